Background: an optimization exercise with open tools, aiming at small area, a short achievable clock period and few clock cycles per item. Do not read the settings as production practice.
Where RTL was checked, it was by simulation tests only, not by an equivalence proof against the original.
Runs are listed by start time; runs that overlapped did not see each other's results, and the first one shown may already differ from the original design.
The series may have gaps, and a smaller design here may also do less where the tests do not look.
The RTL of runs 11 to 16, 18 to 20, 26, 27, 36 and 42 was laid out without a check of its function.
Power is estimated from default activity; no workload was simulated.

[flow/config.mk]
export PLATFORM = sky130hd
export DESIGN_NAME = IOTDF
export DESIGN_NICKNAME = IOTDF
export VERILOG_FILES = /design/flow/design.v
export SDC_FILE = /design/flow/constraint.sdc
export NUM_CORES = 4
export LEC_CHECK = 0
export CAP_MARGIN = 20
export CORE_MARGIN = 2
export CORE_UTILIZATION = 40
export SLEW_MARGIN = 20
[flow/constraint.sdc]
create_clock -name core_clock -period 4.5 [get_ports {clk}]
set_input_delay 0.9000 -clock core_clock [delete_from_list [all_inputs] [get_ports {clk}]]
set_output_delay 0.9000 -clock core_clock [all_outputs]
set_load 0.01 [all_outputs]
[flow/design.v]
module Sbox (input [47:0] S_in, output [31:0] S_out);
    S1 box1(.x(S_in[47:42]), .y(S_out[31:28]));
    S2 box2(.x(S_in[41:36]), .y(S_out[27:24]));
    S3 box3(.x(S_in[35:30]), .y(S_out[23:20]));
    S4 box4(.x(S_in[29:24]), .y(S_out[19:16]));
    S5 box5(.x(S_in[23:18]), .y(S_out[15:12]));
    S6 box6(.x(S_in[17:12]), .y(S_out[11:8]));
    S7 box7(.x(S_in[11:6]), .y(S_out[7:4]));
    S8 box8(.x(S_in[5:0]), .y(S_out[3:0]));
endmodule
module S1 (input [5:0] x, output [3:0] y);
    reg [3:0] o_data;
    assign y = o_data;
    always @(*) begin
        case ({x[5], x[0]})
            2'd0 : begin
                case (x[4:1])
                    4'd0 : o_data = 4'd14;
                    4'd1 : o_data = 4'd4;
                    4'd2 : o_data = 4'd13;
                    4'd3 : o_data = 4'd1;
                    4'd4 : o_data = 4'd2;
                    4'd5 : o_data = 4'd15;
                    4'd6 : o_data = 4'd11;
                    4'd7 : o_data = 4'd8;
                    4'd8 : o_data = 4'd3;
                    4'd9 : o_data = 4'd10;
                    4'd10 : o_data = 4'd6;
                    4'd11 : o_data = 4'd12;
                    4'd12 : o_data = 4'd5;
                    4'd13 : o_data = 4'd9;
                    4'd14 : o_data = 4'd0;
                    4'd15 : o_data = 4'd7;
                    default : o_data = 0;
                endcase
            end
            2'd1 : begin
                case (x[4:1])
                    4'd0 : o_data = 4'd0;
                    4'd1 : o_data = 4'd15;
                    4'd2 : o_data = 4'd7;
                    4'd3 : o_data = 4'd4;
                    4'd4 : o_data = 4'd14;
                    4'd5 : o_data = 4'd2;
                    4'd6 : o_data = 4'd13;
                    4'd7 : o_data = 4'd1;
                    4'd8 : o_data = 4'd10;
                    4'd9 : o_data = 4'd6;
                    4'd10 : o_data = 4'd12;
                    4'd11 : o_data = 4'd11;
                    4'd12 : o_data = 4'd9;
                    4'd13 : o_data = 4'd5;
                    4'd14 : o_data = 4'd3;
                    4'd15 : o_data = 4'd8;
                    default : o_data = 0;
                endcase
            end
            2'd2 : begin
                case (x[4:1])
                    4'd0 : o_data = 4'd4;
                    4'd1 : o_data = 4'd1;
                    4'd2 : o_data = 4'd14;
                    4'd3 : o_data = 4'd8;
                    4'd4 : o_data = 4'd13;
                    4'd5 : o_data = 4'd6;
                    4'd6 : o_data = 4'd2;
                    4'd7 : o_data = 4'd11;
                    4'd8 : o_data = 4'd15;
                    4'd9 : o_data = 4'd12;
                    4'd10 : o_data = 4'd9;
                    4'd11 : o_data = 4'd7;
                    4'd12 : o_data = 4'd3;
                    4'd13 : o_data = 4'd10;
                    4'd14 : o_data = 4'd5;
                    4'd15 : o_data = 4'd0;
                    default : o_data = 0;
                endcase
            end
            2'd3 : begin
                case (x[4:1])
                    4'd0 : o_data = 4'd15;
                    4'd1 : o_data = 4'd12;
                    4'd2 : o_data = 4'd8;
                    4'd3 : o_data = 4'd2;
                    4'd4 : o_data = 4'd4;
                    4'd5 : o_data = 4'd9;
                    4'd6 : o_data = 4'd1;
                    4'd7 : o_data = 4'd7;
                    4'd8 : o_data = 4'd5;
                    4'd9 : o_data = 4'd11;
                    4'd10 : o_data = 4'd3;
                    4'd11 : o_data = 4'd14;
                    4'd12 : o_data = 4'd10;
                    4'd13 : o_data = 4'd0;
                    4'd14 : o_data = 4'd6;
                    4'd15 : o_data = 4'd13;
                    default : o_data = 0;
                endcase
            end
        endcase
    end
endmodule
module S2 (input [5:0] x, output [3:0] y);
    reg [3:0] o_data;
    assign y = o_data;
    always @(*) begin
        case ({x[5], x[0]})
            2'd0 : begin
                case (x[4:1])
                    4'd0 : o_data = 4'd15;
                    4'd1 : o_data = 4'd1;
                    4'd2 : o_data = 4'd8;
                    4'd3 : o_data = 4'd14;
                    4'd4 : o_data = 4'd6;
                    4'd5 : o_data = 4'd11;
                    4'd6 : o_data = 4'd3;
                    4'd7 : o_data = 4'd4;
                    4'd8 : o_data = 4'd9;
                    4'd9 : o_data = 4'd7;
                    4'd10 : o_data = 4'd2;
                    4'd11 : o_data = 4'd13;
                    4'd12 : o_data = 4'd12;
                    4'd13 : o_data = 4'd0;
                    4'd14 : o_data = 4'd5;
                    4'd15 : o_data = 4'd10;
                    default : o_data = 0;
                endcase
            end
            2'd1 : begin
                case (x[4:1])
                    4'd0 : o_data = 4'd3;
                    4'd1 : o_data = 4'd13;
                    4'd2 : o_data = 4'd4;
                    4'd3 : o_data = 4'd7;
                    4'd4 : o_data = 4'd15;
                    4'd5 : o_data = 4'd2;
                    4'd6 : o_data = 4'd8;
                    4'd7 : o_data = 4'd14;
                    4'd8 : o_data = 4'd12;
                    4'd9 : o_data = 4'd0;
                    4'd10 : o_data = 4'd1;
                    4'd11 : o_data = 4'd10;
                    4'd12 : o_data = 4'd6;
                    4'd13 : o_data = 4'd9;
                    4'd14 : o_data = 4'd11;
                    4'd15 : o_data = 4'd5;
                    default : o_data = 0;
                endcase
            end
            2'd2 : begin
                case (x[4:1])
                    4'd0 : o_data = 4'd0;
                    4'd1 : o_data = 4'd14;
                    4'd2 : o_data = 4'd7;
                    4'd3 : o_data = 4'd11;
                    4'd4 : o_data = 4'd10;
                    4'd5 : o_data = 4'd4;
                    4'd6 : o_data = 4'd13;
                    4'd7 : o_data = 4'd1;
                    4'd8 : o_data = 4'd5;
                    4'd9 : o_data = 4'd8;
                    4'd10 : o_data = 4'd12;
                    4'd11 : o_data = 4'd6;
                    4'd12 : o_data = 4'd9;
                    4'd13 : o_data = 4'd3;
                    4'd14 : o_data = 4'd2;
                    4'd15 : o_data = 4'd15;
                    default : o_data = 0;
                endcase
            end
            2'd3 : begin
                case (x[4:1])
                    4'd0 : o_data = 4'd13;
                    4'd1 : o_data = 4'd8;
                    4'd2 : o_data = 4'd10;
                    4'd3 : o_data = 4'd1;
                    4'd4 : o_data = 4'd3;
                    4'd5 : o_data = 4'd15;
                    4'd6 : o_data = 4'd4;
                    4'd7 : o_data = 4'd2;
                    4'd8 : o_data = 4'd11;
                    4'd9 : o_data = 4'd6;
                    4'd10 : o_data = 4'd7;
                    4'd11 : o_data = 4'd12;
                    4'd12 : o_data = 4'd0;
                    4'd13 : o_data = 4'd5;
                    4'd14 : o_data = 4'd14;
                    4'd15 : o_data = 4'd9;
                    default : o_data = 0;
                endcase
            end
        endcase
    end
endmodule
module S3 (input [5:0] x, output [3:0] y);
    reg [3:0] o_data;
    assign y = o_data;
    always @(*) begin
        case ({x[5], x[0]})
            2'd0 : begin
                case (x[4:1])
                    4'd0 : o_data = 4'd10;
                    4'd1 : o_data = 4'd0;
                    4'd2 : o_data = 4'd9;
                    4'd3 : o_data = 4'd14;
                    4'd4 : o_data = 4'd6;
                    4'd5 : o_data = 4'd3;
                    4'd6 : o_data = 4'd15;
                    4'd7 : o_data = 4'd5;
                    4'd8 : o_data = 4'd1;
                    4'd9 : o_data = 4'd13;
                    4'd10 : o_data = 4'd12;
                    4'd11 : o_data = 4'd7;
                    4'd12 : o_data = 4'd11;
                    4'd13 : o_data = 4'd4;
                    4'd14 : o_data = 4'd2;
                    4'd15 : o_data = 4'd8;
                    default : o_data = 0;
                endcase
            end
            2'd1 : begin
                case (x[4:1])
                    4'd0 : o_data = 4'd13;
                    4'd1 : o_data = 4'd7;
                    4'd2 : o_data = 4'd0;
                    4'd3 : o_data = 4'd9;
                    4'd4 : o_data = 4'd3;
                    4'd5 : o_data = 4'd4;
                    4'd6 : o_data = 4'd6;
                    4'd7 : o_data = 4'd10;
                    4'd8 : o_data = 4'd2;
                    4'd9 : o_data = 4'd8;
                    4'd10 : o_data = 4'd5;
                    4'd11 : o_data = 4'd14;
                    4'd12 : o_data = 4'd12;
                    4'd13 : o_data = 4'd11;
                    4'd14 : o_data = 4'd15;
                    4'd15 : o_data = 4'd1;
                    default : o_data = 0;
                endcase
            end
            2'd2 : begin
                case (x[4:1])
                    4'd0 : o_data = 4'd13;
                    4'd1 : o_data = 4'd6;
                    4'd2 : o_data = 4'd4;
                    4'd3 : o_data = 4'd9;
                    4'd4 : o_data = 4'd8;
                    4'd5 : o_data = 4'd15;
                    4'd6 : o_data = 4'd3;
                    4'd7 : o_data = 4'd0;
                    4'd8 : o_data = 4'd11;
                    4'd9 : o_data = 4'd1;
                    4'd10 : o_data = 4'd2;
                    4'd11 : o_data = 4'd12;
                    4'd12 : o_data = 4'd5;
                    4'd13 : o_data = 4'd10;
                    4'd14 : o_data = 4'd14;
                    4'd15 : o_data = 4'd7;
                    default : o_data = 0;
                endcase
            end
            2'd3 : begin
                case (x[4:1])
                    4'd0 : o_data = 4'd1;
                    4'd1 : o_data = 4'd10;
                    4'd2 : o_data = 4'd13;
                    4'd3 : o_data = 4'd0;
                    4'd4 : o_data = 4'd6;
                    4'd5 : o_data = 4'd9;
                    4'd6 : o_data = 4'd8;
                    4'd7 : o_data = 4'd7;
                    4'd8 : o_data = 4'd4;
                    4'd9 : o_data = 4'd15;
                    4'd10 : o_data = 4'd14;
                    4'd11 : o_data = 4'd3;
                    4'd12 : o_data = 4'd11;
                    4'd13 : o_data = 4'd5;
                    4'd14 : o_data = 4'd2;
                    4'd15 : o_data = 4'd12;
                    default : o_data = 0;
                endcase
            end
        endcase
    end
endmodule
module S4 (input [5:0] x, output [3:0] y);
    reg [3:0] o_data;
    assign y = o_data;
    always @(*) begin
        case ({x[5], x[0]})
            2'd0 : begin
                case (x[4:1])
                    4'd0 : o_data = 4'd7;
                    4'd1 : o_data = 4'd13;
                    4'd2 : o_data = 4'd14;
                    4'd3 : o_data = 4'd3;
                    4'd4 : o_data = 4'd0;
                    4'd5 : o_data = 4'd6;
                    4'd6 : o_data = 4'd9;
                    4'd7 : o_data = 4'd10;
                    4'd8 : o_data = 4'd1;
                    4'd9 : o_data = 4'd2;
                    4'd10 : o_data = 4'd8;
                    4'd11 : o_data = 4'd5;
                    4'd12 : o_data = 4'd11;
                    4'd13 : o_data = 4'd12;
                    4'd14 : o_data = 4'd4;
                    4'd15 : o_data = 4'd15;
                    default : o_data = 0;
                endcase
            end
            2'd1 : begin
                case (x[4:1])
                    4'd0 : o_data = 4'd13;
                    4'd1 : o_data = 4'd8;
                    4'd2 : o_data = 4'd11;
                    4'd3 : o_data = 4'd5;
                    4'd4 : o_data = 4'd6;
                    4'd5 : o_data = 4'd15;
                    4'd6 : o_data = 4'd0;
                    4'd7 : o_data = 4'd3;
                    4'd8 : o_data = 4'd4;
                    4'd9 : o_data = 4'd7;
                    4'd10 : o_data = 4'd2;
                    4'd11 : o_data = 4'd12;
                    4'd12 : o_data = 4'd1;
                    4'd13 : o_data = 4'd10;
                    4'd14 : o_data = 4'd14;
                    4'd15 : o_data = 4'd9;
                    default : o_data = 0;
                endcase
            end
            2'd2 : begin
                case (x[4:1])
                    4'd0 : o_data = 4'd10;
                    4'd1 : o_data = 4'd6;
                    4'd2 : o_data = 4'd9;
                    4'd3 : o_data = 4'd0;
                    4'd4 : o_data = 4'd12;
                    4'd5 : o_data = 4'd11;
                    4'd6 : o_data = 4'd7;
                    4'd7 : o_data = 4'd13;
                    4'd8 : o_data = 4'd15;
                    4'd9 : o_data = 4'd1;
                    4'd10 : o_data = 4'd3;
                    4'd11 : o_data = 4'd14;
                    4'd12 : o_data = 4'd5;
                    4'd13 : o_data = 4'd2;
                    4'd14 : o_data = 4'd8;
                    4'd15 : o_data = 4'd4;
                    default : o_data = 0;
                endcase
            end
            2'd3 : begin
                case (x[4:1])
                    4'd0 : o_data = 4'd3;
                    4'd1 : o_data = 4'd15;
                    4'd2 : o_data = 4'd0;
                    4'd3 : o_data = 4'd6;
                    4'd4 : o_data = 4'd10;
                    4'd5 : o_data = 4'd1;
                    4'd6 : o_data = 4'd13;
                    4'd7 : o_data = 4'd8;
                    4'd8 : o_data = 4'd9;
                    4'd9 : o_data = 4'd4;
                    4'd10 : o_data = 4'd5;
                    4'd11 : o_data = 4'd11;
                    4'd12 : o_data = 4'd12;
                    4'd13 : o_data = 4'd7;
                    4'd14 : o_data = 4'd2;
                    4'd15 : o_data = 4'd14;
                    default : o_data = 0;
                endcase
            end
        endcase
    end
endmodule
module S5 (input [5:0] x, output [3:0] y);
    reg [3:0] o_data;
    assign y = o_data;
    always @(*) begin
        case ({x[5], x[0]})
            2'd0 : begin
                case (x[4:1])
                    4'd0 : o_data = 4'd2;
                    4'd1 : o_data = 4'd12;
                    4'd2 : o_data = 4'd4;
                    4'd3 : o_data = 4'd1;
                    4'd4 : o_data = 4'd7;
                    4'd5 : o_data = 4'd10;
                    4'd6 : o_data = 4'd11;
                    4'd7 : o_data = 4'd6;
                    4'd8 : o_data = 4'd8;
                    4'd9 : o_data = 4'd5;
                    4'd10 : o_data = 4'd3;
                    4'd11 : o_data = 4'd15;
                    4'd12 : o_data = 4'd13;
                    4'd13 : o_data = 4'd0;
                    4'd14 : o_data = 4'd14;
                    4'd15 : o_data = 4'd9;
                    default : o_data = 0;
                endcase
            end
            2'd1 : begin
                case (x[4:1])
                    4'd0 : o_data = 4'd14;
                    4'd1 : o_data = 4'd11;
                    4'd2 : o_data = 4'd2;
                    4'd3 : o_data = 4'd12;
                    4'd4 : o_data = 4'd4;
                    4'd5 : o_data = 4'd7;
                    4'd6 : o_data = 4'd13;
                    4'd7 : o_data = 4'd1;
                    4'd8 : o_data = 4'd5;
                    4'd9 : o_data = 4'd0;
                    4'd10 : o_data = 4'd15;
                    4'd11 : o_data = 4'd10;
                    4'd12 : o_data = 4'd3;
                    4'd13 : o_data = 4'd9;
                    4'd14 : o_data = 4'd8;
                    4'd15 : o_data = 4'd6;
                    default : o_data = 0;
                endcase
            end
            2'd2 : begin
                case (x[4:1])
                    4'd0 : o_data = 4'd4;
                    4'd1 : o_data = 4'd2;
                    4'd2 : o_data = 4'd1;
                    4'd3 : o_data = 4'd11;
                    4'd4 : o_data = 4'd10;
                    4'd5 : o_data = 4'd13;
                    4'd6 : o_data = 4'd7;
                    4'd7 : o_data = 4'd8;
                    4'd8 : o_data = 4'd15;
                    4'd9 : o_data = 4'd9;
                    4'd10 : o_data = 4'd12;
                    4'd11 : o_data = 4'd5;
                    4'd12 : o_data = 4'd6;
                    4'd13 : o_data = 4'd3;
                    4'd14 : o_data = 4'd0;
                    4'd15 : o_data = 4'd14;
                    default : o_data = 0;
                endcase
            end
            2'd3 : begin
                case (x[4:1])
                    4'd0 : o_data = 4'd11;
                    4'd1 : o_data = 4'd8;
                    4'd2 : o_data = 4'd12;
                    4'd3 : o_data = 4'd7;
                    4'd4 : o_data = 4'd1;
                    4'd5 : o_data = 4'd14;
                    4'd6 : o_data = 4'd2;
                    4'd7 : o_data = 4'd13;
                    4'd8 : o_data = 4'd6;
                    4'd9 : o_data = 4'd15;
                    4'd10 : o_data = 4'd0;
                    4'd11 : o_data = 4'd9;
                    4'd12 : o_data = 4'd10;
                    4'd13 : o_data = 4'd4;
                    4'd14 : o_data = 4'd5;
                    4'd15 : o_data = 4'd3;
                    default : o_data = 0;
                endcase
            end
        endcase
    end
endmodule
module S6 (input [5:0] x, output [3:0] y);
    reg [3:0] o_data;
    assign y = o_data;
    always @(*) begin
        case ({x[5], x[0]})
            2'd0 : begin
                case (x[4:1])
                    4'd0 : o_data = 4'd12;
                    4'd1 : o_data = 4'd1;
                    4'd2 : o_data = 4'd10;
                    4'd3 : o_data = 4'd15;
                    4'd4 : o_data = 4'd9;
                    4'd5 : o_data = 4'd2;
                    4'd6 : o_data = 4'd6;
                    4'd7 : o_data = 4'd8;
                    4'd8 : o_data = 4'd0;
                    4'd9 : o_data = 4'd13;
                    4'd10 : o_data = 4'd3;
                    4'd11 : o_data = 4'd4;
                    4'd12 : o_data = 4'd14;
                    4'd13 : o_data = 4'd7;
                    4'd14 : o_data = 4'd5;
                    4'd15 : o_data = 4'd11;
                    default : o_data = 0;
                endcase
            end
            2'd1 : begin
                case (x[4:1])
                    4'd0 : o_data = 4'd10;
                    4'd1 : o_data = 4'd15;
                    4'd2 : o_data = 4'd4;
                    4'd3 : o_data = 4'd2;
                    4'd4 : o_data = 4'd7;
                    4'd5 : o_data = 4'd12;
                    4'd6 : o_data = 4'd9;
                    4'd7 : o_data = 4'd5;
                    4'd8 : o_data = 4'd6;
                    4'd9 : o_data = 4'd1;
                    4'd10 : o_data = 4'd13;
                    4'd11 : o_data = 4'd14;
                    4'd12 : o_data = 4'd0;
                    4'd13 : o_data = 4'd11;
                    4'd14 : o_data = 4'd3;
                    4'd15 : o_data = 4'd8;
                    default : o_data = 0;
                endcase
            end
            2'd2 : begin
                case (x[4:1])
                    4'd0 : o_data = 4'd9;
                    4'd1 : o_data = 4'd14;
                    4'd2 : o_data = 4'd15;
                    4'd3 : o_data = 4'd5;
                    4'd4 : o_data = 4'd2;
                    4'd5 : o_data = 4'd8;
                    4'd6 : o_data = 4'd12;
                    4'd7 : o_data = 4'd3;
                    4'd8 : o_data = 4'd7;
                    4'd9 : o_data = 4'd0;
                    4'd10 : o_data = 4'd4;
                    4'd11 : o_data = 4'd10;
                    4'd12 : o_data = 4'd1;
                    4'd13 : o_data = 4'd13;
                    4'd14 : o_data = 4'd11;
                    4'd15 : o_data = 4'd6;
                    default : o_data = 0;
                endcase
            end
            2'd3 : begin
                case (x[4:1])
                    4'd0 : o_data = 4'd4;
                    4'd1 : o_data = 4'd3;
                    4'd2 : o_data = 4'd2;
                    4'd3 : o_data = 4'd12;
                    4'd4 : o_data = 4'd9;
                    4'd5 : o_data = 4'd5;
                    4'd6 : o_data = 4'd15;
                    4'd7 : o_data = 4'd10;
                    4'd8 : o_data = 4'd11;
                    4'd9 : o_data = 4'd14;
                    4'd10 : o_data = 4'd1;
                    4'd11 : o_data = 4'd7;
                    4'd12 : o_data = 4'd6;
                    4'd13 : o_data = 4'd0;
                    4'd14 : o_data = 4'd8;
                    4'd15 : o_data = 4'd13;
                    default : o_data = 0;
                endcase
            end
        endcase
    end
endmodule
module S7 (input [5:0] x, output [3:0] y);
    reg [3:0] o_data;
    assign y = o_data;
    always @(*) begin
        case ({x[5], x[0]})
            2'd0 : begin
                case (x[4:1])
                    4'd0 : o_data = 4'd4;
                    4'd1 : o_data = 4'd11;
                    4'd2 : o_data = 4'd2;
                    4'd3 : o_data = 4'd14;
                    4'd4 : o_data = 4'd15;
                    4'd5 : o_data = 4'd0;
                    4'd6 : o_data = 4'd8;
                    4'd7 : o_data = 4'd13;
                    4'd8 : o_data = 4'd3;
                    4'd9 : o_data = 4'd12;
                    4'd10 : o_data = 4'd9;
                    4'd11 : o_data = 4'd7;
                    4'd12 : o_data = 4'd5;
                    4'd13 : o_data = 4'd10;
                    4'd14 : o_data = 4'd6;
                    4'd15 : o_data = 4'd1;
                    default : o_data = 0;
                endcase
            end
            2'd1 : begin
                case (x[4:1])
                    4'd0 : o_data = 4'd13;
                    4'd1 : o_data = 4'd0;
                    4'd2 : o_data = 4'd11;
                    4'd3 : o_data = 4'd7;
                    4'd4 : o_data = 4'd4;
                    4'd5 : o_data = 4'd9;
                    4'd6 : o_data = 4'd1;
                    4'd7 : o_data = 4'd10;
                    4'd8 : o_data = 4'd14;
                    4'd9 : o_data = 4'd3;
                    4'd10 : o_data = 4'd5;
                    4'd11 : o_data = 4'd12;
                    4'd12 : o_data = 4'd2;
                    4'd13 : o_data = 4'd15;
                    4'd14 : o_data = 4'd8;
                    4'd15 : o_data = 4'd6;
                    default : o_data = 0;
                endcase
            end
            2'd2 : begin
                case (x[4:1])
                    4'd0 : o_data = 4'd1;
                    4'd1 : o_data = 4'd4;
                    4'd2 : o_data = 4'd11;
                    4'd3 : o_data = 4'd13;
                    4'd4 : o_data = 4'd12;
                    4'd5 : o_data = 4'd3;
                    4'd6 : o_data = 4'd7;
                    4'd7 : o_data = 4'd14;
                    4'd8 : o_data = 4'd10;
                    4'd9 : o_data = 4'd15;
                    4'd10 : o_data = 4'd6;
                    4'd11 : o_data = 4'd8;
                    4'd12 : o_data = 4'd0;
                    4'd13 : o_data = 4'd5;
                    4'd14 : o_data = 4'd9;
                    4'd15 : o_data = 4'd2;
                    default : o_data = 0;
                endcase
            end
            2'd3 : begin
                case (x[4:1])
                    4'd0 : o_data = 4'd6;
                    4'd1 : o_data = 4'd11;
                    4'd2 : o_data = 4'd13;
                    4'd3 : o_data = 4'd8;
                    4'd4 : o_data = 4'd1;
                    4'd5 : o_data = 4'd4;
                    4'd6 : o_data = 4'd10;
                    4'd7 : o_data = 4'd7;
                    4'd8 : o_data = 4'd9;
                    4'd9 : o_data = 4'd5;
                    4'd10 : o_data = 4'd0;
                    4'd11 : o_data = 4'd15;
                    4'd12 : o_data = 4'd14;
                    4'd13 : o_data = 4'd2;
                    4'd14 : o_data = 4'd3;
                    4'd15 : o_data = 4'd12;
                    default : o_data = 0;
                endcase
            end
        endcase
    end
endmodule
module S8 (input [5:0] x, output [3:0] y);
    reg [3:0] o_data;
    assign y = o_data;
    always @(*) begin
        case ({x[5], x[0]})
            2'd0 : begin
                case (x[4:1])
                    4'd0 : o_data = 4'd13;
                    4'd1 : o_data = 4'd2;
                    4'd2 : o_data = 4'd8;
                    4'd3 : o_data = 4'd4;
                    4'd4 : o_data = 4'd6;
                    4'd5 : o_data = 4'd15;
                    4'd6 : o_data = 4'd11;
                    4'd7 : o_data = 4'd1;
                    4'd8 : o_data = 4'd10;
                    4'd9 : o_data = 4'd9;
                    4'd10 : o_data = 4'd3;
                    4'd11 : o_data = 4'd14;
                    4'd12 : o_data = 4'd5;
                    4'd13 : o_data = 4'd0;
                    4'd14 : o_data = 4'd12;
                    4'd15 : o_data = 4'd7;
                    default : o_data = 0;
                endcase
            end
            2'd1 : begin
                case (x[4:1])
                    4'd0 : o_data = 4'd1;
                    4'd1 : o_data = 4'd15;
                    4'd2 : o_data = 4'd13;
                    4'd3 : o_data = 4'd8;
                    4'd4 : o_data = 4'd10;
                    4'd5 : o_data = 4'd3;
                    4'd6 : o_data = 4'd7;
                    4'd7 : o_data = 4'd4;
                    4'd8 : o_data = 4'd12;
                    4'd9 : o_data = 4'd5;
                    4'd10 : o_data = 4'd6;
                    4'd11 : o_data = 4'd11;
                    4'd12 : o_data = 4'd0;
                    4'd13 : o_data = 4'd14;
                    4'd14 : o_data = 4'd9;
                    4'd15 : o_data = 4'd2;
                    default : o_data = 0;
                endcase
            end
            2'd2 : begin
                case (x[4:1])
                    4'd0 : o_data = 4'd7;
                    4'd1 : o_data = 4'd11;
                    4'd2 : o_data = 4'd4;
                    4'd3 : o_data = 4'd1;
                    4'd4 : o_data = 4'd9;
                    4'd5 : o_data = 4'd12;
                    4'd6 : o_data = 4'd14;
                    4'd7 : o_data = 4'd2;
                    4'd8 : o_data = 4'd0;
                    4'd9 : o_data = 4'd6;
                    4'd10 : o_data = 4'd10;
                    4'd11 : o_data = 4'd13;
                    4'd12 : o_data = 4'd15;
                    4'd13 : o_data = 4'd3;
                    4'd14 : o_data = 4'd5;
                    4'd15 : o_data = 4'd8;
                    default : o_data = 0;
                endcase
            end
            2'd3 : begin
                case (x[4:1])
                    4'd0 : o_data = 4'd2;
                    4'd1 : o_data = 4'd1;
                    4'd2 : o_data = 4'd14;
                    4'd3 : o_data = 4'd7;
                    4'd4 : o_data = 4'd4;
                    4'd5 : o_data = 4'd10;
                    4'd6 : o_data = 4'd8;
                    4'd7 : o_data = 4'd13;
                    4'd8 : o_data = 4'd15;
                    4'd9 : o_data = 4'd12;
                    4'd10 : o_data = 4'd9;
                    4'd11 : o_data = 4'd0;
                    4'd12 : o_data = 4'd3;
                    4'd13 : o_data = 4'd5;
                    4'd14 : o_data = 4'd6;
                    4'd15 : o_data = 4'd11;
                    default : o_data = 0;
                endcase
            end
        endcase
    end
endmodule
module F_function (input [47:0] key, input [31:0] F_in, output [31:0] F_out);
    wire [47:0] o_exp, i_sbox;
    wire [31:0] o_sbox;
    assign i_sbox = key ^ o_exp;
    Expansion exp(.x(F_in), .y(o_exp));
    Sbox s_box(.S_in(i_sbox), .S_out(o_sbox));
    P p1(.x(o_sbox), .y(F_out));
endmodule
module Expansion (input [31:0] x, output [47:0] y);
    wire[47:0]  data;
    assign y = ~data;
    assign data = ~{x[0], x[31], x[30], x[29], x[28], x[27], x[28], x[27], 
                x[26], x[25], x[24], x[23], x[24], x[23], x[22], x[21], 
                x[20], x[19], x[20], x[19], x[18], x[17], x[16], x[15], 
                x[16], x[15], x[14], x[13], x[12], x[11], x[12], x[11], 
                x[10], x[9], x[8], x[7], x[8], x[7], x[6], x[5], 
                x[4], x[3], x[4], x[3], x[2], x[1], x[0], x[31]};
endmodule
module P (input [31:0] x, output [31:0] y);
    wire[31:0]  data;
    assign y = ~data;
    assign data = ~{x[16], x[25], x[12], x[11], x[3], x[20], x[4], x[15], 
                x[31], x[17], x[9], x[6], x[27], x[14], x[1], x[22], 
                x[30], x[24], x[8], x[18], x[0], x[5], x[29], x[23], 
                x[13], x[19], x[2], x[26], x[10], x[21], x[28], x[7]};
endmodule
module CRC (input clk, input rst, input en, input [127:0] i_data, output [2:0] o_data, output o_valid);
    localparam idle = 2'd0;
    localparam load = 2'd1;
    localparam crc_gen = 2'd2;
    localparam crc_out = 2'd3;
    localparam poly = 4'b1011;
    reg [1:0]   state, next_state;
    reg [2:0]   o_data_r;
    reg [3:0]   poly_reg;
    reg [6:0]   crc_cnt;
    reg [127:0] in_reg;
    assign o_valid = (state == crc_out);
    assign o_data = o_data_r;
    always @(*) begin
        case (state)
            idle : next_state = (en) ? load : idle;
            load : next_state = crc_gen;
            crc_gen : next_state = (&crc_cnt) ? crc_out : crc_gen;
            crc_out : next_state = idle;
            default : next_state = state;
        endcase
    end
    always @(posedge clk or posedge rst) begin
        if (rst) begin
            state <= idle;
            poly_reg <= 0;
            in_reg <= 0;
            crc_cnt <= 0;
            o_data_r <= 0;
        end else begin
            state <= next_state;
            in_reg <= (state == load) ? i_data : in_reg << 1;
            if (state == crc_gen) begin
                crc_cnt <= crc_cnt + 1;
                poly_reg <= (poly_reg[3]) ? {poly[2:0] ^ poly_reg[2:0], in_reg[123]} : {poly_reg[2:0], in_reg[123]};
            end else begin
                crc_cnt <= crc_cnt;
                poly_reg <= (state == load) ? i_data[127:124] : poly_reg;
            end
            o_data_r <= (state == crc_out) ? poly_reg[3:1] : 0;
        end
    end
endmodule
module Gray_Bin (input en, input[2:0] fn, input clk, input rst, input[127:0] i_data, output[127:0] o_data, output o_valid);
    parameter idle = 2'd0;
    parameter bin2gray = 2'd1;
    parameter gray2bin = 2'd2;
    parameter data_out = 2'd3;
    reg [1:0] state, next_state;
    reg [6:0] cnt;
    reg [128:0] data_reg;
    assign o_valid = (state == data_out);
    assign o_data = data_reg[127:0];
    always @(*) begin
        case (state) 
            idle : begin
                if (en) begin
                    case (fn)
                        4 : next_state = bin2gray;
                        5 : next_state = gray2bin;
                        default : next_state = state;
                    endcase
                end else next_state = idle;
            end
            bin2gray : next_state = (&cnt) ? data_out : bin2gray;
            gray2bin : next_state = (&cnt) ? data_out : gray2bin;
            data_out : next_state = idle;
            default : next_state = state;
        endcase
    end
    always @(posedge clk or posedge rst) begin
        if (rst) begin
            state <= idle;
            cnt <= 0;
            data_reg <= 0;
        end else begin
            state <= next_state;
            cnt <= (^state) ? cnt + 1 : 0;
            case (state)
                idle : data_reg <= (fn == 4) ? {1'b0, i_data} : (fn == 5) ? {i_data, 1'b0} : 0;
                bin2gray : data_reg <= {data_reg[127:0], ^data_reg[128:127]};
                gray2bin : data_reg <= {data_reg[127:0], data_reg[128] ^ data_reg[0]};
                default : data_reg <= data_reg;
            endcase
        end
    end
endmodule
module IOTDF (input clk, input rst, input in_en, input [7:0] iot_in, input [2:0] fn_sel, output busy, output valid, output [127:0] iot_out);
    integer i;
    reg         busy_w, busy_r, valid_w, valid_r;
    reg [127:0] iot_out_w, iot_out_r;
    assign busy = busy_r;
    assign valid = valid_r;
    assign iot_out = iot_out_r;
    wire        DES_valid, CRC_valid, GB_valid;
    wire        DES_en, CRC_en, GB_en; 
    wire[2:0]   o_CRC;
    wire[63:0]  o_DES;
    wire[47:0]  sub_key;
    reg [3:0]   state, next_state;
    reg [3:0]   load_cnt, key_cnt;
    reg [7:0]   in_reg[15:0];
    wire[63:0]  Left_data, Right_data;
    wire[127:0] o_GB;
    Key_generator kg(.fn(fn_sel), .clk(clk), .rst(rst), .key_cnt(key_cnt), .i_mk(Left_data), .o_sk(sub_key));
    Plaintext pt(.state(state), .clk(clk), .rst(rst), .key(sub_key), .key_cnt(key_cnt), .i_pt(Right_data), .o_ct(o_DES), .o_valid(DES_valid));
    CRC crc(.clk(clk), .rst(rst), .en(CRC_en), .i_data({Left_data, Right_data}), .o_data(o_CRC), .o_valid(CRC_valid));
    Gray_Bin GB(.en(GB_en), .fn(fn_sel), .clk(clk), .rst(rst), .i_data({Left_data, Right_data}), .o_data(o_GB), .o_valid(GB_valid));
    assign Left_data = {in_reg[15], in_reg[14], in_reg[13], in_reg[12], in_reg[11], in_reg[10], in_reg[9], in_reg[8]};
    assign Right_data = {in_reg[7], in_reg[6], in_reg[5], in_reg[4], in_reg[3], in_reg[2], in_reg[1], in_reg[0]};
    assign CRC_en = (state == 3);
    assign GB_en = (state == 4);
    always @(*) begin
        case (state)
            0 : next_state = 1;
            1 : begin
                if(&load_cnt)begin
                    case (fn_sel)
                        1, 2 : next_state = 2;
                        3 : next_state = 3;
                        4 : next_state = 4;
                        5 : next_state = 4;
                        default : next_state = state;
                    endcase
                end else next_state = 1;
            end
            2 : next_state = (DES_valid) ? 5 : 2;
            3 : next_state = (CRC_valid) ? 5 : 3;
            4 : next_state = (GB_valid) ? 5 : 4;
            5 : next_state = 0;
            default : next_state = state;
        endcase
        busy_w = (state == 1) ? &load_cnt[3:1] : (state != 0);
        valid_w = (state == 5);
        case (fn_sel)
            1, 2 : iot_out_w = (state == 5) ? {Left_data, o_DES} : 0;
            3 : iot_out_w = (state == 5) ? {125'b0, o_CRC} : 0;
            4, 5 : iot_out_w = (state == 5) ? o_GB : 0;
            default : iot_out_w = iot_out_r; 
        endcase
    end
    always @(posedge clk or posedge rst) begin
        if (rst) begin
            busy_r <= 1; valid_r <= 0; iot_out_r <= 0;
            state <= 0;
            load_cnt <= 0;
            key_cnt <= 0;
            for(i = 0;i < 16; i = i + 1) in_reg[i] <= 0;
        end else begin
            busy_r <= busy_w; valid_r <= valid_w; iot_out_r <= iot_out_w;
            state <= next_state;
            load_cnt <= (in_en) ? load_cnt + 1 : load_cnt;
            key_cnt <= (state == 2) ? key_cnt + 1 : 0;
            in_reg[0] <= (in_en) ? iot_in : in_reg[0];
            for(i = 1;i < 16; i = i + 1) in_reg[i] <= (in_en) ? in_reg[i - 1] : in_reg[i];
        end
    end
endmodule
module Key_generator (input[2:0] fn, input clk, input rst, input[3:0] key_cnt, input[63:0] i_mk, output[47:0] o_sk);
    wire[55:0]  cipher_key, x;
    reg [27:0]  inL_w, inL, inR_w, inR;
    assign x = {inL, inR};
    assign cipher_key =  
        {i_mk[7], i_mk[15], i_mk[23], i_mk[31], i_mk[39], i_mk[47], i_mk[55], i_mk[63], 
         i_mk[6], i_mk[14], i_mk[22], i_mk[30], i_mk[38], i_mk[46], i_mk[54], i_mk[62], 
         i_mk[5], i_mk[13], i_mk[21], i_mk[29], i_mk[37], i_mk[45], i_mk[53], i_mk[61], 
         i_mk[4], i_mk[12], i_mk[20], i_mk[28], i_mk[1], i_mk[9], i_mk[17], i_mk[25], 
         i_mk[33], i_mk[41], i_mk[49], i_mk[57], i_mk[2], i_mk[10], i_mk[18], i_mk[26], 
         i_mk[34], i_mk[42], i_mk[50], i_mk[58], i_mk[3], i_mk[11], i_mk[19], i_mk[27], 
         i_mk[35], i_mk[43], i_mk[51], i_mk[59], i_mk[36], i_mk[44], i_mk[52], i_mk[60]};
    assign o_sk =  
        {x[42], x[39], x[45], x[32], x[55], x[51], x[53], x[28], 
         x[41], x[50], x[35], x[46], x[33], x[37], x[44], x[52], 
         x[30], x[48], x[40], x[49], x[29], x[36], x[43], x[54], 
         x[15], x[4], x[25], x[19], x[9], x[1], x[26], x[16], 
         x[5], x[11], x[23], x[8], x[12], x[7], x[17], x[0], 
         x[22], x[3], x[10], x[14], x[6], x[20], x[27], x[24]};
    always @(*) begin
        if (fn == 1) begin
            case (key_cnt)
                4'h0 : {inL_w, inR_w} = {{cipher_key[54:28], cipher_key[55]}, {cipher_key[26:0], cipher_key[27]}};
                4'h1, 4'h8, 4'hF : {inL_w, inR_w} = {{inL[26:0], inL[27]}, {inR[26:0], inR[27]}};
                default : {inL_w, inR_w} = {{inL[25:0], inL[27:26]}, {inR[25:0], inR[27:26]}};
            endcase
        end else if (fn == 2) begin
            case (key_cnt)
                4'h0 : {inL_w, inR_w} = {cipher_key[55:28], cipher_key[27:0]};
                4'h1, 4'h8, 4'hF : {inL_w, inR_w} = {{inL[0], inL[27:1]}, {inR[0], inR[27:1]}};
                default : {inL_w, inR_w} = {{inL[1:0], inL[27:2]}, {inR[1:0], inR[27:2]}};
            endcase            
        end else {inL_w, inR_w} = 0;
    end
    always @(posedge clk or posedge rst) begin
        if (rst) begin
            inL <= 0;   inR <= 0;
        end else begin
            inL <= inL_w;   inR <= inR_w;
        end
    end    
endmodule
module Plaintext (input[3:0] state, input clk, input rst, input[47:0] key, input[3:0] key_cnt, input[63:0] i_pt, output[63:0] o_ct, output o_valid);
    wire[31:0]  dataL, dataR, f_out, LxorF;
    wire[63:0]  x;
    reg [3:0]   DES_cnt;
    reg [31:0]  Ln, Rn;
    assign o_valid = &DES_cnt;
    assign x = {Ln, Rn};
    assign dataL = {i_pt[6], i_pt[14], i_pt[22], i_pt[30], i_pt[38], i_pt[46], i_pt[54], i_pt[62], 
                    i_pt[4], i_pt[12], i_pt[20], i_pt[28], i_pt[36], i_pt[44], i_pt[52], i_pt[60], 
                    i_pt[2], i_pt[10], i_pt[18], i_pt[26], i_pt[34], i_pt[42], i_pt[50], i_pt[58], 
                    i_pt[0], i_pt[8], i_pt[16], i_pt[24], i_pt[32], i_pt[40], i_pt[48], i_pt[56]};
    assign dataR = {i_pt[7], i_pt[15], i_pt[23], i_pt[31], i_pt[39], i_pt[47], i_pt[55], i_pt[63], 
                    i_pt[5], i_pt[13], i_pt[21], i_pt[29], i_pt[37], i_pt[45], i_pt[53], i_pt[61], 
                    i_pt[3], i_pt[11], i_pt[19], i_pt[27], i_pt[35], i_pt[43], i_pt[51], i_pt[59], 
                    i_pt[1], i_pt[9], i_pt[17], i_pt[25], i_pt[33], i_pt[41], i_pt[49], i_pt[57]};
    assign o_ct = {x[24], x[56], x[16], x[48], x[8], x[40], x[0], x[32], 
                   x[25], x[57], x[17], x[49], x[9], x[41], x[1], x[33], 
                   x[26], x[58], x[18], x[50], x[10], x[42], x[2], x[34], 
                   x[27], x[59], x[19], x[51], x[11], x[43], x[3], x[35], 
                   x[28], x[60], x[20], x[52], x[12], x[44], x[4], x[36], 
                   x[29], x[61], x[21], x[53], x[13], x[45], x[5], x[37], 
                   x[30], x[62], x[22], x[54], x[14], x[46], x[6], x[38], 
                   x[31], x[63], x[23], x[55], x[15], x[47], x[7], x[39]};
    assign LxorF = Ln ^ f_out;
    F_function f(.key(key), .F_in(Rn), .F_out(f_out));
    always @(posedge clk or posedge rst) begin
        if (rst) begin
            DES_cnt <= 0;
            Ln <= 0;
            Rn <= 0;
        end else begin
            DES_cnt <= key_cnt;
            if(state == 2) begin
                Ln <= (~|key_cnt & ~|DES_cnt) ? dataL : (~|key_cnt & (&DES_cnt)) ? LxorF : Rn;
                Rn <= (~|key_cnt & ~|DES_cnt) ? dataR : (~|key_cnt & (&DES_cnt)) ? Rn : LxorF;                
            end else begin
                Ln <= Ln;
                Rn <= Rn;
            end
        end
    end
endmodule
[flow/run.sh]
#!/bin/bash
# synth_recipe.tcl (not shown) runs the flow's synth.tcl, then flattens the netlist and writes it again
# the make line also repeats each setting of config.mk as NAME=value (left out here)
make -C /OpenROAD-flow-scripts/flow DESIGN_CONFIG=/design/flow/config.mk WORK_HOME=/design/flow/orfs CLKGATE_MAP_FILE= SYNTH_SCRIPT=/design/flow/synth_recipe.tcl finish
==> impl_results.md, run 1 <==
- Hold_buf cts: 0
- Status: no timing/DRC/antenna violations
- CTS Buffer Depth: 3
- Top-Level Pins: between 100 and 150
- Most frequent CP cell: xnor2_1
- Share of the yosys chip area belonging to registers: 0.457
- Vias in the first global route: 27500
- Largest net degree at the start of global routing: ~130
- Post-synthesis compound-gate area fraction: 0.193
- Vias after detailed routing: between 20000 and 30000
- CTS tree: yes
- Die ar.: 94300 sq um
- First-pass GRT wire length: 169000 um
- Leading area contributor after synthesis: dfrtp_1
- Setup ws final: just under 1 ns
- Postcts setup bufs: 0
- GP Congestion: 0.958
- Period utilisation layout: 0.785
- Post-synth ARST share: 1.00
- CTS H-tree lvls: 3
- Max reg flops: 129
- Die Y: ~310 um
- Worst setup SP type: flop
- Internal reg-to-reg setup slack: about 0.97 ns
- Wirelength per Cell: 22.4 um
- Final HPWL DP: a little over 70000 um
- Post-synth top area share: 0.456
- Synth Area in Adders: 0.0262
- Worst slew pin tran: 1.11 ns
- CP bufs+invs: 1
- Mapped Cells: about 3500
- Clk root buf: clkbuf_16
- Site row count: 111
- Post-synthesis mux area share: 0.159
- RSZ-0062 raised after global routing: false
- Layout cells sized above 1: 0.192
- Cell Chain, Critical Path: xnor2_1 -> inv_1 -> ha_1 -> mux2_2 -> a211o_1 -> mux4_2 -> xnor2_1 -> nand2_1 -> a21oi_1
- Post-Synth XOR/XNOR Area: 0.0366
- Post-synth EDFFs: 0
- Routed Antenna Nets: 0
- Max Freq: ~0.28 GHz
- Resized Gates After CTS: 0
- Core footprint: 91400 sq um
- Tightest Hold Check Type: flop to flop
- Synth warnings: 14
- Count of cell types in the netlist: 82
- PwrDens: 541 nW/um^2
- # diodes: 0
- DR pass1 iterations: 7
- Synth Cell Area: 36800 sq um
- Critical path's top delay family: XOR/XNOR gates
- Final WL: 107000 um
- Number of synthesized register bits: around 670
- Main combinational cell family by area after synthesis: compound AO/OA/AOI/OAI gates
- Clock sink total: 671
- Final slew viol count: 0
- Gr ovfl total: 0
- Layout area overhead: 14.4%
- Clock Pin Slew Worst Setup and Hold Paths: 0.07 ns
- Syn Area/Cell: 10.5 sq um
- Simple-gate area share of the yosys netlist: 0.0768
- Hold WS: 0.460 ns
- Max incr delay on CP: between 0.8 and 0.9 ns
- Ranking of synthesized cells by area: dfrtp_1 (46%), mux2_2 (12%), a221oi_1 (5.9%)
- Vias/cell: around 6.0
- Setup violators final: 0
- Post-route minimum period: 3.53 ns
- Max-cap check violation count: 0
- Final Net Count: 3609
- DP Worst Slack: 1.02 ns
- Crit path DAT: approximately 4.1 ns
- Final number of hold-violating endpoints: 0
- CTS Buf Count: 75
- Slew headroom: 0.257
- Crit Path Class: flop to flop
- DRT iter0 DRCs: 2930
- Worst vdd ir: 272 uV
- DRC violations left: 0
- Buffers added on ports: ~140
- Critical Path RT: roughly 5 ns
- Worst path slowest cell: xnor2_1
- Crit. End Element: flop
- Ys flop type: dfrtp_1
- Mapped Nets: 3599
- GRT Resource Usage Total: 0.225
- Die width: 307 um
- CP Max Fanout: 12
- Clock latency (worst-skew pair): 0.65 ns
- Initial antenna violation count: 1
- Worst clock skew: 0.0309 ns
- Leakage: 17.8 nW
- Starting density of the core: 0.402
==> final timing paths <==
kind,start,to,cells after the start
setup reg to reg,pt.Rn[0],pt.Rn[5],9
hold reg to reg,key_cnt[1],pt.DES_cnt[1],0
max in group asynchronous,rst,GB.data_reg[93],4
setup / recovery,pt.Rn[0],pt.Rn[5],9
min in group asynchronous,rst,GB.data_reg[19],2
hold / removal,key_cnt[1],pt.DES_cnt[1],0
==> cells by family after synthesis <==
family,after synthesis
buf+inv,486
simple gates,610
fa+ha+maj,77
compound gates,1037
mux,491
flops,671
xor+xnor,136
==> power by group <==
| group | internal [mW] | switching (mW) | leakage, nW | total (mW) |
|---|---|---|---|---|
| Clock | 3.61 | 2.59 | 1.22 | 6.20 |
| Combinational | 3.69 | 3.88 | 7.68 | 7.57 |
| Sequential | 6.98 | 1.98 | 8.90 | 8.97 |
==> synthesized netlist by cell type, drive strengths merged (36+ instances only) <==
library cell  number
a21oi            219
a221oi           247
a22oi            130
buf               57
clkbuf           239
dfrtp            670
ha                77
inv              189
mux2             392
mux2i             63
mux4              36
nand2            253
nand3             62
nor2             108
nor2b             59
nor3              38
o21ai            192
o22ai             86
xnor2             82
xor2              54
==> layout by cell type (no fill, tap or decap), types with 20 or more instances in the layout <==
cell type and count:
nand2_1 251, clkdlybuf4s50_1 141, and3_1 25, nor2b_1 58
clkbuf_16 75, a221oi_1 246, a22oi_1 129, xnor2_1 72
nor2_1 105, a31oi_1 20, buf_12 23, dfrtp_1 670
nand3_1 62, nor3_1 38, ha_1 75, o21ai_0 175
inv_1 177, mux4_2 36, a21oi_1 216, o22ai_1 86
xor2_1 44, a211oi_1 27, mux2_2 389, buf_4 63
mux2i_1 63
==> metal layers <==
layer  wire (um)  vias to the layer above  GRT usage  part of all wire
li1            -                    13000          -                 -
met1       49100                    14300      0.328              0.46
met2       48200                      898      0.343              0.45
met3        6180                      151     0.0313             0.058
met4        3250                        0     0.0763             0.030
met5           0                        -          0                 0
==> worst register-to-register path, stage by stage, from the launching register on <==
cell     delay, ns
dfrtp_1       0.51
xnor2_1       0.88
inv_1         0.18
ha_1          0.39
mux2_2        0.28
a211o_1       0.30
mux4_2        0.55
xnor2_1       0.17
nand2_1       0.07
a21oi_1       0.15
==> per-stage QoR <==
step | area (sq um) | std cells | total power [mW] | setup TNS [ns] | utilization
5_1_grt | 42100 | 4756 | 24.1 | 0 | 0.460
4_1_cts | 42000 | 4755 | 22.8 | 0 | 0.460
3_3_place_gp | 39500 | 4626 | 16.5 | 0 | 0.433
2_1_floorplan | 36800 | 3508 | 14.1 | -3738.58 | -
3_5_place_dp | 39500 | 4626 | 16.5 | 0 | 0.433
6_report | 42100 | 4756 | 22.7 | 0 | 0.460
==> cell type report <==
type	count	area, sq um
clock buffers	108	2180
clock inverters	21	293
fillers	8431	49300
inverters	190	719
multi-input cells	2351	18200
flip-flops and latches	671	16800
well taps	1186	1480
repair buffers	229	2380
Testbench counts, summed over its fixed seeds: cycles 49,356, items 480.
==> run 2: changes to the inputs <==
==> flow/design.v (replaced) <==
module IOTDF (input clk, input rst, input in_en, input [7:0] iot_in, input [2:0] fn_sel,
              output busy, output valid, output [127:0] iot_out);
    function [3:0] s1;
        input [5:0] x;
        case (x)
            6'd0: s1 = 4'd14;
            6'd1: s1 = 4'd0;
            6'd2: s1 = 4'd4;
            6'd3: s1 = 4'd15;
            6'd4: s1 = 4'd13;
            6'd5: s1 = 4'd7;
            6'd6: s1 = 4'd1;
            6'd7: s1 = 4'd4;
            6'd8: s1 = 4'd2;
            6'd9: s1 = 4'd14;
            6'd10: s1 = 4'd15;
            6'd11: s1 = 4'd2;
            6'd12: s1 = 4'd11;
            6'd13: s1 = 4'd13;
            6'd14: s1 = 4'd8;
            6'd15: s1 = 4'd1;
            6'd16: s1 = 4'd3;
            6'd17: s1 = 4'd10;
            6'd18: s1 = 4'd10;
            6'd19: s1 = 4'd6;
            6'd20: s1 = 4'd6;
            6'd21: s1 = 4'd12;
            6'd22: s1 = 4'd12;
            6'd23: s1 = 4'd11;
            6'd24: s1 = 4'd5;
            6'd25: s1 = 4'd9;
            6'd26: s1 = 4'd9;
            6'd27: s1 = 4'd5;
            6'd28: s1 = 4'd0;
            6'd29: s1 = 4'd3;
            6'd30: s1 = 4'd7;
            6'd31: s1 = 4'd8;
            6'd32: s1 = 4'd4;
            6'd33: s1 = 4'd15;
            6'd34: s1 = 4'd1;
            6'd35: s1 = 4'd12;
            6'd36: s1 = 4'd14;
            6'd37: s1 = 4'd8;
            6'd38: s1 = 4'd8;
            6'd39: s1 = 4'd2;
            6'd40: s1 = 4'd13;
            6'd41: s1 = 4'd4;
            6'd42: s1 = 4'd6;
            6'd43: s1 = 4'd9;
            6'd44: s1 = 4'd2;
            6'd45: s1 = 4'd1;
            6'd46: s1 = 4'd11;
            6'd47: s1 = 4'd7;
            6'd48: s1 = 4'd15;
            6'd49: s1 = 4'd5;
            6'd50: s1 = 4'd12;
            6'd51: s1 = 4'd11;
            6'd52: s1 = 4'd9;
            6'd53: s1 = 4'd3;
            6'd54: s1 = 4'd7;
            6'd55: s1 = 4'd14;
            6'd56: s1 = 4'd3;
            6'd57: s1 = 4'd10;
            6'd58: s1 = 4'd10;
            6'd59: s1 = 4'd0;
            6'd60: s1 = 4'd5;
            6'd61: s1 = 4'd6;
            6'd62: s1 = 4'd0;
            6'd63: s1 = 4'd13;
        endcase
    endfunction
    function [3:0] s2;
        input [5:0] x;
        case (x)
            6'd0: s2 = 4'd15;
            6'd1: s2 = 4'd3;
            6'd2: s2 = 4'd1;
            6'd3: s2 = 4'd13;
            6'd4: s2 = 4'd8;
            6'd5: s2 = 4'd4;
            6'd6: s2 = 4'd14;
            6'd7: s2 = 4'd7;
            6'd8: s2 = 4'd6;
            6'd9: s2 = 4'd15;
            6'd10: s2 = 4'd11;
            6'd11: s2 = 4'd2;
            6'd12: s2 = 4'd3;
            6'd13: s2 = 4'd8;
            6'd14: s2 = 4'd4;
            6'd15: s2 = 4'd14;
            6'd16: s2 = 4'd9;
            6'd17: s2 = 4'd12;
            6'd18: s2 = 4'd7;
            6'd19: s2 = 4'd0;
            6'd20: s2 = 4'd2;
            6'd21: s2 = 4'd1;
            6'd22: s2 = 4'd13;
            6'd23: s2 = 4'd10;
            6'd24: s2 = 4'd12;
            6'd25: s2 = 4'd6;
            6'd26: s2 = 4'd0;
            6'd27: s2 = 4'd9;
            6'd28: s2 = 4'd5;
            6'd29: s2 = 4'd11;
            6'd30: s2 = 4'd10;
            6'd31: s2 = 4'd5;
            6'd32: s2 = 4'd0;
            6'd33: s2 = 4'd13;
            6'd34: s2 = 4'd14;
            6'd35: s2 = 4'd8;
            6'd36: s2 = 4'd7;
            6'd37: s2 = 4'd10;
            6'd38: s2 = 4'd11;
            6'd39: s2 = 4'd1;
            6'd40: s2 = 4'd10;
            6'd41: s2 = 4'd3;
            6'd42: s2 = 4'd4;
            6'd43: s2 = 4'd15;
            6'd44: s2 = 4'd13;
            6'd45: s2 = 4'd4;
            6'd46: s2 = 4'd1;
            6'd47: s2 = 4'd2;
            6'd48: s2 = 4'd5;
            6'd49: s2 = 4'd11;
            6'd50: s2 = 4'd8;
            6'd51: s2 = 4'd6;
            6'd52: s2 = 4'd12;
            6'd53: s2 = 4'd7;
            6'd54: s2 = 4'd6;
            6'd55: s2 = 4'd12;
            6'd56: s2 = 4'd9;
            6'd57: s2 = 4'd0;
            6'd58: s2 = 4'd3;
            6'd59: s2 = 4'd5;
            6'd60: s2 = 4'd2;
            6'd61: s2 = 4'd14;
            6'd62: s2 = 4'd15;
            6'd63: s2 = 4'd9;
        endcase
    endfunction
    function [3:0] s3;
        input [5:0] x;
        case (x)
            6'd0: s3 = 4'd10;
            6'd1: s3 = 4'd13;
            6'd2: s3 = 4'd0;
            6'd3: s3 = 4'd7;
            6'd4: s3 = 4'd9;
            6'd5: s3 = 4'd0;
            6'd6: s3 = 4'd14;
            6'd7: s3 = 4'd9;
            6'd8: s3 = 4'd6;
            6'd9: s3 = 4'd3;
            6'd10: s3 = 4'd3;
            6'd11: s3 = 4'd4;
            6'd12: s3 = 4'd15;
            6'd13: s3 = 4'd6;
            6'd14: s3 = 4'd5;
            6'd15: s3 = 4'd10;
            6'd16: s3 = 4'd1;
            6'd17: s3 = 4'd2;
            6'd18: s3 = 4'd13;
            6'd19: s3 = 4'd8;
            6'd20: s3 = 4'd12;
            6'd21: s3 = 4'd5;
            6'd22: s3 = 4'd7;
            6'd23: s3 = 4'd14;
            6'd24: s3 = 4'd11;
            6'd25: s3 = 4'd12;
            6'd26: s3 = 4'd4;
            6'd27: s3 = 4'd11;
            6'd28: s3 = 4'd2;
            6'd29: s3 = 4'd15;
            6'd30: s3 = 4'd8;
            6'd31: s3 = 4'd1;
            6'd32: s3 = 4'd13;
            6'd33: s3 = 4'd1;
            6'd34: s3 = 4'd6;
            6'd35: s3 = 4'd10;
            6'd36: s3 = 4'd4;
            6'd37: s3 = 4'd13;
            6'd38: s3 = 4'd9;
            6'd39: s3 = 4'd0;
            6'd40: s3 = 4'd8;
            6'd41: s3 = 4'd6;
            6'd42: s3 = 4'd15;
            6'd43: s3 = 4'd9;
            6'd44: s3 = 4'd3;
            6'd45: s3 = 4'd8;
            6'd46: s3 = 4'd0;
            6'd47: s3 = 4'd7;
            6'd48: s3 = 4'd11;
            6'd49: s3 = 4'd4;
            6'd50: s3 = 4'd1;
            6'd51: s3 = 4'd15;
            6'd52: s3 = 4'd2;
            6'd53: s3 = 4'd14;
            6'd54: s3 = 4'd12;
            6'd55: s3 = 4'd3;
            6'd56: s3 = 4'd5;
            6'd57: s3 = 4'd11;
            6'd58: s3 = 4'd10;
            6'd59: s3 = 4'd5;
            6'd60: s3 = 4'd14;
            6'd61: s3 = 4'd2;
            6'd62: s3 = 4'd7;
            6'd63: s3 = 4'd12;
        endcase
    endfunction
    function [3:0] s4;
        input [5:0] x;
        case (x)
            6'd0: s4 = 4'd7;
            6'd1: s4 = 4'd13;
            6'd2: s4 = 4'd13;
            6'd3: s4 = 4'd8;
            6'd4: s4 = 4'd14;
            6'd5: s4 = 4'd11;
            6'd6: s4 = 4'd3;
            6'd7: s4 = 4'd5;
            6'd8: s4 = 4'd0;
            6'd9: s4 = 4'd6;
            6'd10: s4 = 4'd6;
            6'd11: s4 = 4'd15;
            6'd12: s4 = 4'd9;
            6'd13: s4 = 4'd0;
            6'd14: s4 = 4'd10;
            6'd15: s4 = 4'd3;
            6'd16: s4 = 4'd1;
            6'd17: s4 = 4'd4;
            6'd18: s4 = 4'd2;
            6'd19: s4 = 4'd7;
            6'd20: s4 = 4'd8;
            6'd21: s4 = 4'd2;
            6'd22: s4 = 4'd5;
            6'd23: s4 = 4'd12;
            6'd24: s4 = 4'd11;
            6'd25: s4 = 4'd1;
            6'd26: s4 = 4'd12;
            6'd27: s4 = 4'd10;
            6'd28: s4 = 4'd4;
            6'd29: s4 = 4'd14;
            6'd30: s4 = 4'd15;
            6'd31: s4 = 4'd9;
            6'd32: s4 = 4'd10;
            6'd33: s4 = 4'd3;
            6'd34: s4 = 4'd6;
            6'd35: s4 = 4'd15;
            6'd36: s4 = 4'd9;
            6'd37: s4 = 4'd0;
            6'd38: s4 = 4'd0;
            6'd39: s4 = 4'd6;
            6'd40: s4 = 4'd12;
            6'd41: s4 = 4'd10;
            6'd42: s4 = 4'd11;
            6'd43: s4 = 4'd1;
            6'd44: s4 = 4'd7;
            6'd45: s4 = 4'd13;
            6'd46: s4 = 4'd13;
            6'd47: s4 = 4'd8;
            6'd48: s4 = 4'd15;
            6'd49: s4 = 4'd9;
            6'd50: s4 = 4'd1;
            6'd51: s4 = 4'd4;
            6'd52: s4 = 4'd3;
            6'd53: s4 = 4'd5;
            6'd54: s4 = 4'd14;
            6'd55: s4 = 4'd11;
            6'd56: s4 = 4'd5;
            6'd57: s4 = 4'd12;
            6'd58: s4 = 4'd2;
            6'd59: s4 = 4'd7;
            6'd60: s4 = 4'd8;
            6'd61: s4 = 4'd2;
            6'd62: s4 = 4'd4;
            6'd63: s4 = 4'd14;
        endcase
    endfunction
    function [3:0] s5;
        input [5:0] x;
        case (x)
            6'd0: s5 = 4'd2;
            6'd1: s5 = 4'd14;
            6'd2: s5 = 4'd12;
            6'd3: s5 = 4'd11;
            6'd4: s5 = 4'd4;
            6'd5: s5 = 4'd2;
            6'd6: s5 = 4'd1;
            6'd7: s5 = 4'd12;
            6'd8: s5 = 4'd7;
            6'd9: s5 = 4'd4;
            6'd10: s5 = 4'd10;
            6'd11: s5 = 4'd7;
            6'd12: s5 = 4'd11;
            6'd13: s5 = 4'd13;
            6'd14: s5 = 4'd6;
            6'd15: s5 = 4'd1;
            6'd16: s5 = 4'd8;
            6'd17: s5 = 4'd5;
            6'd18: s5 = 4'd5;
            6'd19: s5 = 4'd0;
            6'd20: s5 = 4'd3;
            6'd21: s5 = 4'd15;
            6'd22: s5 = 4'd15;
            6'd23: s5 = 4'd10;
            6'd24: s5 = 4'd13;
            6'd25: s5 = 4'd3;
            6'd26: s5 = 4'd0;
            6'd27: s5 = 4'd9;
            6'd28: s5 = 4'd14;
            6'd29: s5 = 4'd8;
            6'd30: s5 = 4'd9;
            6'd31: s5 = 4'd6;
            6'd32: s5 = 4'd4;
            6'd33: s5 = 4'd11;
            6'd34: s5 = 4'd2;
            6'd35: s5 = 4'd8;
            6'd36: s5 = 4'd1;
            6'd37: s5 = 4'd12;
            6'd38: s5 = 4'd11;
            6'd39: s5 = 4'd7;
            6'd40: s5 = 4'd10;
            6'd41: s5 = 4'd1;
            6'd42: s5 = 4'd13;
            6'd43: s5 = 4'd14;
            6'd44: s5 = 4'd7;
            6'd45: s5 = 4'd2;
            6'd46: s5 = 4'd8;
            6'd47: s5 = 4'd13;
            6'd48: s5 = 4'd15;
            6'd49: s5 = 4'd6;
            6'd50: s5 = 4'd9;
            6'd51: s5 = 4'd15;
            6'd52: s5 = 4'd12;
            6'd53: s5 = 4'd0;
            6'd54: s5 = 4'd5;
            6'd55: s5 = 4'd9;
            6'd56: s5 = 4'd6;
            6'd57: s5 = 4'd10;
            6'd58: s5 = 4'd3;
            6'd59: s5 = 4'd4;
            6'd60: s5 = 4'd0;
            6'd61: s5 = 4'd5;
            6'd62: s5 = 4'd14;
            6'd63: s5 = 4'd3;
        endcase
    endfunction
    function [3:0] s6;
        input [5:0] x;
        case (x)
            6'd0: s6 = 4'd12;
            6'd1: s6 = 4'd10;
            6'd2: s6 = 4'd1;
            6'd3: s6 = 4'd15;
            6'd4: s6 = 4'd10;
            6'd5: s6 = 4'd4;
            6'd6: s6 = 4'd15;
            6'd7: s6 = 4'd2;
            6'd8: s6 = 4'd9;
            6'd9: s6 = 4'd7;
            6'd10: s6 = 4'd2;
            6'd11: s6 = 4'd12;
            6'd12: s6 = 4'd6;
            6'd13: s6 = 4'd9;
            6'd14: s6 = 4'd8;
            6'd15: s6 = 4'd5;
            6'd16: s6 = 4'd0;
            6'd17: s6 = 4'd6;
            6'd18: s6 = 4'd13;
            6'd19: s6 = 4'd1;
            6'd20: s6 = 4'd3;
            6'd21: s6 = 4'd13;
            6'd22: s6 = 4'd4;
            6'd23: s6 = 4'd14;
            6'd24: s6 = 4'd14;
            6'd25: s6 = 4'd0;
            6'd26: s6 = 4'd7;
            6'd27: s6 = 4'd11;
            6'd28: s6 = 4'd5;
            6'd29: s6 = 4'd3;
            6'd30: s6 = 4'd11;
            6'd31: s6 = 4'd8;
            6'd32: s6 = 4'd9;
            6'd33: s6 = 4'd4;
            6'd34: s6 = 4'd14;
            6'd35: s6 = 4'd3;
            6'd36: s6 = 4'd15;
            6'd37: s6 = 4'd2;
            6'd38: s6 = 4'd5;
            6'd39: s6 = 4'd12;
            6'd40: s6 = 4'd2;
            6'd41: s6 = 4'd9;
            6'd42: s6 = 4'd8;
            6'd43: s6 = 4'd5;
            6'd44: s6 = 4'd12;
            6'd45: s6 = 4'd15;
            6'd46: s6 = 4'd3;
            6'd47: s6 = 4'd10;
            6'd48: s6 = 4'd7;
            6'd49: s6 = 4'd11;
            6'd50: s6 = 4'd0;
            6'd51: s6 = 4'd14;
            6'd52: s6 = 4'd4;
            6'd53: s6 = 4'd1;
            6'd54: s6 = 4'd10;
            6'd55: s6 = 4'd7;
            6'd56: s6 = 4'd1;
            6'd57: s6 = 4'd6;
            6'd58: s6 = 4'd13;
            6'd59: s6 = 4'd0;
            6'd60: s6 = 4'd11;
            6'd61: s6 = 4'd8;
            6'd62: s6 = 4'd6;
            6'd63: s6 = 4'd13;
        endcase
    endfunction
    function [3:0] s7;
        input [5:0] x;
        case (x)
            6'd0: s7 = 4'd4;
            6'd1: s7 = 4'd13;
            6'd2: s7 = 4'd11;
            6'd3: s7 = 4'd0;
            6'd4: s7 = 4'd2;
            6'd5: s7 = 4'd11;
            6'd6: s7 = 4'd14;
            6'd7: s7 = 4'd7;
            6'd8: s7 = 4'd15;
            6'd9: s7 = 4'd4;
            6'd10: s7 = 4'd0;
            6'd11: s7 = 4'd9;
            6'd12: s7 = 4'd8;
            6'd13: s7 = 4'd1;
            6'd14: s7 = 4'd13;
            6'd15: s7 = 4'd10;
            6'd16: s7 = 4'd3;
            6'd17: s7 = 4'd14;
            6'd18: s7 = 4'd12;
            6'd19: s7 = 4'd3;
            6'd20: s7 = 4'd9;
            6'd21: s7 = 4'd5;
            6'd22: s7 = 4'd7;
            6'd23: s7 = 4'd12;
            6'd24: s7 = 4'd5;
            6'd25: s7 = 4'd2;
            6'd26: s7 = 4'd10;
            6'd27: s7 = 4'd15;
            6'd28: s7 = 4'd6;
            6'd29: s7 = 4'd8;
            6'd30: s7 = 4'd1;
            6'd31: s7 = 4'd6;
            6'd32: s7 = 4'd1;
            6'd33: s7 = 4'd6;
            6'd34: s7 = 4'd4;
            6'd35: s7 = 4'd11;
            6'd36: s7 = 4'd11;
            6'd37: s7 = 4'd13;
            6'd38: s7 = 4'd13;
            6'd39: s7 = 4'd8;
            6'd40: s7 = 4'd12;
            6'd41: s7 = 4'd1;
            6'd42: s7 = 4'd3;
            6'd43: s7 = 4'd4;
            6'd44: s7 = 4'd7;
            6'd45: s7 = 4'd10;
            6'd46: s7 = 4'd14;
            6'd47: s7 = 4'd7;
            6'd48: s7 = 4'd10;
            6'd49: s7 = 4'd9;
            6'd50: s7 = 4'd15;
            6'd51: s7 = 4'd5;
            6'd52: s7 = 4'd6;
            6'd53: s7 = 4'd0;
            6'd54: s7 = 4'd8;
            6'd55: s7 = 4'd15;
            6'd56: s7 = 4'd0;
            6'd57: s7 = 4'd14;
            6'd58: s7 = 4'd5;
            6'd59: s7 = 4'd2;
            6'd60: s7 = 4'd9;
            6'd61: s7 = 4'd3;
            6'd62: s7 = 4'd2;
            6'd63: s7 = 4'd12;
        endcase
    endfunction
    function [3:0] s8;
        input [5:0] x;
        case (x)
            6'd0: s8 = 4'd13;
            6'd1: s8 = 4'd1;
            6'd2: s8 = 4'd2;
            6'd3: s8 = 4'd15;
            6'd4: s8 = 4'd8;
            6'd5: s8 = 4'd13;
            6'd6: s8 = 4'd4;
            6'd7: s8 = 4'd8;
            6'd8: s8 = 4'd6;
            6'd9: s8 = 4'd10;
            6'd10: s8 = 4'd15;
            6'd11: s8 = 4'd3;
            6'd12: s8 = 4'd11;
            6'd13: s8 = 4'd7;
            6'd14: s8 = 4'd1;
            6'd15: s8 = 4'd4;
            6'd16: s8 = 4'd10;
            6'd17: s8 = 4'd12;
            6'd18: s8 = 4'd9;
            6'd19: s8 = 4'd5;
            6'd20: s8 = 4'd3;
            6'd21: s8 = 4'd6;
            6'd22: s8 = 4'd14;
            6'd23: s8 = 4'd11;
            6'd24: s8 = 4'd5;
            6'd25: s8 = 4'd0;
            6'd26: s8 = 4'd0;
            6'd27: s8 = 4'd14;
            6'd28: s8 = 4'd12;
            6'd29: s8 = 4'd9;
            6'd30: s8 = 4'd7;
            6'd31: s8 = 4'd2;
            6'd32: s8 = 4'd7;
            6'd33: s8 = 4'd2;
            6'd34: s8 = 4'd11;
            6'd35: s8 = 4'd1;
            6'd36: s8 = 4'd4;
            6'd37: s8 = 4'd14;
            6'd38: s8 = 4'd1;
            6'd39: s8 = 4'd7;
            6'd40: s8 = 4'd9;
            6'd41: s8 = 4'd4;
            6'd42: s8 = 4'd12;
            6'd43: s8 = 4'd10;
            6'd44: s8 = 4'd14;
            6'd45: s8 = 4'd8;
            6'd46: s8 = 4'd2;
            6'd47: s8 = 4'd13;
            6'd48: s8 = 4'd0;
            6'd49: s8 = 4'd15;
            6'd50: s8 = 4'd6;
            6'd51: s8 = 4'd12;
            6'd52: s8 = 4'd10;
            6'd53: s8 = 4'd9;
            6'd54: s8 = 4'd13;
            6'd55: s8 = 4'd0;
            6'd56: s8 = 4'd15;
            6'd57: s8 = 4'd3;
            6'd58: s8 = 4'd3;
            6'd59: s8 = 4'd5;
            6'd60: s8 = 4'd5;
            6'd61: s8 = 4'd6;
            6'd62: s8 = 4'd8;
            6'd63: s8 = 4'd11;
        endcase
    endfunction
    function [55:0] pc1;
        input [63:0] k;
        pc1 = {k[7], k[15], k[23], k[31], k[39], k[47], k[55], k[63], k[6], k[14], k[22], k[30], k[38], k[46], k[54], k[62], k[5], k[13], k[21], k[29], k[37], k[45], k[53], k[61], k[4], k[12], k[20], k[28], k[1], k[9], k[17], k[25], k[33], k[41], k[49], k[57], k[2], k[10], k[18], k[26], k[34], k[42], k[50], k[58], k[3], k[11], k[19], k[27], k[35], k[43], k[51], k[59], k[36], k[44], k[52], k[60]};
    endfunction
    function [63:0] ipc1;
        input [55:0] cd;
        input [7:0] p;
        ipc1 = {cd[48], cd[40], cd[32], cd[0], cd[4], cd[12], cd[20], p[7], cd[49], cd[41], cd[33], cd[1], cd[5], cd[13], cd[21], p[6], cd[50], cd[42], cd[34], cd[2], cd[6], cd[14], cd[22], p[5], cd[51], cd[43], cd[35], cd[3], cd[7], cd[15], cd[23], p[4], cd[52], cd[44], cd[36], cd[28], cd[8], cd[16], cd[24], p[3], cd[53], cd[45], cd[37], cd[29], cd[9], cd[17], cd[25], p[2], cd[54], cd[46], cd[38], cd[30], cd[10], cd[18], cd[26], p[1], cd[55], cd[47], cd[39], cd[31], cd[11], cd[19], cd[27], p[0]};
    endfunction
    function [47:0] pc2;
        input [55:0] x;
        pc2 = {x[42], x[39], x[45], x[32], x[55], x[51], x[53], x[28], x[41], x[50], x[35], x[46], x[33], x[37], x[44], x[52], x[30], x[48], x[40], x[49], x[29], x[36], x[43], x[54], x[15], x[4], x[25], x[19], x[9], x[1], x[26], x[16], x[5], x[11], x[23], x[8], x[12], x[7], x[17], x[0], x[22], x[3], x[10], x[14], x[6], x[20], x[27], x[24]};
    endfunction
    function [63:0] ip;
        input [63:0] p;
        ip = {p[6], p[14], p[22], p[30], p[38], p[46], p[54], p[62], p[4], p[12], p[20], p[28], p[36], p[44], p[52], p[60], p[2], p[10], p[18], p[26], p[34], p[42], p[50], p[58], p[0], p[8], p[16], p[24], p[32], p[40], p[48], p[56], p[7], p[15], p[23], p[31], p[39], p[47], p[55], p[63], p[5], p[13], p[21], p[29], p[37], p[45], p[53], p[61], p[3], p[11], p[19], p[27], p[35], p[43], p[51], p[59], p[1], p[9], p[17], p[25], p[33], p[41], p[49], p[57]};
    endfunction
    function [63:0] fp;
        input [63:0] x;
        fp = {x[24], x[56], x[16], x[48], x[8], x[40], x[0], x[32], x[25], x[57], x[17], x[49], x[9], x[41], x[1], x[33], x[26], x[58], x[18], x[50], x[10], x[42], x[2], x[34], x[27], x[59], x[19], x[51], x[11], x[43], x[3], x[35], x[28], x[60], x[20], x[52], x[12], x[44], x[4], x[36], x[29], x[61], x[21], x[53], x[13], x[45], x[5], x[37], x[30], x[62], x[22], x[54], x[14], x[46], x[6], x[38], x[31], x[63], x[23], x[55], x[15], x[47], x[7], x[39]};
    endfunction
    function [47:0] e;
        input [31:0] x;
        e = {x[0], x[31], x[30], x[29], x[28], x[27], x[28], x[27], x[26], x[25], x[24], x[23], x[24], x[23], x[22], x[21], x[20], x[19], x[20], x[19], x[18], x[17], x[16], x[15], x[16], x[15], x[14], x[13], x[12], x[11], x[12], x[11], x[10], x[9], x[8], x[7], x[8], x[7], x[6], x[5], x[4], x[3], x[4], x[3], x[2], x[1], x[0], x[31]};
    endfunction
    function [31:0] pp;
        input [31:0] x;
        pp = {x[16], x[25], x[12], x[11], x[3], x[20], x[4], x[15], x[31], x[17], x[9], x[6], x[27], x[14], x[1], x[22], x[30], x[24], x[8], x[18], x[0], x[5], x[29], x[23], x[13], x[19], x[2], x[26], x[10], x[21], x[28], x[7]};
    endfunction
    function [2:0] crc8;
        input [2:0] r;
        input [7:0] d;
        integer i;
        reg [2:0] c;
        reg fb;
        begin
            c = r;
            for (i = 7; i >= 0; i = i - 1) begin
                fb = c[2] ^ d[i];
                c = {c[1], c[0] ^ fb, fb};
            end
            crc8 = c;
        end
    endfunction
    function [7:0] g2b;
        input c;
        input [7:0] g;
        integer i;
        reg b;
        begin
            b = c;
            for (i = 7; i >= 0; i = i - 1) begin
                b = b ^ g[i];
                g2b[i] = b;
            end
        end
    endfunction
    reg         busy_r, valid_r;
    reg [3:0]   cnt;         
    reg         sv;          
    reg [7:0]   S;           
    reg         m_des, m_enc, m_crc, m_b2g, m_g2b;    
    reg         plsb;        
    reg [127:0] O;           
    reg         act;         
    reg [3:0]   rc;          
    reg [31:0]  Lr, Rr;
    reg [27:0]  Cr, Dr;
    reg [7:0]   P;           
    assign busy = busy_r;
    assign valid = valid_r;
    assign iot_out = O;
    wire [127:0] blk   = {O[119:0], S};            
    wire         first = sv & (cnt == 4'd1);
    wire         load  = sv & (cnt == 4'd0) & m_des;
    wire         copy  = act & (rc == 4'd0);
    wire [55:0]  cd0 = pc1(blk[127:64]);
    wire [47:0]  K   = pc2({Cr, Dr});
    wire [47:0]  sx  = e(Rr) ^ K;
    wire [31:0]  so  = {s1(sx[47:42]), s2(sx[41:36]), s3(sx[35:30]), s4(sx[29:24]),
                        s5(sx[23:18]), s6(sx[17:12]), s7(sx[11:6]), s8(sx[5:0])};
    wire [31:0]  Rn  = Lr ^ pp(so);
    wire [63:0]  des_out = fp({Rn, Rr});
    wire [55:0]  cd_key  = m_enc ? {Cr, Dr} : {Cr[0], Cr[27:1], Dr[0], Dr[27:1]};
    wire [63:0]  key_out = ipc1(cd_key, P);
    wire         amt1 = (rc == 4'd1) | (rc == 4'd8) | (rc == 4'd15);
    wire         c_in = first ? 1'b0 : (m_g2b ? O[0] : plsb);
    wire [2:0]   crc_in = first ? 3'd0 : O[2:0];
    reg  [7:0]   byte_in;
    always @(*) begin
        if (m_crc)      byte_in = {5'd0, crc8(crc_in, S)};
        else if (m_b2g) byte_in = S ^ {c_in, S[7:1]};
        else if (m_g2b) byte_in = g2b(c_in, S);
        else            byte_in = S;
    end
    wire busy_n = ~(in_en & (cnt == 4'd14)) &
                  ((in_en & (cnt == 4'd15) & m_des) | load |
                   (act & ~((rc == 4'd0) | (rc == 4'd14) | (rc == 4'd15))));
    wire valid_n = (sv & (cnt == 4'd0) & ~m_des) | copy;
    always @(posedge clk or posedge rst) begin
        if (rst) begin
            busy_r <= 1'b0; valid_r <= 1'b0;
            cnt <= 4'd0; sv <= 1'b0;
            act <= 1'b0; rc <= 4'd0;
        end else begin
            busy_r <= busy_n; valid_r <= valid_n;
            if (in_en) cnt <= cnt + 4'd1;
            sv <= in_en;
            if (load) begin
                act <= 1'b1; rc <= 4'd1;
            end else begin
                if (copy) act <= 1'b0;
                rc <= rc + 4'd1;
            end
        end
    end
    always @(posedge clk) begin
        S <= iot_in;
        plsb <= S[0];
        m_des <= (fn_sel == 3'd1) | (fn_sel == 3'd2);
        m_enc <= (fn_sel == 3'd1);
        m_crc <= (fn_sel == 3'd3);
        m_b2g <= (fn_sel == 3'd4);
        m_g2b <= (fn_sel == 3'd5);
        if (copy) O <= {key_out, des_out};
        else O <= {O[119:8], O[7:3], O[2:0] & {3{~m_crc}}, byte_in};
        if (load) begin
            {Lr, Rr} <= ip(blk[63:0]);
            {Cr, Dr} <= m_enc ? {cd0[54:28], cd0[55], cd0[26:0], cd0[27]} : cd0;
            P <= {blk[120], blk[112], blk[104], blk[96], blk[88], blk[80], blk[72], blk[64]};
        end else begin
            Lr <= Rr;
            Rr <= Rn;
            if (m_enc) begin
                if (amt1) {Cr, Dr} <= {Cr[26:0], Cr[27], Dr[26:0], Dr[27]};
                else      {Cr, Dr} <= {Cr[25:0], Cr[27:26], Dr[25:0], Dr[27:26]};
            end else begin
                if (amt1) {Cr, Dr} <= {Cr[0], Cr[27:1], Dr[0], Dr[27:1]};
                else      {Cr, Dr} <= {Cr[1:0], Cr[27:2], Dr[1:0], Dr[27:2]};
            end
        end
    end
endmodule
==> run 2 against run 1 <==
First-iteration DRC count down 50%. Still clean on timing, DRC and antenna. Via count down 47%. Global-route usage down 1.1 points.
==> impl_results.md, run 2 <==
- Post-synth EDFFs: 8
- CTS Buffer Depth: 3
- Number of synthesized register bits: around 280
- Mapped Nets: 2095
- Crit. End Element: flop
- Clk root buf: clkbuf_16
- Resized Gates After CTS: 0
- R2R depth: 9
- CP Max Fanout: 10
- Worst clock skew: ~0.024 ns
- Hold_buf cts: 0
- Worst R2R Start: Dr[27]
- Worst path slowest cell: xor2_1
- Internal reg-to-reg setup slack: between 0.9 and 1 ns
- GRT Resource Usage Total: 0.214
- CTS tree: yes
- Layout area overhead: 17.2%
- Crit Path Class: flop to flop
- Vias in the first global route: 13900
- DRT iter0 DRCs: 1461
- Max incr delay on CP: 0.80 ns
- CP startpoint: Dr[27]
- # diodes: 0
- Worst setup SP type: flop
- Gr ovfl total: 0
- Synth Cell Area: between 15000 and 20000 sq um
- Hold depth: 2
- Largest net degree at the start of global routing: slightly below 90
- Most frequent CP cell: xor2_1
- Worst slew pin tran: 1.09 ns
- Final WL: 50600 um
- Max reg flops: 128
- Mapped Cells: 2017
- Post-synth ARST share: 0.0426
- DRC violations left: 0
- Core footprint: 43900 sq um
- CP bufs+invs: 1
- CTS H-tree lvls: 2
- Critical Path RT: roughly 4.9 ns
- Commonest non-fill, non-tap cell in the layout: nand2_1
- Syn Area/Cell: 8.76 sq um
- Clock latency (worst-skew pair): 0.56 ns
- Min-Delay Endpoint: O[96]
- Final HPWL DP: approximately 36000 um
- First-pass GRT wire length: roughly 80000 um
- Status: no timing/DRC/antenna violations
- Max-cap check violation count: 0
- Vias after detailed routing: 14900
- Routed Antenna Nets: 0
- Design Area, Final: 20700 sq um
- Post-Route Setup TNS: 0 ns
- Clock sink total: 282
- GP Congestion: 0.896
- Wirelength per Cell: approximately 19 um
- Synth warnings: 1
- Top cells by count, synth: nand2_1 (383), dfxtp_1 (262), nor2_1 (148)
- Worst R2R End: Rr[27]
- Min-delay src: P[4]
- Die ar.: about 46000 sq um
- Post-route minimum period: 3.51 ns
- Buffers added on ports: 143
- RSZ-0062 raised after global routing: false
- Starting density of the core: 0.402
- Clock Pin Slew Worst Setup and Hold Paths: 0.06 ns
- Postcts setup bufs: 0
- Count of cell types in the netlist: 73
- CTS Buf Count: 35
- Area after DPL: 19500 sq um
- Max Freq: 0.285 GHz
- Top-Level Pins: around 140
- Site row count: 77
- Crit path DAT: 3.92 ns
- Setup violators final: 0
- Leading area contributor after synthesis: dfxtp_1
- Ys flop type: dfxtp_1
- Die Y: between 200 and 250 um
- DR pass1 iterations: 5
- Critical path's top delay family: XOR/XNOR gates
- Cell Chain, Critical Path: xor2_1 -> inv_1 -> ha_1 -> nor2_1 -> a21oi_1 -> mux4_2 -> mux2i_1 -> xor2_1 -> o21ai_0
- Die width: 214 um
- Ranking of synthesized cells by area: dfxtp_1 (30%), mux4_2 (10%), mux2i_1 (8.2%)
- Period utilisation layout: 0.780
- Vias/cell: 5.56
- Share of the yosys chip area belonging to registers: 0.327
- Initial antenna violation count: 0
- Final Net Count: approximately 2100
- Top-count cell post-synth: nand2_1
- Final number of hold-violating endpoints: 0
- Layout cells sized above 1: 0.101
- Final slew viol count: 0
- Tightest Hold Check Type: flop to flop
- Slew headroom: 0.267
- Post-synth top area share: 0.297
- Most frequent cells in the layout: nand2_1 (382), dfxtp_1 (261), nor2_1 (148)
==> run 2: cell count changes after synthesis, sizes merged, moves of 49 or more <==
cell	before	now
dfrtp	670	12
mux2	392	7
dfxtp	0	262
a221oi	247	4
inv	189	38
clkbuf	239	107
nand2	253	383
a22oi	130	4
a21oi	219	130
o22ai	86	3
mux2i	63	144
nor2b	59	1
mux4	36	85
==> run 2: metal layers <==
| metal | global-route usage | wire length [um] |
|---|---|---|
| met5 | 0 | 0 |
| met4 | 0.0583 | 1170 |
| met3 | 0.0409 | 3220 |
| met2 | 0.322 | 22200 |
| met1 | 0.311 | 24000 |
==> run 2: worst reg2reg max path: stages (launching register included) <==
cell and delay, ns:
dfxtp_1 0.45, xor2_1 0.80, inv_1 0.31, ha_1 0.31, nor2_1 0.24, a21oi_1 0.08, mux4_2 0.51, mux2i_1 0.36
xor2_1 0.23, o21ai_0 0.09
==> run 2: per-stage QoR <==
step / setup WS (ns) / util / cells / hold slack (ns)
2_1_floorplan: 1.76 / - / 2017 / 0.329
3_3_place_gp: 1.08 / 0.443 / 2620 / 0.414
3_5_place_dp: 1.06 / 0.443 / 2620 / 0.423
4_1_cts: 1.04 / 0.471 / 2681 / 0.431
5_1_grt: 0.761 / 0.471 / 2681 / 0.451
6_report: 0.991 / 0.471 / 2681 / 0.427
==> run 2: worst max-delay path by stage <==
| stage | end | slack [ns] | depth (start not counted) |
|---|---|---|---|
| final | Rr[27] | 0.99 | 9 |
| after global routing | Rr[27] | 0.76 | 9 |
| after CTS | Rr[27] | 1.04 | 9 |
| after detailed placement | Rr[27] | 1.06 | 9 |
| after global placement | Rr[27] | 1.08 | 9 |
| after floorplan | Rr[12] | 1.76 | 11 |
==> run 2: final cells by class <==
cell class,count,area (sq um)
fillers,4227,23200
multi-input cells,1530,11100
flip-flops and latches,282,5790
repair buffers,178,1720
clock buffers,47,1010
well taps,592,741
clock inverters,14,195
inverters,38,150
==> run 2: logic make-up after synthesis <==
kind of cell	count (synthesis)	synth area share
compound gates	426	0.146
xor+xnor	158	0.0883
fa+ha+maj	64	0.0453
buf+inv	205	0.0474
flops	282	0.327
mux	236	0.195
simple gates	646	0.151
Testbench counts for the RTL of run 2, summed over its fixed seeds: cycles 8,152, items 480.
Power of run 2 is left out: the tool's default activity adds up to more than one toggle a clock period on the data nets, which glitch-free logic cannot reach.
==> run 3: changes to the inputs <==
--- a/flow/config.mk
+++ b/flow/config.mk
@@ -7,5 +7,7 @@
 export LEC_CHECK = 0
+export ABC_CLOCK_PERIOD_IN_PS = 2200
 export CAP_MARGIN = 20
 export CORE_MARGIN = 2
-export CORE_UTILIZATION = 40
+export CORE_UTILIZATION = 65
+export SETUP_SLACK_MARGIN = 2.3
 export SLEW_MARGIN = 20
==> run 3 against run 2 <==
Critical path depth did not move. Design area rose by 19%. Non-clock buffer count rose by 198. Highest routed layer unchanged.
==> impl_results.md, run 3 <==
- Period utilisation layout: 0.593
- Synth Area in Adders: 0.0453
- Most frequent cells in the layout: nand2_1 (374), buf_4 (169), dfxtp_1 (153)
- FILL cells: 1000
- CTS Buffer Depth: 3
- Starting density of the core: 0.660
- Wirelength per Cell: roughly 27 um
- Clk root buf: clkbuf_16
- Critical path's top delay family: XOR/XNOR gates
- CTS tree: yes
- Post-route minimum period: approximately 2.7 ns
- GP Congestion: 0.949
- Count of cell types in the netlist: 73
- Max Freq: about 0.37 GHz
- CTS Buf Count: 31
- Post-synth EDFFs: 8
- Die width: 169 um
- Gr ovfl total: 0
- First-pass GRT wire length: 91200 um
- Status: no timing/DRC/antenna violations
- Vias/cell: 7.14
- Final slew viol count: 0
- Largest net degree at the start of global routing: ~170
- Mapped Cells: about 2000
- Final Net Count: 2339
- Routed Antenna Nets: 0
- Main combinational cell family by area after synthesis: multiplexers
- CP bufs+invs: 1
- GRT Resource Usage Total: 0.401
- Worst slew pin tran: 0.926 ns
- Number of synthesized register bits: 282
- DR pass1 iterations: 8
- Post-Synth XOR/XNOR Area: 0.0883
- RSZ-0062 raised after global routing: true
- Synth warnings: 1
- Synth Cell Area: approximately 18000 sq um
- Layout area overhead: 39.7%
- Final WL: ~70000 um
- Area of the multi-input gates: 13400 sq um
- Slew headroom: 0.381
- Max reg flops: 128
- Crit. End Element: flop
- Initial antenna violation count: 0
- Post-synthesis compound-gate area fraction: 0.146
- Final number of hold-violating endpoints: 0
- Site row count: 60
- Setup violators final: 0
- Top-count cell post-synth: nand2_1
- CTS H-tree lvls: 1
- Worst setup SP type: flop
- Post-synth ARST share: 0.0426
- Vias in the first global route: 16600
- Die Y: 169 um
- DRT iter0 DRCs: 3031
- Cell Chain, Critical Path: xor2_4 -> buf_6 -> ha_4 -> mux4_2 -> or2_4 -> o211ai_1 -> o21ai_1 -> xnor2_1 -> o21ai_1
- Die ar.: 28500 sq um
- Tightest Hold Check Type: flop to flop
- Commonest non-fill, non-tap cell in the layout: nand2_1
- Leading area contributor after synthesis: dfxtp_1
- Max incr delay on CP: 0.47 ns
- Top cells by count, synth: nand2_1 (383), dfxtp_1 (262), nor2_1 (148)
- Crit Path Class: flop to flop
- Clock Pin Slew Worst Setup and Hold Paths: 0.07 ns
- Ranking of synthesized cells by area: dfxtp_1 (30%), mux4_2 (10%), mux2i_1 (8.2%)
- Post-synth top area share: 0.297
- Worst path slowest cell: mux4_2
- Register Area: 6010 sq um
- Final HPWL DP: between 30000 and 40000 um
- Clock latency (worst-skew pair): around 0.58 ns
- Worst clock skew: around 0.018 ns
- Critical Path RT: just under 5 ns
- Vias after detailed routing: 18800
- Crit path DAT: around 3.1 ns
- Share of the yosys chip area belonging to registers: 0.327
- Clock sink total: 282
- Simple-gate area share of the yosys netlist: 0.151
- Ys flop type: dfxtp_1
- Mapped Nets: 2095
- Post-synthesis mux area share: 0.195
- Hold_buf cts: 0
- Post-Route Setup TNS: 0 ns
- Most frequent CP cell: o21ai_1
- Core footprint: roughly 27000 sq um
- Buffers added on ports: 143
- Top-Level Pins: approximately 140
- CP Max Fanout: 7
- Max-cap check violation count: 0
- DRC violations left: 0
- Syn Area/Cell: between 8 and 9 sq um
- Layout cells sized above 1: 0.341
-- run 3: worst paths after layout --
path                        start       to  slack [ns]  cells past startpoint
max reg2reg                Rr[12]    O[62]        1.83                      9
min in group asynchronous     rst       sv        0.63                      2
max                        Rr[12]    O[62]        1.83                      9
min reg2reg                  P[0]    O[64]        0.44                      2
min                          P[0]    O[64]        0.44                      2
max in group asynchronous     rst  valid_r        3.55                      2
-- run 3: area by class of cell --
cell class	instances	share of cell area
flip-flops and latches	282	0.244
clock inverters	14	0.00856
clock buffers	44	0.0380
diodes	1	0.000101
well taps	341	0.0173
inverters	38	0.00785
multi-input cells	1532	0.543
repair buffers	376	0.142
-- run 3: tightest hold or removal path: stages, from the launching register on --
cell      delay (ns)
edfxtp_1        0.32
nand2_1         0.05
nand2_1         0.04
-- run 3: what timing repair did --
item	CTS	global route
setup buffers	144	53
cloned	4	6
pin swaps	116	114
resized for setup	531	194
endpoints found under the setup margin	269	153
-- run 3: per-layer routing --
layer | vias to the layer above | part of all wire | global-route usage
met1 | 8845 | 0.34 | 0.525
met5 | - | 0 | 0
met3 | 512 | 0.13 | 0.0837
met2 | 1827 | 0.46 | 0.650
met4 | 0 | 0.074 | 0.165
li1 | 7586 | - | -
-- run 3: metrics by stage --
stage | setup slack (ns) | utilization | instance area (sq um) | instances | hold slack (ns)
global placement | 1.57 | 0.728 | 19500 | 2361 | 0.412
finish | 1.83 | 0.921 | 24700 | 2628 | 0.442
CTS | 2.13 | 0.869 | 23300 | 2567 | 0.437
floorplan | 2.18 | - | 18200 | 2017 | 0.329
detailed placement | 1.52 | 0.728 | 19500 | 2361 | 0.421
global route | 1.78 | 0.921 | 24700 | 2627 | 0.471
-- run 3: cells by family (layout without fill, tap and decap cells) --
family / after synthesis / count (layout)
xor gates and xnor gates: 158 / 160
and+or+nand+nor: 646 / 646
DFF: 282 / 282
other: 0 / 1
adders and majority gates: 64 / 64
buffers and inverters: 205 / 472
AOI/OAI and AO/OA: 426 / 426
muxes: 236 / 236
Power of run 3 is left out for the same reason.
==> run 4: changes to the inputs <==
--- a/flow/config.mk
+++ b/flow/config.mk
@@ -10,3 +10,3 @@
 export CORE_MARGIN = 2
-export CORE_UTILIZATION = 65
+export CORE_UTILIZATION = 40
 export SETUP_SLACK_MARGIN = 2.3
==> run 4 against run 3 <==
Still clean on timing, DRC and antenna. Count of clock-buffer cells in the layout is 2 lower. Sequential cell count stayed put. Worst setup slack better by 0.19 ns. Design area is 0.31% lower. Global-route usage is 16 points lower. Worst hold slack worse by 0.020 ns. Via count is 14% lower. Die area is 61% higher. First-iteration DRC count is 58% lower. Critical path depth is 2 higher. Critical endpoint is now Rr[7]. Highest routed layer unchanged.
==> impl_results.md, run 4 <==
- Status: no timing/DRC/antenna violations
- Initial antenna violation count: 4
- DRT iter0 DRCs: 1277
- Clock latency (worst-skew pair): between 0.5 and 0.6 ns
- Synth Cell Area: 17700 sq um
- DRC violations left: 0
- CTS Buffer Depth: 3
- Crit Path Class: flop to flop
- Max Freq: 0.403 GHz
- Post-route minimum period: approximately 2.5 ns
- Mapped Cells: 2017
- Worst setup SP type: flop
- Share of the yosys chip area belonging to registers: 0.327
- Tightest Hold Check Type: flop to flop
- Final slew viol count: 0
- Setup ws final: 2.02 ns
- Max-cap check violation count: 0
- Period utilisation layout: 0.552
- Busiest layer in global routing: met2
- R2R depth: 11
- RSZ-0062 raised after global routing: true
- CTS Buf Count: 34
- Largest net degree at the start of global routing: 98
- CP startpoint: Dr[9]
- Clock Pin Slew Worst Setup and Hold Paths: around 0.060 ns
- Slew headroom: 0.276
- Post-Route Setup TNS: 0 ns
- Top-count cell post-synth: nand2_1
- Leading area contributor after synthesis: dfxtp_1
- Crit. End Element: flop
- Vias after detailed routing: 16100
- DR pass1 iterations: 5
- Synth warnings: 1
- CTS tree: yes
- DP Worst Slack: 1.64 ns
- Die Y: roughly 210 um
- Vias/cell: 5.64
- Setup violators final: 0
- Gr ovfl total: 0
- Finished Layout Cells: about 2900
- First-pass GRT wire length: 88000 um
- Site row count: 77
- Syn Area/Cell: 8.76 sq um
- Final WL: 57700 um
- Buffers added on ports: 143
- Setup crit end: Rr[7]
- Global Route met3 Usage: 0.0484
- GR Util met1: 0.335
- Ranking of synthesized cells by area: dfxtp_1 (30%), mux4_2 (10%), mux2i_1 (8.2%)
- Wirelength per Cell: 20.2 um
- Layout area overhead: 39.2%
- Internal reg-to-reg setup slack: just over 2 ns
- CTS H-tree lvls: 2
- Clock sink total: 282
- Worst R2R Start: Dr[9]
- Crit path DAT: 2.92 ns
- CP Max Fanout: 6
- GRT Resource Usage Total: 0.240
- Grt met2 use: 0.371
- Top-Level Pins: ~140
- Vias in the first global route: 15200
- Final HPWL DP: 34700 um
- Post-synth EDFFs: 8
- Most frequent cells in the layout: nand2_1 (375), dfxtp_1 (157), buf_4 (142)
- Commonest non-fill, non-tap cell in the layout: nand2_1
- # diodes: 0
- Die ar.: about 46000 sq um
- Clk root buf: clkbuf_16
- Worst slew pin tran: 1.08 ns
- Count of cell types in the netlist: 73
- Number of synthesized register bits: roughly 280
- Mapped Nets: ~2100
- Core footprint: 43900 sq um
- Die width: 214 um
- Worst R2R End: Rr[7]
- Layout cells sized above 1: 0.318
- Ys flop type: dfxtp_1
- Starting density of the core: 0.402
- Post-synth top area share: 0.297
- Post-synth ARST share: 0.0426
- Routed Antenna Nets: 0
- Max reg flops: between 100 and 150
- Final Net Count: between 2000 and 2500
- Final number of hold-violating endpoints: 0
- Critical Path RT: 4.94 ns
- Placed cell count: 2615
- Top cells by count, synth: nand2_1 (383), dfxtp_1 (262), nor2_1 (148)
- Worst clock skew: about 0.024 ns
- Final Util: 0.560
- GP Congestion: between 0.8 and 0.9
run 4: cell counts after synthesis:
Identical to the previous run, type by type.
run 4: per-layer routing:
metal  share of wire  vias up
met2            0.45      612
li1                -     7537
met5               0        -
met3           0.069      120
met4           0.034        0
met1            0.45     7828
run 4: timing repair:
action | CTS | global route
pin swaps | 128 | 83
resized for setup | 503 | 163
gates cloned | 8 | 3
setup endpoints to repair | 327 | 165
setup buffers | 129 | 38
hold buffers | 0 | 0
run 4: cells by family after synthesis:
kind of cell,after synthesis,share of synthesized area
AO/OA/AOI/OAI,426,0.146
flip-flops,282,0.327
buffers and inverters,205,0.0474
adder cells (fa/ha/maj),64,0.0453
AND/OR/NAND/NOR,646,0.151
XOR/XNOR,158,0.0883
multiplexers,236,0.195
run 4: how the worst min path moves through the flow:
| stage | end | cells after the start | slack (ns) | from |
|---|---|---|---|---|
| 2_1_floorplan | plsb | 0 | 0.33 | S[0] |
| 3_3_place_gp | O[72] | 2 | 0.41 | P[1] |
| 3_5_place_dp | O[64] | 2 | 0.42 | P[0] |
| 4_1_cts | O[72] | 2 | 0.43 | P[1] |
| 5_1_grt | O[64] | 2 | 0.45 | P[0] |
| 6_report | O[72] | 2 | 0.42 | P[1] |
run 4: cell type report:
type / instances / area (sq um)
Inverter: 38 / 220
Timing Repair inverter: 1 / 8.76
Tap cell: 592 / 741
Sequential cell: 282 / 6020
Multi-Input combinational cell: 1534 / 13100
Clock buffer: 42 / 932
Fill cell: 3845 / 19300
Timing Repair Buffer: 346 / 3270
Clock inverter: 20 / 275
run 4: through the flow:
step	hold slack (ns)	instance area (sq um)
after floorplan	0.329	18200
after global placement	0.413	19900
after detailed placement	0.417	19900
after CTS	0.425	23600
after global routing	0.445	24600
final	0.422	24600
run 4: critical path, stage by stage (launching register included):
cell	delay, ns
dfxtp_4	0.41
xor2_4	0.29
buf_4	0.17
buf_6	0.09
ha_4	0.14
nor2_2	0.06
mux4_2	0.46
nor2_1	0.10
a31oi_1	0.06
o21ai_2	0.19
xor2_1	0.12
mux2_2	0.27
Power of run 4 is left out for the same reason.
==> run 5: changes to the inputs <==
--- a/flow/design.v
+++ b/flow/design.v
@@ -613,5 +613,3 @@
     reg [3:0]   cnt;         
-    reg         sv;          
-    reg [7:0]   S;           
-    reg         m_des, m_enc, m_crc, m_b2g, m_g2b;    
+    reg         m_des, m_enc;    
     reg         plsb;        
@@ -626,5 +624,6 @@
     assign iot_out = O;
-    wire [127:0] blk   = {O[119:0], S};            
-    wire         first = sv & (cnt == 4'd1);
-    wire         load  = sv & (cnt == 4'd0) & m_des;
+    wire [127:0] blk   = {O[119:0], iot_in};       
+    wire         first = (cnt == 4'd0);
+    wire         last  = in_en & (cnt == 4'd15);
+    wire         load  = last & m_des;
     wire         copy  = act & (rc == 4'd0);
@@ -640,3 +639,6 @@
     wire         amt1 = (rc == 4'd1) | (rc == 4'd8) | (rc == 4'd15);
-    wire         c_in = first ? 1'b0 : (m_g2b ? O[0] : plsb);
+    wire         f_crc = (fn_sel == 3'd3);
+    wire         f_b2g = (fn_sel == 3'd4);
+    wire         f_g2b = (fn_sel == 3'd5);
+    wire         c_in = ~first & (f_g2b ? O[0] : plsb);
     wire [2:0]   crc_in = first ? 3'd0 : O[2:0];
@@ -644,11 +646,10 @@
     always @(*) begin
-        if (m_crc)      byte_in = {5'd0, crc8(crc_in, S)};
-        else if (m_b2g) byte_in = S ^ {c_in, S[7:1]};
-        else if (m_g2b) byte_in = g2b(c_in, S);
-        else            byte_in = S;
+        if (f_crc)      byte_in = {5'd0, crc8(crc_in, iot_in)};
+        else if (f_b2g) byte_in = iot_in ^ {c_in, iot_in[7:1]};
+        else if (f_g2b) byte_in = g2b(c_in, iot_in);
+        else            byte_in = iot_in;
     end
     wire busy_n = ~(in_en & (cnt == 4'd14)) &
-                  ((in_en & (cnt == 4'd15) & m_des) | load |
-                   (act & ~((rc == 4'd0) | (rc == 4'd14) | (rc == 4'd15))));
-    wire valid_n = (sv & (cnt == 4'd0) & ~m_des) | copy;
+                  (load | (act & ~((rc == 4'd0) | (rc == 4'd15))));
+    wire valid_n = (last & ~m_des) | copy;
     always @(posedge clk or posedge rst) begin
@@ -656,4 +657,4 @@
             busy_r <= 1'b0; valid_r <= 1'b0;
-            cnt <= 4'd0; sv <= 1'b0;
-            act <= 1'b0; rc <= 4'd0;
+            cnt <= 4'd0;
+            act <= 1'b0;
         end else begin
@@ -661,9 +662,4 @@
             if (in_en) cnt <= cnt + 4'd1;
-            sv <= in_en;
-            if (load) begin
-                act <= 1'b1; rc <= 4'd1;
-            end else begin
-                if (copy) act <= 1'b0;
-                rc <= rc + 4'd1;
-            end
+            if (load) act <= 1'b1;
+            else if (copy) act <= 1'b0;
         end
@@ -671,11 +667,8 @@
     always @(posedge clk) begin
-        S <= iot_in;
-        plsb <= S[0];
+        plsb <= iot_in[0];
         m_des <= (fn_sel == 3'd1) | (fn_sel == 3'd2);
         m_enc <= (fn_sel == 3'd1);
-        m_crc <= (fn_sel == 3'd3);
-        m_b2g <= (fn_sel == 3'd4);
-        m_g2b <= (fn_sel == 3'd5);
+        rc <= load ? 4'd1 : rc + 4'd1;
         if (copy) O <= {key_out, des_out};
-        else O <= {O[119:8], O[7:3], O[2:0] & {3{~m_crc}}, byte_in};
+        else O <= {O[119:8], O[7:3], O[2:0] & {3{~f_crc}}, byte_in};
         if (load) begin
--- a/flow/config.mk
+++ b/flow/config.mk
@@ -7,3 +7,3 @@
 export LEC_CHECK = 0
-export ABC_CLOCK_PERIOD_IN_PS = 2200
+export ABC_CLOCK_PERIOD_IN_PS = 2800
 export CAP_MARGIN = 20
@@ -11,3 +11,3 @@
 export CORE_UTILIZATION = 40
-export SETUP_SLACK_MARGIN = 2.3
+export SETUP_SLACK_MARGIN = 1.7
 export SLEW_MARGIN = 20
==> run 5 against run 4 <==
Still clean. Non-clock buffer count decreased by 163. Design area fell by 15%. First-iteration DRC count is 3.4% lower. Worst setup slack worse by 0.21 ns. Final cell count fell by 7.4%. Critical path type unchanged.
==> impl_results.md, run 5 <==
- Buffers added on ports: 143
- GP Congestion: 0.896
- FILL cells: 4055
- Cell Chain, Critical Path: xor2_1 -> buf_4 -> inv_2 -> ha_1 -> nor2_2 -> mux4_2 -> nand2_1 -> o211ai_1 -> o21ai_2 -> xnor2_1 -> o21ai_0
- Max incr delay on CP: between 0.4 and 0.5 ns
- First-pass GRT wire length: roughly 79000 um
- Worst path slowest cell: mux4_2
- Synth Cell Area: about 17000 sq um
- Gr ovfl total: 0
- Share of the yosys chip area belonging to registers: 0.320
- CTS Buf Count: 34
- Worst clock skew: 0.0162 ns
- Synth warnings: 1
- Clock latency (worst-skew pair): 0.54 ns
- Die ar.: between 40000 and 50000 sq um
- Die Y: 212 um
- Mapped Cells: 1980
- Post-synth EDFFs: 8
- Post-Route Setup TNS: 0 ns
- Top cells by count, synth: nand2_1 (395), dfxtp_1 (255), mux2i_1 (149)
- Routed Antenna Nets: 0
- Hold WS: 0.433 ns
- Starting density of the core: 0.403
- Mapped Nets: around 2000
- Vias/cell: 5.58
- RSZ-0062 raised after global routing: false
- Critical Path RT: 4.88 ns
- Commonest non-fill, non-tap cell in the layout: nand2_1
- Max-cap check violation count: 0
- Vias in the first global route: 13600
- Hold_buf cts: 0
- Final Net Count: about 2100
- Layout area overhead: 20.6%
- CTS Buffer Depth: 3
- Syn Area/Cell: 8.72 sq um
- Ranking of synthesized cells by area: dfxtp_1 (30%), mux4_2 (10%), mux2i_1 (8.6%)
- Core footprint: 42900 sq um
- Clock sink total: 270
- Worst setup SP type: flop
- CTS H-tree lvls: 2
- Max Freq: around 0.37 GHz
- Clk root buf: clkbuf_16
- Layout cells sized above 1: 0.144
- CTS tree: yes
- Top-Level Pins: 144
- Number of synthesized register bits: between 200 and 300
- Post-route minimum period: 2.69 ns
- Vias after detailed routing: 14700
- Area of the multi-input gates: 11400 sq um
- Site row count: 76
- DR pass1 iterations: 6
- CP Max Fanout: 10
- Wirelength per Cell: ~19 um
- Setup violators final: 0
- Period utilisation layout: 0.597
- Crit path DAT: ~3 ns
- Slew headroom: 0.324
- Final WL: 50700 um
- Most frequent cells in the layout: nand2_1 (395), dfxtp_1 (227), mux2i_1 (149)
- Final HPWL DP: 35300 um
- R2R depth: 11
- Final slew viol count: 0
- Tightest Hold Check Type: flop to flop
- Post-synth top area share: 0.296
- DRT iter0 DRCs: around 1200
- Crit. End Element: flop
- Post-synth ARST share: 0.0259
- Ys flop type: dfxtp_1
- Die width: 212 um
- Leading area contributor after synthesis: dfxtp_1
- Status: no timing/DRC/antenna violations
- Initial antenna violation count: 0
- Crit Path Class: flop to flop
- Hold depth: 2
- GRT Resource Usage Total: 0.224
- DRC violations left: 0
- Worst slew pin tran: 1.01 ns
- Final number of hold-violating endpoints: 0
- # diodes: 0
- Clock Pin Slew Worst Setup and Hold Paths: 0.06 ns
- Register Area: 5560 sq um
- Largest net degree at the start of global routing: 131
- Count of cell types in the netlist: 74
- Top-count cell post-synth: nand2_1
- Max reg flops: 128
-- run 5: per-layer routing --
layer  part of all wire  routed length, um  global-route usage  up-vias
li1                   -                  -                   -     7108
met1               0.45              22500               0.307     7130
met2               0.47              23900               0.370      418
met3              0.052               2620              0.0264       89
met4              0.032               1620              0.0707        0
met5                  0                  0                   0        -
-- run 5: worst max-delay path, delay by kind of cell (launching register included) --
family | cells | cell delay, ns
mux | 1 | 0.48
compound gates | 3 | 0.43
flops | 1 | 0.38
xor+xnor | 2 | 0.36
fa+ha+maj | 1 | 0.34
buf+inv | 2 | 0.34
simple gates | 2 | 0.19
-- run 5: cell families after synthesis --
| logic type | count (synthesis) | share of synthesized area |
|---|---|---|
| DFF | 270 | 0.320 |
| AOI/OAI and AO/OA | 438 | 0.156 |
| muxes | 238 | 0.197 |
| adders and majority gates | 62 | 0.0449 |
| and+or+nand+nor | 612 | 0.143 |
| xor gates and xnor gates | 149 | 0.0887 |
| buffers and inverters | 211 | 0.0508 |
-- run 5: layout make-up --
| cell class | instances | share of cell area |
|---|---|---|
| multi-input combinational | 1499 | 0.547 |
| sequential | 270 | 0.267 |
| timing repair buffer | 183 | 0.0859 |
| clock buffer | 45 | 0.0462 |
| tap | 585 | 0.0351 |
| clock inverter | 16 | 0.00967 |
| inverter | 46 | 0.00895 |
-- run 5: worst paths after layout --
path | startpoint | end | slack (ns)
worst min register to register | P[6] | O[112] | 0.43
min in group asynchronous | rst | cnt[1] | 0.61
worst min-delay path | P[6] | O[112] | 0.43
worst max-delay path | Dr[24] | Rr[17] | 1.81
worst max register to register | Dr[24] | Rr[17] | 1.81
max in group asynchronous | rst | cnt[3] | 3.67
-- run 5: repair_timing --
item                                   4_1_cts  5_1_grt
cloned                                       0        0
gates resized for setup                     45       58
pin swaps                                    3        3
endpoints found under the hold margin        0        0
setup endpoints to repair                   52       61
buffers inserted                             3        8
-- run 5: through the flow --
step                instance area (sq um)  cells  utilization  worst slack, ns
floorplan                           17300   1980            -             1.70
global placement                    19000   2572        0.444             1.07
detailed placement                  19000   2572        0.444             1.03
CTS                                 20500   2636        0.477             1.70
global route                        20800   2644        0.486             1.66
finish                              20800   2644        0.486             1.81
Testbench counts for the RTL of run 5, summed over its fixed seeds: cycles 8,100, items 480.
Power of run 5 is not shown: the default activity estimate is doubtful for this run.
==> run 6: changes to the inputs <==
--- a/flow/config.mk
+++ b/flow/config.mk
@@ -7,3 +7,3 @@
 export LEC_CHECK = 0
-export ABC_CLOCK_PERIOD_IN_PS = 2800
+export ABC_CLOCK_PERIOD_IN_PS = 1900
 export CAP_MARGIN = 20
@@ -11,3 +11,3 @@
 export CORE_UTILIZATION = 40
-export SETUP_SLACK_MARGIN = 1.7
+export SETUP_SLACK_MARGIN = 2.6
 export SLEW_MARGIN = 20
==> run 6 against run 5 <==
Worst setup slack better by 0.22 ns. Final cell count is 12% higher. Maximum frequency is 8.9% higher. Die area stayed put. Worst hold slack worse by 0.0071 ns. Area after synthesis stayed put. Sequential cell count stayed put. Design area is 25% higher.
==> impl_results.md, run 6 <==
- Status: no timing/DRC/antenna violations
- Met2 routed wirelength: 30200 um
- Post-synth top area share: 0.296
- Routed Antenna Nets: 0
- CTS H-tree lvls: 1
- Ys flop type: dfxtp_1
- Met1 WL: 25800 um
- Worst R2R End: O[50]
- Top-Level Pins: around 140
- GP Congestion: 0.907
- Syn Area/Cell: roughly 8.7 sq um
- Slew headroom: 0.578
- Count of cell types in the netlist: 74
- Largest net degree at the start of global routing: 139
- Final number of hold-violating endpoints: 0
- DRC violations left: 0
- Synth warnings: 1
- Number of synthesized register bits: 270
- Die ar.: 44900 sq um
- Die Y: 212 um
- Post-synth ARST share: 0.0259
- RSZ-0062 raised after global routing: true
- Worst slew pin tran: 0.633 ns
- GRT Resource Usage Total: 0.260
- Crit. End Element: flop
- Starting density of the core: 0.403
- Final slew viol count: 0
- DR pass1 iterations: 5
- Register Area: 5950 sq um
- Layout area overhead: 50.9%
- Buffers added on ports: 143
- CTS Buf Count: 31
- First-pass GRT wire length: 91300 um
- Clock sink total: 270
- Post-synth EDFFs: 8
- Design Area, Final: between 20000 and 30000 sq um
- Clk root buf: clkbuf_16
- Highest metal used: met4
- Top-count cell post-synth: nand2_1
- Crit Path Class: flop to flop
- Clock latency (worst-skew pair): about 0.59 ns
- Leading area contributor after synthesis: dfxtp_1
- Met3 wire length: 4110 um
- DRT iter0 DRCs: 1242
- Final HPWL DP: 36300 um
- Area after DPL: around 20000 sq um
- Die width: about 210 um
- Vias/cell: 5.61
- Ranking of synthesized cells by area: dfxtp_1 (30%), mux4_2 (10%), mux2i_1 (8.6%)
- Commonest non-fill, non-tap cell in the layout: nand2_1
- CTS Buffer Depth: 3
- Share of the yosys chip area belonging to registers: 0.320
- Internal reg-to-reg setup slack: 2.03 ns
- Setup crit end: O[50]
- FILL cells: 3510
- Wirelength per Cell: 20.9 um
- Area of the multi-input gates: 13300 sq um
- Final Net Count: 2439
- Initial antenna violation count: 0
- Synth Cell Area: around 17000 sq um
- Max-cap check violation count: 0
- Crit path DAT: 2.92 ns
- Mapped Nets: 2056
- Vias after detailed routing: between 15000 and 20000
- Post-Route Setup TNS: 0 ns
- Critical Path RT: approximately 5 ns
- Core footprint: roughly 43000 sq um
- Setup violators final: 0
- Most frequent cells in the layout: nand2_1 (383), buf_4 (304), buf_6 (162)
- Vias in the first global route: between 15000 and 20000
- Top cells by count, synth: nand2_1 (395), dfxtp_1 (255), mux2i_1 (149)
- Worst clock skew: 0.0218 ns
- CP Max Fanout: 5
- Worst R2R Start: Cr[23]
- Tightest Hold Check Type: flop to flop
- Gr ovfl total: 0
- Period utilisation layout: 0.549
- Layout cells sized above 1: 0.474
- Site row count: between 70 and 80
- CTS tree: yes
- Final WL: 62100 um
- Worst setup SP type: flop
- Max reg flops: around 130
- CP startpoint: Cr[23]
- Post-route minimum period: between 2 and 2.5 ns
- R2R depth: 11
- Mapped Cells: 1980
- Max Freq: roughly 0.40 GHz
- Clock Pin Slew Worst Setup and Hold Paths: 0.07 ns
==> run 6: cell types whose count changed in the layout (fill, tap and decap cells not counted), sizes merged, moves of 2 or more <==
cell           delta
clkdlybuf4s50   -132
bufinv            -2
clkinv            +6
dlygate4sd2       -2
inv               +7
dlymetal6s2s      -5
clkdlybuf4s15     +6
clkbuf            -5
buf             +455
clkinvlp          -2
==> run 6: logic make-up (layout without fill, tap and decap cells) <==
group                    count (synthesis)  in the layout  synth area share
flip-flops                             270            270             0.320
buffers and inverters                  211            616            0.0508
AO/OA/AOI/OAI                          438            438             0.156
multiplexers                           238            238             0.197
XOR/XNOR                               149            150            0.0887
AND/OR/NAND/NOR                        612            614             0.143
other                                    0              1                 0
adder cells (fa/ha/maj)                 62             62            0.0449
==> run 6: per-stage QoR <==
stage          cells  setup slack [ns]  hold WS, ns   util
2_1_floorplan   1980              1.73        0.403      -
3_3_place_gp    2565             0.770        0.413  0.460
3_5_place_dp    2565             0.675        0.419  0.460
4_1_cts         2898              2.05        0.427  0.574
5_1_grt         2973              1.97        0.436  0.608
6_report        2974              2.03        0.426  0.608
==> run 6: worst min path at each step <==
stage,from,endpoint,cells past startpoint
after floorplan,rc[0],rc[0],1
after global placement,P[4],O[96],2
after detailed placement,P[3],O[88],2
after CTS,rc[0],rc[0],1
after global routing,rc[0],rc[0],1
final,rc[0],rc[0],1
==> run 6: worst max-delay path, stage by stage, from the launching register on <==
cell and delay (ns):
dfxtp_4 0.38, xnor2_4 0.25, inv_2 0.09, ha_4 0.30, buf_12 0.12, inv_6 0.04, mux4_2 0.46, nand2_2 0.10
o311ai_4 0.12, o31ai_4 0.12, xor2_1 0.24, o21ai_1 0.09
==> run 6: layout make-up <==
cell class	instances	share of cell area
inverters	46	0.00951
repair inverters	4	0.00144
repair buffers	508	0.184
clock buffers	37	0.0310
well taps	585	0.0281
diodes	1	0.0000960
flip-flops and latches	270	0.228
multi-input cells	1502	0.510
clock inverters	21	0.00758
==> run 6: repair_timing <==
item | in CTS | in global routing
setup buffers | 265 | 71
pin swaps | 113 | 108
endpoints found under the setup margin | 362 | 259
hold buffers | 0 | 0
cloned | 10 | 4
resized for setup | 1124 | 174
==> run 6: layer usage <==
layer,global-route usage,up-vias
met4,0.0782,0
met2,0.447,665
met1,0.341,8128
met3,0.0341,114
met5,0,-
li1,-,7785
Power of run 6 is not shown: the default activity estimate is doubtful for this run.
==> run 7: changes to the inputs <==
--- a/flow/config.mk
+++ b/flow/config.mk
@@ -7,3 +7,3 @@
 export LEC_CHECK = 0
-export ABC_CLOCK_PERIOD_IN_PS = 1900
+export ABC_CLOCK_PERIOD_IN_PS = 2600
 export CAP_MARGIN = 20
@@ -11,3 +11,3 @@
 export CORE_UTILIZATION = 40
-export SETUP_SLACK_MARGIN = 2.6
+export SETUP_SLACK_MARGIN = 1.9
 export SLEW_MARGIN = 20
==> run 7 against run 6 <==
Still clean on timing, DRC and antenna. Design area fell by 17%. Critical path depth fell by 2. Via count shrank 9.8%. Clock skew shrank 0.00089 ns. Register-to-register slack got worse by 0.09 ns. Routed wire length decreased by 16%. Final cell count down 9.6%. Maximum frequency is 3.7% lower. Core utilization fell by 10 points. Area after synthesis unchanged. Global-route usage decreased by 2.8 points. Worst hold slack better by 0.0032 ns. Highest routed layer unchanged.
==> impl_results.md, run 7 <==
- Status: no timing/DRC/antenna violations
- Placed cell count: around 2600
- Setup violators final: 0
- Top-Level Pins: 144
- Mapped Nets: 2056
- Ranking of synthesized cells by area: dfxtp_1 (30%), mux4_2 (10%), mux2i_1 (8.6%)
- Slew headroom: 0.360
- Final Net Count: 2156
- Synth warnings: 1
- Gr ovfl total: 0
- Final WL: 52300 um
- Routed Antenna Nets: 0
- Crit. End Element: flop
- CP startpoint: Cr[27]
- Largest net degree at the start of global routing: between 150 and 200
- Critical Path RT: 4.89 ns
- Die width: 212 um
- Max reg flops: 128
- Worst setup SP type: flop
- Post-synth top area share: 0.296
- First-pass GRT wire length: 82000 um
- Synth Cell Area: 17300 sq um
- RSZ-0062 raised after global routing: true
- Internal reg-to-reg setup slack: 1.94 ns
- CTS H-tree lvls: 2
- Clock sink total: 270
- Count of cell types in the netlist: 74
- Die ar.: 44900 sq um
- Commonest non-fill, non-tap cell in the layout: nand2_1
- Setup ws final: ~1.9 ns
- Post-synth ARST share: 0.0259
- Ys flop type: dfxtp_1
- CTS Buffer Depth: 3
- GP Congestion: 0.911
- Tightest Hold Check Type: flop to flop
- Leading area contributor after synthesis: dfxtp_1
- Vias after detailed routing: about 15000
- Worst R2R End: O[4]
- Period utilisation layout: 0.570
- R2R depth: 9
- Post-route minimum period: 2.56 ns
- Worst slew pin tran: 0.960 ns
- Max incr delay on CP: 0.54 ns
- CP bufs+invs: 2
- Crit Path Class: flop to flop
- Layout area overhead: 25.0%
- Final HPWL DP: 36000 um
- Syn Area/Cell: 8.72 sq um
- Finished Layout Cells: 2688
- DP Worst Slack: 0.680 ns
- Clock Pin Slew Worst Setup and Hold Paths: approximately 0.060 ns
- GRT Resource Usage Total: 0.232
- Area after DPL: between 15000 and 20000 sq um
- Global Route met3 Usage: 0.0309
- Layout cells sized above 1: 0.189
- Top cells by count, synth: nand2_1 (395), dfxtp_1 (255), mux2i_1 (149)
- Starting density of the core: 0.403
- Worst path slowest cell: mux4_2
- Final slew viol count: 0
- Cell Chain, Critical Path: xor2_4 -> buf_4 -> ha_1 -> inv_1 -> o21ai_0 -> a21oi_1 -> mux4_2 -> xor2_2 -> o21ai_1
- Setup crit end: O[4]
- Crit path DAT: 2.95 ns
- CP Max Fanout: 6
- Vias/cell: 5.60
- CP Depth: 9
- Vias in the first global route: 14100
- Core footprint: between 40000 and 50000 sq um
- Number of synthesized register bits: 270
- CTS tree: yes
- Post-Route Setup TNS: 0 ns
- Die Y: 212 um
- Final number of hold-violating endpoints: 0
- Wirelength per Cell: approximately 19 um
- Initial antenna violation count: 0
- Grt met2 use: 0.397
- Critical path's top delay family: multiplexers
- Top-count cell post-synth: nand2_1
- GR Util met1: 0.299
- Mapped Cells: 1980
- Max-cap check violation count: 0
- Most frequent cells in the layout: nand2_1 (394), dfxtp_1 (211), mux2i_1 (148)
- Worst R2R Start: Cr[27]
- Post-synth EDFFs: 8
- # diodes: 0
- DRT iter0 DRCs: 1300
- Worst clock skew: 0.0209 ns
- Design Area, Final: about 22000 sq um
- DR pass1 iterations: 6
- DRC violations left: 0
- Site row count: 76
- Clk root buf: clkbuf_16
- Buffers added on ports: 143
- Share of the yosys chip area belonging to registers: 0.320
- Max Freq: 0.390 GHz
- Busiest layer in global routing: met2
- CTS Buf Count: 35
- Clock latency (worst-skew pair): around 0.55 ns
run 7: cell count changes in the layout (fill, tap and decap cells not counted), moves of 17 or more:
cell / previous run / this run
xnor2_1: 35 / 56
buf_4: 304 / 77
dfxtp_1: 71 / 211
nor2_1: 110 / 127
buf_6: 162 / 4
clkdlybuf4s50_1: 3 / 136
o21ai_1: 54 / 13
dfxtp_2: 104 / 22
o21ai_0: 78 / 130
ha_1: 16 / 49
dfxtp_4: 80 / 22
ha_4: 33 / 8
run 7: worst min-delay path by stage:
stage               startpoint     end  slack, ns  cells after the start
finish                    P[4]   O[96]       0.43                      2
global placement          P[5]  O[104]       0.42                      2
floorplan                rc[0]   rc[0]       0.40                      1
detailed placement        P[3]   O[88]       0.42                      2
global route              P[7]  O[120]       0.46                      2
CTS                       P[3]   O[88]       0.44                      2
run 7: logic make-up after synthesis:
logic type | after synthesis | share of synthesized area
and+or+nand+nor | 612 | 0.143
AOI/OAI and AO/OA | 438 | 0.156
DFF | 270 | 0.320
muxes | 238 | 0.197
buffers and inverters | 211 | 0.0508
xor gates and xnor gates | 149 | 0.0887
adders and majority gates | 62 | 0.0449
run 7: metal layers:
| metal | vias to the layer above | wire length, um |
|---|---|---|
| met3 | 81 | 2670 |
| met2 | 463 | 25600 |
| met1 | 7328 | 22100 |
| met5 | - | 0 |
| li1 | 7180 | - |
| met4 | 0 | 1870 |
run 7: metrics by stage:
step            util  hold WS [ns]
3_3_place_gp   0.444         0.417
5_1_grt        0.503         0.458
3_5_place_dp   0.444         0.423
2_1_floorplan      -         0.403
6_report       0.503         0.429
4_1_cts        0.489         0.437
run 7: repair_timing:
action	CTS	global route
pin swaps	16	25
setup buffers	29	32
hold buffers	0	0
hold endpoints to repair	0	0
gates resized for setup	119	91
setup endpoints to repair	67	99
run 7: worst reg2reg max path, delay by kind of cell, from the launching register on:
kind	cells	cell delay, ns
adder cells (fa/ha/maj)	1	0.23
AO/OA/AOI/OAI	3	0.48
XOR/XNOR	2	0.48
flip-flops	1	0.42
multiplexers	1	0.54
buffers and inverters	2	0.26
run 7: layout make-up:
class / instances / area [sq um]
Fill cell: 4018 / 21300
Multi-Input combinational cell: 1499 / 11800
Sequential cell: 270 / 5630
Timing Repair Buffer: 228 / 2120
Clock buffer: 46 / 968
Tap cell: 585 / 732
Inverter: 46 / 184
Clock inverter: 14 / 173
Power of run 7 is not shown: the default activity estimate is doubtful for this run.
==> run 8: changes to the inputs <==
--- a/flow/config.mk
+++ b/flow/config.mk
@@ -7,3 +7,3 @@
 export LEC_CHECK = 0
-export ABC_CLOCK_PERIOD_IN_PS = 2600
+export ABC_CLOCK_PERIOD_IN_PS = 3000
 export CAP_MARGIN = 20
@@ -11,3 +11,3 @@
 export CORE_UTILIZATION = 40
-export SETUP_SLACK_MARGIN = 1.9
+export SETUP_SLACK_MARGIN = 1.5
 export SLEW_MARGIN = 20
==> run 8 against run 7 <==
Still clean. Die area stayed put. Worst hold slack better by 0.0032 ns. Count of clock-buffer cells in the layout is 4 higher. Worst setup slack worse by 0.36 ns. Register-to-register slack worse by 0.36 ns. Routed wire length is 3.9% lower.
==> impl_results.md, run 8 <==
- Wirelength per Cell: around 19 um
- Worst R2R Start: Cr[13]
- Final slew viol count: 0
- Final WL: 50200 um
- Max reg flops: 128
- Share of the yosys chip area belonging to registers: 0.320
- Clock sink total: 270
- Period utilisation layout: 0.649
- Worst clock skew: around 0.028 ns
- Post-synth ARST share: 0.0259
- Crit Path Class: flop to flop
- Clk root buf: clkbuf_16
- Buffers added on ports: roughly 140
- Top-count cell post-synth: nand2_1
- CP Max Fanout: 18
- DRC violations left: 0
- Top-Level Pins: around 140
- Syn Area/Cell: 8.72 sq um
- Vias in the first global route: between 10000 and 15000
- Setup violators final: 0
- Core footprint: 42900 sq um
- First-pass GRT wire length: 79600 um
- Post-Route Setup TNS: 0 ns
- Critical Path RT: 4.92 ns
- Vias after detailed routing: 14700
- Mapped Cells: 1980
- Die width: ~210 um
- CTS Buf Count: 34
- Initial antenna violation count: 0
- DRT iter0 DRCs: 1058
- Min-delay src: P[7]
- CTS Buffer Depth: 3
- Clock Pin Slew Worst Setup and Hold Paths: 0.06 ns
- Die Y: approximately 210 um
- Count of cell types in the netlist: 74
- Die ar.: 44900 sq um
- Routed Antenna Nets: 0
- Leading area contributor after synthesis: dfxtp_1
- Vias/cell: 5.59
- CP startpoint: Cr[13]
- Top cells by count, synth: nand2_1 (395), dfxtp_1 (255), mux2i_1 (149)
- Final Net Count: 2094
- Final number of hold-violating endpoints: 0
- Final HPWL DP: 35200 um
- Max Freq: 0.343 GHz
- Starting density of the core: 0.403
- Slew headroom: 0.338
- Post-synth EDFFs: 8
- Ranking of synthesized cells by area: dfxtp_1 (30%), mux4_2 (10%), mux2i_1 (8.6%)
- Clock latency (worst-skew pair): roughly 0.54 ns
- Crit. End Element: flop
- CTS tree: yes
- Largest net degree at the start of global routing: 131
- Layout cells sized above 1: 0.124
- RSZ-0062 raised after global routing: true
- Crit path DAT: about 3.3 ns
- GRT Resource Usage Total: 0.225
- Site row count: 76
- Worst setup SP type: flop
- CTS H-tree lvls: 2
- Ys flop type: dfxtp_1
- Postcts setup bufs: 0
- Gr ovfl total: 0
- Max-cap check violation count: 0
- Synth Cell Area: 17300 sq um
- Number of synthesized register bits: 270
- Status: no timing/DRC/antenna violations
- Tightest Hold Check Type: flop to flop
- Post-synth top area share: 0.296
- GP Congestion: just under 0.9
- DR pass1 iterations: 5
- Worst slew pin tran: 0.986 ns
- Commonest non-fill, non-tap cell in the layout: nand2_1
- Hold_buf cts: 0
- Most frequent cells in the layout: nand2_1 (395), dfxtp_1 (242), mux2i_1 (149)
- # diodes: 0
- Post-route minimum period: 2.92 ns
- Mapped Nets: 2056
- Synth warnings: 1
- Layout area overhead: 18.3%
==> run 8: routing by layer <==
metal / vias up / part of all wire / track usage
met5: - / 0 / 0
li1: 7067 / - / -
met2: 425 / 0.47 / 0.361
met1: 7121 / 0.44 / 0.296
met4: 0 / 0.038 / 0.0949
met3: 90 / 0.057 / 0.0467
==> run 8: final cells by class <==
| cell class | instances | area [sq um] |
|---|---|---|
| Clock inverter | 11 | 77.6 |
| Sequential cell | 270 | 5540 |
| Fill cell | 4104 | 22400 |
| Inverter | 46 | 179 |
| Tap cell | 585 | 732 |
| Clock buffer | 50 | 1070 |
| Multi-Input combinational cell | 1499 | 11200 |
| Timing Repair Buffer | 167 | 1660 |
==> run 8: repair_timing <==
| action | in CTS | in global routing |
|---|---|---|
| pin swaps | 0 | 1 |
| endpoints found under the setup margin | 33 | 43 |
| resized for setup | 15 | 34 |
==> run 8: worst max-delay path, cell delays in order, from the launching register on <==
cell,delay (ns)
dfxtp_1,0.60
xor2_2,0.76
nand2_1,0.22
a21oi_1,0.20
a311oi_1,0.07
o31ai_1,0.62
xnor2_1,0.23
o21ai_1,0.10
==> run 8: final timing paths <==
check	endpoint	slack, ns	depth (start not counted)
worst min register to register	O[120]	0.43	2
min in group asynchronous	busy_r	0.64	2
worst min-delay path	O[120]	0.43	2
worst max-delay path	Rr[14]	1.58	7
max in group asynchronous	act	3.58	2
worst max register to register	Rr[14]	1.58	7
==> run 8: cells by family after synthesis <==
logic type                 share of synthesized area
AOI/OAI and AO/OA                              0.156
adders and majority gates                     0.0449
and+or+nand+nor                                0.143
muxes                                          0.197
xor gates and xnor gates                      0.0887
DFF                                            0.320
buffers and inverters                         0.0508
==> run 8: through the flow <==
stage	instances	hold slack, ns	utilization	area (sq um)	setup slack, ns
4_1_cts	2628	0.439	0.472	20200	1.50
5_1_grt	2628	0.454	0.477	20400	1.41
6_report	2628	0.432	0.477	20400	1.58
3_3_place_gp	2567	0.416	0.443	19000	1.05
2_1_floorplan	1980	0.403	-	17300	1.59
3_5_place_dp	2567	0.427	0.443	19000	0.993
Power of run 8 is not shown: the default activity estimate is doubtful for this run.
==> run 9: changes to the inputs <==
==> flow/flow/run.sh (new file) <==
#!/bin/bash
# Standard ORFS layout (standard.sh, standard synthesis), with the
# port buffers made of sky130_fd_sc_hd__buf_1 instead of the resizer's default pick.
set -uo pipefail
export BUFFER_PORTS_ARGS="-buffer_cell sky130_fd_sc_hd__buf_1"
bash standard.sh > standard_flow.log 2>&1
==> flow/standard.sh (new file) <==
#!/bin/bash
# synth_recipe.tcl (not shown) runs the flow's synth.tcl, then flattens the netlist and writes it again
# the make line also repeats each setting of config.mk as NAME=value (left out here)
make -C /OpenROAD-flow-scripts/flow DESIGN_CONFIG=/design/flow/config.mk WORK_HOME=/design/flow/orfs CLKGATE_MAP_FILE= SYNTH_SCRIPT=/design/flow/synth_recipe.tcl "${@:-finish}"
--- a/flow/config.mk
+++ b/flow/config.mk
@@ -7,3 +7,3 @@
 export LEC_CHECK = 0
-export ABC_CLOCK_PERIOD_IN_PS = 3000
+export ABC_CLOCK_PERIOD_IN_PS = 2600
 export CAP_MARGIN = 20
@@ -11,3 +11,3 @@
 export CORE_UTILIZATION = 40
-export SETUP_SLACK_MARGIN = 1.5
+export SETUP_SLACK_MARGIN = 1.9
 export SLEW_MARGIN = 20
removed: flow/run.sh
==> run 9 against run 8 <==
Maximum frequency up 15%. Largest cell class unchanged. Design area increased by 1.2%. First-iteration DRC count rose by 9.9%. Core utilization is 0.57 points higher. Worst setup slack improved by 0.37 ns. Sequential share of layout area up 0.096 points. Still clean on timing, DRC and antenna. Sequential cell count is the same. Critical endpoint is now Rr[7]. Critical path type unchanged.
==> impl_results.md, run 9 <==
- Final slew viol count: 0
- Setup crit end: Rr[7]
- FILL cells: 4050
- Post-synth ARST share: 0.0259
- Clock Pin Slew Worst Setup and Hold Paths: ~0.06 ns
- RSZ-0062 raised after global routing: true
- Register Area: 5630 sq um
- Placed cell count: 2567
- Clk root buf: clkbuf_16
- Die width: 212 um
- Commonest non-fill, non-tap cell in the layout: nand2_1
- Hold WS: roughly 0.26 ns
- Area of the multi-input gates: 11700 sq um
- Gr ovfl total: 0
- Ys flop type: dfxtp_1
- Worst slew pin tran: 0.932 ns
- Finished Layout Cells: ~2700
- Worst R2R Start: Rr[12]
- Mapped Nets: ~2100
- Vias/cell: 5.62
- CTS Buffer Depth: 3
- CTS H-tree lvls: 2
- Clock sink total: 270
- Post-synth top area share: 0.296
- CP startpoint: Rr[12]
- DRT iter0 DRCs: 1163
- Clock latency (worst-skew pair): between 0.5 and 0.6 ns
- Max-cap check violation count: 0
- GRT Resource Usage Total: 0.225
- Layout area overhead: 19.7%
- Critical Path RT: 4.92 ns
- Core footprint: between 40000 and 50000 sq um
- Final WL: approximately 52000 um
- Wirelength per Cell: 19.3 um
- Crit path DAT: 2.97 ns
- Design Area, Final: 20700 sq um
- First-pass GRT wire length: between 70000 and 80000 um
- Synth warnings: 1
- Count of cell types in the netlist: 74
- Number of synthesized register bits: 270
- Tightest Hold Check Type: input port to async pin
- CP Max Fanout: 5
- Status: no timing/DRC/antenna violations
- Most frequent cells in the layout: nand2_1 (395), dfxtp_1 (215), mux2i_1 (149)
- Routed Antenna Nets: 0
- Area after DPL: 18200 sq um
- DRC violations left: 0
- Crit Path Class: flop to flop
- Worst clock skew: 0.0205 ns
- Post-route minimum period: around 2.5 ns
- Top cells by count, synth: nand2_1 (395), dfxtp_1 (255), mux2i_1 (149)
- Period utilisation layout: 0.565
- Post-synth EDFFs: 8
- Syn Area/Cell: around 8.7 sq um
- GP Congestion: 0.893
- Mapped Cells: 1980
- Site row count: 76
- Ranking of synthesized cells by area: dfxtp_1 (30%), mux4_2 (10%), mux2i_1 (8.6%)
- Internal reg-to-reg setup slack: between 1.5 and 2 ns
- Final Net Count: approximately 2200
- CTS Buf Count: 34
- Largest net degree at the start of global routing: between 100 and 150
- Max Freq: 0.393 GHz
- Final HPWL DP: ~36000 um
- Worst R2R End: Rr[7]
- Leading area contributor after synthesis: dfxtp_1
- CTS tree: yes
- Initial antenna violation count: 0
- Worst setup SP type: flop
- Starting density of the core: 0.403
- Max reg flops: approximately 130
- DR pass1 iterations: 4
- Vias after detailed routing: around 15000
- Die Y: around 210 um
- Top-Level Pins: ~140
- Crit. End Element: flop
- # diodes: 0
- Top-count cell post-synth: nand2_1
- Die ar.: between 40000 and 50000 sq um
- Post-Route Setup TNS: 0 ns
- Layout cells sized above 1: 0.189
- Slew headroom: 0.376
- Share of the yosys chip area belonging to registers: 0.320
- Setup violators final: 0
- Buffers added on ports: ~140
- R2R depth: 9
- Vias in the first global route: 13900
- Synth Cell Area: 17300 sq um
- Final number of hold-violating endpoints: 0
## run 9: per-stage QoR
step | setup slack, ns | utilization
2_1_floorplan | 1.73 | -
3_3_place_gp | 1.06 | 0.423
3_5_place_dp | 0.993 | 0.423
4_1_cts | 1.86 | 0.463
5_1_grt | 1.85 | 0.482
6_report | 1.96 | 0.482
## run 9: how the worst min path moves through the flow
stage | startpoint | endpoint | slack (ns) | depth (start not counted)
3_3_place_gp | P[6] | O[112] | 0.41 | 2
5_1_grt | rst | cnt[1] | 0.27 | 2
6_report | rst | cnt[1] | 0.26 | 2
4_1_cts | rst | cnt[1] | 0.24 | 2
2_1_floorplan | rc[0] | rc[0] | 0.40 | 1
3_5_place_dp | P[7] | O[120] | 0.42 | 2
## run 9: metal layers
metal	vias up	routed length, um	GRT usage
met2	494	25600	0.379
met4	0	1780	0.0823
met3	76	2750	0.0297
li1	7190	-	-
met5	-	0	0
met1	7369	21900	0.295
## run 9: critical path: stages, from the launching register on
cell,delay [ns]
dfxtp_4,0.39
xnor2_4,0.15
inv_1,0.17
ha_1,0.29
nor2_1,0.11
mux4_2,0.48
o211ai_1,0.18
o21ai_1,0.18
xnor2_1,0.20
mux2_2,0.27
## run 9: area by class of cell
cell class              count  share of cell area
multi-input cells        1499               0.567
flip-flops and latches    270               0.272
repair buffers            236              0.0634
clock buffers              46              0.0472
well taps                 585              0.0354
inverters                  46             0.00907
clock inverters            11             0.00563
## run 9: cell families (layout without fill, tap and decap cells)
group	after synthesis	after routing	synth area share
buffers and inverters	211	339	0.0508
AO/OA/AOI/OAI	438	438	0.156
adder cells (fa/ha/maj)	62	62	0.0449
XOR/XNOR	149	149	0.0887
flip-flops	270	270	0.320
AND/OR/NAND/NOR	612	612	0.143
multiplexers	238	238	0.197
## run 9: repair_timing
item,in CTS,in global routing
pin swaps,12,22
resized for setup,99,88
setup endpoints to repair,80,62
hold buffers,0,0
setup buffers,17,52
hold endpoints to repair,0,0
Power of run 9 is not shown: the default activity estimate is doubtful for this run.
==> run 10: changes to the inputs <==
--- a/flow/config.mk
+++ b/flow/config.mk
@@ -11,2 +11,5 @@
 export CORE_UTILIZATION = 40
+export CTS_BUF_LIST = sky130_fd_sc_hd__clkbuf_8
+export CTS_CLUSTER_DIAMETER = 60
+export CTS_CLUSTER_SIZE = 14
 export SETUP_SLACK_MARGIN = 1.9
==> run 10 against run 9 <==
Area after synthesis is the same. Highest routed layer unchanged. Sequential cell count unchanged. Maximum frequency about the same. Clock skew grew 0.012 ns. Register-to-register slack is essentially flat. Final cell count is 0.26% lower. Non-clock buffer count down 3. Routed wire length is 1.1% lower. Sequential share of layout area increased by 0.62 points. Synthesized cell count unchanged.
==> impl_results.md, run 10 <==
- Synth warnings: 1
- Hold_buf cts: 0
- Die Y: about 210 um
- Internal reg-to-reg setup slack: 1.95 ns
- Clk root buf: clkbuf_8
- Mapped Nets: 2056
- Clock sink total: 270
- Final Net Count: 2156
- Top-count cell post-synth: nand2_1
- Critical Path RT: between 5 and 6 ns
- Most frequent cells in the layout: nand2_1 (394), dfxtp_1 (214), mux2i_1 (149)
- Setup violators final: 0
- Gr ovfl total: 0
- First-pass GRT wire length: 79300 um
- Site row count: 76
- Tightest Hold Check Type: input port to async pin
- Post-synth EDFFs: 8
- Final WL: 51600 um
- Initial antenna violation count: 0
- DP Worst Slack: 0.993 ns
- Synth Cell Area: 17300 sq um
- Crit path DAT: 3.06 ns
- DRC violations left: 0
- Clock Pin Slew Worst Setup and Hold Paths: 0.09 ns
- Syn Area/Cell: 8.72 sq um
- Final slew viol count: 0
- Mapped Cells: 1980
- CP Max Fanout: 6
- CTS tree: yes
- Finished Layout Cells: approximately 2700
- Post-route minimum period: 2.55 ns
- Worst setup SP type: input port
- Top cells by count, synth: nand2_1 (395), dfxtp_1 (255), mux2i_1 (149)
- Starting density of the core: 0.403
- Max-cap check violation count: 0
- Period utilisation layout: 0.566
- Ranking of synthesized cells by area: dfxtp_1 (30%), mux4_2 (10%), mux2i_1 (8.6%)
- Final Util: 0.472
- R2R depth: 9
- Leading area contributor after synthesis: dfxtp_1
- Ys flop type: dfxtp_1
- Vias/cell: 5.58
- Setup ws final: 1.95 ns
- Layout area overhead: 17.3%
- Crit Path Class: input port to flop
- Layout cells sized above 1: 0.185
- Status: no timing/DRC/antenna violations
- Worst clock skew: 0.0329 ns
- RSZ-0062 raised after global routing: true
- Final number of hold-violating endpoints: 0
- Vias in the first global route: 13800
- FILL cells: 4118
- Worst slew pin tran: just over 0.9 ns
- Top-Level Pins: 144
- CTS Buf Count: 30
- Commonest non-fill, non-tap cell in the layout: nand2_1
- GP Congestion: ~0.89
- Buffers added on ports: 143
- Number of synthesized register bits: 270
- Count of cell types in the netlist: 74
- Post-Route Setup TNS: 0 ns
- Core footprint: 42900 sq um
- Post-synth ARST share: 0.0259
- Clock latency (worst-skew pair): 0.64 ns
- Worst R2R End: Rr[7]
- Post-synth top area share: 0.296
- Worst R2R Start: Rr[11]
- Final HPWL DP: 35500 um
- CTS H-tree lvls: 1
- Vias after detailed routing: 15000
- DRT iter0 DRCs: 1146
- Share of the yosys chip area belonging to registers: 0.320
- GRT Resource Usage Total: 0.222
- CTS Buffer Depth: 3
- # diodes: 0
- Max reg flops: 128
- Max Freq: 0.393 GHz
- Die ar.: 44900 sq um
- DR pass1 iterations: 5
- Crit. End Element: flop
- Slew headroom: 0.380
- Routed Antenna Nets: 0
- Wirelength per Cell: 19.2 um
- Placed cell count: 2567
- Die width: 212 um
- Largest net degree at the start of global routing: 140
## run 10: cell type report
type | instances | area, sq um | area share
clock inverter | 22 | 210 | 0.0104
sequential | 270 | 5640 | 0.278
multi-input combinational | 1499 | 11800 | 0.581
tap | 585 | 732 | 0.0361
clock buffer | 31 | 427 | 0.0211
timing repair buffer | 233 | 1290 | 0.0637
inverter | 46 | 185 | 0.00914
## run 10: repair_timing
action                                  CTS  global route
pin swaps                                14            28
resized for setup                        99            91
buffers inserted                         17            49
endpoints found under the hold margin     0             0
endpoints found under the setup margin   81            64
## run 10: cells by family (layout without fill, tap and decap cells)
kind of cell	count (synthesis)	in the layout	synth area share
multiplexers	238	238	0.197
AO/OA/AOI/OAI	438	438	0.156
XOR/XNOR	149	149	0.0887
buffers and inverters	211	332	0.0508
flip-flops	270	270	0.320
adder cells (fa/ha/maj)	62	62	0.0449
AND/OR/NAND/NOR	612	612	0.143
## run 10: worst max-delay path by stage
stage	start	slack, ns	to	cells past startpoint
after floorplan	iot_in[7]	1.73	O[0]	8
after global placement	fn_sel[2]	1.06	O[0]	8
after detailed placement	fn_sel[2]	0.99	O[1]	8
after CTS	Rr[12]	1.89	Rr[24]	10
after global routing	Rr[7]	1.82	O[30]	10
final	iot_in[7]	1.95	O[1]	8
## run 10: worst max-delay path, cell delays in order
cell,delay (ns)
buf_1,0.32
xor3_2,0.54
xnor3_1,0.25
a21oi_1,0.24
nor2_1,0.11
mux2_2,0.28
a311oi_1,0.31
o21ai_1,0.11
## run 10: per-layer routing
metal | up-vias | GRT usage | share of wire
met5 | - | 0 | 0
met4 | 0 | 0.0665 | 0.029
met2 | 482 | 0.381 | 0.49
met1 | 7251 | 0.294 | 0.42
met3 | 74 | 0.0257 | 0.056
li1 | 7170 | - | -
## run 10: stage by stage
step | area (sq um) | hold WS, ns
6_report | 20300 | 0.132
5_1_grt | 20300 | 0.120
4_1_cts | 19400 | 0.0964
3_5_place_dp | 18200 | 0.424
3_3_place_gp | 18100 | 0.415
2_1_floorplan | 17300 | 0.403
Power of run 10 is not shown: the default activity estimate is doubtful for this run.
==> run 11: changes to the inputs <==
==> flow/design.v (replaced) <==
module IOTDF (input clk, input rst, input in_en, input [7:0] iot_in, input [2:0] fn_sel,
              output busy, output valid, output [127:0] iot_out);
    function [3:0] s1;
        input [5:0] x;
        reg [63:0] t0, t1, t2, t3;
        begin
            t0 = 64'h917be9066f81b478;
            t1 = 64'h27e9d492609f1f29;
            t2 = 64'hb0c7871b497826bd;
            t3 = 64'h869d497a86e67619;
            s1 = {t3[x], t2[x], t1[x], t0[x]};
        end
    endfunction
    function [3:0] s2;
        input [5:0] x;
        reg [63:0] t0, t1, t2, t3;
        begin
            t0 = 64'hcd235ad2b865168f;
            t1 = 64'h746a8b7462949fc3;
            t2 = 64'h68f93c169346c3e9;
            t3 = 64'he196196e69c3a659;
            s2 = {t3[x], t2[x], t1[x], t0[x]};
        end
    endfunction
    function [3:0] s3;
        input [5:0] x;
        reg [63:0] t0, t1, t2, t3;
        begin
            t0 = 64'h4b8d9c63a965569a;
            t1 = 64'h76b9960c39c2b749;
            t2 = 64'hd96a863526f4794a;
            t3 = 64'h96692d696b9c90d3;
            s3 = {t3[x], t2[x], t1[x], t0[x]};
        end
    endfunction
    function [3:0] s4;
        input [5:0] x;
        reg [63:0] t0, t1, t2, t3;
        begin
            t0 = 64'h09b77c1ac34998e7;
            t1 = 64'hacd1168f692cce71;
            t2 = 64'hcb69718c74ca0e97;
            t3 = 64'h92c3e719ed90583e;
            s4 = {t3[x], t2[x], t1[x], t0[x]};
        end
    endfunction
    function [3:0] s5;
        input [5:0] x;
        reg [63:0] t0, t1, t2, t3;
        begin
            t0 = 64'ha4cd96d24b76b948;
            t1 = 64'hc70b39c692f05d2b;
            t2 = 64'h695b9ca191666b96;
            t3 = 64'h429dcd6a79e1348e;
            s5 = {t3[x], t2[x], t1[x], t0[x]};
        end
    endfunction
    function [3:0] s6;
        input [5:0] x;
        reg [63:0] t0, t1, t2, t3;
        begin
            t0 = 64'h95a36a597c3ca34c;
            t1 = 64'h52cbe13c6d9216da;
            t2 = 64'hc69938d615e69a69;
            t3 = 64'hb44ab695c9a4695b;
            s6 = {t3[x], t2[x], t1[x], t0[x]};
        end
    endfunction
    function [3:0] s7;
        input [5:0] x;
        reg [63:0] t0, t1, t2, t3;
        begin
            t0 = 64'h348e9679497969a6;
            t1 = 64'h6a95f41a9e4b81f4;
            t2 = 64'h869cd96699e643c3;
            t3 = 64'h92c761f82c96d966;
            s7 = {t3[x], t2[x], t1[x], t0[x]};
        end
    endfunction
    function [3:0] s8;
        input [5:0] x;
        reg [63:0] t0, t1, t2, t3;
        begin
            t0 = 64'h9f6281cd619c7c2b;
            t1 = 64'ha71658a7c8f13f0c;
            t2 = 64'h394e96b1596aa569;
            t3 = 64'hc17abd2438c716b9;
            s8 = {t3[x], t2[x], t1[x], t0[x]};
        end
    endfunction
    function [55:0] pc1;
        input [63:0] k;
        pc1 = {k[7], k[15], k[23], k[31], k[39], k[47], k[55], k[63], k[6], k[14], k[22], k[30], k[38], k[46], k[54], k[62], k[5], k[13], k[21], k[29], k[37], k[45], k[53], k[61], k[4], k[12], k[20], k[28], k[1], k[9], k[17], k[25], k[33], k[41], k[49], k[57], k[2], k[10], k[18], k[26], k[34], k[42], k[50], k[58], k[3], k[11], k[19], k[27], k[35], k[43], k[51], k[59], k[36], k[44], k[52], k[60]};
    endfunction
    function [63:0] ipc1;
        input [55:0] cd;
        input [7:0] p;
        ipc1 = {cd[48], cd[40], cd[32], cd[0], cd[4], cd[12], cd[20], p[7], cd[49], cd[41], cd[33], cd[1], cd[5], cd[13], cd[21], p[6], cd[50], cd[42], cd[34], cd[2], cd[6], cd[14], cd[22], p[5], cd[51], cd[43], cd[35], cd[3], cd[7], cd[15], cd[23], p[4], cd[52], cd[44], cd[36], cd[28], cd[8], cd[16], cd[24], p[3], cd[53], cd[45], cd[37], cd[29], cd[9], cd[17], cd[25], p[2], cd[54], cd[46], cd[38], cd[30], cd[10], cd[18], cd[26], p[1], cd[55], cd[47], cd[39], cd[31], cd[11], cd[19], cd[27], p[0]};
    endfunction
    function [47:0] pc2;
        input [55:0] x;
        pc2 = {x[42], x[39], x[45], x[32], x[55], x[51], x[53], x[28], x[41], x[50], x[35], x[46], x[33], x[37], x[44], x[52], x[30], x[48], x[40], x[49], x[29], x[36], x[43], x[54], x[15], x[4], x[25], x[19], x[9], x[1], x[26], x[16], x[5], x[11], x[23], x[8], x[12], x[7], x[17], x[0], x[22], x[3], x[10], x[14], x[6], x[20], x[27], x[24]};
    endfunction
    function [63:0] ip;
        input [63:0] p;
        ip = {p[6], p[14], p[22], p[30], p[38], p[46], p[54], p[62], p[4], p[12], p[20], p[28], p[36], p[44], p[52], p[60], p[2], p[10], p[18], p[26], p[34], p[42], p[50], p[58], p[0], p[8], p[16], p[24], p[32], p[40], p[48], p[56], p[7], p[15], p[23], p[31], p[39], p[47], p[55], p[63], p[5], p[13], p[21], p[29], p[37], p[45], p[53], p[61], p[3], p[11], p[19], p[27], p[35], p[43], p[51], p[59], p[1], p[9], p[17], p[25], p[33], p[41], p[49], p[57]};
    endfunction
    function [63:0] fp;
        input [63:0] x;
        fp = {x[24], x[56], x[16], x[48], x[8], x[40], x[0], x[32], x[25], x[57], x[17], x[49], x[9], x[41], x[1], x[33], x[26], x[58], x[18], x[50], x[10], x[42], x[2], x[34], x[27], x[59], x[19], x[51], x[11], x[43], x[3], x[35], x[28], x[60], x[20], x[52], x[12], x[44], x[4], x[36], x[29], x[61], x[21], x[53], x[13], x[45], x[5], x[37], x[30], x[62], x[22], x[54], x[14], x[46], x[6], x[38], x[31], x[63], x[23], x[55], x[15], x[47], x[7], x[39]};
    endfunction
    function [47:0] e;
        input [31:0] x;
        e = {x[0], x[31], x[30], x[29], x[28], x[27], x[28], x[27], x[26], x[25], x[24], x[23], x[24], x[23], x[22], x[21], x[20], x[19], x[20], x[19], x[18], x[17], x[16], x[15], x[16], x[15], x[14], x[13], x[12], x[11], x[12], x[11], x[10], x[9], x[8], x[7], x[8], x[7], x[6], x[5], x[4], x[3], x[4], x[3], x[2], x[1], x[0], x[31]};
    endfunction
    function [31:0] pp;
        input [31:0] x;
        pp = {x[16], x[25], x[12], x[11], x[3], x[20], x[4], x[15], x[31], x[17], x[9], x[6], x[27], x[14], x[1], x[22], x[30], x[24], x[8], x[18], x[0], x[5], x[29], x[23], x[13], x[19], x[2], x[26], x[10], x[21], x[28], x[7]};
    endfunction
    function [2:0] crc8;
        input [2:0] r;
        input [7:0] d;
        integer i;
        reg [2:0] c;
        reg fb;
        begin
            c = r;
            for (i = 7; i >= 0; i = i - 1) begin
                fb = c[2] ^ d[i];
                c = {c[1], c[0] ^ fb, fb};
            end
            crc8 = c;
        end
    endfunction
    function [7:0] g2b;
        input c;
        input [7:0] g;
        integer i;
        reg b;
        begin
            b = c;
            for (i = 7; i >= 0; i = i - 1) begin
                b = b ^ g[i];
                g2b[i] = b;
            end
        end
    endfunction
    reg         busy_r, valid_r;
    reg [3:0]   cnt;         
    reg         m_des, m_enc;    
    reg         plsb;        
    reg [127:0] O;           
    reg         act;         
    reg [3:0]   rc;          
    reg [31:0]  Lr;
    reg [47:0]  Xr;          
    reg [27:0]  Cr, Dr;
    reg [7:0]   P;           
    assign busy = busy_r;
    assign valid = valid_r;
    assign iot_out = O;
    wire [127:0] blk   = {O[119:0], iot_in};       
    wire         first = (cnt == 4'd0);
    wire         last  = in_en & (cnt == 4'd15);
    wire         load  = last & m_des;
    wire         copy  = act & (rc == 4'd0);
    wire [55:0]  cd0 = pc1(blk[127:64]);
    wire [47:0]  K   = pc2({Cr, Dr});
    wire [31:0]  so  = {s1(Xr[47:42]), s2(Xr[41:36]), s3(Xr[35:30]), s4(Xr[29:24]),
                        s5(Xr[23:18]), s6(Xr[17:12]), s7(Xr[11:6]), s8(Xr[5:0])};
    wire [31:0]  fo  = pp(so);
    wire [47:0]  XK  = Xr ^ K;
    wire [31:0]  Rc  = {XK[46:43], XK[40:37], XK[34:31], XK[28:25], XK[22:19], XK[16:13], XK[10:7], XK[4:1]};
    wire [31:0]  Rn  = Lr ^ fo;
    wire [63:0]  des_out = fp({Rn, Rc});
    wire [55:0]  cd_key  = m_enc ? {Cr, Dr} : {Cr[0], Cr[27:1], Dr[0], Dr[27:1]};
    wire [63:0]  key_out = ipc1(cd_key, P);
    reg  [55:0]  cd_n;
    wire [63:0]  ip_blk = ip(blk[63:0]);
    wire [31:0]  Lsrc = load ? ip_blk[31:0] : Lr;
    wire [47:0]  Z    = e(Lsrc) ^ pc2(cd_n);
    wire [47:0]  Xn   = Z ^ (e(fo) & {48{~load}});
    wire         amt1 = (rc == 4'd1) | (rc == 4'd8) | (rc == 4'd15);
    wire         f_crc = (fn_sel == 3'd3);
    wire         f_b2g = (fn_sel == 3'd4);
    wire         f_g2b = (fn_sel == 3'd5);
    wire         c_in = ~first & (f_g2b ? O[0] : plsb);
    wire [2:0]   crc_in = first ? 3'd0 : O[2:0];
    reg  [7:0]   byte_in;
    always @(*) begin
        if (f_crc)      byte_in = {5'd0, crc8(crc_in, iot_in)};
        else if (f_b2g) byte_in = iot_in ^ {c_in, iot_in[7:1]};
        else if (f_g2b) byte_in = g2b(c_in, iot_in);
        else            byte_in = iot_in;
    end
    always @(*) begin
        if (load)
            cd_n = m_enc ? {cd0[54:28], cd0[55], cd0[26:0], cd0[27]} : cd0;
        else if (m_enc)
            cd_n = amt1 ? {Cr[26:0], Cr[27], Dr[26:0], Dr[27]} : {Cr[25:0], Cr[27:26], Dr[25:0], Dr[27:26]};
        else
            cd_n = amt1 ? {Cr[0], Cr[27:1], Dr[0], Dr[27:1]} : {Cr[1:0], Cr[27:2], Dr[1:0], Dr[27:2]};
    end
    wire busy_n = ~(in_en & (cnt == 4'd14)) &
                  (load | (act & ~((rc == 4'd0) | (rc == 4'd15))));
    wire valid_n = (last & ~m_des) | copy;
    always @(posedge clk or posedge rst) begin
        if (rst) begin
            busy_r <= 1'b0; valid_r <= 1'b0;
            cnt <= 4'd0;
            act <= 1'b0;
        end else begin
            busy_r <= busy_n; valid_r <= valid_n;
            if (in_en) cnt <= cnt + 4'd1;
            if (load) act <= 1'b1;
            else if (copy) act <= 1'b0;
        end
    end
    always @(posedge clk) begin
        plsb <= iot_in[0];
        m_des <= (fn_sel == 3'd1) | (fn_sel == 3'd2);
        m_enc <= (fn_sel == 3'd1);
        rc <= load ? 4'd1 : rc + 4'd1;
        if (copy) O <= {key_out, des_out};
        else O <= {O[119:8], O[7:3], O[2:0] & {3{~f_crc}}, byte_in};
        Xr <= Xn;
        {Cr, Dr} <= cd_n;
        if (load) begin
            Lr <= ip_blk[63:32];
            P <= {blk[120], blk[112], blk[104], blk[96], blk[88], blk[80], blk[72], blk[64]};
        end else begin
            Lr <= Rc;
        end
    end
endmodule
--- a/flow/config.mk
+++ b/flow/config.mk
@@ -11,5 +11,2 @@
 export CORE_UTILIZATION = 40
-export CTS_BUF_LIST = sky130_fd_sc_hd__clkbuf_8
-export CTS_CLUSTER_DIAMETER = 60
-export CTS_CLUSTER_SIZE = 14
 export SETUP_SLACK_MARGIN = 1.9
==> run 11 against run 10 <==
Maximum frequency decreased by 2.2%. Count of clock-buffer cells in the layout increased by 16. First-iteration DRC count increased by 48%. Die area increased by 3.5%. Highest routed layer is now met5. Via count increased by 2.3%. Worst setup slack got worse by 0.057 ns. Area after synthesis increased by 3.5%. Routed wire length increased by 11%.
==> impl_results.md, run 11 <==
- CTS H-tree lvls: 2
- Setup violators final: 0
- Worst clock skew: 0.0180 ns
- Die width: 215 um
- Post-Synth XOR/XNOR Area: 0.0901
- GRT Resource Usage Total: 0.236
- Number of synthesized register bits: 286
- Gr ovfl total: 0
- Synth warnings: 1
- Ranking of synthesized cells by area: dfxtp_1 (30%), mux4_2 (11%), mux2i_1 (8.6%)
- First-pass GRT wire length: 85600 um
- Top cells by count, synth: dfxtp_1 (271), nand2_1 (227), o21ai_0 (173)
- Worst R2R End: Xr[12]
- Crit. End Element: flop
- CTS Buffer Depth: 3
- Starting density of the core: 0.405
- Internal reg-to-reg setup slack: 1.90 ns
- Buffers added on ports: 143
- GP Congestion: 0.952
- Critical Path RT: slightly below 5 ns
- Status: no timing/DRC/antenna violations
- Worst R2R Start: Xr[18]
- Post-synthesis compound-gate area fraction: 0.156
- Final number of hold-violating endpoints: 0
- Initial antenna violation count: 3
- Finished Layout Cells: about 2700
- # diodes: 0
- Share of the yosys chip area belonging to registers: 0.327
- Ys flop type: dfxtp_1
- DRT iter0 DRCs: 1699
- Crit Path Class: flop to flop
- Max reg flops: 128
- Mapped Nets: just over 2000
- Vias in the first global route: roughly 14000
- Routed Antenna Nets: 0
- Leading area contributor after synthesis: dfxtp_1
- Post-synth top area share: 0.303
- Clock Pin Slew Worst Setup and Hold Paths: 0.06 ns
- Vias after detailed routing: 15300
- Tightest Hold Check Type: input port to async pin
- Crit path DAT: between 3 and 4 ns
- Count of cell types in the netlist: 80
- Top-count cell post-synth: dfxtp_1
- RSZ-0062 raised after global routing: true
- Layout cells sized above 1: 0.163
- Core footprint: 44100 sq um
- DRC violations left: 0
- Post-synthesis mux area share: 0.205
- Top-Level Pins: 144
- Synth Cell Area: between 15000 and 20000 sq um
- Vias/cell: 5.68
- CTS tree: yes
- Main combinational cell family by area after synthesis: multiplexers
- Period utilisation layout: 0.578
- Placed cell count: 2597
- Clk root buf: clkbuf_16
- Clock sink total: 286
- Slew headroom: 0.422
- Final Net Count: between 2000 and 2500
- Syn Area/Cell: a little under 9 sq um
- Die ar.: 46400 sq um
- Design Area, Final: about 21000 sq um
- Final Util: 0.470
- Synth Area in Adders: 0.0399
- R2R depth: 8
- Max-cap check violation count: 0
- Clock latency (worst-skew pair): 0.53 ns
- Worst setup SP type: flop
- Largest net degree at the start of global routing: about 110
- Final HPWL DP: 41300 um
- Post-Route Setup TNS: 0 ns
- Final WL: about 57000 um
- Layout area overhead: 16.1%
- Site row count: slightly below 80
- Area after DPL: 18700 sq um
- Simple-gate area share of the yosys netlist: 0.128
- Mapped Cells: around 2000
- DR pass1 iterations: 5
- Post-route minimum period: 2.60 ns
- CP Max Fanout: 7
- CTS Buf Count: 34
- FILL cells: 4225
- Commonest non-fill, non-tap cell in the layout: dfxtp_1
- Most frequent cells in the layout: dfxtp_1 (242), nand2_1 (225), o21ai_0 (170)
- Final slew viol count: 0
- Die Y: 215 um
- Worst slew pin tran: 0.868 ns
- Post-synth ARST share: 0.0245
- Post-synth EDFFs: 8
- Wirelength per Cell: 21.1 um
- Max Freq: 0.384 GHz
[run 11: area by class of cell]
| type | instances | area (sq um) | share of cell area |
|---|---|---|---|
| multi-input cells | 1494 | 11500 | 0.556 |
| flip-flops and latches | 286 | 5910 | 0.285 |
| repair buffers | 209 | 1130 | 0.0544 |
| clock buffers | 47 | 981 | 0.0473 |
| well taps | 592 | 741 | 0.0357 |
| inverters | 57 | 241 | 0.0116 |
| clock inverters | 14 | 214 | 0.0103 |
[run 11: kinds of logic (layout without fill, tap and decap cells)]
logic type,count (synthesis),in the layout
AND/OR/NAND/NOR,525,525
XOR/XNOR,178,178
buffers and inverters,219,327
flip-flops,286,286
AO/OA/AOI/OAI,479,479
multiplexers,255,255
adder cells (fa/ha/maj),57,57
[run 11: layer usage]
metal,up-vias,global-route usage,share of wire
met5,-,0,0.00023
met4,2,0.0726,0.030
met1,7449,0.345,0.46
met2,600,0.348,0.43
met3,86,0.0462,0.076
li1,7185,-,-
[run 11: timing repair]
| action | in CTS | in global routing |
|---|---|---|
| setup endpoints to repair | 102 | 56 |
| hold buffers | 0 | 0 |
| buffers inserted | 10 | 30 |
| pin swaps | 9 | 16 |
| cloned | 0 | 1 |
| resized for setup | 78 | 66 |
[run 11: worst max path at each step]
| stage | startpoint | endpoint | slack [ns] | cells after the start |
|---|---|---|---|---|
| finish | Xr[18] | Xr[12] | 1.90 | 8 |
| global route | Xr[18] | Xr[12] | 1.81 | 9 |
| CTS | Xr[18] | Xr[12] | 1.86 | 9 |
| detailed placement | in_en | Xr[22] | 1.13 | 8 |
| global placement | in_en | Xr[22] | 1.19 | 8 |
| floorplan | Xr[12] | Xr[4] | 1.93 | 10 |
[run 11: through the flow]
step,setup WS [ns],hold WS (ns)
floorplan,1.93,0.404
global placement,1.19,0.411
detailed placement,1.13,0.414
CTS,1.86,0.287
global route,1.81,0.298
finish,1.90,0.277
[run 11: worst max-delay path, cell delays in order, from the launching register on]
cell and delay, ns:
dfxtp_4 0.41, clkinvlp_4 0.18, ha_4 0.22, mux4_2 0.44
mux4_2 0.53, xor2_4 0.20, nand2_1 0.12, o21ai_4 0.10
xnor2_2 0.27
Power of run 11 is not shown: the default activity estimate is doubtful for this run.
==> run 12: changes to the inputs <==
--- a/flow/config.mk
+++ b/flow/config.mk
@@ -7,3 +7,3 @@
 export LEC_CHECK = 0
-export ABC_CLOCK_PERIOD_IN_PS = 2600
+export ABC_CLOCK_PERIOD_IN_PS = 2300
 export CAP_MARGIN = 20
@@ -11,3 +11,6 @@
 export CORE_UTILIZATION = 40
-export SETUP_SLACK_MARGIN = 1.9
+export CTS_BUF_LIST = sky130_fd_sc_hd__clkbuf_8
+export CTS_CLUSTER_DIAMETER = 60
+export CTS_CLUSTER_SIZE = 14
+export SETUP_SLACK_MARGIN = 2.2
 export SLEW_MARGIN = 20
==> run 12 against run 11 <==
Critical path depth increased by 2. Global-route usage is 0.83 points higher. Synthesized cell count did not move. Area after synthesis unchanged. Die area did not move. Still clean on timing, DRC and antenna. Maximum frequency up 5.9%. Count of clock-buffer cells in the layout fell by 16. Worst setup slack better by 0.15 ns. Clock skew rose by 0.017 ns. Non-clock buffer count is 62 higher. First-iteration DRC count is 13% lower.
==> impl_results.md, run 12 <==
- Top cells by count, synth: dfxtp_1 (271), nand2_1 (227), o21ai_0 (173)
- Final slew viol count: 0
- Crit. End Element: flop
- Post-synth top area share: 0.303
- Most frequent cells in the layout: dfxtp_1 (226), nand2_1 (218), o21ai_0 (159)
- Setup violators final: 0
- Crit Path Class: flop to flop
- Mapped Cells: 1999
- Die Y: 215 um
- Busiest layer in global routing: met2
- Initial antenna violation count: 0
- Routed Antenna Nets: 0
- Top-count cell post-synth: dfxtp_1
- # diodes: 0
- Internal reg-to-reg setup slack: 2.04 ns
- Count of cell types in the netlist: 80
- CTS tree: yes
- Vias/cell: 5.69
- Max-cap check violation count: 0
- Clock sink total: 286
- Clock latency (worst-skew pair): 0.63 ns
- Clk root buf: clkbuf_8
- Worst clock skew: between 0.03 and 0.04 ns
- R2R depth: 10
- Crit path DAT: 3.02 ns
- Layout cells sized above 1: 0.243
- GP Congestion: approximately 0.9
- Largest net degree at the start of global routing: 79
- Area of the multi-input gates: 12300 sq um
- CTS Buf Count: 28
- Placed cell count: between 2000 and 3000
- Post-route minimum period: 2.46 ns
- GRT Resource Usage Total: 0.244
- Gr ovfl total: 0
- Final WL: approximately 59000 um
- Site row count: between 70 and 80
- Global Route met3 Usage: 0.0390
- Synth Cell Area: 17900 sq um
- Die ar.: 46400 sq um
- Grt met2 use: 0.373
- Syn Area/Cell: around 9 sq um
- Max Freq: about 0.41 GHz
- Leading area contributor after synthesis: dfxtp_1
- Ranking of synthesized cells by area: dfxtp_1 (30%), mux4_2 (11%), mux2i_1 (8.6%)
- GR Util met1: 0.354
- Wirelength per Cell: 21.6 um
- Share of the yosys chip area belonging to registers: 0.327
- Vias in the first global route: 14500
- Layout area overhead: 20.7%
- Period utilisation layout: 0.546
- DP Worst Slack: 1.29 ns
- Post-synth EDFFs: 8
- Max reg flops: ~130
- DRC violations left: 0
- Final Net Count: 2209
- Register Area: between 5000 and 6000 sq um
- Core footprint: 44100 sq um
- Commonest non-fill, non-tap cell in the layout: dfxtp_1
- Post-synth ARST share: 0.0245
- Tightest Hold Check Type: input port to async pin
- CP startpoint: Xr[31]
- CTS H-tree lvls: 1
- Worst R2R Start: Xr[31]
- Worst setup SP type: flop
- Worst R2R End: Xr[23]
- Final number of hold-violating endpoints: 0
- Critical Path RT: 5.06 ns
- Slew headroom: 0.478
- Post-Route Setup TNS: 0 ns
- FILL cells: 4224
- Mapped Nets: 2070
- Worst slew pin tran: around 0.8 ns
- Status: no timing/DRC/antenna violations
- Finished Layout Cells: around 2700
- Number of synthesized register bits: roughly 290
- Synth warnings: 1
- Vias after detailed routing: 15600
- RSZ-0062 raised after global routing: true
- Starting density of the core: 0.405
- CTS Buffer Depth: 3
- DRT iter0 DRCs: 1484
- Area after DPL: 18800 sq um
- Top-Level Pins: about 140
- Design Area, Final: 21600 sq um
- Die width: 215 um
- Setup ws final: 2.04 ns
- CP Max Fanout: 6
- Hold_buf cts: 0
- Final HPWL DP: 41700 um
- DR pass1 iterations: 5
- Buffers added on ports: 143
- Ys flop type: dfxtp_1
- Clock Pin Slew Worst Setup and Hold Paths: 0.09 ns
- First-pass GRT wire length: 88900 um
-- run 12: cell counts after synthesis --
No cell type changed its count.
-- run 12: timing repair --
| item | CTS | global route |
|---|---|---|
| gates resized for setup | 234 | 135 |
| endpoints found under the setup margin | 182 | 138 |
| pin swaps | 71 | 93 |
| buffers inserted | 72 | 30 |
-- run 12: through the flow --
stage | hold WS, ns | util
floorplan | 0.404 | -
CTS | 0.136 | 0.471
finish | 0.158 | 0.489
global route | 0.192 | 0.489
detailed placement | 0.418 | 0.426
global placement | 0.412 | 0.426
-- run 12: worst max-delay path by stage --
stage	endpoint	slack, ns	cells after the start
floorplan	O[0]	2.16	7
global placement	Xr[39]	1.32	8
detailed placement	Xr[39]	1.29	8
CTS	Xr[42]	2.07	9
global route	Xr[23]	1.96	10
finish	Xr[23]	2.04	10
-- run 12: area by class of cell --
class                           count  share of cell area
Multi-Input combinational cell   1494               0.569
Sequential cell                   286               0.277
Timing Repair Buffer              271              0.0808
Tap cell                          592              0.0343
Clock buffer                       31              0.0198
Inverter                           57              0.0125
Clock inverter                     16             0.00672
-- run 12: logic make-up after synthesis --
logic type / count (synthesis) / synth area share
AO/OA/AOI/OAI: 479 / 0.156
XOR/XNOR: 178 / 0.0901
adder cells (fa/ha/maj): 57 / 0.0399
buffers and inverters: 219 / 0.0546
flip-flops: 286 / 0.327
multiplexers: 255 / 0.205
AND/OR/NAND/NOR: 525 / 0.128
-- run 12: per-layer routing --
layer / up-vias / routed length (um)
li1: 7292 / -
met1: 7622 / 26900
met2: 634 / 26700
met3: 82 / 4300
met4: 0 / 1560
met5: - / 0
-- run 12: worst max-delay path, cell delays in order (launching register included) --
cell,delay (ns)
dfxtp_4,0.43
inv_4,0.05
ha_4,0.30
buf_6,0.12
inv_2,0.03
mux4_2,0.46
mux2i_2,0.24
o221ai_4,0.20
xnor2_2,0.20
a21oi_2,0.20
xor2_1,0.17
Power of run 12 is not shown: the default activity estimate is doubtful for this run.
==> run 13: changes to the inputs <==
--- a/flow/config.mk
+++ b/flow/config.mk
@@ -7,3 +7,3 @@
 export LEC_CHECK = 0
-export ABC_CLOCK_PERIOD_IN_PS = 2300
+export ABC_CLOCK_PERIOD_IN_PS = 2450
 export CAP_MARGIN = 20
@@ -14,3 +14,3 @@
 export CTS_CLUSTER_SIZE = 14
-export SETUP_SLACK_MARGIN = 2.2
+export SETUP_SLACK_MARGIN = 2.05
 export SLEW_MARGIN = 20
==> run 13 against run 12 <==
First-iteration DRC count is 4.2% higher. Count of clock-buffer cells in the layout is 2 lower. Synthesized cell count stayed put. Clock skew is 0.0031 ns lower. Sequential cell count stayed put. Register-to-register slack hardly changed. Design area is 3.4% lower. Routed wire length is 3.8% lower. Area after synthesis stayed put. Worst hold slack better by 0.019 ns. Non-clock buffer count is 32 lower. Sequential share of layout area is 0.87 points higher. Highest routed layer unchanged.
==> impl_results.md, run 13 <==
- GP Congestion: 0.905
- Mapped Nets: between 2000 and 2500
- Worst R2R Start: Xr[43]
- Clock sink total: 286
- Layout area overhead: 16.6%
- Final WL: about 57000 um
- Setup violators final: 0
- Synth warnings: 1
- Clock latency (worst-skew pair): about 0.64 ns
- Die Y: 215 um
- DRC violations left: 0
- Max reg flops: 128
- Design Area, Final: about 21000 sq um
- First-pass GRT wire length: ~85000 um
- Finished Layout Cells: roughly 2700
- Area after DPL: 18700 sq um
- Die ar.: 46400 sq um
- Ranking of synthesized cells by area: dfxtp_1 (30%), mux4_2 (11%), mux2i_1 (8.6%)
- DRT iter0 DRCs: 1547
- Internal reg-to-reg setup slack: just over 2 ns
- Tightest Hold Check Type: input port to async pin
- Starting density of the core: 0.405
- Syn Area/Cell: 8.95 sq um
- Top cells by count, synth: dfxtp_1 (271), nand2_1 (227), o21ai_0 (173)
- DR pass1 iterations: 5
- Mapped Cells: 1999
- FILL cells: 4257
- Worst slew pin tran: 0.853 ns
- Slew headroom: 0.431
- Leading area contributor after synthesis: dfxtp_1
- Vias in the first global route: 14100
- Commonest non-fill, non-tap cell in the layout: dfxtp_1
- Worst R2R End: Xr[14]
- R2R depth: 10
- Ys flop type: dfxtp_1
- CP Max Fanout: 5
- Post-route minimum period: between 2 and 2.5 ns
- Initial antenna violation count: 1
- Max-cap check violation count: 0
- Worst setup SP type: flop
- CTS Buf Count: 29
- Final number of hold-violating endpoints: 0
- RSZ-0062 raised after global routing: true
- Vias after detailed routing: 15500
- Max Freq: between 0.4 and 0.5 GHz
- Most frequent cells in the layout: dfxtp_1 (232), nand2_1 (222), o21ai_0 (169)
- Number of synthesized register bits: roughly 290
- CTS H-tree lvls: 1
- Worst clock skew: around 0.032 ns
- Status: no timing/DRC/antenna violations
- Routed Antenna Nets: 0
- Layout cells sized above 1: 0.201
- Final HPWL DP: 40500 um
- Critical Path RT: 5.02 ns
- Largest net degree at the start of global routing: 89
- Buffers added on ports: ~140
- Wirelength per Cell: 21.1 um
- Crit. End Element: flop
- GRT Resource Usage Total: 0.234
- Post-synth top area share: 0.303
- Post-Route Setup TNS: 0 ns
- Gr ovfl total: 0
- Site row count: 77
- Clk root buf: clkbuf_8
- CTS tree: yes
- Die width: ~220 um
- Hold_buf cts: 0
- Synth Cell Area: ~18000 sq um
- Core footprint: 44100 sq um
- Clock Pin Slew Worst Setup and Hold Paths: ~0.10 ns
- Post-synth ARST share: 0.0245
- Final Net Count: 2179
- Period utilisation layout: 0.544
- Crit path DAT: 2.97 ns
- Vias/cell: 5.70
- Crit Path Class: flop to flop
- Share of the yosys chip area belonging to registers: 0.327
- Top-Level Pins: 144
- Post-synth EDFFs: 8
- Final slew viol count: 0
- Placed cell count: between 2000 and 3000
- CTS Buffer Depth: 3
- Top-count cell post-synth: dfxtp_1
- Count of cell types in the netlist: 80
-- run 13: worst max-delay path, stage by stage, from the launching register on --
cell and delay, ns:
dfxtp_4 0.39, inv_4 0.05, ha_4 0.30, buf_4 0.11, or3b_2 0.43, a21oi_1 0.16
a2111oi_1 0.09, a31oi_2 0.31, xor2_1 0.21, o21ai_0 0.12, xor2_1 0.16
-- run 13: metrics by stage --
step	hold WS, ns	util	setup WS (ns)
6_report	0.177	0.473	2.05
5_1_grt	0.208	0.473	1.93
4_1_cts	0.165	0.456	2.05
3_5_place_dp	0.422	0.424	1.28
3_3_place_gp	0.414	0.424	1.21
2_1_floorplan	0.404	-	2.06
-- run 13: worst max path at each step --
stage / from / endpoint / slack, ns / cells after the start
4_1_cts: Xr[25] / Xr[33] / 2.05 / 10
6_report: Xr[43] / Xr[14] / 2.05 / 10
3_5_place_dp: in_en / Xr[5] / 1.28 / 8
3_3_place_gp: in_en / Xr[5] / 1.21 / 8
2_1_floorplan: Xr[31] / Xr[23] / 2.06 / 11
5_1_grt: Xr[43] / Xr[14] / 1.93 / 10
-- run 13: area by class of cell --
class / instances / area (sq um) / share of cell area
clock inverters: 16 / 164 / 0.00786
clock buffers: 29 / 399 / 0.0191
flip-flops and latches: 286 / 5950 / 0.285
inverters: 57 / 270 / 0.0130
repair buffers: 239 / 1440 / 0.0691
diodes: 1 / 2.50 / 0.000120
multi-input cells: 1495 / 11900 / 0.570
well taps: 592 / 741 / 0.0355
-- run 13: cell families after synthesis --
family / Yosys count / synth area share
AND/OR/NAND/NOR: 525 / 0.128
AO/OA/AOI/OAI: 479 / 0.156
flip-flops: 286 / 0.327
multiplexers: 255 / 0.205
buffers and inverters: 219 / 0.0546
XOR/XNOR: 178 / 0.0901
adder cells (fa/ha/maj): 57 / 0.0399
-- run 13: timing repair --
item,in CTS,in global routing
setup endpoints to repair,132,60
gates resized for setup,137,121
pin swaps,20,49
buffers inserted,40,29
gates cloned,1,2
-- run 13: layer usage --
layer	global-route usage	wire, um	vias to the layer above
met2	0.347	24900	596
li1	-	-	7243
met4	0.0782	1850	0
met5	0	0	-
met3	0.0482	4610	97
met1	0.339	25800	7534
Power of run 13 is not shown: the default activity estimate is doubtful for this run.
==> run 14: changes to the inputs <==
--- a/flow/flow/run.sh
+++ b/flow/flow/run.sh
@@ -5,2 +5,3 @@
 export BUFFER_PORTS_ARGS="-buffer_cell sky130_fd_sc_hd__buf_1"
+export RECOVER_POWER=100
 bash standard.sh > standard_flow.log 2>&1
==> run 14 against run 13 <==
Design area down 1.4%. Sequential share of layout area increased by 0.31 points. Via count barely moved. Routed wire length fell by 0.13%. Area after synthesis unchanged. Global-route usage is the same. Core utilization shrank 0.66 points. Largest cell class unchanged. Maximum frequency down 29%. Critical path type unchanged. Still clean on timing, DRC and antenna. Non-clock buffer count unchanged.
==> impl_results.md, run 14 <==
- Setup violators final: 0
- CTS Buf Count: 29
- Starting density of the core: 0.405
- Largest net degree at the start of global routing: 89
- Clock latency (worst-skew pair): approximately 0.64 ns
- GP Congestion: 0.905
- Worst path slowest cell: clkbuf_1
- CTS H-tree lvls: 1
- Count of cell types in the netlist: 80
- Crit. End Element: flop
- Initial antenna violation count: 1
- CP startpoint: rc[1]
- Number of synthesized register bits: 286
- Die ar.: 46400 sq um
- Crit path DAT: 3.95 ns
- Vias after detailed routing: between 15000 and 20000
- Die width: 215 um
- First-pass GRT wire length: between 80000 and 90000 um
- Clk root buf: clkbuf_8
- Max-cap check violation count: 0
- Top-Level Pins: 144
- Final slew viol count: 0
- Final Net Count: 2179
- R2R depth: 11
- Share of the yosys chip area belonging to registers: 0.327
- Buffers added on ports: 143
- Wirelength per Cell: 21.0 um
- Routed Antenna Nets: 0
- Vias in the first global route: approximately 14000
- Max Freq: 0.291 GHz
- Crit Path Class: flop to flop
- Post-synth ARST share: 0.0245
- Critical Path RT: roughly 5 ns
- Status: no timing/DRC/antenna violations
- DRC violations left: 0
- Most frequent cells in the layout: dfxtp_1 (238), nand2_1 (223), o21ai_0 (181)
- Worst R2R End: Xr[7]
- Clock sink total: 286
- Slew headroom: 0.408
- Max incr delay on CP: 0.73 ns
- Max reg flops: 128
- Final HPWL DP: 40500 um
- Ys flop type: dfxtp_1
- Post-synth EDFFs: 8
- Hold_buf cts: 0
- Top cells by count, synth: dfxtp_1 (271), nand2_1 (227), o21ai_0 (173)
- Period utilisation layout: 0.763
- Vias/cell: approximately 5.7
- Worst clock skew: 0.0267 ns
- GRT Resource Usage Total: 0.234
- Worst setup SP type: flop
- Post-synth top area share: 0.303
- Core footprint: roughly 44000 sq um
- Clock Pin Slew Worst Setup and Hold Paths: 0.09 ns
- Worst slew pin tran: ~0.89 ns
- CTS tree: yes
- Ranking of synthesized cells by area: dfxtp_1 (30%), mux4_2 (11%), mux2i_1 (8.6%)
- Internal reg-to-reg setup slack: 1.06 ns
- RSZ-0062 raised after global routing: true
- CTS Buffer Depth: 3
- DRT iter0 DRCs: 1529
- Final WL: 57100 um
- Mapped Nets: approximately 2100
- Mapped Cells: 1999
- Synth warnings: 1
- CP Max Fanout: 8
- Syn Area/Cell: 8.95 sq um
- Commonest non-fill, non-tap cell in the layout: dfxtp_1
- Worst R2R Start: rc[1]
- Tightest Hold Check Type: input port to async pin
- Most frequent CP cell: clkbuf_1
- Cell Chain, Critical Path: clkinvlp_2 -> ha_1 -> mux2i_4 -> o21ai_0 -> clkbuf_1 -> clkbuf_1 -> clkbuf_16 -> mux4_2 -> nor2_1 -> a21oi_2 -> xor2_1
- Gr ovfl total: 0
- Post-Route Setup TNS: 0 ns
- Critical path's top delay family: buffers and inverters
- Layout cells sized above 1: 0.178
- Synth Cell Area: 17900 sq um
- Die Y: 215 um
- CP bufs+invs: 4
- Leading area contributor after synthesis: dfxtp_1
- Post-route minimum period: 3.44 ns
- Top-count cell post-synth: dfxtp_1
- Final number of hold-violating endpoints: 0
- Site row count: 77
- DR pass1 iterations: 5
- Layout area overhead: 15.0%
-- run 14: cell counts after synthesis --
No cell type changed its count.
-- run 14: cell families after synthesis --
kind of cell | synth area share
AND/OR/NAND/NOR | 0.128
multiplexers | 0.205
XOR/XNOR | 0.0901
AO/OA/AOI/OAI | 0.156
buffers and inverters | 0.0546
adder cells (fa/ha/maj) | 0.0399
flip-flops | 0.327
-- run 14: through the flow --
stage / instance area, sq um / utilization / instances / hold slack (ns) / setup slack, ns
2_1_floorplan: 17900 / - / 1999 / 0.404 / 2.06
3_3_place_gp: 18700 / 0.424 / 2597 / 0.414 / 1.21
3_5_place_dp: 18700 / 0.424 / 2597 / 0.422 / 1.28
4_1_cts: 20100 / 0.456 / 2683 / 0.165 / 2.05
5_1_grt: 20600 / 0.466 / 2715 / 0.208 / 0.987
6_report: 20600 / 0.466 / 2715 / 0.175 / 1.06
-- run 14: worst max-delay path by stage --
stage | endpoint | slack [ns] | cells after the start
2_1_floorplan | Xr[23] | 2.06 | 11
3_3_place_gp | Xr[5] | 1.21 | 8
3_5_place_dp | Xr[5] | 1.28 | 8
4_1_cts | Xr[33] | 2.05 | 10
5_1_grt | Xr[7] | 0.99 | 11
6_report | Xr[7] | 1.06 | 11
-- run 14: per-layer routing --
layer  wire, um  GRT usage  up-vias
met5          0          0        -
met1      25700      0.339     7534
li1           -          -     7242
met4       1980     0.0782        0
met3       4680     0.0482       95
met2      24700      0.347      604
-- run 14: repair_timing --
item | 4_1_cts | 5_1_grt
gates cloned | 1 | 2
setup buffers | 40 | 29
pin swaps | 20 | 49
resized for setup | 137 | 121
setup endpoints to repair | 132 | 60
-- run 14: layout make-up --
type                    instances  area [sq um]
diodes                          1          2.50
clock buffers                  29           399
clock inverters                16           164
fillers                      4315         23600
inverters                      57           269
multi-input cells            1495         11700
flip-flops and latches        286          5930
well taps                     592           741
repair buffers                239          1340
Power of run 14 is not shown: the default activity estimate is doubtful for this run.
==> run 15: changes to the inputs <==
--- a/flow/flow/run.sh
+++ b/flow/flow/run.sh
@@ -5,3 +5,2 @@
 export BUFFER_PORTS_ARGS="-buffer_cell sky130_fd_sc_hd__buf_1"
-export RECOVER_POWER=100
 bash standard.sh > standard_flow.log 2>&1
--- a/flow/config.mk
+++ b/flow/config.mk
@@ -7,2 +7,3 @@
 export LEC_CHECK = 0
+export ABC_AREA = 1
 export ABC_CLOCK_PERIOD_IN_PS = 2450
==> run 15 against run 14 <==
Worst setup slack better by 1.1 ns. Core utilization fell by 1.5 points. Still clean. Maximum frequency up 46%. Routed wire length increased by 7.9%.
==> impl_results.md, run 15 <==
- Status: no timing/DRC/antenna violations
- Worst R2R Start: Xr[43]
- Most frequent cells in the layout: nand2_1 (697), o21ai_0 (267), dfxtp_1 (241), inv_1 (241), nand3_1 (240)
- Hold WS: 0.179 ns
- Worst R2R End: Xr[36]
- Die width: 213 um
- Clk root buf: clkbuf_8
- First-pass GRT wire length: 91800 um
- CP Max Fanout: 9
- GP Congestion: 0.962
- Buffers added on ports: 143
- Die ar.: 45400 sq um
- DRC violations left: 0
- Synth warnings: 1
- Layout area overhead: 11.1%
- RSZ-0062 raised after global routing: true
- Final Util: 0.451
- Leading area contributor after synthesis: dfxtp_1
- Final WL: roughly 60000 um
- R2R depth: 13
- CTS tree: yes
- Clock sink total: 286
- Number of synthesized register bits: 286
- Final number of hold-violating endpoints: 0
- CTS Buf Count: 27
- Crit path DAT: 2.89 ns
- Wirelength per Cell: 19.0 um
- Final Net Count: approximately 2700
- Crit Path Class: flop to flop
- Layout cells sized above 1: 0.0761
- Final slew viol count: 0
- Worst slew pin tran: 0.912 ns
- DRT iter0 DRCs: 1815
- Ranking of synthesized cells by area: dfxtp_1 (31%), nand2_1 (15%), o21ai_0 (7.9%)
- GRT Resource Usage Total: 0.259
- Post-synth ARST share: 0.0245
- Share of the yosys chip area belonging to registers: 0.334
- Vias in the first global route: 15900
- Initial antenna violation count: 0
- Max-cap check violation count: 0
- Vias after detailed routing: 18000
- Tightest Hold Check Type: input port to async pin
- Max reg flops: 128
- FILL cells: about 4400
- Worst setup SP type: flop
- Vias/cell: 5.55
- CTS Buffer Depth: 3
- Post-route minimum period: 2.35 ns
- Setup violators final: 0
- Post-synth top area share: 0.310
- Critical Path RT: 5.04 ns
- Mapped Nets: 2659
- Gr ovfl total: 0
- Worst clock skew: 0.0287 ns
- Core footprint: roughly 43000 sq um
- DR pass1 iterations: 7
- Max Freq: 0.425 GHz
- Crit. End Element: flop
- Period utilisation layout: 0.523
- Internal reg-to-reg setup slack: between 2 and 2.5 ns
- Starting density of the core: 0.406
- Slew headroom: 0.392
- Top cells by count, synth: nand2_1 (703), o21ai_0 (277), dfxtp_1 (271)
- Top-Level Pins: about 140
- Syn Area/Cell: 6.76 sq um
- Clock Pin Slew Worst Setup and Hold Paths: 0.09 ns
- Commonest non-fill, non-tap cell in the layout: nand2_1
- CTS H-tree lvls: 1
- Synth Cell Area: 17500 sq um
- Site row count: 76
- Final HPWL DP: 45600 um
- Mapped Cells: 2588
- Hold_buf cts: 0
- Ys flop type: dfxtp_1
- Top-count cell post-synth: nand2_1
- Clock latency (worst-skew pair): 0.61 ns
- Die Y: 213 um
- # diodes: 0
- Routed Antenna Nets: 0
- Count of cell types in the netlist: 57
- Area after DPL: 18200 sq um
- Largest net degree at the start of global routing: 100
- Post-synth EDFFs: 8
- Design Area, Final: 19400 sq um
- Post-Route Setup TNS: 0 ns
-- run 15: changes by cell type in the layout (fill, tap and decap cells not counted), moves of 86 or more --
cell	delta
mux4_2	-87
inv_1	+200
mux2i_1	-145
nand2_1	+474
nand3_1	+220
o21ai_0	+86
-- run 15: worst max path at each step --
stage | startpoint | end | slack [ns] | cells past startpoint
6_report | Xr[43] | Xr[36] | 2.15 | 13
5_1_grt | cnt[0] | Xr[18] | 2.01 | 11
4_1_cts | Xr[42] | Xr[36] | 1.99 | 12
3_5_place_dp | in_en | Xr[44] | 1.42 | 12
3_3_place_gp | in_en | Xr[44] | 1.42 | 12
2_1_floorplan | in_en | P[0] | 2.20 | 10
-- run 15: kinds of logic (layout without fill, tap and decap cells) --
| group | count (synthesis) | count (layout) | share of synthesized area |
|---|---|---|---|
| buffers and inverters | 403 | 468 | 0.0955 |
| xor gates and xnor gates | 133 | 133 | 0.0666 |
| and+or+nand+nor | 1129 | 1131 | 0.266 |
| AOI/OAI and AO/OA | 578 | 578 | 0.196 |
| muxes | 2 | 2 | 0.00114 |
| adders and majority gates | 57 | 57 | 0.0408 |
| DFF | 286 | 286 | 0.334 |
-- run 15: layer usage --
metal	vias to the layer above	part of all wire	GRT usage
met3	114	0.089	0.0481
met2	829	0.42	0.387
met1	8382	0.45	0.371
met4	0	0.039	0.0926
met5	-	0	0
li1	8647	-	-
-- run 15: timing repair --
action | in CTS | in global routing
pin swaps | 1 | 11
setup endpoints to repair | 96 | 92
gates cloned | 0 | 5
buffers inserted | 0 | 11
resized for setup | 43 | 97
-- run 15: cell type report --
class                           instances  area, sq um  share of cell area
Multi-Input combinational cell       1901        10300               0.532
Sequential cell                       286         5910               0.304
Inverter                              254         1000              0.0517
Timing Repair Buffer                  174          875              0.0450
Tap cell                              585          732              0.0377
Clock buffer                           30          413              0.0212
Clock inverter                         10          164             0.00843
-- run 15: critical path, cell delays in order (launching register included) --
cell and delay, ns:
dfxtp_1 0.34, buf_6 0.17, inv_1 0.12, ha_4 0.31
nor2_4 0.04, o21ai_1 0.15, nand2_1 0.09, o211ai_1 0.28
nand2_1 0.10, nor2_1 0.12, nor2_2 0.04, buf_4 0.15
mux2i_4 0.20, xnor2_1 0.15
-- run 15: metrics by stage --
| stage | worst slack [ns] | instances |
|---|---|---|
| floorplan | 2.20 | 2588 |
| global placement | 1.42 | 3184 |
| detailed placement | 1.42 | 3184 |
| CTS | 1.99 | 3224 |
| global route | 2.01 | 3240 |
| finish | 2.15 | 3240 |
Power of run 15 is not shown: the default activity estimate is doubtful for this run.
==> run 16: changes to the inputs <==
--- a/flow/config.mk
+++ b/flow/config.mk
@@ -8,3 +8,3 @@
 export ABC_AREA = 1
-export ABC_CLOCK_PERIOD_IN_PS = 2450
+export ABC_CLOCK_PERIOD_IN_PS = 2300
 export CAP_MARGIN = 20
@@ -15,3 +15,3 @@
 export CTS_CLUSTER_SIZE = 14
-export SETUP_SLACK_MARGIN = 2.05
+export SETUP_SLACK_MARGIN = 2.2
 export SLEW_MARGIN = 20
==> run 16 against run 15 <==
Still clean. Synthesized cell count did not move. Design area rose by 4.5%. Global-route usage grew 0.47 points. Core utilization up 2.0 points. Maximum frequency rose by 3.1%. Critical endpoint is now Xr[5].
==> impl_results.md, run 16 <==
- Status: no timing/DRC/antenna violations
- Layout area overhead: 16.1%
- CTS tree: yes
- Tightest Hold Check Type: input port to async pin
- Buffers added on ports: 143
- Main combinational cell family by area after synthesis: simple AND/OR/NAND/NOR gates
- Post-synthesis compound-gate area fraction: 0.196
- Period utilisation layout: 0.507
- Synth Area in Adders: 0.0408
- Post-synth EDFFs: 8
- Worst path slowest cell: dfxtp_4
- Count of cell types in the netlist: 57
- # diodes: 0
- CTS Buf Count: 27
- Layout cells sized above 1: 0.122
- Most frequent cells in the layout: nand2_1 (673), o21ai_0 (253), dfxtp_1 (238)
- Post-Route Setup TNS: 0 ns
- Critical path's top delay family: simple AND/OR/NAND/NOR gates
- Max-cap check violation count: 0
- Final slew viol count: 0
- CTS H-tree lvls: 1
- DRT iter0 DRCs: 1917
- Max incr delay on CP: 0.41 ns
- Top-Level Pins: 144
- Synth Cell Area: between 15000 and 20000 sq um
- Post-synth top area share: 0.310
- Wirelength per Cell: between 15 and 20 um
- Top cells by count, synth: nand2_1 (703), o21ai_0 (277), dfxtp_1 (271)
- Post-route minimum period: 2.28 ns
- Max Freq: 0.438 GHz
- FILL cells: 4385
- Crit Path Class: flop to flop
- DR pass1 iterations: 8
- Clk root buf: clkbuf_8
- Post-synthesis mux area share: 0.00114
- Routed Antenna Nets: 0
- Setup violators final: 0
- Crit path DAT: 2.75 ns
- Simple-gate area share of the yosys netlist: 0.266
- CTS Buffer Depth: 3
- Max reg flops: 128
- Final HPWL DP: 45600 um
- Mapped Cells: ~2600
- Synth warnings: 1
- Area of the multi-input gates: 10600 sq um
- CP bufs+invs: 3
- Top-count cell post-synth: nand2_1
- Vias/cell: 5.55
- Post-synth ARST share: 0.0245
- Syn Area/Cell: a little under 7 sq um
- Initial antenna violation count: 0
- Die ar.: 45400 sq um
- Crit. End Element: flop
- Final WL: around 64000 um
- Number of synthesized register bits: 286
- GP Congestion: 0.962
- Post-Synth XOR/XNOR Area: 0.0666
- CP startpoint: Xr[37]
- Core footprint: 43100 sq um
- Die Y: 213 um
- Commonest non-fill, non-tap cell in the layout: nand2_1
- Critical Path RT: 4.96 ns
- Site row count: 76
- Clock latency (worst-skew pair): 0.61 ns
- CP Max Fanout: 4
- Ranking of synthesized cells by area: dfxtp_1 (31%), nand2_1 (15%), o21ai_0 (7.9%)
- Worst setup SP type: flop
- Largest net degree at the start of global routing: 100
- RSZ-0062 raised after global routing: true
- Mapped Nets: 2659
- Cell Chain, Critical Path: clkinvlp_4 -> ha_4 -> inv_2 -> nand2_4 -> inv_1 -> nor3_2 -> o21ai_1 -> o31ai_1 -> nand2_1 -> nand2_2 -> xor2_2 -> nor2_1 -> nor2_2 -> xnor2_1
- Final number of hold-violating endpoints: 0
- Final Net Count: about 2800
- Starting density of the core: 0.406
- Hold_buf cts: 0
- First-pass GRT wire length: 93200 um
- Worst R2R Start: Xr[37]
- DRC violations left: 0
- Clock Pin Slew Worst Setup and Hold Paths: 0.10 ns
- Slew headroom: 0.564
- Leading area contributor after synthesis: dfxtp_1
- Clock sink total: 286
- Gr ovfl total: 0
- Vias after detailed routing: 18200
- Vias in the first global route: 16100
- Ys flop type: dfxtp_1
- Worst slew pin tran: 0.654 ns
- GRT Resource Usage Total: 0.264
- Worst clock skew: 0.0283 ns
- Register Area: 5930 sq um
- Share of the yosys chip area belonging to registers: 0.334
- Die width: 213 um
==> run 16: cell types whose count changed in the layout (fill, tap and decap cells not counted), sizes merged <==
cell      change
clkinv        +1
buf          +45
inv           -5
clkbuf        +3
clkinvlp      +5
==> run 16: through the flow <==
stage	util	hold slack (ns)	area, sq um	worst slack [ns]	instances
3_5_place_dp	0.423	0.431	18200	1.42	3184
3_3_place_gp	0.423	0.427	18200	1.42	3184
4_1_cts	0.445	0.160	19200	2.18	3232
6_report	0.471	0.179	20300	2.22	3289
5_1_grt	0.471	0.211	20300	2.12	3289
2_1_floorplan	-	0.412	17500	2.20	2588
==> run 16: path summary, 6_finish.rpt <==
| kind | slack (ns) | to | depth (start not counted) |
|---|---|---|---|
| hold reg to reg | 0.43 | O[120] | 2 |
| hold / removal | 0.18 | cnt[1] | 2 |
| setup reg to reg | 2.22 | Xr[5] | 14 |
| min in group core_clock | 0.43 | O[120] | 2 |
| setup / recovery | 2.22 | Xr[5] | 14 |
| max in group asynchronous | 4.10 | cnt[0] | 2 |
==> run 16: area by class of cell <==
| class | instances | area share |
|---|---|---|
| multi-input combinational | 1901 | 0.523 |
| clock inverter | 10 | 0.00807 |
| timing repair inverter | 1 | 0.000431 |
| clock buffer | 30 | 0.0203 |
| timing repair buffer | 222 | 0.0685 |
| sequential | 286 | 0.292 |
| inverter | 254 | 0.0515 |
| tap | 585 | 0.0360 |
==> run 16: logic make-up after synthesis <==
family,Yosys count
xor+xnor,133
buf+inv,403
simple gates,1129
flops,286
fa+ha+maj,57
compound gates,578
mux,2
==> run 16: metal layers <==
layer | part of all wire | vias to the layer above | global-route usage | routed length, um
li1 | - | 8739 | - | -
met1 | 0.44 | 8536 | 0.375 | 28100
met2 | 0.43 | 866 | 0.396 | 27300
met3 | 0.092 | 107 | 0.0482 | 5880
met4 | 0.036 | 0 | 0.0984 | 2310
met5 | 0 | - | 0 | 0
==> run 16: worst register-to-register path, cell delays in order, from the launching register on <==
cell,delay [ns]
dfxtp_4,0.41
clkinvlp_4,0.16
ha_4,0.29
inv_2,0.07
nand2_4,0.06
inv_1,0.10
nor3_2,0.04
o21ai_1,0.15
o31ai_1,0.09
nand2_1,0.10
nand2_2,0.11
xor2_2,0.20
nor2_1,0.07
nor2_2,0.17
xnor2_1,0.10
==> run 16: what timing repair did <==
action | 4_1_cts | 5_1_grt
setup buffers | 6 | 49
pin swaps | 8 | 52
resized for setup | 100 | 171
endpoints found under the setup margin | 145 | 74
cloned | 2 | 8
Power of run 16 is not shown: the default activity estimate is doubtful for this run.
==> run 17: changes to the inputs <==
==> flow/design.v: back to that of run 5 <==
--- a/flow/config.mk
+++ b/flow/config.mk
@@ -8,3 +8,3 @@
 export ABC_AREA = 1
-export ABC_CLOCK_PERIOD_IN_PS = 2300
+export ABC_CLOCK_PERIOD_IN_PS = 2450
 export CAP_MARGIN = 20
@@ -15,3 +15,3 @@
 export CTS_CLUSTER_SIZE = 14
-export SETUP_SLACK_MARGIN = 2.2
+export SETUP_SLACK_MARGIN = 2.05
 export SLEW_MARGIN = 20
==> run 17 against run 16 <==
Final cell count decreased by 3.9%. Still clean. Routed wire length decreased by 10%. Sequential cell count decreased by 16. Sequential share of layout area increased by 0.32 points. Synthesized cell count decreased by 3.4%. Count of clock-buffer cells in the layout increased by 12.
==> impl_results.md, run 17 <==
- Layout cells sized above 1: 0.0981
- Ranking of synthesized cells by area: dfxtp_1 (31%), nand2_1 (17%), nand3_1 (10%)
- Vias in the first global route: 15600
- Core footprint: 40900 sq um
- Mapped Nets: 2575
- CTS tree: yes
- DRC violations left: 0
- Most frequent cells in the layout: nand2_1 (733), nand3_1 (334), o21ai_0 (225)
- Clk root buf: clkbuf_8
- Post-route minimum period: around 2.3 ns
- Mapped Cells: 2499
- Final number of hold-violating endpoints: 0
- Top-Level Pins: 144
- # diodes: 0
- Starting density of the core: 0.406
- Die Y: 208 um
- Top-count cell post-synth: nand2_1
- Setup violators final: 0
- Ys flop type: dfxtp_1
- Period utilisation layout: 0.520
- Cell Chain, Critical Path: xnor2_2 -> buf_4 -> inv_1 -> ha_4 -> inv_1 -> nand2_2 -> nand2_1 -> o211ai_1 -> o21ai_1 -> nand2_1 -> nand2_2 -> xnor2_2 -> nand2_1 -> o21ai_0
- CTS Buffer Depth: 3
- Count of cell types in the netlist: 48
- Layout area overhead: 14.4%
- Worst clock skew: roughly 0.024 ns
- CTS H-tree lvls: 1
- Crit path DAT: around 2.8 ns
- RSZ-0062 raised after global routing: false
- Crit. End Element: flop
- Post-Route Setup TNS: 0 ns
- First-pass GRT wire length: 88200 um
- Synth Cell Area: between 15000 and 20000 sq um
- Gr ovfl total: 0
- Tightest Hold Check Type: input port to async pin
- CTS Buf Count: 30
- Slew headroom: 0.342
- Clock latency (worst-skew pair): 0.63 ns
- Share of the yosys chip area belonging to registers: 0.332
- Largest net degree at the start of global routing: 163
- Max incr delay on CP: a little under 0.4 ns
- Final HPWL DP: 41700 um
- Top cells by count, synth: nand2_1 (742), nand3_1 (335), dfxtp_1 (255)
- Worst setup SP type: flop
- DRT iter0 DRCs: 1889
- Site row count: 74
- Syn Area/Cell: 6.65 sq um
- Routed Antenna Nets: 0
- Initial antenna violation count: 0
- GP Congestion: 0.934
- GRT Resource Usage Total: 0.253
- Worst slew pin tran: between 0.9 and 1 ns
- Internal reg-to-reg setup slack: 2.16 ns
- Buffers added on ports: around 140
- Die ar.: 43200 sq um
- Final slew viol count: 0
- Clock Pin Slew Worst Setup and Hold Paths: 0.09 ns
- Max Freq: 0.427 GHz
- Vias/cell: between 5 and 6
- Post-synth top area share: 0.307
- Status: no timing/DRC/antenna violations
- Critical Path RT: 4.99 ns
- Vias after detailed routing: 17400
- Leading area contributor after synthesis: dfxtp_1
- Max-cap check violation count: 0
- Final Net Count: 2682
- Clock sink total: 270
- Final WL: 57300 um
- Crit Path Class: flop to flop
- Synth warnings: 1
- Worst path slowest cell: dfxtp_4
- DR pass1 iterations: 6
- Wirelength per Cell: 18.1 um
- Post-synth EDFFs: 8
- Die width: ~210 um
- CP Max Fanout: 5
- Max reg flops: 128
- Number of synthesized register bits: 270
- Post-synth ARST share: 0.0259
- Commonest non-fill, non-tap cell in the layout: nand2_1
- Most frequent CP cell: nand2_1
## run 17: cell count changes after synthesis, sizes merged, moves of 27 or more
cell	before	now
buf	87	58
a21oi	96	40
xor2	95	25
o31ai	19	55
inv	252	202
nand3	244	337
o21ai	303	263
nand2	707	752
nor2	147	174
## run 17: repair_timing
item / in CTS / in global routing
resized for setup: 56 / 85
endpoints found under the setup margin: 124 / 115
pin swaps: 6 / 16
setup buffers: 10 / 37
cloned: 0 / 1
hold buffers: 0 / 0
## run 17: path summary, 6_finish.rpt
| check | cells past startpoint | endpoint | from |
|---|---|---|---|
| min in group core_clock | 2 | O[104] | P[5] |
| hold reg to reg | 2 | O[104] | P[5] |
| max in group asynchronous | 2 | cnt[1] | rst |
| setup reg to reg | 14 | Rr[21] | Dr[8] |
| setup / recovery | 14 | Rr[21] | Dr[8] |
| hold / removal | 2 | act | rst |
## run 17: area by class of cell
type / instances / area (sq um)
clock buffers: 42 / 578
clock inverters: 13 / 109
fillers: 4252 / 21900
inverters: 202 / 806
multi-input cells: 1896 / 10200
flip-flops and latches: 270 / 5620
well taps: 532 / 666
repair buffers: 205 / 1040
repair inverters: 1 / 5.00
## run 17: metal layers
layer	global-route usage	routed length, um	up-vias
met4	0.0768	1930	0
met3	0.0382	4110	102
met1	0.364	26300	8132
li1	-	-	8535
met5	0	0	-
met2	0.390	25000	675
## run 17: worst max-delay path, delay by kind of cell, from the launching register on
kind | cells | cell delay, ns
buffers and inverters | 3 | 0.34
and+or+nand+nor | 5 | 0.47
AOI/OAI and AO/OA | 3 | 0.37
adders and majority gates | 1 | 0.31
DFF | 1 | 0.39
xor gates and xnor gates | 2 | 0.32
## run 17: metrics by stage
step                setup WS, ns  cell area [sq um]   util  hold slack (ns)  instances
finish                      2.16              19000  0.465            0.161       3161
global route                2.02              19000  0.465            0.182       3161
CTS                         2.06              18400  0.449            0.140       3123
detailed placement          1.55              17400  0.424            0.436       3058
global placement            1.59              17400  0.424            0.425       3058
floorplan                   2.22              16600      -            0.413       2499
## run 17: logic make-up after synthesis
kind of cell    synth area share
xor+xnor                  0.0467
flops                      0.332
buf+inv                   0.0822
simple gates               0.321
fa+ha+maj                 0.0467
compound gates             0.172
Testbench counts for the RTL of run 17, summed over its fixed seeds: cycles 8,100, items 480.
Power of run 17 is not shown: default switching activity piles up to over one toggle a cycle in this logic, so the estimate is an artifact.
==> run 18: changes to the inputs <==
==> flow/design.v (replaced) <==
module IOTDF (input clk, input rst, input in_en, input [7:0] iot_in, input [2:0] fn_sel,
              output busy, output valid, output [127:0] iot_out);
    function [3:0] s1;
        input [5:0] x;
        reg [63:0] t0, t1, t2, t3;
        begin
            t0 = 64'h917be9066f81b478;
            t1 = 64'h27e9d492609f1f29;
            t2 = 64'hb0c7871b497826bd;
            t3 = 64'h869d497a86e67619;
            s1 = {t3[x], t2[x], t1[x], t0[x]};
        end
    endfunction
    function [3:0] s2;
        input [5:0] x;
        reg [63:0] t0, t1, t2, t3;
        begin
            t0 = 64'hcd235ad2b865168f;
            t1 = 64'h746a8b7462949fc3;
            t2 = 64'h68f93c169346c3e9;
            t3 = 64'he196196e69c3a659;
            s2 = {t3[x], t2[x], t1[x], t0[x]};
        end
    endfunction
    function [3:0] s3;
        input [5:0] x;
        reg [63:0] t0, t1, t2, t3;
        begin
            t0 = 64'h4b8d9c63a965569a;
            t1 = 64'h76b9960c39c2b749;
            t2 = 64'hd96a863526f4794a;
            t3 = 64'h96692d696b9c90d3;
            s3 = {t3[x], t2[x], t1[x], t0[x]};
        end
    endfunction
    function [3:0] s4;
        input [5:0] x;
        reg [63:0] t0, t1, t2, t3;
        begin
            t0 = 64'h09b77c1ac34998e7;
            t1 = 64'hacd1168f692cce71;
            t2 = 64'hcb69718c74ca0e97;
            t3 = 64'h92c3e719ed90583e;
            s4 = {t3[x], t2[x], t1[x], t0[x]};
        end
    endfunction
    function [3:0] s5;
        input [5:0] x;
        reg [63:0] t0, t1, t2, t3;
        begin
            t0 = 64'ha4cd96d24b76b948;
            t1 = 64'hc70b39c692f05d2b;
            t2 = 64'h695b9ca191666b96;
            t3 = 64'h429dcd6a79e1348e;
            s5 = {t3[x], t2[x], t1[x], t0[x]};
        end
    endfunction
    function [3:0] s6;
        input [5:0] x;
        reg [63:0] t0, t1, t2, t3;
        begin
            t0 = 64'h95a36a597c3ca34c;
            t1 = 64'h52cbe13c6d9216da;
            t2 = 64'hc69938d615e69a69;
            t3 = 64'hb44ab695c9a4695b;
            s6 = {t3[x], t2[x], t1[x], t0[x]};
        end
    endfunction
    function [3:0] s7;
        input [5:0] x;
        reg [63:0] t0, t1, t2, t3;
        begin
            t0 = 64'h348e9679497969a6;
            t1 = 64'h6a95f41a9e4b81f4;
            t2 = 64'h869cd96699e643c3;
            t3 = 64'h92c761f82c96d966;
            s7 = {t3[x], t2[x], t1[x], t0[x]};
        end
    endfunction
    function [3:0] s8;
        input [5:0] x;
        reg [63:0] t0, t1, t2, t3;
        begin
            t0 = 64'h9f6281cd619c7c2b;
            t1 = 64'ha71658a7c8f13f0c;
            t2 = 64'h394e96b1596aa569;
            t3 = 64'hc17abd2438c716b9;
            s8 = {t3[x], t2[x], t1[x], t0[x]};
        end
    endfunction
    function [55:0] pc1;
        input [63:0] k;
        pc1 = {k[7], k[15], k[23], k[31], k[39], k[47], k[55], k[63], k[6], k[14], k[22], k[30], k[38], k[46], k[54], k[62], k[5], k[13], k[21], k[29], k[37], k[45], k[53], k[61], k[4], k[12], k[20], k[28], k[1], k[9], k[17], k[25], k[33], k[41], k[49], k[57], k[2], k[10], k[18], k[26], k[34], k[42], k[50], k[58], k[3], k[11], k[19], k[27], k[35], k[43], k[51], k[59], k[36], k[44], k[52], k[60]};
    endfunction
    function [63:0] ipc1;
        input [55:0] cd;
        input [7:0] p;
        ipc1 = {cd[48], cd[40], cd[32], cd[0], cd[4], cd[12], cd[20], p[7], cd[49], cd[41], cd[33], cd[1], cd[5], cd[13], cd[21], p[6], cd[50], cd[42], cd[34], cd[2], cd[6], cd[14], cd[22], p[5], cd[51], cd[43], cd[35], cd[3], cd[7], cd[15], cd[23], p[4], cd[52], cd[44], cd[36], cd[28], cd[8], cd[16], cd[24], p[3], cd[53], cd[45], cd[37], cd[29], cd[9], cd[17], cd[25], p[2], cd[54], cd[46], cd[38], cd[30], cd[10], cd[18], cd[26], p[1], cd[55], cd[47], cd[39], cd[31], cd[11], cd[19], cd[27], p[0]};
    endfunction
    function [47:0] pc2;
        input [55:0] x;
        pc2 = {x[42], x[39], x[45], x[32], x[55], x[51], x[53], x[28], x[41], x[50], x[35], x[46], x[33], x[37], x[44], x[52], x[30], x[48], x[40], x[49], x[29], x[36], x[43], x[54], x[15], x[4], x[25], x[19], x[9], x[1], x[26], x[16], x[5], x[11], x[23], x[8], x[12], x[7], x[17], x[0], x[22], x[3], x[10], x[14], x[6], x[20], x[27], x[24]};
    endfunction
    function [63:0] ip;
        input [63:0] p;
        ip = {p[6], p[14], p[22], p[30], p[38], p[46], p[54], p[62], p[4], p[12], p[20], p[28], p[36], p[44], p[52], p[60], p[2], p[10], p[18], p[26], p[34], p[42], p[50], p[58], p[0], p[8], p[16], p[24], p[32], p[40], p[48], p[56], p[7], p[15], p[23], p[31], p[39], p[47], p[55], p[63], p[5], p[13], p[21], p[29], p[37], p[45], p[53], p[61], p[3], p[11], p[19], p[27], p[35], p[43], p[51], p[59], p[1], p[9], p[17], p[25], p[33], p[41], p[49], p[57]};
    endfunction
    function [63:0] fp;
        input [63:0] x;
        fp = {x[24], x[56], x[16], x[48], x[8], x[40], x[0], x[32], x[25], x[57], x[17], x[49], x[9], x[41], x[1], x[33], x[26], x[58], x[18], x[50], x[10], x[42], x[2], x[34], x[27], x[59], x[19], x[51], x[11], x[43], x[3], x[35], x[28], x[60], x[20], x[52], x[12], x[44], x[4], x[36], x[29], x[61], x[21], x[53], x[13], x[45], x[5], x[37], x[30], x[62], x[22], x[54], x[14], x[46], x[6], x[38], x[31], x[63], x[23], x[55], x[15], x[47], x[7], x[39]};
    endfunction
    function [47:0] e;
        input [31:0] x;
        e = {x[0], x[31], x[30], x[29], x[28], x[27], x[28], x[27], x[26], x[25], x[24], x[23], x[24], x[23], x[22], x[21], x[20], x[19], x[20], x[19], x[18], x[17], x[16], x[15], x[16], x[15], x[14], x[13], x[12], x[11], x[12], x[11], x[10], x[9], x[8], x[7], x[8], x[7], x[6], x[5], x[4], x[3], x[4], x[3], x[2], x[1], x[0], x[31]};
    endfunction
    function [31:0] pp;
        input [31:0] x;
        pp = {x[16], x[25], x[12], x[11], x[3], x[20], x[4], x[15], x[31], x[17], x[9], x[6], x[27], x[14], x[1], x[22], x[30], x[24], x[8], x[18], x[0], x[5], x[29], x[23], x[13], x[19], x[2], x[26], x[10], x[21], x[28], x[7]};
    endfunction
    function [2:0] crc8;
        input [2:0] r;
        input [7:0] d;
        integer i;
        reg [2:0] c;
        reg fb;
        begin
            c = r;
            for (i = 7; i >= 0; i = i - 1) begin
                fb = c[2] ^ d[i];
                c = {c[1], c[0] ^ fb, fb};
            end
            crc8 = c;
        end
    endfunction
    function [7:0] g2b;
        input c;
        input [7:0] g;
        integer i;
        reg b;
        begin
            b = c;
            for (i = 7; i >= 0; i = i - 1) begin
                b = b ^ g[i];
                g2b[i] = b;
            end
        end
    endfunction
    reg         busy_r, valid_r;
    reg [3:0]   cnt;         
    reg         m_des, m_enc;    
    reg         m_e0, m_d1;      
    reg         ldA, ldB, ldC;   
    reg         amt1;            
    reg         plsb;        
    reg [127:0] O;           
    reg         act;         
    reg [3:0]   rc;          
    reg [31:0]  Lr;
    reg [47:0]  Xr;          
    reg [27:0]  Cr, Dr;
    reg [7:0]   P;           
    assign busy = busy_r;
    assign valid = valid_r;
    assign iot_out = O;
    wire [127:0] blk   = {O[119:0], iot_in};       
    wire         first = (cnt == 4'd0);
    wire         last  = in_en & (cnt == 4'd15);
    wire         load  = ldC;    
    wire         copy  = act & (rc == 4'd0);
    wire [55:0]  cd0 = pc1(blk[127:64]);
    wire [47:0]  K   = pc2({Cr, Dr});
    wire [31:0]  so  = {s1(Xr[47:42]), s2(Xr[41:36]), s3(Xr[35:30]), s4(Xr[29:24]),
                        s5(Xr[23:18]), s6(Xr[17:12]), s7(Xr[11:6]), s8(Xr[5:0])};
    wire [31:0]  fo  = pp(so);
    wire [47:0]  XK  = Xr ^ K;
    wire [31:0]  Rc  = {XK[46:43], XK[40:37], XK[34:31], XK[28:25], XK[22:19], XK[16:13], XK[10:7], XK[4:1]};
    wire [31:0]  Rn  = Lr ^ fo;
    wire [63:0]  des_out = fp({Rn, Rc});
    wire [55:0]  cd_key  = m_enc ? {Cr, Dr} : {Cr[0], Cr[27:1], Dr[0], Dr[27:1]};
    wire [63:0]  key_out = ipc1(cd_key, P);
    reg  [55:0]  cd_n;
    wire [63:0]  ip_blk = ip(blk[63:0]);
    wire [31:0]  Lsrc = ldB ? ip_blk[31:0] : Lr;
    wire [47:0]  Z    = e(Lsrc) ^ pc2(cd_n);
    wire [47:0]  Xn   = Z ^ (e(fo) & {48{~ldB}});
    wire         f_crc = (fn_sel == 3'd3);
    wire         f_b2g = (fn_sel == 3'd4);
    wire         f_g2b = (fn_sel == 3'd5);
    wire         c_in = ~first & (f_g2b ? O[0] : plsb);
    wire [2:0]   crc_in = first ? 3'd0 : O[2:0];
    reg  [7:0]   byte_in;
    always @(*) begin
        if (f_crc)      byte_in = {5'd0, crc8(crc_in, iot_in)};
        else if (f_b2g) byte_in = iot_in ^ {c_in, iot_in[7:1]};
        else if (f_g2b) byte_in = g2b(c_in, iot_in);
        else            byte_in = iot_in;
    end
    always @(*) begin
        if (ldA)
            cd_n = m_d1 ? cd0 : {cd0[54:28], cd0[55], cd0[26:0], cd0[27]};
        else if (m_e0)
            cd_n = amt1 ? {Cr[26:0], Cr[27], Dr[26:0], Dr[27]} : {Cr[25:0], Cr[27:26], Dr[25:0], Dr[27:26]};
        else
            cd_n = amt1 ? {Cr[0], Cr[27:1], Dr[0], Dr[27:1]} : {Cr[1:0], Cr[27:2], Dr[1:0], Dr[27:2]};
    end
    wire busy_n = ~(in_en & (cnt == 4'd14)) &
                  (load | (act & ~((rc == 4'd0) | (rc == 4'd15))));
    wire valid_n = (last & ~m_des) | copy;
    always @(posedge clk or posedge rst) begin
        if (rst) begin
            busy_r <= 1'b0; valid_r <= 1'b0; ldC <= 1'b0;
            cnt <= 4'd0;
            act <= 1'b0;
        end else begin
            busy_r <= busy_n; valid_r <= valid_n;
            ldC <= in_en & (cnt == 4'd14) & ((fn_sel == 3'd1) | (fn_sel == 3'd2));
            if (in_en) cnt <= cnt + 4'd1;
            if (load) act <= 1'b1;
            else if (copy) act <= 1'b0;
        end
    end
    always @(posedge clk) begin
        plsb <= iot_in[0];
        m_des <= (fn_sel == 3'd1) | (fn_sel == 3'd2);
        m_enc <= (fn_sel == 3'd1);
        m_e0 <= fn_sel[0];
        m_d1 <= fn_sel[1];
        ldA <= in_en & (cnt == 4'd14) & ~fn_sel[2];
        ldB <= in_en & (cnt == 4'd14);
        amt1 <= load | (rc == 4'd7) | (rc == 4'd14);
        rc <= load ? 4'd1 : rc + 4'd1;
        if (copy) O <= {key_out, des_out};
        else O <= {O[119:8], O[7:3], O[2:0] & {3{~f_crc}}, byte_in};
        Xr <= Xn;
        {Cr, Dr} <= cd_n;
        Lr <= ldB ? ip_blk[63:32] : Rc;
        if (ldA) P <= {blk[120], blk[112], blk[104], blk[96], blk[88], blk[80], blk[72], blk[64]};
    end
endmodule
==> run 18 against run 17 <==
Still clean. Worst hold slack better by 0.0035 ns. Via count grew 1.0%. Worst setup slack worse by 0.012 ns. Maximum frequency decreased by 0.51%. Design area is 1.5% higher. Count of clock-buffer cells in the layout is 9 lower. Global-route usage down 0.49 points. Critical endpoint is now Xr[29].
==> impl_results.md, run 18 <==
- Post-route minimum period: 2.35 ns
- RSZ-0062 raised after global routing: true
- R2R depth: 7
- First-pass GRT wire length: 91000 um
- Max-cap check violation count: 0
- CP Max Fanout: 38
- Buffers added on ports: 143
- Clock latency (worst-skew pair): between 0.6 and 0.7 ns
- Vias in the first global route: 15800
- Commonest non-fill, non-tap cell in the layout: nand2_1
- Max Freq: about 0.43 GHz
- Share of the yosys chip area belonging to registers: 0.338
- Register Area: 6020 sq um
- Routed Antenna Nets: 0
- Max reg flops: 128
- GRT Resource Usage Total: 0.248
- Count of cell types in the netlist: 48
- Post-Route Setup TNS: 0 ns
- Crit. End Element: flop
- Ys flop type: dfxtp_1
- Tightest Hold Check Type: input port to async pin
- Site row count: 76
- Area of the multi-input gates: about 10000 sq um
- Worst setup SP type: flop
- Slew headroom: 0.399
- Wirelength per Cell: between 15 and 20 um
- # diodes: 0
- Starting density of the core: 0.407
- CTS H-tree lvls: 1
- Die ar.: between 40000 and 50000 sq um
- Post-synth EDFFs: 8
- Vias/cell: 5.40
- Leading area contributor after synthesis: dfxtp_1
- Final slew viol count: 0
- Die Y: roughly 210 um
- Vias after detailed routing: 17600
- Clk root buf: clkbuf_8
- Layout cells sized above 1: 0.0556
- Synth Cell Area: 17700 sq um
- Placed cell count: 3204
- DRC violations left: 0
- Mapped Nets: 2676
- Most frequent cells in the layout: nand2_1 (588), o21ai_0 (323), inv_1 (270)
- Finished Layout Cells: around 3300
- Worst slew pin tran: roughly 0.9 ns
- Setup violators final: 0
- Crit path DAT: 2.88 ns
- Hold_buf cts: 0
- Number of synthesized register bits: 292
- Top-count cell post-synth: nand2_1
- Synth warnings: 1
- CTS tree: yes
- Post-synth top area share: 0.313
- Largest net degree at the start of global routing: ~120
- Status: no timing/DRC/antenna violations
- Top-Level Pins: 144
- DR pass1 iterations: 8
- Layout area overhead: 9.33%
- Clock sink total: 292
- Crit Path Class: flop to flop
- Clock Pin Slew Worst Setup and Hold Paths: 0.09 ns
- Top cells by count, synth: nand2_1 (588), o21ai_0 (333), dfxtp_1 (276)
- Post-synth ARST share: 0.0274
- GP Congestion: 0.908
- Final number of hold-violating endpoints: 0
- Initial antenna violation count: 0
- DRT iter0 DRCs: 1990
- CTS Buffer Depth: 3
- FILL cells: 4566
- Final WL: 59900 um
- Syn Area/Cell: approximately 6.8 sq um
- CTS Buf Count: 30
- Period utilisation layout: 0.523
- Die width: 214 um
- Mapped Cells: 2604
- Core footprint: 43400 sq um
- Final Net Count: 2730
- Worst clock skew: 0.0216 ns
- Gr ovfl total: 0
- Critical Path RT: 5.03 ns
- Ranking of synthesized cells by area: dfxtp_1 (31%), nand2_1 (13%), o21ai_0 (9.4%)
- Final HPWL DP: 44900 um
==> run 18: cell count changes in the layout (fill, tap and decap cells not counted), sizes merged, moves of 49 or more <==
cell | previous run | this run
a21oi | 40 | 179
xor2 | 25 | 135
nand3 | 337 | 220
o21ai | 263 | 337
nand2 | 752 | 604
inv | 204 | 280
o31ai | 55 | 6
==> run 18: logic make-up after synthesis <==
logic type,Yosys count,share of synthesized area
DFF,292,0.338
and+or+nand+nor,1011,0.238
AOI/OAI and AO/OA,664,0.211
buffers and inverters,419,0.0930
adders and majority gates,58,0.0411
xor gates and xnor gates,160,0.0794
==> run 18: final timing paths <==
check	slack, ns	to	start
setup / recovery	2.15	Xr[29]	amt1
hold / removal	0.16	valid_r	rst
setup reg to reg	2.15	Xr[29]	amt1
hold reg to reg	0.43	rc[0]	rc[0]
max in group asynchronous	4.11	cnt[2]	rst
min in group core_clock	0.43	rc[0]	rc[0]
==> run 18: repair_timing <==
action | CTS | global route
cloned | 0 | 0
buffers inserted | 2 | 5
endpoints found under the hold margin | 0 | 0
gates resized for setup | 12 | 39
pin swaps | 2 | 2
endpoints found under the setup margin | 23 | 63
==> run 18: worst max-delay path, cell delays in order, from the launching register on <==
cell	delay, ns
dfxtp_2	0.60
buf_4	0.46
nand2_1	0.12
nand3_1	0.11
a21oi_1	0.07
nor2_1	0.51
xor2_1	0.16
xor2_1	0.19
==> run 18: per-layer routing <==
metal	track usage	wire length, um
met5	0	0
met4	0.0775	2130
met1	0.323	26100
met3	0.0313	3440
met2	0.427	28300
==> run 18: layout make-up <==
| type | instances | share of cell area |
|---|---|---|
| clock buffer | 33 | 0.0235 |
| clock inverter | 19 | 0.0102 |
| inverter | 273 | 0.0533 |
| multi-input combinational | 1893 | 0.525 |
| sequential | 292 | 0.312 |
| tap | 585 | 0.0379 |
| timing repair buffer | 168 | 0.0386 |
==> run 18: metrics by stage <==
stage	hold WS, ns	cell area, sq um	worst slack (ns)	util
2_1_floorplan	0.395	17700	2.29	-
3_3_place_gp	0.410	18500	1.90	0.426
3_5_place_dp	0.415	18500	1.78	0.426
4_1_cts	0.136	19200	2.07	0.442
5_1_grt	0.184	19300	1.98	0.445
6_report	0.164	19300	2.15	0.445
Power of run 18 is not shown: the default activity estimate is doubtful for this run.
==> run 19: changes to the inputs <==
--- a/flow/design.v
+++ b/flow/design.v
@@ -4,10 +4,68 @@
         input [5:0] x;
-        reg [63:0] t0, t1, t2, t3;
-        begin
-            t0 = 64'h917be9066f81b478;
-            t1 = 64'h27e9d492609f1f29;
-            t2 = 64'hb0c7871b497826bd;
-            t3 = 64'h869d497a86e67619;
-            s1 = {t3[x], t2[x], t1[x], t0[x]};
-        end
+        case (x)
+            6'd0: s1 = 4'd14;
+            6'd1: s1 = 4'd0;
+            6'd2: s1 = 4'd4;
+            6'd3: s1 = 4'd15;
+            6'd4: s1 = 4'd13;
+            6'd5: s1 = 4'd7;
+            6'd6: s1 = 4'd1;
+            6'd7: s1 = 4'd4;
+            6'd8: s1 = 4'd2;
+            6'd9: s1 = 4'd14;
+            6'd10: s1 = 4'd15;
+            6'd11: s1 = 4'd2;
+            6'd12: s1 = 4'd11;
+            6'd13: s1 = 4'd13;
+            6'd14: s1 = 4'd8;
+            6'd15: s1 = 4'd1;
+            6'd16: s1 = 4'd3;
+            6'd17: s1 = 4'd10;
+            6'd18: s1 = 4'd10;
+            6'd19: s1 = 4'd6;
+            6'd20: s1 = 4'd6;
+            6'd21: s1 = 4'd12;
+            6'd22: s1 = 4'd12;
+            6'd23: s1 = 4'd11;
+            6'd24: s1 = 4'd5;
+            6'd25: s1 = 4'd9;
+            6'd26: s1 = 4'd9;
+            6'd27: s1 = 4'd5;
+            6'd28: s1 = 4'd0;
+            6'd29: s1 = 4'd3;
+            6'd30: s1 = 4'd7;
+            6'd31: s1 = 4'd8;
+            6'd32: s1 = 4'd4;
+            6'd33: s1 = 4'd15;
+            6'd34: s1 = 4'd1;
+            6'd35: s1 = 4'd12;
+            6'd36: s1 = 4'd14;
+            6'd37: s1 = 4'd8;
+            6'd38: s1 = 4'd8;
+            6'd39: s1 = 4'd2;
+            6'd40: s1 = 4'd13;
+            6'd41: s1 = 4'd4;
+            6'd42: s1 = 4'd6;
+            6'd43: s1 = 4'd9;
+            6'd44: s1 = 4'd2;
+            6'd45: s1 = 4'd1;
+            6'd46: s1 = 4'd11;
+            6'd47: s1 = 4'd7;
+            6'd48: s1 = 4'd15;
+            6'd49: s1 = 4'd5;
+            6'd50: s1 = 4'd12;
+            6'd51: s1 = 4'd11;
+            6'd52: s1 = 4'd9;
+            6'd53: s1 = 4'd3;
+            6'd54: s1 = 4'd7;
+            6'd55: s1 = 4'd14;
+            6'd56: s1 = 4'd3;
+            6'd57: s1 = 4'd10;
+            6'd58: s1 = 4'd10;
+            6'd59: s1 = 4'd0;
+            6'd60: s1 = 4'd5;
+            6'd61: s1 = 4'd6;
+            6'd62: s1 = 4'd0;
+            6'd63: s1 = 4'd13;
+        endcase
     endfunction
@@ -15,10 +73,68 @@
         input [5:0] x;
-        reg [63:0] t0, t1, t2, t3;
-        begin
-            t0 = 64'hcd235ad2b865168f;
-            t1 = 64'h746a8b7462949fc3;
-            t2 = 64'h68f93c169346c3e9;
-            t3 = 64'he196196e69c3a659;
-            s2 = {t3[x], t2[x], t1[x], t0[x]};
-        end
+        case (x)
+            6'd0: s2 = 4'd15;
+            6'd1: s2 = 4'd3;
+            6'd2: s2 = 4'd1;
+            6'd3: s2 = 4'd13;
+            6'd4: s2 = 4'd8;
+            6'd5: s2 = 4'd4;
+            6'd6: s2 = 4'd14;
+            6'd7: s2 = 4'd7;
+            6'd8: s2 = 4'd6;
+            6'd9: s2 = 4'd15;
+            6'd10: s2 = 4'd11;
+            6'd11: s2 = 4'd2;
+            6'd12: s2 = 4'd3;
+            6'd13: s2 = 4'd8;
+            6'd14: s2 = 4'd4;
+            6'd15: s2 = 4'd14;
+            6'd16: s2 = 4'd9;
+            6'd17: s2 = 4'd12;
+            6'd18: s2 = 4'd7;
+            6'd19: s2 = 4'd0;
+            6'd20: s2 = 4'd2;
+            6'd21: s2 = 4'd1;
+            6'd22: s2 = 4'd13;
+            6'd23: s2 = 4'd10;
+            6'd24: s2 = 4'd12;
+            6'd25: s2 = 4'd6;
+            6'd26: s2 = 4'd0;
+            6'd27: s2 = 4'd9;
+            6'd28: s2 = 4'd5;
+            6'd29: s2 = 4'd11;
+            6'd30: s2 = 4'd10;
+            6'd31: s2 = 4'd5;
+            6'd32: s2 = 4'd0;
+            6'd33: s2 = 4'd13;
+            6'd34: s2 = 4'd14;
+            6'd35: s2 = 4'd8;
+            6'd36: s2 = 4'd7;
+            6'd37: s2 = 4'd10;
+            6'd38: s2 = 4'd11;
+            6'd39: s2 = 4'd1;
+            6'd40: s2 = 4'd10;
+            6'd41: s2 = 4'd3;
+            6'd42: s2 = 4'd4;
+            6'd43: s2 = 4'd15;
+            6'd44: s2 = 4'd13;
+            6'd45: s2 = 4'd4;
+            6'd46: s2 = 4'd1;
+            6'd47: s2 = 4'd2;
+            6'd48: s2 = 4'd5;
+            6'd49: s2 = 4'd11;
+            6'd50: s2 = 4'd8;
+            6'd51: s2 = 4'd6;
+            6'd52: s2 = 4'd12;
+            6'd53: s2 = 4'd7;
+            6'd54: s2 = 4'd6;
+            6'd55: s2 = 4'd12;
+            6'd56: s2 = 4'd9;
+            6'd57: s2 = 4'd0;
+            6'd58: s2 = 4'd3;
+            6'd59: s2 = 4'd5;
+            6'd60: s2 = 4'd2;
+            6'd61: s2 = 4'd14;
+            6'd62: s2 = 4'd15;
+            6'd63: s2 = 4'd9;
+        endcase
     endfunction
@@ -26,10 +142,68 @@
         input [5:0] x;
-        reg [63:0] t0, t1, t2, t3;
-        begin
-            t0 = 64'h4b8d9c63a965569a;
-            t1 = 64'h76b9960c39c2b749;
-            t2 = 64'hd96a863526f4794a;
-            t3 = 64'h96692d696b9c90d3;
-            s3 = {t3[x], t2[x], t1[x], t0[x]};
-        end
+        case (x)
+            6'd0: s3 = 4'd10;
+            6'd1: s3 = 4'd13;
+            6'd2: s3 = 4'd0;
+            6'd3: s3 = 4'd7;
+            6'd4: s3 = 4'd9;
+            6'd5: s3 = 4'd0;
+            6'd6: s3 = 4'd14;
+            6'd7: s3 = 4'd9;
+            6'd8: s3 = 4'd6;
+            6'd9: s3 = 4'd3;
+            6'd10: s3 = 4'd3;
+            6'd11: s3 = 4'd4;
+            6'd12: s3 = 4'd15;
+            6'd13: s3 = 4'd6;
+            6'd14: s3 = 4'd5;
+            6'd15: s3 = 4'd10;
+            6'd16: s3 = 4'd1;
+            6'd17: s3 = 4'd2;
+            6'd18: s3 = 4'd13;
+            6'd19: s3 = 4'd8;
+            6'd20: s3 = 4'd12;
+            6'd21: s3 = 4'd5;
+            6'd22: s3 = 4'd7;
+            6'd23: s3 = 4'd14;
+            6'd24: s3 = 4'd11;
+            6'd25: s3 = 4'd12;
+            6'd26: s3 = 4'd4;
+            6'd27: s3 = 4'd11;
+            6'd28: s3 = 4'd2;
+            6'd29: s3 = 4'd15;
+            6'd30: s3 = 4'd8;
+            6'd31: s3 = 4'd1;
+            6'd32: s3 = 4'd13;
+            6'd33: s3 = 4'd1;
+            6'd34: s3 = 4'd6;
+            6'd35: s3 = 4'd10;
+            6'd36: s3 = 4'd4;
+            6'd37: s3 = 4'd13;
+            6'd38: s3 = 4'd9;
+            6'd39: s3 = 4'd0;
+            6'd40: s3 = 4'd8;
+            6'd41: s3 = 4'd6;
+            6'd42: s3 = 4'd15;
+            6'd43: s3 = 4'd9;
+            6'd44: s3 = 4'd3;
+            6'd45: s3 = 4'd8;
+            6'd46: s3 = 4'd0;
+            6'd47: s3 = 4'd7;
+            6'd48: s3 = 4'd11;
+            6'd49: s3 = 4'd4;
+            6'd50: s3 = 4'd1;
+            6'd51: s3 = 4'd15;
+            6'd52: s3 = 4'd2;
+            6'd53: s3 = 4'd14;
+            6'd54: s3 = 4'd12;
+            6'd55: s3 = 4'd3;
+            6'd56: s3 = 4'd5;
+            6'd57: s3 = 4'd11;
+            6'd58: s3 = 4'd10;
+            6'd59: s3 = 4'd5;
+            6'd60: s3 = 4'd14;
+            6'd61: s3 = 4'd2;
+            6'd62: s3 = 4'd7;
+            6'd63: s3 = 4'd12;
+        endcase
     endfunction
@@ -37,10 +211,68 @@
         input [5:0] x;
-        reg [63:0] t0, t1, t2, t3;
-        begin
-            t0 = 64'h09b77c1ac34998e7;
-            t1 = 64'hacd1168f692cce71;
-            t2 = 64'hcb69718c74ca0e97;
-            t3 = 64'h92c3e719ed90583e;
-            s4 = {t3[x], t2[x], t1[x], t0[x]};
-        end
+        case (x)
+            6'd0: s4 = 4'd7;
+            6'd1: s4 = 4'd13;
+            6'd2: s4 = 4'd13;
+            6'd3: s4 = 4'd8;
+            6'd4: s4 = 4'd14;
+            6'd5: s4 = 4'd11;
+            6'd6: s4 = 4'd3;
+            6'd7: s4 = 4'd5;
+            6'd8: s4 = 4'd0;
+            6'd9: s4 = 4'd6;
+            6'd10: s4 = 4'd6;
+            6'd11: s4 = 4'd15;
+            6'd12: s4 = 4'd9;
+            6'd13: s4 = 4'd0;
+            6'd14: s4 = 4'd10;
+            6'd15: s4 = 4'd3;
+            6'd16: s4 = 4'd1;
+            6'd17: s4 = 4'd4;
+            6'd18: s4 = 4'd2;
+            6'd19: s4 = 4'd7;
+            6'd20: s4 = 4'd8;
+            6'd21: s4 = 4'd2;
+            6'd22: s4 = 4'd5;
+            6'd23: s4 = 4'd12;
+            6'd24: s4 = 4'd11;
+            6'd25: s4 = 4'd1;
+            6'd26: s4 = 4'd12;
+            6'd27: s4 = 4'd10;
+            6'd28: s4 = 4'd4;
+            6'd29: s4 = 4'd14;
+            6'd30: s4 = 4'd15;
+            6'd31: s4 = 4'd9;
+            6'd32: s4 = 4'd10;
+            6'd33: s4 = 4'd3;
+            6'd34: s4 = 4'd6;
+            6'd35: s4 = 4'd15;
+            6'd36: s4 = 4'd9;
+            6'd37: s4 = 4'd0;
+            6'd38: s4 = 4'd0;
+            6'd39: s4 = 4'd6;
+            6'd40: s4 = 4'd12;
+            6'd41: s4 = 4'd10;
+            6'd42: s4 = 4'd11;
+            6'd43: s4 = 4'd1;
+            6'd44: s4 = 4'd7;
+            6'd45: s4 = 4'd13;
+            6'd46: s4 = 4'd13;
+            6'd47: s4 = 4'd8;
+            6'd48: s4 = 4'd15;
+            6'd49: s4 = 4'd9;
+            6'd50: s4 = 4'd1;
+            6'd51: s4 = 4'd4;
+            6'd52: s4 = 4'd3;
+            6'd53: s4 = 4'd5;
+            6'd54: s4 = 4'd14;
+            6'd55: s4 = 4'd11;
+            6'd56: s4 = 4'd5;
+            6'd57: s4 = 4'd12;
+            6'd58: s4 = 4'd2;
+            6'd59: s4 = 4'd7;
+            6'd60: s4 = 4'd8;
+            6'd61: s4 = 4'd2;
+            6'd62: s4 = 4'd4;
+            6'd63: s4 = 4'd14;
+        endcase
     endfunction
@@ -48,10 +280,68 @@
         input [5:0] x;
-        reg [63:0] t0, t1, t2, t3;
-        begin
-            t0 = 64'ha4cd96d24b76b948;
-            t1 = 64'hc70b39c692f05d2b;
-            t2 = 64'h695b9ca191666b96;
-            t3 = 64'h429dcd6a79e1348e;
-            s5 = {t3[x], t2[x], t1[x], t0[x]};
-        end
+        case (x)
+            6'd0: s5 = 4'd2;
+            6'd1: s5 = 4'd14;
+            6'd2: s5 = 4'd12;
+            6'd3: s5 = 4'd11;
+            6'd4: s5 = 4'd4;
+            6'd5: s5 = 4'd2;
+            6'd6: s5 = 4'd1;
+            6'd7: s5 = 4'd12;
+            6'd8: s5 = 4'd7;
+            6'd9: s5 = 4'd4;
+            6'd10: s5 = 4'd10;
+            6'd11: s5 = 4'd7;
+            6'd12: s5 = 4'd11;
+            6'd13: s5 = 4'd13;
+            6'd14: s5 = 4'd6;
+            6'd15: s5 = 4'd1;
+            6'd16: s5 = 4'd8;
+            6'd17: s5 = 4'd5;
+            6'd18: s5 = 4'd5;
+            6'd19: s5 = 4'd0;
+            6'd20: s5 = 4'd3;
+            6'd21: s5 = 4'd15;
+            6'd22: s5 = 4'd15;
+            6'd23: s5 = 4'd10;
+            6'd24: s5 = 4'd13;
+            6'd25: s5 = 4'd3;
+            6'd26: s5 = 4'd0;
+            6'd27: s5 = 4'd9;
+            6'd28: s5 = 4'd14;
+            6'd29: s5 = 4'd8;
+            6'd30: s5 = 4'd9;
+            6'd31: s5 = 4'd6;
+            6'd32: s5 = 4'd4;
+            6'd33: s5 = 4'd11;
+            6'd34: s5 = 4'd2;
+            6'd35: s5 = 4'd8;
+            6'd36: s5 = 4'd1;
+            6'd37: s5 = 4'd12;
+            6'd38: s5 = 4'd11;
+            6'd39: s5 = 4'd7;
+            6'd40: s5 = 4'd10;
+            6'd41: s5 = 4'd1;
+            6'd42: s5 = 4'd13;
+            6'd43: s5 = 4'd14;
+            6'd44: s5 = 4'd7;
+            6'd45: s5 = 4'd2;
+            6'd46: s5 = 4'd8;
+            6'd47: s5 = 4'd13;
+            6'd48: s5 = 4'd15;
+            6'd49: s5 = 4'd6;
+            6'd50: s5 = 4'd9;
+            6'd51: s5 = 4'd15;
+            6'd52: s5 = 4'd12;
+            6'd53: s5 = 4'd0;
+            6'd54: s5 = 4'd5;
+            6'd55: s5 = 4'd9;
+            6'd56: s5 = 4'd6;
+            6'd57: s5 = 4'd10;
+            6'd58: s5 = 4'd3;
+            6'd59: s5 = 4'd4;
+            6'd60: s5 = 4'd0;
+            6'd61: s5 = 4'd5;
+            6'd62: s5 = 4'd14;
+            6'd63: s5 = 4'd3;
+        endcase
     endfunction
@@ -59,10 +349,68 @@
         input [5:0] x;
-        reg [63:0] t0, t1, t2, t3;
-        begin
-            t0 = 64'h95a36a597c3ca34c;
-            t1 = 64'h52cbe13c6d9216da;
-            t2 = 64'hc69938d615e69a69;
-            t3 = 64'hb44ab695c9a4695b;
-            s6 = {t3[x], t2[x], t1[x], t0[x]};
-        end
+        case (x)
+            6'd0: s6 = 4'd12;
+            6'd1: s6 = 4'd10;
+            6'd2: s6 = 4'd1;
+            6'd3: s6 = 4'd15;
+            6'd4: s6 = 4'd10;
+            6'd5: s6 = 4'd4;
+            6'd6: s6 = 4'd15;
+            6'd7: s6 = 4'd2;
+            6'd8: s6 = 4'd9;
+            6'd9: s6 = 4'd7;
+            6'd10: s6 = 4'd2;
+            6'd11: s6 = 4'd12;
+            6'd12: s6 = 4'd6;
+            6'd13: s6 = 4'd9;
+            6'd14: s6 = 4'd8;
+            6'd15: s6 = 4'd5;
+            6'd16: s6 = 4'd0;
+            6'd17: s6 = 4'd6;
+            6'd18: s6 = 4'd13;
+            6'd19: s6 = 4'd1;
+            6'd20: s6 = 4'd3;
+            6'd21: s6 = 4'd13;
+            6'd22: s6 = 4'd4;
+            6'd23: s6 = 4'd14;
+            6'd24: s6 = 4'd14;
+            6'd25: s6 = 4'd0;
+            6'd26: s6 = 4'd7;
+            6'd27: s6 = 4'd11;
+            6'd28: s6 = 4'd5;
+            6'd29: s6 = 4'd3;
+            6'd30: s6 = 4'd11;
+            6'd31: s6 = 4'd8;
+            6'd32: s6 = 4'd9;
+            6'd33: s6 = 4'd4;
+            6'd34: s6 = 4'd14;
+            6'd35: s6 = 4'd3;
+            6'd36: s6 = 4'd15;
+            6'd37: s6 = 4'd2;
+            6'd38: s6 = 4'd5;
+            6'd39: s6 = 4'd12;
+            6'd40: s6 = 4'd2;
+            6'd41: s6 = 4'd9;
+            6'd42: s6 = 4'd8;
+            6'd43: s6 = 4'd5;
+            6'd44: s6 = 4'd12;
+            6'd45: s6 = 4'd15;
+            6'd46: s6 = 4'd3;
+            6'd47: s6 = 4'd10;
+            6'd48: s6 = 4'd7;
+            6'd49: s6 = 4'd11;
+            6'd50: s6 = 4'd0;
+            6'd51: s6 = 4'd14;
+            6'd52: s6 = 4'd4;
+            6'd53: s6 = 4'd1;
+            6'd54: s6 = 4'd10;
+            6'd55: s6 = 4'd7;
+            6'd56: s6 = 4'd1;
+            6'd57: s6 = 4'd6;
+            6'd58: s6 = 4'd13;
+            6'd59: s6 = 4'd0;
+            6'd60: s6 = 4'd11;
+            6'd61: s6 = 4'd8;
+            6'd62: s6 = 4'd6;
+            6'd63: s6 = 4'd13;
+        endcase
     endfunction
@@ -70,10 +418,68 @@
         input [5:0] x;
-        reg [63:0] t0, t1, t2, t3;
-        begin
-            t0 = 64'h348e9679497969a6;
-            t1 = 64'h6a95f41a9e4b81f4;
-            t2 = 64'h869cd96699e643c3;
-            t3 = 64'h92c761f82c96d966;
-            s7 = {t3[x], t2[x], t1[x], t0[x]};
-        end
+        case (x)
+            6'd0: s7 = 4'd4;
+            6'd1: s7 = 4'd13;
+            6'd2: s7 = 4'd11;
+            6'd3: s7 = 4'd0;
+            6'd4: s7 = 4'd2;
+            6'd5: s7 = 4'd11;
+            6'd6: s7 = 4'd14;
+            6'd7: s7 = 4'd7;
+            6'd8: s7 = 4'd15;
+            6'd9: s7 = 4'd4;
+            6'd10: s7 = 4'd0;
+            6'd11: s7 = 4'd9;
+            6'd12: s7 = 4'd8;
+            6'd13: s7 = 4'd1;
+            6'd14: s7 = 4'd13;
+            6'd15: s7 = 4'd10;
+            6'd16: s7 = 4'd3;
+            6'd17: s7 = 4'd14;
+            6'd18: s7 = 4'd12;
+            6'd19: s7 = 4'd3;
+            6'd20: s7 = 4'd9;
+            6'd21: s7 = 4'd5;
+            6'd22: s7 = 4'd7;
+            6'd23: s7 = 4'd12;
+            6'd24: s7 = 4'd5;
+            6'd25: s7 = 4'd2;
+            6'd26: s7 = 4'd10;
+            6'd27: s7 = 4'd15;
+            6'd28: s7 = 4'd6;
+            6'd29: s7 = 4'd8;
+            6'd30: s7 = 4'd1;
+            6'd31: s7 = 4'd6;
+            6'd32: s7 = 4'd1;
+            6'd33: s7 = 4'd6;
+            6'd34: s7 = 4'd4;
+            6'd35: s7 = 4'd11;
+            6'd36: s7 = 4'd11;
+            6'd37: s7 = 4'd13;
+            6'd38: s7 = 4'd13;
+            6'd39: s7 = 4'd8;
+            6'd40: s7 = 4'd12;
+            6'd41: s7 = 4'd1;
+            6'd42: s7 = 4'd3;
+            6'd43: s7 = 4'd4;
+            6'd44: s7 = 4'd7;
+            6'd45: s7 = 4'd10;
+            6'd46: s7 = 4'd14;
+            6'd47: s7 = 4'd7;
+            6'd48: s7 = 4'd10;
+            6'd49: s7 = 4'd9;
+            6'd50: s7 = 4'd15;
+            6'd51: s7 = 4'd5;
+            6'd52: s7 = 4'd6;
+            6'd53: s7 = 4'd0;
+            6'd54: s7 = 4'd8;
+            6'd55: s7 = 4'd15;
+            6'd56: s7 = 4'd0;
+            6'd57: s7 = 4'd14;
+            6'd58: s7 = 4'd5;
+            6'd59: s7 = 4'd2;
+            6'd60: s7 = 4'd9;
+            6'd61: s7 = 4'd3;
+            6'd62: s7 = 4'd2;
+            6'd63: s7 = 4'd12;
+        endcase
     endfunction
@@ -81,10 +487,68 @@
         input [5:0] x;
-        reg [63:0] t0, t1, t2, t3;
-        begin
-            t0 = 64'h9f6281cd619c7c2b;
-            t1 = 64'ha71658a7c8f13f0c;
-            t2 = 64'h394e96b1596aa569;
-            t3 = 64'hc17abd2438c716b9;
-            s8 = {t3[x], t2[x], t1[x], t0[x]};
-        end
+        case (x)
+            6'd0: s8 = 4'd13;
+            6'd1: s8 = 4'd1;
+            6'd2: s8 = 4'd2;
+            6'd3: s8 = 4'd15;
+            6'd4: s8 = 4'd8;
+            6'd5: s8 = 4'd13;
+            6'd6: s8 = 4'd4;
+            6'd7: s8 = 4'd8;
+            6'd8: s8 = 4'd6;
+            6'd9: s8 = 4'd10;
+            6'd10: s8 = 4'd15;
+            6'd11: s8 = 4'd3;
+            6'd12: s8 = 4'd11;
+            6'd13: s8 = 4'd7;
+            6'd14: s8 = 4'd1;
+            6'd15: s8 = 4'd4;
+            6'd16: s8 = 4'd10;
+            6'd17: s8 = 4'd12;
+            6'd18: s8 = 4'd9;
+            6'd19: s8 = 4'd5;
+            6'd20: s8 = 4'd3;
+            6'd21: s8 = 4'd6;
+            6'd22: s8 = 4'd14;
+            6'd23: s8 = 4'd11;
+            6'd24: s8 = 4'd5;
+            6'd25: s8 = 4'd0;
+            6'd26: s8 = 4'd0;
+            6'd27: s8 = 4'd14;
+            6'd28: s8 = 4'd12;
+            6'd29: s8 = 4'd9;
+            6'd30: s8 = 4'd7;
+            6'd31: s8 = 4'd2;
+            6'd32: s8 = 4'd7;
+            6'd33: s8 = 4'd2;
+            6'd34: s8 = 4'd11;
+            6'd35: s8 = 4'd1;
+            6'd36: s8 = 4'd4;
+            6'd37: s8 = 4'd14;
+            6'd38: s8 = 4'd1;
+            6'd39: s8 = 4'd7;
+            6'd40: s8 = 4'd9;
+            6'd41: s8 = 4'd4;
+            6'd42: s8 = 4'd12;
+            6'd43: s8 = 4'd10;
+            6'd44: s8 = 4'd14;
+            6'd45: s8 = 4'd8;
+            6'd46: s8 = 4'd2;
+            6'd47: s8 = 4'd13;
+            6'd48: s8 = 4'd0;
+            6'd49: s8 = 4'd15;
+            6'd50: s8 = 4'd6;
+            6'd51: s8 = 4'd12;
+            6'd52: s8 = 4'd10;
+            6'd53: s8 = 4'd9;
+            6'd54: s8 = 4'd13;
+            6'd55: s8 = 4'd0;
+            6'd56: s8 = 4'd15;
+            6'd57: s8 = 4'd3;
+            6'd58: s8 = 4'd3;
+            6'd59: s8 = 4'd5;
+            6'd60: s8 = 4'd5;
+            6'd61: s8 = 4'd6;
+            6'd62: s8 = 4'd8;
+            6'd63: s8 = 4'd11;
+        endcase
     endfunction
@@ -157,4 +621,3 @@
     reg [3:0]   rc;          
-    reg [31:0]  Lr;
-    reg [47:0]  Xr;          
+    reg [31:0]  Lr, Rr;
     reg [27:0]  Cr, Dr;
@@ -171,16 +634,9 @@
     wire [47:0]  K   = pc2({Cr, Dr});
-    wire [31:0]  so  = {s1(Xr[47:42]), s2(Xr[41:36]), s3(Xr[35:30]), s4(Xr[29:24]),
-                        s5(Xr[23:18]), s6(Xr[17:12]), s7(Xr[11:6]), s8(Xr[5:0])};
-    wire [31:0]  fo  = pp(so);
-    wire [47:0]  XK  = Xr ^ K;
-    wire [31:0]  Rc  = {XK[46:43], XK[40:37], XK[34:31], XK[28:25], XK[22:19], XK[16:13], XK[10:7], XK[4:1]};
-    wire [31:0]  Rn  = Lr ^ fo;
-    wire [63:0]  des_out = fp({Rn, Rc});
+    wire [47:0]  sx  = e(Rr) ^ K;
+    wire [31:0]  so  = {s1(sx[47:42]), s2(sx[41:36]), s3(sx[35:30]), s4(sx[29:24]),
+                        s5(sx[23:18]), s6(sx[17:12]), s7(sx[11:6]), s8(sx[5:0])};
+    wire [31:0]  Rn  = Lr ^ pp(so);
+    wire [63:0]  des_out = fp({Rn, Rr});
     wire [55:0]  cd_key  = m_enc ? {Cr, Dr} : {Cr[0], Cr[27:1], Dr[0], Dr[27:1]};
     wire [63:0]  key_out = ipc1(cd_key, P);
-    reg  [55:0]  cd_n;
-    wire [63:0]  ip_blk = ip(blk[63:0]);
-    wire [31:0]  Lsrc = ldB ? ip_blk[31:0] : Lr;
-    wire [47:0]  Z    = e(Lsrc) ^ pc2(cd_n);
-    wire [47:0]  Xn   = Z ^ (e(fo) & {48{~ldB}});
     wire         f_crc = (fn_sel == 3'd3);
@@ -197,10 +653,2 @@
     end
-    always @(*) begin
-        if (ldA)
-            cd_n = m_d1 ? cd0 : {cd0[54:28], cd0[55], cd0[26:0], cd0[27]};
-        else if (m_e0)
-            cd_n = amt1 ? {Cr[26:0], Cr[27], Dr[26:0], Dr[27]} : {Cr[25:0], Cr[27:26], Dr[25:0], Dr[27:26]};
-        else
-            cd_n = amt1 ? {Cr[0], Cr[27:1], Dr[0], Dr[27:1]} : {Cr[1:0], Cr[27:2], Dr[1:0], Dr[27:2]};
-    end
     wire busy_n = ~(in_en & (cnt == 4'd14)) &
@@ -233,6 +681,17 @@
         else O <= {O[119:8], O[7:3], O[2:0] & {3{~f_crc}}, byte_in};
-        Xr <= Xn;
-        {Cr, Dr} <= cd_n;
-        Lr <= ldB ? ip_blk[63:32] : Rc;
-        if (ldA) P <= {blk[120], blk[112], blk[104], blk[96], blk[88], blk[80], blk[72], blk[64]};
+        if (ldB) {Lr, Rr} <= ip(blk[63:0]);
+        else begin
+            Lr <= Rr;
+            Rr <= Rn;
+        end
+        if (ldA) begin
+            {Cr, Dr} <= m_d1 ? cd0 : {cd0[54:28], cd0[55], cd0[26:0], cd0[27]};
+            P <= {blk[120], blk[112], blk[104], blk[96], blk[88], blk[80], blk[72], blk[64]};
+        end else if (m_e0) begin
+            if (amt1) {Cr, Dr} <= {Cr[26:0], Cr[27], Dr[26:0], Dr[27]};
+            else      {Cr, Dr} <= {Cr[25:0], Cr[27:26], Dr[25:0], Dr[27:26]};
+        end else begin
+            if (amt1) {Cr, Dr} <= {Cr[0], Cr[27:1], Dr[0], Dr[27:1]};
+            else      {Cr, Dr} <= {Cr[1:0], Cr[27:2], Dr[1:0], Dr[27:2]};
+        end
     end
==> run 19 against run 18 <==
Die area shrank 4.7%. Sequential share of layout area decreased by 1.2 points. Maximum frequency down 0.47%. Global-route usage increased by 0.63 points. Highest routed layer unchanged.
==> impl_results.md, run 19 <==
- Status: no timing/DRC/antenna violations
- Max-cap check violation count: 0
- Setup violators final: 0
- Worst clock skew: 0.0246 ns
- Post-synth ARST share: 0.0290
- Synth warnings: 1
- Leading area contributor after synthesis: dfxtp_1
- Critical Path RT: 4.98 ns
- Ys flop type: dfxtp_1
- Clk root buf: clkbuf_8
- Vias in the first global route: 15800
- # diodes: 0
- Count of cell types in the netlist: 49
- Crit Path Class: flop to flop
- GRT Resource Usage Total: 0.254
- DRC violations left: 0
- Core footprint: 41800 sq um
- Clock Pin Slew Worst Setup and Hold Paths: 0.10 ns
- RSZ-0062 raised after global routing: true
- Starting density of the core: 0.403
- Final WL: 57900 um
- Synth Cell Area: between 15000 and 20000 sq um
- Top cells by count, synth: nand2_1 (681), o21ai_0 (302), dfxtp_1 (260)
- Clock sink total: 276
- GP Congestion: 0.971
- Post-Route Setup TNS: 0 ns
- Worst slew pin tran: 1.06 ns
- Number of synthesized register bits: 276
- Post-route minimum period: around 2.4 ns
- Mapped Nets: 2604
- Period utilisation layout: 0.525
- Layout area overhead: 13.7%
- Largest net degree at the start of global routing: 106
- Max reg flops: 128
- Worst setup SP type: flop
- Commonest non-fill, non-tap cell in the layout: nand2_1
- Wirelength per Cell: about 18 um
- Post-synth top area share: 0.310
- Final Net Count: 2703
- Internal reg-to-reg setup slack: 2.14 ns
- First-pass GRT wire length: 89000 um
- Initial antenna violation count: 0
- Final HPWL DP: 42400 um
- Crit. End Element: flop
- DR pass1 iterations: 5
- CP Max Fanout: 7
- Final Util: 0.458
- Layout cells sized above 1: 0.108
- Die Y: 209 um
- Tightest Hold Check Type: input port to async pin
- Worst R2R End: Rr[20]
- CTS Buffer Depth: 3
- Setup crit end: Rr[20]
- Top-count cell post-synth: nand2_1
- CTS Buf Count: 26
- Post-synth EDFFs: 8
- Top-Level Pins: 144
- Die width: ~210 um
- Routed Antenna Nets: 0
- CTS tree: yes
- Clock latency (worst-skew pair): 0.62 ns
- Worst R2R Start: Dr[3]
- CTS H-tree lvls: 1
- Vias/cell: around 5.4
- Gr ovfl total: 0
- Final slew viol count: 0
- Site row count: 75
- Crit path DAT: 2.84 ns
- DRT iter0 DRCs: 1656
- Max Freq: approximately 0.42 GHz
- Vias after detailed routing: 17300
- Die ar.: around 44000 sq um
- Most frequent cells in the layout: nand2_1 (665), o21ai_0 (295), nand3_1 (251)
- R2R depth: 14
- Buffers added on ports: 143
- Ranking of synthesized cells by area: dfxtp_1 (31%), nand2_1 (15%), o21ai_0 (9.0%)
- Slew headroom: 0.289
- CP startpoint: Dr[3]
- Mapped Cells: 2528
- Share of the yosys chip area belonging to registers: 0.336
- Final number of hold-violating endpoints: 0
- Syn Area/Cell: roughly 6.7 sq um
==> run 19: cell types whose count changed in the layout (fill, tap and decap cells not counted), sizes merged, moves of 6 or more <==
cell and change:
a21oi -21, a31oi -6, buf +29, dfxtp -16, inv -24, nand2 +108
nand3 +40, nor2 -41, xnor2 +28, xor2 -113
==> run 19: through the flow <==
stage / area [sq um] / hold WS, ns / std cells / setup WS, ns
after floorplan: 16800 / 0.395 / 2528 / 2.27
after global placement: 17600 / 0.410 / 3098 / 1.56
after detailed placement: 17600 / 0.415 / 3098 / 1.54
after CTS: 18500 / 0.162 / 3147 / 1.98
after global routing: 19100 / 0.177 / 3180 / 1.92
final: 19100 / 0.181 / 3180 / 2.14
==> run 19: worst min path at each step <==
stage / startpoint / endpoint / slack (ns)
after floorplan: m_des / valid_r / 0.40
after global placement: rc[0] / rc[0] / 0.41
after detailed placement: rc[0] / rc[0] / 0.41
after CTS: rst / ldC / 0.16
after global routing: rst / ldC / 0.18
final: rst / ldC / 0.18
==> run 19: timing repair <==
item                                    in CTS  in global routing
setup buffers                                7                 31
gates cloned                                 0                  2
resized for setup                           60                 88
pin swaps                                   10                 24
hold buffers                                 0                  0
endpoints found under the setup margin      73                 70
==> run 19: final cells by class <==
| class | count | area (sq um) |
|---|---|---|
| inverter | 256 | 973 |
| multi-input combinational | 1868 | 10200 |
| clock buffer | 29 | 399 |
| timing repair buffer | 199 | 1000 |
| tap | 539 | 674 |
| sequential | 276 | 5730 |
| fill | 4309 | 22600 |
| clock inverter | 13 | 126 |
==> run 19: metal layers <==
layer	vias up	share of wire	track usage
met4	0	0.039	0.0874
li1	8564	-	-
met5	-	0	0
met2	644	0.45	0.417
met1	7953	0.45	0.347
met3	92	0.063	0.0283
==> run 19: cell families after synthesis <==
kind of cell,Yosys count,synth area share
simple gates,1111,0.279
xor+xnor,75,0.0444
buf+inv,385,0.0904
fa+ha+maj,62,0.0461
flops,276,0.336
compound gates,619,0.205
==> run 19: worst max-delay path, cell delays in order, from the launching register on <==
cell and delay, ns:
dfxtp_4 0.40, xnor2_2 0.16, buf_4 0.17, inv_1 0.10, ha_4 0.31, inv_1 0.06
nand2_2 0.10, nand2_2 0.07, o22ai_1 0.12, nand2_1 0.11, nand3_1 0.14, nand2_2 0.10
xor2_1 0.18, nand2_1 0.08, nand2_2 0.14
Power of run 19 is not shown: default switching activity piles up to over one toggle a cycle in this logic, so the estimate is an artifact.
==> run 20: changes to the inputs <==
--- a/flow/config.mk
+++ b/flow/config.mk
@@ -8,3 +8,3 @@
 export ABC_AREA = 1
-export ABC_CLOCK_PERIOD_IN_PS = 2450
+export ABC_CLOCK_PERIOD_IN_PS = 2300
 export CAP_MARGIN = 20
@@ -15,3 +15,3 @@
 export CTS_CLUSTER_SIZE = 14
-export SETUP_SLACK_MARGIN = 2.05
+export SETUP_SLACK_MARGIN = 2.2
 export SLEW_MARGIN = 20
==> run 20 against run 19 <==
Still clean on timing, DRC and antenna. Core utilization is 1.5 points higher. Global-route usage increased by 0.46 points. Non-clock buffer count grew 29. Design area rose by 3.3%. Worst hold slack improved by 0.0017 ns. Via count grew 1.8%. Count of clock-buffer cells in the layout stayed put. Routed wire length up 1.9%. Die area unchanged. First-iteration DRC count is 2.2% higher. Largest cell class unchanged. Highest routed layer unchanged.
==> impl_results.md, run 20 <==
- DR pass1 iterations: 8
- Leading area contributor after synthesis: dfxtp_1
- Worst slew pin tran: 1.05 ns
- Commonest non-fill, non-tap cell in the layout: nand2_1
- Clk root buf: clkbuf_8
- Ranking of synthesized cells by area: dfxtp_1 (31%), nand2_1 (15%), o21ai_0 (9.0%)
- Top-count cell post-synth: nand2_1
- Starting density of the core: 0.403
- Die ar.: 43700 sq um
- Internal reg-to-reg setup slack: ~2.2 ns
- GRT Resource Usage Total: 0.259
- Count of cell types in the netlist: 49
- Final number of hold-violating endpoints: 0
- Clock sink total: 276
- CP bufs+invs: 1
- Design Area, Final: 19700 sq um
- Max incr delay on CP: approximately 0.55 ns
- CP Max Fanout: 3
- Layout cells sized above 1: 0.146
- Mapped Cells: 2528
- Max-cap check violation count: 0
- Largest net degree at the start of global routing: 106
- Vias after detailed routing: 17600
- # diodes: 0
- Crit. End Element: output port
- Post-Route Setup TNS: 0 ns
- Clock latency (worst-skew pair): roughly 0.62 ns
- GP Congestion: a little under 1
- Final Net Count: 2734
- Layout area overhead: 17.4%
- Critical path's top delay family: flip-flops
- Max Freq: 0.440 GHz
- Area after DPL: 17600 sq um
- R2R depth: 12
- RSZ-0062 raised after global routing: true
- Buffers added on ports: approximately 140
- Tightest Hold Check Type: input port to async pin
- CTS H-tree lvls: 1
- Crit path DAT: ~1.4 ns
- Die Y: 209 um
- Setup violators final: 0
- Clock Pin Slew Worst Setup and Hold Paths: 0.10 ns
- Ys flop type: dfxtp_1
- Worst R2R Start: Cr[7]
- Final HPWL DP: 42400 um
- Cell Chain, Critical Path: buf_1
- Worst setup SP type: flop
- Core footprint: ~42000 sq um
- Most frequent cells in the layout: nand2_1 (646), o21ai_0 (292), nand3_1 (247)
- Slew headroom: 0.299
- CTS Buffer Depth: 3
- Final WL: 59000 um
- Post-route minimum period: 2.27 ns
- CTS tree: yes
- First-pass GRT wire length: around 90000 um
- Final slew viol count: 0
- DRC violations left: 0
- Max reg flops: 128
- Hold_buf cts: 0
- Crit Path Class: flop to output port
- Routed Antenna Nets: 0
- Critical Path RT: 3.60 ns
- Worst path slowest cell: dfxtp_1
- Vias/cell: 5.47
- Vias in the first global route: 16000
- Synth Cell Area: 16800 sq um
- Number of synthesized register bits: 276
- Post-synth EDFFs: 8
- CTS Buf Count: 26
- Post-synth top area share: 0.310
- Post-synth ARST share: 0.0290
- Mapped Nets: 2604
- Wirelength per Cell: between 15 and 20 um
- Worst R2R End: Rr[30]
- Worst clock skew: 0.0295 ns
- Syn Area/Cell: 6.65 sq um
- DRT iter0 DRCs: 1693
- Gr ovfl total: 0
- Finished Layout Cells: 3211
- Site row count: 75
- Placed cell count: 3098
- Status: no timing/DRC/antenna violations
- Top-Level Pins: roughly 140
- Top cells by count, synth: nand2_1 (681), o21ai_0 (302), dfxtp_1 (260)
- Die width: 209 um
- Period utilisation layout: 0.506
- Synth warnings: 1
- Share of the yosys chip area belonging to registers: 0.336
- Initial antenna violation count: 0
run 20: per-layer routing:
metal / part of all wire / vias up / routed length, um / global-route usage
met3: 0.061 / 90 / 3620 / 0.0261
met4: 0.037 / 0 / 2200 / 0.0899
met5: 0 / - / 0 / 0
met1: 0.45 / 8185 / 26400 / 0.357
li1: - / 8622 / - / -
met2: 0.45 / 660 / 26800 / 0.423
run 20: how the worst max path moves through the flow:
stage          startpoint     endpoint  depth (start not counted)
6_report            O[43]  iot_out[43]                          1
5_1_grt            Cr[22]       Rr[30]                         13
4_1_cts            Dr[17]       Rr[20]                         12
3_5_place_dp       Dr[22]       Rr[20]                         13
3_3_place_gp        rc[0]         O[5]                         11
2_1_floorplan      Dr[22]        O[54]                         14
run 20: stage by stage:
stage / util / hold slack (ns) / setup slack, ns
3_3_place_gp: 0.422 / 0.410 / 1.56
5_1_grt: 0.473 / 0.177 / 2.13
3_5_place_dp: 0.422 / 0.415 / 1.54
2_1_floorplan: - / 0.395 / 2.27
4_1_cts: 0.450 / 0.162 / 2.15
6_report: 0.473 / 0.183 / 2.23
run 20: what timing repair did:
| action | in CTS | in global routing |
|---|---|---|
| resized for setup | 107 | 158 |
| gates cloned | 2 | 2 |
| endpoints found under the setup margin | 115 | 84 |
| buffers inserted | 16 | 51 |
| pin swaps | 21 | 47 |
run 20: worst register-to-register path, stage by stage, from the launching register on:
cell and delay (ns):
dfxtp_4 0.38, xnor2_4 0.17, buf_4 0.15, buf_6 0.13, ha_2 0.19, or2_2 0.31, nand2_1 0.08, nand2_1 0.05
nand3_1 0.11, o211ai_1 0.11, nand2_1 0.18, xor2_2 0.17, o21ai_1 0.07
run 20: final cells by class:
type	count	area, sq um
clock buffer	29	399
multi-input combinational	1869	10500
tap	539	674
timing repair buffer	228	1240
sequential	276	5780
clock inverter	13	126
timing repair inverter	1	5.00
fill	4238	22000
inverter	256	982
run 20: logic make-up (layout without fill, tap and decap cells):
| kind of cell | count (synthesis) | after routing | share of synthesized area |
|---|---|---|---|
| fa+ha+maj | 62 | 62 | 0.0461 |
| compound gates | 619 | 619 | 0.205 |
| xor+xnor | 75 | 75 | 0.0444 |
| buf+inv | 385 | 527 | 0.0904 |
| simple gates | 1111 | 1113 | 0.279 |
| flops | 276 | 276 | 0.336 |
Power of run 20 is left out for the same reason.
==> run 21: changes to the inputs <==
==> flow/design.v: back to that of run 5 <==
--- a/flow/config.mk
+++ b/flow/config.mk
@@ -8,3 +8,3 @@
 export ABC_AREA = 1
-export ABC_CLOCK_PERIOD_IN_PS = 2300
+export ABC_CLOCK_PERIOD_IN_PS = 2150
 export CAP_MARGIN = 20
@@ -15,3 +15,3 @@
 export CTS_CLUSTER_SIZE = 14
-export SETUP_SLACK_MARGIN = 2.2
+export SETUP_SLACK_MARGIN = 2.35
 export SLEW_MARGIN = 20
==> run 21 against run 20 <==
Synthesized cell count shrank 1.1%. Sequential cell count shrank 6. Routed wire length grew 5.5%. Final cell count grew 1.1%. Global-route usage grew 0.28 points. Clock skew grew 0.021 ns. Worst setup slack gained 0.056 ns. Design area grew 6.1%. Die area shrank 1.1%. Largest cell class unchanged. Still clean on timing, DRC and antenna. Count of clock-buffer cells in the layout grew 3.
==> impl_results.md, run 21 <==
- Status: no timing/DRC/antenna violations
- Final WL: about 62000 um
- Crit. End Element: flop
- RSZ-0062 raised after global routing: true
- Worst setup SP type: flop
- Post-synth EDFFs: 8
- GP Congestion: just under 1
- Crit Path Class: flop to flop
- Buffers added on ports: 143
- Critical Path RT: 5.04 ns
- Wirelength per Cell: 19.2 um
- Worst R2R Start: Dr[8]
- CTS Buffer Depth: 3
- Top cells by count, synth: nand2_1 (742), nand3_1 (335), dfxtp_1 (255)
- First-pass GRT wire length: between 90000 and 100000 um
- Die ar.: 43200 sq um
- Synth Area in Adders: 0.0467
- Main combinational cell family by area after synthesis: simple AND/OR/NAND/NOR gates
- Post-synth top area share: 0.307
- Max reg flops: 128
- Clk root buf: clkbuf_8
- Ys flop type: dfxtp_1
- Leading area contributor after synthesis: dfxtp_1
- CTS H-tree lvls: 1
- R2R depth: 13
- Synth warnings: 1
- Layout area overhead: 26.0%
- Setup violators final: 0
- CP Max Fanout: 6
- Post-synthesis compound-gate area fraction: 0.172
- CTS tree: yes
- Final number of hold-violating endpoints: 0
- Most frequent cells in the layout: nand2_1 (671), nand3_1 (324), o21ai_0 (177)
- Site row count: 74
- Worst R2R End: Rr[28]
- Final slew viol count: 0
- DRC violations left: 0
- Tightest Hold Check Type: input port to async pin
- Vias after detailed routing: about 18000
- Post-synth ARST share: 0.0259
- Post-synthesis mux area share: 0
- Gr ovfl total: 0
- Commonest non-fill, non-tap cell in the layout: nand2_1
- Post-Synth XOR/XNOR Area: 0.0467
- Mapped Cells: 2499
- Count of cell types in the netlist: between 40 and 50
- Share of the yosys chip area belonging to registers: 0.332
- Vias/cell: 5.63
- Top-Level Pins: around 140
- Hold WS: about 0.15 ns
- Mapped Nets: approximately 2600
- Syn Area/Cell: 6.65 sq um
- Clock Pin Slew Worst Setup and Hold Paths: 0.09 ns
- Final Util: 0.512
- Die width: 208 um
- Worst slew pin tran: 0.716 ns
- Grt met2 use: 0.411
- Die Y: between 200 and 250 um
- Max-cap check violation count: 0
- Initial antenna violation count: 0
- Slew headroom: 0.519
- Worst clock skew: around 0.05 ns
- Routed Antenna Nets: 0
- Largest net degree at the start of global routing: 163
- Starting density of the core: 0.406
- Vias in the first global route: 15900
- # diodes: 0
- Layout cells sized above 1: 0.223
- Ranking of synthesized cells by area: dfxtp_1 (31%), nand2_1 (17%), nand3_1 (10%)
- DRT iter0 DRCs: 2010
- Final HPWL DP: around 42000 um
- Setup ws final: 2.28 ns
- Simple-gate area share of the yosys netlist: 0.321
- Clock sink total: 270
- DR pass1 iterations: 5
- CTS Buf Count: 28
- Post-route minimum period: approximately 2.2 ns
- Clock latency (worst-skew pair): 0.64 ns
- GRT Resource Usage Total: 0.262
- Top-count cell post-synth: nand2_1
- Crit path DAT: 2.76 ns
- Final Net Count: 2772
- Synth Cell Area: 16600 sq um
- FILL cells: ~4000
- Global Route met3 Usage: 0.0346
- GR Util met1: 0.382
- Max Freq: 0.451 GHz
- Number of synthesized register bits: 270
- Period utilisation layout: 0.493
- DP Worst Slack: roughly 1.6 ns
- Internal reg-to-reg setup slack: 2.28 ns
- Busiest layer in global routing: met2
- Core footprint: 40900 sq um
- Post-Route Setup TNS: 0 ns
==> run 21: stage by stage <==
step | area (sq um) | instances
global route | 21000 | 3246
global placement | 17400 | 3053
CTS | 19400 | 3166
finish | 21000 | 3246
detailed placement | 17400 | 3053
floorplan | 16700 | 2499
==> run 21: worst max-delay path by stage <==
stage,from,slack [ns],to
after floorplan,Dr[9],2.29,O[0]
after global placement,in_en,1.64,Rr[7]
after detailed placement,in_en,1.57,Rr[7]
after CTS,Rr[24],2.30,O[10]
after global routing,Dr[8],2.17,Rr[28]
final,Dr[8],2.28,Rr[28]
==> run 21: kinds of logic after synthesis <==
logic type | Yosys count
compound gates | 480
simple gates | 1283
buf+inv | 333
fa+ha+maj | 62
xor+xnor | 71
flops | 270
==> run 21: worst max-delay path, cell delays in order, from the launching register on <==
cell     delay, ns
dfxtp_4       0.39
xnor2_4       0.24
buf_4         0.20
ha_2          0.22
nor2_4        0.05
o21ai_2       0.18
nand2_1       0.11
nand2_1       0.09
nand2_1       0.07
o21ai_2       0.07
o21ai_2       0.10
xnor2_2       0.22
nand2_1       0.07
o21ai_1       0.09
==> run 21: layout make-up <==
cell class | count | area, sq um | area share
Timing Repair inverter | 1 | 7.51 | 0.000358
Clock inverter | 16 | 139 | 0.00663
Tap cell | 532 | 666 | 0.0318
Sequential cell | 270 | 5750 | 0.274
Inverter | 202 | 838 | 0.0400
Clock buffer | 32 | 440 | 0.0210
Multi-Input combinational cell | 1898 | 11100 | 0.531
Timing Repair Buffer | 295 | 1990 | 0.0951
==> run 21: routing by layer <==
layer	wire length, um	vias up
met5	0	-
met4	1720	0
met3	4520	96
met2	28200	825
met1	27800	8610
li1	-	8729
==> run 21: what timing repair did <==
item / 4_1_cts / 5_1_grt
pin swaps: 45 / 125
setup buffers: 64 / 73
gates resized for setup: 275 / 288
gates cloned: 1 / 7
hold buffers: 0 / 0
endpoints found under the setup margin: 260 / 216
Testbench counts for the RTL of run 21, summed over its fixed seeds: cycles 8,100, items 480.
Power of run 21 is left out for the same reason.
==> run 22: changes to the inputs <==
--- a/flow/config.mk
+++ b/flow/config.mk
@@ -8,3 +8,3 @@
 export ABC_AREA = 1
-export ABC_CLOCK_PERIOD_IN_PS = 2150
+export ABC_CLOCK_PERIOD_IN_PS = 2300
 export CAP_MARGIN = 20
@@ -15,3 +15,3 @@
 export CTS_CLUSTER_SIZE = 14
-export SETUP_SLACK_MARGIN = 2.35
+export SETUP_SLACK_MARGIN = 2.2
 export SLEW_MARGIN = 20
==> run 22 against run 21 <==
Largest cell class unchanged. Via count is 3.2% lower. First-iteration DRC count is 1.4% higher. Worst setup slack worse by 0.047 ns. Maximum frequency is 2.1% lower. Highest routed layer unchanged. Critical endpoint is now O[20]. Clock skew is 0.021 ns lower. Non-clock buffer count is 52 lower.
==> impl_results.md, run 22 <==
- Status: no timing/DRC/antenna violations
- Crit. End Element: flop
- Post-synth top area share: 0.307
- DRT iter0 DRCs: 2038
- Tightest Hold Check Type: input port to async pin
- Worst setup SP type: flop
- Initial antenna violation count: 0
- Most frequent cells in the layout: nand2_1 (714), nand3_1 (332), o21ai_0 (214)
- CTS tree: yes
- Synth Cell Area: 16600 sq um
- Mapped Cells: 2499
- DP Worst Slack: between 1.5 and 2 ns
- FILL cells: 4208
- First-pass GRT wire length: 88800 um
- Crit Path Class: flop to flop
- DR pass1 iterations: 6
- Vias after detailed routing: 17700
- Layout cells sized above 1: 0.137
- Post-synth EDFFs: 8
- Clock Pin Slew Worst Setup and Hold Paths: 0.09 ns
- Share of the yosys chip area belonging to registers: 0.332
- Syn Area/Cell: 6.65 sq um
- Post-Route Setup TNS: 0 ns
- Final Util: 0.481
- Setup violators final: 0
- Crit path DAT: between 2 and 3 ns
- CP Max Fanout: 4
- Die width: 208 um
- Final number of hold-violating endpoints: 0
- Design Area, Final: 19700 sq um
- Mapped Nets: ~2600
- Worst R2R End: O[20]
- Final WL: 58900 um
- Max reg flops: 128
- Buffers added on ports: 143
- Final Net Count: 2722
- Core footprint: 40900 sq um
- Commonest non-fill, non-tap cell in the layout: nand2_1
- Gr ovfl total: 0
- Number of synthesized register bits: 270
- Top cells by count, synth: nand2_1 (742), nand3_1 (335), dfxtp_1 (255)
- RSZ-0062 raised after global routing: true
- Die ar.: roughly 43000 sq um
- Final HPWL DP: ~42000 um
- Vias/cell: about 5.5
- CTS H-tree lvls: 1
- Final slew viol count: 0
- Internal reg-to-reg setup slack: 2.23 ns
- Starting density of the core: 0.406
- Top-Level Pins: 144
- Area after DPL: 17400 sq um
- Critical Path RT: between 5 and 6 ns
- Wirelength per Cell: 18.4 um
- Top-count cell post-synth: nand2_1
- Synth warnings: 1
- Clk root buf: clkbuf_8
- CTS Buf Count: 30
- Setup ws final: 2.23 ns
- DRC violations left: 0
- Site row count: 74
- Largest net degree at the start of global routing: 163
- Clock latency (worst-skew pair): 0.64 ns
- Count of cell types in the netlist: 48
- Die Y: 208 um
- Worst clock skew: 0.0289 ns
- Max-cap check violation count: 0
- Post-synth ARST share: 0.0259
- Ranking of synthesized cells by area: dfxtp_1 (31%), nand2_1 (17%), nand3_1 (10%)
- Post-route minimum period: 2.27 ns
- Vias in the first global route: 15700
- Slew headroom: 0.357
- Period utilisation layout: 0.504
- Layout area overhead: 18.5%
- Ys flop type: dfxtp_1
- # diodes: 0
- GP Congestion: about 0.93
- GRT Resource Usage Total: 0.255
- Leading area contributor after synthesis: dfxtp_1
- Worst slew pin tran: between 0.9 and 1 ns
- Routed Antenna Nets: 0
- Clock sink total: 270
- CTS Buffer Depth: 3
- Worst R2R Start: Rr[7]
- R2R depth: 14
- Max Freq: 0.441 GHz
[run 22: cell counts after synthesis]
No cell type changed its count.
[run 22: repair_timing]
action | in CTS | in global routing
pin swaps | 18 | 54
endpoints found under the setup margin | 198 | 107
endpoints found under the hold margin | 0 | 0
setup buffers | 23 | 61
cloned | 1 | 3
hold buffers | 0 | 0
resized for setup | 103 | 150
[run 22: kinds of logic (layout without fill, tap and decap cells)]
logic type / after synthesis / in the layout / share of synthesized area
AOI/OAI and AO/OA: 480 / 480 / 0.172
buffers and inverters: 333 / 502 / 0.0822
DFF: 270 / 270 / 0.332
xor gates and xnor gates: 71 / 71 / 0.0467
and+or+nand+nor: 1283 / 1284 / 0.321
adders and majority gates: 62 / 62 / 0.0467
[run 22: cell type report]
type	instances	area [sq um]	area share
clock buffer	42	578	0.0293
clock inverter	13	109	0.00553
inverter	202	815	0.0414
multi-input combinational	1897	10500	0.532
sequential	270	5650	0.287
tap	532	666	0.0338
timing repair buffer	243	1400	0.0708
timing repair inverter	2	12.5	0.000635
[run 22: how the worst max path moves through the flow]
stage,startpoint,endpoint
after floorplan,Rr[11],O[0]
after global placement,in_en,Rr[7]
after detailed placement,in_en,Rr[7]
after CTS,Rr[8],Rr[21]
after global routing,Rr[15],Rr[12]
final,Rr[7],O[20]
[run 22: worst max-delay path, cell delays in order, from the launching register on]
cell      delay (ns)
dfxtp_4         0.38
xnor2_2         0.18
buf_6           0.14
inv_2           0.07
ha_4            0.29
inv_2           0.06
nand2_4         0.08
nand2_2         0.07
o211ai_1        0.24
o21ai_2         0.09
nand2_1         0.09
nand2_2         0.12
xnor2_2         0.21
nand2_1         0.08
nand2_2         0.09
[run 22: routing by layer]
layer / track usage / vias to the layer above / share of wire
met5: 0 / - / 0
met4: 0.0775 / 0 / 0.028
met3: 0.0412 / 101 / 0.080
met2: 0.393 / 705 / 0.45
met1: 0.363 / 8264 / 0.44
li1: - / 8613 / -
[run 22: stage by stage]
stage               hold slack, ns  instances
finish                       0.160       3201
global route                 0.182       3201
CTS                          0.140       3137
detailed placement           0.436       3058
global placement             0.425       3058
floorplan                    0.413       2499
Power of run 22 is left out for the same reason.
==> run 23: changes to the inputs <==
==> flow/config.mk (replaced) <==
export PLATFORM = sky130hd
export DESIGN_NAME = IOTDF
export DESIGN_NICKNAME = IOTDF
export VERILOG_FILES = /design/flow/design.v
export SDC_FILE = /design/flow/constraint.sdc
export NUM_CORES = 4
export LEC_CHECK = 0
export ABC_AREA = 1
export ABC_CLOCK_PERIOD_IN_PS = 2150
export CAP_MARGIN = 20
export CORE_MARGIN = 2
export CORE_UTILIZATION = 40
export SETUP_SLACK_MARGIN = 2.35
export SLEW_MARGIN = 20
==> run 23 against run 22 <==
Still clean on timing, DRC and antenna. Sequential share of layout area fell by 1.9 points. Non-clock buffer count rose by 44. Worst setup slack improved by 0.098 ns. First-iteration DRC count fell by 13%. Count of clock-buffer cells in the layout rose by 4. Die area did not move. Via count rose by 3.1%. Area after synthesis did not move. Critical path depth fell by 2. Sequential cell count did not move. Core utilization rose by 3.7 points. Critical endpoint is now O[10]. Highest routed layer unchanged.
==> impl_results.md, run 23 <==
- Status: no timing/DRC/antenna violations
- Met3 wire length: about 4300 um
- CTS H-tree lvls: 1
- Mapped Nets: between 2000 and 3000
- Worst R2R End: O[10]
- GP Congestion: about 0.96
- Period utilisation layout: 0.482
- Hold_buf cts: 0
- Vias in the first global route: 16000
- Slew headroom: 0.316
- Routed Antenna Nets: 0
- Worst slew pin tran: ~1.0 ns
- Final number of hold-violating endpoints: 0
- DP Worst Slack: approximately 1.6 ns
- First-pass GRT wire length: approximately 90000 um
- R2R depth: 12
- Die Y: 208 um
- Die width: 208 um
- DRC violations left: 0
- Internal reg-to-reg setup slack: roughly 2.3 ns
- Final slew viol count: 0
- Setup violators final: 0
- Largest net degree at the start of global routing: approximately 160
- Ys flop type: dfxtp_1
- Synth Cell Area: 16600 sq um
- Core footprint: 40900 sq um
- Gr ovfl total: 0
- Post-Route Setup TNS: 0 ns
- Top cells by count, synth: nand2_1 (742), nand3_1 (335), dfxtp_1 (255)
- Synth warnings: 1
- GRT Resource Usage Total: 0.262
- Wirelength per Cell: between 15 and 20 um
- Site row count: between 70 and 80
- Layout area overhead: 27.5%
- Critical Path RT: ~5.0 ns
- Clk root buf: clkbuf_16
- CTS tree: yes
- Setup ws final: 2.33 ns
- CTS Buffer Depth: 3
- Clock sink total: 270
- Final Net Count: 2766
- Post-route minimum period: about 2.2 ns
- Max Freq: 0.461 GHz
- Tightest Hold Check Type: input port to async pin
- Highest metal used: met4
- Ranking of synthesized cells by area: dfxtp_1 (31%), nand2_1 (17%), nand3_1 (10%)
- Most frequent cells in the layout: nand2_1 (679), nand3_1 (325), dfxtp_1 (192)
- Commonest non-fill, non-tap cell in the layout: nand2_1
- Vias/cell: 5.62
- Met2 routed wirelength: 27800 um
- DRT iter0 DRCs: 1763
- Max-cap check violation count: 0
- Buffers added on ports: around 140
- Max reg flops: approximately 130
- Crit. End Element: flop
- Starting density of the core: 0.406
- Top-count cell post-synth: nand2_1
- Top-Level Pins: 144
- DR pass1 iterations: 6
- Layout cells sized above 1: 0.194
- Count of cell types in the netlist: 48
- Final WL: 62100 um
- Clock latency (worst-skew pair): 0.60 ns
- RSZ-0062 raised after global routing: true
- Leading area contributor after synthesis: dfxtp_1
- Worst setup SP type: flop
- Syn Area/Cell: ~6.7 sq um
- Crit Path Class: flop to flop
- Share of the yosys chip area belonging to registers: 0.332
- Post-synth top area share: 0.307
- CP Max Fanout: 4
- Post-synth EDFFs: 8
- CTS Buf Count: 31
- Worst R2R Start: Cr[7]
- Vias after detailed routing: 18200
- Final HPWL DP: about 42000 um
- Clock Pin Slew Worst Setup and Hold Paths: about 0.07 ns
- Number of synthesized register bits: 270
- Crit path DAT: ~2.7 ns
- Die ar.: between 40000 and 50000 sq um
- Met1 WL: 28100 um
- Post-synth ARST share: 0.0259
- Mapped Cells: 2499
- Initial antenna violation count: 0
- Worst clock skew: 0.0260 ns
==> run 23: cell counts after synthesis <==
Identical to the previous run, type by type.
==> run 23: how the worst max path moves through the flow <==
stage            from    end  slack, ns  cells past startpoint
6_report        Cr[7]  O[10]       2.33                     12
5_1_grt         Cr[7]  O[10]       2.21                     12
4_1_cts        Rr[23]  O[10]       2.31                     13
3_5_place_dp    in_en  Rr[7]       1.57                      7
3_3_place_gp    in_en  Rr[7]       1.64                      7
2_1_floorplan   Dr[9]   O[0]       2.29                     14
==> run 23: cell families after synthesis <==
family	after synthesis	synth area share
compound gates	480	0.172
xor+xnor	71	0.0467
buf+inv	333	0.0822
simple gates	1283	0.321
fa+ha+maj	62	0.0467
flops	270	0.332
==> run 23: critical path, stage by stage, from the launching register on <==
cell and delay (ns):
dfxtp_4 0.38, xnor2_4 0.27, inv_2 0.11, ha_4 0.32, inv_4 0.05, nand2_4 0.06
nand2_2 0.05, o211ai_1 0.20, o21ai_1 0.11, o21ai_2 0.16, xor2_1 0.21, nand2_1 0.07
o21ai_1 0.08
==> run 23: timing repair <==
action	CTS	global route
cloned	1	8
gates resized for setup	216	256
setup buffers	58	69
pin swaps	44	110
hold endpoints to repair	0	0
endpoints found under the setup margin	219	192
==> run 23: through the flow <==
step | utilization | area (sq um) | std cells | hold slack, ns
floorplan | - | 16700 | 2499 | 0.413
global placement | 0.425 | 17400 | 3053 | 0.425
detailed placement | 0.425 | 17400 | 3053 | 0.435
CTS | 0.480 | 19600 | 3167 | 0.193
global route | 0.518 | 21200 | 3244 | 0.228
finish | 0.518 | 21200 | 3245 | 0.193
==> run 23: per-layer routing <==
metal  vias up  global-route usage
li1       8724                   -
met1      8579               0.384
met2       803               0.410
met3       117              0.0311
met4         0              0.0651
met5         -                   0
==> run 23: area by class of cell <==
class | count | area (sq um)
Fill cell | 4026 | 19700
Multi-Input combinational cell | 1897 | 11100
Clock buffer | 46 | 882
Sequential cell | 270 | 5680
Antenna cell | 1 | 2.50
Timing Repair inverter | 1 | 7.51
Inverter | 202 | 841
Clock inverter | 9 | 118
Timing Repair Buffer | 287 | 1930
Tap cell | 532 | 666
Power of run 23 is left out for the same reason.
==> run 24: changes to the inputs <==
--- a/flow/config.mk
+++ b/flow/config.mk
@@ -8,7 +8,10 @@
 export ABC_AREA = 1
-export ABC_CLOCK_PERIOD_IN_PS = 2150
+export ABC_CLOCK_PERIOD_IN_PS = 2300
 export CAP_MARGIN = 20
 export CORE_MARGIN = 2
-export CORE_UTILIZATION = 40
-export SETUP_SLACK_MARGIN = 2.35
+export CORE_UTILIZATION = 50
+export CTS_BUF_LIST = sky130_fd_sc_hd__clkbuf_8
+export CTS_CLUSTER_DIAMETER = 60
+export CTS_CLUSTER_SIZE = 14
+export SETUP_SLACK_MARGIN = 2.2
 export SLEW_MARGIN = 20
==> run 24 against run 23 <==
Count of clock-buffer cells in the layout shrank 16. Core utilization grew 7.6 points. Worst setup slack lost 0.12 ns. Register-to-register slack lost 0.12 ns. Non-clock buffer count shrank 60. Critical path depth shrank 11. Largest cell class unchanged.
==> impl_results.md, run 24 <==
- Worst slew pin tran: 0.959 ns
- Simple-gate area share of the yosys netlist: 0.321
- Period utilisation layout: 0.508
- Grt met2 use: 0.482
- Site row count: 66
- Die Y: 186 um
- RSZ-0062 raised after global routing: true
- FILL cells: approximately 3100
- Post-route minimum period: 2.28 ns
- Die width: approximately 190 um
- Setup violators final: 0
- Most frequent cells in the layout: nand2_1 (721), nand3_1 (332), o21ai_0 (219)
- # diodes: 0
- Synth Area in Adders: 0.0467
- Top cells by count, synth: nand2_1 (742), nand3_1 (335), dfxtp_1 (255)
- Initial antenna violation count: 0
- Register Area: approximately 5600 sq um
- Critical Path RT: 3.60 ns
- Buffers added on ports: 143
- Mapped Nets: 2575
- Count of cell types in the netlist: 48
- CTS Buffer Depth: 3
- Setup ws final: about 2.2 ns
- CTS H-tree lvls: 1
- GRT Resource Usage Total: 0.303
- Crit. End Element: output port
- Slew headroom: 0.361
- CP Max Fanout: 4
- Clk root buf: clkbuf_8
- Final HPWL DP: about 40000 um
- Worst setup SP type: flop
- Synth warnings: 1
- Post-synth top area share: 0.307
- GR Util met1: 0.436
- Worst clock skew: 0.0584 ns
- DP Worst Slack: roughly 1.5 ns
- Vias/cell: 5.75
- Layout area overhead: 16.5%
- GP Congestion: 0.946
- Hold_buf cts: 0
- Vias after detailed routing: about 18000
- Wirelength per Cell: 18.2 um
- Main combinational cell family by area after synthesis: simple AND/OR/NAND/NOR gates
- Clock sink total: 270
- Post-synthesis mux area share: 0
- DRC violations left: 0
- CTS Buf Count: 27
- Number of synthesized register bits: 270
- Leading area contributor after synthesis: dfxtp_1
- Crit path DAT: roughly 1.4 ns
- Max Freq: 0.438 GHz
- Worst path slowest cell: dfxtp_1
- Mapped Cells: 2499
- Clock latency (worst-skew pair): 0.64 ns
- Syn Area/Cell: about 6.7 sq um
- Max reg flops: 128
- Tightest Hold Check Type: input port to async pin
- Share of the yosys chip area belonging to registers: 0.332
- Die ar.: 34700 sq um
- Gr ovfl total: 0
- Final slew viol count: 0
- Vias in the first global route: 15500
- Post-synth EDFFs: 8
- Commonest non-fill, non-tap cell in the layout: nand2_1
- Status: no timing/DRC/antenna violations
- Post-Route Setup TNS: 0 ns
- Global Route met3 Usage: 0.0354
- Final Net Count: 2702
- Top-count cell post-synth: nand2_1
- Cell Chain, Critical Path: buf_1
- Crit Path Class: flop to output port
- Post-Synth XOR/XNOR Area: 0.0467
- Core footprint: 32600 sq um
- Max incr delay on CP: between 0.5 and 0.6 ns
- Post-synth ARST share: 0.0259
- Area of the multi-input gates: between 10000 and 15000 sq um
- Routed Antenna Nets: 0
- CTS tree: yes
- Ranking of synthesized cells by area: dfxtp_1 (31%), nand2_1 (17%), nand3_1 (10%)
- First-pass GRT wire length: 85500 um
- Busiest layer in global routing: met2
- Max-cap check violation count: 0
- Clock Pin Slew Worst Setup and Hold Paths: 0.10 ns
- Top-Level Pins: 144
- Final number of hold-violating endpoints: 0
- CP bufs+invs: 1
- Hold WS: approximately 0.17 ns
- Synth Cell Area: 16600 sq um
- Critical path's top delay family: flip-flops
- Ys flop type: dfxtp_1
- DRT iter0 DRCs: 2123
- DR pass1 iterations: 6
- Final WL: 56100 um
- Starting density of the core: 0.510
- Post-synthesis compound-gate area fraction: 0.172
- Largest net degree at the start of global routing: 98
- Layout cells sized above 1: 0.121
## run 24: layout make-up
class                           count  area share
Clock inverter                     14     0.00808
Sequential cell                   270       0.291
Tap cell                          442      0.0286
Inverter                          202      0.0413
Timing Repair Buffer              227      0.0685
Timing Repair inverter              1    0.000258
Multi-Input combinational cell   1897       0.541
Clock buffer                       30      0.0213
## run 24: timing repair
| action | 4_1_cts | 5_1_grt |
|---|---|---|
| setup buffers | 26 | 45 |
| gates cloned | 0 | 3 |
| pin swaps | 17 | 31 |
| gates resized for setup | 103 | 121 |
| setup endpoints to repair | 143 | 125 |
## run 24: path summary, 6_finish.rpt
kind / start / endpoint / slack, ns / cells past startpoint
worst max register to register: Cr[13] / Rr[4] / 2.22 / 9
worst min register to register: P[7] / O[120] / 0.45 / 2
max in group asynchronous: rst / busy_r / 4.08 / 2
worst max-delay path: O[62] / iot_out[62] / 2.22 / 1
min in group core_clock: P[7] / O[120] / 0.45 / 2
worst min-delay path: rst / act / 0.17 / 2
## run 24: layer usage
layer	wire, um	up-vias
met2	25200	846
met5	0	-
met1	25100	8220
met4	1450	0
met3	4410	88
li1	-	8562
## run 24: kinds of logic (layout without fill, tap and decap cells)
family,after synthesis,in the layout
buffers and inverters,333,474
AO/OA/AOI/OAI,480,480
XOR/XNOR,71,71
flip-flops,270,270
AND/OR/NAND/NOR,1283,1284
adder cells (fa/ha/maj),62,62
## run 24: metrics by stage
stage	cells	area, sq um	util
finish	3083	19400	0.594
global route	3083	19400	0.594
CTS	3035	18600	0.569
detailed placement	2965	17300	0.529
global placement	2965	17300	0.529
floorplan	2499	16600	-
Power of run 24 is left out for the same reason.
==> run 25: changes to the inputs <==
--- a/flow/config.mk
+++ b/flow/config.mk
@@ -11,3 +11,3 @@
 export CORE_MARGIN = 2
-export CORE_UTILIZATION = 50
+export CORE_UTILIZATION = 22
 export CTS_BUF_LIST = sky130_fd_sc_hd__clkbuf_8
==> run 25 against run 24 <==
Maximum frequency rose by 0.75%. Area after synthesis unchanged. Design area grew 3.7%. Sequential share of layout area fell by 0.96 points. Via count is 0.56% lower. Highest routed layer unchanged.
==> impl_results.md, run 25 <==
- Worst setup SP type: flop
- Layout area overhead: 20.7%
- Tightest Hold Check Type: input port to async pin
- GP Congestion: 0.935
- Top-Level Pins: 144
- Placed cell count: 3498
- Final Net Count: between 2000 and 3000
- CP Max Fanout: 5
- Worst clock skew: 0.0408 ns
- Top cells by count, synth: nand2_1 (742), nand3_1 (335), dfxtp_1 (255)
- Clk root buf: clkbuf_8
- Setup ws final: 2.23 ns
- Wirelength per Cell: 17.3 um
- Final HPWL DP: 45600 um
- Die ar.: 77800 sq um
- Post-synth EDFFs: 8
- Synth Cell Area: 16600 sq um
- RSZ-0062 raised after global routing: true
- Synth warnings: 1
- Commonest non-fill, non-tap cell in the layout: nand2_1
- Clock Pin Slew Worst Setup and Hold Paths: around 0.090 ns
- Max reg flops: 128
- Vias/cell: 4.85
- DP Worst Slack: 1.65 ns
- Initial antenna violation count: 2
- Top-count cell post-synth: nand2_1
- Final number of hold-violating endpoints: 0
- Site row count: 100
- Crit Path Class: flop to flop
- Post-route minimum period: between 2 and 2.5 ns
- Final Util: 0.269
- Routed Antenna Nets: 0
- Critical Path RT: around 5.0 ns
- Gr ovfl total: 0
- DRC violations left: 0
- First-pass GRT wire length: 93400 um
- Die Y: 279 um
- Max Freq: 0.441 GHz
- Buffers added on ports: 143
- Mapped Cells: 2499
- Ys flop type: dfxtp_1
- Starting density of the core: 0.223
- Clock sink total: 270
- FILL cells: slightly above 8000
- Crit path DAT: 2.76 ns
- Clock latency (worst-skew pair): 0.63 ns
- Worst slew pin tran: 0.927 ns
- Crit. End Element: flop
- Setup violators final: 0
- Share of the yosys chip area belonging to registers: 0.332
- Largest net degree at the start of global routing: 119
- Die width: 279 um
- Ranking of synthesized cells by area: dfxtp_1 (31%), nand2_1 (17%), nand3_1 (10%)
- Post-Route Setup TNS: 0 ns
- Post-synth ARST share: 0.0259
- Vias after detailed routing: 17600
- CTS Buffer Depth: 3
- Final WL: roughly 63000 um
- Layout cells sized above 1: 0.134
- Post-synth top area share: 0.307
- CTS tree: yes
- Hold_buf cts: 0
- DRT iter0 DRCs: 1815
- Count of cell types in the netlist: 48
- CTS H-tree lvls: 1
- Final slew viol count: 0
- Worst R2R Start: Rr[28]
- CTS Buf Count: 27
- Status: no timing/DRC/antenna violations
- Core footprint: 74700 sq um
- Finished Layout Cells: between 3000 and 4000
- Period utilisation layout: 0.504
- Syn Area/Cell: 6.65 sq um
- Internal reg-to-reg setup slack: 2.23 ns
- Most frequent cells in the layout: nand2_1 (715), nand3_1 (332), dfxtp_1 (210)
- Number of synthesized register bits: 270
- GRT Resource Usage Total: 0.151
- Leading area contributor after synthesis: dfxtp_1
- Mapped Nets: 2575
- Vias in the first global route: ~16000
- Max-cap check violation count: 0
- DR pass1 iterations: 5
- Slew headroom: 0.382
- CP startpoint: Rr[28]
-- run 25: repair_timing --
| item | 4_1_cts | 5_1_grt |
|---|---|---|
| setup endpoints to repair | 147 | 152 |
| cloned | 1 | 3 |
| gates resized for setup | 101 | 145 |
| pin swaps | 15 | 40 |
| buffers inserted | 32 | 56 |
| hold endpoints to repair | 0 | 0 |
-- run 25: worst paths after layout --
check	end	cells after the start
worst min register to register	O[80]	2
max in group asynchronous	cnt[0]	2
min in group core_clock	O[80]	2
worst min-delay path	valid_r	2
worst max register to register	Rr[23]	14
worst max-delay path	Rr[23]	14
-- run 25: cell families (layout without fill, tap and decap cells) --
group	after synthesis	count (layout)	share of synthesized area
AND/OR/NAND/NOR	1283	1284	0.321
AO/OA/AOI/OAI	480	480	0.172
buffers and inverters	333	497	0.0822
flip-flops	270	270	0.332
XOR/XNOR	71	71	0.0467
adder cells (fa/ha/maj)	62	62	0.0467
other	0	1	0
-- run 25: metrics by stage --
stage | instance area, sq um | hold slack [ns]
after floorplan | 16600 | 0.413
after global placement | 18000 | 0.425
after detailed placement | 18000 | 0.432
after CTS | 19100 | 0.155
after global routing | 20100 | 0.190
final | 20100 | 0.176
-- run 25: final cells by class --
type	instances	area [sq um]	share of cell area
antenna	1	2.50	0.000125
clock buffer	27	372	0.0185
clock inverter	16	128	0.00636
inverter	202	831	0.0414
multi-input combinational	1897	10400	0.519
sequential	270	5650	0.281
tap	969	1210	0.0604
timing repair buffer	250	1450	0.0720
timing repair inverter	2	12.5	0.000623
-- run 25: worst max-delay path, cell delays in order, from the launching register on --
cell and delay, ns:
dfxtp_4 0.38, xnor2_1 0.15, buf_4 0.16, clkinvlp_4 0.14
buf_12 0.16, ha_1 0.22, nand2_2 0.10, inv_1 0.07
o21ai_0 0.18, nand3_1 0.09, nand3_1 0.11, nand2_1 0.09
xnor2_2 0.15, nand2_1 0.05, o21ai_0 0.07
-- run 25: routing by layer --
layer  vias up  routed length (um)  global-route usage
li1       8614                   -                   -
met4         0                2020              0.0463
met3        93                4980              0.0286
met5         -                   0                   0
met1      8199               27800               0.208
met2       710               27900               0.237
Power of run 25 is left out for the same reason.
--- run 26: outline of the changes from run 25 ---
flow/design.v: 690 -> 1711 lines; modules unchanged: 0
  sb1: new, 192 lines, not shown
  sb2: new, 184 lines
  sb3: new, 186 lines
  sb4: new, 186 lines, not shown
  sb5: new, 216 lines, not shown
  sb6: new, 202 lines, not shown
  sb7: new, 192 lines, not shown
  sb8: new, 208 lines, not shown
  IOTDF: edited, 690 -> 145 lines, shown in part
==> module sb2 as of run 26 <==
module sb2(x, y);
  input [5:0] x;
  wire [5:0] x;
  output [3:0] y;
  wire [3:0] y;
  wire _000_;
  wire _001_;
  wire _002_;
  wire _003_;
  wire _004_;
  wire _005_;
  wire _006_;
  wire _007_;
  wire _008_;
  wire _009_;
  wire _010_;
  wire _011_;
  wire _012_;
  wire _013_;
  wire _014_;
  wire _015_;
  wire _016_;
  wire _017_;
  wire _018_;
  wire _019_;
  wire _020_;
  wire _021_;
  wire _022_;
  wire _023_;
  wire _024_;
  wire _025_;
  wire _026_;
  wire _027_;
  wire _028_;
  wire _029_;
  wire _030_;
  wire _031_;
  wire _032_;
  wire _033_;
  wire _034_;
  wire _035_;
  wire _036_;
  wire _037_;
  wire _038_;
  wire _039_;
  wire _040_;
  wire _041_;
  wire _042_;
  wire _043_;
  wire _044_;
  wire _045_;
  wire _046_;
  wire _047_;
  wire _048_;
  wire _049_;
  wire _050_;
  wire _051_;
  wire _052_;
  wire _053_;
  wire _054_;
  wire _055_;
  wire _056_;
  wire _057_;
  wire _058_;
  wire _059_;
  wire _060_;
  wire _061_;
  wire _062_;
  wire _063_;
  wire _064_;
  wire _065_;
  wire _066_;
  wire _067_;
  wire _068_;
  wire _069_;
  wire _070_;
  wire _071_;
  wire _072_;
  wire _073_;
  wire _074_;
  wire _075_;
  wire _076_;
  wire _077_;
  wire _078_;
  wire _079_;
  wire _080_;
  wire _081_;
  wire _082_;
  wire _083_;
  wire _084_;
  wire _085_;
  wire _086_;
  assign _001_ = x[1] ^ x[0];
  assign _002_ = _001_ | x[2];
  assign _003_ = ~x[2];
  assign _004_ = _001_ ^ _003_;
  assign _005_ = x[1] ? x[2] : _004_;
  assign _006_ = _005_ | x[3];
  assign _007_ = _006_ | ~(_002_);
  assign _008_ = ~(x[1] ^ x[2]);
  assign _009_ = x[3] & ~(_008_);
  assign _010_ = _009_ | x[4];
  assign _011_ = _007_ & ~(_010_);
  assign _012_ = x[1] & ~(x[2]);
  assign _013_ = x[3] & ~(_012_);
  assign _014_ = _013_ | _001_;
  assign _015_ = ~x[4];
  assign _016_ = _001_ & ~(_003_);
  assign _017_ = _016_ | _015_;
  assign _018_ = _017_ | ~(_014_);
  assign _019_ = _018_ & ~(_011_);
  assign _020_ = _014_ | _012_;
  assign _021_ = ~x[3];
  assign _022_ = ~(x[1] | x[0]);
  assign _023_ = _022_ | _021_;
  assign _024_ = _002_ & ~(_023_);
  assign _025_ = _024_ | ~(_020_);
  assign _026_ = x[1] ? x[0] : x[2];
  assign _027_ = x[4] & ~(_026_);
  assign _028_ = _027_ & ~(_025_);
  assign _029_ = _013_ & ~(_017_);
  assign _030_ = _029_ | _028_;
  assign _031_ = _030_ | _011_;
  assign y[2] = x[5] ? _019_ : _031_;
  assign _032_ = _008_ | x[3];
  assign _033_ = _032_ | x[0];
  assign _034_ = ~x[0];
  assign _035_ = ~x[1];
  assign _036_ = _035_ ? x[2] : _034_;
  assign _037_ = _006_ & ~(_036_);
  assign _038_ = _033_ & ~(_037_);
  assign _039_ = _038_ | _015_;
  assign _040_ = ~x[5];
  assign _041_ = _036_ ^ x[3];
  assign _042_ = _015_ & ~(_041_);
  assign _043_ = _042_ | _040_;
  assign _044_ = _039_ & ~(_043_);
  assign _045_ = ~_004_;
  assign _046_ = x[1] & ~(x[3]);
  assign _047_ = _033_ & ~(_046_);
  assign _048_ = _045_ & ~(_047_);
  assign _049_ = ~(x[0] | x[2]);
  assign _050_ = _049_ | _021_;
  assign _051_ = _001_ & ~(_050_);
  assign _052_ = _051_ | _015_;
  assign _053_ = _052_ | _048_;
  assign _054_ = x[0] & ~(_046_);
  assign _055_ = _054_ & ~(x[2]);
  assign _056_ = _015_ & ~(_055_);
  assign _057_ = _032_ & ~(_051_);
  assign _058_ = _056_ & ~(_057_);
  assign _059_ = _058_ | x[5];
  assign _060_ = _053_ & ~(_059_);
  assign y[1] = _060_ | _044_;
  assign _061_ = _035_ & ~(_050_);
  assign _062_ = _047_ & ~(_061_);
  assign _063_ = _062_ | _015_;
  assign _064_ = x[2] & ~(_054_);
  assign _065_ = _056_ & ~(_064_);
  assign _066_ = _065_ | _040_;
  assign _067_ = _063_ & ~(_066_);
  assign _068_ = _001_ ? x[2] : _041_;
  assign _069_ = _026_ | _021_;
  assign _070_ = _021_ & ~(_049_);
  assign _071_ = _070_ & ~(_016_);
  assign _072_ = _071_ | ~(_069_);
  assign _073_ = _015_ ? _068_ : _072_;
  assign _074_ = _040_ & ~(_073_);
  assign y[0] = _074_ | _067_;
  assign _075_ = _004_ | _021_;
  assign _076_ = ~(_032_ & x[4]);
  assign _077_ = _075_ & ~(_076_);
  assign _078_ = _012_ ^ _021_;
  assign _079_ = _078_ ^ _034_;
  assign _080_ = _015_ & ~(_079_);
  assign _081_ = _080_ | x[5];
  assign _082_ = _081_ | _077_;
  assign _083_ = _021_ ? _045_ : _005_;
  assign _084_ = ~(_083_ & x[4]);
  assign _085_ = _015_ & ~(_025_);
  assign _086_ = _085_ | _040_;
  assign _000_ = _084_ & ~(_086_);
  assign y[3] = _082_ & ~(_000_);
endmodule
==> module sb3 as of run 26 <==
module sb3(x, y);
  input [5:0] x;
  wire [5:0] x;
  output [3:0] y;
  wire [3:0] y;
  wire _000_;
  wire _001_;
  wire _002_;
  wire _003_;
  wire _004_;
  wire _005_;
  wire _006_;
  wire _007_;
  wire _008_;
  wire _009_;
  wire _010_;
  wire _011_;
  wire _012_;
  wire _013_;
  wire _014_;
  wire _015_;
  wire _016_;
  wire _017_;
  wire _018_;
  wire _019_;
  wire _020_;
  wire _021_;
  wire _022_;
  wire _023_;
  wire _024_;
  wire _025_;
  wire _026_;
  wire _027_;
  wire _028_;
  wire _029_;
  wire _030_;
  wire _031_;
  wire _032_;
  wire _033_;
  wire _034_;
  wire _035_;
  wire _036_;
  wire _037_;
  wire _038_;
  wire _039_;
  wire _040_;
  wire _041_;
  wire _042_;
  wire _043_;
  wire _044_;
  wire _045_;
  wire _046_;
  wire _047_;
  wire _048_;
  wire _049_;
  wire _050_;
  wire _051_;
  wire _052_;
  wire _053_;
  wire _054_;
  wire _055_;
  wire _056_;
  wire _057_;
  wire _058_;
  wire _059_;
  wire _060_;
  wire _061_;
  wire _062_;
  wire _063_;
  wire _064_;
  wire _065_;
  wire _066_;
  wire _067_;
  wire _068_;
  wire _069_;
  wire _070_;
  wire _071_;
  wire _072_;
  wire _073_;
  wire _074_;
  wire _075_;
  wire _076_;
  wire _077_;
  wire _078_;
  wire _079_;
  wire _080_;
  wire _081_;
  wire _082_;
  wire _083_;
  wire _084_;
  wire _085_;
  wire _086_;
  wire _087_;
  assign _002_ = ~x[4];
  assign _003_ = x[0] & ~(x[1]);
  assign _004_ = ~x[2];
  assign _005_ = ~(x[0] ^ x[1]);
  assign _006_ = _004_ & ~(_005_);
  assign _007_ = _006_ | _003_;
  assign _008_ = ~x[3];
  assign _009_ = ~(x[0] | x[2]);
  assign _010_ = _008_ & ~(_009_);
  assign _011_ = _005_ ^ _004_;
  assign _012_ = x[0] & ~(_011_);
  assign _013_ = _010_ & ~(_012_);
  assign _014_ = _013_ | _007_;
  assign _015_ = _010_ & _006_;
  assign _016_ = _014_ & ~(_015_);
  assign _017_ = _016_ | _002_;
  assign _018_ = ~(x[0] | x[1]);
  assign _019_ = _011_ & ~(_018_);
  assign _020_ = x[3] & ~(_019_);
  assign _021_ = _002_ & ~(_020_);
  assign _022_ = x[2] & ~(x[1]);
  assign _023_ = ~_022_;
  assign _024_ = _005_ & ~(_004_);
  assign _025_ = _024_ | ~(_010_);
  assign _026_ = _023_ & ~(_025_);
  assign _027_ = _021_ & ~(_026_);
  assign _028_ = _017_ & ~(_027_);
  assign _029_ = _028_ | x[5];
  assign _030_ = ~(_023_ & _010_);
  assign _031_ = ~(_030_ & _021_);
  assign _032_ = ~x[5];
  assign _033_ = x[3] & ~(_007_);
  assign _034_ = _025_ & ~(_033_);
  assign _035_ = x[4] & ~(_034_);
  assign _036_ = _035_ | _032_;
  assign _037_ = _031_ & ~(_036_);
  assign y[2] = _029_ & ~(_037_);
  assign _038_ = _022_ | _002_;
  assign _039_ = _005_ ^ x[3];
  assign _040_ = _039_ | _038_;
  assign _041_ = ~(_011_ & x[3]);
  assign _042_ = x[2] | ~(x[1]);
  assign _043_ = _008_ & ~(_042_);
  assign _044_ = _043_ | x[4];
  assign _045_ = _041_ & ~(_044_);
  assign _046_ = _040_ & ~(_045_);
  assign _047_ = _046_ | _032_;
  assign _048_ = x[0] | ~(x[1]);
  assign _049_ = ~(_020_ & _048_);
  assign _050_ = _013_ & ~(_018_);
  assign _051_ = _049_ & ~(_050_);
  assign _052_ = _051_ | _002_;
  assign _053_ = ~x[1];
  assign _054_ = _020_ & ~(_053_);
  assign _055_ = _011_ | _003_;
  assign _056_ = ~(_055_ & _008_);
  assign _057_ = _056_ & ~(x[4]);
  assign _058_ = _057_ & ~(_054_);
  assign _059_ = _058_ | x[5];
  assign _060_ = _052_ & ~(_059_);
  assign y[1] = _047_ & ~(_060_);
  assign _061_ = x[0] ^ x[1];
  assign _062_ = _004_ ? _053_ : _061_;
  assign _063_ = ~(_062_ & _008_);
  assign _064_ = _062_ | _008_;
  assign _065_ = _055_ & ~(_064_);
  assign _066_ = _063_ & ~(_065_);
  assign _067_ = ~(_066_ | _018_);
  assign _068_ = _023_ & ~(_067_);
  assign _069_ = _068_ | _002_;
  assign _070_ = ~(_064_ & _063_);
  assign _071_ = _002_ & ~(_070_);
  assign _072_ = _071_ | _032_;
  assign _073_ = _069_ & ~(_072_);
  assign _074_ = x[1] ? x[3] : x[2];
  assign _075_ = ~(x[4] ^ x[0]);
  assign _076_ = _075_ ^ _074_;
  assign _077_ = _032_ & ~(_076_);
  assign y[0] = _077_ | _073_;
  assign _078_ = _023_ & ~(_063_);
  assign _079_ = _024_ | x[4];
  assign _080_ = _079_ | _078_;
  assign _081_ = x[4] & ~(_066_);
  assign _082_ = _080_ & ~(_081_);
  assign _083_ = _082_ | x[5];
  assign _084_ = _012_ | _009_;
  assign _085_ = x[4] ? _011_ : _084_;
  assign _086_ = ~(_085_ & x[3]);
  assign _087_ = _008_ & ~(_011_);
  assign _000_ = _087_ | _032_;
  assign _001_ = _086_ & ~(_000_);
  assign y[3] = _083_ & ~(_001_);
endmodule
==> module IOTDF as of run 26, first 17 of 145 lines <==
module IOTDF (input clk, input rst, input in_en, input [7:0] iot_in, input [2:0] fn_sel,
              output busy, output valid, output [127:0] iot_out);
    function [55:0] pc1;
        input [63:0] k;
        pc1 = {k[7], k[15], k[23], k[31], k[39], k[47], k[55], k[63], k[6], k[14], k[22], k[30], k[38], k[46], k[54], k[62], k[5], k[13], k[21], k[29], k[37], k[45], k[53], k[61], k[4], k[12], k[20], k[28], k[1], k[9], k[17], k[25], k[33], k[41], k[49], k[57], k[2], k[10], k[18], k[26], k[34], k[42], k[50], k[58], k[3], k[11], k[19], k[27], k[35], k[43], k[51], k[59], k[36], k[44], k[52], k[60]};
    endfunction
    function [63:0] ipc1;
        input [55:0] cd;
        input [7:0] p;
        ipc1 = {cd[48], cd[40], cd[32], cd[0], cd[4], cd[12], cd[20], p[7], cd[49], cd[41], cd[33], cd[1], cd[5], cd[13], cd[21], p[6], cd[50], cd[42], cd[34], cd[2], cd[6], cd[14], cd[22], p[5], cd[51], cd[43], cd[35], cd[3], cd[7], cd[15], cd[23], p[4], cd[52], cd[44], cd[36], cd[28], cd[8], cd[16], cd[24], p[3], cd[53], cd[45], cd[37], cd[29], cd[9], cd[17], cd[25], p[2], cd[54], cd[46], cd[38], cd[30], cd[10], cd[18], cd[26], p[1], cd[55], cd[47], cd[39], cd[31], cd[11], cd[19], cd[27], p[0]};
    endfunction
    function [47:0] pc2;
        input [55:0] x;
        pc2 = {x[42], x[39], x[45], x[32], x[55], x[51], x[53], x[28], x[41], x[50], x[35], x[46], x[33], x[37], x[44], x[52], x[30], x[48], x[40], x[49], x[29], x[36], x[43], x[54], x[15], x[4], x[25], x[19], x[9], x[1], x[26], x[16], x[5], x[11], x[23], x[8], x[12], x[7], x[17], x[0], x[22], x[3], x[10], x[14], x[6], x[20], x[27], x[24]};
    endfunction
    function [63:0] ip;
        input [63:0] p;
--- a/flow/config.mk
+++ b/flow/config.mk
@@ -11,3 +11,3 @@
 export CORE_MARGIN = 2
-export CORE_UTILIZATION = 22
+export CORE_UTILIZATION = 40
 export CTS_BUF_LIST = sky130_fd_sc_hd__clkbuf_8
==> run 26 against run 25 <==
Critical endpoint is now Rr[4]. Via count down 3.5%. Design area down 2.0%. Critical path type unchanged. Sequential cell count unchanged. Core utilization up 24 points. Count of clock-buffer cells in the layout up 5. Non-clock buffer count unchanged. Worst hold slack worse by 0.0086 ns. Critical path depth up 1.
==> impl_results.md, run 26 <==
- DRC violations left: 0
- Final slew viol count: 0
- Post-route minimum period: 2.38 ns
- Top-Level Pins: between 100 and 150
- Crit path DAT: 2.90 ns
- Status: no timing/DRC/antenna violations
- Top cells by count, synth: nand2_1 (757), nand3_1 (313), dfxtp_1 (255)
- GP Congestion: 0.932
- FILL cells: 4003
- DRT iter0 DRCs: 1558
- Main combinational cell family by area after synthesis: simple AND/OR/NAND/NOR gates
- Post-synthesis compound-gate area fraction: 0.158
- Max reg flops: ~130
- GRT Resource Usage Total: 0.260
- Setup violators final: 0
- R2R depth: 15
- Vias/cell: 5.44
- Max-cap check violation count: 0
- CTS Buffer Depth: 3
- First-pass GRT wire length: 85100 um
- Internal reg-to-reg setup slack: around 2.1 ns
- Vias after detailed routing: 17000
- Initial antenna violation count: 0
- Synth Cell Area: 15800 sq um
- CTS tree: yes
- Period utilisation layout: 0.530
- # diodes: 0
- Critical Path RT: approximately 5.0 ns
- Tightest Hold Check Type: input port to async pin
- Clock sink total: 270
- DP Worst Slack: roughly 1.3 ns
- Starting density of the core: 0.407
- Post-synth EDFFs: 8
- Vias in the first global route: 15300
- Final number of hold-violating endpoints: 0
- Number of synthesized register bits: 270
- DR pass1 iterations: 7
- Post-Synth XOR/XNOR Area: 0.0413
- Clock latency (worst-skew pair): 0.63 ns
- Simple-gate area share of the yosys netlist: 0.328
- Final WL: roughly 57000 um
- Worst R2R End: Rr[4]
- Core footprint: 38900 sq um
- Die width: 203 um
- CP startpoint: Cr[7]
- Top-count cell post-synth: nand2_1
- Area after DPL: 16800 sq um
- Crit. End Element: flop
- Count of cell types in the netlist: 52
- Max Freq: 0.419 GHz
- Worst slew pin tran: 0.833 ns
- Clk root buf: clkbuf_8
- Wirelength per Cell: 18.3 um
- Die Y: ~200 um
- Clock Pin Slew Worst Setup and Hold Paths: roughly 0.10 ns
- Mapped Cells: 2416
- Worst R2R Start: Cr[7]
- RSZ-0062 raised after global routing: true
- Synth warnings: 1
- CTS H-tree lvls: 1
- Most frequent cells in the layout: nand2_1 (691), nand3_1 (288), o21ai_0 (212)
- Site row count: 72
- Die ar.: between 40000 and 50000 sq um
- CP Max Fanout: 4
- Final HPWL DP: 39800 um
- Synth Area in Adders: 0.0404
- Ranking of synthesized cells by area: dfxtp_1 (32%), nand2_1 (18%), nand3_1 (9.9%)
- CTS Buf Count: 29
- Final Util: 0.505
- Leading area contributor after synthesis: dfxtp_1
- Post-Route Setup TNS: 0 ns
- Mapped Nets: 2480
- Crit Path Class: flop to flop
- Routed Antenna Nets: 0
- Slew headroom: 0.440
- Worst clock skew: approximately 0.027 ns
- Gr ovfl total: 0
- Largest net degree at the start of global routing: ~110
- Setup ws final: 2.12 ns
- Post-synth ARST share: 0.0259
- Design Area, Final: 19700 sq um
- Post-synth top area share: 0.322
- Commonest non-fill, non-tap cell in the layout: nand2_1
- Setup crit end: Rr[4]
- Syn Area/Cell: approximately 6.6 sq um
- Post-synthesis mux area share: 0
- Hold_buf cts: 0
- Ys flop type: dfxtp_1
- Final Net Count: 2653
- Layout area overhead: 24.1%
- Share of the yosys chip area belonging to registers: 0.348
- Worst setup SP type: flop
- Buffers added on ports: 143
- Layout cells sized above 1: 0.185
==> run 26: cell types whose count changed after synthesis, sizes merged, moves of 6 or more <==
cell and change:
a31oi -6, buf -37, clkbuf +17, ha -14, inv +35, nand2 +12, nand3 -19, nor2 -43
o211ai -22, o21ai +7, o22ai -8, o31ai -18, xnor2 -7
==> run 26: how the worst min path moves through the flow <==
stage          startpoint      end  slack [ns]  depth (start not counted)
2_1_floorplan       rc[0]    rc[0]        0.41                          1
3_3_place_gp         P[1]    O[72]        0.42                          2
3_5_place_dp         P[7]   O[120]        0.43                          2
4_1_cts               rst  valid_r        0.13                          2
5_1_grt               rst      act        0.19                          2
6_report              rst   cnt[0]        0.17                          2
==> run 26: what timing repair did <==
action,in CTS,in global routing
setup buffers,42,50
pin swaps,46,118
cloned,0,3
resized for setup,188,245
endpoints found under the setup margin,147,168
==> run 26: worst max-delay path, cell delays in order (launching register included) <==
cell	delay [ns]
dfxtp_4	0.38
xnor2_4	0.26
ha_4	0.27
inv_4	0.07
ha_4	0.21
inv_4	0.06
nand2_2	0.05
o21ai_2	0.07
nor2_1	0.09
nand2_1	0.10
nand3_2	0.09
o31ai_1	0.09
nand2_1	0.17
a21o_1	0.22
nand3_1	0.07
nand2_1	0.07
==> run 26: area by class of cell <==
| class | instances | area, sq um | share of cell area |
|---|---|---|---|
| well taps | 518 | 648 | 0.0329 |
| clock inverters | 17 | 201 | 0.0102 |
| repair buffers | 250 | 1460 | 0.0742 |
| clock buffers | 32 | 440 | 0.0224 |
| multi-input cells | 1797 | 10300 | 0.523 |
| inverters | 241 | 956 | 0.0486 |
| flip-flops and latches | 270 | 5680 | 0.289 |
==> run 26: cell families after synthesis <==
group / after synthesis
AND/OR/NAND/NOR: 1244
AO/OA/AOI/OAI: 433
buffers and inverters: 352
flip-flops: 270
XOR/XNOR: 67
adder cells (fa/ha/maj): 50
==> run 26: per-stage QoR <==
step / cells / hold slack [ns]
after global routing: 3125 / 0.187
after CTS: 3072 / 0.135
after global placement: 2981 / 0.424
after floorplan: 2416 / 0.413
final: 3125 / 0.168
after detailed placement: 2981 / 0.426
==> run 26: layer usage <==
layer | track usage | wire [um]
met1 | 0.380 | 26400
met2 | 0.401 | 25000
met3 | 0.0254 | 3670
met4 | 0.0808 | 2160
met5 | 0 | 0
Power of run 26 is left out for the same reason.
==> run 27: changes to the inputs <==
--- a/flow/config.mk
+++ b/flow/config.mk
@@ -11,3 +11,3 @@
 export CORE_MARGIN = 2
-export CORE_UTILIZATION = 40
+export CORE_UTILIZATION = 30
 export CTS_BUF_LIST = sky130_fd_sc_hd__clkbuf_8
==> run 27 against run 26 <==
Count of clock-buffer cells in the layout grew 1. Worst setup slack improved by 0.018 ns. Routed wire length decreased by 1.5%. Critical path depth unchanged. Die area rose by 33%. First-iteration DRC count grew 0.45%. Area after synthesis did not move. Clock skew up 0.012 ns. Worst hold slack worse by 0.0065 ns.
==> impl_results.md, run 27 <==
- Status: no timing/DRC/antenna violations
- Post-synth EDFFs: 8
- Max Freq: 0.423 GHz
- GP Congestion: 0.957
- Worst setup SP type: flop
- Commonest non-fill, non-tap cell in the layout: nand2_1
- Mapped Nets: 2480
- Clock Pin Slew Worst Setup and Hold Paths: roughly 0.1 ns
- GRT Resource Usage Total: 0.195
- Die Y: 234 um
- Buffers added on ports: between 100 and 150
- Final HPWL DP: 39100 um
- Cell Chain, Critical Path: xnor2_4 -> buf_6 -> inv_4 -> ha_4 -> inv_2 -> ha_2 -> nor2_2 -> nand2_1 -> o31ai_2 -> nor3_1 -> a21oi_1 -> nand3_2 -> a21o_1 -> nand3_2 -> nand2_1
- Setup violators final: 0
- Worst path slowest cell: dfxtp_4
- Tightest Hold Check Type: input port to async pin
- Post-synth top area share: 0.322
- Mapped Cells: 2416
- Hold_buf cts: 0
- Die width: 234 um
- Finished Layout Cells: 3289
- Leading area contributor after synthesis: dfxtp_1
- Wirelength per Cell: 17.1 um
- Layout cells sized above 1: 0.194
- Initial antenna violation count: 0
- CTS Buffer Depth: 3
- Final WL: 56400 um
- Largest net degree at the start of global routing: 204
- CTS tree: yes
- First-pass GRT wire length: 84000 um
- Synth warnings: 1
- CTS Buf Count: 28
- Ranking of synthesized cells by area: dfxtp_1 (32%), nand2_1 (18%), nand3_1 (9.9%)
- Vias/cell: 5.10
- Max reg flops: 128
- Critical Path RT: 5.01 ns
- Final number of hold-violating endpoints: 0
- Max-cap check violation count: 0
- Crit. End Element: flop
- Clk root buf: clkbuf_8
- Die ar.: 54700 sq um
- DRC violations left: 0
- Worst slew pin tran: 0.937 ns
- Syn Area/Cell: about 6.6 sq um
- Gr ovfl total: 0
- Area after DPL: about 17000 sq um
- Vias in the first global route: 14800
- Number of synthesized register bits: 270
- Placed cell count: 3146
- Routed Antenna Nets: 0
- Final Util: 0.383
- Max incr delay on CP: around 0.38 ns
- Slew headroom: 0.375
- Core footprint: 52400 sq um
- RSZ-0062 raised after global routing: true
- Starting density of the core: 0.302
- Crit path DAT: roughly 2.9 ns
- Clock latency (worst-skew pair): 0.64 ns
- Post-Route Setup TNS: 0 ns
- Top-count cell post-synth: nand2_1
- Share of the yosys chip area belonging to registers: 0.348
- CTS H-tree lvls: 1
- CP Max Fanout: 5
- Most frequent cells in the layout: nand2_1 (678), nand3_1 (281), o21ai_0 (205)
- Area of the multi-input gates: 10500 sq um
- Crit Path Class: flop to flop
- Site row count: 84
- Count of cell types in the netlist: 52
- Final Net Count: 2644
- Top-Level Pins: 144
- Post-route minimum period: 2.37 ns
- DR pass1 iterations: 6
- Post-synth ARST share: 0.0259
- Vias after detailed routing: 16800
- Layout area overhead: 26.6%
- FILL cells: 5415
- Register Area: 5690 sq um
- Period utilisation layout: 0.526
- Clock sink total: 270
- Synth Cell Area: 15800 sq um
- Ys flop type: dfxtp_1
- Worst clock skew: 0.0391 ns
- DRT iter0 DRCs: 1565
- Final slew viol count: 0
- Design Area, Final: 20100 sq um
- Top cells by count, synth: nand2_1 (757), nand3_1 (313), dfxtp_1 (255)
run 27: cell count changes in the layout (fill, tap and decap cells not counted), sizes merged:
| cell | previous run | this run |
|---|---|---|
| buf | 250 | 244 |
| bufinv | 3 | 5 |
| clkinv | 9 | 7 |
| nand3 | 321 | 319 |
| clkbuf | 32 | 33 |
| clkinvlp | 1 | 2 |
| diode | 0 | 1 |
| inv | 245 | 244 |
run 27: worst max-delay path, delay by kind of cell (launching register included):
family                     cells  cell delay, ns
and+or+nand+nor                6            0.65
xor gates and xnor gates       1            0.16
adders and majority gates      2            0.32
DFF                            1            0.38
AOI/OAI and AO/OA              3            0.49
buffers and inverters          3            0.24
run 27: area by class of cell:
cell class,count,share of cell area
diodes,1,0.000125
multi-input cells,1795,0.522
repair buffers,244,0.0695
clock inverters,17,0.0119
clock buffers,33,0.0226
inverters,241,0.0473
flip-flops and latches,270,0.284
well taps,688,0.0429
run 27: what timing repair did:
action                                  4_1_cts  5_1_grt
setup buffers                                44       47
gates resized for setup                     191      286
endpoints found under the setup margin       69       96
cloned                                        1        0
pin swaps                                    52      110
run 27: kinds of logic after synthesis:
logic type | after synthesis | share of synthesized area
AOI/OAI and AO/OA | 433 | 0.158
adders and majority gates | 50 | 0.0404
DFF | 270 | 0.348
xor gates and xnor gates | 67 | 0.0413
buffers and inverters | 352 | 0.0845
and+or+nand+nor | 1244 | 0.328
run 27: layer usage:
metal	track usage	share of wire	routed length, um	vias to the layer above
li1	-	-	-	8286
met5	0	0	0	-
met2	0.290	0.43	24200	643
met1	0.285	0.47	26200	7770
met3	0.0339	0.074	4180	77
met4	0.0595	0.032	1780	0
run 27: through the flow:
step                hold slack, ns  setup slack, ns
floorplan                    0.413             2.18
CTS                          0.150             2.14
global route                 0.180             2.00
detailed placement           0.427             1.61
global placement             0.426             1.66
finish                       0.161             2.13
run 27: path summary, 6_finish.rpt:
kind / cells past startpoint / to / startpoint / slack, ns
setup / recovery: 15 / O[24] / Cr[7] / 2.13
hold / removal: 2 / valid_r / rst / 0.16
setup reg to reg: 15 / O[24] / Cr[7] / 2.13
hold reg to reg: 2 / O[64] / P[0] / 0.45
max in group asynchronous: 2 / cnt[3] / rst / 4.10
min in group core_clock: 2 / O[64] / P[0] / 0.45
Power of run 27 is left out for the same reason.
==> run 28: changes to the inputs <==
==> flow/design.v: back to that of run 5 <==
--- a/flow/config.mk
+++ b/flow/config.mk
@@ -17 +17,2 @@
 export SLEW_MARGIN = 20
+export TNS_END_PERCENT = 0
==> run 28 against run 27 <==
Still clean on timing, DRC and antenna. Routed wire length is 1.7% higher. Sequential share of layout area grew 1.1 points. Final cell count grew 1.9%. Non-clock buffer count down 57. Highest routed layer unchanged.
==> impl_results.md, run 28 <==
- CP Max Fanout: 8
- Clk root buf: clkbuf_8
- Clock Pin Slew Worst Setup and Hold Paths: 0.09 ns
- Final HPWL DP: 42200 um
- Mapped Cells: 2499
- Critical Path RT: 5.02 ns
- Cell Chain, Critical Path: xnor2_1 -> inv_1 -> o211ai_1 -> nand3_1 -> nand2_1 -> xor2_1 -> nand2_1 -> o21ai_0
- Worst R2R Start: Dr[7]
- Busiest layer in global routing: met2
- Slew headroom: 0.349
- Setup violators final: 0
- Top-count cell post-synth: nand2_1
- Final WL: ~57000 um
- Leading area contributor after synthesis: dfxtp_1
- CTS tree: yes
- Routed Antenna Nets: 0
- Die Y: 239 um
- Vias after detailed routing: around 17000
- Period utilisation layout: 0.540
- Worst path slowest cell: xnor2_1
- Mapped Nets: roughly 2600
- Vias/cell: 5.11
- CTS H-tree lvls: 1
- Post-synth EDFFs: 8
- Synth warnings: 1
- DR pass1 iterations: 8
- Initial antenna violation count: 2
- GR Util met1: 0.280
- Post-Route Setup TNS: 0 ns
- Most frequent cells in the layout: nand2_1 (736), nand3_1 (334), o21ai_0 (229)
- DRT iter0 DRCs: 1716
- Hold_buf cts: 0
- Starting density of the core: 0.302
- CTS Buf Count: 28
- Ranking of synthesized cells by area: dfxtp_1 (31%), nand2_1 (17%), nand3_1 (10%)
- Max Freq: 0.411 GHz
- Post-synth ARST share: 0.0259
- Grt met2 use: 0.303
- Commonest non-fill, non-tap cell in the layout: nand2_1
- Worst clock skew: about 0.059 ns
- Die ar.: approximately 57000 sq um
- Internal reg-to-reg setup slack: 2.07 ns
- Final Net Count: 2662
- First-pass GRT wire length: about 89000 um
- Vias in the first global route: 15300
- FILL cells: 5958
- Design Area, Final: 18900 sq um
- Status: no timing/DRC/antenna violations
- Gr ovfl total: 0
- Critical path's top delay family: XOR/XNOR gates
- CP bufs+invs: 1
- Share of the yosys chip area belonging to registers: 0.332
- Count of cell types in the netlist: 48
- Post-synth top area share: 0.307
- Worst R2R End: O[28]
- Clock latency (worst-skew pair): 0.63 ns
- Top cells by count, synth: nand2_1 (742), nand3_1 (335), dfxtp_1 (255)
- Max-cap check violation count: 0
- DRC violations left: 0
- Die width: ~240 um
- CTS Buffer Depth: 3
- Layout area overhead: 13.8%
- Core footprint: 55000 sq um
- RSZ-0062 raised after global routing: true
- Max incr delay on CP: just under 0.8 ns
- Register Area: 5580 sq um
- Wirelength per Cell: 17.1 um
- GRT Resource Usage Total: 0.194
- Buffers added on ports: 143
- Tightest Hold Check Type: input port to async pin
- Area of the multi-input gates: 10100 sq um
- Layout cells sized above 1: 0.0819
- GP Congestion: 0.950
- Worst setup SP type: flop
- Worst slew pin tran: ~0.98 ns
- Synth Cell Area: 16600 sq um
- Area after DPL: 17700 sq um
- Crit. End Element: flop
- Final slew viol count: 0
- Post-route minimum period: 2.43 ns
- R2R depth: 8
- Crit Path Class: flop to flop
- Top-Level Pins: roughly 140
- Syn Area/Cell: 6.65 sq um
- Most frequent CP cell: nand2_1
- Site row count: 86
- Final Util: 0.344
- Max reg flops: 128
- Crit path DAT: 2.95 ns
- Largest net degree at the start of global routing: 142
- Ys flop type: dfxtp_1
- Clock sink total: 270
- Global Route met3 Usage: 0.0236
- Final number of hold-violating endpoints: 0
- Number of synthesized register bits: 270
==> run 28: cell types whose count changed after synthesis, moves of 9 or more <==
cell	before	now
o211ai_1	60	81
buf_2	5	28
inv_2	5	19
o21ai_0	247	230
xnor2_2	5	14
nor2_1	129	171
inv_1	232	182
nand2_1	757	742
clkbuf_1	87	73
ha_1	48	62
o31ai_1	37	55
o21ai_1	20	30
nand3_1	313	335
==> run 28: worst max path at each step <==
stage / startpoint / to / slack [ns] / depth (start not counted)
after floorplan: Rr[11] / O[0] / 2.22 / 14
after global placement: in_en / Rr[7] / 1.66 / 7
after detailed placement: Rr[11] / O[0] / 1.67 / 14
after CTS: Rr[28] / Rr[1] / 2.07 / 14
after global routing: Cr[27] / Rr[9] / 1.93 / 13
final: Dr[7] / O[28] / 2.07 / 8
==> run 28: area by class of cell <==
cell class,count,share of cell area
repair inverters,1,0.000265
flip-flops and latches,270,0.295
multi-input cells,1896,0.535
clock inverters,15,0.00833
well taps,748,0.0495
diodes,2,0.000265
inverters,202,0.0416
clock buffers,31,0.0226
repair buffers,187,0.0478
==> run 28: cells by family after synthesis <==
kind of cell,after synthesis,share of synthesized area
AND/OR/NAND/NOR,1283,0.321
AO/OA/AOI/OAI,480,0.172
adder cells (fa/ha/maj),62,0.0467
buffers and inverters,333,0.0822
flip-flops,270,0.332
XOR/XNOR,71,0.0467
==> run 28: per-stage QoR <==
| step | hold slack, ns | cells | setup WS [ns] |
|---|---|---|---|
| final | 0.194 | 3352 | 2.07 |
| after global routing | 0.180 | 3351 | 1.93 |
| after floorplan | 0.413 | 2499 | 2.22 |
| after global placement | 0.424 | 3275 | 1.66 |
| after detailed placement | 0.431 | 3275 | 1.67 |
| after CTS | 0.158 | 3329 | 2.07 |
==> run 28: repair_timing <==
item	4_1_cts	5_1_grt
gates cloned	1	0
resized for setup	57	34
setup endpoints to repair	128	168
buffers inserted	7	21
pin swaps	9	12
==> run 28: per-layer routing <==
| layer | up-vias | share of wire | routed length, um |
|---|---|---|---|
| met5 | - | 0 | 0 |
| li1 | 8478 | - | - |
| met4 | 0 | 0.028 | 1590 |
| met1 | 7921 | 0.46 | 26600 |
| met2 | 635 | 0.44 | 25300 |
| met3 | 81 | 0.066 | 3790 |
==> run 28: worst reg2reg max path, stage by stage (launching register included) <==
cell and delay [ns]:
dfxtp_1 0.39, xnor2_1 0.78, inv_1 0.33, o211ai_1 0.19, nand3_1 0.09, nand2_1 0.17
xor2_1 0.20, nand2_1 0.06, o21ai_0 0.10
Testbench counts for the RTL of run 28, summed over its fixed seeds: cycles 8,100, items 480.
Power of run 28 is left out for the same reason.
==> run 29: changes to the inputs <==
--- a/flow/config.mk
+++ b/flow/config.mk
@@ -12,7 +12,3 @@
 export CORE_UTILIZATION = 30
-export CTS_BUF_LIST = sky130_fd_sc_hd__clkbuf_8
-export CTS_CLUSTER_DIAMETER = 60
-export CTS_CLUSTER_SIZE = 14
 export SETUP_SLACK_MARGIN = 2.2
 export SLEW_MARGIN = 20
-export TNS_END_PERCENT = 0
==> run 29 against run 28 <==
Worst hold slack better by 0.037 ns. Via count is 1.4% higher. Die area stayed put. Design area is 6.1% higher.
==> impl_results.md, run 29 <==
- Hold WS: 0.230 ns
- Commonest non-fill, non-tap cell in the layout: nand2_1
- Top-Level Pins: between 100 and 150
- Global Route met3 Usage: 0.0271
- DRT iter0 DRCs: 1727
- Clock sink total: 270
- Final number of hold-violating endpoints: 0
- CTS Buffer Depth: 3
- Post-synth EDFFs: 8
- Layout cells sized above 1: 0.123
- GRT Resource Usage Total: 0.196
- Ranking of synthesized cells by area: dfxtp_1 (31%), nand2_1 (17%), nand3_1 (10%)
- Layout area overhead: 20.7%
- Synth Cell Area: 16600 sq um
- Vias/cell: between 5 and 6
- Leading area contributor after synthesis: dfxtp_1
- Final WL: 58500 um
- Final HPWL DP: around 42000 um
- Number of synthesized register bits: 270
- DRC violations left: 0
- Grt met2 use: 0.309
- CTS tree: yes
- Period utilisation layout: 0.515
- Mapped Cells: approximately 2500
- Share of the yosys chip area belonging to registers: 0.332
- Vias in the first global route: 15400
- RSZ-0062 raised after global routing: true
- Crit path DAT: 2.82 ns
- Vias after detailed routing: 17400
- Max-cap check violation count: 0
- GP Congestion: between 0.9 and 1
- Starting density of the core: 0.302
- Routed Antenna Nets: 0
- Syn Area/Cell: 6.65 sq um
- Slew headroom: 0.252
- Buffers added on ports: 143
- Final slew viol count: 0
- CTS Buf Count: 30
- Crit Path Class: flop to flop
- GR Util met1: 0.279
- FILL cells: 5826
- Initial antenna violation count: 1
- Die Y: 239 um
- Clk root buf: clkbuf_16
- Mapped Nets: 2575
- CP Max Fanout: 5
- Core footprint: approximately 55000 sq um
- Post-Route Setup TNS: 0 ns
- Register Area: between 5000 and 6000 sq um
- Worst slew pin tran: around 1.1 ns
- Post-route minimum period: around 2.3 ns
- Gr ovfl total: 0
- CTS H-tree lvls: 1
- Top cells by count, synth: nand2_1 (742), nand3_1 (335), dfxtp_1 (255)
- Worst setup SP type: flop
- Hold_buf cts: 0
- Max Freq: 0.432 GHz
- Area of the multi-input gates: ~11000 sq um
- First-pass GRT wire length: about 90000 um
- Status: no timing/DRC/antenna violations
- Post-synth top area share: 0.307
- Max reg flops: 128
- Site row count: 86
- Worst clock skew: 0.00942 ns
- Largest net degree at the start of global routing: 142
- Critical Path RT: 5.00 ns
- Busiest layer in global routing: met2
- Die width: about 240 um
- Crit. End Element: flop
- Count of cell types in the netlist: 48
- Clock Pin Slew Worst Setup and Hold Paths: roughly 0.06 ns
- Ys flop type: dfxtp_1
- Final Net Count: 2689
- Clock latency (worst-skew pair): about 0.57 ns
- Most frequent cells in the layout: nand2_1 (715), nand3_1 (329), dfxtp_1 (218)
- DR pass1 iterations: 6
- Post-synth ARST share: 0.0259
- Synth warnings: 1
- Top-count cell post-synth: nand2_1
- Tightest Hold Check Type: input port to async pin
- Die ar.: 57300 sq um
- Setup violators final: 0
- Wirelength per Cell: 17.3 um
-- run 29: timing repair --
action | 4_1_cts | 5_1_grt
cloned | 1 | 1
gates resized for setup | 83 | 161
pin swaps | 13 | 42
setup endpoints to repair | 140 | 137
buffers inserted | 23 | 29
-- run 29: per-stage QoR --
stage	utilization	instance area (sq um)	instances	setup slack, ns
finish	0.365	20100	3385	2.18
floorplan	-	16600	2499	2.22
CTS	0.351	19300	3354	2.21
global placement	0.321	17600	3275	1.66
detailed placement	0.321	17700	3275	1.67
global route	0.365	20100	3384	2.05
-- run 29: area by class of cell --
class                      count  share of cell area
antenna                        1            0.000125
multi-input combinational   1897               0.523
tap                          748              0.0466
inverter                     202              0.0408
sequential                   270               0.280
timing repair buffer         211              0.0555
timing repair inverter         1            0.000374
clock buffer                  43              0.0444
clock inverter                12             0.00848
-- run 29: worst paths after layout --
path                            depth (start not counted)  slack (ns)      to   start
worst max-delay path                                   14        2.18  Rr[23]  Rr[28]
worst min-delay path                                    2        0.23  cnt[1]     rst
worst max register to register                         14        2.18  Rr[23]  Rr[28]
worst min register to register                          2        0.45   O[96]    P[4]
max in group asynchronous                               2        4.05  busy_r     rst
min in group core_clock                                 2        0.45   O[96]    P[4]
-- run 29: worst max-delay path: stages (launching register included) --
cell        delay (ns)
dfxtp_4           0.38
xnor2_2           0.17
buf_6             0.15
clkinvlp_4        0.14
ha_4              0.34
inv_2             0.05
nand2_4           0.08
o21ai_2           0.05
nand2_1           0.09
o21ai_1           0.10
o211ai_1          0.23
nand2_1           0.13
xnor2_2           0.19
nand2_1           0.07
o21ai_1           0.07
-- run 29: cells by family (layout without fill, tap and decap cells) --
group / Yosys count / after routing / share of synthesized area
AO/OA/AOI/OAI: 480 / 480 / 0.172
XOR/XNOR: 71 / 71 / 0.0467
adder cells (fa/ha/maj): 62 / 62 / 0.0467
buffers and inverters: 333 / 469 / 0.0822
flip-flops: 270 / 270 / 0.332
other: 0 / 1 / 0
AND/OR/NAND/NOR: 1283 / 1284 / 0.321
-- run 29: per-layer routing --
layer	vias to the layer above	wire, um	part of all wire
li1	8550	-	-
met1	8065	26700	0.46
met2	666	26200	0.45
met3	69	4020	0.069
met4	0	1540	0.026
met5	-	0	0
Power of run 29 is left out for the same reason.
==> run 30: changes to the inputs <==
--- a/flow/config.mk
+++ b/flow/config.mk
@@ -12,2 +12,5 @@
 export CORE_UTILIZATION = 30
+export CTS_BUF_LIST = sky130_fd_sc_hd__clkbuf_8
+export CTS_CLUSTER_DIAMETER = 60
+export CTS_CLUSTER_SIZE = 14
 export SETUP_SLACK_MARGIN = 2.2
==> run 30 against run 29 <==
Still clean. Routed wire length increased by 0.27%. Worst setup slack improved by 0.066 ns. Final cell count increased by 0.27%. Clock skew increased by 0.047 ns. Core utilization decreased by 0.73 points. Count of clock-buffer cells in the layout decreased by 12.
==> impl_results.md, run 30 <==
- Clock Pin Slew Worst Setup and Hold Paths: 0.09 ns
- GRT Resource Usage Total: 0.196
- Post-synth EDFFs: 8
- RSZ-0062 raised after global routing: true
- Post-synth top area share: 0.307
- Post-Route Setup TNS: 0 ns
- Crit path DAT: 2.77 ns
- Post-synthesis compound-gate area fraction: 0.172
- Clock latency (worst-skew pair): about 0.63 ns
- Site row count: 86
- R2R depth: 12
- Crit. End Element: flop
- Die width: 239 um
- Ranking of synthesized cells by area: dfxtp_1 (31%), nand2_1 (17%), nand3_1 (10%)
- Tightest Hold Check Type: input port to async pin
- Period utilisation layout: 0.500
- Worst setup SP type: flop
- DRC violations left: 0
- Slew headroom: 0.360
- Ys flop type: dfxtp_1
- Leading area contributor after synthesis: dfxtp_1
- Synth warnings: 1
- Internal reg-to-reg setup slack: 2.25 ns
- Final WL: 58600 um
- Post-synthesis mux area share: 0
- CTS Buf Count: 28
- Setup violators final: 0
- Routed Antenna Nets: 0
- Main combinational cell family by area after synthesis: simple AND/OR/NAND/NOR gates
- Top-count cell post-synth: nand2_1
- Buffers added on ports: roughly 140
- Layout cells sized above 1: 0.125
- CTS Buffer Depth: 3
- Starting density of the core: 0.302
- Clk root buf: clkbuf_8
- Status: no timing/DRC/antenna violations
- Vias/cell: 5.14
- Worst R2R Start: Cr[7]
- Syn Area/Cell: approximately 6.7 sq um
- Top cells by count, synth: nand2_1 (742), nand3_1 (335), dfxtp_1 (255)
- Number of synthesized register bits: 270
- Max reg flops: 128
- Layout area overhead: 18.3%
- CP Max Fanout: 4
- Largest net degree at the start of global routing: 142
- Max-cap check violation count: 0
- Clock sink total: 270
- Vias after detailed routing: 17500
- Most frequent cells in the layout: nand2_1 (719), nand3_1 (330), dfxtp_1 (215)
- Critical Path RT: 5.02 ns
- Post-synth ARST share: 0.0259
- Gr ovfl total: 0
- Final slew viol count: 0
- Final Net Count: 2704
- Final HPWL DP: 42200 um
- GP Congestion: 0.950
- Initial antenna violation count: 2
- Final number of hold-violating endpoints: 0
- Max Freq: ~0.44 GHz
- Crit Path Class: flop to flop
- Worst slew pin tran: 0.952 ns
- Post-Synth XOR/XNOR Area: 0.0467
- Count of cell types in the netlist: 48
- Mapped Cells: 2499
- Share of the yosys chip area belonging to registers: 0.332
- Simple-gate area share of the yosys netlist: 0.321
- DRT iter0 DRCs: 1821
- Worst clock skew: roughly 0.057 ns
- First-pass GRT wire length: 89500 um
- Synth Area in Adders: 0.0467
- Worst R2R End: O[10]
- Wirelength per Cell: 17.3 um
- DR pass1 iterations: 6
- CTS H-tree lvls: 1
- CTS tree: yes
- Die ar.: around 57000 sq um
- Synth Cell Area: 16600 sq um
- Post-route minimum period: roughly 2.2 ns
- Hold_buf cts: 0
- Vias in the first global route: ~15000
- Top-Level Pins: 144
- Core footprint: about 55000 sq um
- Commonest non-fill, non-tap cell in the layout: nand2_1
- Die Y: 239 um
- Mapped Nets: 2575
-- run 30: cell count changes in the layout (fill, tap and decap cells not counted), moves of 4 or more --
cell       delta
o21ai_0       -4
clkbuf_16    -31
clkinv_2      -4
clkbuf_1      -5
buf_4        +19
o21ai_1      +10
o21ai_2       -5
nand2_1       +4
clkbuf_8     +24
-- run 30: critical path: stages, from the launching register on --
cell      delay (ns)
dfxtp_4         0.39
xnor2_4         0.25
inv_2           0.10
ha_4            0.29
inv_1           0.06
nand2_1         0.10
nand2_1         0.08
o211ai_1        0.22
o21ai_1         0.12
o21ai_2         0.17
xor2_1          0.20
nand2_1         0.06
o21ai_1         0.09
-- run 30: through the flow --
stage | hold slack, ns | instances | cell area [sq um] | worst slack [ns] | utilization
after floorplan | 0.413 | 2499 | 16600 | 2.22 | -
after global placement | 0.424 | 3275 | 17600 | 1.66 | 0.321
after detailed placement | 0.431 | 3275 | 17700 | 1.67 | 0.321
after CTS | 0.158 | 3347 | 18900 | 2.17 | 0.343
after global routing | 0.180 | 3393 | 19700 | 2.10 | 0.358
final | 0.194 | 3394 | 19700 | 2.25 | 0.358
-- run 30: layout make-up --
type / instances / area (sq um)
diodes: 2 / 5.00
clock buffers: 31 / 427
repair buffers: 228 / 1240
repair inverters: 1 / 7.51
clock inverters: 15 / 158
multi-input cells: 1897 / 10400
inverters: 202 / 817
well taps: 748 / 936
fillers: 5896 / 35300
flip-flops and latches: 270 / 5640
-- run 30: cells by family after synthesis --
group | Yosys count
AO/OA/AOI/OAI | 480
XOR/XNOR | 71
adder cells (fa/ha/maj) | 62
buffers and inverters | 333
flip-flops | 270
AND/OR/NAND/NOR | 1283
-- run 30: worst max-delay path by stage --
stage,startpoint,end,slack (ns),depth (start not counted)
6_report,Cr[7],O[10],2.25,12
5_1_grt,Cr[27],O[4],2.10,14
4_1_cts,Rr[11],O[0],2.17,14
3_5_place_dp,Rr[11],O[0],1.67,14
3_3_place_gp,in_en,Rr[7],1.66,7
2_1_floorplan,Rr[11],O[0],2.22,14
-- run 30: metal layers --
metal / vias to the layer above / track usage / share of wire / wire, um
met4: 0 / 0.0580 / 0.030 / 1780
met2: 657 / 0.307 / 0.44 / 26000
met1: 8144 / 0.281 / 0.46 / 26800
met3: 106 / 0.0229 / 0.068 / 3990
li1: 8554 / - / - / -
met5: - / 0 / 0 / 0
-- run 30: what timing repair did --
| action | 4_1_cts | 5_1_grt |
|---|---|---|
| pin swaps | 16 | 42 |
| setup endpoints to repair | 128 | 135 |
| buffers inserted | 25 | 44 |
| hold endpoints to repair | 0 | 0 |
| resized for setup | 91 | 148 |
| gates cloned | 1 | 1 |
Power of run 30 is left out for the same reason.
==> run 31: changes to the inputs <==
--- a/flow/config.mk
+++ b/flow/config.mk
@@ -8,3 +8,3 @@
 export ABC_AREA = 1
-export ABC_CLOCK_PERIOD_IN_PS = 2300
+export ABC_CLOCK_PERIOD_IN_PS = 2000
 export CAP_MARGIN = 20
==> run 31 against run 30 <==
Core utilization is the same. Still clean. Global-route usage is the same. Critical endpoint unchanged. Worst hold slack is the same. Sequential cell count is the same. Worst setup slack is the same.
==> impl_results.md, run 31 <==
- Count of cell types in the netlist: 48
- Post-synth top area share: 0.307
- Synth Cell Area: 16600 sq um
- Number of synthesized register bits: 270
- Worst slew pin tran: 0.952 ns
- CP startpoint: Cr[7]
- Max Freq: 0.444 GHz
- Layout cells sized above 1: 0.125
- First-pass GRT wire length: 89500 um
- Status: no timing/DRC/antenna violations
- Mapped Nets: roughly 2600
- Most frequent cells in the layout: nand2_1 (719), nand3_1 (330), dfxtp_1 (215)
- Commonest non-fill, non-tap cell in the layout: nand2_1
- Post-synthesis compound-gate area fraction: 0.172
- Post-Route Setup TNS: 0 ns
- Die ar.: 57300 sq um
- Crit path DAT: about 2.8 ns
- DRC violations left: 0
- Tightest Hold Check Type: input port to async pin
- Vias after detailed routing: 17500
- Die width: 239 um
- Starting density of the core: 0.302
- Worst setup SP type: flop
- Worst clock skew: 0.0569 ns
- Ranking of synthesized cells by area: dfxtp_1 (31%), nand2_1 (17%), nand3_1 (10%)
- Setup violators final: 0
- Core footprint: between 50000 and 60000 sq um
- CTS tree: yes
- CTS Buf Count: 28
- Layout area overhead: 18.3%
- Period utilisation layout: 0.500
- CTS Buffer Depth: 3
- Wirelength per Cell: 17.3 um
- Worst R2R Start: Cr[7]
- Crit Path Class: flop to flop
- Largest net degree at the start of global routing: 142
- Post-synth ARST share: 0.0259
- Syn Area/Cell: ~6.7 sq um
- DR pass1 iterations: 6
- Hold_buf cts: 0
- Routed Antenna Nets: 0
- Clk root buf: clkbuf_8
- Final HPWL DP: 42200 um
- Slew headroom: 0.360
- Buffers added on ports: 143
- Post-synth EDFFs: 8
- Share of the yosys chip area belonging to registers: 0.332
- Final Net Count: around 2700
- Die Y: 239 um
- Leading area contributor after synthesis: dfxtp_1
- Vias/cell: 5.14
- Clock latency (worst-skew pair): 0.63 ns
- Critical Path RT: around 5 ns
- GP Congestion: 0.950
- Top-Level Pins: 144
- RSZ-0062 raised after global routing: true
- Synth Area in Adders: 0.0467
- Clock Pin Slew Worst Setup and Hold Paths: 0.09 ns
- Mapped Cells: 2499
- Post-route minimum period: around 2.2 ns
- GRT Resource Usage Total: 0.196
- Final slew viol count: 0
- Gr ovfl total: 0
- Site row count: 86
- Main combinational cell family by area after synthesis: simple AND/OR/NAND/NOR gates
- Simple-gate area share of the yosys netlist: 0.321
- Post-synthesis mux area share: 0
- Synth warnings: 1
- Post-Synth XOR/XNOR Area: 0.0467
- Crit. End Element: flop
- Clock sink total: 270
- Max reg flops: 128
- CP Max Fanout: 4
- Top cells by count, synth: nand2_1 (742), nand3_1 (335), dfxtp_1 (255)
- Max-cap check violation count: 0
- Vias in the first global route: 15500
- CTS H-tree lvls: 1
- Final number of hold-violating endpoints: 0
- DRT iter0 DRCs: 1821
- Final WL: 58600 um
- Initial antenna violation count: 2
- Ys flop type: dfxtp_1
- Top-count cell post-synth: nand2_1
==> run 31: worst paths after layout <==
path                           end  slack (ns)  cells after the start
hold reg to reg              O[52]        0.45                      2
hold / removal             valid_r        0.19                      2
setup reg to reg             O[10]        2.25                     12
min in group core_clock      O[52]        0.45                      2
max in group asynchronous      act        4.08                      2
setup / recovery             O[10]        2.25                     12
==> run 31: area by class of cell <==
class | count | area, sq um
fillers | 5896 | 35300
multi-input cells | 1897 | 10400
flip-flops and latches | 270 | 5640
repair buffers | 228 | 1240
well taps | 748 | 936
inverters | 202 | 817
clock buffers | 31 | 427
clock inverters | 15 | 158
repair inverters | 1 | 7.51
diodes | 2 | 5.00
==> run 31: cell families (layout without fill, tap and decap cells) <==
logic type / Yosys count / in the layout
adder cells (fa/ha/maj): 62 / 62
buffers and inverters: 333 / 477
AO/OA/AOI/OAI: 480 / 480
other: 0 / 2
flip-flops: 270 / 270
XOR/XNOR: 71 / 71
AND/OR/NAND/NOR: 1283 / 1284
==> run 31: worst max-delay path: stages, from the launching register on <==
cell	delay [ns]
dfxtp_4	0.39
xnor2_4	0.25
inv_2	0.10
ha_4	0.29
inv_1	0.06
nand2_1	0.10
nand2_1	0.08
o211ai_1	0.22
o21ai_1	0.12
o21ai_2	0.17
xor2_1	0.20
nand2_1	0.06
o21ai_1	0.09
==> run 31: repair_timing <==
| item | in CTS | in global routing |
|---|---|---|
| resized for setup | 91 | 148 |
| setup endpoints to repair | 128 | 135 |
| cloned | 1 | 1 |
| setup buffers | 25 | 44 |
| pin swaps | 16 | 42 |
==> run 31: metrics by stage <==
stage / cell area (sq um) / util / hold WS [ns] / instances / worst slack, ns
2_1_floorplan: 16600 / - / 0.413 / 2499 / 2.22
4_1_cts: 18900 / 0.343 / 0.158 / 3347 / 2.17
5_1_grt: 19700 / 0.358 / 0.180 / 3393 / 2.10
3_5_place_dp: 17700 / 0.321 / 0.431 / 3275 / 1.67
6_report: 19700 / 0.358 / 0.194 / 3394 / 2.25
3_3_place_gp: 17600 / 0.321 / 0.424 / 3275 / 1.66
==> run 31: metal layers <==
metal  vias to the layer above  track usage  share of wire
li1                       8554            -              -
met1                      8144        0.281           0.46
met2                       657        0.307           0.44
met3                       106       0.0229          0.068
met4                         0       0.0580          0.030
met5                         -            0              0
Power of run 31 is left out for the same reason.
==> run 32: changes to the inputs <==
--- a/flow/config.mk
+++ b/flow/config.mk
@@ -8,3 +8,3 @@
 export ABC_AREA = 1
-export ABC_CLOCK_PERIOD_IN_PS = 2000
+export ABC_CLOCK_PERIOD_IN_PS = 3000
 export CAP_MARGIN = 20
==> run 32 against run 31 <==
Maximum frequency unchanged. Register-to-register slack about the same. Worst setup slack stayed put. Final cell count unchanged. Highest routed layer unchanged.
==> impl_results.md, run 32 <==
- Die ar.: 57300 sq um
- Crit. End Element: flop
- R2R depth: 12
- Syn Area/Cell: approximately 6.7 sq um
- Area after DPL: roughly 18000 sq um
- CTS Buf Count: 28
- Top cells by count, synth: nand2_1 (742), nand3_1 (335), dfxtp_1 (255)
- Vias in the first global route: 15500
- Tightest Hold Check Type: input port to async pin
- CTS tree: yes
- Final slew viol count: 0
- Gr ovfl total: 0
- CTS Buffer Depth: 3
- Initial antenna violation count: 2
- CP Max Fanout: 4
- Largest net degree at the start of global routing: roughly 140
- First-pass GRT wire length: 89500 um
- Top-count cell post-synth: nand2_1
- Post-synth top area share: 0.307
- Clock Pin Slew Worst Setup and Hold Paths: 0.09 ns
- Post-synth EDFFs: 8
- Final Net Count: 2704
- Mapped Cells: between 2000 and 2500
- Worst R2R Start: Cr[7]
- Crit path DAT: 2.77 ns
- Die Y: 239 um
- DR pass1 iterations: 6
- Clock sink total: between 200 and 300
- Buffers added on ports: 143
- Layout area overhead: 18.3%
- Worst clock skew: 0.0569 ns
- CTS H-tree lvls: 1
- Worst R2R End: O[10]
- Number of synthesized register bits: 270
- Synth Cell Area: 16600 sq um
- Worst slew pin tran: 0.952 ns
- Max reg flops: 128
- GRT Resource Usage Total: 0.196
- Leading area contributor after synthesis: dfxtp_1
- Count of cell types in the netlist: 48
- Routed Antenna Nets: 0
- Final WL: slightly below 60000 um
- Clk root buf: clkbuf_8
- Status: no timing/DRC/antenna violations
- Worst setup SP type: flop
- Ys flop type: dfxtp_1
- Ranking of synthesized cells by area: dfxtp_1 (31%), nand2_1 (17%), nand3_1 (10%)
- GP Congestion: 0.950
- Layout cells sized above 1: 0.125
- Final number of hold-violating endpoints: 0
- Max Freq: 0.444 GHz
- Max-cap check violation count: 0
- Wirelength per Cell: approximately 17 um
- RSZ-0062 raised after global routing: true
- Post-synth ARST share: 0.0259
- Final HPWL DP: roughly 42000 um
- Critical Path RT: around 5 ns
- Clock latency (worst-skew pair): 0.63 ns
- Post-Route Setup TNS: 0 ns
- Hold_buf cts: 0
- Slew headroom: 0.360
- Commonest non-fill, non-tap cell in the layout: nand2_1
- Top-Level Pins: 144
- Design Area, Final: 19700 sq um
- Period utilisation layout: 0.500
- Starting density of the core: 0.302
- DRC violations left: 0
- Vias after detailed routing: 17500
- Most frequent cells in the layout: nand2_1 (719), nand3_1 (330), dfxtp_1 (215)
- Mapped Nets: 2575
- Core footprint: 55000 sq um
- Vias/cell: 5.14
- Setup violators final: 0
- Share of the yosys chip area belonging to registers: 0.332
- Site row count: 86
- Internal reg-to-reg setup slack: 2.25 ns
- Crit Path Class: flop to flop
- Post-route minimum period: 2.25 ns
- DRT iter0 DRCs: 1821
- Die width: 239 um
- Synth warnings: 1
## run 32: cell counts after synthesis
Identical to the previous run, type by type.
## run 32: layout make-up
type,count,area (sq um)
well taps,748,936
inverters,202,817
clock inverters,15,158
diodes,2,5.00
fillers,5896,35300
multi-input cells,1897,10400
repair inverters,1,7.51
clock buffers,31,427
flip-flops and latches,270,5640
repair buffers,228,1240
## run 32: worst max path at each step
stage / from / to / slack, ns
2_1_floorplan: Rr[11] / O[0] / 2.22
3_3_place_gp: in_en / Rr[7] / 1.66
3_5_place_dp: Rr[11] / O[0] / 1.67
4_1_cts: Rr[11] / O[0] / 2.17
5_1_grt: Cr[27] / O[4] / 2.10
6_report: Cr[7] / O[10] / 2.25
## run 32: logic make-up after synthesis
group                      count (synthesis)  synth area share
adders and majority gates                 62            0.0467
AOI/OAI and AO/OA                        480             0.172
xor gates and xnor gates                  71            0.0467
buffers and inverters                    333            0.0822
DFF                                      270             0.332
and+or+nand+nor                         1283             0.321
## run 32: per-stage QoR
| stage | instances | setup slack, ns | util | hold WS, ns |
|---|---|---|---|---|
| after floorplan | 2499 | 2.22 | - | 0.413 |
| after global placement | 3275 | 1.66 | 0.321 | 0.424 |
| after detailed placement | 3275 | 1.67 | 0.321 | 0.431 |
| after CTS | 3347 | 2.17 | 0.343 | 0.158 |
| after global routing | 3393 | 2.10 | 0.358 | 0.180 |
| final | 3394 | 2.25 | 0.358 | 0.194 |
## run 32: layer usage
| metal | part of all wire | vias to the layer above | wire (um) | GRT usage |
|---|---|---|---|---|
| li1 | - | 8554 | - | - |
| met1 | 0.46 | 8144 | 26800 | 0.281 |
| met2 | 0.44 | 657 | 26000 | 0.307 |
| met3 | 0.068 | 106 | 3990 | 0.0229 |
| met4 | 0.030 | 0 | 1780 | 0.0580 |
| met5 | 0 | - | 0 | 0 |
## run 32: worst max-delay path, cell delays in order, from the launching register on
cell	delay [ns]
dfxtp_4	0.39
xnor2_4	0.25
inv_2	0.10
ha_4	0.29
inv_1	0.06
nand2_1	0.10
nand2_1	0.08
o211ai_1	0.22
o21ai_1	0.12
o21ai_2	0.17
xor2_1	0.20
nand2_1	0.06
o21ai_1	0.09
## run 32: timing repair
item | CTS | global route
buffers inserted | 25 | 44
endpoints found under the setup margin | 128 | 135
pin swaps | 16 | 42
gates resized for setup | 91 | 148
cloned | 1 | 1
Power of run 32 is left out for the same reason.
==> run 33: changes to the inputs <==
--- a/flow/config.mk
+++ b/flow/config.mk
@@ -8,3 +8,3 @@
 export ABC_AREA = 1
-export ABC_CLOCK_PERIOD_IN_PS = 3000
+export ABC_CLOCK_PERIOD_IN_PS = 2300
 export CAP_MARGIN = 20
@@ -15,3 +15,3 @@
 export CTS_CLUSTER_SIZE = 14
-export SETUP_SLACK_MARGIN = 2.2
+export SETUP_SLACK_MARGIN = 2.1
 export SLEW_MARGIN = 20
==> run 33 against run 32 <==
Still clean on timing, DRC and antenna. First-iteration DRC count decreased by 9.2%. Worst setup slack lost 0.048 ns. Area after synthesis stayed put. Critical path depth up 1. Via count down 1.3%. Routed wire length shrank 1.7%. Core utilization fell by 0.69 points. Global-route usage fell by 0.20 points. Critical endpoint is now O[46]. Highest routed layer unchanged.
==> impl_results.md, run 33 <==
- Layout area overhead: 16.0%
- Post-route minimum period: 2.30 ns
- Max Freq: between 0.4 and 0.5 GHz
- Max incr delay on CP: ~0.44 ns
- Wirelength per Cell: 17.1 um
- Cell Chain, Critical Path: xor2_4 -> ha_1 -> nor2_2 -> inv_1 -> nand2_1 -> inv_1 -> o21ai_1 -> nor2_1 -> nand2_1 -> nand2_1 -> or2_1 -> nand3_1 -> o21ai_1
- Die Y: 239 um
- Internal reg-to-reg setup slack: about 2.2 ns
- Post-synth EDFFs: 8
- Vias in the first global route: 15300
- Clock sink total: 270
- CTS H-tree lvls: 1
- Crit path DAT: 2.78 ns
- Clock Pin Slew Worst Setup and Hold Paths: about 0.090 ns
- Final WL: 57600 um
- Routed Antenna Nets: 0
- Final Util: 0.351
- Syn Area/Cell: 6.65 sq um
- Vias/cell: 5.11
- Final Net Count: 2682
- Clock latency (worst-skew pair): 0.63 ns
- Setup violators final: 0
- Critical Path RT: 4.98 ns
- Commonest non-fill, non-tap cell in the layout: nand2_1
- DRC violations left: 0
- R2R depth: 13
- Mapped Cells: 2499
- CTS Buffer Depth: 3
- GRT Resource Usage Total: 0.194
- Synth warnings: 1
- Setup ws final: between 2 and 2.5 ns
- Period utilisation layout: 0.511
- Most frequent cells in the layout: nand2_1 (728), nand3_1 (332), dfxtp_1 (218)
- Synth Cell Area: 16600 sq um
- Clk root buf: clkbuf_8
- DRT iter0 DRCs: 1654
- RSZ-0062 raised after global routing: true
- Buffers added on ports: 143
- Status: no timing/DRC/antenna violations
- Tightest Hold Check Type: input port to async pin
- Mapped Nets: 2575
- Top-count cell post-synth: nand2_1
- CTS Buf Count: 28
- Top-Level Pins: 144
- Core footprint: 55000 sq um
- Final slew viol count: 0
- Top cells by count, synth: nand2_1 (742), nand3_1 (335), dfxtp_1 (255)
- FILL cells: 5920
- Worst slew pin tran: 1.03 ns
- Site row count: 86
- Gr ovfl total: 0
- Post-synthesis compound-gate area fraction: 0.172
- Ranking of synthesized cells by area: dfxtp_1 (31%), nand2_1 (17%), nand3_1 (10%)
- Synth Area in Adders: 0.0467
- Starting density of the core: 0.302
- Leading area contributor after synthesis: dfxtp_1
- Vias after detailed routing: ~17000
- Main combinational cell family by area after synthesis: simple AND/OR/NAND/NOR gates
- Initial antenna violation count: 2
- Post-synthesis mux area share: 0
- GP Congestion: 0.950
- CP bufs+invs: 2
- Final HPWL DP: 42200 um
- CTS tree: yes
- Share of the yosys chip area belonging to registers: 0.332
- Crit Path Class: flop to flop
- Max reg flops: about 130
- DR pass1 iterations: 6
- Largest net degree at the start of global routing: approximately 140
- Post-synth ARST share: 0.0259
- Simple-gate area share of the yosys netlist: 0.321
- Hold_buf cts: 0
- Die ar.: about 57000 sq um
- Slew headroom: 0.308
- Worst path slowest cell: dfxtp_4
- Ys flop type: dfxtp_1
- CP Max Fanout: 5
- Post-Route Setup TNS: 0 ns
- Post-Synth XOR/XNOR Area: 0.0467
- Final number of hold-violating endpoints: 0
- Layout cells sized above 1: 0.104
- Die width: 239 um
- Max-cap check violation count: 0
- CP Depth: 13
- Hold WS: 0.193 ns
- Crit. End Element: flop
- Count of cell types in the netlist: 48
- DP Worst Slack: 1.67 ns
- Post-synth top area share: 0.307
- Most frequent CP cell: nand2_1
- Worst clock skew: slightly below 0.06 ns
- First-pass GRT wire length: 88200 um
- Number of synthesized register bits: 270
- Critical path's top delay family: simple AND/OR/NAND/NOR gates
- Worst setup SP type: flop
run 33: cell counts after synthesis:
Identical to the previous run, type by type.
run 33: final cells by class:
class | count | area, sq um | share of cell area
multi-input combinational | 1896 | 10300 | 0.532
sequential | 270 | 5620 | 0.291
timing repair buffer | 207 | 1070 | 0.0554
tap | 748 | 936 | 0.0485
inverter | 202 | 801 | 0.0415
clock buffer | 31 | 427 | 0.0221
clock inverter | 15 | 158 | 0.00817
timing repair inverter | 1 | 7.51 | 0.000389
antenna | 2 | 5.00 | 0.000259
run 33: path summary, 6_finish.rpt:
| check | from | end |
|---|---|---|
| worst max register to register | Rr[19] | O[46] |
| worst min register to register | rc[0] | rc[0] |
| worst max-delay path | Rr[19] | O[46] |
| min in group core_clock | rc[0] | rc[0] |
| worst min-delay path | rst | valid_r |
| max in group asynchronous | rst | act |
run 33: what timing repair did:
item	in CTS	in global routing
setup endpoints to repair	108	149
gates cloned	1	0
setup buffers	10	38
gates resized for setup	62	108
pin swaps	9	30
run 33: through the flow:
stage / instance area, sq um / std cells
after floorplan: 16600 / 2499
after global placement: 17600 / 3275
after detailed placement: 17700 / 3275
after CTS: 18600 / 3332
after global routing: 19300 / 3371
final: 19300 / 3372
run 33: layer usage:
layer / up-vias / global-route usage / wire, um
met5: - / 0 / 0
met4: 0 / 0.0646 / 1740
met3: 89 / 0.0241 / 4040
met2: 669 / 0.297 / 25300
met1: 7960 / 0.280 / 26500
li1: 8513 / - / -
run 33: cells by family after synthesis:
group / Yosys count
fa+ha+maj: 62
flops: 270
compound gates: 480
buf+inv: 333
simple gates: 1283
xor+xnor: 71
Power of run 33 is left out for the same reason.
==> run 34: changes to the inputs <==
--- a/flow/config.mk
+++ b/flow/config.mk
@@ -15,3 +15,4 @@
 export CTS_CLUSTER_SIZE = 14
-export SETUP_SLACK_MARGIN = 2.1
+export PLACE_DENSITY = 0.75
+export SETUP_SLACK_MARGIN = 2.2
 export SLEW_MARGIN = 20
==> run 34 against run 33 <==
Still clean. Sequential share of layout area decreased by 0.20 points. Design area grew 1.0%. Via count is 2.3% higher. Routed wire length decreased by 1.3%. Count of clock-buffer cells in the layout shrank 2. Synthesized cell count unchanged. Worst setup slack improved by 0.041 ns. Critical path depth down 12. Non-clock buffer count increased by 3. First-iteration DRC count is 23% higher. Register-to-register slack better by 0.05 ns. Worst hold slack got worse by 0.013 ns.
==> impl_results.md, run 34 <==
- Status: no timing/DRC/antenna violations
- Clk root buf: clkbuf_8
- Clock latency (worst-skew pair): 0.63 ns
- Worst clock skew: 0.0369 ns
- CTS H-tree lvls: 1
- RSZ-0062 raised after global routing: true
- Final HPWL DP: 41500 um
- Mapped Cells: 2499
- Register Area: 5640 sq um
- Hold WS: roughly 0.18 ns
- Commonest non-fill, non-tap cell in the layout: nand2_1
- Layout area overhead: 17.2%
- Max incr delay on CP: 0.44 ns
- Die ar.: 57300 sq um
- Die Y: approximately 240 um
- CTS Buffer Depth: 3
- CTS tree: yes
- Crit. End Element: output port
- Post-synth top area share: 0.307
- DP Worst Slack: approximately 1.6 ns
- Die width: ~240 um
- Final slew viol count: 0
- Setup violators final: 0
- Gr ovfl total: 0
- Max reg flops: 128
- Final WL: 56900 um
- Share of the yosys chip area belonging to registers: 0.332
- Placed cell count: between 3000 and 4000
- Number of synthesized register bits: 270
- Layout cells sized above 1: 0.110
- Critical path's top delay family: flip-flops
- Critical Path RT: 3.60 ns
- GP Congestion: roughly 0.96
- CTS Buf Count: 29
- Worst slew pin tran: around 1.0 ns
- Crit path DAT: 1.36 ns
- Finished Layout Cells: 3375
- Cell Chain, Critical Path: buf_1
- Ys flop type: dfxtp_1
- Vias after detailed routing: 17600
- First-pass GRT wire length: 86200 um
- Top cells by count, synth: nand2_1 (742), nand3_1 (335), dfxtp_1 (255)
- Site row count: 86
- Hold_buf cts: 0
- Top-count cell post-synth: nand2_1
- Post-Route Setup TNS: 0 ns
- Leading area contributor after synthesis: dfxtp_1
- Core footprint: 55000 sq um
- Synth Cell Area: 16600 sq um
- GRT Resource Usage Total: 0.188
- Setup ws final: 2.24 ns
- Period utilisation layout: 0.502
- Starting density of the core: 0.302
- Crit Path Class: flop to output port
- R2R depth: 12
- DRC violations left: 0
- Max-cap check violation count: 0
- Worst path slowest cell: dfxtp_1
- DRT iter0 DRCs: between 2000 and 2500
- Area of the multi-input gates: 10400 sq um
- Ranking of synthesized cells by area: dfxtp_1 (31%), nand2_1 (17%), nand3_1 (10%)
- Worst setup SP type: flop
- Post-route minimum period: 2.26 ns
- Clock Pin Slew Worst Setup and Hold Paths: approximately 0.090 ns
- Clock sink total: 270
- Initial antenna violation count: 2
- Synth warnings: 1
- Top-Level Pins: about 140
- CP bufs+invs: 1
- Vias in the first global route: 15200
- Most frequent cells in the layout: nand2_1 (721), nand3_1 (333), dfxtp_1 (217)
- Tightest Hold Check Type: input port to async pin
- Max Freq: 0.443 GHz
- CP Depth: 1
- Largest net degree at the start of global routing: about 160
- Slew headroom: 0.319
- Final number of hold-violating endpoints: 0
- Post-synth EDFFs: 8
- Routed Antenna Nets: 0
- Final Net Count: 2687
- Vias/cell: 5.22
- Wirelength per Cell: about 17 um
- CP Max Fanout: 3
- DR pass1 iterations: 6
- Buffers added on ports: between 100 and 150
- Post-synth ARST share: 0.0259
- Syn Area/Cell: 6.65 sq um
- Mapped Nets: ~2600
- FILL cells: 5791
- Count of cell types in the netlist: 48
-- run 34: cell counts after synthesis --
No cell type changed its count.
-- run 34: cell families after synthesis --
kind of cell,count (synthesis),share of synthesized area
fa+ha+maj,62,0.0467
compound gates,480,0.172
xor+xnor,71,0.0467
flops,270,0.332
buf+inv,333,0.0822
simple gates,1283,0.321
-- run 34: timing repair --
item / 4_1_cts / 5_1_grt
pin swaps: 15 / 27
endpoints found under the setup margin: 152 / 104
gates cloned: 1 / 1
buffers inserted: 19 / 36
gates resized for setup: 93 / 113
-- run 34: path summary, 6_finish.rpt --
check                           startpoint          end  slack (ns)
worst min register to register        P[2]        O[80]        0.45
max in group asynchronous              rst       cnt[2]        4.07
worst min-delay path                   rst      valid_r        0.18
worst max-delay path                 O[55]  iot_out[55]        2.24
worst max register to register      Cr[18]       Rr[14]        2.25
min in group core_clock               P[2]        O[80]        0.45
-- run 34: layout make-up --
class / count / share of cell area
antenna: 1 / 0.000128
clock buffer: 29 / 0.0205
clock inverter: 17 / 0.0110
inverter: 202 / 0.0423
multi-input combinational: 1896 / 0.532
sequential: 270 / 0.289
tap: 748 / 0.0480
timing repair buffer: 210 / 0.0561
timing repair inverter: 2 / 0.000642
-- run 34: through the flow --
step,util,area (sq um)
CTS,0.342,18800
global placement,0.321,17600
finish,0.354,19500
detailed placement,0.321,17600
global route,0.354,19500
floorplan,-,16600
-- run 34: per-layer routing --
metal	GRT usage	wire length (um)	part of all wire	vias to the layer above
met4	0.0608	1790	0.032	2
met2	0.287	25000	0.44	843
met1	0.265	24800	0.44	8124
li1	-	-	-	8543
met3	0.0358	5280	0.093	116
met5	0	14	0.00025	-
Power of run 34 is left out for the same reason.
==> run 35: changes to the inputs <==
--- a/flow/config.mk
+++ b/flow/config.mk
@@ -12,6 +12,5 @@
 export CORE_UTILIZATION = 30
-export CTS_BUF_LIST = sky130_fd_sc_hd__clkbuf_8
-export CTS_CLUSTER_DIAMETER = 60
-export CTS_CLUSTER_SIZE = 14
-export PLACE_DENSITY = 0.75
+export CTS_BUF_LIST = sky130_fd_sc_hd__clkbuf_4
+export CTS_CLUSTER_DIAMETER = 50
+export CTS_CLUSTER_SIZE = 10
 export SETUP_SLACK_MARGIN = 2.2
==> run 35 against run 34 <==
Clock skew grew 0.027 ns. Register-to-register slack about the same. Count of clock-buffer cells in the layout up 16. Die area unchanged. Routed wire length up 3.6%. Global-route usage grew 1.0 points. Non-clock buffer count is 7 higher. Synthesized cell count did not move. Maximum frequency is 0.21% higher.
==> impl_results.md, run 35 <==
- Status: no timing/DRC/antenna violations
- Post-synth ARST share: 0.0259
- Max Freq: 0.444 GHz
- Layout cells sized above 1: 0.167
- Final slew viol count: 0
- Most frequent cells in the layout: nand2_1 (713), nand3_1 (331), o21ai_0 (201)
- Die ar.: 57300 sq um
- Max incr delay on CP: 0.41 ns
- CP bufs+invs: 1
- Internal reg-to-reg setup slack: 2.26 ns
- FILL cells: 5880
- Final HPWL DP: 42200 um
- Crit. End Element: output port
- Slew headroom: 0.256
- Worst slew pin tran: 1.11 ns
- Tightest Hold Check Type: input port to flop
- Count of cell types in the netlist: 48
- Ys flop type: dfxtp_1
- Setup violators final: 0
- Period utilisation layout: 0.500
- Die Y: between 200 and 250 um
- Setup crit end: iot_out[95]
- Hold WS: 0.397 ns
- Critical path's top delay family: flip-flops
- Worst path slowest cell: dfxtp_2
- Final Net Count: 2704
- Largest net degree at the start of global routing: 142
- Number of synthesized register bits: 270
- Post-synthesis compound-gate area fraction: 0.172
- Clock latency (worst-skew pair): 0.78 ns
- Top cells by count, synth: nand2_1 (742), nand3_1 (335), dfxtp_1 (255)
- Clock sink total: 270
- CP Depth: 1
- Crit Path Class: flop to output port
- Syn Area/Cell: 6.65 sq um
- Final WL: 58900 um
- Post-Route Setup TNS: 0 ns
- Final number of hold-violating endpoints: 0
- Post-synthesis mux area share: 0
- Max reg flops: 128
- CP Max Fanout: 3
- Die width: 239 um
- CTS Buf Count: 39
- Synth Cell Area: 16600 sq um
- Worst R2R Start: Rr[28]
- Top-count cell post-synth: nand2_1
- Synth Area in Adders: 0.0467
- Vias after detailed routing: 17400
- GP Congestion: about 0.95
- CTS Buffer Depth: 3
- Routed Antenna Nets: 0
- CTS H-tree lvls: 2
- DRT iter0 DRCs: 1648
- Synth warnings: 1
- Ranking of synthesized cells by area: dfxtp_1 (31%), nand2_1 (17%), nand3_1 (10%)
- Mapped Nets: 2575
- Gr ovfl total: 0
- First-pass GRT wire length: 89500 um
- Simple-gate area share of the yosys netlist: 0.321
- Buffers added on ports: 143
- CTS tree: yes
- Worst clock skew: 0.0644 ns
- R2R depth: 15
- Layout area overhead: 18.7%
- Starting density of the core: 0.302
- Mapped Cells: roughly 2500
- Clock Pin Slew Worst Setup and Hold Paths: roughly 0.11 ns
- Post-synth top area share: 0.307
- Worst R2R End: Rr[23]
- Leading area contributor after synthesis: dfxtp_1
- Main combinational cell family by area after synthesis: simple AND/OR/NAND/NOR gates
- Initial antenna violation count: 2
- Post-synth EDFFs: 8
- Top-Level Pins: 144
- Worst setup SP type: flop
- DRC violations left: 0
- Vias/cell: 5.14
- Site row count: 86
- Post-Synth XOR/XNOR Area: 0.0467
- DR pass1 iterations: 5
- Vias in the first global route: between 15000 and 20000
- Critical Path RT: 3.60 ns
- Commonest non-fill, non-tap cell in the layout: nand2_1
- GRT Resource Usage Total: 0.198
- Core footprint: approximately 55000 sq um
- Cell Chain, Critical Path: buf_1
- Post-route minimum period: 2.25 ns
- RSZ-0062 raised after global routing: true
- CP startpoint: O[95]
- Clk root buf: clkbuf_4
- Max-cap check violation count: 0
- Crit path DAT: 1.35 ns
- Wirelength per Cell: between 15 and 20 um
- Share of the yosys chip area belonging to registers: 0.332
-- run 35: cell counts after synthesis --
Identical to the previous run, type by type.
-- run 35: area by class of cell --
type                    count  area [sq um]  area share
multi-input cells        1897         10500       0.531
flip-flops and latches    270          5750       0.291
repair buffers            217          1220      0.0617
well taps                 748           936      0.0474
inverters                 202           825      0.0418
clock buffers              45           338      0.0171
clock inverters            15           170     0.00862
repair inverters            1          7.51    0.000380
diodes                      2          5.00    0.000253
-- run 35: per-stage QoR --
stage                     cell area [sq um]  cells  setup WS (ns)  utilization
after floorplan                       16600   2499           2.22            -
after CTS                             18900   3363           2.20        0.344
after detailed placement              17700   3275           1.67        0.321
after global routing                  19700   3396           2.09        0.359
final                                 19700   3397           2.25        0.359
after global placement                17600   3275           1.66        0.321
-- run 35: worst min path at each step --
stage / start / endpoint / depth (start not counted)
2_1_floorplan: rc[0] / rc[0] / 1
3_3_place_gp: P[0] / O[64] / 2
3_5_place_dp: P[4] / O[96] / 2
4_1_cts: iot_in[0] / plsb / 1
5_1_grt: iot_in[0] / plsb / 1
6_report: iot_in[0] / plsb / 1
-- run 35: what timing repair did --
| action | in CTS | in global routing |
|---|---|---|
| hold buffers | 1 | 0 |
| setup buffers | 26 | 31 |
| hold endpoints to repair | 7 | 0 |
| pin swaps | 18 | 40 |
| endpoints found under the setup margin | 227 | 150 |
| resized for setup | 207 | 175 |
| cloned | 1 | 1 |
-- run 35: kinds of logic (layout without fill, tap and decap cells) --
kind of cell | count (synthesis) | after routing
xor+xnor | 71 | 71
compound gates | 480 | 480
fa+ha+maj | 62 | 62
other cells | 0 | 2
buf+inv | 333 | 480
flops | 270 | 270
simple gates | 1283 | 1284
-- run 35: metal layers --
metal / part of all wire / global-route usage / up-vias
met4: 0.027 / 0.0616 / 0
met5: 0 / 0 / -
met2: 0.45 / 0.311 / 681
li1: - / - / 8573
met1: 0.46 / 0.280 / 8090
met3: 0.067 / 0.0270 / 105
Power of run 35 is left out for the same reason.
==> run 36: changes to the inputs <==
==> flow/design.v: back to that of run 19 <==
--- a/flow/config.mk
+++ b/flow/config.mk
@@ -12,5 +12,6 @@
 export CORE_UTILIZATION = 30
-export CTS_BUF_LIST = sky130_fd_sc_hd__clkbuf_4
-export CTS_CLUSTER_DIAMETER = 50
-export CTS_CLUSTER_SIZE = 10
+export CTS_BUF_LIST = sky130_fd_sc_hd__clkbuf_8
+export CTS_CLUSTER_DIAMETER = 60
+export CTS_CLUSTER_SIZE = 14
+export PLACE_DENSITY = 0.75
 export SETUP_SLACK_MARGIN = 2.2
==> run 36 against run 35 <==
Via count is 0.21% lower. Maximum frequency shrank 0.71%. Core utilization shrank 0.20 points. Critical path depth did not move. Global-route usage fell by 1.3 points. Design area is essentially flat. Final cell count increased by 0.38%. Largest cell class unchanged. Highest routed layer unchanged.
==> impl_results.md, run 36 <==
- Status: no timing/DRC/antenna violations
- Commonest non-fill, non-tap cell in the layout: nand2_1
- Crit path DAT: between 1 and 1.5 ns
- Worst R2R Start: Dr[16]
- Final WL: 56100 um
- Share of the yosys chip area belonging to registers: 0.336
- Hold_buf cts: 0
- Final slew viol count: 0
- DRT iter0 DRCs: 1550
- Internal reg-to-reg setup slack: 2.28 ns
- Setup ws final: 2.23 ns
- CTS tree: yes
- DRC violations left: 0
- CTS Buf Count: 31
- Clk root buf: clkbuf_8
- Routed Antenna Nets: 0
- Die Y: 241 um
- Worst R2R End: Rr[28]
- Tightest Hold Check Type: input port to async pin
- GP Congestion: 0.961
- Clock Pin Slew Worst Setup and Hold Paths: 0.09 ns
- Synth warnings: 1
- Ys flop type: dfxtp_1
- Count of cell types in the netlist: 49
- Cell Chain, Critical Path: buf_1
- CTS H-tree lvls: 1
- CP bufs+invs: 1
- Vias/cell: roughly 5
- GRT Resource Usage Total: 0.185
- Wirelength per Cell: 16.5 um
- Slew headroom: 0.311
- Vias in the first global route: 15300
- DP Worst Slack: 1.65 ns
- Post-Route Setup TNS: 0 ns
- Top-count cell post-synth: nand2_1
- Post-route minimum period: 2.27 ns
- Vias after detailed routing: approximately 17000
- Initial antenna violation count: 0
- Worst path slowest cell: dfxtp_1
- CP Max Fanout: 6
- Post-synth top area share: 0.310
- Critical Path RT: 3.60 ns
- Buffers added on ports: 143
- Crit Path Class: flop to output port
- Post-synth EDFFs: 8
- Max-cap check violation count: 0
- Setup violators final: 0
- Synth Cell Area: 16800 sq um
- Core footprint: 55300 sq um
- Largest net degree at the start of global routing: roughly 110
- Clock sink total: 276
- Top-Level Pins: 144
- Top cells by count, synth: nand2_1 (681), o21ai_0 (302), dfxtp_1 (260)
- Period utilisation layout: 0.504
- Die width: 241 um
- Layout area overhead: 17.5%
- Starting density of the core: 0.304
- RSZ-0062 raised after global routing: true
- Max Freq: 0.441 GHz
- Clock latency (worst-skew pair): 0.65 ns
- Max reg flops: ~130
- Mapped Cells: 2528
- Worst slew pin tran: 1.03 ns
- Register Area: ~5800 sq um
- Final Net Count: 2722
- Leading area contributor after synthesis: dfxtp_1
- Syn Area/Cell: 6.65 sq um
- Gr ovfl total: 0
- Layout cells sized above 1: 0.130
- Mapped Nets: 2604
- Worst clock skew: 0.0509 ns
- Die ar.: 58000 sq um
- R2R depth: 7
- Crit. End Element: output port
- CTS Buffer Depth: 3
- Max incr delay on CP: 0.53 ns
- Post-synth ARST share: 0.0290
- First-pass GRT wire length: 84800 um
- DR pass1 iterations: 6
- # diodes: 0
- Final number of hold-violating endpoints: 0
- Number of synthesized register bits: between 200 and 300
- Most frequent cells in the layout: nand2_1 (659), o21ai_0 (287), nand3_1 (250)
- Area of the multi-input gates: 10400 sq um
- FILL cells: roughly 6000
- Site row count: 86
- Critical path's top delay family: flip-flops
- Final HPWL DP: approximately 41000 um
- Worst setup SP type: flop
- Ranking of synthesized cells by area: dfxtp_1 (31%), nand2_1 (15%), o21ai_0 (9.0%)
-- run 36: through the flow --
| step | instances | utilization | hold WS [ns] | area (sq um) |
|---|---|---|---|---|
| 4_1_cts | 3368 | 0.343 | 0.136 | 19000 |
| 2_1_floorplan | 2528 | - | 0.395 | 16800 |
| 6_report | 3410 | 0.357 | 0.149 | 19800 |
| 3_5_place_dp | 3305 | 0.323 | 0.413 | 17900 |
| 5_1_grt | 3410 | 0.357 | 0.174 | 19800 |
| 3_3_place_gp | 3305 | 0.323 | 0.414 | 17900 |
-- run 36: how the worst max path moves through the flow --
| stage | start | endpoint | cells after the start |
|---|---|---|---|
| floorplan | Dr[22] | O[54] | 14 |
| finish | O[0] | iot_out[0] | 1 |
| global route | Dr[23] | Rr[3] | 12 |
| CTS | Dr[11] | Rr[28] | 12 |
| global placement | Dr[23] | Rr[3] | 12 |
| detailed placement | Dr[23] | O[30] | 12 |
-- run 36: cell type report --
type | instances | share of cell area
repair buffers | 214 | 0.0552
multi-input cells | 1867 | 0.525
well taps | 748 | 0.0474
clock inverters | 18 | 0.00849
flip-flops and latches | 276 | 0.292
clock buffers | 31 | 0.0216
inverters | 256 | 0.0500
-- run 36: what timing repair did --
item,4_1_cts,5_1_grt
pin swaps,16,37
endpoints found under the setup margin,70,72
resized for setup,83,136
buffers inserted,14,42
-- run 36: worst register-to-register path, cell delays in order, from the launching register on --
cell and delay [ns]:
dfxtp_1 0.52, xor2_2 0.49, inv_1 0.28, nand2_1 0.13, nand3_1 0.09, a21oi_2 0.22, xor2_1 0.21, o21ai_0 0.10
-- run 36: cell families (layout without fill, tap and decap cells) --
kind of cell / after synthesis / after routing / synth area share
and+or+nand+nor: 1111 / 1111 / 0.279
adders and majority gates: 62 / 62 / 0.0461
DFF: 276 / 276 / 0.336
buffers and inverters: 385 / 519 / 0.0904
AOI/OAI and AO/OA: 619 / 619 / 0.205
xor gates and xnor gates: 75 / 75 / 0.0444
-- run 36: per-layer routing --
metal,global-route usage,routed length [um],up-vias,part of all wire
met3,0.0300,4190,123,0.075
met4,0.0945,2940,0,0.052
met2,0.301,25800,800,0.46
li1,-,-,8612,-
met5,0,0,-,0
met1,0.235,23200,7878,0.41
Power of run 36 is left out for the same reason.
==> run 37: changes to the inputs <==
==> flow/design.v: back to that of run 5 <==
--- a/flow/config.mk
+++ b/flow/config.mk
@@ -16,3 +16,3 @@
 export PLACE_DENSITY = 0.75
-export SETUP_SLACK_MARGIN = 2.2
+export SETUP_SLACK_MARGIN = 2.25
 export SLEW_MARGIN = 20
==> run 37 against run 36 <==
Maximum frequency grew 2.3%. Area after synthesis shrank 1.1%. Global-route usage grew 0.62 points. Die area decreased by 1.1%. Largest cell class unchanged. Highest routed layer is now met5. Worst setup slack better by 0.051 ns. Sequential cell count shrank 6. Critical endpoint is now O[10]. Count of clock-buffer cells in the layout is 2 lower.
==> impl_results.md, run 37 <==
- Status: no timing/DRC/antenna violations
- Critical Path RT: 5.03 ns
- Initial antenna violation count: 1
- Tightest Hold Check Type: input port to async pin
- Die width: approximately 240 um
- Synth Area in Adders: 0.0467
- DRC violations left: 0
- Post-synthesis mux area share: 0
- Buffers added on ports: around 140
- R2R depth: 12
- CP Depth: 12
- Layout cells sized above 1: 0.133
- Worst slew pin tran: 0.859 ns
- Hold_buf cts: 0
- Final slew viol count: 0
- Post-synthesis compound-gate area fraction: 0.172
- FILL cells: 5756
- Critical path's top delay family: compound AO/OA/AOI/OAI gates
- Max Freq: 0.451 GHz
- Syn Area/Cell: 6.65 sq um
- Die Y: 239 um
- Post-synth EDFFs: 8
- Max reg flops: 128
- Most frequent CP cell: nand2_1
- Post-Route Setup TNS: 0 ns
- Share of the yosys chip area belonging to registers: 0.332
- Post-synth top area share: 0.307
- Cell Chain, Critical Path: xnor2_4 -> inv_4 -> ha_4 -> inv_1 -> nand2_1 -> nand2_1 -> o211ai_1 -> o21ai_1 -> o21ai_2 -> xor2_2 -> nand2_1 -> o21ai_2
- GP Congestion: between 0.9 and 1
- CP Max Fanout: 4
- Crit. End Element: flop
- Layout area overhead: 19.3%
- Internal reg-to-reg setup slack: around 2.3 ns
- CTS Buf Count: 26
- Count of cell types in the netlist: 48
- Die ar.: approximately 57000 sq um
- Largest net degree at the start of global routing: 162
- GRT Resource Usage Total: 0.191
- Vias/cell: about 5.2
- Final Net Count: 2707
- Vias after detailed routing: ~18000
- Period utilisation layout: 0.493
- CTS tree: yes
- Setup violators final: 0
- Mapped Nets: 2575
- Main combinational cell family by area after synthesis: simple AND/OR/NAND/NOR gates
- CTS Buffer Depth: 3
- DRT iter0 DRCs: 2147
- Top-Level Pins: 144
- Starting density of the core: 0.302
- Ys flop type: dfxtp_1
- Hold WS: 0.170 ns
- Final HPWL DP: around 42000 um
- Site row count: 86
- Mapped Cells: ~2500
- Top-count cell post-synth: nand2_1
- Max incr delay on CP: 0.38 ns
- Vias in the first global route: 15300
- Most frequent cells in the layout: nand2_1 (716), nand3_1 (333), dfxtp_1 (210)
- Routed Antenna Nets: 0
- RSZ-0062 raised after global routing: true
- Worst path slowest cell: dfxtp_4
- Wirelength per Cell: 17.0 um
- Commonest non-fill, non-tap cell in the layout: nand2_1
- Leading area contributor after synthesis: dfxtp_1
- Slew headroom: 0.423
- Final number of hold-violating endpoints: 0
- Top cells by count, synth: nand2_1 (742), nand3_1 (335), dfxtp_1 (255)
- Clock Pin Slew Worst Setup and Hold Paths: 0.10 ns
- Ranking of synthesized cells by area: dfxtp_1 (31%), nand2_1 (17%), nand3_1 (10%)
- Simple-gate area share of the yosys netlist: 0.321
- CP bufs+invs: 2
- Post-Synth XOR/XNOR Area: 0.0467
- Core footprint: 55000 sq um
- Synth warnings: 1
- Final WL: 57800 um
- DR pass1 iterations: 6
- Worst clock skew: a little under 0.05 ns
- Synth Cell Area: 16600 sq um
- Crit path DAT: approximately 2.7 ns
- Worst R2R Start: Cr[18]
- Max-cap check violation count: 0
- First-pass GRT wire length: 87400 um
- Setup crit end: O[10]
- Post-route minimum period: 2.22 ns
- CP startpoint: Cr[18]
- Post-synth ARST share: 0.0259
- Clock sink total: 270
- Number of synthesized register bits: 270
- Worst R2R End: O[10]
- Clk root buf: clkbuf_8
- Crit Path Class: flop to flop
- CTS H-tree lvls: 1
- Clock latency (worst-skew pair): 0.62 ns
- Gr ovfl total: 0
- Worst setup SP type: flop
## run 37: cell count changes in the layout (fill, tap and decap cells not counted), moves of 9 or more
| cell | delta |
|---|---|
| inv_1 | -59 |
| nand2_1 | +57 |
| nor2_1 | +47 |
| nand3_1 | +83 |
| a21oi_1 | -114 |
| buf_4 | +9 |
| nand2_2 | -13 |
| o21ai_0 | -80 |
| o31ai_1 | +54 |
## run 37: what timing repair did
item | in CTS | in global routing
endpoints found under the hold margin | 0 | 0
setup buffers | 28 | 48
resized for setup | 104 | 168
endpoints found under the setup margin | 175 | 105
cloned | 2 | 1
pin swaps | 18 | 42
## run 37: routing by layer
layer	share of wire	global-route usage
met4	0.031	0.0538
met3	0.098	0.0419
met2	0.44	0.297
met1	0.43	0.264
met5	0.00024	0
## run 37: how the worst min path moves through the flow
stage / cells past startpoint / startpoint / endpoint / slack, ns
2_1_floorplan: 1 / rc[0] / rc[0] / 0.41
3_3_place_gp: 2 / P[0] / O[64] / 0.42
3_5_place_dp: 2 / P[2] / O[80] / 0.43
4_1_cts: 2 / rst / valid_r / 0.16
5_1_grt: 2 / rst / valid_r / 0.18
6_report: 2 / rst / valid_r / 0.17
## run 37: cells by family after synthesis
group | Yosys count
simple gates | 1283
compound gates | 480
buf+inv | 333
flops | 270
xor+xnor | 71
fa+ha+maj | 62
## run 37: worst register-to-register path: stages, from the launching register on
cell      delay [ns]
dfxtp_4         0.38
xnor2_4         0.28
inv_4           0.09
ha_4            0.30
inv_1           0.06
nand2_1         0.08
nand2_1         0.09
o211ai_1        0.18
o21ai_1         0.12
o21ai_2         0.20
xor2_2          0.19
nand2_1         0.08
o21ai_2         0.08
## run 37: through the flow
step	setup WS, ns	instances	util	cell area, sq um
6_report	2.28	3397	0.361	19800
5_1_grt	2.17	3396	0.361	19800
4_1_cts	2.25	3347	0.344	18900
3_5_place_dp	1.63	3272	0.321	17600
3_3_place_gp	1.65	3272	0.321	17600
2_1_floorplan	2.28	2499	-	16600
## run 37: layout make-up
class	count	area, sq um	share of cell area
diodes	1	2.50	0.000126
clock buffers	29	399	0.0201
clock inverters	16	208	0.0105
inverters	202	827	0.0417
multi-input cells	1898	10500	0.531
flip-flops and latches	270	5650	0.285
well taps	748	936	0.0472
repair buffers	232	1290	0.0648
repair inverters	1	5.00	0.000252
Testbench counts for the RTL of run 37, summed over its fixed seeds: cycles 8,100, items 480.
Power of run 37 is left out for the same reason.
==> run 38: changes to the inputs <==
--- a/flow/config.mk
+++ b/flow/config.mk
@@ -15,3 +15,3 @@
 export CTS_CLUSTER_SIZE = 14
-export PLACE_DENSITY = 0.75
+export PLACE_DENSITY = 0.85
 export SETUP_SLACK_MARGIN = 2.25
==> run 38 against run 37 <==
Maximum frequency is 3.3% lower. Global-route usage decreased by 0.31 points. Design area is essentially flat. Clock skew grew 0.0077 ns. Critical path depth grew 1.
==> impl_results.md, run 38 <==
- Number of synthesized register bits: 270
- CTS H-tree lvls: 1
- Worst slew pin tran: 0.827 ns
- Synth warnings: 1
- Post-Route Setup TNS: 0 ns
- Simple-gate area share of the yosys netlist: 0.321
- Top-Level Pins: 144
- RSZ-0062 raised after global routing: true
- First-pass GRT wire length: 86100 um
- Mapped Cells: between 2000 and 2500
- Final number of hold-violating endpoints: 0
- Largest net degree at the start of global routing: between 100 and 150
- Most frequent cells in the layout: nand2_1 (718), nand3_1 (326), dfxtp_1 (213)
- Layout area overhead: 19.4%
- Core footprint: 55000 sq um
- Tightest Hold Check Type: input port to async pin
- Post-synth ARST share: 0.0259
- Main combinational cell family by area after synthesis: simple AND/OR/NAND/NOR gates
- R2R depth: 13
- Final Net Count: 2708
- Post-Synth XOR/XNOR Area: 0.0467
- Count of cell types in the netlist: 48
- Max-cap check violation count: 0
- Die width: ~240 um
- Buffers added on ports: 143
- Status: no timing/DRC/antenna violations
- Post-synthesis mux area share: 0
- GP Congestion: 0.937
- DRC violations left: 0
- Post-route minimum period: around 2.3 ns
- Clock sink total: 270
- CTS tree: yes
- GRT Resource Usage Total: 0.188
- Vias in the first global route: 15600
- Max Freq: 0.436 GHz
- Initial antenna violation count: 0
- Die ar.: 57300 sq um
- Final WL: 58900 um
- Post-synthesis compound-gate area fraction: 0.172
- Ranking of synthesized cells by area: dfxtp_1 (31%), nand2_1 (17%), nand3_1 (10%)
- CTS Buffer Depth: 3
- Crit path DAT: 2.75 ns
- CTS Buf Count: 26
- Clk root buf: clkbuf_8
- Slew headroom: 0.445
- Setup violators final: 0
- CP Max Fanout: 4
- Commonest non-fill, non-tap cell in the layout: nand2_1
- Clock latency (worst-skew pair): 0.61 ns
- Synth Area in Adders: 0.0467
- Die Y: between 200 and 250 um
- Clock Pin Slew Worst Setup and Hold Paths: 0.10 ns
- Max reg flops: 128
- Site row count: 86
- Period utilisation layout: 0.509
- Worst clock skew: 0.0560 ns
- DRT iter0 DRCs: 2315
- Syn Area/Cell: 6.65 sq um
- Leading area contributor after synthesis: dfxtp_1
- # diodes: 0
- Share of the yosys chip area belonging to registers: 0.332
- Crit Path Class: flop to flop
- DR pass1 iterations: 8
- Ys flop type: dfxtp_1
- Setup ws final: 2.21 ns
- Top-count cell post-synth: nand2_1
- Vias/cell: 5.33
- Worst setup SP type: flop
- Routed Antenna Nets: 0
- Final slew viol count: 0
- Wirelength per Cell: 17.4 um
- Post-synth EDFFs: 8
- Starting density of the core: 0.302
- Top cells by count, synth: nand2_1 (742), nand3_1 (335), dfxtp_1 (255)
- DP Worst Slack: 1.67 ns
- Vias after detailed routing: 18100
- Final HPWL DP: approximately 42000 um
- Gr ovfl total: 0
- Layout cells sized above 1: 0.130
- Critical Path RT: 4.96 ns
- Crit. End Element: flop
- Synth Cell Area: 16600 sq um
- Post-synth top area share: 0.307
- Mapped Nets: 2575
## run 38: cell counts after synthesis
Identical to the previous run, type by type.
## run 38: logic make-up (layout without fill, tap and decap cells)
logic type	after synthesis	after routing
buf+inv	333	477
flops	270	270
xor+xnor	71	71
compound gates	480	480
fa+ha+maj	62	62
simple gates	1283	1284
## run 38: through the flow
stage | instances | utilization | hold slack, ns | cell area (sq um)
6_report | 3392 | 0.361 | 0.168 | 19900
5_1_grt | 3392 | 0.361 | 0.173 | 19900
4_1_cts | 3334 | 0.343 | 0.147 | 18800
3_5_place_dp | 3273 | 0.321 | 0.431 | 17700
3_3_place_gp | 3273 | 0.321 | 0.426 | 17700
2_1_floorplan | 2499 | - | 0.413 | 16600
## run 38: cell type report
cell class,count,area (sq um)
multi-input cells,1897,10500
inverters,202,807
repair inverters,1,5.00
flip-flops and latches,270,5640
well taps,748,936
repair buffers,234,1360
clock inverters,12,179
fillers,5678,35100
clock buffers,28,385
## run 38: timing repair
item                                    4_1_cts  5_1_grt
endpoints found under the setup margin      122      142
setup buffers                                21       53
cloned                                        0        5
gates resized for setup                      97      162
hold buffers                                  0        0
pin swaps                                    17       56
## run 38: critical path, cell delays in order (launching register included)
cell     delay [ns]
dfxtp_4        0.43
xor2_4         0.28
inv_2          0.10
ha_2           0.21
inv_1          0.07
nand2_1        0.09
nand2_2        0.11
o21ai_1        0.08
nand2_1        0.06
o21ai_1        0.08
o21ai_2        0.30
xnor2_2        0.14
nand2_1        0.07
o21ai_0        0.13
## run 38: path summary, 6_finish.rpt
| kind | from | to | slack [ns] |
|---|---|---|---|
| worst max register to register | Rr[31] | O[34] | 2.21 |
| max in group asynchronous | rst | cnt[3] | 4.10 |
| worst max-delay path | Rr[31] | O[34] | 2.21 |
| worst min-delay path | rst | busy_r | 0.17 |
| worst min register to register | rc[0] | rc[0] | 0.44 |
| min in group core_clock | rc[0] | rc[0] | 0.44 |
## run 38: layer usage
layer / GRT usage / routed length [um]
met1: 0.250 / 23800
met2: 0.290 / 25700
met3: 0.0445 / 6620
met4: 0.0773 / 2860
met5: 0 / 0
Power of run 38 is left out for the same reason.
==> run 39: changes to the inputs <==
--- a/flow/config.mk
+++ b/flow/config.mk
@@ -15,4 +15,4 @@
 export CTS_CLUSTER_SIZE = 14
-export PLACE_DENSITY = 0.85
-export SETUP_SLACK_MARGIN = 2.25
+export PLACE_DENSITY = 0.75
+export SETUP_SLACK_MARGIN = 2.35
 export SLEW_MARGIN = 20
==> run 39 against run 38 <==
Count of clock-buffer cells in the layout up 3. Sequential cell count stayed put. Non-clock buffer count up 49. Final cell count is 1.8% higher. Maximum frequency increased by 3.8%. Design area rose by 4.6%. Worst hold slack lost 0.020 ns. Register-to-register slack improved by 0.08 ns. Largest cell class unchanged. Critical path depth down 1.
==> impl_results.md, run 39 <==
- Status: no timing/DRC/antenna violations
- CTS Buf Count: 30
- FILL cells: 5551
- Placed cell count: 3272
- Max incr delay on CP: 0.38 ns
- Ranking of synthesized cells by area: dfxtp_1 (31%), nand2_1 (17%), nand3_1 (10%)
- Max reg flops: 128
- Wirelength per Cell: 17.1 um
- Largest net degree at the start of global routing: 143
- Post-synth ARST share: 0.0259
- Ys flop type: dfxtp_1
- Vias in the first global route: 15300
- CP Max Fanout: 15
- Site row count: 86
- Worst clock skew: about 0.018 ns
- Die Y: 239 um
- Crit path DAT: 2.72 ns
- Layout area overhead: 24.9%
- Clock latency (worst-skew pair): 0.65 ns
- CTS tree: yes
- Post-Route Setup TNS: 0 ns
- Slew headroom: 0.391
- Most frequent cells in the layout: nand2_1 (683), nand3_1 (324), o21ai_0 (190)
- Syn Area/Cell: ~6.7 sq um
- Hold_buf cts: 0
- Final Net Count: 2762
- Worst path slowest cell: dfxtp_1
- Area of the multi-input gates: 10900 sq um
- Gr ovfl total: 0
- Layout cells sized above 1: 0.216
- Core footprint: 55000 sq um
- Post-route minimum period: about 2.2 ns
- Vias after detailed routing: 18200
- Vias/cell: 5.26
- Die ar.: roughly 57000 sq um
- Clock sink total: 270
- First-pass GRT wire length: 86000 um
- DRC violations left: 0
- RSZ-0062 raised after global routing: true
- Clk root buf: clkbuf_8
- Mapped Cells: 2499
- Setup violators final: 0
- Final slew viol count: 0
- Leading area contributor after synthesis: dfxtp_1
- Routed Antenna Nets: 0
- Final WL: 59000 um
- Tightest Hold Check Type: input port to async pin
- CP bufs+invs: 3
- Synth Cell Area: 16600 sq um
- Starting density of the core: 0.302
- Share of the yosys chip area belonging to registers: 0.332
- Synth warnings: 1
- Top-Level Pins: 144
- Die width: ~240 um
- GP Congestion: 0.979
- Post-synth EDFFs: 8
- Mapped Nets: around 2600
- Worst slew pin tran: 0.907 ns
- Critical path's top delay family: compound AO/OA/AOI/OAI gates
- # diodes: 0
- Number of synthesized register bits: 270
- Max-cap check violation count: 0
- Count of cell types in the netlist: 48
- Critical Path RT: 5.01 ns
- CTS H-tree lvls: 1
- Clock Pin Slew Worst Setup and Hold Paths: 0.09 ns
- Post-synth top area share: 0.307
- Cell Chain, Critical Path: inv_1 -> nand2_1 -> nand2_4 -> inv_1 -> nand2_1 -> o22ai_1 -> o21ai_1 -> o211ai_1 -> buf_4 -> a21o_1 -> nand3_1 -> o21ai_0
- Initial antenna violation count: 0
- Period utilisation layout: 0.491
- DR pass1 iterations: 6
- Commonest non-fill, non-tap cell in the layout: nand2_1
- Final HPWL DP: 40100 um
- Top-count cell post-synth: nand2_1
- Finished Layout Cells: 3453
- Final number of hold-violating endpoints: 0
- Top cells by count, synth: nand2_1 (742), nand3_1 (335), dfxtp_1 (255)
- Max Freq: 0.453 GHz
- Buffers added on ports: 143
- Crit Path Class: flop to flop
- Crit. End Element: flop
- Worst setup SP type: flop
- CTS Buffer Depth: 3
- Register Area: ~5700 sq um
- GRT Resource Usage Total: 0.187
- Hold WS: roughly 0.15 ns
- DRT iter0 DRCs: 1893
## run 39: cell counts after synthesis
No cell type changed its count.
## run 39: metal layers
layer	wire length (um)	part of all wire	GRT usage
met5	0	0	0
met1	25100	0.42	0.258
met4	2240	0.038	0.0602
met3	5300	0.090	0.0341
met2	26400	0.45	0.295
## run 39: cell type report
class | instances | area share
multi-input cells | 1897 | 0.523
flip-flops and latches | 270 | 0.276
repair buffers | 283 | 0.0847
well taps | 748 | 0.0451
inverters | 202 | 0.0399
clock buffers | 31 | 0.0205
clock inverters | 20 | 0.00976
repair inverters | 2 | 0.000603
## run 39: stage by stage
step	cell area, sq um	setup WS (ns)	util
after detailed placement	17700	1.76	0.322
after global placement	17700	1.82	0.322
after CTS	19200	2.23	0.350
final	20800	2.29	0.378
after floorplan	16700	2.29	-
after global routing	20800	2.22	0.378
## run 39: worst paths after layout
check                      startpoint  endpoint  slack, ns  cells after the start
max                            Rr[21]     O[40]       2.29                     12
min                               rst   valid_r       0.15                      2
max reg2reg                    Rr[21]     O[40]       2.29                     12
min reg2reg                      P[3]     O[88]       0.44                      2
max in group asynchronous         rst    cnt[0]       4.13                      2
min in group core_clock          P[3]     O[88]       0.44                      2
## run 39: logic make-up after synthesis
logic type / Yosys count / synth area share
xor gates and xnor gates: 71 / 0.0467
AOI/OAI and AO/OA: 480 / 0.172
DFF: 270 / 0.332
and+or+nand+nor: 1283 / 0.321
adders and majority gates: 62 / 0.0467
buffers and inverters: 333 / 0.0822
## run 39: what timing repair did
| item | in CTS | in global routing |
|---|---|---|
| setup buffers | 34 | 93 |
| resized for setup | 210 | 283 |
| endpoints found under the setup margin | 174 | 163 |
| cloned | 1 | 2 |
| pin swaps | 19 | 104 |
Power of run 39 is left out for the same reason.
==> run 40: changes to the inputs <==
--- a/flow/config.mk
+++ b/flow/config.mk
@@ -16,3 +16,3 @@
 export PLACE_DENSITY = 0.75
-export SETUP_SLACK_MARGIN = 2.35
+export SETUP_SLACK_MARGIN = 2.4
 export SLEW_MARGIN = 20
==> run 40 against run 39 <==
Still clean on timing, DRC and antenna. Worst hold slack better by 0.070 ns. Clock skew is 0.012 ns higher. Die area unchanged. Core utilization grew 1.1 points. Worst setup slack improved by 0.062 ns. Via count rose by 1.9%. First-iteration DRC count rose by 11%. Sequential share of layout area decreased by 0.55 points. Synthesized cell count stayed put. Critical path type unchanged. Critical endpoint is now O[54].
==> impl_results.md, run 40 <==
- Worst slew pin tran: roughly 0.74 ns
- Wirelength per Cell: 17.7 um
- Share of the yosys chip area belonging to registers: 0.332
- Clock sink total: 270
- Starting density of the core: 0.302
- Routed Antenna Nets: 0
- Setup violators final: 0
- Synth Cell Area: 16600 sq um
- Layout cells sized above 1: 0.257
- # diodes: 0
- Syn Area/Cell: approximately 6.7 sq um
- Initial antenna violation count: 0
- First-pass GRT wire length: 87500 um
- Top cells by count, synth: nand2_1 (742), nand3_1 (335), dfxtp_1 (255)
- Status: no timing/DRC/antenna violations
- Commonest non-fill, non-tap cell in the layout: nand2_1
- CTS H-tree lvls: 1
- Final WL: just over 60000 um
- Post-synth EDFFs: 8
- Post-synth top area share: 0.307
- Top-count cell post-synth: nand2_1
- Vias in the first global route: between 15000 and 20000
- Worst setup SP type: flop
- Layout area overhead: 28.7%
- Die Y: 239 um
- Largest net degree at the start of global routing: 102
- Worst R2R Start: Dr[22]
- Most frequent cells in the layout: nand2_1 (667), nand3_1 (321), o21ai_0 (178)
- Internal reg-to-reg setup slack: 2.35 ns
- Die ar.: 57300 sq um
- Buffers added on ports: 143
- Final number of hold-violating endpoints: 0
- Worst clock skew: 0.0302 ns
- Core footprint: 55000 sq um
- Vias/cell: 5.34
- Max reg flops: 128
- Final HPWL DP: a little over 40000 um
- Leading area contributor after synthesis: dfxtp_1
- GRT Resource Usage Total: 0.191
- Mapped Nets: 2575
- Die width: 239 um
- CTS Buf Count: 29
- CTS tree: yes
- Gr ovfl total: 0
- Ranking of synthesized cells by area: dfxtp_1 (31%), nand2_1 (17%), nand3_1 (10%)
- Clk root buf: clkbuf_8
- Site row count: between 80 and 90
- Slew headroom: 0.502
- R2R depth: 12
- Top-Level Pins: 144
- CP Max Fanout: 4
- DRC violations left: 0
- Design Area, Final: 21400 sq um
- Max Freq: 0.466 GHz
- Mapped Cells: 2499
- CP startpoint: Dr[22]
- Post-Route Setup TNS: 0 ns
- Post-synth ARST share: 0.0259
- Critical Path RT: between 5 and 6 ns
- Number of synthesized register bits: 270
- Ys flop type: dfxtp_1
- GP Congestion: approximately 0.94
- Crit path DAT: ~2.7 ns
- Final slew viol count: 0
- CTS Buffer Depth: 3
- Worst R2R End: O[54]
- RSZ-0062 raised after global routing: true
- DRT iter0 DRCs: 2102
- Post-route minimum period: 2.15 ns
- Max-cap check violation count: 0
- Count of cell types in the netlist: 48
- Period utilisation layout: 0.477
- Crit. End Element: flop
- Final Net Count: 2778
- Synth warnings: 1
- DR pass1 iterations: 7
- Crit Path Class: flop to flop
- Vias after detailed routing: 18500
- Area after DPL: 17700 sq um
- Clock latency (worst-skew pair): around 0.63 ns
- Tightest Hold Check Type: input port to async pin
- Clock Pin Slew Worst Setup and Hold Paths: 0.09 ns
run 40: timing repair:
item                                    in CTS  in global routing
endpoints found under the setup margin     292                188
hold buffers                                 0                  0
pin swaps                                   38                128
buffers inserted                            65                 79
gates cloned                                 2                  4
resized for setup                          313                350
endpoints found under the hold margin        0                  0
run 40: cell families after synthesis:
family	Yosys count	share of synthesized area
flip-flops	270	0.332
AO/OA/AOI/OAI	480	0.172
AND/OR/NAND/NOR	1283	0.321
buffers and inverters	333	0.0822
adder cells (fa/ha/maj)	62	0.0467
XOR/XNOR	71	0.0467
run 40: through the flow:
step                hold WS [ns]   util  cells  setup WS [ns]
finish                     0.218  0.389   3467           2.35
global route               0.256  0.389   3467           2.27
CTS                        0.238  0.358   3384           2.36
detailed placement         0.429  0.322   3269           1.79
global placement           0.426  0.322   3269           1.83
floorplan                  0.413      -   2499           2.29
run 40: layout make-up:
cell class | instances | area [sq um]
Timing Repair Buffer | 299 | 2070
Inverter | 202 | 862
Multi-Input combinational cell | 1898 | 11200
Sequential cell | 270 | 5800
Clock inverter | 19 | 161
Timing Repair inverter | 2 | 12.5
Fill cell | 5528 | 33600
Clock buffer | 29 | 399
Tap cell | 748 | 936
run 40: per-layer routing:
layer | global-route usage | vias up | wire length, um
met2 | 0.299 | 1077 | 26700
li1 | - | 8730 | -
met5 | 0 | - | 0
met3 | 0.0423 | 226 | 6550
met1 | 0.258 | 8482 | 25100
met4 | 0.0691 | 0 | 2880
run 40: critical path: stages (launching register included):
cell	delay, ns
dfxtp_4	0.40
xnor2_4	0.22
inv_2	0.09
ha_4	0.31
inv_4	0.04
nand2_4	0.10
nand2_4	0.06
nand2_2	0.06
nand2_2	0.05
o211ai_1	0.38
a21o_1	0.20
nand3_1	0.08
nand2_1	0.08
run 40: worst max path at each step:
stage | slack, ns | to | cells past startpoint
2_1_floorplan | 2.29 | O[0] | 14
3_3_place_gp | 1.83 | Rr[12] | 13
3_5_place_dp | 1.79 | O[6] | 10
4_1_cts | 2.36 | O[0] | 12
5_1_grt | 2.27 | O[2] | 11
6_report | 2.35 | O[54] | 12
Power of run 40 is left out for the same reason.
==> run 41: changes to the inputs <==
--- a/flow/config.mk
+++ b/flow/config.mk
@@ -16,3 +16,3 @@
 export PLACE_DENSITY = 0.75
-export SETUP_SLACK_MARGIN = 2.4
+export SETUP_SLACK_MARGIN = 2.3
 export SLEW_MARGIN = 20
==> run 41 against run 40 <==
Highest routed layer unchanged. Design area shrank 6.8%. Synthesized cell count unchanged. Global-route usage is 0.12 points lower. Non-clock buffer count is 68 lower. Routed wire length down 5.7%. Critical path depth is 11 lower. Register-to-register slack hardly changed. Largest cell class unchanged. Maximum frequency is 1.7% lower. Sequential cell count did not move.
==> impl_results.md, run 41 <==
- Status: no timing/DRC/antenna violations
- Wirelength per Cell: 17.0 um
- DRC violations left: 0
- Syn Area/Cell: around 6.7 sq um
- Critical Path RT: between 3 and 4 ns
- Hold_buf cts: 0
- Ranking of synthesized cells by area: dfxtp_1 (31%), nand2_1 (17%), nand3_1 (10%)
- Slew headroom: 0.393
- CTS Buf Count: 27
- Share of the yosys chip area belonging to registers: 0.332
- Top cells by count, synth: nand2_1 (742), nand3_1 (335), dfxtp_1 (255)
- GP Congestion: 0.981
- Vias/cell: 5.20
- Clock Pin Slew Worst Setup and Hold Paths: 0.10 ns
- Register Area: 5670 sq um
- Worst R2R Start: Dr[22]
- Worst path slowest cell: dfxtp_1
- Max-cap check violation count: 0
- Final Util: 0.363
- Max Freq: 0.458 GHz
- Starting density of the core: 0.302
- Commonest non-fill, non-tap cell in the layout: nand2_1
- Count of cell types in the netlist: 48
- Most frequent cells in the layout: nand2_1 (701), nand3_1 (333), o21ai_0 (206)
- RSZ-0062 raised after global routing: true
- Post-synth ARST share: 0.0259
- CP Max Fanout: 2
- Post-synth EDFFs: 8
- Gr ovfl total: 0
- Worst R2R End: Rr[25]
- Synth Cell Area: 16600 sq um
- Layout area overhead: 19.9%
- Die ar.: 57300 sq um
- Final HPWL DP: approximately 41000 um
- Crit path DAT: 1.28 ns
- Vias after detailed routing: 17700
- Post-route minimum period: 2.18 ns
- Ys flop type: dfxtp_1
- CTS Buffer Depth: 3
- Area of the multi-input gates: roughly 11000 sq um
- Final slew viol count: 0
- Site row count: 86
- Clock sink total: 270
- Max reg flops: 128
- Synth warnings: 1
- Leading area contributor after synthesis: dfxtp_1
- CTS tree: yes
- GRT Resource Usage Total: 0.190
- Final number of hold-violating endpoints: 0
- Final Net Count: between 2000 and 3000
- Internal reg-to-reg setup slack: 2.34 ns
- Setup violators final: 0
- Core footprint: 55000 sq um
- Crit Path Class: flop to output port
- Die width: 239 um
- Worst slew pin tran: between 0.9 and 1 ns
- FILL cells: 5755
- Layout cells sized above 1: 0.148
- First-pass GRT wire length: 86700 um
- Post-Route Setup TNS: 0 ns
- Period utilisation layout: 0.485
- Top-count cell post-synth: nand2_1
- Die Y: ~240 um
- DR pass1 iterations: 7
- Area after DPL: 17600 sq um
- Number of synthesized register bits: 270
- Initial antenna violation count: 2
- DRT iter0 DRCs: 2242
- Crit. End Element: output port
- Vias in the first global route: about 15000
- Clk root buf: clkbuf_8
- CTS H-tree lvls: 1
- Routed Antenna Nets: 0
- Top-Level Pins: 144
- Mapped Cells: 2499
- Tightest Hold Check Type: input port to async pin
- Worst clock skew: 0.0308 ns
- Buffers added on ports: 143
- Design Area, Final: 19900 sq um
- Final WL: 57700 um
- Mapped Nets: 2575
- Cell Chain, Critical Path: buf_1
- Post-synth top area share: 0.307
- Largest net degree at the start of global routing: between 100 and 150
- CP bufs+invs: 1
- Clock latency (worst-skew pair): ~0.63 ns
- R2R depth: 13
- Worst setup SP type: flop
- Critical path's top delay family: flip-flops
- Max incr delay on CP: slightly below 0.5 ns
==> run 41: stage by stage <==
step / hold slack (ns) / std cells / setup WS, ns
6_report: 0.161 / 3397 / 2.32
5_1_grt: 0.209 / 3395 / 2.21
4_1_cts: 0.158 / 3344 / 2.23
3_5_place_dp: 0.429 / 3271 / 1.70
3_3_place_gp: 0.423 / 3271 / 1.69
2_1_floorplan: 0.413 / 2499 / 2.29
==> run 41: area by class of cell <==
class                      instances  area share
antenna                            2    0.000251
clock buffer                      31      0.0214
clock inverter                    15     0.00628
inverter                         202      0.0416
multi-input combinational       1898       0.533
sequential                       270       0.284
tap                              748      0.0469
timing repair buffer             231      0.0667
==> run 41: worst max-delay path by stage <==
stage,start,endpoint,cells after the start,slack [ns]
floorplan,Dr[9],O[0],14,2.29
global placement,in_en,Rr[7],7,1.69
detailed placement,in_en,Rr[7],7,1.70
CTS,rc[1],O[6],10,2.23
global route,Dr[22],Rr[0],13,2.21
finish,O[63],iot_out[63],1,2.32
==> run 41: per-layer routing <==
layer / track usage / wire [um]
met1: 0.263 / 24500
met2: 0.293 / 25400
met3: 0.0373 / 5640
met4: 0.0648 / 2130
met5: 0 / 0
==> run 41: timing repair <==
item	CTS	global route
cloned	0	3
resized for setup	141	189
buffers inserted	27	48
endpoints found under the setup margin	200	153
pin swaps	20	54
==> run 41: cell families after synthesis <==
group           count (synthesis)  synth area share
compound gates                480             0.172
simple gates                 1283             0.321
fa+ha+maj                      62            0.0467
flops                         270             0.332
xor+xnor                       71            0.0467
buf+inv                       333            0.0822
Power of run 41 is left out for the same reason.
==> run 42: changes to the inputs <==
==> flow/design.v: back to that of run 19 <==
==> run 42 against run 41 <==
First-iteration DRC count is 26% lower. Clock skew hardly changed. Non-clock buffer count decreased by 15. Routed wire length is 1.3% lower. Largest cell class unchanged. Critical path depth grew 11. Sequential share of layout area increased by 0.34 points. Synthesized cell count increased by 1.2%. Count of clock-buffer cells in the layout fell by 1.
==> impl_results.md, run 42 <==
- CTS Buffer Depth: 3
- Synth Area in Adders: 0.0461
- Core footprint: 55300 sq um
- Ys flop type: dfxtp_1
- Clock sink total: 276
- Post-route minimum period: 2.19 ns
- GP Congestion: 0.956
- Number of synthesized register bits: 276
- Status: no timing/DRC/antenna violations
- Crit. End Element: flop
- Synth warnings: 1
- DRC violations left: 0
- Post-synth EDFFs: 8
- Gr ovfl total: 0
- Clock Pin Slew Worst Setup and Hold Paths: 0.10 ns
- # diodes: 0
- Die ar.: ~58000 sq um
- Period utilisation layout: 0.487
- Clock latency (worst-skew pair): ~0.63 ns
- Final slew viol count: 0
- FILL cells: 5818
- Post-Synth XOR/XNOR Area: 0.0444
- Layout area overhead: 19.9%
- Final number of hold-violating endpoints: 0
- Largest net degree at the start of global routing: just under 90
- Die width: 241 um
- Die Y: 241 um
- Mapped Cells: between 2000 and 3000
- Worst clock skew: 0.0303 ns
- Setup crit end: O[60]
- Cell Chain, Critical Path: xor2_4 -> inv_1 -> ha_2 -> or2_2 -> nand2_1 -> o21ai_0 -> a21oi_1 -> o21ai_1 -> nand2_1 -> nand2_1 -> nand3_1 -> nand2_1
- Hold_buf cts: 0
- Vias after detailed routing: 17600
- CTS Buf Count: 29
- Ranking of synthesized cells by area: dfxtp_1 (31%), nand2_1 (15%), o21ai_0 (9.0%)
- Final WL: 56900 um
- Mapped Nets: approximately 2600
- Starting density of the core: 0.304
- Post-synthesis compound-gate area fraction: 0.205
- Vias/cell: 5.16
- Max incr delay on CP: 0.40 ns
- Max-cap check violation count: 0
- Main combinational cell family by area after synthesis: simple AND/OR/NAND/NOR gates
- GRT Resource Usage Total: 0.187
- Max reg flops: 128
- Internal reg-to-reg setup slack: between 2 and 2.5 ns
- Top cells by count, synth: nand2_1 (681), o21ai_0 (302), dfxtp_1 (260)
- Top-count cell post-synth: nand2_1
- Synth Cell Area: 16800 sq um
- Routed Antenna Nets: 0
- Site row count: 86
- Worst setup SP type: flop
- First-pass GRT wire length: 86900 um
- Layout cells sized above 1: 0.161
- Vias in the first global route: 15900
- Critical Path RT: roughly 5 ns
- Worst R2R Start: Rr[19]
- Slew headroom: 0.389
- CP Max Fanout: 4
- Worst path slowest cell: dfxtp_4
- Top-Level Pins: 144
- Most frequent cells in the layout: nand2_1 (643), o21ai_0 (274), nand3_1 (250)
- Register Area: 5800 sq um
- Worst slew pin tran: slightly above 0.9 ns
- Max Freq: ~0.46 GHz
- Count of cell types in the netlist: between 40 and 50
- Post-synth ARST share: 0.0290
- Post-synthesis mux area share: 0
- Initial antenna violation count: 0
- Syn Area/Cell: 6.65 sq um
- R2R depth: 12
- Area of the multi-input gates: 10600 sq um
- Worst R2R End: O[60]
- Wirelength per Cell: 16.7 um
- Leading area contributor after synthesis: dfxtp_1
- CTS H-tree lvls: 1
- Final HPWL DP: 41100 um
- RSZ-0062 raised after global routing: true
- DRT iter0 DRCs: between 1500 and 2000
- Tightest Hold Check Type: input port to async pin
- DR pass1 iterations: 6
- Clk root buf: clkbuf_8
- CP startpoint: Rr[19]
- CTS tree: yes
- Commonest non-fill, non-tap cell in the layout: nand2_1
- Simple-gate area share of the yosys netlist: 0.279
- Post-Route Setup TNS: 0 ns
- Post-synth top area share: 0.310
- Buffers added on ports: 143
- Crit path DAT: 2.70 ns
- Setup violators final: 0
- Final Net Count: approximately 2700
- Share of the yosys chip area belonging to registers: 0.336
- Most frequent CP cell: nand2_1
- Crit Path Class: flop to flop
run 42: changes by cell type after synthesis, sizes merged, moves of 5 or more:
| cell | delta |
|---|---|
| a21oi | +118 |
| nand3 | -77 |
| o21ai | +70 |
| nor2 | -54 |
| o31ai | -54 |
| inv | +52 |
| nand2 | -41 |
| buf | -12 |
| clkbuf | +10 |
| xnor2 | +7 |
| dfxtp | +5 |
run 42: per-layer routing:
| metal | global-route usage | up-vias | share of wire |
|---|---|---|---|
| li1 | - | 8623 | - |
| met1 | 0.237 | 8112 | 0.41 |
| met2 | 0.312 | 732 | 0.46 |
| met3 | 0.0265 | 146 | 0.073 |
| met4 | 0.0933 | 0 | 0.054 |
| met5 | 0 | - | 0 |
run 42: cell families after synthesis:
kind of cell	Yosys count
xor gates and xnor gates	75
adders and majority gates	62
buffers and inverters	385
AOI/OAI and AO/OA	619
DFF	276
and+or+nand+nor	1111
run 42: worst min-delay path by stage:
stage                     cells after the start  endpoint
after floorplan                               1   valid_r
after global placement                        2     O[64]
after detailed placement                      1     rc[0]
after CTS                                     2    cnt[1]
after global routing                          2    cnt[2]
final                                         2   valid_r
run 42: layout make-up:
class / instances / share of cell area
clock inverter: 18 / 0.0109
timing repair inverter: 1 / 0.000248
inverter: 256 / 0.0498
timing repair buffer: 216 / 0.0585
multi-input combinational: 1870 / 0.526
clock buffer: 30 / 0.0205
sequential: 276 / 0.288
tap: 748 / 0.0464
run 42: worst max-delay path: cells and delay by family, from the launching register on:
kind	cells	cell delay, ns
buffers and inverters	1	0.09
AO/OA/AOI/OAI	3	0.43
AND/OR/NAND/NOR	6	0.73
XOR/XNOR	1	0.22
flip-flops	1	0.40
adder cells (fa/ha/maj)	1	0.19
run 42: what timing repair did:
| action | 4_1_cts | 5_1_grt |
|---|---|---|
| pin swaps | 28 | 56 |
| setup endpoints to repair | 119 | 152 |
| gates resized for setup | 145 | 185 |
| buffers inserted | 23 | 31 |
| gates cloned | 2 | 3 |
run 42: through the flow:
step                      instance area (sq um)  hold slack (ns)  std cells  utilization  setup slack [ns]
after floorplan                           16800            0.395       2528            -              2.31
after CTS                                 19300            0.156       3381        0.349              2.29
after detailed placement                  17900            0.419       3308        0.324              1.64
final                                     20200            0.182       3415        0.365              2.31
after global routing                      20200            0.202       3415        0.365              2.17
after global placement                    17900            0.413       3308        0.324              1.65
Power of run 42 is left out for the same reason.

==> re-timing with driven ports <==
How much do the figures lean on ideal ports? The routed layouts below were timed once more, with nothing changed but the port constraints.
Step 1: set_driving_cell puts a clkbuf_16 on clk and a buf_2 on each other input, an assumption about the parent block.
Step 2 also shifts input and output timing later by t, the mid clock arrival at the registers, as if the neighbouring blocks saw the same clock.
Three values: ideal ports, drivers, drivers and shift; two values: the first two.
| run | shift t [ns] | setup slack, ns | hold WS [ns] | worst setup path after step 2 | worst slew at a driven data input, ns |
|---|---|---|---|---|---|
| run 1 | 0.706 | 0.969 / 0.969 / 0.936 | 0.460 / 0.460 / 0.460 | input to register | 0.09 |
| run 2 | 0.595 | 0.991 / 0.991 / 0.991 | 0.427 / 0.427 / 0.427 | register to register | 0.03 |
| run 3 | 0.631 | 1.829 / 1.829 / 1.829 | 0.442 / 0.442 / 0.442 | register to register | 0.03 |
| run 4 | 0.603 | 2.018 / 2.002 / 2.018 | 0.422 / 0.422 / 0.422 | register to register | 0.03 |
| run 5 | 0.582 | 1.812 / 1.812 / 1.305 | 0.433 / 0.433 / 0.433 | input to register | 0.03 |
| run 6 | 0.631 | 2.030 / 2.030 / 1.443 | 0.426 / 0.426 / 0.426 | input to register | 0.07 |
| run 7 | 0.594 | 1.936 / 1.929 / 1.420 | 0.429 / 0.429 / 0.429 | input to register | 0.05 |
| run 8 | 0.581 | 1.581 / 1.581 / 1.104 | 0.432 / 0.432 / 0.432 | input to register | 0.05 |
| run 9 | 0.593 | 1.955 / 1.955 / 1.488 | 0.257 / 0.224 / 0.432 | input to register | 0.05 |
| run 10 | 0.673 | 1.955 / 1.955 / 1.310 | 0.132 / 0.103 / 0.442 | input to register | 0.05 |
| run 11 | 0.577 | 1.898 / 1.898 / 1.512 | 0.277 / 0.247 / 0.427 | input to register | 0.05 |
| run 12 | 0.669 | 2.044 / 2.044 / 1.516 | 0.158 / 0.128 / 0.435 | input to register | 0.05 |
| run 13 | 0.671 | 2.051 / 2.051 / 1.543 | 0.177 / 0.149 / 0.431 | input to register | 0.04 |
| run 14 | 0.672 | 1.065 / 1.065 / 1.065 | 0.175 / 0.147 / 0.430 | register to register | 0.04 |
| run 15 | 0.647 | 2.147 / 2.147 / 1.638 | 0.179 / 0.148 / 0.433 | input to register | 0.03 |
| run 16 | 0.650 | 2.217 / 2.215 / 1.731 | 0.179 / 0.150 / 0.433 | input to register | 0.03 |
| run 17 | 0.673 | 2.160 / 2.113 / 1.768 | 0.161 / 0.127 / 0.445 | input to register | 0.04 |
| run 18 | 0.676 | 2.148 / 2.148 / 1.877 | 0.164 / 0.137 / 0.434 | input to register | 0.03 |
| run 19 | 0.651 | 2.137 / 2.137 / 1.678 | 0.181 / 0.152 / 0.437 | input to register | 0.04 |
| run 20 | 0.655 | 2.225 / 2.176 / 1.769 | 0.183 / 0.155 / 0.437 | input to register | 0.04 |
| run 21 | 0.666 | 2.281 / 2.281 / 1.907 | 0.151 / 0.118 / 0.432 | input to register | 0.05 |
| run 22 | 0.677 | 2.234 / 2.225 / 1.778 | 0.160 / 0.128 / 0.447 | input to register | 0.04 |
| run 23 | 0.647 | 2.332 / 2.305 / 1.859 | 0.193 / 0.153 / 0.444 | input to register | 0.05 |
| run 24 | 0.664 | 2.215 / 2.164 / 1.837 | 0.166 / 0.134 / 0.452 | input to register | 0.03 |
| run 25 | 0.668 | 2.232 / 2.193 / 1.788 | 0.176 / 0.149 / 0.451 | input to register | 0.06 |
| run 26 | 0.671 | 2.116 / 2.116 / 1.768 | 0.168 / 0.138 / 0.445 | input to register | 0.03 |
| run 27 | 0.670 | 2.134 / 2.134 / 1.723 | 0.161 / 0.133 / 0.447 | input to register | 0.03 |
| run 28 | 0.661 | 2.068 / 2.068 / 1.838 | 0.194 / 0.159 / 0.451 | input to register | 0.08 |
| run 29 | 0.622 | 2.184 / 2.184 / 1.857 | 0.230 / 0.195 / 0.445 | input to register | 0.08 |
| run 30 | 0.659 | 2.250 / 2.200 / 1.750 | 0.194 / 0.160 / 0.450 | input to register | 0.08 |
| run 31 | 0.659 | 2.250 / 2.200 / 1.750 | 0.194 / 0.160 / 0.450 | input to register | 0.08 |
| run 32 | 0.659 | 2.250 / 2.200 / 1.750 | 0.194 / 0.160 / 0.450 | input to register | 0.08 |
| run 33 | 0.659 | 2.202 / 2.180 / 1.844 | 0.193 / 0.159 / 0.452 | input to register | 0.08 |
| run 34 | 0.661 | 2.243 / 2.192 / 1.792 | 0.180 / 0.152 / 0.453 | input to register | 0.07 |
| run 35 | 0.802 | 2.248 / 2.194 / 1.897 | 0.397 / 0.362 / 0.452 | input to register | 0.08 |
| run 36 | 0.673 | 2.232 / 2.185 / 1.786 | 0.149 / 0.123 / 0.438 | input to register | 0.03 |
| run 37 | 0.647 | 2.283 / 2.246 / 1.868 | 0.170 / 0.143 / 0.454 | input to register | 0.07 |
| run 38 | 0.632 | 2.207 / 2.207 / 1.768 | 0.168 / 0.143 / 0.435 | input to register | 0.05 |
| run 39 | 0.686 | 2.291 / 2.291 / 1.854 | 0.148 / 0.119 / 0.439 | input to register | 0.03 |
| run 40 | 0.667 | 2.353 / 2.353 / 1.795 | 0.218 / 0.187 / 0.445 | input to register | 0.03 |
| run 41 | 0.670 | 2.315 / 2.265 / 1.789 | 0.161 / 0.134 / 0.451 | input to register | 0.07 |
| run 42 | 0.663 | 2.309 / 2.277 / 1.881 | 0.182 / 0.151 / 0.428 | input to register | 0.03 |
After both steps every run listed still meets setup and hold. The setup slack of run 10, which loses most, moves by 0.000 ns with the drivers and by -0.645 ns with both steps.
